This is an optimization exercise on Yosys and OpenROAD, whose aim is small area and a short achievable clock period, not a production implementation. At most, simulation tests tie the RTL to the original design; equivalence was not proved. Order is by start time. A run may have started before the one above it ended, and the first run may already hold edits. Not every run is shown, and edits may drop behaviour that the tests do not exercise. For runs 2, 4 to 8, 11 to 15, 20, 22 and 23, only the layout was checked, not whether the RTL still works. Power and IR drop assume default switching activity.

$ cat design/flow/design.v
`timescale 1ns/1ps
module d_flip_flop (
    input clk,              
    input rst,              
    input d,                
    output reg q            
);
    always @(posedge clk or posedge rst) begin
        if (rst)
            q <= 1'b0;
        else
            q <= d;
    end
endmodule
module register #(parameter WIDTH = 16) (
    input clk,              
    input rst,              
    input [WIDTH-1:0] d,    
    output [WIDTH-1:0] q    
);
    genvar i;
    generate
        for (i = 0; i < WIDTH; i = i + 1) begin : dff_array
            d_flip_flop dff (
                .clk(clk),
                .rst(rst),
                .d(d[i]),
                .q(q[i])
            );
        end
    endgenerate
endmodule
module mac (
    input clk,               
    input rst,               
    input [15:0] a,          
    input [15:0] b,          
    input [31:0] acc_in,     
    output [31:0] acc_out    
);
    wire [15:0] a_reg1, b_reg1;
    wire [31:0] mul_reg1, mul_reg2;
    wire [31:0] acc_reg1, acc_reg2;
    register #(16) reg_a (.clk(clk), .rst(rst), .d(a), .q(a_reg1));
    register #(16) reg_b (.clk(clk), .rst(rst), .d(b), .q(b_reg1));
    wire [31:0] mul_result = a_reg1 * b_reg1;
    register #(32) reg_mul1 (.clk(clk), .rst(rst), .d(mul_result), .q(mul_reg1));
    register #(32) reg_mul2 (.clk(clk), .rst(rst), .d(mul_reg1), .q(mul_reg2));
    wire [31:0] acc_result = mul_reg2 + acc_in;
    register #(32) reg_acc1 (.clk(clk), .rst(rst), .d(acc_result), .q(acc_reg1));
    register #(32) reg_acc2 (.clk(clk), .rst(rst), .d(acc_reg1), .q(acc_reg2));
    assign acc_out = acc_reg2;
endmodule
$ cat design/flow/run.sh
#!/bin/bash
# synth_recipe.tcl (not shown) runs the flow's synth.tcl, then flattens the netlist and writes it again
# the make line also repeats each setting of config.mk as NAME=value (left out here)
make -C /OpenROAD-flow-scripts/flow DESIGN_CONFIG=/design/flow/config.mk WORK_HOME=/design/flow/orfs CLKGATE_MAP_FILE= SYNTH_SCRIPT=/design/flow/synth_recipe.tcl finish
$ cat design/flow/constraint.sdc
create_clock -name core_clock -period 6.5 [get_ports {clk}]
set_input_delay 1.3000 -clock core_clock [delete_from_list [all_inputs] [get_ports {clk}]]
set_output_delay 1.3000 -clock core_clock [all_outputs]
set_load 0.01 [all_outputs]
$ cat design/flow/config.mk
export PLATFORM = sky130hd
export DESIGN_NAME = mac
export DESIGN_NICKNAME = mac
export VERILOG_FILES = /design/flow/design.v
export SDC_FILE = /design/flow/constraint.sdc
export NUM_CORES = 4
export LEC_CHECK = 0
export CAP_MARGIN = 20
export CORE_MARGIN = 2
export CORE_UTILIZATION = 40
export SLEW_MARGIN = 20
==> flow_summary.toml, run 1 <==
[timing]
worstMarginPinSlew_ps = 844
final.min_clock_period_ps = 6090
relSlewSlack_pct = 43.7
finalHoldViolCount = 0
fmax_mhz = 164
setup_tns_ps = 0
clock_skew_ps = 11.6
setup_viol = 0
slew_violations = 0
rsz0062_at_grt = "false"
fin_crit_sh_pct = 93.6

[grt]
grt_pass1_vias = 10100
grt_pass1_wl_um = 52800
grt_max_degree = 99
antenna_found_initial = 0
grt.total_usage_pct = 17.7
overflow = 0

[worst_setup_path]
required_ps = 6860
path_max_fanout = 16
setup.worst_path.class = "flop to flop"
arrival_ps = 6440
rrSetupSlack_ps = 410
r2r-start = "reg_b.dff_array[10].dff.q"
path_delay_family = "adder cells"
critPathSlowestCell = "dfrtp_1"
r2r_cells = 19
crit_chain = "and2_1, fa_1, inv_1, fa_1, inv_1, fa_1, fa_1, fa_1, inv_1, fa_1, inv_1, ha_1, a21o_1, a31oi_1, o21ai_0, a2111oi_0, nor2_1, a31oi_1, xnor2_1"
start_kind = "flop"
max_stage_delay_ps = 680
crit_buf_inv = 4
end_kind = "flop"
cp_common_cell = "fa_1"
rr_endpoint = "reg_mul1.dff_array[30].dff.q"

[clocking]
clock_sinks = 160
ctsResizeCount = 0
insertion_delay_ps = 450
cts.clk_slew.worst_paths_ps = 60
htree_levels = 4
cts_root_buf = "clkbuf_16"
cts_setup_buffers = 0
cts_buffer_depth = 2
cts_made_buffers = 17
hold_buffers = 0
cts_tree = "built"

[place]
dp_cells = 1904
port-buffer-count = 97
place_congestion = 0.873
dpl.hpwl_um = 25100

[logic_synthesis]
synth-compound-area-share_pct = 7.79
synth_edf_count = 0
synthFlopType = "dfrtp_1"
yosysSeqAreaShare_pct = 27.7
synth_adder_area_share_pct = 38.7
ys_warn_count = 1
synth-xor-area-share_pct = 3.64
postSynthCellCount = 1413
synth.area.mux_share_pct = 0
synth-simple-area-share_pct = 13.3
avgSynthCellArea_um2 = 10.2
syn_area_um2 = 14400
async_reset_ff_share_pct = 100
synth.distinct_cells = 63
synth-seq-cells = 160
synth_top_family_by_area = "adder cells"

[route]
drt_first_pass_iters = 4
wl_per_cell_um = 16.3
ant_nets = 0
via_count = 9428
wirelength_um = 31600
drtIter0Drc = 479
drc = 0
detail_route.vias_per_cell = 4.87

[finish]
final_cell_mix = "inv_1, fa_1, nand2_1, dfrtp_1, ha_1"
diodes = 0
final_common_cell = "inv_1"
finalNonFillerCells = 1936
area_growth_pct = 12.9
nets = 1858
drive_above_1_share_pct = 3.59

[floorplan]
core_area_um2 = 35600
die_x_um = 194
placementRows = 69
initial_core_util_pct = 40.6
dieHeight_um = 194
num_io_pins = 98
die-area_um2 = 37600

[min_path]
hold_depth = 0
hp-class = "flop to flop"
whs_endpoint = "reg_mul2.dff_array[5].dff.q"
hp-start = "reg_mul1.dff_array[5].dff.q"

[flow_run]
drv_cap = 0

[outcome]
status = "timing/DRC/antenna clean"
## how the worst max path moves through the flow
stage                                         start                            to  depth (start not counted)
after floorplan                                 rst      reg_a.dff_array[0].dff.q                          1
after global placement     reg_a.dff_array[8].dff.q  reg_mul1.dff_array[30].dff.q                         18
after detailed placement   reg_a.dff_array[8].dff.q  reg_mul1.dff_array[30].dff.q                         18
after CTS                  reg_a.dff_array[8].dff.q  reg_mul1.dff_array[30].dff.q                         18
after global routing      reg_b.dff_array[10].dff.q  reg_mul1.dff_array[30].dff.q                         18
final                     reg_b.dff_array[10].dff.q  reg_mul1.dff_array[30].dff.q                         19
## final cells by class
cell class / count / area, µm²
multi-input combinational: 949 / 9170
clock inverter: 13 / 193
timing repair buffer: 106 / 1040
clock buffer: 19 / 453
fill: 3435 / 19300
sequential: 160 / 4000
tap: 461 / 577
inverter: 228 / 861
## worst register-to-register path, cell delays in order, from the launching register on
cell and delay [ps]:
dfrtp_1 680, and2_1 320, fa_1 530, inv_1 50, fa_1 530, inv_1 50, fa_1 520, fa_1 440
fa_1 500, inv_1 50, fa_1 470, inv_1 40, ha_1 370, a21o_1 230, a31oi_1 240, o21ai_0 120
a2111oi_0 420, nor2_1 110, a31oi_1 210, xnor2_1 140
## sequential cells by signal, summed over array words and instances (netlist names)
| signal | cells |
|---|---|
| reg_b.dff_array.dff.q | 16 |
| reg_acc1.dff_array.dff.q | 32 |
| reg_a.dff_array.dff.q | 16 |
| reg_mul1.dff_array.dff.q | 32 |
| reg_mul2.dff_array.dff.q | 32 |
| reg_acc2.dff_array.dff.q | 32 |
## kinds of logic after synthesis
group / after synthesis
simple gates: 388
fa+ha+maj: 330
buf+inv: 304
compound gates: 171
flops: 160
xor+xnor: 60
## per-stage QoR
stage	area (µm²)	setup slack [ps]	hold WS [ps]	utilization, %
2_1_floorplan	14400	880	331	-
3_3_place_gp	15600	459	331	44.0
3_5_place_dp	15600	410	335	44.0
4_1_cts	16300	397	345	45.8
5_1_grt	16300	41.7	346	45.8
6_report	16300	413	346	45.8
## cells in the mapped netlist (3+ instances only)
cell type / n / share of area [%]
nand4_1: 10 / 0.43
o21a_1: 9 / 0.47
clkbuf_1: 40 / 1.0
nor2_1: 30 / 0.78
a21oi_1: 48 / 1.7
buf_4: 32 / 1.7
xnor2_1: 37 / 2.2
dfrtp_1: 160 / 28
and2_1: 123 / 5.3
nand2b_1: 3 / 0.13
nand3_1: 7 / 0.24
a311oi_1: 4 / 0.24
and3_1: 9 / 0.39
o21ai_0: 25 / 0.87
a21o_1: 25 / 1.3
o211ai_1: 8 / 0.42
inv_1: 228 / 5.9
o31a_1: 4 / 0.24
a31oi_1: 15 / 0.65
xor2_1: 23 / 1.4
nand2_1: 183 / 4.8
nor2b_1: 4 / 0.17
o31ai_1: 3 / 0.16
buf_2: 3 / 0.10
a2111oi_0: 3 / 0.18
ha_1: 135 / 12
nor3_1: 6 / 0.21
fa_1: 195 / 27
## per-layer routing
metal  vias to the layer above  wire length [µm]  part of all wire [%]  global-route usage [%]
met1                      4641             14800                    47                    24.5
met3                        37              1470                   4.7                    3.25
met5                         -                 0                     0                       0
met4                         0               654                   2.1                    6.06
li1                       4503                 -                     -                       -
met2                       247             14600                    46                    28.1
Power of run 1 is not shown: the default activity estimate is doubtful for this run.
==> run 2: changes to the inputs <==
==> design/flow/design.v (replaced) <==
`timescale 1ns/1ps
module mac (
    input clk,
    input rst,
    input [15:0] a,
    input [15:0] b,
    input [31:0] acc_in,
    output [31:0] acc_out
);
reg [15:0] ar, br;
reg [61:0] e2;
wire bp_0_0;
wire bp_0_1;
wire bp_0_2;
wire bp_0_3;
wire bp_0_4;
wire bp_0_5;
wire bp_0_6;
wire bp_0_7;
wire bp_0_8;
wire bp_0_9;
wire bp_0_10;
wire bp_0_11;
wire bp_0_12;
wire bp_0_13;
wire bp_0_14;
wire bp_0_15;
wire bp_0_16;
wire ns_0;
wire bp_1_0;
wire bp_1_1;
wire bp_1_2;
wire bp_1_3;
wire bp_1_4;
wire bp_1_5;
wire bp_1_6;
wire bp_1_7;
wire bp_1_8;
wire bp_1_9;
wire bp_1_10;
wire bp_1_11;
wire bp_1_12;
wire bp_1_13;
wire bp_1_14;
wire bp_1_15;
wire bp_1_16;
wire ns_1;
wire bp_2_0;
wire bp_2_1;
wire bp_2_2;
wire bp_2_3;
wire bp_2_4;
wire bp_2_5;
wire bp_2_6;
wire bp_2_7;
wire bp_2_8;
wire bp_2_9;
wire bp_2_10;
wire bp_2_11;
wire bp_2_12;
wire bp_2_13;
wire bp_2_14;
wire bp_2_15;
wire bp_2_16;
wire ns_2;
wire bp_3_0;
wire bp_3_1;
wire bp_3_2;
wire bp_3_3;
wire bp_3_4;
wire bp_3_5;
wire bp_3_6;
wire bp_3_7;
wire bp_3_8;
wire bp_3_9;
wire bp_3_10;
wire bp_3_11;
wire bp_3_12;
wire bp_3_13;
wire bp_3_14;
wire bp_3_15;
wire bp_3_16;
wire ns_3;
wire bp_4_0;
wire bp_4_1;
wire bp_4_2;
wire bp_4_3;
wire bp_4_4;
wire bp_4_5;
wire bp_4_6;
wire bp_4_7;
wire bp_4_8;
wire bp_4_9;
wire bp_4_10;
wire bp_4_11;
wire bp_4_12;
wire bp_4_13;
wire bp_4_14;
wire bp_4_15;
wire bp_4_16;
wire ns_4;
wire bp_5_0;
wire bp_5_1;
wire bp_5_2;
wire bp_5_3;
wire bp_5_4;
wire bp_5_5;
wire bp_5_6;
wire bp_5_7;
wire bp_5_8;
wire bp_5_9;
wire bp_5_10;
wire bp_5_11;
wire bp_5_12;
wire bp_5_13;
wire bp_5_14;
wire bp_5_15;
wire bp_5_16;
wire ns_5;
wire bp_6_0;
wire bp_6_1;
wire bp_6_2;
wire bp_6_3;
wire bp_6_4;
wire bp_6_5;
wire bp_6_6;
wire bp_6_7;
wire bp_6_8;
wire bp_6_9;
wire bp_6_10;
wire bp_6_11;
wire bp_6_12;
wire bp_6_13;
wire bp_6_14;
wire bp_6_15;
wire bp_6_16;
wire ns_6;
wire bp_7_0;
wire bp_7_1;
wire bp_7_2;
wire bp_7_3;
wire bp_7_4;
wire bp_7_5;
wire bp_7_6;
wire bp_7_7;
wire bp_7_8;
wire bp_7_9;
wire bp_7_10;
wire bp_7_11;
wire bp_7_12;
wire bp_7_13;
wire bp_7_14;
wire bp_7_15;
wire bp_7_16;
wire ns_7;
wire bp_8_0;
wire bp_8_1;
wire bp_8_2;
wire bp_8_3;
wire bp_8_4;
wire bp_8_5;
wire bp_8_6;
wire bp_8_7;
wire bp_8_8;
wire bp_8_9;
wire bp_8_10;
wire bp_8_11;
wire bp_8_12;
wire bp_8_13;
wire bp_8_14;
wire bp_8_15;
wire s_1;
wire c_2;
wire s_3;
wire c_4;
wire s_5;
wire c_6;
wire s_7;
wire c_8;
wire s_9;
wire c_10;
wire s_11;
wire c_12;
wire s_13;
wire c_14;
wire s_15;
wire c_16;
wire s_17;
wire c_18;
wire s_19;
wire c_20;
wire s_21;
wire c_22;
wire s_23;
wire c_24;
wire s_25;
wire c_26;
wire s_27;
wire c_28;
wire s_29;
wire c_30;
wire s_31;
wire c_32;
wire s_33;
wire c_34;
wire s_35;
wire c_36;
wire s_37;
wire c_38;
wire s_39;
wire c_40;
wire s_41;
wire c_42;
wire s_43;
wire c_44;
wire s_45;
wire c_46;
wire s_47;
wire c_48;
wire s_49;
wire c_50;
wire s_51;
wire c_52;
wire s_53;
wire c_54;
wire s_55;
wire c_56;
wire s_57;
wire c_58;
wire s_59;
wire c_60;
wire s_61;
wire c_62;
wire s_63;
wire c_64;
wire s_65;
wire c_66;
wire s_67;
wire c_68;
wire s_69;
wire c_70;
wire s_71;
wire c_72;
wire s_73;
wire c_74;
wire s_75;
wire c_76;
wire s_77;
wire c_78;
wire s_79;
wire c_80;
wire s_81;
wire c_82;
wire s_83;
wire c_84;
wire s_85;
wire c_86;
wire s_87;
wire c_88;
wire s_89;
wire c_90;
wire s_91;
wire c_92;
wire s_93;
wire c_94;
wire s_95;
wire c_96;
wire s_97;
wire c_98;
wire s_99;
wire c_100;
wire s_101;
wire c_102;
wire s_103;
wire c_104;
wire s_105;
wire c_106;
wire s_107;
wire c_108;
wire s_109;
wire c_110;
wire s_111;
wire c_112;
wire s_113;
wire c_114;
wire s_115;
wire c_116;
wire s_117;
wire c_118;
wire s_119;
wire c_120;
wire s_121;
wire c_122;
wire s_123;
wire c_124;
wire s_125;
wire c_126;
wire s_127;
wire c_128;
wire s_129;
wire c_130;
wire s_131;
wire c_132;
wire s_133;
wire c_134;
wire s_135;
wire c_136;
wire s_137;
wire c_138;
wire s_139;
wire c_140;
wire s_141;
wire c_142;
wire s_143;
wire c_144;
wire s_145;
wire c_146;
wire s_147;
wire c_148;
wire s_149;
wire c_150;
wire s_151;
wire c_152;
wire s_153;
wire c_154;
wire s_155;
wire c_156;
wire s_157;
wire c_158;
wire s_159;
wire c_160;
wire s_161;
wire c_162;
wire s_163;
wire c_164;
wire s_165;
wire c_166;
wire s_167;
wire c_168;
wire s_169;
wire c_170;
wire s_171;
wire c_172;
wire s_173;
wire c_174;
wire s_175;
wire c_176;
wire s_177;
wire c_178;
wire s_179;
wire c_180;
wire s_181;
wire c_182;
wire s_183;
wire c_184;
wire s_185;
wire c_186;
wire s_187;
wire c_188;
wire s_189;
wire c_190;
wire s_191;
wire c_192;
wire s_193;
wire c_194;
wire s_195;
wire c_196;
wire s_197;
wire c_198;
wire s_199;
wire c_200;
wire s_201;
wire c_202;
wire s_203;
wire c_204;
wire s_205;
wire c_206;
wire s_207;
wire c_208;
wire s_209;
wire c_210;
wire s_211;
wire c_212;
wire s_213;
wire c_214;
wire s_215;
wire c_216;
wire s_217;
wire c_218;
wire s_219;
wire c_220;
wire s_221;
wire c_222;
wire s_223;
wire c_224;
wire s_225;
wire c_226;
wire one0 = br[0] ^ 1'b0;
wire two0 = (br[1] & ~br[0] & ~1'b0) | (~br[1] & br[0] & 1'b0);
wire neg0 = br[1];
assign bp_0_0 = ((one0 & ar[0]) | (two0 & 1'b0)) ^ neg0;
assign bp_0_1 = ((one0 & ar[1]) | (two0 & ar[0])) ^ neg0;
assign bp_0_2 = ((one0 & ar[2]) | (two0 & ar[1])) ^ neg0;
assign bp_0_3 = ((one0 & ar[3]) | (two0 & ar[2])) ^ neg0;
assign bp_0_4 = ((one0 & ar[4]) | (two0 & ar[3])) ^ neg0;
assign bp_0_5 = ((one0 & ar[5]) | (two0 & ar[4])) ^ neg0;
assign bp_0_6 = ((one0 & ar[6]) | (two0 & ar[5])) ^ neg0;
assign bp_0_7 = ((one0 & ar[7]) | (two0 & ar[6])) ^ neg0;
assign bp_0_8 = ((one0 & ar[8]) | (two0 & ar[7])) ^ neg0;
assign bp_0_9 = ((one0 & ar[9]) | (two0 & ar[8])) ^ neg0;
assign bp_0_10 = ((one0 & ar[10]) | (two0 & ar[9])) ^ neg0;
assign bp_0_11 = ((one0 & ar[11]) | (two0 & ar[10])) ^ neg0;
assign bp_0_12 = ((one0 & ar[12]) | (two0 & ar[11])) ^ neg0;
assign bp_0_13 = ((one0 & ar[13]) | (two0 & ar[12])) ^ neg0;
assign bp_0_14 = ((one0 & ar[14]) | (two0 & ar[13])) ^ neg0;
assign bp_0_15 = ((one0 & ar[15]) | (two0 & ar[14])) ^ neg0;
assign bp_0_16 = ((one0 & 1'b0) | (two0 & ar[15])) ^ neg0;
assign ns_0 = ~neg0;
wire one1 = br[2] ^ br[1];
wire two1 = (br[3] & ~br[2] & ~br[1]) | (~br[3] & br[2] & br[1]);
wire neg1 = br[3];
assign bp_1_0 = ((one1 & ar[0]) | (two1 & 1'b0)) ^ neg1;
assign bp_1_1 = ((one1 & ar[1]) | (two1 & ar[0])) ^ neg1;
assign bp_1_2 = ((one1 & ar[2]) | (two1 & ar[1])) ^ neg1;
assign bp_1_3 = ((one1 & ar[3]) | (two1 & ar[2])) ^ neg1;
assign bp_1_4 = ((one1 & ar[4]) | (two1 & ar[3])) ^ neg1;
assign bp_1_5 = ((one1 & ar[5]) | (two1 & ar[4])) ^ neg1;
assign bp_1_6 = ((one1 & ar[6]) | (two1 & ar[5])) ^ neg1;
assign bp_1_7 = ((one1 & ar[7]) | (two1 & ar[6])) ^ neg1;
assign bp_1_8 = ((one1 & ar[8]) | (two1 & ar[7])) ^ neg1;
assign bp_1_9 = ((one1 & ar[9]) | (two1 & ar[8])) ^ neg1;
assign bp_1_10 = ((one1 & ar[10]) | (two1 & ar[9])) ^ neg1;
assign bp_1_11 = ((one1 & ar[11]) | (two1 & ar[10])) ^ neg1;
assign bp_1_12 = ((one1 & ar[12]) | (two1 & ar[11])) ^ neg1;
assign bp_1_13 = ((one1 & ar[13]) | (two1 & ar[12])) ^ neg1;
assign bp_1_14 = ((one1 & ar[14]) | (two1 & ar[13])) ^ neg1;
assign bp_1_15 = ((one1 & ar[15]) | (two1 & ar[14])) ^ neg1;
assign bp_1_16 = ((one1 & 1'b0) | (two1 & ar[15])) ^ neg1;
assign ns_1 = ~neg1;
wire one2 = br[4] ^ br[3];
wire two2 = (br[5] & ~br[4] & ~br[3]) | (~br[5] & br[4] & br[3]);
wire neg2 = br[5];
assign bp_2_0 = ((one2 & ar[0]) | (two2 & 1'b0)) ^ neg2;
assign bp_2_1 = ((one2 & ar[1]) | (two2 & ar[0])) ^ neg2;
assign bp_2_2 = ((one2 & ar[2]) | (two2 & ar[1])) ^ neg2;
assign bp_2_3 = ((one2 & ar[3]) | (two2 & ar[2])) ^ neg2;
assign bp_2_4 = ((one2 & ar[4]) | (two2 & ar[3])) ^ neg2;
assign bp_2_5 = ((one2 & ar[5]) | (two2 & ar[4])) ^ neg2;
assign bp_2_6 = ((one2 & ar[6]) | (two2 & ar[5])) ^ neg2;
assign bp_2_7 = ((one2 & ar[7]) | (two2 & ar[6])) ^ neg2;
assign bp_2_8 = ((one2 & ar[8]) | (two2 & ar[7])) ^ neg2;
assign bp_2_9 = ((one2 & ar[9]) | (two2 & ar[8])) ^ neg2;
assign bp_2_10 = ((one2 & ar[10]) | (two2 & ar[9])) ^ neg2;
assign bp_2_11 = ((one2 & ar[11]) | (two2 & ar[10])) ^ neg2;
assign bp_2_12 = ((one2 & ar[12]) | (two2 & ar[11])) ^ neg2;
assign bp_2_13 = ((one2 & ar[13]) | (two2 & ar[12])) ^ neg2;
assign bp_2_14 = ((one2 & ar[14]) | (two2 & ar[13])) ^ neg2;
assign bp_2_15 = ((one2 & ar[15]) | (two2 & ar[14])) ^ neg2;
assign bp_2_16 = ((one2 & 1'b0) | (two2 & ar[15])) ^ neg2;
assign ns_2 = ~neg2;
wire one3 = br[6] ^ br[5];
wire two3 = (br[7] & ~br[6] & ~br[5]) | (~br[7] & br[6] & br[5]);
wire neg3 = br[7];
assign bp_3_0 = ((one3 & ar[0]) | (two3 & 1'b0)) ^ neg3;
assign bp_3_1 = ((one3 & ar[1]) | (two3 & ar[0])) ^ neg3;
assign bp_3_2 = ((one3 & ar[2]) | (two3 & ar[1])) ^ neg3;
assign bp_3_3 = ((one3 & ar[3]) | (two3 & ar[2])) ^ neg3;
assign bp_3_4 = ((one3 & ar[4]) | (two3 & ar[3])) ^ neg3;
assign bp_3_5 = ((one3 & ar[5]) | (two3 & ar[4])) ^ neg3;
assign bp_3_6 = ((one3 & ar[6]) | (two3 & ar[5])) ^ neg3;
assign bp_3_7 = ((one3 & ar[7]) | (two3 & ar[6])) ^ neg3;
assign bp_3_8 = ((one3 & ar[8]) | (two3 & ar[7])) ^ neg3;
assign bp_3_9 = ((one3 & ar[9]) | (two3 & ar[8])) ^ neg3;
assign bp_3_10 = ((one3 & ar[10]) | (two3 & ar[9])) ^ neg3;
assign bp_3_11 = ((one3 & ar[11]) | (two3 & ar[10])) ^ neg3;
assign bp_3_12 = ((one3 & ar[12]) | (two3 & ar[11])) ^ neg3;
assign bp_3_13 = ((one3 & ar[13]) | (two3 & ar[12])) ^ neg3;
assign bp_3_14 = ((one3 & ar[14]) | (two3 & ar[13])) ^ neg3;
assign bp_3_15 = ((one3 & ar[15]) | (two3 & ar[14])) ^ neg3;
assign bp_3_16 = ((one3 & 1'b0) | (two3 & ar[15])) ^ neg3;
assign ns_3 = ~neg3;
wire one4 = br[8] ^ br[7];
wire two4 = (br[9] & ~br[8] & ~br[7]) | (~br[9] & br[8] & br[7]);
wire neg4 = br[9];
assign bp_4_0 = ((one4 & ar[0]) | (two4 & 1'b0)) ^ neg4;
assign bp_4_1 = ((one4 & ar[1]) | (two4 & ar[0])) ^ neg4;
assign bp_4_2 = ((one4 & ar[2]) | (two4 & ar[1])) ^ neg4;
assign bp_4_3 = ((one4 & ar[3]) | (two4 & ar[2])) ^ neg4;
assign bp_4_4 = ((one4 & ar[4]) | (two4 & ar[3])) ^ neg4;
assign bp_4_5 = ((one4 & ar[5]) | (two4 & ar[4])) ^ neg4;
assign bp_4_6 = ((one4 & ar[6]) | (two4 & ar[5])) ^ neg4;
assign bp_4_7 = ((one4 & ar[7]) | (two4 & ar[6])) ^ neg4;
assign bp_4_8 = ((one4 & ar[8]) | (two4 & ar[7])) ^ neg4;
assign bp_4_9 = ((one4 & ar[9]) | (two4 & ar[8])) ^ neg4;
assign bp_4_10 = ((one4 & ar[10]) | (two4 & ar[9])) ^ neg4;
assign bp_4_11 = ((one4 & ar[11]) | (two4 & ar[10])) ^ neg4;
assign bp_4_12 = ((one4 & ar[12]) | (two4 & ar[11])) ^ neg4;
assign bp_4_13 = ((one4 & ar[13]) | (two4 & ar[12])) ^ neg4;
assign bp_4_14 = ((one4 & ar[14]) | (two4 & ar[13])) ^ neg4;
assign bp_4_15 = ((one4 & ar[15]) | (two4 & ar[14])) ^ neg4;
assign bp_4_16 = ((one4 & 1'b0) | (two4 & ar[15])) ^ neg4;
assign ns_4 = ~neg4;
wire one5 = br[10] ^ br[9];
wire two5 = (br[11] & ~br[10] & ~br[9]) | (~br[11] & br[10] & br[9]);
wire neg5 = br[11];
assign bp_5_0 = ((one5 & ar[0]) | (two5 & 1'b0)) ^ neg5;
assign bp_5_1 = ((one5 & ar[1]) | (two5 & ar[0])) ^ neg5;
assign bp_5_2 = ((one5 & ar[2]) | (two5 & ar[1])) ^ neg5;
assign bp_5_3 = ((one5 & ar[3]) | (two5 & ar[2])) ^ neg5;
assign bp_5_4 = ((one5 & ar[4]) | (two5 & ar[3])) ^ neg5;
assign bp_5_5 = ((one5 & ar[5]) | (two5 & ar[4])) ^ neg5;
assign bp_5_6 = ((one5 & ar[6]) | (two5 & ar[5])) ^ neg5;
assign bp_5_7 = ((one5 & ar[7]) | (two5 & ar[6])) ^ neg5;
assign bp_5_8 = ((one5 & ar[8]) | (two5 & ar[7])) ^ neg5;
assign bp_5_9 = ((one5 & ar[9]) | (two5 & ar[8])) ^ neg5;
assign bp_5_10 = ((one5 & ar[10]) | (two5 & ar[9])) ^ neg5;
assign bp_5_11 = ((one5 & ar[11]) | (two5 & ar[10])) ^ neg5;
assign bp_5_12 = ((one5 & ar[12]) | (two5 & ar[11])) ^ neg5;
assign bp_5_13 = ((one5 & ar[13]) | (two5 & ar[12])) ^ neg5;
assign bp_5_14 = ((one5 & ar[14]) | (two5 & ar[13])) ^ neg5;
assign bp_5_15 = ((one5 & ar[15]) | (two5 & ar[14])) ^ neg5;
assign bp_5_16 = ((one5 & 1'b0) | (two5 & ar[15])) ^ neg5;
assign ns_5 = ~neg5;
wire one6 = br[12] ^ br[11];
wire two6 = (br[13] & ~br[12] & ~br[11]) | (~br[13] & br[12] & br[11]);
wire neg6 = br[13];
assign bp_6_0 = ((one6 & ar[0]) | (two6 & 1'b0)) ^ neg6;
assign bp_6_1 = ((one6 & ar[1]) | (two6 & ar[0])) ^ neg6;
assign bp_6_2 = ((one6 & ar[2]) | (two6 & ar[1])) ^ neg6;
assign bp_6_3 = ((one6 & ar[3]) | (two6 & ar[2])) ^ neg6;
assign bp_6_4 = ((one6 & ar[4]) | (two6 & ar[3])) ^ neg6;
assign bp_6_5 = ((one6 & ar[5]) | (two6 & ar[4])) ^ neg6;
assign bp_6_6 = ((one6 & ar[6]) | (two6 & ar[5])) ^ neg6;
assign bp_6_7 = ((one6 & ar[7]) | (two6 & ar[6])) ^ neg6;
assign bp_6_8 = ((one6 & ar[8]) | (two6 & ar[7])) ^ neg6;
assign bp_6_9 = ((one6 & ar[9]) | (two6 & ar[8])) ^ neg6;
assign bp_6_10 = ((one6 & ar[10]) | (two6 & ar[9])) ^ neg6;
assign bp_6_11 = ((one6 & ar[11]) | (two6 & ar[10])) ^ neg6;
assign bp_6_12 = ((one6 & ar[12]) | (two6 & ar[11])) ^ neg6;
assign bp_6_13 = ((one6 & ar[13]) | (two6 & ar[12])) ^ neg6;
assign bp_6_14 = ((one6 & ar[14]) | (two6 & ar[13])) ^ neg6;
assign bp_6_15 = ((one6 & ar[15]) | (two6 & ar[14])) ^ neg6;
assign bp_6_16 = ((one6 & 1'b0) | (two6 & ar[15])) ^ neg6;
assign ns_6 = ~neg6;
wire one7 = br[14] ^ br[13];
wire two7 = (br[15] & ~br[14] & ~br[13]) | (~br[15] & br[14] & br[13]);
wire neg7 = br[15];
assign bp_7_0 = ((one7 & ar[0]) | (two7 & 1'b0)) ^ neg7;
assign bp_7_1 = ((one7 & ar[1]) | (two7 & ar[0])) ^ neg7;
assign bp_7_2 = ((one7 & ar[2]) | (two7 & ar[1])) ^ neg7;
assign bp_7_3 = ((one7 & ar[3]) | (two7 & ar[2])) ^ neg7;
assign bp_7_4 = ((one7 & ar[4]) | (two7 & ar[3])) ^ neg7;
assign bp_7_5 = ((one7 & ar[5]) | (two7 & ar[4])) ^ neg7;
assign bp_7_6 = ((one7 & ar[6]) | (two7 & ar[5])) ^ neg7;
assign bp_7_7 = ((one7 & ar[7]) | (two7 & ar[6])) ^ neg7;
assign bp_7_8 = ((one7 & ar[8]) | (two7 & ar[7])) ^ neg7;
assign bp_7_9 = ((one7 & ar[9]) | (two7 & ar[8])) ^ neg7;
assign bp_7_10 = ((one7 & ar[10]) | (two7 & ar[9])) ^ neg7;
assign bp_7_11 = ((one7 & ar[11]) | (two7 & ar[10])) ^ neg7;
assign bp_7_12 = ((one7 & ar[12]) | (two7 & ar[11])) ^ neg7;
assign bp_7_13 = ((one7 & ar[13]) | (two7 & ar[12])) ^ neg7;
assign bp_7_14 = ((one7 & ar[14]) | (two7 & ar[13])) ^ neg7;
assign bp_7_15 = ((one7 & ar[15]) | (two7 & ar[14])) ^ neg7;
assign bp_7_16 = ((one7 & 1'b0) | (two7 & ar[15])) ^ neg7;
assign ns_7 = ~neg7;
assign bp_8_0 = ar[0] & br[15];
assign bp_8_1 = ar[1] & br[15];
assign bp_8_2 = ar[2] & br[15];
assign bp_8_3 = ar[3] & br[15];
assign bp_8_4 = ar[4] & br[15];
assign bp_8_5 = ar[5] & br[15];
assign bp_8_6 = ar[6] & br[15];
assign bp_8_7 = ar[7] & br[15];
assign bp_8_8 = ar[8] & br[15];
assign bp_8_9 = ar[9] & br[15];
assign bp_8_10 = ar[10] & br[15];
assign bp_8_11 = ar[11] & br[15];
assign bp_8_12 = ar[12] & br[15];
assign bp_8_13 = ar[13] & br[15];
assign bp_8_14 = ar[14] & br[15];
assign bp_8_15 = ar[15] & br[15];
assign s_1 = neg1 ^ bp_0_2 ^ bp_1_0;
assign c_2 = (neg1 & bp_0_2) | (neg1 & bp_1_0) | (bp_0_2 & bp_1_0);
assign s_3 = bp_0_3 ^ bp_1_1 ^ c_2;
assign c_4 = (bp_0_3 & bp_1_1) | (bp_0_3 & c_2) | (bp_1_1 & c_2);
assign s_5 = neg2 ^ bp_0_4 ^ bp_1_2;
assign c_6 = (neg2 & bp_0_4) | (neg2 & bp_1_2) | (bp_0_4 & bp_1_2);
assign s_7 = bp_2_0 ^ s_5 ^ c_4;
assign c_8 = (bp_2_0 & s_5) | (bp_2_0 & c_4) | (s_5 & c_4);
assign s_9 = bp_0_5 ^ bp_1_3 ^ bp_2_1;
assign c_10 = (bp_0_5 & bp_1_3) | (bp_0_5 & bp_2_1) | (bp_1_3 & bp_2_1);
assign s_11 = c_6 ^ s_9 ^ c_8;
assign c_12 = (c_6 & s_9) | (c_6 & c_8) | (s_9 & c_8);
assign s_13 = neg3 ^ bp_0_6 ^ bp_1_4;
assign c_14 = (neg3 & bp_0_6) | (neg3 & bp_1_4) | (bp_0_6 & bp_1_4);
assign s_15 = bp_2_2 ^ bp_3_0 ^ c_10;
assign c_16 = (bp_2_2 & bp_3_0) | (bp_2_2 & c_10) | (bp_3_0 & c_10);
assign s_17 = bp_0_7 ^ bp_1_5 ^ bp_2_3;
assign c_18 = (bp_0_7 & bp_1_5) | (bp_0_7 & bp_2_3) | (bp_1_5 & bp_2_3);
assign s_19 = bp_3_1 ^ c_14 ^ s_17;
assign c_20 = (bp_3_1 & c_14) | (bp_3_1 & s_17) | (c_14 & s_17);
assign s_21 = neg4 ^ bp_0_8 ^ bp_1_6;
assign c_22 = (neg4 & bp_0_8) | (neg4 & bp_1_6) | (bp_0_8 & bp_1_6);
assign s_23 = bp_2_4 ^ bp_3_2 ^ bp_4_0;
assign c_24 = (bp_2_4 & bp_3_2) | (bp_2_4 & bp_4_0) | (bp_3_2 & bp_4_0);
assign s_25 = c_18 ^ s_21 ^ s_23;
assign c_26 = (c_18 & s_21) | (c_18 & s_23) | (s_21 & s_23);
assign s_27 = bp_0_9 ^ bp_1_7 ^ bp_2_5;
assign c_28 = (bp_0_9 & bp_1_7) | (bp_0_9 & bp_2_5) | (bp_1_7 & bp_2_5);
assign s_29 = bp_3_3 ^ bp_4_1 ^ c_22;
assign c_30 = (bp_3_3 & bp_4_1) | (bp_3_3 & c_22) | (bp_4_1 & c_22);
assign s_31 = c_24 ^ s_27 ^ c_26;
assign c_32 = (c_24 & s_27) | (c_24 & c_26) | (s_27 & c_26);
assign s_33 = neg5 ^ bp_0_10 ^ bp_1_8;
assign c_34 = (neg5 & bp_0_10) | (neg5 & bp_1_8) | (bp_0_10 & bp_1_8);
assign s_35 = bp_2_6 ^ bp_3_4 ^ bp_4_2;
assign c_36 = (bp_2_6 & bp_3_4) | (bp_2_6 & bp_4_2) | (bp_3_4 & bp_4_2);
assign s_37 = bp_5_0 ^ c_28 ^ s_33;
assign c_38 = (bp_5_0 & c_28) | (bp_5_0 & s_33) | (c_28 & s_33);
assign s_39 = s_35 ^ c_30 ^ s_37;
assign c_40 = (s_35 & c_30) | (s_35 & s_37) | (c_30 & s_37);
assign s_41 = bp_0_11 ^ bp_1_9 ^ bp_2_7;
assign c_42 = (bp_0_11 & bp_1_9) | (bp_0_11 & bp_2_7) | (bp_1_9 & bp_2_7);
assign s_43 = bp_3_5 ^ bp_4_3 ^ bp_5_1;
assign c_44 = (bp_3_5 & bp_4_3) | (bp_3_5 & bp_5_1) | (bp_4_3 & bp_5_1);
assign s_45 = c_34 ^ c_36 ^ s_41;
assign c_46 = (c_34 & c_36) | (c_34 & s_41) | (c_36 & s_41);
assign s_47 = s_43 ^ c_38 ^ s_45;
assign c_48 = (s_43 & c_38) | (s_43 & s_45) | (c_38 & s_45);
assign s_49 = neg6 ^ bp_0_12 ^ bp_1_10;
assign c_50 = (neg6 & bp_0_12) | (neg6 & bp_1_10) | (bp_0_12 & bp_1_10);
assign s_51 = bp_2_8 ^ bp_3_6 ^ bp_4_4;
assign c_52 = (bp_2_8 & bp_3_6) | (bp_2_8 & bp_4_4) | (bp_3_6 & bp_4_4);
assign s_53 = bp_5_2 ^ bp_6_0 ^ c_42;
assign c_54 = (bp_5_2 & bp_6_0) | (bp_5_2 & c_42) | (bp_6_0 & c_42);
assign s_55 = c_44 ^ s_49 ^ s_51;
assign c_56 = (c_44 & s_49) | (c_44 & s_51) | (s_49 & s_51);
assign s_57 = c_46 ^ s_53 ^ s_55;
assign c_58 = (c_46 & s_53) | (c_46 & s_55) | (s_53 & s_55);
assign s_59 = bp_0_13 ^ bp_1_11 ^ bp_2_9;
assign c_60 = (bp_0_13 & bp_1_11) | (bp_0_13 & bp_2_9) | (bp_1_11 & bp_2_9);
assign s_61 = bp_3_7 ^ bp_4_5 ^ bp_5_3;
assign c_62 = (bp_3_7 & bp_4_5) | (bp_3_7 & bp_5_3) | (bp_4_5 & bp_5_3);
assign s_63 = bp_6_1 ^ c_50 ^ c_52;
assign c_64 = (bp_6_1 & c_50) | (bp_6_1 & c_52) | (c_50 & c_52);
assign s_65 = s_59 ^ s_61 ^ c_54;
assign c_66 = (s_59 & s_61) | (s_59 & c_54) | (s_61 & c_54);
assign s_67 = c_56 ^ s_63 ^ s_65;
assign c_68 = (c_56 & s_63) | (c_56 & s_65) | (s_63 & s_65);
assign s_69 = neg7 ^ bp_0_14 ^ bp_1_12;
assign c_70 = (neg7 & bp_0_14) | (neg7 & bp_1_12) | (bp_0_14 & bp_1_12);
assign s_71 = bp_2_10 ^ bp_3_8 ^ bp_4_6;
assign c_72 = (bp_2_10 & bp_3_8) | (bp_2_10 & bp_4_6) | (bp_3_8 & bp_4_6);
assign s_73 = bp_5_4 ^ bp_6_2 ^ bp_7_0;
assign c_74 = (bp_5_4 & bp_6_2) | (bp_5_4 & bp_7_0) | (bp_6_2 & bp_7_0);
assign s_75 = c_60 ^ c_62 ^ s_69;
assign c_76 = (c_60 & c_62) | (c_60 & s_69) | (c_62 & s_69);
assign s_77 = s_71 ^ s_73 ^ c_64;
assign c_78 = (s_71 & s_73) | (s_71 & c_64) | (s_73 & c_64);
assign s_79 = s_75 ^ c_66 ^ s_77;
assign c_80 = (s_75 & c_66) | (s_75 & s_77) | (c_66 & s_77);
assign s_81 = bp_0_15 ^ bp_1_13 ^ bp_2_11;
assign c_82 = (bp_0_15 & bp_1_13) | (bp_0_15 & bp_2_11) | (bp_1_13 & bp_2_11);
assign s_83 = bp_3_9 ^ bp_4_7 ^ bp_5_5;
assign c_84 = (bp_3_9 & bp_4_7) | (bp_3_9 & bp_5_5) | (bp_4_7 & bp_5_5);
assign s_85 = bp_6_3 ^ bp_7_1 ^ c_70;
assign c_86 = (bp_6_3 & bp_7_1) | (bp_6_3 & c_70) | (bp_7_1 & c_70);
assign s_87 = c_72 ^ c_74 ^ s_81;
assign c_88 = (c_72 & c_74) | (c_72 & s_81) | (c_74 & s_81);
assign s_89 = s_83 ^ c_76 ^ s_85;
assign c_90 = (s_83 & c_76) | (s_83 & s_85) | (c_76 & s_85);
assign s_91 = s_87 ^ c_78 ^ s_89;
assign c_92 = (s_87 & c_78) | (s_87 & s_89) | (c_78 & s_89);
assign s_93 = bp_8_0 ^ bp_0_16 ^ bp_1_14;
assign c_94 = (bp_8_0 & bp_0_16) | (bp_8_0 & bp_1_14) | (bp_0_16 & bp_1_14);
assign s_95 = bp_2_12 ^ bp_3_10 ^ bp_4_8;
assign c_96 = (bp_2_12 & bp_3_10) | (bp_2_12 & bp_4_8) | (bp_3_10 & bp_4_8);
assign s_97 = bp_5_6 ^ bp_6_4 ^ bp_7_2;
assign c_98 = (bp_5_6 & bp_6_4) | (bp_5_6 & bp_7_2) | (bp_6_4 & bp_7_2);
assign s_99 = c_82 ^ c_84 ^ s_93;
assign c_100 = (c_82 & c_84) | (c_82 & s_93) | (c_84 & s_93);
assign s_101 = s_95 ^ s_97 ^ c_86;
assign c_102 = (s_95 & s_97) | (s_95 & c_86) | (s_97 & c_86);
assign s_103 = c_88 ^ s_99 ^ c_90;
assign c_104 = (c_88 & s_99) | (c_88 & c_90) | (s_99 & c_90);
assign s_105 = ~(bp_8_1 ^ ns_0);
assign c_106 = bp_8_1 | ns_0;
assign s_107 = bp_1_15 ^ bp_2_13 ^ bp_3_11;
assign c_108 = (bp_1_15 & bp_2_13) | (bp_1_15 & bp_3_11) | (bp_2_13 & bp_3_11);
assign s_109 = bp_4_9 ^ bp_5_7 ^ bp_6_5;
assign c_110 = (bp_4_9 & bp_5_7) | (bp_4_9 & bp_6_5) | (bp_5_7 & bp_6_5);
assign s_111 = bp_7_3 ^ s_105 ^ c_94;
assign c_112 = (bp_7_3 & s_105) | (bp_7_3 & c_94) | (s_105 & c_94);
assign s_113 = c_96 ^ c_98 ^ s_107;
assign c_114 = (c_96 & c_98) | (c_96 & s_107) | (c_98 & s_107);
assign s_115 = s_109 ^ c_100 ^ s_111;
assign c_116 = (s_109 & c_100) | (s_109 & s_111) | (c_100 & s_111);
assign s_117 = s_113 ^ c_102 ^ s_115;
assign c_118 = (s_113 & c_102) | (s_113 & s_115) | (c_102 & s_115);
assign s_119 = ~(bp_8_2 ^ bp_1_16);
assign c_120 = bp_8_2 | bp_1_16;
assign s_121 = bp_2_14 ^ bp_3_12 ^ bp_4_10;
assign c_122 = (bp_2_14 & bp_3_12) | (bp_2_14 & bp_4_10) | (bp_3_12 & bp_4_10);
assign s_123 = bp_5_8 ^ bp_6_6 ^ bp_7_4;
assign c_124 = (bp_5_8 & bp_6_6) | (bp_5_8 & bp_7_4) | (bp_6_6 & bp_7_4);
assign s_125 = c_106 ^ c_108 ^ c_110;
assign c_126 = (c_106 & c_108) | (c_106 & c_110) | (c_108 & c_110);
assign s_127 = s_119 ^ s_121 ^ s_123;
assign c_128 = (s_119 & s_121) | (s_119 & s_123) | (s_121 & s_123);
assign s_129 = c_112 ^ c_114 ^ s_125;
assign c_130 = (c_112 & c_114) | (c_112 & s_125) | (c_114 & s_125);
assign s_131 = s_127 ^ c_116 ^ s_129;
assign c_132 = (s_127 & c_116) | (s_127 & s_129) | (c_116 & s_129);
assign s_133 = bp_8_3 ^ ns_1 ^ bp_2_15;
assign c_134 = (bp_8_3 & ns_1) | (bp_8_3 & bp_2_15) | (ns_1 & bp_2_15);
assign s_135 = bp_3_13 ^ bp_4_11 ^ bp_5_9;
assign c_136 = (bp_3_13 & bp_4_11) | (bp_3_13 & bp_5_9) | (bp_4_11 & bp_5_9);
assign s_137 = bp_6_7 ^ bp_7_5 ^ c_120;
assign c_138 = (bp_6_7 & bp_7_5) | (bp_6_7 & c_120) | (bp_7_5 & c_120);
assign s_139 = c_122 ^ c_124 ^ s_133;
assign c_140 = (c_122 & c_124) | (c_122 & s_133) | (c_124 & s_133);
assign s_141 = s_135 ^ c_126 ^ c_128;
assign c_142 = (s_135 & c_126) | (s_135 & c_128) | (c_126 & c_128);
assign s_143 = s_137 ^ s_139 ^ c_130;
assign c_144 = (s_137 & s_139) | (s_137 & c_130) | (s_139 & c_130);
assign s_145 = ~(bp_8_4 ^ bp_2_16);
assign c_146 = bp_8_4 | bp_2_16;
assign s_147 = bp_3_14 ^ bp_4_12 ^ bp_5_10;
assign c_148 = (bp_3_14 & bp_4_12) | (bp_3_14 & bp_5_10) | (bp_4_12 & bp_5_10);
assign s_149 = bp_6_8 ^ bp_7_6 ^ c_134;
assign c_150 = (bp_6_8 & bp_7_6) | (bp_6_8 & c_134) | (bp_7_6 & c_134);
assign s_151 = c_136 ^ s_145 ^ s_147;
assign c_152 = (c_136 & s_145) | (c_136 & s_147) | (s_145 & s_147);
assign s_153 = c_138 ^ c_140 ^ s_149;
assign c_154 = (c_138 & c_140) | (c_138 & s_149) | (c_140 & s_149);
assign s_155 = s_151 ^ c_142 ^ s_153;
assign c_156 = (s_151 & c_142) | (s_151 & s_153) | (c_142 & s_153);
assign s_157 = bp_8_5 ^ ns_2 ^ bp_3_15;
assign c_158 = (bp_8_5 & ns_2) | (bp_8_5 & bp_3_15) | (ns_2 & bp_3_15);
assign s_159 = bp_4_13 ^ bp_5_11 ^ bp_6_9;
assign c_160 = (bp_4_13 & bp_5_11) | (bp_4_13 & bp_6_9) | (bp_5_11 & bp_6_9);
assign s_161 = bp_7_7 ^ c_146 ^ c_148;
assign c_162 = (bp_7_7 & c_146) | (bp_7_7 & c_148) | (c_146 & c_148);
assign s_163 = s_157 ^ s_159 ^ c_150;
assign c_164 = (s_157 & s_159) | (s_157 & c_150) | (s_159 & c_150);
assign s_165 = c_152 ^ s_161 ^ c_154;
assign c_166 = (c_152 & s_161) | (c_152 & c_154) | (s_161 & c_154);
assign s_167 = ~(bp_8_6 ^ bp_3_16);
assign c_168 = bp_8_6 | bp_3_16;
assign s_169 = bp_4_14 ^ bp_5_12 ^ bp_6_10;
assign c_170 = (bp_4_14 & bp_5_12) | (bp_4_14 & bp_6_10) | (bp_5_12 & bp_6_10);
assign s_171 = bp_7_8 ^ c_158 ^ c_160;
assign c_172 = (bp_7_8 & c_158) | (bp_7_8 & c_160) | (c_158 & c_160);
assign s_173 = s_167 ^ s_169 ^ c_162;
assign c_174 = (s_167 & s_169) | (s_167 & c_162) | (s_169 & c_162);
assign s_175 = s_171 ^ c_164 ^ s_173;
assign c_176 = (s_171 & c_164) | (s_171 & s_173) | (c_164 & s_173);
assign s_177 = bp_8_7 ^ ns_3 ^ bp_4_15;
assign c_178 = (bp_8_7 & ns_3) | (bp_8_7 & bp_4_15) | (ns_3 & bp_4_15);
assign s_179 = bp_5_13 ^ bp_6_11 ^ bp_7_9;
assign c_180 = (bp_5_13 & bp_6_11) | (bp_5_13 & bp_7_9) | (bp_6_11 & bp_7_9);
assign s_181 = c_168 ^ c_170 ^ s_177;
assign c_182 = (c_168 & c_170) | (c_168 & s_177) | (c_170 & s_177);
assign s_183 = s_179 ^ c_172 ^ s_181;
assign c_184 = (s_179 & c_172) | (s_179 & s_181) | (c_172 & s_181);
assign s_185 = ~(bp_8_8 ^ bp_4_16);
assign c_186 = bp_8_8 | bp_4_16;
assign s_187 = bp_5_14 ^ bp_6_12 ^ bp_7_10;
assign c_188 = (bp_5_14 & bp_6_12) | (bp_5_14 & bp_7_10) | (bp_6_12 & bp_7_10);
assign s_189 = c_178 ^ c_180 ^ s_185;
assign c_190 = (c_178 & c_180) | (c_178 & s_185) | (c_180 & s_185);
assign s_191 = s_187 ^ c_182 ^ s_189;
assign c_192 = (s_187 & c_182) | (s_187 & s_189) | (c_182 & s_189);
assign s_193 = bp_8_9 ^ ns_4 ^ bp_5_15;
assign c_194 = (bp_8_9 & ns_4) | (bp_8_9 & bp_5_15) | (ns_4 & bp_5_15);
assign s_195 = bp_6_13 ^ bp_7_11 ^ c_186;
assign c_196 = (bp_6_13 & bp_7_11) | (bp_6_13 & c_186) | (bp_7_11 & c_186);
assign s_197 = c_188 ^ s_193 ^ c_190;
assign c_198 = (c_188 & s_193) | (c_188 & c_190) | (s_193 & c_190);
assign s_199 = s_195 ^ c_192 ^ s_197;
assign c_200 = (s_195 & c_192) | (s_195 & s_197) | (c_192 & s_197);
assign s_201 = ~(bp_8_10 ^ bp_5_16);
assign c_202 = bp_8_10 | bp_5_16;
assign s_203 = bp_6_14 ^ bp_7_12 ^ c_194;
assign c_204 = (bp_6_14 & bp_7_12) | (bp_6_14 & c_194) | (bp_7_12 & c_194);
assign s_205 = s_201 ^ c_196 ^ s_203;
assign c_206 = (s_201 & c_196) | (s_201 & s_203) | (c_196 & s_203);
assign s_207 = bp_8_11 ^ ns_5 ^ bp_6_15;
assign c_208 = (bp_8_11 & ns_5) | (bp_8_11 & bp_6_15) | (ns_5 & bp_6_15);
assign s_209 = bp_7_13 ^ c_202 ^ s_207;
assign c_210 = (bp_7_13 & c_202) | (bp_7_13 & s_207) | (c_202 & s_207);
assign s_211 = c_204 ^ s_209 ^ c_206;
assign c_212 = (c_204 & s_209) | (c_204 & c_206) | (s_209 & c_206);
assign s_213 = ~(bp_8_12 ^ bp_6_16);
assign c_214 = bp_8_12 | bp_6_16;
assign s_215 = bp_7_14 ^ c_208 ^ s_213;
assign c_216 = (bp_7_14 & c_208) | (bp_7_14 & s_213) | (c_208 & s_213);
assign s_217 = bp_8_13 ^ ns_6 ^ bp_7_15;
assign c_218 = (bp_8_13 & ns_6) | (bp_8_13 & bp_7_15) | (ns_6 & bp_7_15);
assign s_219 = c_214 ^ s_217 ^ c_216;
assign c_220 = (c_214 & s_217) | (c_214 & c_216) | (s_217 & c_216);
assign s_221 = ~(bp_8_14 ^ bp_7_16);
assign c_222 = bp_8_14 | bp_7_16;
assign s_223 = c_218 ^ s_221 ^ c_220;
assign c_224 = (c_218 & s_221) | (c_218 & c_220) | (s_221 & c_220);
assign s_225 = bp_8_15 ^ ns_7 ^ c_222;
assign c_226 = (bp_8_15 & ns_7) | (bp_8_15 & c_222) | (ns_7 & c_222);
wire [61:0] e2_d;
assign e2_d[0] = bp_0_0;
assign e2_d[1] = neg0;
assign e2_d[2] = bp_0_1;
assign e2_d[3] = s_1;
assign e2_d[4] = s_3;
assign e2_d[5] = s_7;
assign e2_d[6] = s_11;
assign e2_d[7] = s_13;
assign e2_d[8] = c_12;
assign e2_d[9] = s_15;
assign e2_d[10] = c_16;
assign e2_d[11] = s_19;
assign e2_d[12] = c_20;
assign e2_d[13] = s_25;
assign e2_d[14] = s_29;
assign e2_d[15] = s_31;
assign e2_d[16] = c_32;
assign e2_d[17] = s_39;
assign e2_d[18] = c_40;
assign e2_d[19] = s_47;
assign e2_d[20] = c_48;
assign e2_d[21] = s_57;
assign e2_d[22] = c_58;
assign e2_d[23] = s_67;
assign e2_d[24] = c_68;
assign e2_d[25] = s_79;
assign e2_d[26] = c_80;
assign e2_d[27] = s_91;
assign e2_d[28] = s_101;
assign e2_d[29] = c_92;
assign e2_d[30] = s_103;
assign e2_d[31] = c_104;
assign e2_d[32] = s_117;
assign e2_d[33] = c_118;
assign e2_d[34] = s_131;
assign e2_d[35] = s_141;
assign e2_d[36] = c_132;
assign e2_d[37] = s_143;
assign e2_d[38] = c_144;
assign e2_d[39] = s_155;
assign e2_d[40] = s_163;
assign e2_d[41] = c_156;
assign e2_d[42] = s_165;
assign e2_d[43] = c_166;
assign e2_d[44] = s_175;
assign e2_d[45] = c_174;
assign e2_d[46] = c_176;
assign e2_d[47] = s_183;
assign e2_d[48] = c_184;
assign e2_d[49] = s_191;
assign e2_d[50] = s_199;
assign e2_d[51] = c_198;
assign e2_d[52] = c_200;
assign e2_d[53] = s_205;
assign e2_d[54] = s_211;
assign e2_d[55] = c_210;
assign e2_d[56] = c_212;
assign e2_d[57] = s_215;
assign e2_d[58] = s_219;
assign e2_d[59] = s_223;
assign e2_d[60] = c_224;
assign e2_d[61] = s_225;
reg [31:0] pr;
wire [31:0] row0 = {e2[60], e2[59], e2[58], e2[55], e2[54], e2[51], e2[50], e2[48], e2[45], e2[43], e2[40], e2[38], e2[35], e2[33], e2[31], e2[28], e2[26], e2[24], e2[22], e2[20], e2[18], e2[16], e2[14], e2[12], e2[10], e2[7], e2[6], e2[5], e2[4], e2[3], e2[2], e2[0]};
wire [31:0] row1 = {e2[61], 1'b0, 1'b0, e2[56], 1'b0, e2[52], 1'b0, e2[49], e2[46], e2[44], e2[41], e2[39], e2[36], e2[34], e2[32], e2[29], e2[27], e2[25], e2[23], e2[21], e2[19], e2[17], e2[15], e2[13], e2[11], e2[8], 1'b0, 1'b0, 1'b0, 1'b0, 1'b0, e2[1]};
wire [31:0] row2 = {1'b0, 1'b0, 1'b0, e2[57], 1'b0, e2[53], 1'b0, 1'b0, e2[47], 1'b0, e2[42], 1'b0, e2[37], 1'b0, 1'b0, e2[30], 1'b0, 1'b0, 1'b0, 1'b0, 1'b0, 1'b0, 1'b0, 1'b0, 1'b0, e2[9], 1'b0, 1'b0, 1'b0, 1'b0, 1'b0, 1'b0};
wire [31:0] prod = row0 + row1 + row2;
reg [31:0] s4, s5;
always @(posedge clk or posedge rst) begin
  if (rst) begin
    ar <= 16'd0; br <= 16'd0; e2 <= 0; pr <= 32'd0; s4 <= 32'd0; s5 <= 32'd0;
  end else begin
    ar <= a; br <= b; e2 <= e2_d; pr <= prod; s4 <= pr + acc_in; s5 <= s4;
  end
end
assign acc_out = s5;
endmodule
==> run 2 against run 1 <==
Effect of this change:
- clock skew increased by 1.2 ps
- worst hold slack improved by 3.6 ps
- sequential share of layout area increased by 2.0 points
- critical path depth decreased by 7
- clock-buffer cell count decreased by 1
==> flow_summary.toml, run 2 <==
[outcome]
status = "timing/DRC/antenna clean"

[finish]
postLayoutCoreUtil_pct = 45.1
diodes = 0
final_cell_mix = "nand2_1, o21ai_0, dfrtp_1, a21oi_1, nor2_1"
area_growth_pct = 11.5
finalNonFillerCells = 2413
final_common_cell = "nand2_1"
largest_reg_flops = 62
top_register = "e2"
post-route-cell-area_um2 = 17900
nets = 2129
drive_above_1_share_pct = 4.66

[floorplan]
num_io_pins = 98
initial_core_util_pct = 40.5
dieHeight_um = 204
die_x_um = 204
die-area_um2 = 41800
placementRows = 73
core_area_um2 = 39700

[logic_synthesis]
yosys-top-cells-area = "dfrtp_1, fa_1, ha_1"
yosysTopAreaCellShare_pct = 29.6
synthFlopType = "dfrtp_1"
async_reset_ff_share_pct = 100
ys_warn_count = 1
syn_area_um2 = 16100
synth_common_cells = "nand2_1, dfrtp_1, o21ai_0"
yosysSeqAreaShare_pct = 29.6
synth-seq-cells = 190
yosysMostFrequentCell = "nand2_1"
synth_edf_count = 0
avgSynthCellArea_um2 = 8.46
synth_top_area_cell = "dfrtp_1"
synth.distinct_cells = 71
postSynthCellCount = 1901

[place]
port-buffer-count = 97
dpl.hpwl_um = 30200
place_congestion = 0.917
pre_cts_ws_ps = 2290
dp_cells = 2381
dpl_cell_area_um2 = 17300

[clocking]
htree_levels = 4
hold_buffers = 0
cts_buffer_depth = 2
clock_sinks = 190
cts_made_buffers = 17
cts_root_buf = "clkbuf_16"
cts.clk_slew.worst_paths_ps = 80
insertion_delay_ps = 470
cts_setup_buffers = 0
ctsResizeCount = 0
cts_tree = "built"

[pwr]
p_switching_mw = 3.28
finalPower_mw = 7.45
netSwitchingFraction_pct = 44.0
p_clk_share_pct = 14.9
internal_power_mw = 4.18
p_leak_nw = 7.52
p_seq_share_pct = 25.4
power_density_nw_per_um2 = 416
peakVddDrop_mv = 0.202
pwr-share-comb_pct = 59.7

[timing]
finalHoldViolCount = 0
worstMarginPinSlew_ps = 1020
clock_skew_ps = 12.8
slew_violations = 0
fmax_mhz = 249
setup_viol = 0
fin_ws_ps = 2480
whs_ps = 350
final.min_clock_period_ps = 4020
rsz0062_at_grt = "false"
relSlewSlack_pct = 31.1
fin_crit_sh_pct = 61.9
setup_tns_ps = 0

[route]
drtIter0Drc = 1152
wirelength_um = 41800
drc = 0
drt_first_pass_iters = 6
wl_per_cell_um = 17.3
ant_nets = 0
via_count = 13200
detail_route.vias_per_cell = 5.48

[min_path]
hp-class = "flop to flop"
hp-start = "s4[15]"

[worst_setup_path]
r2r-start = "ar[13]"
required_ps = 6850
start_kind = "flop"
crit_chain = "inv_1, nand3_1, o211ai_1, o21ai_0, o21ai_0, fa_1, inv_1, fa_1, inv_1, fa_1, inv_1, fa_1"
end_kind = "flop"
startpoint = "ar[13]"
path_max_fanout = 24
critPathSlowestCell = "dfrtp_1"
arrival_ps = 4370
setup.worst_path.class = "flop to flop"
max_stage_delay_ps = 960

[grt]
overflow = 0
antenna_found_initial = 0
grt.total_usage_pct = 20.4
grt_pass1_vias = 12500
grt_max_degree = 97
grt_pass1_wl_um = 67100

[flow_run]
drv_cap = 0
[run 2: cell families after synthesis]
| family | synth area share [%] |
|---|---|
| muxes | 0.0623 |
| adders and majority gates | 22.4 |
| and+or+nand+nor | 13.3 |
| AOI/OAI and AO/OA | 22.8 |
| DFF | 29.6 |
| xor gates and xnor gates | 4.63 |
| buffers and inverters | 7.20 |
[run 2: routing by layer]
layer | up-vias | share of wire (%) | global-route usage, %
li1 | 6486 | - | -
met1 | 6248 | 46 | 28.1
met2 | 438 | 46 | 32.2
met3 | 61 | 6.2 | 3.96
met4 | 0 | 2.1 | 6.73
met5 | - | 0 | 0
[run 2: layout make-up]
cell class              count  area [µm²]
clock buffers              18         439
clock inverters            14         188
fillers                  3789       21800
inverters                 134         510
multi-input cells        1405       10200
flip-flops and latches    190        4760
well taps                 525         657
repair buffers            127        1200
[run 2: power by group through the flow]
stage / clock network, mW / registers (mW) / logic, mW
6_report: 1.11 / 1.90 / 4.45
5_1_grt: 1.19 / 1.95 / 5.02
2_1_floorplan: 0 / 1.92 / 3.27
3_3_place_gp: 0 / 1.92 / 4.36
4_1_cts: 1.14 / 1.90 / 4.46
3_5_place_dp: 0 / 1.93 / 4.44
[run 2: final timing paths]
check,to,slack (ps),cells after the start
max,e2[32],2480,12
min,s5[15],350,0
max reg2reg,e2[32],2480,12
min reg2reg,s5[15],350,0
max in group asynchronous,br[10],4020,3
min in group asynchronous,s5[5],1330,2
[run 2: worst max-delay path, delay by kind of cell (launching register included)]
kind	cells	cell delay (ps)
simple gates	1	180
compound gates	3	410
fa+ha+maj	4	1740
flops	1	960
buf+inv	4	600
==> run 3: changes to the inputs <==
==> design/flow/design.v (replaced) <==
`timescale 1ns/1ps
module d_flip_flop (
    input clk,              
    input rst,              
    input d,                
    output reg q            
);
    always @(posedge clk or posedge rst) begin
        if (rst)
            q <= 1'b0;
        else
            q <= d;
    end
endmodule
module register #(parameter WIDTH = 16) (
    input clk,              
    input rst,              
    input [WIDTH-1:0] d,    
    output [WIDTH-1:0] q    
);
    genvar i;
    generate
        for (i = 0; i < WIDTH; i = i + 1) begin : dff_array
            d_flip_flop dff (
                .clk(clk),
                .rst(rst),
                .d(d[i]),
                .q(q[i])
            );
        end
    endgenerate
endmodule
module mac (
    input clk,               
    input rst,               
    input [15:0] a,          
    input [15:0] b,          
    input [31:0] acc_in,     
    output [31:0] acc_out    
);
    wire [15:0] a_reg1, b_reg1;
    wire [31:0] mul_reg1, mul_reg2;
    wire [31:0] acc_reg1, acc_reg2;
    register #(16) reg_a (.clk(clk), .rst(rst), .d(a), .q(a_reg1));
    register #(16) reg_b (.clk(clk), .rst(rst), .d(b), .q(b_reg1));
    wire [31:0] mul_result = a_reg1 * b_reg1;
    register #(32) reg_mul1 (.clk(clk), .rst(rst), .d(mul_result), .q(mul_reg1));
    register #(32) reg_mul2 (.clk(clk), .rst(rst), .d(mul_reg1), .q(mul_reg2));
    wire [31:0] acc_result = mul_reg2 + acc_in;
    register #(32) reg_acc1 (.clk(clk), .rst(rst), .d(acc_result), .q(acc_reg1));
    register #(32) reg_acc2 (.clk(clk), .rst(rst), .d(acc_reg1), .q(acc_reg2));
    assign acc_out = acc_reg2;
endmodule
--- a/design/flow/config.mk
+++ b/design/flow/config.mk
@@ -9,3 +9,4 @@
 export CORE_MARGIN = 2
 export CORE_UTILIZATION = 40
+export SETUP_SLACK_MARGIN = 2.5
 export SLEW_MARGIN = 20
==> run 3 against run 2 <==
Effect of this change:
- fmax shrank 28%
- final cell count fell by 17%
- clock skew down 3.4 ps
- first-iteration DRC count shrank 54%
- synthesized cell count is 26% lower
- sequential share of layout area shrank 3.4 points
==> flow_summary.toml, run 3 <==
[route]
drtIter0Drc = 526
wirelength_um = 32900
drt_first_pass_iters = 5
ant_nets = 0
detail_route.vias_per_cell = 4.91
drc = 0
wl_per_cell_um = 16.4
via_count = 9865

[min_path]
hold_depth = 0
hp-class = "flop to flop"

[worst_setup_path]
end_kind = "flop"
path_max_fanout = 8
max_stage_delay_ps = 530
crit_chain = "buf_4, and2_1, fa_1, inv_1, fa_1, inv_1, fa_1, fa_1, fa_1, inv_1, fa_1, inv_1, ha_4, a21o_1, a31oi_2, o21ai_1, a2111oi_2, nor2_1, a31oi_1, xnor2_1"
required_ps = 6860
r2r_cells = 20
setup.worst_path.class = "flop to flop"
cp_common_cell = "fa_1"
arrival_ps = 5930
critPathSlowestCell = "fa_1"
crit_buf_inv = 5
start_kind = "flop"
cp.depth = 20
path_delay_family = "adder cells"

[logic_synthesis]
postSynthCellCount = 1413
yosys-top-cells-area = "dfrtp_1, fa_1, ha_1"
synth-seq-cells = 160
yosysTopAreaCellShare_pct = 27.7
ys_warn_count = 1
avgSynthCellArea_um2 = 10.2
yosysMostFrequentCell = "inv_1"
synth_edf_count = 0
synth_common_cells = "inv_1, fa_1, nand2_1"
yosysSeqAreaShare_pct = 27.7
synth.distinct_cells = 63
synth_top_area_cell = "dfrtp_1"
synthFlopType = "dfrtp_1"
syn_area_um2 = 14400
async_reset_ff_share_pct = 100

[clocking]
cts_buffer_depth = 2
hold_buffers = 0
cts_made_buffers = 17
clock_sinks = 160
cts_tree = "built"
cts_root_buf = "clkbuf_16"
htree_levels = 4
cts.clk_slew.worst_paths_ps = 60
insertion_delay_ps = 440

[outcome]
status = "timing/DRC/antenna clean"

[grt]
overflow = 0
grt_pass1_wl_um = 54600
grt.total_usage_pct = 18.4
grt_pass1_vias = 10600
grt_max_degree = 161
antenna_found_initial = 0

[floorplan]
die_x_um = 194
dieHeight_um = 194
num_io_pins = 98
core_area_um2 = 35600
placementRows = 69
die-area_um2 = 37600
initial_core_util_pct = 40.6

[timing]
final.min_clock_period_ps = 5570
worstMarginPinSlew_ps = 1090
relSlewSlack_pct = 27.4
rsz0062_at_grt = "true"
fmax_mhz = 180
setup_tns_ps = 0
finalHoldViolCount = 0
slew_violations = 0
fin_crit_sh_pct = 85.7
setup_viol = 0
clock_skew_ps = 9.42

[flow_run]
drv_cap = 0

[place]
port-buffer-count = 97
dpl.hpwl_um = 25100
dp_cells = 1906
place_congestion = 0.898

[finish]
drive_above_1_share_pct = 16.5
diodes = 0
area_growth_pct = 21.6
finalNonFillerCells = 2008
final_cell_mix = "inv_1, fa_1, nand2_1, dfrtp_1, ha_1"
nets = 1930
nFillCells = 3247
final_common_cell = "inv_1"
==> run 3: changes by cell type after synthesis, sizes merged, moves of 32 or more <==
cell | previous run | this run
clkbuf | 131 | 41
a21oi | 176 | 48
a211oi | 37 | 1
maj3 | 42 | 0
and2 | 15 | 123
o21ai | 183 | 29
ha | 77 | 135
a22oi | 32 | 0
fa | 111 | 195
nand3 | 47 | 7
nor2 | 157 | 30
inv | 131 | 228
==> run 3: final timing paths <==
kind / endpoint / slack [ps] / start
max in group asynchronous: reg_mul1.dff_array[14].dff.q / 4270 / rst
min in group asynchronous: reg_a.dff_array[15].dff.q / 1260 / rst
setup reg to reg: reg_mul1.dff_array[30].dff.q / 930 / reg_b.dff_array[4].dff.q
setup / recovery: reg_mul1.dff_array[30].dff.q / 930 / reg_b.dff_array[4].dff.q
hold reg to reg: reg_mul2.dff_array[8].dff.q / 340 / reg_mul1.dff_array[8].dff.q
hold / removal: reg_mul2.dff_array[8].dff.q / 340 / reg_mul1.dff_array[8].dff.q
==> run 3: metal layers <==
metal	global-route usage (%)	wire length (µm)
met1	26.1	15300
met2	28.8	15200
met3	3.41	1800
met4	5.36	558
met5	0	0
==> run 3: final cells by class <==
cell class | count | area [µm²] | area share (%)
repair buffers | 178 | 1690 | 9.62
clock inverters | 14 | 213 | 1.21
flip-flops and latches | 160 | 4060 | 23.1
multi-input cells | 949 | 9730 | 55.4
well taps | 461 | 577 | 3.29
inverters | 228 | 860 | 4.90
clock buffers | 18 | 429 | 2.44
==> run 3: kinds of logic (layout without fill, tap and decap cells) <==
logic type                 Yosys count  in the layout  share of synthesized area, %
AOI/OAI and AO/OA                  171            171                          7.79
xor gates and xnor gates            60             60                          3.64
adders and majority gates          330            330                          38.7
buffers and inverters              304            438                          8.77
DFF                                160            160                          27.7
and+or+nand+nor                    388            388                          13.3
==> run 3: metrics by stage <==
step | cell area [µm²] | worst slack [ps] | hold slack [ps] | util (%)
detailed placement | 16000 | 545 | 335 | 44.8
finish | 17600 | 930 | 345 | 49.4
global placement | 16000 | 655 | 332 | 44.8
global route | 17600 | 704 | 353 | 49.4
floorplan | 14900 | 1160 | 331 | -
CTS | 17300 | 932 | 345 | 48.8
==> run 3: what timing repair did <==
item                                    in CTS  in global routing
cloned                                       0                  0
resized for setup                           84                 35
setup buffers                               60                 10
pin swaps                                   46                 22
endpoints found under the setup margin      25                 26
Power of run 3 is not shown: the default activity estimate is doubtful for this run.
==> run 4: changes to the inputs <==
==> design/flow/design.v: back to that of run 2 <==
--- a/design/flow/config.mk
+++ b/design/flow/config.mk
@@ -9,4 +9,4 @@
 export CORE_MARGIN = 2
 export CORE_UTILIZATION = 40
-export SETUP_SLACK_MARGIN = 2.5
+export SETUP_SLACK_MARGIN = 3.5
 export SLEW_MARGIN = 20
==> run 4 against run 3 <==
Effect of this change:
- still clean
- design area increased by 17%
- critical path depth decreased by 7
- core utilization increased by 2.5 points
- fmax increased by 72%
- flip-flop and latch count increased by 30
- clock skew increased by 3.5 ps
- synthesized cell count increased by 35%
- final cell count increased by 27%
- clock-buffer cell count decreased by 1
- area after synthesis increased by 11%
- critical endpoint is now e2[32]
- highest routed layer unchanged
==> flow_summary.toml, run 4 <==
[outcome]
status = "timing/DRC/antenna clean"

[grt]
grt_max_degree = 144
grt_pass1_wl_um = 76100
overflow = 0
antenna_found_initial = 0
grt.total_usage_pct = 23.5
grt_pass1_vias = 14000

[logic_synthesis]
synth_edf_count = 0
synth_top_family_by_area = "compound AO/OA/AOI/OAI gates"
synth_top_area_cell = "dfrtp_1"
syn_area_um2 = 16100
ys_warn_count = 1
synth.distinct_cells = 71
synth_common_cells = "nand2_1, dfrtp_1, o21ai_0"
yosysSeqAreaShare_pct = 29.6
yosysTopAreaCellShare_pct = 29.6
synth.area.mux_share_pct = 0.0623
avgSynthCellArea_um2 = 8.46
yosysMostFrequentCell = "nand2_1"
synthFlopType = "dfrtp_1"
synth-xor-area-share_pct = 4.63
yosys-top-cells-area = "dfrtp_1, fa_1, ha_1"
postSynthCellCount = 1901
synth_adder_area_share_pct = 22.4
synth-compound-area-share_pct = 22.8
synth-simple-area-share_pct = 13.3
synth-seq-cells = 190
async_reset_ff_share_pct = 100

[place]
dpl_cell_area_um2 = 17500
port-buffer-count = 97
pre_cts_ws_ps = 2510
place_congestion = 0.907
dpl.hpwl_um = 29900

[flow_run]
drv_cap = 0

[finish]
final_cell_mix = "nand2_1, dfrtp_1, a21oi_1, nor2_1, o21ai_0"
post-route-cell-area_um2 = 20600
nets = 2270
drive_above_1_share_pct = 21.7
final_common_cell = "nand2_1"
ff_latch_area_um2 = 4810
top_register = "e2"
multi_input_area_um2 = 11100
largest_reg_flops = 62
nFillCells = 3656
diodes = 0
area_growth_pct = 28.3

[worst_setup_path]
required_ps = 6840
r2r-start = "br[3]"
arrival_ps = 3580
r2r_cells = 13
path_max_fanout = 9
rrSetupSlack_ps = 3270
start_kind = "flop"
setup.worst_path.class = "flop to flop"
startpoint = "br[3]"
end_kind = "flop"
rr_endpoint = "e2[32]"

[clocking]
hold_buffers = 0
cts_tree = "built"
cts_buffer_depth = 2
cts_root_buf = "clkbuf_16"
cts_made_buffers = 17
clock_sinks = 190
cts.clk_slew.worst_paths_ps = 70
insertion_delay_ps = 470
htree_levels = 4

[timing]
worstMarginPinSlew_ps = 797
fin_crit_sh_pct = 49.8
rsz0062_at_grt = "true"
relSlewSlack_pct = 46.9
finalHoldViolCount = 0
slew_violations = 0
setup_viol = 0
fin_ws_ps = 3270
fmax_mhz = 309
whs_ps = 348
clock_skew_ps = 12.9
final.min_clock_period_ps = 3230
setup_tns_ps = 0

[pwr]
peakVddDrop_mv = 0.205
p_leak_nw = 8.54
power_density_nw_per_um2 = 397

[floorplan]
initial_core_util_pct = 40.5
die-area_um2 = 41800
die_x_um = 204
num_io_pins = 98
placementRows = 73
core_area_um2 = 39700
dieHeight_um = 204

[min_path]
hp-start = "s4[5]"
whs_endpoint = "s5[5]"
hold_depth = 0
hp-class = "flop to flop"

[route]
ant_nets = 0
detail_route.vias_per_cell = 5.71
wirelength_um = 49100
drtIter0Drc = 1397
drc = 0
wl_per_cell_um = 19.2
drt_first_pass_iters = 7
via_count = 14600
==> run 4: changes by cell type after synthesis, moves of 90 or more <==
cell / before / now
nor2_1: 30 / 157
and2_1: 123 / 14
o21ai_0: 25 / 182
a21oi_1: 48 / 174
inv_1: 228 / 130
clkbuf_1: 40 / 130
==> run 4: per-layer routing <==
layer / up-vias / share of wire [%] / global-route usage, %
met5: - / 0 / 0
met4: 0 / 4.3 / 10.5
met3: 144 / 6.8 / 4.07
met2: 613 / 46 / 37.7
met1: 7029 / 43 / 31.0
li1: 6784 / - / -
==> run 4: final cells by class <==
| type | instances | share of cell area, % |
|---|---|---|
| Multi-Input combinational cell | 1406 | 53.7 |
| Clock inverter | 14 | 0.746 |
| Inverter | 134 | 2.77 |
| Tap cell | 525 | 3.18 |
| Clock buffer | 17 | 2.06 |
| Sequential cell | 190 | 23.3 |
| Timing Repair Buffer | 267 | 14.2 |
==> run 4: worst max path at each step <==
stage / end / slack, ps
2_1_floorplan: ar[0] / 2750
3_3_place_gp: e2[32] / 2540
3_5_place_dp: e2[44] / 2510
4_1_cts: e2[39] / 3260
5_1_grt: e2[32] / 3140
6_report: e2[32] / 3270
==> run 4: cells by family after synthesis <==
| family | count (synthesis) |
|---|---|
| DFF | 190 |
| and+or+nand+nor | 488 |
| AOI/OAI and AO/OA | 601 |
| adders and majority gates | 230 |
| buffers and inverters | 306 |
| muxes | 1 |
| xor gates and xnor gates | 85 |
==> run 4: per-stage QoR <==
stage | std cells | power [mW] | util [%]
floorplan | 1901 | 5.31 | -
global placement | 2378 | 6.38 | 44.0
detailed placement | 2378 | 6.48 | 44.0
CTS | 2513 | 7.86 | 49.9
global route | 2553 | 8.87 | 51.9
finish | 2553 | 8.19 | 51.9
==> run 4: critical path, stage by stage (launching register included) <==
cell        delay (ps)
dfrtp_4            480
buf_12             150
clkinvlp_4         180
nand3_2            120
o211ai_1            90
o21ai_0             80
o21ai_1            100
fa_2               530
inv_2               40
fa_2               370
inv_2               60
fa_1               400
inv_1               90
fa_1               400
==> run 4: power by group <==
| group | switching [mW] | internal [mW] | total, mW |
|---|---|---|---|
| clock | 0.498 | 0.540 | 1.04 |
| sequential | 0.212 | 1.72 | 1.93 |
| combinational | 2.84 | 2.38 | 5.22 |
==> run 4: repair_timing <==
| item | CTS | global route |
|---|---|---|
| pin swaps | 50 | 48 |
| setup endpoints to repair | 71 | 67 |
| setup buffers | 94 | 36 |
| gates resized for setup | 225 | 128 |
| cloned | 10 | 3 |
==> run 5: too many edits to list; what changed since run 4 <==
design/flow/design.v: 885 -> 573 lines; modules unchanged: 0
  mac: edited, 884 -> 572 lines, shown in part
==> module mac as of run 5, first 64 of 572 lines <==
module mac (
    input clk,
    input rst,
    input [15:0] a,
    input [15:0] b,
    input [31:0] acc_in,
    output [31:0] acc_out
);
reg [15:0] ar;
reg [7:0] one_r, two_r, neg_r;
reg b15r;
wire one0 = one_r[0];
wire two0 = two_r[0];
wire neg0 = neg_r[0];
wire one1 = one_r[1];
wire two1 = two_r[1];
wire neg1 = neg_r[1];
wire one2 = one_r[2];
wire two2 = two_r[2];
wire neg2 = neg_r[2];
wire one3 = one_r[3];
wire two3 = two_r[3];
wire neg3 = neg_r[3];
wire one4 = one_r[4];
wire two4 = two_r[4];
wire neg4 = neg_r[4];
wire one5 = one_r[5];
wire two5 = two_r[5];
wire neg5 = neg_r[5];
wire one6 = one_r[6];
wire two6 = two_r[6];
wire neg6 = neg_r[6];
wire one7 = one_r[7];
wire two7 = two_r[7];
wire neg7 = neg_r[7];
reg [50:0] e2;
reg [31:0] pr;
reg v1, v2, v3;
wire one_d0 = b[0] ^ 1'b0;
wire two_d0 = (b[1] & ~b[0] & ~1'b0) | (~b[1] & b[0] & 1'b0);
wire neg_d0 = b[1];
wire one_d1 = b[2] ^ b[1];
wire two_d1 = (b[3] & ~b[2] & ~b[1]) | (~b[3] & b[2] & b[1]);
wire neg_d1 = b[3];
wire one_d2 = b[4] ^ b[3];
wire two_d2 = (b[5] & ~b[4] & ~b[3]) | (~b[5] & b[4] & b[3]);
wire neg_d2 = b[5];
wire one_d3 = b[6] ^ b[5];
wire two_d3 = (b[7] & ~b[6] & ~b[5]) | (~b[7] & b[6] & b[5]);
wire neg_d3 = b[7];
wire one_d4 = b[8] ^ b[7];
wire two_d4 = (b[9] & ~b[8] & ~b[7]) | (~b[9] & b[8] & b[7]);
wire neg_d4 = b[9];
wire one_d5 = b[10] ^ b[9];
wire two_d5 = (b[11] & ~b[10] & ~b[9]) | (~b[11] & b[10] & b[9]);
wire neg_d5 = b[11];
wire one_d6 = b[12] ^ b[11];
wire two_d6 = (b[13] & ~b[12] & ~b[11]) | (~b[13] & b[12] & b[11]);
wire neg_d6 = b[13];
wire one_d7 = b[14] ^ b[13];
wire two_d7 = (b[15] & ~b[14] & ~b[13]) | (~b[15] & b[14] & b[13]);
wire neg_d7 = b[15];
wire pp0_0 = (one0 & ar[0]) ^ neg0;
wire pp0_1 = ((one0 & ar[1]) | (two0 & ar[0])) ^ neg0;
--- a/design/flow/config.mk
+++ b/design/flow/config.mk
@@ -9,4 +9,4 @@
 export CORE_MARGIN = 2
 export CORE_UTILIZATION = 40
-export SETUP_SLACK_MARGIN = 3.5
+export SETUP_SLACK_MARGIN = 3
 export SLEW_MARGIN = 20
==> run 5 against run 4 <==
Effect of this change:
- area after synthesis is 20% lower
- flip-flop and latch count did not move
- sequential power about the same
- fmax is 4.6% lower
- design area fell by 27%
- power down 25%
- register-to-register slack worse by 140 ps
- via count decreased by 39%
- synthesized cell count down 34%
- setup slack lost 160 ps
- clock power barely moved
- largest cell class unchanged
- largest power group unchanged
- highest routed layer unchanged
==> flow_summary.toml, run 5 <==
[outcome]
status = "timing/DRC/antenna clean"

[logic_synthesis]
ys_warn_count = 1
yosys-top-cells-area = "dfxtp_1, fa_1, dfrtp_1"
yosysSeqAreaShare_pct = 32.3
synth_edf_count = 0
yosysTopAreaCellShare_pct = 19.2
synth-seq-cells = 190
async_reset_ff_share_pct = 35.3
synth_common_cells = "xnor2_1, dfxtp_1, inv_1"
synthFlopType = "dfxtp_1"
synth.distinct_cells = 59
yosysMostFrequentCell = "xnor2_1"
synth_top_area_cell = "dfxtp_1"
syn_area_um2 = 12800
avgSynthCellArea_um2 = 10.2
postSynthCellCount = 1252

[timing]
fin_crit_sh_pct = 52.2
slew_violations = 0
finalHoldViolCount = 0
relSlewSlack_pct = 45.4
final.min_clock_period_ps = 3390
setup_tns_ps = 0
fmax_mhz = 295
worstMarginPinSlew_ps = 820
setup_viol = 0
clock_skew_ps = 13.7
rsz0062_at_grt = "true"

[grt]
grt_pass1_wl_um = 47300
grt_pass1_vias = 9103
antenna_found_initial = 0
grt.total_usage_pct = 17.7
overflow = 0
grt_max_degree = 68

[clocking]
cts_root_buf = "clkbuf_16"
cts.clk_slew.worst_paths_ps = 80
cts_tree = "built"
htree_levels = 4
cts_made_buffers = 17
clock_sinks = 190
cts_buffer_depth = 2
hold_buffers = 0
insertion_delay_ps = 440

[pwr]
finalPower_mw = 6.18
netSwitchingFraction_pct = 39.7
p_leak_nw = 6.33
power_density_nw_per_um2 = 410
p_clk_share_pct = 16.7
p_switching_mw = 2.45
p_seq_share_pct = 31.0
internal_power_mw = 3.72
pwr-share-comb_pct = 52.3
peakVddDrop_mv = 0.226

[worst_setup_path]
critPathCapture = "s4[31]"
max_stage_delay_ps = 490
required_ps = 6870
rr_endpoint = "e2[29]"
crit_chain = "clkdlybuf4s50_1, ha_1, a21oi_2, o21ai_0, a31oi_2, a211oi_1, or4b_1, a31oi_1, xnor2_1"
end_kind = "flop"
rrSetupSlack_ps = 3130
critPathSlowestCell = "or4b_1"
path_max_fanout = 6
r2r-start = "ar[14]"
arrival_ps = 3770
start_kind = "input pin"
setup.worst_path.class = "input pin to flop"
startpoint = "acc_in[14]"
r2r_cells = 10

[finish]
ff_latch_area_um2 = 4230
nFillCells = 2955
multi_input_area_um2 = 7960
finalNonFillerCells = 1729
largest_reg_flops = 51
top_register = "e2"
diodes = 0
final_common_cell = "xnor2_1"
area_growth_pct = 17.5
drive_above_1_share_pct = 11.1
postLayoutCoreUtil_pct = 47.7
final_cell_mix = "xnor2_1, inv_1, a22oi_1, fa_1, clkdlybuf4s50_1"
nets = 1563

[floorplan]
core_area_um2 = 31600
num_io_pins = 98
placementRows = 65
initial_core_util_pct = 40.6
die_x_um = 183
dieHeight_um = 183
die-area_um2 = 33500

[route]
drtIter0Drc = 754
drt_first_pass_iters = 7
drc = 0
via_count = 8873
wl_per_cell_um = 16.7
wirelength_um = 28800
detail_route.vias_per_cell = 5.13
ant_nets = 0

[place]
dp_cells = 1668
port-buffer-count = 97
place_congestion = 0.896
dpl.hpwl_um = 20400

[flow_run]
drv_cap = 0

[min_path]
hp-class = "flop to flop"
hold_depth = 0
==> run 5: cell count changes in the layout (fill, tap and decap cells not counted), sizes merged, moves of 42 or more <==
cell,previous run,this run
a22oi,32,121
xnor2,53,147
a21oi,176,42
maj3,42,0
buf,160,34
nor2,157,20
o21ai,183,40
dfrtp,190,67
nand2,197,61
dfxtp,0,123
==> run 5: logic make-up after synthesis <==
logic type,Yosys count,share of synthesized area [%]
fa+ha+maj,183,24.6
buf+inv,216,6.40
simple gates,183,7.56
compound gates,276,15.2
mux,1,0.0879
other cells,1,0.0293
flops,190,32.3
xor+xnor,202,13.8
==> run 5: stage by stage <==
stage | instance area, µm² | worst slack (ps) | hold WS, ps
final | 15100 | 3110 | 344
after global routing | 15100 | 2940 | 352
after CTS | 14700 | 2980 | 343
after detailed placement | 14000 | 2220 | 335
after global placement | 14000 | 2250 | 332
after floorplan | 12800 | 2980 | 331
==> run 5: layer usage <==
metal	up-vias	track usage [%]	part of all wire [%]
li1	4289	-	-
met1	4203	24.9	47
met2	342	27.8	45
met3	39	3.63	6.5
met4	0	4.80	1.6
met5	-	0	0
==> run 5: final cells by class <==
type                            count  area share, %
Clock buffer                       19           2.88
Sequential cell                   190           28.1
Inverter                          127           3.32
Clock inverter                     13          0.989
Timing Repair Buffer              132           8.53
Tap cell                          402           3.34
Multi-Input combinational cell    846           52.9
==> run 5: worst min path at each step <==
stage	from	to	slack (ps)
4_1_cts	s4[22]	s5[22]	340
3_5_place_dp	s4[10]	s5[10]	330
5_1_grt	s4[10]	s5[10]	350
3_3_place_gp	s4[9]	s5[9]	330
6_report	s4[22]	s5[22]	340
2_1_floorplan	s4[0]	s5[0]	330
==> run 5: worst max-delay path, delay by kind of cell <==
kind / cells / cell delay [ps]
AO/OA/AOI/OAI: 5 / 1020
AND/OR/NAND/NOR: 1 / 490
buffers and inverters: 1 / 430
adder cells (fa/ha/maj): 1 / 390
XOR/XNOR: 1 / 130
==> run 5: what timing repair did <==
| item | 4_1_cts | 5_1_grt |
|---|---|---|
| cloned | 0 | 1 |
| setup endpoints to repair | 38 | 21 |
| pin swaps | 7 | 3 |
| resized for setup | 51 | 51 |
| buffers inserted | 5 | 23 |
==> run 5: power groups by stage <==
stage	Combinational [mW]	Clock, mW	Sequential (mW)
after global placement	3.13	0	1.93
after detailed placement	3.18	0	1.94
after global routing	3.75	1.11	1.97
final	3.23	1.03	1.91
after floorplan	2.31	0	1.89
after CTS	3.22	1.06	1.92
==> run 6: changes to the inputs <==
--- a/design/flow/design.v
+++ b/design/flow/design.v
@@ -35,5 +35,5 @@
 wire two7 = two_r[7];
 wire neg7 = neg_r[7];
-reg [50:0] e2;
+reg [59:0] e2;
 reg [31:0] pr;
 reg v1, v2, v3;
@@ -238,12 +238,12 @@
 wire s_15 = pp2_2 ^ pp3_0 ^ c_10;
 wire c_16 = (pp2_2 & pp3_0) | (pp2_2 & c_10) | (pp3_0 & c_10);
-wire s_17 = s_13 ^ s_15 ^ c_12;
-wire c_18 = (s_13 & s_15) | (s_13 & c_12) | (s_15 & c_12);
+wire s_17 = s_13 ^ s_15;
+wire c_18 = s_13 & s_15;
 wire s_19 = pp0_7 ^ pp1_5 ^ pp2_3;
 wire c_20 = (pp0_7 & pp1_5) | (pp0_7 & pp2_3) | (pp1_5 & pp2_3);
 wire s_21 = pp3_1 ^ c_14 ^ s_19;
 wire c_22 = (pp3_1 & c_14) | (pp3_1 & s_19) | (c_14 & s_19);
-wire s_23 = c_16 ^ s_21;
-wire c_24 = c_16 & s_21;
+wire s_23 = c_16 ^ s_21 ^ c_18;
+wire c_24 = (c_16 & s_21) | (c_16 & c_18) | (s_21 & c_18);
 wire s_25 = neg4 ^ pp0_8 ^ pp1_6;
 wire c_26 = (neg4 & pp0_8) | (neg4 & pp1_6) | (pp0_8 & pp1_6);
@@ -252,6 +252,6 @@
 wire s_29 = c_20 ^ s_25 ^ s_27;
 wire c_30 = (c_20 & s_25) | (c_20 & s_27) | (s_25 & s_27);
-wire s_31 = c_22 ^ s_29 ^ c_24;
-wire c_32 = (c_22 & s_29) | (c_22 & c_24) | (s_29 & c_24);
+wire s_31 = c_22 ^ s_29;
+wire c_32 = c_22 & s_29;
 wire s_33 = pp0_9 ^ pp1_7 ^ pp2_5;
 wire c_34 = (pp0_9 & pp1_7) | (pp0_9 & pp2_5) | (pp1_7 & pp2_5);
@@ -260,6 +260,6 @@
 wire s_37 = c_28 ^ s_33 ^ c_30;
 wire c_38 = (c_28 & s_33) | (c_28 & c_30) | (s_33 & c_30);
-wire s_39 = s_35 ^ s_37 ^ c_32;
-wire c_40 = (s_35 & s_37) | (s_35 & c_32) | (s_37 & c_32);
+wire s_39 = s_35 ^ c_32 ^ s_37;
+wire c_40 = (s_35 & c_32) | (s_35 & s_37) | (c_32 & s_37);
 wire s_41 = neg5 ^ pp0_10 ^ pp1_8;
 wire c_42 = (neg5 & pp0_10) | (neg5 & pp1_8) | (pp0_10 & pp1_8);
@@ -280,6 +280,6 @@
 wire s_57 = s_53 ^ c_46 ^ s_55;
 wire c_58 = (s_53 & c_46) | (s_53 & s_55) | (c_46 & s_55);
-wire s_59 = c_48 ^ s_57 ^ c_50;
-wire c_60 = (c_48 & s_57) | (c_48 & c_50) | (s_57 & c_50);
+wire s_59 = c_48 ^ s_57;
+wire c_60 = c_48 & s_57;
 wire s_61 = neg6 ^ pp0_12 ^ pp1_10;
 wire c_62 = (neg6 & pp0_12) | (neg6 & pp1_10) | (pp0_12 & pp1_10);
@@ -304,191 +304,171 @@
 wire s_81 = c_68 ^ s_77 ^ s_79;
 wire c_82 = (c_68 & s_77) | (c_68 & s_79) | (s_77 & s_79);
-wire s_83 = c_70 ^ c_72 ^ s_81;
-wire c_84 = (c_70 & c_72) | (c_70 & s_81) | (c_72 & s_81);
-wire s_85 = neg7 ^ pp0_14 ^ pp1_12;
-wire c_86 = (neg7 & pp0_14) | (neg7 & pp1_12) | (pp0_14 & pp1_12);
-wire s_87 = pp2_10 ^ pp3_8 ^ pp4_6;
-wire c_88 = (pp2_10 & pp3_8) | (pp2_10 & pp4_6) | (pp3_8 & pp4_6);
-wire s_89 = pp5_4 ^ pp6_2 ^ pp7_0;
-wire c_90 = (pp5_4 & pp6_2) | (pp5_4 & pp7_0) | (pp6_2 & pp7_0);
-wire s_91 = c_74 ^ c_76 ^ s_85;
-wire c_92 = (c_74 & c_76) | (c_74 & s_85) | (c_76 & s_85);
-wire s_93 = s_87 ^ s_89 ^ c_78;
-wire c_94 = (s_87 & s_89) | (s_87 & c_78) | (s_89 & c_78);
-wire s_95 = s_91 ^ c_80 ^ s_93;
-wire c_96 = (s_91 & c_80) | (s_91 & s_93) | (c_80 & s_93);
-wire s_97 = c_82 ^ s_95;
-wire c_98 = c_82 & s_95;
-wire s_99 = pp0_15 ^ pp1_13 ^ pp2_11;
-wire c_100 = (pp0_15 & pp1_13) | (pp0_15 & pp2_11) | (pp1_13 & pp2_11);
-wire s_101 = pp3_9 ^ pp4_7 ^ pp5_5;
-wire c_102 = (pp3_9 & pp4_7) | (pp3_9 & pp5_5) | (pp4_7 & pp5_5);
-wire s_103 = pp6_3 ^ pp7_1 ^ c_86;
-wire c_104 = (pp6_3 & pp7_1) | (pp6_3 & c_86) | (pp7_1 & c_86);
-wire s_105 = c_88 ^ c_90 ^ s_99;
-wire c_106 = (c_88 & c_90) | (c_88 & s_99) | (c_90 & s_99);
-wire s_107 = s_101 ^ c_92 ^ s_103;
-wire c_108 = (s_101 & c_92) | (s_101 & s_103) | (c_92 & s_103);
-wire s_109 = s_105 ^ c_94 ^ s_107;
-wire c_110 = (s_105 & c_94) | (s_105 & s_107) | (c_94 & s_107);
-wire s_111 = c_96 ^ s_109;
-wire c_112 = c_96 & s_109;
-wire s_113 = pp8_0 ^ pp0_16 ^ pp1_14;
-wire c_114 = (pp8_0 & pp0_16) | (pp8_0 & pp1_14) | (pp0_16 & pp1_14);
-wire s_115 = pp2_12 ^ pp3_10 ^ pp4_8;
-wire c_116 = (pp2_12 & pp3_10) | (pp2_12 & pp4_8) | (pp3_10 & pp4_8);
-wire s_117 = pp5_6 ^ pp6_4 ^ pp7_2;
-wire c_118 = (pp5_6 & pp6_4) | (pp5_6 & pp7_2) | (pp6_4 & pp7_2);
-wire s_119 = c_100 ^ c_102 ^ s_113;
-wire c_120 = (c_100 & c_102) | (c_100 & s_113) | (c_102 & s_113);
-wire s_121 = s_115 ^ s_117 ^ c_104;
-wire c_122 = (s_115 & s_117) | (s_115 & c_104) | (s_117 & c_104);
-wire s_123 = c_106 ^ s_119 ^ c_108;
-wire c_124 = (c_106 & s_119) | (c_106 & c_108) | (s_119 & c_108);
-wire s_125 = s_121 ^ c_110 ^ s_123;
-wire c_126 = (s_121 & c_110) | (s_121 & s_123) | (c_110 & s_123);
-wire s_127 = ~(nsg0 ^ pp8_1);
-wire c_128 = nsg0 | pp8_1;
-wire s_129 = s_127 ^ pp1_15 ^ pp2_13;
-wire c_130 = (s_127 & pp1_15) | (s_127 & pp2_13) | (pp1_15 & pp2_13);
-wire s_131 = pp3_11 ^ pp4_9 ^ pp5_7;
-wire c_132 = (pp3_11 & pp4_9) | (pp3_11 & pp5_7) | (pp4_9 & pp5_7);
-wire s_133 = pp6_5 ^ pp7_3 ^ c_114;
-wire c_134 = (pp6_5 & pp7_3) | (pp6_5 & c_114) | (pp7_3 & c_114);
-wire s_135 = c_116 ^ c_118 ^ s_129;
-wire c_136 = (c_116 & c_118) | (c_116 & s_129) | (c_118 & s_129);
-wire s_137 = s_131 ^ c_120 ^ s_133;
-wire c_138 = (s_131 & c_120) | (s_131 & s_133) | (c_120 & s_133);
-wire s_139 = s_135 ^ c_122 ^ s_137;
-wire c_140 = (s_135 & c_122) | (s_135 & s_137) | (c_122 & s_137);
-wire s_141 = c_124 ^ s_139;
-wire c_142 = c_124 & s_139;
-wire s_143 = ~(pp8_2 ^ c_128);
-wire c_144 = pp8_2 | c_128;
-wire s_145 = pp1_16 ^ pp2_14 ^ pp3_12;
-wire c_146 = (pp1_16 & pp2_14) | (pp1_16 & pp3_12) | (pp2_14 & pp3_12);
-wire s_147 = pp4_10 ^ pp5_8 ^ pp6_6;
-wire c_148 = (pp4_10 & pp5_8) | (pp4_10 & pp6_6) | (pp5_8 & pp6_6);
-wire s_149 = pp7_4 ^ s_143 ^ c_130;
-wire c_150 = (pp7_4 & s_143) | (pp7_4 & c_130) | (s_143 & c_130);
-wire s_151 = c_132 ^ s_145 ^ s_147;
-wire c_152 = (c_132 & s_145) | (c_132 & s_147) | (s_145 & s_147);
-wire s_153 = c_134 ^ c_136 ^ s_149;
-wire c_154 = (c_134 & c_136) | (c_134 & s_149) | (c_136 & s_149);
-wire s_155 = s_151 ^ c_138 ^ s_153;
-wire c_156 = (s_151 & c_138) | (s_151 & s_153) | (c_138 & s_153);
-wire s_157 = c_140 ^ s_155;
-wire c_158 = c_140 & s_155;
-wire s_159 = nsg1 ^ pp8_3 ^ pp2_15;
-wire c_160 = (nsg1 & pp8_3) | (nsg1 & pp2_15) | (pp8_3 & pp2_15);
-wire s_161 = pp3_13 ^ pp4_11 ^ pp5_9;
-wire c_162 = (pp3_13 & pp4_11) | (pp3_13 & pp5_9) | (pp4_11 & pp5_9);
-wire s_163 = pp6_7 ^ pp7_5 ^ c_144;
-wire c_164 = (pp6_7 & pp7_5) | (pp6_7 & c_144) | (pp7_5 & c_144);
-wire s_165 = c_146 ^ c_148 ^ s_159;
-wire c_166 = (c_146 & c_148) | (c_146 & s_159) | (c_148 & s_159);
-wire s_167 = s_161 ^ s_163 ^ c_150;
-wire c_168 = (s_161 & s_163) | (s_161 & c_150) | (s_163 & c_150);
-wire s_169 = c_152 ^ s_165 ^ c_154;
-wire c_170 = (c_152 & s_165) | (c_152 & c_154) | (s_165 & c_154);
-wire s_171 = s_167 ^ c_156 ^ s_169;
-wire c_172 = (s_167 & c_156) | (s_167 & s_169) | (c_156 & s_169);
-wire s_173 = ~(pp8_4 ^ pp2_16);
-wire c_174 = pp8_4 | pp2_16;
-wire s_175 = pp3_14 ^ pp4_12 ^ pp5_10;
-wire c_176 = (pp3_14 & pp4_12) | (pp3_14 & pp5_10) | (pp4_12 & pp5_10);
-wire s_177 = pp6_8 ^ pp7_6 ^ s_173;
-wire c_178 = (pp6_8 & pp7_6) | (pp6_8 & s_173) | (pp7_6 & s_173);
-wire s_179 = c_160 ^ c_162 ^ s_175;
-wire c_180 = (c_160 & c_162) | (c_160 & s_175) | (c_162 & s_175);
-wire s_181 = c_164 ^ s_177 ^ c_166;
-wire c_182 = (c_164 & s_177) | (c_164 & c_166) | (s_177 & c_166);
-wire s_183 = s_179 ^ c_168 ^ s_181;
-wire c_184 = (s_179 & c_168) | (s_179 & s_181) | (c_168 & s_181);
-wire s_185 = c_170 ^ s_183;
-wire c_186 = c_170 & s_183;
-wire s_187 = nsg2 ^ pp8_5 ^ pp3_15;
-wire c_188 = (nsg2 & pp8_5) | (nsg2 & pp3_15) | (pp8_5 & pp3_15);
-wire s_189 = pp4_13 ^ pp5_11 ^ pp6_9;
-wire c_190 = (pp4_13 & pp5_11) | (pp4_13 & pp6_9) | (pp5_11 & pp6_9);
-wire s_191 = pp7_7 ^ c_174 ^ c_176;
-wire c_192 = (pp7_7 & c_174) | (pp7_7 & c_176) | (c_174 & c_176);
-wire s_193 = s_187 ^ s_189 ^ c_178;
-wire c_194 = (s_187 & s_189) | (s_187 & c_178) | (s_189 & c_178);
-wire s_195 = c_180 ^ s_191 ^ s_193;
-wire c_196 = (c_180 & s_191) | (c_180 & s_193) | (s_191 & s_193);
-wire s_197 = c_182 ^ s_195 ^ c_184;
-wire c_198 = (c_182 & s_195) | (c_182 & c_184) | (s_195 & c_184);
-wire s_199 = ~(pp8_6 ^ pp3_16);
-wire c_200 = pp8_6 | pp3_16;
-wire s_201 = pp4_14 ^ pp5_12 ^ pp6_10;
-wire c_202 = (pp4_14 & pp5_12) | (pp4_14 & pp6_10) | (pp5_12 & pp6_10);
-wire s_203 = pp7_8 ^ s_199 ^ c_188;
-wire c_204 = (pp7_8 & s_199) | (pp7_8 & c_188) | (s_199 & c_188);
-wire s_205 = c_190 ^ s_201 ^ c_192;
-wire c_206 = (c_190 & s_201) | (c_190 & c_192) | (s_201 & c_192);
-wire s_207 = s_203 ^ c_194 ^ s_205;
-wire c_208 = (s_203 & c_194) | (s_203 & s_205) | (c_194 & s_205);
-wire s_209 = c_196 ^ s_207;
-wire c_210 = c_196 & s_207;
-wire s_211 = nsg3 ^ pp8_7 ^ pp4_15;
-wire c_212 = (nsg3 & pp8_7) | (nsg3 & pp4_15) | (pp8_7 & pp4_15);
-wire s_213 = pp5_13 ^ pp6_11 ^ pp7_9;
-wire c_214 = (pp5_13 & pp6_11) | (pp5_13 & pp7_9) | (pp6_11 & pp7_9);
-wire s_215 = c_200 ^ c_202 ^ s_211;
-wire c_216 = (c_200 & c_202) | (c_200 & s_211) | (c_202 & s_211);
-wire s_217 = s_213 ^ c_204 ^ s_215;
-wire c_218 = (s_213 & c_204) | (s_213 & s_215) | (c_204 & s_215);
-wire s_219 = c_206 ^ s_217 ^ c_208;
-wire c_220 = (c_206 & s_217) | (c_206 & c_208) | (s_217 & c_208);
-wire s_221 = ~(pp8_8 ^ pp4_16);
-wire c_222 = pp8_8 | pp4_16;
-wire s_223 = pp5_14 ^ pp6_12 ^ pp7_10;
-wire c_224 = (pp5_14 & pp6_12) | (pp5_14 & pp7_10) | (pp6_12 & pp7_10);
-wire s_225 = s_221 ^ c_212 ^ c_214;
-wire c_226 = (s_221 & c_212) | (s_221 & c_214) | (c_212 & c_214);
-wire s_227 = s_223 ^ c_216 ^ s_225;
-wire c_228 = (s_223 & c_216) | (s_223 & s_225) | (c_216 & s_225);
-wire s_229 = c_218 ^ s_227;
-wire c_230 = c_218 & s_227;
-wire s_231 = nsg4 ^ pp8_9 ^ pp5_15;
-wire c_232 = (nsg4 & pp8_9) | (nsg4 & pp5_15) | (pp8_9 & pp5_15);
-wire s_233 = pp6_13 ^ pp7_11 ^ c_222;
-wire c_234 = (pp6_13 & pp7_11) | (pp6_13 & c_222) | (pp7_11 & c_222);
-wire s_235 = c_224 ^ s_231 ^ s_233;
-wire c_236 = (c_224 & s_231) | (c_224 & s_233) | (s_231 & s_233);
-wire s_237 = c_226 ^ s_235 ^ c_228;
-wire c_238 = (c_226 & s_235) | (c_226 & c_228) | (s_235 & c_228);
-wire s_239 = ~(pp8_10 ^ pp5_16);
-wire c_240 = pp8_10 | pp5_16;
-wire s_241 = pp6_14 ^ pp7_12 ^ s_239;
-wire c_242 = (pp6_14 & pp7_12) | (pp6_14 & s_239) | (pp7_12 & s_239);
-wire s_243 = c_232 ^ c_234 ^ s_241;
-wire c_244 = (c_232 & c_234) | (c_232 & s_241) | (c_234 & s_241);
-wire s_245 = c_236 ^ s_243 ^ c_238;
-wire c_246 = (c_236 & s_243) | (c_236 & c_238) | (s_243 & c_238);
-wire s_247 = nsg5 ^ pp8_11 ^ pp6_15;
-wire c_248 = (nsg5 & pp8_11) | (nsg5 & pp6_15) | (pp8_11 & pp6_15);
-wire s_249 = pp7_13 ^ c_240 ^ s_247;
-wire c_250 = (pp7_13 & c_240) | (pp7_13 & s_247) | (c_240 & s_247);
-wire s_251 = c_242 ^ s_249 ^ c_244;
-wire c_252 = (c_242 & s_249) | (c_242 & c_244) | (s_249 & c_244);
-wire s_253 = ~(pp8_12 ^ pp6_16);
-wire c_254 = pp8_12 | pp6_16;
-wire s_255 = pp7_14 ^ s_253 ^ c_248;
-wire c_256 = (pp7_14 & s_253) | (pp7_14 & c_248) | (s_253 & c_248);
-wire s_257 = c_250 ^ s_255 ^ c_252;
-wire c_258 = (c_250 & s_255) | (c_250 & c_252) | (s_255 & c_252);
-wire s_259 = nsg6 ^ pp8_13 ^ pp7_15;
-wire c_260 = (nsg6 & pp8_13) | (nsg6 & pp7_15) | (pp8_13 & pp7_15);
-wire s_261 = c_254 ^ s_259 ^ c_256;
-wire c_262 = (c_254 & s_259) | (c_254 & c_256) | (s_259 & c_256);
-wire s_263 = ~(pp8_14 ^ pp7_16);
-wire c_264 = pp8_14 | pp7_16;
-wire s_265 = s_263 ^ c_260 ^ c_262;
-wire c_266 = (s_263 & c_260) | (s_263 & c_262) | (c_260 & c_262);
-wire s_267 = nsg7 ^ pp8_15 ^ c_264;
-wire c_268 = (nsg7 & pp8_15) | (nsg7 & c_264) | (pp8_15 & c_264);
-wire [50:0] e2_d;
+wire s_83 = neg7 ^ pp0_14 ^ pp1_12;
+wire c_84 = (neg7 & pp0_14) | (neg7 & pp1_12) | (pp0_14 & pp1_12);
+wire s_85 = pp2_10 ^ pp3_8 ^ pp4_6;
+wire c_86 = (pp2_10 & pp3_8) | (pp2_10 & pp4_6) | (pp3_8 & pp4_6);
+wire s_87 = pp5_4 ^ pp6_2 ^ pp7_0;
+wire c_88 = (pp5_4 & pp6_2) | (pp5_4 & pp7_0) | (pp6_2 & pp7_0);
+wire s_89 = c_74 ^ c_76 ^ s_83;
+wire c_90 = (c_74 & c_76) | (c_74 & s_83) | (c_76 & s_83);
+wire s_91 = s_85 ^ s_87 ^ c_78;
+wire c_92 = (s_85 & s_87) | (s_85 & c_78) | (s_87 & c_78);
+wire s_93 = s_89 ^ c_80 ^ s_91;
+wire c_94 = (s_89 & c_80) | (s_89 & s_91) | (c_80 & s_91);
+wire s_95 = pp0_15 ^ pp1_13 ^ pp2_11;
+wire c_96 = (pp0_15 & pp1_13) | (pp0_15 & pp2_11) | (pp1_13 & pp2_11);
+wire s_97 = pp3_9 ^ pp4_7 ^ pp5_5;
+wire c_98 = (pp3_9 & pp4_7) | (pp3_9 & pp5_5) | (pp4_7 & pp5_5);
+wire s_99 = pp6_3 ^ pp7_1 ^ c_84;
+wire c_100 = (pp6_3 & pp7_1) | (pp6_3 & c_84) | (pp7_1 & c_84);
+wire s_101 = c_86 ^ c_88 ^ s_95;
+wire c_102 = (c_86 & c_88) | (c_86 & s_95) | (c_88 & s_95);
+wire s_103 = s_97 ^ c_90 ^ s_99;
+wire c_104 = (s_97 & c_90) | (s_97 & s_99) | (c_90 & s_99);
+wire s_105 = s_101 ^ c_92 ^ s_103;
+wire c_106 = (s_101 & c_92) | (s_101 & s_103) | (c_92 & s_103);
+wire s_107 = pp8_0 ^ pp0_16 ^ pp1_14;
+wire c_108 = (pp8_0 & pp0_16) | (pp8_0 & pp1_14) | (pp0_16 & pp1_14);
+wire s_109 = pp2_12 ^ pp3_10 ^ pp4_8;
+wire c_110 = (pp2_12 & pp3_10) | (pp2_12 & pp4_8) | (pp3_10 & pp4_8);
+wire s_111 = pp5_6 ^ pp6_4 ^ pp7_2;
+wire c_112 = (pp5_6 & pp6_4) | (pp5_6 & pp7_2) | (pp6_4 & pp7_2);
+wire s_113 = c_96 ^ c_98 ^ s_107;
+wire c_114 = (c_96 & c_98) | (c_96 & s_107) | (c_98 & s_107);
+wire s_115 = s_109 ^ s_111 ^ c_100;
+wire c_116 = (s_109 & s_111) | (s_109 & c_100) | (s_111 & c_100);
+wire s_117 = c_102 ^ s_113 ^ c_104;
+wire c_118 = (c_102 & s_113) | (c_102 & c_104) | (s_113 & c_104);
+wire s_119 = ~(nsg0 ^ pp8_1);
+wire c_120 = nsg0 | pp8_1;
+wire s_121 = s_119 ^ pp1_15 ^ pp2_13;
+wire c_122 = (s_119 & pp1_15) | (s_119 & pp2_13) | (pp1_15 & pp2_13);
+wire s_123 = pp3_11 ^ pp4_9 ^ pp5_7;
+wire c_124 = (pp3_11 & pp4_9) | (pp3_11 & pp5_7) | (pp4_9 & pp5_7);
+wire s_125 = pp6_5 ^ pp7_3 ^ c_108;
+wire c_126 = (pp6_5 & pp7_3) | (pp6_5 & c_108) | (pp7_3 & c_108);
+wire s_127 = c_110 ^ c_112 ^ s_121;
+wire c_128 = (c_110 & c_112) | (c_110 & s_121) | (c_112 & s_121);
+wire s_129 = s_123 ^ c_114 ^ s_125;
+wire c_130 = (s_123 & c_114) | (s_123 & s_125) | (c_114 & s_125);
+wire s_131 = s_127 ^ c_116 ^ s_129;
+wire c_132 = (s_127 & c_116) | (s_127 & s_129) | (c_116 & s_129);
+wire s_133 = ~(pp8_2 ^ c_120);
+wire c_134 = pp8_2 | c_120;
+wire s_135 = pp1_16 ^ pp2_14 ^ pp3_12;
+wire c_136 = (pp1_16 & pp2_14) | (pp1_16 & pp3_12) | (pp2_14 & pp3_12);
+wire s_137 = pp4_10 ^ pp5_8 ^ pp6_6;
+wire c_138 = (pp4_10 & pp5_8) | (pp4_10 & pp6_6) | (pp5_8 & pp6_6);
+wire s_139 = pp7_4 ^ s_133 ^ c_122;
+wire c_140 = (pp7_4 & s_133) | (pp7_4 & c_122) | (s_133 & c_122);
+wire s_141 = c_124 ^ s_135 ^ s_137;
+wire c_142 = (c_124 & s_135) | (c_124 & s_137) | (s_135 & s_137);
+wire s_143 = c_126 ^ c_128 ^ s_139;
+wire c_144 = (c_126 & c_128) | (c_126 & s_139) | (c_128 & s_139);
+wire s_145 = s_141 ^ c_130 ^ s_143;
+wire c_146 = (s_141 & c_130) | (s_141 & s_143) | (c_130 & s_143);
+wire s_147 = nsg1 ^ pp8_3 ^ pp2_15;
+wire c_148 = (nsg1 & pp8_3) | (nsg1 & pp2_15) | (pp8_3 & pp2_15);
+wire s_149 = pp3_13 ^ pp4_11 ^ pp5_9;
+wire c_150 = (pp3_13 & pp4_11) | (pp3_13 & pp5_9) | (pp4_11 & pp5_9);
+wire s_151 = pp6_7 ^ pp7_5 ^ c_134;
+wire c_152 = (pp6_7 & pp7_5) | (pp6_7 & c_134) | (pp7_5 & c_134);
+wire s_153 = c_136 ^ c_138 ^ s_147;
+wire c_154 = (c_136 & c_138) | (c_136 & s_147) | (c_138 & s_147);
+wire s_155 = s_149 ^ s_151 ^ c_140;
+wire c_156 = (s_149 & s_151) | (s_149 & c_140) | (s_151 & c_140);
+wire s_157 = c_142 ^ s_153 ^ c_144;
+wire c_158 = (c_142 & s_153) | (c_142 & c_144) | (s_153 & c_144);
+wire s_159 = ~(pp8_4 ^ pp2_16);
+wire c_160 = pp8_4 | pp2_16;
+wire s_161 = pp3_14 ^ pp4_12 ^ pp5_10;
+wire c_162 = (pp3_14 & pp4_12) | (pp3_14 & pp5_10) | (pp4_12 & pp5_10);
+wire s_163 = pp6_8 ^ pp7_6 ^ s_159;
+wire c_164 = (pp6_8 & pp7_6) | (pp6_8 & s_159) | (pp7_6 & s_159);
+wire s_165 = c_148 ^ c_150 ^ s_161;
+wire c_166 = (c_148 & c_150) | (c_148 & s_161) | (c_150 & s_161);
+wire s_167 = c_152 ^ s_163 ^ c_154;
+wire c_168 = (c_152 & s_163) | (c_152 & c_154) | (s_163 & c_154);
+wire s_169 = s_165 ^ c_156 ^ s_167;
+wire c_170 = (s_165 & c_156) | (s_165 & s_167) | (c_156 & s_167);
+wire s_171 = nsg2 ^ pp8_5 ^ pp3_15;
+wire c_172 = (nsg2 & pp8_5) | (nsg2 & pp3_15) | (pp8_5 & pp3_15);
+wire s_173 = pp4_13 ^ pp5_11 ^ pp6_9;
+wire c_174 = (pp4_13 & pp5_11) | (pp4_13 & pp6_9) | (pp5_11 & pp6_9);
+wire s_175 = pp7_7 ^ c_160 ^ c_162;
+wire c_176 = (pp7_7 & c_160) | (pp7_7 & c_162) | (c_160 & c_162);
+wire s_177 = s_171 ^ s_173 ^ c_164;
+wire c_178 = (s_171 & s_173) | (s_171 & c_164) | (s_173 & c_164);
+wire s_179 = c_166 ^ s_175 ^ s_177;
+wire c_180 = (c_166 & s_175) | (c_166 & s_177) | (s_175 & s_177);
+wire s_181 = ~(pp8_6 ^ pp3_16);
+wire c_182 = pp8_6 | pp3_16;
+wire s_183 = pp4_14 ^ pp5_12 ^ pp6_10;
+wire c_184 = (pp4_14 & pp5_12) | (pp4_14 & pp6_10) | (pp5_12 & pp6_10);
+wire s_185 = pp7_8 ^ s_181 ^ c_172;
+wire c_186 = (pp7_8 & s_181) | (pp7_8 & c_172) | (s_181 & c_172);
+wire s_187 = c_174 ^ s_183 ^ c_176;
+wire c_188 = (c_174 & s_183) | (c_174 & c_176) | (s_183 & c_176);
+wire s_189 = s_185 ^ c_178 ^ s_187;
+wire c_190 = (s_185 & c_178) | (s_185 & s_187) | (c_178 & s_187);
+wire s_191 = nsg3 ^ pp8_7 ^ pp4_15;
+wire c_192 = (nsg3 & pp8_7) | (nsg3 & pp4_15) | (pp8_7 & pp4_15);
+wire s_193 = pp5_13 ^ pp6_11 ^ pp7_9;
+wire c_194 = (pp5_13 & pp6_11) | (pp5_13 & pp7_9) | (pp6_11 & pp7_9);
+wire s_195 = c_182 ^ c_184 ^ s_191;
+wire c_196 = (c_182 & c_184) | (c_182 & s_191) | (c_184 & s_191);
+wire s_197 = s_193 ^ c_186 ^ s_195;
+wire c_198 = (s_193 & c_186) | (s_193 & s_195) | (c_186 & s_195);
+wire s_199 = c_188 ^ s_197;
+wire c_200 = c_188 & s_197;
+wire s_201 = ~(pp8_8 ^ pp4_16);
+wire c_202 = pp8_8 | pp4_16;
+wire s_203 = pp5_14 ^ pp6_12 ^ pp7_10;
+wire c_204 = (pp5_14 & pp6_12) | (pp5_14 & pp7_10) | (pp6_12 & pp7_10);
+wire s_205 = s_201 ^ c_192 ^ c_194;
+wire c_206 = (s_201 & c_192) | (s_201 & c_194) | (c_192 & c_194);
+wire s_207 = s_203 ^ c_196 ^ s_205;
+wire c_208 = (s_203 & c_196) | (s_203 & s_205) | (c_196 & s_205);
+wire s_209 = c_198 ^ s_207;
+wire c_210 = c_198 & s_207;
+wire s_211 = nsg4 ^ pp8_9 ^ pp5_15;
+wire c_212 = (nsg4 & pp8_9) | (nsg4 & pp5_15) | (pp8_9 & pp5_15);
+wire s_213 = pp6_13 ^ pp7_11 ^ c_202;
+wire c_214 = (pp6_13 & pp7_11) | (pp6_13 & c_202) | (pp7_11 & c_202);
+wire s_215 = c_204 ^ s_211 ^ s_213;
+wire c_216 = (c_204 & s_211) | (c_204 & s_213) | (s_211 & s_213);
+wire s_217 = c_206 ^ s_215 ^ c_208;
+wire c_218 = (c_206 & s_215) | (c_206 & c_208) | (s_215 & c_208);
+wire s_219 = ~(pp8_10 ^ pp5_16);
+wire c_220 = pp8_10 | pp5_16;
+wire s_221 = pp6_14 ^ pp7_12 ^ s_219;
+wire c_222 = (pp6_14 & pp7_12) | (pp6_14 & s_219) | (pp7_12 & s_219);
+wire s_223 = c_212 ^ c_214 ^ s_221;
+wire c_224 = (c_212 & c_214) | (c_212 & s_221) | (c_214 & s_221);
+wire s_225 = c_216 ^ s_223;
+wire c_226 = c_216 & s_223;
+wire s_227 = nsg5 ^ pp8_11 ^ pp6_15;
+wire c_228 = (nsg5 & pp8_11) | (nsg5 & pp6_15) | (pp8_11 & pp6_15);
+wire s_229 = pp7_13 ^ c_220 ^ s_227;
+wire c_230 = (pp7_13 & c_220) | (pp7_13 & s_227) | (c_220 & s_227);
+wire s_231 = c_222 ^ s_229 ^ c_224;
+wire c_232 = (c_222 & s_229) | (c_222 & c_224) | (s_229 & c_224);
+wire s_233 = ~(pp8_12 ^ pp6_16);
+wire c_234 = pp8_12 | pp6_16;
+wire s_235 = pp7_14 ^ s_233 ^ c_228;
+wire c_236 = (pp7_14 & s_233) | (pp7_14 & c_228) | (s_233 & c_228);
+wire s_237 = c_230 ^ s_235;
+wire c_238 = c_230 & s_235;
+wire s_239 = nsg6 ^ pp8_13 ^ pp7_15;
+wire c_240 = (nsg6 & pp8_13) | (nsg6 & pp7_15) | (pp8_13 & pp7_15);
+wire s_241 = c_234 ^ s_239 ^ c_236;
+wire c_242 = (c_234 & s_239) | (c_234 & c_236) | (s_239 & c_236);
+wire s_243 = ~(pp8_14 ^ pp7_16);
+wire c_244 = pp8_14 | pp7_16;
+wire s_245 = s_243 ^ c_240 ^ c_242;
+wire c_246 = (s_243 & c_240) | (s_243 & c_242) | (c_240 & c_242);
+wire s_247 = nsg7 ^ pp8_15 ^ c_244;
+wire c_248 = (nsg7 & pp8_15) | (nsg7 & c_244) | (pp8_15 & c_244);
+wire [59:0] e2_d;
 assign e2_d[0] = pp0_0;
 assign e2_d[1] = neg0;
@@ -498,51 +478,63 @@
 assign e2_d[5] = s_7;
 assign e2_d[6] = s_11;
-assign e2_d[7] = s_17;
-assign e2_d[8] = c_18;
+assign e2_d[7] = c_12;
+assign e2_d[8] = s_17;
 assign e2_d[9] = s_23;
-assign e2_d[10] = s_31;
-assign e2_d[11] = s_39;
-assign e2_d[12] = c_40;
-assign e2_d[13] = s_49;
-assign e2_d[14] = s_59;
-assign e2_d[15] = c_60;
-assign e2_d[16] = s_71;
-assign e2_d[17] = s_83;
-assign e2_d[18] = c_84;
-assign e2_d[19] = s_97;
-assign e2_d[20] = c_98;
-assign e2_d[21] = s_111;
-assign e2_d[22] = c_112;
-assign e2_d[23] = s_125;
-assign e2_d[24] = c_126;
-assign e2_d[25] = s_141;
-assign e2_d[26] = c_142;
-assign e2_d[27] = s_157;
-assign e2_d[28] = c_158;
-assign e2_d[29] = s_171;
-assign e2_d[30] = c_172;
-assign e2_d[31] = s_185;
-assign e2_d[32] = c_186;
-assign e2_d[33] = s_197;
-assign e2_d[34] = c_198;
-assign e2_d[35] = s_209;
-assign e2_d[36] = c_210;
-assign e2_d[37] = s_219;
-assign e2_d[38] = c_220;
-assign e2_d[39] = s_229;
-assign e2_d[40] = c_230;
-assign e2_d[41] = s_237;
-assign e2_d[42] = s_245;
-assign e2_d[43] = c_246;
-assign e2_d[44] = s_251;
-assign e2_d[45] = s_257;
-assign e2_d[46] = c_258;
-assign e2_d[47] = s_261;
-assign e2_d[48] = s_265;
-assign e2_d[49] = c_266;
-assign e2_d[50] = s_267;
-wire [31:0] row0 = {e2[49], e2[48], e2[46], e2[45], e2[43], e2[42], e2[40], e2[38], e2[36], e2[34], e2[32], e2[30], e2[28], e2[26], e2[24], e2[22], e2[20], e2[18], e2[17], e2[15], e2[14], e2[12], e2[11], e2[10], e2[8], e2[7], e2[6], e2[5], e2[4], e2[3], e2[2], e2[0]};
-wire [31:0] row1 = {e2[50], 1'b0, e2[47], 1'b0, e2[44], 1'b0, e2[41], e2[39], e2[37], e2[35], e2[33], e2[31], e2[29], e2[27], e2[25], e2[23], e2[21], e2[19], 1'b0, e2[16], 1'b0, e2[13], 1'b0, 1'b0, e2[9], 1'b0, 1'b0, 1'b0, 1'b0, 1'b0, 1'b0, e2[1]};
-wire [31:0] prod = row0 + row1;
+assign e2_d[10] = c_24;
+assign e2_d[11] = s_31;
+assign e2_d[12] = s_39;
+assign e2_d[13] = c_40;
+assign e2_d[14] = s_49;
+assign e2_d[15] = c_50;
+assign e2_d[16] = s_59;
+assign e2_d[17] = c_60;
+assign e2_d[18] = s_71;
+assign e2_d[19] = c_70;
+assign e2_d[20] = c_72;
+assign e2_d[21] = s_81;
+assign e2_d[22] = c_82;
+assign e2_d[23] = s_93;
+assign e2_d[24] = c_94;
+assign e2_d[25] = s_105;
+assign e2_d[26] = s_115;
+assign e2_d[27] = c_106;
+assign e2_d[28] = s_117;
+assign e2_d[29] = c_118;
+assign e2_d[30] = s_131;
+assign e2_d[31] = c_132;
+assign e2_d[32] = s_145;
+assign e2_d[33] = s_155;
+assign e2_d[34] = c_146;
+assign e2_d[35] = s_157;
+assign e2_d[36] = c_158;
+assign e2_d[37] = s_169;
+assign e2_d[38] = c_168;
+assign e2_d[39] = c_170;
+assign e2_d[40] = s_179;
+assign e2_d[41] = c_180;
+assign e2_d[42] = s_189;
+assign e2_d[43] = c_190;
+assign e2_d[44] = s_199;
+assign e2_d[45] = c_200;
+assign e2_d[46] = s_209;
+assign e2_d[47] = c_210;
+assign e2_d[48] = s_217;
+assign e2_d[49] = c_218;
+assign e2_d[50] = s_225;
+assign e2_d[51] = c_226;
+assign e2_d[52] = s_231;
+assign e2_d[53] = c_232;
+assign e2_d[54] = s_237;
+assign e2_d[55] = c_238;
+assign e2_d[56] = s_241;
+assign e2_d[57] = s_245;
+assign e2_d[58] = c_246;
+assign e2_d[59] = s_247;
+wire [31:0] row0 = {e2[58], e2[57], e2[55], e2[53], e2[51], e2[49], e2[47], e2[45], e2[43], e2[41], e2[38], e2[36], e2[33], e2[31], e2[29], e2[26], e2[24], e2[22], e2[19], e2[17], e2[15], e2[13], e2[12], e2[10], e2[9], e2[7], e2[6], e2[5], e2[4], e2[3], e2[2], e2[0]};
+wire [31:0] row1 = {e2[59], 1'b0, e2[56], e2[54], e2[52], e2[50], e2[48], e2[46], e2[44], e2[42], e2[39], e2[37], e2[34], e2[32], e2[30], e2[27], e2[25], e2[23], e2[20], e2[18], e2[16], e2[14], 1'b0, e2[11], 1'b0, e2[8], 1'b0, 1'b0, 1'b0, 1'b0, 1'b0, e2[1]};
+wire [31:0] row2 = {1'b0, 1'b0, 1'b0, 1'b0, 1'b0, 1'b0, 1'b0, 1'b0, 1'b0, 1'b0, e2[40], 1'b0, e2[35], 1'b0, 1'b0, e2[28], 1'b0, 1'b0, e2[21], 1'b0, 1'b0, 1'b0, 1'b0, 1'b0, 1'b0, 1'b0, 1'b0, 1'b0, 1'b0, 1'b0, 1'b0, 1'b0};
+wire [31:0] csx = row0 ^ row1 ^ row2;
+wire [31:0] csy = {(row0[30:0] & row1[30:0]) | (row0[30:0] & row2[30:0]) | (row1[30:0] & row2[30:0]), 1'b0};
+wire [31:0] prod = csx + csy;
 reg [31:0] s4, s5;
 always @(posedge clk) begin
--- a/design/flow/config.mk
+++ b/design/flow/config.mk
@@ -9,4 +9,4 @@
 export CORE_MARGIN = 2
 export CORE_UTILIZATION = 40
-export SETUP_SLACK_MARGIN = 3
+export SETUP_SLACK_MARGIN = 3.5
 export SLEW_MARGIN = 20
==> run 6 against run 5 <==
Effect of this change:
- register-to-register slack gained 440 ps
- combinational power grew 21%
- sequential share of layout area shrank 0.38 points
- area after synthesis grew 2.8%
- setup slack gained 350 ps
- final cell count grew 6.7%
- worst hold slack gained 3.0 ps
- synthesized cell count grew 2.7%
- largest power group unchanged
- critical endpoint is now s4[29]
==> flow_summary.toml, run 6 <==
[timing]
slew_violations = 0
fmax_mhz = 328
setup_tns_ps = 0
clock_skew_ps = 22.0
worstMarginPinSlew_ps = 827
setup_viol = 0
rsz0062_at_grt = "true"
whs_ps = 347
finalHoldViolCount = 0
relSlewSlack_pct = 44.9
fin_crit_sh_pct = 46.9
final.min_clock_period_ps = 3050

[route]
detail_route.vias_per_cell = 5.09
drc = 0
ant_nets = 0
via_count = 9379
wl_per_cell_um = 16.5
drtIter0Drc = 586
drt_first_pass_iters = 5
wirelength_um = 30400

[floorplan]
die_x_um = 185
dieHeight_um = 185
placementRows = 66
num_io_pins = 98
initial_core_util_pct = 40.6
die-area_um2 = 34400
core_area_um2 = 32500

[logic_synthesis]
synthFlopType = "dfxtp_1"
yosys-top-cells-area = "dfxtp_1, fa_1, dfrtp_1"
async_reset_ff_share_pct = 33.7
synth-seq-cells = 199
syn_area_um2 = 13200
synth_common_cells = "xnor2_1, dfxtp_1, a22oi_1"
yosysMostFrequentCell = "xnor2_1"
ys_warn_count = 1
yosysSeqAreaShare_pct = 32.8
synth_edf_count = 0
yosysTopAreaCellShare_pct = 20.1
synth_top_area_cell = "dfxtp_1"
synth.distinct_cells = 63
avgSynthCellArea_um2 = 10.2
postSynthCellCount = 1286

[finish]
final_cell_mix = "xnor2_1, a22oi_1, inv_1, fa_1, dfxtp_1"
final_common_cell = "xnor2_1"
finalNonFillerCells = 1844
nFillCells = 2927
drive_above_1_share_pct = 16.5
largest_reg_flops = 60
nets = 1656
diodes = 0
top_register = "e2"
area_growth_pct = 22.3

[place]
place_congestion = 0.868
dp_cells = 1742
dpl.hpwl_um = 20800
port-buffer-count = 97

[worst_setup_path]
crit_chain = "dlygate4sd2_1, ha_4, a21oi_1, o21ai_2, a21oi_2, or2_1, nand4_1, nand4_1, a31oi_4, nor4_2, a311o_1"
arrival_ps = 3380
max_stage_delay_ps = 310
path_max_fanout = 5
critPathSlowestCell = "a311o_1"
setup.worst_path.class = "input pin to flop"
rrSetupSlack_ps = 3570
end_kind = "flop"
start_kind = "input pin"
required_ps = 6840
cp_common_cell = "nand4_1"

[grt]
overflow = 0
grt_max_degree = 68
antenna_found_initial = 0
grt_pass1_vias = 9559
grt_pass1_wl_um = 49600
grt.total_usage_pct = 18.4

[clocking]
clock_sinks = 199
cts_root_buf = "clkbuf_16"
htree_levels = 4
cts_tree = "built"
insertion_delay_ps = 440
cts_made_buffers = 17
cts_buffer_depth = 2
cts.clk_slew.worst_paths_ps = 90
hold_buffers = 0

[outcome]
status = "timing/DRC/antenna clean"

[pwr]
power_density_nw_per_um2 = 435
p_leak_nw = 6.85
peakVddDrop_mv = 0.232

[flow_run]
drv_cap = 0

[min_path]
hp-class = "flop to flop"
==> run 6: changes by cell type after synthesis, moves of 6 or more <==
cell | before | now
nor2_1 | 20 | 36
o21ai_0 | 36 | 25
o21ai_1 | 4 | 15
a21oi_1 | 40 | 49
dfxtp_1 | 123 | 132
ha_1 | 68 | 91
xor2_1 | 55 | 44
a21o_1 | 14 | 26
nand2_1 | 61 | 55
xnor2_1 | 147 | 153
==> run 6: worst max-delay path: cells and delay by family <==
| kind | cells | cell delay (ps) |
|---|---|---|
| AO/OA/AOI/OAI | 5 | 920 |
| AND/OR/NAND/NOR | 4 | 720 |
| buffers and inverters | 1 | 260 |
| adder cells (fa/ha/maj) | 1 | 180 |
==> run 6: cell families (layout without fill, tap and decap cells) <==
group                      Yosys count  after routing  share of synthesized area [%]
AOI/OAI and AO/OA                  282            282                           14.8
buffers and inverters              204            320                           5.82
adders and majority gates          201            201                           25.4
and+or+nand+nor                    201            201                           7.97
DFF                                199            199                           32.8
xor gates and xnor gates           197            197                           13.1
other                                1              1                         0.0285
muxes                                1              1                         0.0855
==> run 6: layout make-up <==
cell class	instances	area, µm²	share of cell area, %
Clock buffer	18	439	2.73
Multi-Input combinational cell	883	8530	52.9
Clock inverter	14	175	1.09
Inverter	119	463	2.87
Tap cell	442	553	3.43
Timing Repair Buffer	169	1490	9.25
Sequential cell	199	4460	27.7
==> run 6: routing by layer <==
layer	share of wire (%)	up-vias	track usage, %
met5	0	-	0
li1	-	4486	-
met4	1.7	0	5.05
met3	7.5	43	4.17
met1	45	4486	25.0
met2	46	364	29.3
==> run 6: per-stage QoR <==
step	power [mW]	worst slack, ps	cell area (µm²)	util, %
final	7.00	3450	16100	49.6
after global routing	7.70	3340	16100	49.6
after global placement	5.68	2500	14500	44.7
after CTS	6.99	3480	15600	48.2
after floorplan	4.73	3270	13300	-
after detailed placement	5.74	2500	14500	44.7
==> run 6: what timing repair did <==
item / CTS / global route
resized for setup: 119 / 63
pin swaps: 41 / 43
setup buffers: 25 / 45
endpoints found under the setup margin: 63 / 30
==> run 6: path summary, 6_finish.rpt <==
check	startpoint	endpoint	depth (start not counted)
worst max-delay path	acc_in[5]	s4[29]	11
worst min-delay path	s4[3]	s5[3]	0
worst max register to register	v3	s4[29]	11
worst min register to register	s4[3]	s5[3]	0
max in group asynchronous	rst	v3	3
min in group asynchronous	rst	s5[30]	3
==> run 6: where the power goes <==
group	internal, mW	switching [mW]	total (mW)
clock network	0.540	0.546	1.09
registers	1.78	0.225	2.00
logic	1.86	2.05	3.92
total	4.18	2.82	7.00
==> run 7: changes to the inputs <==
==> design/flow/design.v (replaced) <==
`timescale 1ns/1ps
module mac (
    input clk,
    input rst,
    input [15:0] a,
    input [15:0] b,
    input [31:0] acc_in,
    output [31:0] acc_out
);
reg [15:0] ar;
reg [7:0] one_r, two_r, neg_r;
reg b15r;
reg [91:0] t0;
reg [62:0] t_cs;
reg [2:0] v;
wire one_d0 = b[0] ^ 1'b0;
wire two_d0 = (b[1] & ~b[0] & ~1'b0) | (~b[1] & b[0] & 1'b0);
wire neg_d0 = b[1];
wire one0 = one_r[0];
wire two0 = two_r[0];
wire neg0 = neg_r[0];
wire one_d1 = b[2] ^ b[1];
wire two_d1 = (b[3] & ~b[2] & ~b[1]) | (~b[3] & b[2] & b[1]);
wire neg_d1 = b[3];
wire one1 = one_r[1];
wire two1 = two_r[1];
wire neg1 = neg_r[1];
wire one_d2 = b[4] ^ b[3];
wire two_d2 = (b[5] & ~b[4] & ~b[3]) | (~b[5] & b[4] & b[3]);
wire neg_d2 = b[5];
wire one2 = one_r[2];
wire two2 = two_r[2];
wire neg2 = neg_r[2];
wire one_d3 = b[6] ^ b[5];
wire two_d3 = (b[7] & ~b[6] & ~b[5]) | (~b[7] & b[6] & b[5]);
wire neg_d3 = b[7];
wire one3 = one_r[3];
wire two3 = two_r[3];
wire neg3 = neg_r[3];
wire one_d4 = b[8] ^ b[7];
wire two_d4 = (b[9] & ~b[8] & ~b[7]) | (~b[9] & b[8] & b[7]);
wire neg_d4 = b[9];
wire one4 = one_r[4];
wire two4 = two_r[4];
wire neg4 = neg_r[4];
wire one_d5 = b[10] ^ b[9];
wire two_d5 = (b[11] & ~b[10] & ~b[9]) | (~b[11] & b[10] & b[9]);
wire neg_d5 = b[11];
wire one5 = one_r[5];
wire two5 = two_r[5];
wire neg5 = neg_r[5];
wire one_d6 = b[12] ^ b[11];
wire two_d6 = (b[13] & ~b[12] & ~b[11]) | (~b[13] & b[12] & b[11]);
wire neg_d6 = b[13];
wire one6 = one_r[6];
wire two6 = two_r[6];
wire neg6 = neg_r[6];
wire one_d7 = b[14] ^ b[13];
wire two_d7 = (b[15] & ~b[14] & ~b[13]) | (~b[15] & b[14] & b[13]);
wire neg_d7 = b[15];
wire one7 = one_r[7];
wire two7 = two_r[7];
wire neg7 = neg_r[7];
wire pp0_0 = (one0 & ar[0]) ^ neg0;
wire pp0_1 = ((one0 & ar[1]) | (two0 & ar[0])) ^ neg0;
wire pp0_2 = ((one0 & ar[2]) | (two0 & ar[1])) ^ neg0;
wire pp0_3 = ((one0 & ar[3]) | (two0 & ar[2])) ^ neg0;
wire pp0_4 = ((one0 & ar[4]) | (two0 & ar[3])) ^ neg0;
wire pp0_5 = ((one0 & ar[5]) | (two0 & ar[4])) ^ neg0;
wire pp0_6 = ((one0 & ar[6]) | (two0 & ar[5])) ^ neg0;
wire pp0_7 = ((one0 & ar[7]) | (two0 & ar[6])) ^ neg0;
wire pp0_8 = ((one0 & ar[8]) | (two0 & ar[7])) ^ neg0;
wire pp0_9 = ((one0 & ar[9]) | (two0 & ar[8])) ^ neg0;
wire pp0_10 = ((one0 & ar[10]) | (two0 & ar[9])) ^ neg0;
wire pp0_11 = ((one0 & ar[11]) | (two0 & ar[10])) ^ neg0;
wire pp0_12 = ((one0 & ar[12]) | (two0 & ar[11])) ^ neg0;
wire pp0_13 = ((one0 & ar[13]) | (two0 & ar[12])) ^ neg0;
wire pp0_14 = ((one0 & ar[14]) | (two0 & ar[13])) ^ neg0;
wire pp0_15 = ((one0 & ar[15]) | (two0 & ar[14])) ^ neg0;
wire pp0_16 = (two0 & ar[15]) ^ neg0;
wire nsg0 = ~neg0;
wire pp1_0 = (one1 & ar[0]) ^ neg1;
wire pp1_1 = ((one1 & ar[1]) | (two1 & ar[0])) ^ neg1;
wire pp1_2 = ((one1 & ar[2]) | (two1 & ar[1])) ^ neg1;
wire pp1_3 = ((one1 & ar[3]) | (two1 & ar[2])) ^ neg1;
wire pp1_4 = ((one1 & ar[4]) | (two1 & ar[3])) ^ neg1;
wire pp1_5 = ((one1 & ar[5]) | (two1 & ar[4])) ^ neg1;
wire pp1_6 = ((one1 & ar[6]) | (two1 & ar[5])) ^ neg1;
wire pp1_7 = ((one1 & ar[7]) | (two1 & ar[6])) ^ neg1;
wire pp1_8 = ((one1 & ar[8]) | (two1 & ar[7])) ^ neg1;
wire pp1_9 = ((one1 & ar[9]) | (two1 & ar[8])) ^ neg1;
wire pp1_10 = ((one1 & ar[10]) | (two1 & ar[9])) ^ neg1;
wire pp1_11 = ((one1 & ar[11]) | (two1 & ar[10])) ^ neg1;
wire pp1_12 = ((one1 & ar[12]) | (two1 & ar[11])) ^ neg1;
wire pp1_13 = ((one1 & ar[13]) | (two1 & ar[12])) ^ neg1;
wire pp1_14 = ((one1 & ar[14]) | (two1 & ar[13])) ^ neg1;
wire pp1_15 = ((one1 & ar[15]) | (two1 & ar[14])) ^ neg1;
wire pp1_16 = (two1 & ar[15]) ^ neg1;
wire nsg1 = ~neg1;
wire pp2_0 = (one2 & ar[0]) ^ neg2;
wire pp2_1 = ((one2 & ar[1]) | (two2 & ar[0])) ^ neg2;
wire pp2_2 = ((one2 & ar[2]) | (two2 & ar[1])) ^ neg2;
wire pp2_3 = ((one2 & ar[3]) | (two2 & ar[2])) ^ neg2;
wire pp2_4 = ((one2 & ar[4]) | (two2 & ar[3])) ^ neg2;
wire pp2_5 = ((one2 & ar[5]) | (two2 & ar[4])) ^ neg2;
wire pp2_6 = ((one2 & ar[6]) | (two2 & ar[5])) ^ neg2;
wire pp2_7 = ((one2 & ar[7]) | (two2 & ar[6])) ^ neg2;
wire pp2_8 = ((one2 & ar[8]) | (two2 & ar[7])) ^ neg2;
wire pp2_9 = ((one2 & ar[9]) | (two2 & ar[8])) ^ neg2;
wire pp2_10 = ((one2 & ar[10]) | (two2 & ar[9])) ^ neg2;
wire pp2_11 = ((one2 & ar[11]) | (two2 & ar[10])) ^ neg2;
wire pp2_12 = ((one2 & ar[12]) | (two2 & ar[11])) ^ neg2;
wire pp2_13 = ((one2 & ar[13]) | (two2 & ar[12])) ^ neg2;
wire pp2_14 = ((one2 & ar[14]) | (two2 & ar[13])) ^ neg2;
wire pp2_15 = ((one2 & ar[15]) | (two2 & ar[14])) ^ neg2;
wire pp2_16 = (two2 & ar[15]) ^ neg2;
wire nsg2 = ~neg2;
wire pp3_0 = (one3 & ar[0]) ^ neg3;
wire pp3_1 = ((one3 & ar[1]) | (two3 & ar[0])) ^ neg3;
wire pp3_2 = ((one3 & ar[2]) | (two3 & ar[1])) ^ neg3;
wire pp3_3 = ((one3 & ar[3]) | (two3 & ar[2])) ^ neg3;
wire pp3_4 = ((one3 & ar[4]) | (two3 & ar[3])) ^ neg3;
wire pp3_5 = ((one3 & ar[5]) | (two3 & ar[4])) ^ neg3;
wire pp3_6 = ((one3 & ar[6]) | (two3 & ar[5])) ^ neg3;
wire pp3_7 = ((one3 & ar[7]) | (two3 & ar[6])) ^ neg3;
wire pp3_8 = ((one3 & ar[8]) | (two3 & ar[7])) ^ neg3;
wire pp3_9 = ((one3 & ar[9]) | (two3 & ar[8])) ^ neg3;
wire pp3_10 = ((one3 & ar[10]) | (two3 & ar[9])) ^ neg3;
wire pp3_11 = ((one3 & ar[11]) | (two3 & ar[10])) ^ neg3;
wire pp3_12 = ((one3 & ar[12]) | (two3 & ar[11])) ^ neg3;
wire pp3_13 = ((one3 & ar[13]) | (two3 & ar[12])) ^ neg3;
wire pp3_14 = ((one3 & ar[14]) | (two3 & ar[13])) ^ neg3;
wire pp3_15 = ((one3 & ar[15]) | (two3 & ar[14])) ^ neg3;
wire pp3_16 = (two3 & ar[15]) ^ neg3;
wire nsg3 = ~neg3;
wire pp4_0 = (one4 & ar[0]) ^ neg4;
wire pp4_1 = ((one4 & ar[1]) | (two4 & ar[0])) ^ neg4;
wire pp4_2 = ((one4 & ar[2]) | (two4 & ar[1])) ^ neg4;
wire pp4_3 = ((one4 & ar[3]) | (two4 & ar[2])) ^ neg4;
wire pp4_4 = ((one4 & ar[4]) | (two4 & ar[3])) ^ neg4;
wire pp4_5 = ((one4 & ar[5]) | (two4 & ar[4])) ^ neg4;
wire pp4_6 = ((one4 & ar[6]) | (two4 & ar[5])) ^ neg4;
wire pp4_7 = ((one4 & ar[7]) | (two4 & ar[6])) ^ neg4;
wire pp4_8 = ((one4 & ar[8]) | (two4 & ar[7])) ^ neg4;
wire pp4_9 = ((one4 & ar[9]) | (two4 & ar[8])) ^ neg4;
wire pp4_10 = ((one4 & ar[10]) | (two4 & ar[9])) ^ neg4;
wire pp4_11 = ((one4 & ar[11]) | (two4 & ar[10])) ^ neg4;
wire pp4_12 = ((one4 & ar[12]) | (two4 & ar[11])) ^ neg4;
wire pp4_13 = ((one4 & ar[13]) | (two4 & ar[12])) ^ neg4;
wire pp4_14 = ((one4 & ar[14]) | (two4 & ar[13])) ^ neg4;
wire pp4_15 = ((one4 & ar[15]) | (two4 & ar[14])) ^ neg4;
wire pp4_16 = (two4 & ar[15]) ^ neg4;
wire nsg4 = ~neg4;
wire pp5_0 = (one5 & ar[0]) ^ neg5;
wire pp5_1 = ((one5 & ar[1]) | (two5 & ar[0])) ^ neg5;
wire pp5_2 = ((one5 & ar[2]) | (two5 & ar[1])) ^ neg5;
wire pp5_3 = ((one5 & ar[3]) | (two5 & ar[2])) ^ neg5;
wire pp5_4 = ((one5 & ar[4]) | (two5 & ar[3])) ^ neg5;
wire pp5_5 = ((one5 & ar[5]) | (two5 & ar[4])) ^ neg5;
wire pp5_6 = ((one5 & ar[6]) | (two5 & ar[5])) ^ neg5;
wire pp5_7 = ((one5 & ar[7]) | (two5 & ar[6])) ^ neg5;
wire pp5_8 = ((one5 & ar[8]) | (two5 & ar[7])) ^ neg5;
wire pp5_9 = ((one5 & ar[9]) | (two5 & ar[8])) ^ neg5;
wire pp5_10 = ((one5 & ar[10]) | (two5 & ar[9])) ^ neg5;
wire pp5_11 = ((one5 & ar[11]) | (two5 & ar[10])) ^ neg5;
wire pp5_12 = ((one5 & ar[12]) | (two5 & ar[11])) ^ neg5;
wire pp5_13 = ((one5 & ar[13]) | (two5 & ar[12])) ^ neg5;
wire pp5_14 = ((one5 & ar[14]) | (two5 & ar[13])) ^ neg5;
wire pp5_15 = ((one5 & ar[15]) | (two5 & ar[14])) ^ neg5;
wire pp5_16 = (two5 & ar[15]) ^ neg5;
wire nsg5 = ~neg5;
wire pp6_0 = (one6 & ar[0]) ^ neg6;
wire pp6_1 = ((one6 & ar[1]) | (two6 & ar[0])) ^ neg6;
wire pp6_2 = ((one6 & ar[2]) | (two6 & ar[1])) ^ neg6;
wire pp6_3 = ((one6 & ar[3]) | (two6 & ar[2])) ^ neg6;
wire pp6_4 = ((one6 & ar[4]) | (two6 & ar[3])) ^ neg6;
wire pp6_5 = ((one6 & ar[5]) | (two6 & ar[4])) ^ neg6;
wire pp6_6 = ((one6 & ar[6]) | (two6 & ar[5])) ^ neg6;
wire pp6_7 = ((one6 & ar[7]) | (two6 & ar[6])) ^ neg6;
wire pp6_8 = ((one6 & ar[8]) | (two6 & ar[7])) ^ neg6;
wire pp6_9 = ((one6 & ar[9]) | (two6 & ar[8])) ^ neg6;
wire pp6_10 = ((one6 & ar[10]) | (two6 & ar[9])) ^ neg6;
wire pp6_11 = ((one6 & ar[11]) | (two6 & ar[10])) ^ neg6;
wire pp6_12 = ((one6 & ar[12]) | (two6 & ar[11])) ^ neg6;
wire pp6_13 = ((one6 & ar[13]) | (two6 & ar[12])) ^ neg6;
wire pp6_14 = ((one6 & ar[14]) | (two6 & ar[13])) ^ neg6;
wire pp6_15 = ((one6 & ar[15]) | (two6 & ar[14])) ^ neg6;
wire pp6_16 = (two6 & ar[15]) ^ neg6;
wire nsg6 = ~neg6;
wire pp7_0 = (one7 & ar[0]) ^ neg7;
wire pp7_1 = ((one7 & ar[1]) | (two7 & ar[0])) ^ neg7;
wire pp7_2 = ((one7 & ar[2]) | (two7 & ar[1])) ^ neg7;
wire pp7_3 = ((one7 & ar[3]) | (two7 & ar[2])) ^ neg7;
wire pp7_4 = ((one7 & ar[4]) | (two7 & ar[3])) ^ neg7;
wire pp7_5 = ((one7 & ar[5]) | (two7 & ar[4])) ^ neg7;
wire pp7_6 = ((one7 & ar[6]) | (two7 & ar[5])) ^ neg7;
wire pp7_7 = ((one7 & ar[7]) | (two7 & ar[6])) ^ neg7;
wire pp7_8 = ((one7 & ar[8]) | (two7 & ar[7])) ^ neg7;
wire pp7_9 = ((one7 & ar[9]) | (two7 & ar[8])) ^ neg7;
wire pp7_10 = ((one7 & ar[10]) | (two7 & ar[9])) ^ neg7;
wire pp7_11 = ((one7 & ar[11]) | (two7 & ar[10])) ^ neg7;
wire pp7_12 = ((one7 & ar[12]) | (two7 & ar[11])) ^ neg7;
wire pp7_13 = ((one7 & ar[13]) | (two7 & ar[12])) ^ neg7;
wire pp7_14 = ((one7 & ar[14]) | (two7 & ar[13])) ^ neg7;
wire pp7_15 = ((one7 & ar[15]) | (two7 & ar[14])) ^ neg7;
wire pp7_16 = (two7 & ar[15]) ^ neg7;
wire nsg7 = ~neg7;
wire pp8_0 = ar[0] & b15r;
wire pp8_1 = ar[1] & b15r;
wire pp8_2 = ar[2] & b15r;
wire pp8_3 = ar[3] & b15r;
wire pp8_4 = ar[4] & b15r;
wire pp8_5 = ar[5] & b15r;
wire pp8_6 = ar[6] & b15r;
wire pp8_7 = ar[7] & b15r;
wire pp8_8 = ar[8] & b15r;
wire pp8_9 = ar[9] & b15r;
wire pp8_10 = ar[10] & b15r;
wire pp8_11 = ar[11] & b15r;
wire pp8_12 = ar[12] & b15r;
wire pp8_13 = ar[13] & b15r;
wire pp8_14 = ar[14] & b15r;
wire pp8_15 = ar[15] & b15r;
wire s_1 = neg5 ^ pp0_10;
wire c_2 = neg5 & pp0_10;
wire s_3 = pp0_11 ^ pp1_9;
wire c_4 = pp0_11 & pp1_9;
wire s_5 = neg6 ^ pp0_12 ^ pp1_10;
wire c_6 = (neg6 & pp0_12) | (neg6 & pp1_10) | (pp0_12 & pp1_10);
wire s_7 = pp2_8 ^ pp3_6;
wire c_8 = pp2_8 & pp3_6;
wire s_9 = pp0_13 ^ pp1_11 ^ pp2_9;
wire c_10 = (pp0_13 & pp1_11) | (pp0_13 & pp2_9) | (pp1_11 & pp2_9);
wire s_11 = pp3_7 ^ pp4_5;
wire c_12 = pp3_7 & pp4_5;
wire s_13 = neg7 ^ pp0_14 ^ pp1_12;
wire c_14 = (neg7 & pp0_14) | (neg7 & pp1_12) | (pp0_14 & pp1_12);
wire s_15 = pp2_10 ^ pp3_8 ^ pp4_6;
wire c_16 = (pp2_10 & pp3_8) | (pp2_10 & pp4_6) | (pp3_8 & pp4_6);
wire s_17 = pp5_4 ^ pp6_2;
wire c_18 = pp5_4 & pp6_2;
wire s_19 = pp0_15 ^ pp1_13 ^ pp2_11;
wire c_20 = (pp0_15 & pp1_13) | (pp0_15 & pp2_11) | (pp1_13 & pp2_11);
wire s_21 = pp3_9 ^ pp4_7 ^ pp5_5;
wire c_22 = (pp3_9 & pp4_7) | (pp3_9 & pp5_5) | (pp4_7 & pp5_5);
wire s_23 = pp6_3 ^ pp7_1;
wire c_24 = pp6_3 & pp7_1;
wire s_25 = pp8_0 ^ pp0_16 ^ pp1_14;
wire c_26 = (pp8_0 & pp0_16) | (pp8_0 & pp1_14) | (pp0_16 & pp1_14);
wire s_27 = pp2_12 ^ pp3_10 ^ pp4_8;
wire c_28 = (pp2_12 & pp3_10) | (pp2_12 & pp4_8) | (pp3_10 & pp4_8);
wire s_29 = pp5_6 ^ pp6_4 ^ pp7_2;
wire c_30 = (pp5_6 & pp6_4) | (pp5_6 & pp7_2) | (pp6_4 & pp7_2);
wire s_31 = neg0 ^ pp8_1 ^ pp1_15;
wire c_32 = (neg0 & pp8_1) | (neg0 & pp1_15) | (pp8_1 & pp1_15);
wire s_33 = pp2_13 ^ pp3_11 ^ pp4_9;
wire c_34 = (pp2_13 & pp3_11) | (pp2_13 & pp4_9) | (pp3_11 & pp4_9);
wire s_35 = pp5_7 ^ pp6_5 ^ pp7_3;
wire c_36 = (pp5_7 & pp6_5) | (pp5_7 & pp7_3) | (pp6_5 & pp7_3);
wire s_37 = neg0 ^ pp8_2 ^ pp1_16;
wire c_38 = (neg0 & pp8_2) | (neg0 & pp1_16) | (pp8_2 & pp1_16);
wire s_39 = pp2_14 ^ pp3_12 ^ pp4_10;
wire c_40 = (pp2_14 & pp3_12) | (pp2_14 & pp4_10) | (pp3_12 & pp4_10);
wire s_41 = pp5_8 ^ pp6_6 ^ pp7_4;
wire c_42 = (pp5_8 & pp6_6) | (pp5_8 & pp7_4) | (pp6_6 & pp7_4);
wire s_43 = nsg1 ^ nsg0 ^ pp8_3;
wire c_44 = (nsg1 & nsg0) | (nsg1 & pp8_3) | (nsg0 & pp8_3);
wire s_45 = pp2_15 ^ pp3_13 ^ pp4_11;
wire c_46 = (pp2_15 & pp3_13) | (pp2_15 & pp4_11) | (pp3_13 & pp4_11);
wire s_47 = pp5_9 ^ pp6_7 ^ pp7_5;
wire c_48 = (pp5_9 & pp6_7) | (pp5_9 & pp7_5) | (pp6_7 & pp7_5);
wire s_49 = ~(pp8_4 ^ pp2_16);
wire c_50 = pp8_4 | pp2_16;
wire s_51 = pp3_14 ^ pp4_12 ^ pp5_10;
wire c_52 = (pp3_14 & pp4_12) | (pp3_14 & pp5_10) | (pp4_12 & pp5_10);
wire s_53 = pp6_8 ^ pp7_6;
wire c_54 = pp6_8 & pp7_6;
wire s_55 = nsg2 ^ pp8_5 ^ pp3_15;
wire c_56 = (nsg2 & pp8_5) | (nsg2 & pp3_15) | (pp8_5 & pp3_15);
wire s_57 = pp4_13 ^ pp5_11 ^ pp6_9;
wire c_58 = (pp4_13 & pp5_11) | (pp4_13 & pp6_9) | (pp5_11 & pp6_9);
wire s_59 = ~(pp8_6 ^ pp3_16);
wire c_60 = pp8_6 | pp3_16;
wire s_61 = pp4_14 ^ pp5_12;
wire c_62 = pp4_14 & pp5_12;
wire s_63 = nsg3 ^ pp8_7 ^ pp4_15;
wire c_64 = (nsg3 & pp8_7) | (nsg3 & pp4_15) | (pp8_7 & pp4_15);
wire s_65 = ~pp8_8;
wire c_66 = pp8_8;
wire s_67 = neg3 ^ pp0_6;
wire c_68 = neg3 & pp0_6;
wire s_69 = pp0_7 ^ pp1_5;
wire c_70 = pp0_7 & pp1_5;
wire s_71 = neg4 ^ pp0_8 ^ pp1_6;
wire c_72 = (neg4 & pp0_8) | (neg4 & pp1_6) | (pp0_8 & pp1_6);
wire s_73 = pp2_4 ^ pp3_2;
wire c_74 = pp2_4 & pp3_2;
wire s_75 = pp0_9 ^ pp1_7 ^ pp2_5;
wire c_76 = (pp0_9 & pp1_7) | (pp0_9 & pp2_5) | (pp1_7 & pp2_5);
wire s_77 = pp3_3 ^ pp4_1;
wire c_78 = pp3_3 & pp4_1;
wire s_79 = pp1_8 ^ pp2_6 ^ pp3_4;
wire c_80 = (pp1_8 & pp2_6) | (pp1_8 & pp3_4) | (pp2_6 & pp3_4);
wire s_81 = pp4_2 ^ pp5_0 ^ s_1;
wire c_82 = (pp4_2 & pp5_0) | (pp4_2 & s_1) | (pp5_0 & s_1);
wire s_83 = pp2_7 ^ pp3_5 ^ pp4_3;
wire c_84 = (pp2_7 & pp3_5) | (pp2_7 & pp4_3) | (pp3_5 & pp4_3);
wire s_85 = pp5_1 ^ c_2 ^ s_3;
wire c_86 = (pp5_1 & c_2) | (pp5_1 & s_3) | (c_2 & s_3);
wire s_87 = pp4_4 ^ pp5_2 ^ pp6_0;
wire c_88 = (pp4_4 & pp5_2) | (pp4_4 & pp6_0) | (pp5_2 & pp6_0);
wire s_89 = c_4 ^ s_7 ^ s_5;
wire c_90 = (c_4 & s_7) | (c_4 & s_5) | (s_7 & s_5);
wire s_91 = pp5_3 ^ pp6_1 ^ c_8;
wire c_92 = (pp5_3 & pp6_1) | (pp5_3 & c_8) | (pp6_1 & c_8);
wire s_93 = s_11 ^ c_6 ^ s_9;
wire c_94 = (s_11 & c_6) | (s_11 & s_9) | (c_6 & s_9);
wire s_95 = pp7_0 ^ c_12 ^ s_17;
wire c_96 = (pp7_0 & c_12) | (pp7_0 & s_17) | (c_12 & s_17);
wire s_97 = c_10 ^ s_13 ^ s_15;
wire c_98 = (c_10 & s_13) | (c_10 & s_15) | (s_13 & s_15);
wire s_99 = c_18 ^ s_23 ^ c_14;
wire c_100 = (c_18 & s_23) | (c_18 & c_14) | (s_23 & c_14);
wire s_101 = c_16 ^ s_19 ^ s_21;
wire c_102 = (c_16 & s_19) | (c_16 & s_21) | (s_19 & s_21);
wire s_103 = c_24 ^ c_20 ^ c_22;
wire c_104 = (c_24 & c_20) | (c_24 & c_22) | (c_20 & c_22);
wire s_105 = s_25 ^ s_27 ^ s_29;
wire c_106 = (s_25 & s_27) | (s_25 & s_29) | (s_27 & s_29);
wire s_107 = c_26 ^ c_28 ^ c_30;
wire c_108 = (c_26 & c_28) | (c_26 & c_30) | (c_28 & c_30);
wire s_109 = s_31 ^ s_33 ^ s_35;
wire c_110 = (s_31 & s_33) | (s_31 & s_35) | (s_33 & s_35);
wire s_111 = c_32 ^ c_34 ^ c_36;
wire c_112 = (c_32 & c_34) | (c_32 & c_36) | (c_34 & c_36);
wire s_113 = s_37 ^ s_39 ^ s_41;
wire c_114 = (s_37 & s_39) | (s_37 & s_41) | (s_39 & s_41);
wire s_115 = s_43 ^ c_38 ^ c_40;
wire c_116 = (s_43 & c_38) | (s_43 & c_40) | (c_38 & c_40);
wire s_117 = c_42 ^ s_45 ^ s_47;
wire c_118 = (c_42 & s_45) | (c_42 & s_47) | (s_45 & s_47);
wire s_119 = c_44 ^ s_49 ^ s_53;
wire c_120 = (c_44 & s_49) | (c_44 & s_53) | (s_49 & s_53);
wire s_121 = c_46 ^ c_48 ^ s_51;
wire c_122 = (c_46 & c_48) | (c_46 & s_51) | (c_48 & s_51);
wire s_123 = pp7_7 ^ c_50 ^ c_54;
wire c_124 = (pp7_7 & c_50) | (pp7_7 & c_54) | (c_50 & c_54);
wire s_125 = c_52 ^ s_55 ^ s_57;
wire c_126 = (c_52 & s_55) | (c_52 & s_57) | (s_55 & s_57);
wire s_127 = pp6_10 ^ pp7_8 ^ s_59;
wire c_128 = (pp6_10 & pp7_8) | (pp6_10 & s_59) | (pp7_8 & s_59);
wire s_129 = s_61 ^ c_56 ^ c_58;
wire c_130 = (s_61 & c_56) | (s_61 & c_58) | (c_56 & c_58);
wire s_131 = pp5_13 ^ pp6_11 ^ pp7_9;
wire c_132 = (pp5_13 & pp6_11) | (pp5_13 & pp7_9) | (pp6_11 & pp7_9);
wire s_133 = c_60 ^ c_62 ^ s_63;
wire c_134 = (c_60 & c_62) | (c_60 & s_63) | (c_62 & s_63);
wire s_135 = s_65 ^ pp4_16 ^ pp5_14;
wire c_136 = (s_65 & pp4_16) | (s_65 & pp5_14) | (pp4_16 & pp5_14);
wire s_137 = pp6_12 ^ pp7_10 ^ c_64;
wire c_138 = (pp6_12 & pp7_10) | (pp6_12 & c_64) | (pp7_10 & c_64);
wire s_139 = nsg4 ^ c_66 ^ pp8_9;
wire c_140 = (nsg4 & c_66) | (nsg4 & pp8_9) | (c_66 & pp8_9);
wire s_141 = pp5_15 ^ pp6_13 ^ pp7_11;
wire c_142 = (pp5_15 & pp6_13) | (pp5_15 & pp7_11) | (pp6_13 & pp7_11);
wire s_143 = ~(pp8_10 ^ pp5_16);
wire c_144 = pp8_10 | pp5_16;
wire s_145 = pp6_14 ^ pp7_12;
wire c_146 = pp6_14 & pp7_12;
wire s_147 = nsg5 ^ pp8_11 ^ pp6_15;
wire c_148 = (nsg5 & pp8_11) | (nsg5 & pp6_15) | (pp8_11 & pp6_15);
wire s_149 = ~pp8_12;
wire c_150 = pp8_12;
wire s_151 = neg2 ^ pp0_4;
wire c_152 = neg2 & pp0_4;
wire s_153 = pp0_5 ^ pp1_3;
wire c_154 = pp0_5 & pp1_3;
wire s_155 = pp1_4 ^ pp2_2 ^ pp3_0;
wire c_156 = (pp1_4 & pp2_2) | (pp1_4 & pp3_0) | (pp2_2 & pp3_0);
wire s_157 = pp2_3 ^ pp3_1 ^ c_68;
wire c_158 = (pp2_3 & pp3_1) | (pp2_3 & c_68) | (pp3_1 & c_68);
wire s_159 = pp4_0 ^ c_70 ^ s_73;
wire c_160 = (pp4_0 & c_70) | (pp4_0 & s_73) | (c_70 & s_73);
wire s_161 = c_74 ^ s_77 ^ c_72;
wire c_162 = (c_74 & s_77) | (c_74 & c_72) | (s_77 & c_72);
wire s_163 = c_78 ^ c_76 ^ s_79;
wire c_164 = (c_78 & c_76) | (c_78 & s_79) | (c_76 & s_79);
wire s_165 = c_80 ^ s_83 ^ c_82;
wire c_166 = (c_80 & s_83) | (c_80 & c_82) | (s_83 & c_82);
wire s_167 = c_84 ^ s_87 ^ c_86;
wire c_168 = (c_84 & s_87) | (c_84 & c_86) | (s_87 & c_86);
wire s_169 = c_88 ^ s_91 ^ c_90;
wire c_170 = (c_88 & s_91) | (c_88 & c_90) | (s_91 & c_90);
wire s_171 = c_92 ^ s_95 ^ c_94;
wire c_172 = (c_92 & s_95) | (c_92 & c_94) | (s_95 & c_94);
wire s_173 = c_96 ^ c_98 ^ s_99;
wire c_174 = (c_96 & c_98) | (c_96 & s_99) | (c_98 & s_99);
wire s_175 = c_100 ^ c_102 ^ s_103;
wire c_176 = (c_100 & c_102) | (c_100 & s_103) | (c_102 & s_103);
wire s_177 = c_104 ^ c_106 ^ s_107;
wire c_178 = (c_104 & c_106) | (c_104 & s_107) | (c_106 & s_107);
wire s_179 = c_108 ^ c_110 ^ s_111;
wire c_180 = (c_108 & c_110) | (c_108 & s_111) | (c_110 & s_111);
wire s_181 = c_112 ^ c_114 ^ s_115;
wire c_182 = (c_112 & c_114) | (c_112 & s_115) | (c_114 & s_115);
wire s_183 = c_116 ^ s_119 ^ c_118;
wire c_184 = (c_116 & s_119) | (c_116 & c_118) | (s_119 & c_118);
wire s_185 = c_120 ^ s_123 ^ c_122;
wire c_186 = (c_120 & s_123) | (c_120 & c_122) | (s_123 & c_122);
wire s_187 = c_124 ^ s_127 ^ c_126;
wire c_188 = (c_124 & s_127) | (c_124 & c_126) | (s_127 & c_126);
wire s_189 = s_131 ^ c_128 ^ c_130;
wire c_190 = (s_131 & c_128) | (s_131 & c_130) | (c_128 & c_130);
wire s_191 = c_132 ^ s_135 ^ c_134;
wire c_192 = (c_132 & s_135) | (c_132 & c_134) | (s_135 & c_134);
wire s_193 = s_139 ^ c_136 ^ s_141;
wire c_194 = (s_139 & c_136) | (s_139 & s_141) | (c_136 & s_141);
wire s_195 = c_140 ^ s_143 ^ s_145;
wire c_196 = (c_140 & s_143) | (c_140 & s_145) | (s_143 & s_145);
wire s_197 = pp7_13 ^ c_144 ^ c_146;
wire c_198 = (pp7_13 & c_144) | (pp7_13 & c_146) | (c_144 & c_146);
wire s_199 = s_149 ^ pp6_16 ^ pp7_14;
wire c_200 = (s_149 & pp6_16) | (s_149 & pp7_14) | (pp6_16 & pp7_14);
wire s_201 = nsg6 ^ c_150 ^ pp8_13;
wire c_202 = (nsg6 & c_150) | (nsg6 & pp8_13) | (c_150 & pp8_13);
wire s_203 = ~pp8_14;
wire c_204 = pp8_14;
wire s_205 = t0[3] ^ t0[4];
wire c_206 = t0[3] & t0[4];
wire s_207 = t0[6] ^ t0[7];
wire c_208 = t0[6] & t0[7];
wire s_209 = t0[8] ^ t0[9] ^ t0[10];
wire c_210 = (t0[8] & t0[9]) | (t0[8] & t0[10]) | (t0[9] & t0[10]);
wire s_211 = t0[11] ^ t0[12] ^ t0[13];
wire c_212 = (t0[11] & t0[12]) | (t0[11] & t0[13]) | (t0[12] & t0[13]);
wire s_213 = t0[14] ^ t0[15] ^ t0[16];
wire c_214 = (t0[14] & t0[15]) | (t0[14] & t0[16]) | (t0[15] & t0[16]);
wire s_215 = t0[17] ^ t0[18] ^ t0[19];
wire c_216 = (t0[17] & t0[18]) | (t0[17] & t0[19]) | (t0[18] & t0[19]);
wire s_217 = t0[20] ^ t0[21] ^ t0[22];
wire c_218 = (t0[20] & t0[21]) | (t0[20] & t0[22]) | (t0[21] & t0[22]);
wire s_219 = t0[23] ^ t0[24] ^ t0[25];
wire c_220 = (t0[23] & t0[24]) | (t0[23] & t0[25]) | (t0[24] & t0[25]);
wire s_221 = t0[26] ^ t0[27] ^ t0[28];
wire c_222 = (t0[26] & t0[27]) | (t0[26] & t0[28]) | (t0[27] & t0[28]);
wire s_223 = t0[29] ^ t0[30] ^ t0[31];
wire c_224 = (t0[29] & t0[30]) | (t0[29] & t0[31]) | (t0[30] & t0[31]);
wire s_225 = t0[32] ^ t0[33] ^ t0[34];
wire c_226 = (t0[32] & t0[33]) | (t0[32] & t0[34]) | (t0[33] & t0[34]);
wire s_227 = t0[35] ^ t0[36] ^ t0[37];
wire c_228 = (t0[35] & t0[36]) | (t0[35] & t0[37]) | (t0[36] & t0[37]);
wire s_229 = t0[38] ^ t0[39] ^ t0[40];
wire c_230 = (t0[38] & t0[39]) | (t0[38] & t0[40]) | (t0[39] & t0[40]);
wire s_231 = t0[41] ^ t0[42] ^ t0[43];
wire c_232 = (t0[41] & t0[42]) | (t0[41] & t0[43]) | (t0[42] & t0[43]);
wire s_233 = t0[44] ^ t0[45] ^ t0[46];
wire c_234 = (t0[44] & t0[45]) | (t0[44] & t0[46]) | (t0[45] & t0[46]);
wire s_235 = t0[47] ^ t0[48] ^ t0[49];
wire c_236 = (t0[47] & t0[48]) | (t0[47] & t0[49]) | (t0[48] & t0[49]);
wire s_237 = t0[50] ^ t0[51] ^ t0[52];
wire c_238 = (t0[50] & t0[51]) | (t0[50] & t0[52]) | (t0[51] & t0[52]);
wire s_239 = t0[53] ^ t0[54] ^ t0[55];
wire c_240 = (t0[53] & t0[54]) | (t0[53] & t0[55]) | (t0[54] & t0[55]);
wire s_241 = t0[56] ^ t0[57] ^ t0[58];
wire c_242 = (t0[56] & t0[57]) | (t0[56] & t0[58]) | (t0[57] & t0[58]);
wire s_243 = t0[59] ^ t0[60] ^ t0[61];
wire c_244 = (t0[59] & t0[60]) | (t0[59] & t0[61]) | (t0[60] & t0[61]);
wire s_245 = t0[62] ^ t0[63] ^ t0[64];
wire c_246 = (t0[62] & t0[63]) | (t0[62] & t0[64]) | (t0[63] & t0[64]);
wire s_247 = t0[65] ^ t0[66] ^ t0[67];
wire c_248 = (t0[65] & t0[66]) | (t0[65] & t0[67]) | (t0[66] & t0[67]);
wire s_249 = t0[68] ^ t0[69] ^ t0[70];
wire c_250 = (t0[68] & t0[69]) | (t0[68] & t0[70]) | (t0[69] & t0[70]);
wire s_251 = t0[71] ^ t0[72] ^ t0[73];
wire c_252 = (t0[71] & t0[72]) | (t0[71] & t0[73]) | (t0[72] & t0[73]);
wire s_253 = t0[74] ^ t0[75] ^ t0[76];
wire c_254 = (t0[74] & t0[75]) | (t0[74] & t0[76]) | (t0[75] & t0[76]);
wire s_255 = t0[77] ^ t0[78] ^ t0[79];
wire c_256 = (t0[77] & t0[78]) | (t0[77] & t0[79]) | (t0[78] & t0[79]);
wire s_257 = t0[80] ^ t0[81] ^ t0[82];
wire c_258 = (t0[80] & t0[81]) | (t0[80] & t0[82]) | (t0[81] & t0[82]);
wire s_259 = t0[83] ^ t0[84] ^ t0[85];
wire c_260 = (t0[83] & t0[84]) | (t0[83] & t0[85]) | (t0[84] & t0[85]);
wire s_261 = t0[86] ^ t0[87] ^ t0[88];
wire c_262 = (t0[86] & t0[87]) | (t0[86] & t0[88]) | (t0[87] & t0[88]);
wire s_263 = t0[89] ^ t0[90] ^ t0[91];
wire c_264 = (t0[89] & t0[90]) | (t0[89] & t0[91]) | (t0[90] & t0[91]);
wire [31:0] row0 = {t_cs[31], t_cs[30], t_cs[29], t_cs[28], t_cs[27], t_cs[26], t_cs[25], t_cs[24], t_cs[23], t_cs[22], t_cs[21], t_cs[20], t_cs[19], t_cs[18], t_cs[17], t_cs[16], t_cs[15], t_cs[14], t_cs[13], t_cs[12], t_cs[11], t_cs[10], t_cs[9], t_cs[8], t_cs[7], t_cs[6], t_cs[5], t_cs[4], t_cs[3], t_cs[2], t_cs[1], t_cs[0]};
wire [31:0] row1 = {t_cs[62], t_cs[61], t_cs[60], t_cs[59], t_cs[58], t_cs[57], t_cs[56], t_cs[55], t_cs[54], t_cs[53], t_cs[52], t_cs[51], t_cs[50], t_cs[49], t_cs[48], t_cs[47], t_cs[46], t_cs[45], t_cs[44], t_cs[43], t_cs[42], t_cs[41], t_cs[40], t_cs[39], t_cs[38], t_cs[37], t_cs[36], t_cs[35], t_cs[34], t_cs[33], 1'b0, t_cs[32]};
wire [31:0] prod = row0 + row1;
always @(posedge clk) begin
    ar <= a;
    one_r <= {one_d7, one_d6, one_d5, one_d4, one_d3, one_d2, one_d1, one_d0};
    two_r <= {two_d7, two_d6, two_d5, two_d4, two_d3, two_d2, two_d1, two_d0};
    neg_r <= {neg_d7, neg_d6, neg_d5, neg_d4, neg_d3, neg_d2, neg_d1, neg_d0};
    b15r <= b[15];
    t0 <= {pp8_15, nsg7, c_204, pp7_16, s_203, c_202, pp7_15, s_201, c_200, c_148, s_199, c_198, s_147, s_197, c_196, c_142, s_195, c_194, c_138, s_193, c_192, s_137, s_191, c_190, s_133, s_189, c_188, s_129, s_187, c_186, s_125, s_185, c_184, s_121, s_183, c_182, s_117, s_181, c_180, s_113, s_179, c_178, s_109, s_177, c_176, s_105, s_175, c_174, s_101, s_173, c_172, s_97, s_171, c_170, s_93, s_169, c_168, s_89, s_167, c_166, s_85, s_165, c_164, s_81, s_163, c_162, s_75, s_161, c_160, s_71, s_159, c_158, s_69, s_157, c_156, s_67, s_155, c_154, pp2_1, s_153, c_152, pp2_0, pp1_2, s_151, pp1_1, pp0_3, pp1_0, pp0_2, neg1, pp0_1, pp0_0, neg0};
    t_cs <= {s_263, s_261, s_259, s_257, s_255, s_253, s_251, s_249, s_247, s_245, s_243, s_241, s_239, s_237, s_235, s_233, s_231, s_229, s_227, s_225, s_223, s_221, s_219, s_217, s_215, s_213, s_211, s_209, s_207, t0[5], t0[1], c_262, c_260, c_258, c_256, c_254, c_252, c_250, c_248, c_246, c_244, c_242, c_240, c_238, c_236, c_234, c_232, c_230, c_228, c_226, c_224, c_222, c_220, c_218, c_216, c_214, c_212, c_210, c_208, c_206, s_205, t0[2], t0[0]};
end
always @(posedge clk or posedge rst) begin
  if (rst) v <= 3'd0;
  else v <= {v[1:0], 1'b1};
end
wire [31:0] pg = prod & {32{v[2]}};
reg [31:0] p4, q4, s5;
always @(posedge clk or posedge rst) begin
  if (rst) begin
    p4 <= 32'd0; q4 <= 32'd0; s5 <= 32'd0;
  end else begin
    p4 <= pg; q4 <= acc_in; s5 <= p4 + q4;
  end
end
assign acc_out = s5;
endmodule
--- a/design/flow/config.mk
+++ b/design/flow/config.mk
@@ -9,4 +9,4 @@
 export CORE_MARGIN = 2
 export CORE_UTILIZATION = 40
-export SETUP_SLACK_MARGIN = 3.5
+export SETUP_SLACK_MARGIN = 4
 export SLEW_MARGIN = 20
==> run 7 against run 6 <==
Effect of this change:
- non-clock buffer count decreased by 16
- die area up 16%
- power is 20% higher
- critical path depth shrank 3
- sequential share of layout area grew 7.5 points
- clock-buffer cell count rose by 26
- synthesized cell count increased by 7.9%
- wire length is 18% higher
==> flow_summary.toml, run 7 <==
[outcome]
status = "timing/DRC/antenna clean"

[route]
via_count = 10300
ant_nets = 0
detail_route.vias_per_cell = 5.09
wirelength_um = 35700
wl_per_cell_um = 17.7
drc = 0
drtIter0Drc = 710
drt_first_pass_iters = 5

[timing]
worstMarginPinSlew_ps = 708
setup_tns_ps = 0
fmax_mhz = 368
whs_ps = 325
fin_crit_sh_pct = 41.8
slew_violations = 0
final.min_clock_period_ps = 2720
fin_ws_ps = 3780
finalHoldViolCount = 0
relSlewSlack_pct = 52.7
clock_skew_ps = 23.8
setup_viol = 0
rsz0062_at_grt = "true"

[floorplan]
die_x_um = 200
placementRows = 71
die-area_um2 = 39800
initial_core_util_pct = 40.6
dieHeight_um = 200
core_area_um2 = 37700
num_io_pins = 98

[clocking]
cts_buffer_depth = 3
cts_made_buffers = 34
cts.clk_slew.worst_paths_ps = 60
hold_buffers = 0
clock_sinks = 294
cts_tree = "built"
insertion_delay_ps = 530
cts_root_buf = "clkbuf_16"
htree_levels = 2

[finish]
finalNonFillerCells = 2019
post-route-cell-area_um2 = 18500
nets = 1742
largest_reg_flops = 92
final_cell_mix = "xnor2_1, dfxtp_1, a22oi_1, fa_1, dfrtp_1"
top_regs = "t0 (92), t_cs (63)"
top_register = "t0"
diodes = 0
area_growth_pct = 20.9
nFillCells = 3508
final_common_cell = "xnor2_1"
drive_above_1_share_pct = 13.5

[min_path]
hp-start = "t0[1]"
hp-class = "flop to flop"

[pwr]
netSwitchingFraction_pct = 37.2
p_clk_share_pct = 22.0
p_leak_nw = 7.83
peakVddDrop_mv = 0.187
pwr-share-comb_pct = 45.2
p_switching_mw = 3.14
power_density_nw_per_um2 = 456
internal_power_mw = 5.29
p_seq_share_pct = 32.7

[worst_setup_path]
max_stage_delay_ps = 410
start_kind = "flop"
required_ps = 6890
critPathSlowestCell = "or3_4"
r2r-start = "p4[1]"
setup.worst_path.class = "flop to flop"
startpoint = "p4[1]"
arrival_ps = 3100
cp_common_cell = "a2111oi_4"
end_kind = "flop"
crit_chain = "ha_1, a211o_1, a2111oi_4, o21ai_1, or3_4, a41o_4, a2111oi_4, nor3_2"
path_max_fanout = 4

[logic_synthesis]
yosys-top-cells-area = "dfxtp_1, dfrtp_1, fa_1"
synth_edf_count = 0
synthFlopType = "dfxtp_1"
async_reset_ff_share_pct = 33.7
synth-seq-cells = 294
ys_warn_count = 1
yosysTopAreaCellShare_pct = 25.5
postSynthCellCount = 1388
synth.distinct_cells = 67
syn_area_um2 = 15300
yosysSeqAreaShare_pct = 41.7
synth_common_cells = "dfxtp_1, xnor2_1, a22oi_1"
avgSynthCellArea_um2 = 11.0
synth_top_area_cell = "dfxtp_1"
yosysMostFrequentCell = "dfxtp_1"

[place]
pre_cts_ws_ps = 3380
dp_cells = 1909
place_congestion = 0.847
dpl_cell_area_um2 = 16600
dpl.hpwl_um = 24900
port-buffer-count = 97

[grt]
grt_max_degree = 66
grt_pass1_vias = 10400
overflow = 0
antenna_found_initial = 0
grt.total_usage_pct = 18.1
grt_pass1_wl_um = 56300

[flow_run]
drv_cap = 0
[run 7: area by class of cell]
cell class	count	area, µm²	area share [%]
Sequential cell	294	6520	35.2
Multi-Input combinational cell	922	8510	46.0
Inverter	80	313	1.69
Clock inverter	15	133	0.717
Tap cell	511	639	3.46
Timing Repair Buffer	153	1410	7.60
Clock buffer	44	980	5.30
[run 7: per-layer routing]
metal / global-route usage (%) / wire length (µm) / up-vias
li1: - / - / 4923
met1: 25.3 / 16500 / 4894
met2: 28.4 / 15800 / 384
met3: 3.00 / 2540 / 70
met4: 6.26 / 910 / 0
met5: 0 / 0 / -
[run 7: logic make-up (layout without fill, tap and decap cells)]
group	Yosys count	count (layout)	synth area share, %
muxes	4	4	0.262
AOI/OAI and AO/OA	312	312	14.5
xor gates and xnor gates	196	196	11.2
other	1	1	0.0245
and+or+nand+nor	218	218	7.08
adders and majority gates	191	191	21.0
buffers and inverters	172	292	4.24
DFF	294	294	41.7
[run 7: critical path: cells and delay by family, from the launching register on]
family          cells  cell delay, ps
compound gates      5            1390
fa+ha+maj           1             320
flops               1             400
simple gates        2             490
[run 7: path summary, 6_finish.rpt]
check | end | slack (ps) | cells past startpoint
max | s5[25] | 3780 | 8
min | t_cs[32] | 320 | 0
max reg2reg | s5[25] | 3780 | 8
min reg2reg | t_cs[32] | 320 | 0
max in group asynchronous | s5[30] | 4270 | 3
min in group asynchronous | s5[1] | 1260 | 2
[run 7: per-stage QoR]
| step | power, mW | util [%] |
|---|---|---|
| 5_1_grt | 9.10 | 49.1 |
| 2_1_floorplan | 5.31 | - |
| 4_1_cts | 8.32 | 47.6 |
| 6_report | 8.43 | 49.1 |
| 3_5_place_dp | 6.41 | 44.1 |
| 3_3_place_gp | 6.37 | 44.1 |
[run 7: repair_timing]
item,CTS,global route
resized for setup,105,55
pin swaps,12,16
buffers inserted,11,40
endpoints found under the setup margin,148,43
[run 7: power by group through the flow]
stage          sequential, mW  clock, mW  combinational [mW]
4_1_cts                  2.78       1.92                3.63
6_report                 2.76       1.86                3.81
2_1_floorplan            2.72          0                2.60
3_5_place_dp             2.82          0                3.59
3_3_place_gp             2.81          0                3.56
5_1_grt                  2.82       1.99                4.29
==> run 8: changes to the inputs <==
--- a/design/flow/design.v
+++ b/design/flow/design.v
@@ -12,5 +12,4 @@
 reg b15r;
 reg [91:0] t0;
-reg [62:0] t_cs;
 reg [2:0] v;
 wire one_d0 = b[0] ^ 1'b0;
@@ -486,6 +485,6 @@
 wire s_263 = t0[89] ^ t0[90] ^ t0[91];
 wire c_264 = (t0[89] & t0[90]) | (t0[89] & t0[91]) | (t0[90] & t0[91]);
-wire [31:0] row0 = {t_cs[31], t_cs[30], t_cs[29], t_cs[28], t_cs[27], t_cs[26], t_cs[25], t_cs[24], t_cs[23], t_cs[22], t_cs[21], t_cs[20], t_cs[19], t_cs[18], t_cs[17], t_cs[16], t_cs[15], t_cs[14], t_cs[13], t_cs[12], t_cs[11], t_cs[10], t_cs[9], t_cs[8], t_cs[7], t_cs[6], t_cs[5], t_cs[4], t_cs[3], t_cs[2], t_cs[1], t_cs[0]};
-wire [31:0] row1 = {t_cs[62], t_cs[61], t_cs[60], t_cs[59], t_cs[58], t_cs[57], t_cs[56], t_cs[55], t_cs[54], t_cs[53], t_cs[52], t_cs[51], t_cs[50], t_cs[49], t_cs[48], t_cs[47], t_cs[46], t_cs[45], t_cs[44], t_cs[43], t_cs[42], t_cs[41], t_cs[40], t_cs[39], t_cs[38], t_cs[37], t_cs[36], t_cs[35], t_cs[34], t_cs[33], 1'b0, t_cs[32]};
+wire [31:0] row0 = {c_262, c_260, c_258, c_256, c_254, c_252, c_250, c_248, c_246, c_244, c_242, c_240, c_238, c_236, c_234, c_232, c_230, c_228, c_226, c_224, c_222, c_220, c_218, c_216, c_214, c_212, c_210, c_208, c_206, s_205, t0[2], t0[0]};
+wire [31:0] row1 = {s_263, s_261, s_259, s_257, s_255, s_253, s_251, s_249, s_247, s_245, s_243, s_241, s_239, s_237, s_235, s_233, s_231, s_229, s_227, s_225, s_223, s_221, s_219, s_217, s_215, s_213, s_211, s_209, s_207, t0[5], 1'b0, t0[1]};
 wire [31:0] prod = row0 + row1;
 always @(posedge clk) begin
@@ -496,5 +495,4 @@
     b15r <= b[15];
     t0 <= {pp8_15, nsg7, c_204, pp7_16, s_203, c_202, pp7_15, s_201, c_200, c_148, s_199, c_198, s_147, s_197, c_196, c_142, s_195, c_194, c_138, s_193, c_192, s_137, s_191, c_190, s_133, s_189, c_188, s_129, s_187, c_186, s_125, s_185, c_184, s_121, s_183, c_182, s_117, s_181, c_180, s_113, s_179, c_178, s_109, s_177, c_176, s_105, s_175, c_174, s_101, s_173, c_172, s_97, s_171, c_170, s_93, s_169, c_168, s_89, s_167, c_166, s_85, s_165, c_164, s_81, s_163, c_162, s_75, s_161, c_160, s_71, s_159, c_158, s_69, s_157, c_156, s_67, s_155, c_154, pp2_1, s_153, c_152, pp2_0, pp1_2, s_151, pp1_1, pp0_3, pp1_0, pp0_2, neg1, pp0_1, pp0_0, neg0};
-    t_cs <= {s_263, s_261, s_259, s_257, s_255, s_253, s_251, s_249, s_247, s_245, s_243, s_241, s_239, s_237, s_235, s_233, s_231, s_229, s_227, s_225, s_223, s_221, s_219, s_217, s_215, s_213, s_211, s_209, s_207, t0[5], t0[1], c_262, c_260, c_258, c_256, c_254, c_252, c_250, c_248, c_246, c_244, c_242, c_240, c_238, c_236, c_234, c_232, c_230, c_228, c_226, c_224, c_222, c_220, c_218, c_216, c_214, c_212, c_210, c_208, c_206, s_205, t0[2], t0[0]};
 end
 always @(posedge clk or posedge rst) begin
@@ -502,5 +500,7 @@
   else v <= {v[1:0], 1'b1};
 end
-wire [31:0] pg = prod & {32{v[2]}};
+reg [31:0] pr;
+always @(posedge clk) pr <= prod;
+wire [31:0] pg = pr & {32{v[2]}};
 reg [31:0] p4, q4, s5;
 always @(posedge clk or posedge rst) begin
==> run 8 against run 7 <==
Effect of this change:
- still clean
- register-to-register slack worse by 100 ps
- design area is 2.5% lower
- largest cell class unchanged
- clock-buffer cell count is 7 lower
- via count is 7.2% lower
- sequential power is about 10% lower
- critical endpoint is now pr[30]
==> flow_summary.toml, run 8 <==
[route]
drc = 0
wirelength_um = 33000
drtIter0Drc = 531
wl_per_cell_um = 17.4
detail_route.vias_per_cell = 5.03
via_count = 9535
ant_nets = 0
drt_first_pass_iters = 6

[timing]
fmax_mhz = 355
rsz0062_at_grt = "true"
finalHoldViolCount = 0
final.min_clock_period_ps = 2820
setup_tns_ps = 0
clock_skew_ps = 14.6
fin_ws_ps = 3680
setup_viol = 0
fin_crit_sh_pct = 43.4
slew_violations = 0
worstMarginPinSlew_ps = 827
relSlewSlack_pct = 44.8

[logic_synthesis]
ys_warn_count = 1
synth_edf_count = 0
avgSynthCellArea_um2 = 11.1
yosysMostFrequentCell = "xnor2_1"
syn_area_um2 = 14500
synthFlopType = "dfxtp_1"
async_reset_ff_share_pct = 37.6
yosysSeqAreaShare_pct = 39.8
yosys-top-cells-area = "dfxtp_1, dfrtp_1, fa_1"
synth.distinct_cells = 66
yosysTopAreaCellShare_pct = 22.7
synth-seq-cells = 263
synth_common_cells = "xnor2_1, dfxtp_1, a22oi_1"
synth_top_area_cell = "dfxtp_1"
postSynthCellCount = 1308

[finish]
final_common_cell = "xnor2_1"
top_register = "t0"
diodes = 0
final_cell_mix = "xnor2_1, dfxtp_1, a22oi_1, fa_1, dfrtp_1"
nets = 1668
area_growth_pct = 24.7
postLayoutCoreUtil_pct = 50.7
finalNonFillerCells = 1894
largest_reg_flops = 92
drive_above_1_share_pct = 20.5

[worst_setup_path]
path_max_fanout = 5
r2r-start = "t0[29]"
rr_endpoint = "pr[30]"
r2r_cells = 10
start_kind = "flop"
crit_buf_inv = 0
max_stage_delay_ps = 600
crit_chain = "fa_1, ha_4, a21oi_2, or2_2, a21o_1, o41ai_4, o2111a_2, o21ba_2, o221a_2, xor2_1"
rrSetupSlack_ps = 3680
setup.worst_path.class = "flop to flop"
path_delay_family = "compound AO/OA/AOI/OAI gates"
end_kind = "flop"
required_ps = 6970
arrival_ps = 3290
critPathSlowestCell = "fa_1"

[place]
dpl.hpwl_um = 22400
dp_cells = 1786
port-buffer-count = 97
place_congestion = 0.867
pre_cts_ws_ps = 3410

[grt]
grt_pass1_vias = 9947
antenna_found_initial = 0
grt_pass1_wl_um = 53000
grt_max_degree = 60
overflow = 0
grt.total_usage_pct = 17.4

[pwr]
p_leak_nw = 7.59
peakVddDrop_mv = 0.360
power_density_nw_per_um2 = 560

[clocking]
htree_levels = 1
cts_tree = "built"
cts_made_buffers = 30
hold_buffers = 0
cts_root_buf = "clkbuf_16"
insertion_delay_ps = 590
cts.clk_slew.worst_paths_ps = 60
clock_sinks = 263
cts_buffer_depth = 3

[min_path]
hold_depth = 0
hp-class = "flop to flop"
whs_endpoint = "v[2]"
hp-start = "v[1]"

[floorplan]
core_area_um2 = 35600
num_io_pins = 98
die-area_um2 = 37700
placementRows = 69
dieHeight_um = 194
die_x_um = 194
initial_core_util_pct = 40.7

[outcome]
status = "timing/DRC/antenna clean"

[flow_run]
drv_cap = 0
-- run 8: changes by cell type after synthesis, sizes merged, moves of 11 or more --
cell / change
dfxtp: -31
nand2: -15
nor2: -15
and3: -15
xor2: +11
and2: +27
-- run 8: cell type report --
type / instances / area, µm²
Clock buffer: 37 / 847
Fill cell: 3175 / 17500
Sequential cell: 263 / 5900
Clock inverter: 17 / 233
Timing Repair Buffer: 157 / 1330
Multi-Input combinational cell: 879 / 8830
Tap cell: 461 / 577
Inverter: 80 / 314
-- run 8: power by group --
part	switching, mW	leakage, nW	internal, mW
clock	0.701	0.526	1.09
sequential	0.287	2.59	2.19
combinational	2.85	4.47	2.98
-- run 8: worst reg2reg max path: cells and delay by family, from the launching register on --
kind            cells  cell delay [ps]
compound gates      6             1250
fa+ha+maj           2              850
flops               1              310
simple gates        1              150
xor+xnor            1              130
-- run 8: kinds of logic after synthesis --
group / Yosys count / synth area share [%]
AOI/OAI and AO/OA: 295 / 14.6
xor gates and xnor gates: 204 / 12.4
DFF: 263 / 39.8
buffers and inverters: 166 / 4.32
adders and majority gates: 191 / 22.2
and+or+nand+nor: 188 / 6.67
other: 1 / 0.0259
-- run 8: how the worst max path moves through the flow --
stage	endpoint	startpoint	slack [ps]	depth (start not counted)
finish	pr[30]	t0[29]	3680	10
global route	pr[25]	t0[25]	3590	10
CTS	pr[27]	t0[10]	3680	10
detailed placement	s5[28]	rst	3410	3
global placement	s5[27]	rst	3410	3
floorplan	pr[27]	t0[25]	3860	10
-- run 8: through the flow --
step / hold slack (ps) / cell area (µm²) / power (mW)
after detailed placement: 341 / 15900 / 7.39
final: 350 / 18000 / 10.1
after global routing: 368 / 18000 / 10.9
after floorplan: 330 / 14700 / 6.19
after CTS: 354 / 17500 / 9.52
after global placement: 335 / 15900 / 7.32
-- run 8: repair_timing --
action                                  4_1_cts  5_1_grt
endpoints found under the hold margin         0        0
pin swaps                                    29       38
endpoints found under the setup margin       93      126
resized for setup                           180      117
buffers inserted                             17       37
-- run 8: per-layer routing --
metal / global-route usage, % / part of all wire [%]
met1: 24.3 / 47
met2: 26.7 / 44
met3: 3.69 / 5.9
met4: 6.51 / 3.3
met5: 0 / 0
==> run 9: changes to the inputs <==
--- a/design/flow/design.v
+++ b/design/flow/design.v
@@ -12,5 +12,9 @@
 reg b15r;
 reg [91:0] t0;
-reg [2:0] v;
+reg [31:0] pr;           
+reg [2:0] v;             
+reg [31:0] t4;           
+reg [2:0] g4;            
+reg [31:0] s5;           
 wire one_d0 = b[0] ^ 1'b0;
 wire two_d0 = (b[1] & ~b[0] & ~1'b0) | (~b[1] & b[0] & 1'b0);
@@ -488,4 +492,14 @@
 wire [31:0] row1 = {s_263, s_261, s_259, s_257, s_255, s_253, s_251, s_249, s_247, s_245, s_243, s_241, s_239, s_237, s_235, s_233, s_231, s_229, s_227, s_225, s_223, s_221, s_219, s_217, s_215, s_213, s_211, s_209, s_207, t0[5], 1'b0, t0[1]};
 wire [31:0] prod = row0 + row1;
+wire [31:0] pg = pr & {32{v[2]}};
+wire [8:0] bs_0 = {1'b0, pg[7:0]} + {1'b0, acc_in[7:0]};
+wire [8:0] bs_1 = {1'b0, pg[15:8]} + {1'b0, acc_in[15:8]};
+wire [8:0] bs_2 = {1'b0, pg[23:16]} + {1'b0, acc_in[23:16]};
+wire [8:0] bs_3 = {1'b0, pg[31:24]} + {1'b0, acc_in[31:24]};
+wire rc_0 = 1'b0;
+wire rc_1 = g4[0] | (rc_0 & (&t4[7:0]));
+wire rc_2 = g4[1] | (rc_1 & (&t4[15:8]));
+wire rc_3 = g4[2] | (rc_2 & (&t4[23:16]));
+wire [31:0] sum = {(t4[31:24] + {7'd0, rc_3}), (t4[23:16] + {7'd0, rc_2}), (t4[15:8] + {7'd0, rc_1}), (t4[7:0] + {7'd0, rc_0})};
 always @(posedge clk) begin
     ar <= a;
@@ -495,4 +509,5 @@
     b15r <= b[15];
     t0 <= {pp8_15, nsg7, c_204, pp7_16, s_203, c_202, pp7_15, s_201, c_200, c_148, s_199, c_198, s_147, s_197, c_196, c_142, s_195, c_194, c_138, s_193, c_192, s_137, s_191, c_190, s_133, s_189, c_188, s_129, s_187, c_186, s_125, s_185, c_184, s_121, s_183, c_182, s_117, s_181, c_180, s_113, s_179, c_178, s_109, s_177, c_176, s_105, s_175, c_174, s_101, s_173, c_172, s_97, s_171, c_170, s_93, s_169, c_168, s_89, s_167, c_166, s_85, s_165, c_164, s_81, s_163, c_162, s_75, s_161, c_160, s_71, s_159, c_158, s_69, s_157, c_156, s_67, s_155, c_154, pp2_1, s_153, c_152, pp2_0, pp1_2, s_151, pp1_1, pp0_3, pp1_0, pp0_2, neg1, pp0_1, pp0_0, neg0};
+    pr <= prod;
 end
 always @(posedge clk or posedge rst) begin
@@ -500,13 +515,11 @@
   else v <= {v[1:0], 1'b1};
 end
-reg [31:0] pr;
-always @(posedge clk) pr <= prod;
-wire [31:0] pg = pr & {32{v[2]}};
-reg [31:0] p4, q4, s5;
 always @(posedge clk or posedge rst) begin
   if (rst) begin
-    p4 <= 32'd0; q4 <= 32'd0; s5 <= 32'd0;
+    t4 <= 32'd0; g4 <= 3'd0; s5 <= 32'd0;
   end else begin
-    p4 <= pg; q4 <= acc_in; s5 <= p4 + q4;
+    t4 <= {bs_3[7:0], bs_2[7:0], bs_1[7:0], bs_0[7:0]};
+    g4 <= {bs_2[8], bs_1[8], bs_0[8]};
+    s5 <= sum;
   end
 end
--- a/design/flow/config.mk
+++ b/design/flow/config.mk
@@ -9,4 +9,4 @@
 export CORE_MARGIN = 2
 export CORE_UTILIZATION = 40
-export SETUP_SLACK_MARGIN = 4
+export SETUP_SLACK_MARGIN = 3.5
 export SLEW_MARGIN = 20
==> run 9 against run 8 <==
Effect of this change:
- clock skew grew 6.4 ps
- critical endpoint is now t0[48]
- critical path type unchanged
- fmax decreased by 3.9%
- setup slack lost 110 ps
- largest cell class unchanged
- first-iteration DRC count decreased by 0.19%
- critical path depth down 4
==> flow_summary.toml, run 9 <==
[outcome]
status = "timing/DRC/antenna clean"

[floorplan]
die-area_um2 = 35900
core_area_um2 = 33700
die_x_um = 189
initial_core_util_pct = 40.8
num_io_pins = 98
placementRows = 67
dieHeight_um = 189

[finish]
multi_input_area_um2 = 8080
nFillCells = 3141
largest_reg_flops = 92
drive_above_1_share_pct = 6.31
diodes = 0
area_growth_pct = 16.0
top_register = "t0"
final_common_cell = "xnor2_1"
nets = 1595
final_cell_mix = "xnor2_1, dfxtp_1, a22oi_1, fa_1, clkdlybuf4s50_1"
postLayoutCoreUtil_pct = 47.4
ff_latch_area_um2 = 5050

[clocking]
cts_buffer_depth = 3
insertion_delay_ps = 540
cts_tree = "built"
htree_levels = 1
cts_root_buf = "clkbuf_16"
cts_made_buffers = 26
clock_sinks = 234
cts.clk_slew.worst_paths_ps = 60

[worst_setup_path]
setup.worst_path.class = "flop to flop"
rrSetupSlack_ps = 3570
arrival_ps = 3330
max_stage_delay_ps = 850
path_max_fanout = 17
r2r_cells = 6
start_kind = "flop"
cp_common_cell = "fa_1"
crit_chain = "a22oi_1, xor2_1, fa_1, inv_1, fa_1, fa_1"
rr_endpoint = "t0[48]"
end_kind = "flop"
path_delay_family = "adder cells"
r2r-start = "ar[9]"
required_ps = 6900
critPathSlowestCell = "dfxtp_1"
crit_buf_inv = 1

[pwr]
finalPower_mw = 8.61
power_density_nw_per_um2 = 539
netSwitchingFraction_pct = 40.5
p_seq_share_pct = 27.5
peakVddDrop_mv = 0.281
p_clk_share_pct = 17.2
internal_power_mw = 5.12
pwr-share-comb_pct = 55.3
p_leak_nw = 6.70
p_switching_mw = 3.48

[min_path]
hp-class = "flop to flop"
whs_endpoint = "v[2]"
hold_depth = 0
hp-start = "v[1]"

[grt]
antenna_found_initial = 0
grt_pass1_vias = 9299
overflow = 0
grt_max_degree = 71
grt.total_usage_pct = 17.0
grt_pass1_wl_um = 49100

[timing]
whs_ps = 343
rsz0062_at_grt = "true"
relSlewSlack_pct = 43.3
fmax_mhz = 341
setup_viol = 0
fin_crit_sh_pct = 45.1
fin_ws_ps = 3570
slew_violations = 0
worstMarginPinSlew_ps = 850
finalHoldViolCount = 0
final.min_clock_period_ps = 2930
setup_tns_ps = 0
clock_skew_ps = 21.0

[place]
pre_cts_ws_ps = 3130
place_congestion = 0.846
dpl.hpwl_um = 21300
port-buffer-count = 97

[logic_synthesis]
synth-seq-cells = 234
ys_warn_count = 1
yosysSeqAreaShare_pct = 36.6
async_reset_ff_share_pct = 29.9
syn_area_um2 = 13800
synth_top_area_cell = "dfxtp_1"
yosysTopAreaCellShare_pct = 23.9
avgSynthCellArea_um2 = 10.7
synth.distinct_cells = 49
yosysMostFrequentCell = "xnor2_1"
postSynthCellCount = 1287
synth_edf_count = 0
synth_common_cells = "xnor2_1, dfxtp_1, a22oi_1"
yosys-top-cells-area = "dfxtp_1, fa_1, dfrtp_1"
synthFlopType = "dfxtp_1"

[route]
via_count = 9071
ant_nets = 0
drc = 0
detail_route.vias_per_cell = 5.05
wirelength_um = 29900
drt_first_pass_iters = 5
drtIter0Drc = 530
wl_per_cell_um = 16.7

[flow_run]
drv_cap = 0
-- run 9: cell types whose count changed after synthesis, moves of 8 or more --
cell | previous run | this run
inv_1 | 75 | 91
dfrtp_1 | 99 | 70
a21o_1 | 33 | 18
a21oi_1 | 51 | 40
nor3_1 | 12 | 1
xnor2_1 | 166 | 180
o21ai_0 | 32 | 40
-- run 9: worst max path at each step --
stage                     from     end  slack (ps)  cells past startpoint
finish                   ar[9]  t0[48]        3570                      6
global placement    acc_in[16]   g4[2]        3170                     11
CTS                     t0[17]  pr[27]        3490                      9
detailed placement  acc_in[16]   g4[2]        3130                     11
global route             t0[8]  pr[20]        3460                      9
floorplan             neg_r[0]  t0[45]        3580                      8
-- run 9: per-stage QoR --
step / cell area (µm²) / cells
3_3_place_gp: 15000 / 1749
2_1_floorplan: 13800 / 1287
3_5_place_dp: 15000 / 1749
4_1_cts: 15900 / 1796
5_1_grt: 16000 / 1796
6_report: 16000 / 1796
-- run 9: area by class of cell --
cell class | count | share of cell area [%]
multi-input combinational | 869 | 50.6
clock buffer | 40 | 5.10
inverter | 96 | 2.28
timing repair buffer | 102 | 6.32
clock inverter | 7 | 0.494
sequential | 234 | 31.7
tap | 448 | 3.51
-- run 9: cell families (layout without fill, tap and decap cells) --
family	Yosys count	after routing	share of synthesized area [%]
adders and majority gates	200	200	24.3
and+or+nand+nor	183	183	6.92
xor gates and xnor gates	213	213	13.6
buffers and inverters	184	245	5.02
AOI/OAI and AO/OA	272	272	13.6
other	1	1	0.0273
DFF	234	234	36.6
-- run 9: metal layers --
layer	track usage (%)	part of all wire [%]	wire [µm]
met4	5.10	2.2	665
met3	2.82	6.5	1950
met1	24.4	48	14400
met5	0	0	0
met2	26.2	43	12900
-- run 9: power groups by stage --
stage | logic [mW] | clock network (mW) | registers (mW)
final | 4.76 | 1.48 | 2.37
after global routing | 5.35 | 1.59 | 2.43
after CTS | 4.68 | 1.53 | 2.37
after detailed placement | 4.63 | 0 | 2.40
after global placement | 4.59 | 0 | 2.38
after floorplan | 3.44 | 0 | 2.32
-- run 9: repair_timing --
item / in CTS / in global routing
setup buffers: 0 / 0
pin swaps: 0 / 0
hold endpoints to repair: 0 / 0
endpoints found under the setup margin: 9 / 18
resized for setup: 6 / 22
hold buffers: 0 / 0
==> run 10: changes to the inputs <==
--- a/design/flow/config.mk
+++ b/design/flow/config.mk
@@ -9,4 +9,4 @@
 export CORE_MARGIN = 2
 export CORE_UTILIZATION = 40
-export SETUP_SLACK_MARGIN = 3.5
+export SETUP_SLACK_MARGIN = 4
 export SLEW_MARGIN = 20
==> run 10 against run 9 <==
Effect of this change:
- final cell count is 3.2% higher
- area after synthesis stayed put
- highest routed layer unchanged
- setup slack better by 240 ps
- wire length is 4.8% higher
- clock skew is 5.5 ps lower
- critical path depth is 5 higher
- register-to-register slack better by 240 ps
- via count is 2.4% higher
==> flow_summary.toml, run 10 <==
[route]
drt_first_pass_iters = 5
detail_route.vias_per_cell = 5.01
ant_nets = 0
drtIter0Drc = 694
wl_per_cell_um = 16.9
wirelength_um = 31400
drc = 0
via_count = 9290

[logic_synthesis]
synth.area.mux_share_pct = 0
synth-simple-area-share_pct = 6.92
synth_top_family_by_area = "adder cells"
yosysSeqAreaShare_pct = 36.6
synth-seq-cells = 234
yosysMostFrequentCell = "xnor2_1"
syn_area_um2 = 13800
ys_warn_count = 1
synth.distinct_cells = 49
synth_common_cells = "xnor2_1, dfxtp_1, a22oi_1"
yosysTopAreaCellShare_pct = 23.9
synth-compound-area-share_pct = 13.6
async_reset_ff_share_pct = 29.9
synth_adder_area_share_pct = 24.3
synth_top_area_cell = "dfxtp_1"
synth-xor-area-share_pct = 13.6
synth_edf_count = 0
avgSynthCellArea_um2 = 10.7
postSynthCellCount = 1287
synthFlopType = "dfxtp_1"
yosys-top-cells-area = "dfxtp_1, fa_1, dfrtp_1"

[worst_setup_path]
start_kind = "flop"
arrival_ps = 3130
r2r-start = "t0[8]"
startpoint = "t0[8]"
path_max_fanout = 2
required_ps = 6940
setup.worst_path.class = "flop to flop"
end_kind = "flop"
r2r_cells = 11

[grt]
grt_pass1_vias = 9459
grt.total_usage_pct = 17.2
antenna_found_initial = 0
overflow = 0
grt_max_degree = 71
grt_pass1_wl_um = 49900

[min_path]
hp-start = "v[0]"
hp-class = "flop to flop"
hold_depth = 0

[clocking]
clock_sinks = 234
cts_tree = "built"
hold_buffers = 0
insertion_delay_ps = 560
htree_levels = 1
cts.clk_slew.worst_paths_ps = 60
cts_made_buffers = 27
cts_root_buf = "clkbuf_16"
cts_buffer_depth = 3

[place]
port-buffer-count = 97
dpl.hpwl_um = 21600
place_congestion = 0.857

[timing]
relSlewSlack_pct = 43.9
worstMarginPinSlew_ps = 842
slew_violations = 0
fin_crit_sh_pct = 41.4
rsz0062_at_grt = "true"
fmax_mhz = 372
clock_skew_ps = 15.5
setup_tns_ps = 0
setup_viol = 0
finalHoldViolCount = 0
final.min_clock_period_ps = 2690

[finish]
final_common_cell = "xnor2_1"
top_register = "t0"
nets = 1653
nFillCells = 3008
diodes = 0
area_growth_pct = 23.7
final_cell_mix = "xnor2_1, dfxtp_1, a22oi_1, fa_1, inv_1"
postLayoutCoreUtil_pct = 50.5
drive_above_1_share_pct = 17.1
largest_reg_flops = 92

[floorplan]
num_io_pins = 98
core_area_um2 = 33700
initial_core_util_pct = 40.8
dieHeight_um = 189
placementRows = 67
die_x_um = 189
die-area_um2 = 35900

[flow_run]
drv_cap = 0

[outcome]
status = "timing/DRC/antenna clean"
[run 10: logic make-up (layout without fill, tap and decap cells)]
family | after synthesis | in the layout
xor gates and xnor gates | 213 | 213
DFF | 234 | 234
other | 1 | 1
AOI/OAI and AO/OA | 272 | 272
adders and majority gates | 200 | 200
and+or+nand+nor | 183 | 183
buffers and inverters | 184 | 303
[run 10: final cells by class]
class                   instances  area (µm²)  share of cell area, %
multi-input cells             869        8580                   50.4
repair buffers                159        1490                   8.73
clock buffers                  35         736                   4.32
clock inverters                13         111                  0.654
well taps                     448         561                   3.29
flip-flops and latches        234        5170                   30.4
inverters                      96         370                   2.18
[run 10: timing repair]
action / in CTS / in global routing
gates resized for setup: 187 / 62
hold endpoints to repair: 0 / 0
buffers inserted: 21 / 35
gates cloned: 0 / 0
pin swaps: 40 / 31
endpoints found under the setup margin: 92 / 37
[run 10: through the flow]
step / hold slack [ps] / instance area (µm²) / setup slack, ps / std cells
final: 343 / 17000 / 3810 / 1854
after global placement: 332 / 15200 / 3260 / 1750
after global routing: 356 / 17000 / 3710 / 1854
after detailed placement: 336 / 15200 / 3210 / 1750
after CTS: 347 / 16500 / 3760 / 1819
after floorplan: 330 / 14000 / 3900 / 1287
[run 10: path summary, 6_finish.rpt]
path,end,slack (ps)
setup / recovery,pr[28],3810
hold / removal,v[1],340
setup reg to reg,pr[28],3810
hold reg to reg,v[1],340
max in group asynchronous,v[2],4490
min in group asynchronous,s5[16],1380
[run 10: critical path, cell delays in order (launching register included)]
cell	delay [ps]
dfxtp_2	320
fa_1	490
ha_1	310
o21a_1	120
a211o_1	310
buf_6	140
buf_6	110
a31oi_4	230
a211oi_4	110
o21bai_1	210
a21oi_2	90
xor2_1	150
[run 10: metal layers]
metal / GRT usage (%) / vias up / part of all wire [%]
li1: - / 4495 / -
met1: 24.7 / 4441 / 47
met2: 26.5 / 297 / 44
met3: 3.00 / 57 / 6.0
met4: 5.58 / 0 / 2.6
met5: 0 / - / 0
Power of run 10 is not shown: the default activity estimate is doubtful for this run.
==> run 11: changes to the inputs <==
--- a/design/flow/design.v
+++ b/design/flow/design.v
@@ -12,8 +12,9 @@
 reg b15r;
 reg [91:0] t0;
-reg [31:0] pr;           
+reg [31:0] bs3;          
+reg [6:0] bc3;           
 reg [2:0] v;             
 reg [31:0] t4;           
-reg [2:0] g4;            
+reg [6:0] g4;            
 reg [31:0] s5;           
 wire one_d0 = b[0] ^ 1'b0;
@@ -491,15 +492,26 @@
 wire [31:0] row0 = {c_262, c_260, c_258, c_256, c_254, c_252, c_250, c_248, c_246, c_244, c_242, c_240, c_238, c_236, c_234, c_232, c_230, c_228, c_226, c_224, c_222, c_220, c_218, c_216, c_214, c_212, c_210, c_208, c_206, s_205, t0[2], t0[0]};
 wire [31:0] row1 = {s_263, s_261, s_259, s_257, s_255, s_253, s_251, s_249, s_247, s_245, s_243, s_241, s_239, s_237, s_235, s_233, s_231, s_229, s_227, s_225, s_223, s_221, s_219, s_217, s_215, s_213, s_211, s_209, s_207, t0[5], 1'b0, t0[1]};
-wire [31:0] prod = row0 + row1;
-wire [31:0] pg = pr & {32{v[2]}};
-wire [8:0] bs_0 = {1'b0, pg[7:0]} + {1'b0, acc_in[7:0]};
-wire [8:0] bs_1 = {1'b0, pg[15:8]} + {1'b0, acc_in[15:8]};
-wire [8:0] bs_2 = {1'b0, pg[23:16]} + {1'b0, acc_in[23:16]};
-wire [8:0] bs_3 = {1'b0, pg[31:24]} + {1'b0, acc_in[31:24]};
-wire rc_0 = 1'b0;
-wire rc_1 = g4[0] | (rc_0 & (&t4[7:0]));
-wire rc_2 = g4[1] | (rc_1 & (&t4[15:8]));
-wire rc_3 = g4[2] | (rc_2 & (&t4[23:16]));
-wire [31:0] sum = {(t4[31:24] + {7'd0, rc_3}), (t4[23:16] + {7'd0, rc_2}), (t4[15:8] + {7'd0, rc_1}), (t4[7:0] + {7'd0, rc_0})};
+wire [4:0] cs_0 = {1'b0, row0[3:0]} + {1'b0, row1[3:0]};
+wire [4:0] cs_1 = {1'b0, row0[7:4]} + {1'b0, row1[7:4]};
+wire [4:0] cs_2 = {1'b0, row0[11:8]} + {1'b0, row1[11:8]};
+wire [4:0] cs_3 = {1'b0, row0[15:12]} + {1'b0, row1[15:12]};
+wire [4:0] cs_4 = {1'b0, row0[19:16]} + {1'b0, row1[19:16]};
+wire [4:0] cs_5 = {1'b0, row0[23:20]} + {1'b0, row1[23:20]};
+wire [4:0] cs_6 = {1'b0, row0[27:24]} + {1'b0, row1[27:24]};
+wire [4:0] cs_7 = {1'b0, row0[31:28]} + {1'b0, row1[31:28]};
+wire [31:0] bs_d = {cs_7[3:0], cs_6[3:0], cs_5[3:0], cs_4[3:0], cs_3[3:0], cs_2[3:0], cs_1[3:0], cs_0[3:0]};
+wire [6:0] bc_d = {cs_6[4], cs_5[4], cs_4[4], cs_3[4], cs_2[4], cs_1[4], cs_0[4]};
+wire [31:0] xg = bs3 & {32{v[2]}};
+wire [6:0] cg = bc3 & {7{v[2]}};
+wire [4:0] bs_0 = {1'b0, xg[3:0]} + {1'b0, acc_in[3:0]};
+wire [4:0] bs_1 = {1'b0, xg[7:4]} + {1'b0, acc_in[7:4]} + {4'd0, cg[0]};
+wire [4:0] bs_2 = {1'b0, xg[11:8]} + {1'b0, acc_in[11:8]} + {4'd0, cg[1]};
+wire [4:0] bs_3 = {1'b0, xg[15:12]} + {1'b0, acc_in[15:12]} + {4'd0, cg[2]};
+wire [4:0] bs_4 = {1'b0, xg[19:16]} + {1'b0, acc_in[19:16]} + {4'd0, cg[3]};
+wire [4:0] bs_5 = {1'b0, xg[23:20]} + {1'b0, acc_in[23:20]} + {4'd0, cg[4]};
+wire [4:0] bs_6 = {1'b0, xg[27:24]} + {1'b0, acc_in[27:24]} + {4'd0, cg[5]};
+wire [4:0] bs_7 = {1'b0, xg[31:28]} + {1'b0, acc_in[31:28]} + {4'd0, cg[6]};
+wire [31:0] gsp = {1'b0, 1'b0, 1'b0, g4[6], 1'b0, 1'b0, 1'b0, g4[5], 1'b0, 1'b0, 1'b0, g4[4], 1'b0, 1'b0, 1'b0, g4[3], 1'b0, 1'b0, 1'b0, g4[2], 1'b0, 1'b0, 1'b0, g4[1], 1'b0, 1'b0, 1'b0, g4[0], 1'b0, 1'b0, 1'b0, 1'b0};
+wire [31:0] sum = t4 + gsp;
 always @(posedge clk) begin
     ar <= a;
@@ -509,5 +521,6 @@
     b15r <= b[15];
     t0 <= {pp8_15, nsg7, c_204, pp7_16, s_203, c_202, pp7_15, s_201, c_200, c_148, s_199, c_198, s_147, s_197, c_196, c_142, s_195, c_194, c_138, s_193, c_192, s_137, s_191, c_190, s_133, s_189, c_188, s_129, s_187, c_186, s_125, s_185, c_184, s_121, s_183, c_182, s_117, s_181, c_180, s_113, s_179, c_178, s_109, s_177, c_176, s_105, s_175, c_174, s_101, s_173, c_172, s_97, s_171, c_170, s_93, s_169, c_168, s_89, s_167, c_166, s_85, s_165, c_164, s_81, s_163, c_162, s_75, s_161, c_160, s_71, s_159, c_158, s_69, s_157, c_156, s_67, s_155, c_154, pp2_1, s_153, c_152, pp2_0, pp1_2, s_151, pp1_1, pp0_3, pp1_0, pp0_2, neg1, pp0_1, pp0_0, neg0};
-    pr <= prod;
+    bs3 <= bs_d;
+    bc3 <= bc_d;
 end
 always @(posedge clk or posedge rst) begin
@@ -517,8 +530,8 @@
 always @(posedge clk or posedge rst) begin
   if (rst) begin
-    t4 <= 32'd0; g4 <= 3'd0; s5 <= 32'd0;
+    t4 <= 32'd0; g4 <= 7'd0; s5 <= 32'd0;
   end else begin
-    t4 <= {bs_3[7:0], bs_2[7:0], bs_1[7:0], bs_0[7:0]};
-    g4 <= {bs_2[8], bs_1[8], bs_0[8]};
+    t4 <= {bs_7[3:0], bs_6[3:0], bs_5[3:0], bs_4[3:0], bs_3[3:0], bs_2[3:0], bs_1[3:0], bs_0[3:0]};
+    g4 <= {bs_6[4], bs_5[4], bs_4[4], bs_3[4], bs_2[4], bs_1[4], bs_0[4]};
     s5 <= sum;
   end
==> run 11 against run 10 <==
Effect of this change:
- final cell count decreased by 5.8%
- design area decreased by 4.9%
- fmax increased by 8.8%
- synthesized cell count decreased by 5.9%
- setup slack improved by 220 ps
- worst hold slack improved by 3.4 ps
- die area decreased by 0.52%
==> flow_summary.toml, run 11 <==
[logic_synthesis]
synth_common_cells = "xnor2_1, dfxtp_1, fa_1"
synth_top_area_cell = "dfxtp_1"
yosys-top-cells-area = "dfxtp_1, fa_1, dfrtp_1"
synth-seq-cells = 245
synth-xor-area-share_pct = 13.1
async_reset_ff_share_pct = 30.2
synth.distinct_cells = 41
synth_adder_area_share_pct = 26.6
synth-compound-area-share_pct = 10.7
yosysTopAreaCellShare_pct = 25.0
postSynthCellCount = 1211
synth.area.mux_share_pct = 0
syn_area_um2 = 13700
synthFlopType = "dfxtp_1"
synth_edf_count = 0
synth-simple-area-share_pct = 5.46
avgSynthCellArea_um2 = 11.3
ys_warn_count = 1
yosysSeqAreaShare_pct = 38.6
yosysMostFrequentCell = "xnor2_1"
synth_top_family_by_area = "adder cells"

[finish]
final_cell_mix = "xnor2_1, dfxtp_1, fa_1, a22oi_1, inv_1"
nets = 1560
area_growth_pct = 18.2
top_register = "t0"
final_common_cell = "xnor2_1"
ff_latch_area_um2 = 5400
largest_reg_flops = 92
nFillCells = 3027
drive_above_1_share_pct = 9.71
diodes = 0
multi_input_area_um2 = 7670

[worst_setup_path]
rrSetupSlack_ps = 4030
arrival_ps = 2870
path_max_fanout = 17
start_kind = "flop"
setup.worst_path.class = "flop to flop"
end_kind = "flop"
required_ps = 6900

[timing]
fin_ws_ps = 4030
fmax_mhz = 404
final.min_clock_period_ps = 2470
whs_ps = 347
finalHoldViolCount = 0
relSlewSlack_pct = 40.3
rsz0062_at_grt = "true"
worstMarginPinSlew_ps = 896
setup_tns_ps = 0
clock_skew_ps = 13.4
fin_crit_sh_pct = 38.1
slew_violations = 0
setup_viol = 0

[place]
place_congestion = 0.886
port-buffer-count = 97
pre_cts_ws_ps = 3400
dpl.hpwl_um = 20400

[clocking]
cts_tree = "built"
htree_levels = 1
insertion_delay_ps = 530
cts_buffer_depth = 3
hold_buffers = 0
cts.clk_slew.worst_paths_ps = 60
clock_sinks = 245
cts_root_buf = "clkbuf_16"
cts_made_buffers = 27

[route]
wl_per_cell_um = 16.5
wirelength_um = 28800
ant_nets = 0
drc = 0
detail_route.vias_per_cell = 4.88
via_count = 8520
drt_first_pass_iters = 7
drtIter0Drc = 581

[grt]
grt_pass1_wl_um = 47000
globalRouteMet1Util_pct = 23.3
grt.total_usage_pct = 16.4
busiest_layer = "met2"
overflow = 0
use_met3_pct = 3.19
use_met2_pct = 25.6
antenna_found_initial = 0
grt_pass1_vias = 8764
grt_max_degree = 75

[pwr]
power_density_nw_per_um2 = 421
peakVddDrop_mv = 0.207
p_leak_nw = 7.02

[flow_run]
drv_cap = 0

[floorplan]
die_x_um = 189
die-area_um2 = 35700
initial_core_util_pct = 40.7
dieHeight_um = 189
placementRows = 67
core_area_um2 = 33600
num_io_pins = 98

[min_path]
hp-class = "flop to flop"

[outcome]
status = "timing/DRC/antenna clean"
run 11: cell count changes in the layout (fill, tap and decap cells not counted), sizes merged, moves of 10 or more:
cell           delta
buf              -34
o21ai            -22
inv              +21
nor2             -21
a21oi            -18
clkdlybuf4s15    -18
fa               +18
and2             -13
a211oi           -11
a21o             +11
clkdlybuf4s50    +10
dlygate4sd2      +10
run 11: cell type report:
cell class / count / share of cell area (%)
Multi-Input combinational cell: 763 / 47.4
Sequential cell: 245 / 33.4
Timing Repair Buffer: 124 / 7.40
Clock buffer: 40 / 5.17
Tap cell: 448 / 3.47
Inverter: 120 / 2.91
Clock inverter: 6 / 0.255
run 11: timing repair:
action                                  CTS  global route
gates resized for setup                  95            40
setup buffers                             5            16
endpoints found under the setup margin   65            32
pin swaps                                 0             0
hold endpoints to repair                  0             0
run 11: final timing paths:
path,startpoint,endpoint,cells after the start
worst max-delay path,ar[10],t0[42],7
worst min-delay path,v[1],v[2],0
worst max register to register,ar[10],t0[42],7
worst min register to register,v[1],v[2],0
max in group asynchronous,rst,s5[2],3
min in group asynchronous,rst,s5[21],3
run 11: cells by family after synthesis:
group	count (synthesis)
adders and majority gates	213
other	1
and+or+nand+nor	141
AOI/OAI and AO/OA	204
xor gates and xnor gates	204
DFF	245
buffers and inverters	203
run 11: where the power goes:
group          internal [mW]  switching, mW  total (mW)  leakage (nW)
Sequential              2.14          0.343        2.48          2.33
Combinational           1.46           1.40        2.86          4.27
Clock                  0.885          0.582        1.47         0.425
run 11: per-stage QoR:
step / total power [mW] / utilization, % / std cells / area [µm²]
finish: 6.81 / 48.1 / 1746 / 16200
global route: 7.47 / 48.1 / 1746 / 16200
CTS: 6.89 / 47.4 / 1730 / 15900
detailed placement: 5.45 / 44.5 / 1679 / 14900
global placement: 5.37 / 44.5 / 1679 / 14900
floorplan: 4.57 / - / 1211 / 13800
run 11: critical path, stage by stage (launching register included):
cell,delay [ps]
dfxtp_4,490
a22oi_1,150
xnor2_1,160
fa_1,630
inv_1,80
fa_1,360
inv_1,80
fa_1,400
run 11: layer usage:
metal / part of all wire, % / vias to the layer above
met3: 7.8 / 54
li1: - / 4070
met4: 1.8 / 0
met1: 46 / 4065
met2: 44 / 331
met5: 0 / -
==> run 12: changes to the inputs <==
--- a/design/flow/design.v
+++ b/design/flow/design.v
@@ -11,5 +11,5 @@
 reg [7:0] one_r, two_r, neg_r;
 reg b15r;
-reg [91:0] t0;
+reg [114:0] t0;
 reg [31:0] bs3;          
 reg [6:0] bc3;           
@@ -376,118 +376,118 @@
 wire s_149 = ~pp8_12;
 wire c_150 = pp8_12;
-wire s_151 = neg2 ^ pp0_4;
-wire c_152 = neg2 & pp0_4;
-wire s_153 = pp0_5 ^ pp1_3;
-wire c_154 = pp0_5 & pp1_3;
-wire s_155 = pp1_4 ^ pp2_2 ^ pp3_0;
-wire c_156 = (pp1_4 & pp2_2) | (pp1_4 & pp3_0) | (pp2_2 & pp3_0);
-wire s_157 = pp2_3 ^ pp3_1 ^ c_68;
-wire c_158 = (pp2_3 & pp3_1) | (pp2_3 & c_68) | (pp3_1 & c_68);
-wire s_159 = pp4_0 ^ c_70 ^ s_73;
-wire c_160 = (pp4_0 & c_70) | (pp4_0 & s_73) | (c_70 & s_73);
-wire s_161 = c_74 ^ s_77 ^ c_72;
-wire c_162 = (c_74 & s_77) | (c_74 & c_72) | (s_77 & c_72);
-wire s_163 = c_78 ^ c_76 ^ s_79;
-wire c_164 = (c_78 & c_76) | (c_78 & s_79) | (c_76 & s_79);
-wire s_165 = c_80 ^ s_83 ^ c_82;
-wire c_166 = (c_80 & s_83) | (c_80 & c_82) | (s_83 & c_82);
-wire s_167 = c_84 ^ s_87 ^ c_86;
-wire c_168 = (c_84 & s_87) | (c_84 & c_86) | (s_87 & c_86);
-wire s_169 = c_88 ^ s_91 ^ c_90;
-wire c_170 = (c_88 & s_91) | (c_88 & c_90) | (s_91 & c_90);
-wire s_171 = c_92 ^ s_95 ^ c_94;
-wire c_172 = (c_92 & s_95) | (c_92 & c_94) | (s_95 & c_94);
-wire s_173 = c_96 ^ c_98 ^ s_99;
-wire c_174 = (c_96 & c_98) | (c_96 & s_99) | (c_98 & s_99);
-wire s_175 = c_100 ^ c_102 ^ s_103;
-wire c_176 = (c_100 & c_102) | (c_100 & s_103) | (c_102 & s_103);
-wire s_177 = c_104 ^ c_106 ^ s_107;
-wire c_178 = (c_104 & c_106) | (c_104 & s_107) | (c_106 & s_107);
-wire s_179 = c_108 ^ c_110 ^ s_111;
-wire c_180 = (c_108 & c_110) | (c_108 & s_111) | (c_110 & s_111);
-wire s_181 = c_112 ^ c_114 ^ s_115;
-wire c_182 = (c_112 & c_114) | (c_112 & s_115) | (c_114 & s_115);
-wire s_183 = c_116 ^ s_119 ^ c_118;
-wire c_184 = (c_116 & s_119) | (c_116 & c_118) | (s_119 & c_118);
-wire s_185 = c_120 ^ s_123 ^ c_122;
-wire c_186 = (c_120 & s_123) | (c_120 & c_122) | (s_123 & c_122);
-wire s_187 = c_124 ^ s_127 ^ c_126;
-wire c_188 = (c_124 & s_127) | (c_124 & c_126) | (s_127 & c_126);
-wire s_189 = s_131 ^ c_128 ^ c_130;
-wire c_190 = (s_131 & c_128) | (s_131 & c_130) | (c_128 & c_130);
-wire s_191 = c_132 ^ s_135 ^ c_134;
-wire c_192 = (c_132 & s_135) | (c_132 & c_134) | (s_135 & c_134);
-wire s_193 = s_139 ^ c_136 ^ s_141;
-wire c_194 = (s_139 & c_136) | (s_139 & s_141) | (c_136 & s_141);
-wire s_195 = c_140 ^ s_143 ^ s_145;
-wire c_196 = (c_140 & s_143) | (c_140 & s_145) | (s_143 & s_145);
-wire s_197 = pp7_13 ^ c_144 ^ c_146;
-wire c_198 = (pp7_13 & c_144) | (pp7_13 & c_146) | (c_144 & c_146);
-wire s_199 = s_149 ^ pp6_16 ^ pp7_14;
-wire c_200 = (s_149 & pp6_16) | (s_149 & pp7_14) | (pp6_16 & pp7_14);
-wire s_201 = nsg6 ^ c_150 ^ pp8_13;
-wire c_202 = (nsg6 & c_150) | (nsg6 & pp8_13) | (c_150 & pp8_13);
-wire s_203 = ~pp8_14;
-wire c_204 = pp8_14;
+wire s_151 = t0[8] ^ t0[9];
+wire c_152 = t0[8] & t0[9];
+wire s_153 = t0[12] ^ t0[13];
+wire c_154 = t0[12] & t0[13];
+wire s_155 = t0[15] ^ t0[16] ^ t0[17];
+wire c_156 = (t0[15] & t0[16]) | (t0[15] & t0[17]) | (t0[16] & t0[17]);
+wire s_157 = t0[19] ^ t0[20] ^ t0[21];
+wire c_158 = (t0[19] & t0[20]) | (t0[19] & t0[21]) | (t0[20] & t0[21]);
+wire s_159 = t0[23] ^ t0[24] ^ t0[25];
+wire c_160 = (t0[23] & t0[24]) | (t0[23] & t0[25]) | (t0[24] & t0[25]);
+wire s_161 = t0[27] ^ t0[28] ^ t0[29];
+wire c_162 = (t0[27] & t0[28]) | (t0[27] & t0[29]) | (t0[28] & t0[29]);
+wire s_163 = t0[31] ^ t0[32] ^ t0[33];
+wire c_164 = (t0[31] & t0[32]) | (t0[31] & t0[33]) | (t0[32] & t0[33]);
+wire s_165 = t0[35] ^ t0[36] ^ t0[37];
+wire c_166 = (t0[35] & t0[36]) | (t0[35] & t0[37]) | (t0[36] & t0[37]);
+wire s_167 = t0[39] ^ t0[40] ^ t0[41];
+wire c_168 = (t0[39] & t0[40]) | (t0[39] & t0[41]) | (t0[40] & t0[41]);
+wire s_169 = t0[43] ^ t0[44] ^ t0[45];
+wire c_170 = (t0[43] & t0[44]) | (t0[43] & t0[45]) | (t0[44] & t0[45]);
+wire s_171 = t0[47] ^ t0[48] ^ t0[49];
+wire c_172 = (t0[47] & t0[48]) | (t0[47] & t0[49]) | (t0[48] & t0[49]);
+wire s_173 = t0[51] ^ t0[52] ^ t0[53];
+wire c_174 = (t0[51] & t0[52]) | (t0[51] & t0[53]) | (t0[52] & t0[53]);
+wire s_175 = t0[55] ^ t0[56] ^ t0[57];
+wire c_176 = (t0[55] & t0[56]) | (t0[55] & t0[57]) | (t0[56] & t0[57]);
+wire s_177 = t0[59] ^ t0[60] ^ t0[61];
+wire c_178 = (t0[59] & t0[60]) | (t0[59] & t0[61]) | (t0[60] & t0[61]);
+wire s_179 = t0[63] ^ t0[64] ^ t0[65];
+wire c_180 = (t0[63] & t0[64]) | (t0[63] & t0[65]) | (t0[64] & t0[65]);
+wire s_181 = t0[67] ^ t0[68] ^ t0[69];
+wire c_182 = (t0[67] & t0[68]) | (t0[67] & t0[69]) | (t0[68] & t0[69]);
+wire s_183 = t0[71] ^ t0[72] ^ t0[73];
+wire c_184 = (t0[71] & t0[72]) | (t0[71] & t0[73]) | (t0[72] & t0[73]);
+wire s_185 = t0[75] ^ t0[76] ^ t0[77];
+wire c_186 = (t0[75] & t0[76]) | (t0[75] & t0[77]) | (t0[76] & t0[77]);
+wire s_187 = t0[79] ^ t0[80] ^ t0[81];
+wire c_188 = (t0[79] & t0[80]) | (t0[79] & t0[81]) | (t0[80] & t0[81]);
+wire s_189 = t0[83] ^ t0[84] ^ t0[85];
+wire c_190 = (t0[83] & t0[84]) | (t0[83] & t0[85]) | (t0[84] & t0[85]);
+wire s_191 = t0[87] ^ t0[88] ^ t0[89];
+wire c_192 = (t0[87] & t0[88]) | (t0[87] & t0[89]) | (t0[88] & t0[89]);
+wire s_193 = t0[91] ^ t0[92] ^ t0[93];
+wire c_194 = (t0[91] & t0[92]) | (t0[91] & t0[93]) | (t0[92] & t0[93]);
+wire s_195 = t0[95] ^ t0[96] ^ t0[97];
+wire c_196 = (t0[95] & t0[96]) | (t0[95] & t0[97]) | (t0[96] & t0[97]);
+wire s_197 = t0[99] ^ t0[100] ^ t0[101];
+wire c_198 = (t0[99] & t0[100]) | (t0[99] & t0[101]) | (t0[100] & t0[101]);
+wire s_199 = t0[103] ^ t0[104] ^ t0[105];
+wire c_200 = (t0[103] & t0[104]) | (t0[103] & t0[105]) | (t0[104] & t0[105]);
+wire s_201 = t0[107] ^ t0[108] ^ t0[109];
+wire c_202 = (t0[107] & t0[108]) | (t0[107] & t0[109]) | (t0[108] & t0[109]);
+wire s_203 = ~t0[111];
+wire c_204 = t0[111];
 wire s_205 = t0[3] ^ t0[4];
 wire c_206 = t0[3] & t0[4];
 wire s_207 = t0[6] ^ t0[7];
 wire c_208 = t0[6] & t0[7];
-wire s_209 = t0[8] ^ t0[9] ^ t0[10];
-wire c_210 = (t0[8] & t0[9]) | (t0[8] & t0[10]) | (t0[9] & t0[10]);
-wire s_211 = t0[11] ^ t0[12] ^ t0[13];
-wire c_212 = (t0[11] & t0[12]) | (t0[11] & t0[13]) | (t0[12] & t0[13]);
-wire s_213 = t0[14] ^ t0[15] ^ t0[16];
-wire c_214 = (t0[14] & t0[15]) | (t0[14] & t0[16]) | (t0[15] & t0[16]);
-wire s_215 = t0[17] ^ t0[18] ^ t0[19];
-wire c_216 = (t0[17] & t0[18]) | (t0[17] & t0[19]) | (t0[18] & t0[19]);
-wire s_217 = t0[20] ^ t0[21] ^ t0[22];
-wire c_218 = (t0[20] & t0[21]) | (t0[20] & t0[22]) | (t0[21] & t0[22]);
-wire s_219 = t0[23] ^ t0[24] ^ t0[25];
-wire c_220 = (t0[23] & t0[24]) | (t0[23] & t0[25]) | (t0[24] & t0[25]);
-wire s_221 = t0[26] ^ t0[27] ^ t0[28];
-wire c_222 = (t0[26] & t0[27]) | (t0[26] & t0[28]) | (t0[27] & t0[28]);
-wire s_223 = t0[29] ^ t0[30] ^ t0[31];
-wire c_224 = (t0[29] & t0[30]) | (t0[29] & t0[31]) | (t0[30] & t0[31]);
-wire s_225 = t0[32] ^ t0[33] ^ t0[34];
-wire c_226 = (t0[32] & t0[33]) | (t0[32] & t0[34]) | (t0[33] & t0[34]);
-wire s_227 = t0[35] ^ t0[36] ^ t0[37];
-wire c_228 = (t0[35] & t0[36]) | (t0[35] & t0[37]) | (t0[36] & t0[37]);
-wire s_229 = t0[38] ^ t0[39] ^ t0[40];
-wire c_230 = (t0[38] & t0[39]) | (t0[38] & t0[40]) | (t0[39] & t0[40]);
-wire s_231 = t0[41] ^ t0[42] ^ t0[43];
-wire c_232 = (t0[41] & t0[42]) | (t0[41] & t0[43]) | (t0[42] & t0[43]);
-wire s_233 = t0[44] ^ t0[45] ^ t0[46];
-wire c_234 = (t0[44] & t0[45]) | (t0[44] & t0[46]) | (t0[45] & t0[46]);
-wire s_235 = t0[47] ^ t0[48] ^ t0[49];
-wire c_236 = (t0[47] & t0[48]) | (t0[47] & t0[49]) | (t0[48] & t0[49]);
-wire s_237 = t0[50] ^ t0[51] ^ t0[52];
-wire c_238 = (t0[50] & t0[51]) | (t0[50] & t0[52]) | (t0[51] & t0[52]);
-wire s_239 = t0[53] ^ t0[54] ^ t0[55];
-wire c_240 = (t0[53] & t0[54]) | (t0[53] & t0[55]) | (t0[54] & t0[55]);
-wire s_241 = t0[56] ^ t0[57] ^ t0[58];
-wire c_242 = (t0[56] & t0[57]) | (t0[56] & t0[58]) | (t0[57] & t0[58]);
-wire s_243 = t0[59] ^ t0[60] ^ t0[61];
-wire c_244 = (t0[59] & t0[60]) | (t0[59] & t0[61]) | (t0[60] & t0[61]);
-wire s_245 = t0[62] ^ t0[63] ^ t0[64];
-wire c_246 = (t0[62] & t0[63]) | (t0[62] & t0[64]) | (t0[63] & t0[64]);
-wire s_247 = t0[65] ^ t0[66] ^ t0[67];
-wire c_248 = (t0[65] & t0[66]) | (t0[65] & t0[67]) | (t0[66] & t0[67]);
-wire s_249 = t0[68] ^ t0[69] ^ t0[70];
-wire c_250 = (t0[68] & t0[69]) | (t0[68] & t0[70]) | (t0[69] & t0[70]);
-wire s_251 = t0[71] ^ t0[72] ^ t0[73];
-wire c_252 = (t0[71] & t0[72]) | (t0[71] & t0[73]) | (t0[72] & t0[73]);
-wire s_253 = t0[74] ^ t0[75] ^ t0[76];
-wire c_254 = (t0[74] & t0[75]) | (t0[74] & t0[76]) | (t0[75] & t0[76]);
-wire s_255 = t0[77] ^ t0[78] ^ t0[79];
-wire c_256 = (t0[77] & t0[78]) | (t0[77] & t0[79]) | (t0[78] & t0[79]);
-wire s_257 = t0[80] ^ t0[81] ^ t0[82];
-wire c_258 = (t0[80] & t0[81]) | (t0[80] & t0[82]) | (t0[81] & t0[82]);
-wire s_259 = t0[83] ^ t0[84] ^ t0[85];
-wire c_260 = (t0[83] & t0[84]) | (t0[83] & t0[85]) | (t0[84] & t0[85]);
-wire s_261 = t0[86] ^ t0[87] ^ t0[88];
-wire c_262 = (t0[86] & t0[87]) | (t0[86] & t0[88]) | (t0[87] & t0[88]);
-wire s_263 = t0[89] ^ t0[90] ^ t0[91];
-wire c_264 = (t0[89] & t0[90]) | (t0[89] & t0[91]) | (t0[90] & t0[91]);
+wire s_209 = t0[10] ^ t0[11] ^ s_151;
+wire c_210 = (t0[10] & t0[11]) | (t0[10] & s_151) | (t0[11] & s_151);
+wire s_211 = t0[14] ^ c_152 ^ s_153;
+wire c_212 = (t0[14] & c_152) | (t0[14] & s_153) | (c_152 & s_153);
+wire s_213 = t0[18] ^ c_154 ^ s_155;
+wire c_214 = (t0[18] & c_154) | (t0[18] & s_155) | (c_154 & s_155);
+wire s_215 = t0[22] ^ c_156 ^ s_157;
+wire c_216 = (t0[22] & c_156) | (t0[22] & s_157) | (c_156 & s_157);
+wire s_217 = t0[26] ^ c_158 ^ s_159;
+wire c_218 = (t0[26] & c_158) | (t0[26] & s_159) | (c_158 & s_159);
+wire s_219 = t0[30] ^ c_160 ^ s_161;
+wire c_220 = (t0[30] & c_160) | (t0[30] & s_161) | (c_160 & s_161);
+wire s_221 = t0[34] ^ c_162 ^ s_163;
+wire c_222 = (t0[34] & c_162) | (t0[34] & s_163) | (c_162 & s_163);
+wire s_223 = t0[38] ^ c_164 ^ s_165;
+wire c_224 = (t0[38] & c_164) | (t0[38] & s_165) | (c_164 & s_165);
+wire s_225 = t0[42] ^ c_166 ^ s_167;
+wire c_226 = (t0[42] & c_166) | (t0[42] & s_167) | (c_166 & s_167);
+wire s_227 = t0[46] ^ c_168 ^ s_169;
+wire c_228 = (t0[46] & c_168) | (t0[46] & s_169) | (c_168 & s_169);
+wire s_229 = t0[50] ^ c_170 ^ s_171;
+wire c_230 = (t0[50] & c_170) | (t0[50] & s_171) | (c_170 & s_171);
+wire s_231 = t0[54] ^ c_172 ^ s_173;
+wire c_232 = (t0[54] & c_172) | (t0[54] & s_173) | (c_172 & s_173);
+wire s_233 = t0[58] ^ c_174 ^ s_175;
+wire c_234 = (t0[58] & c_174) | (t0[58] & s_175) | (c_174 & s_175);
+wire s_235 = t0[62] ^ c_176 ^ s_177;
+wire c_236 = (t0[62] & c_176) | (t0[62] & s_177) | (c_176 & s_177);
+wire s_237 = t0[66] ^ c_178 ^ s_179;
+wire c_238 = (t0[66] & c_178) | (t0[66] & s_179) | (c_178 & s_179);
+wire s_239 = t0[70] ^ c_180 ^ s_181;
+wire c_240 = (t0[70] & c_180) | (t0[70] & s_181) | (c_180 & s_181);
+wire s_241 = t0[74] ^ c_182 ^ s_183;
+wire c_242 = (t0[74] & c_182) | (t0[74] & s_183) | (c_182 & s_183);
+wire s_243 = t0[78] ^ c_184 ^ s_185;
+wire c_244 = (t0[78] & c_184) | (t0[78] & s_185) | (c_184 & s_185);
+wire s_245 = t0[82] ^ c_186 ^ s_187;
+wire c_246 = (t0[82] & c_186) | (t0[82] & s_187) | (c_186 & s_187);
+wire s_247 = t0[86] ^ c_188 ^ s_189;
+wire c_248 = (t0[86] & c_188) | (t0[86] & s_189) | (c_188 & s_189);
+wire s_249 = t0[90] ^ c_190 ^ s_191;
+wire c_250 = (t0[90] & c_190) | (t0[90] & s_191) | (c_190 & s_191);
+wire s_251 = t0[94] ^ c_192 ^ s_193;
+wire c_252 = (t0[94] & c_192) | (t0[94] & s_193) | (c_192 & s_193);
+wire s_253 = t0[98] ^ c_194 ^ s_195;
+wire c_254 = (t0[98] & c_194) | (t0[98] & s_195) | (c_194 & s_195);
+wire s_255 = t0[102] ^ c_196 ^ s_197;
+wire c_256 = (t0[102] & c_196) | (t0[102] & s_197) | (c_196 & s_197);
+wire s_257 = t0[106] ^ c_198 ^ s_199;
+wire c_258 = (t0[106] & c_198) | (t0[106] & s_199) | (c_198 & s_199);
+wire s_259 = t0[110] ^ c_200 ^ s_201;
+wire c_260 = (t0[110] & c_200) | (t0[110] & s_201) | (c_200 & s_201);
+wire s_261 = t0[112] ^ s_203 ^ c_202;
+wire c_262 = (t0[112] & s_203) | (t0[112] & c_202) | (s_203 & c_202);
+wire s_263 = c_204 ^ t0[113] ^ t0[114];
+wire c_264 = (c_204 & t0[113]) | (c_204 & t0[114]) | (t0[113] & t0[114]);
 wire [31:0] row0 = {c_262, c_260, c_258, c_256, c_254, c_252, c_250, c_248, c_246, c_244, c_242, c_240, c_238, c_236, c_234, c_232, c_230, c_228, c_226, c_224, c_222, c_220, c_218, c_216, c_214, c_212, c_210, c_208, c_206, s_205, t0[2], t0[0]};
 wire [31:0] row1 = {s_263, s_261, s_259, s_257, s_255, s_253, s_251, s_249, s_247, s_245, s_243, s_241, s_239, s_237, s_235, s_233, s_231, s_229, s_227, s_225, s_223, s_221, s_219, s_217, s_215, s_213, s_211, s_209, s_207, t0[5], 1'b0, t0[1]};
@@ -520,5 +520,5 @@
     neg_r <= {neg_d7, neg_d6, neg_d5, neg_d4, neg_d3, neg_d2, neg_d1, neg_d0};
     b15r <= b[15];
-    t0 <= {pp8_15, nsg7, c_204, pp7_16, s_203, c_202, pp7_15, s_201, c_200, c_148, s_199, c_198, s_147, s_197, c_196, c_142, s_195, c_194, c_138, s_193, c_192, s_137, s_191, c_190, s_133, s_189, c_188, s_129, s_187, c_186, s_125, s_185, c_184, s_121, s_183, c_182, s_117, s_181, c_180, s_113, s_179, c_178, s_109, s_177, c_176, s_105, s_175, c_174, s_101, s_173, c_172, s_97, s_171, c_170, s_93, s_169, c_168, s_89, s_167, c_166, s_85, s_165, c_164, s_81, s_163, c_162, s_75, s_161, c_160, s_71, s_159, c_158, s_69, s_157, c_156, s_67, s_155, c_154, pp2_1, s_153, c_152, pp2_0, pp1_2, s_151, pp1_1, pp0_3, pp1_0, pp0_2, neg1, pp0_1, pp0_0, neg0};
+    t0 <= {pp8_15, nsg7, pp7_16, pp8_14, pp7_15, pp8_13, nsg6, c_150, pp7_14, pp6_16, s_149, c_148, pp7_13, s_147, c_146, c_144, s_145, s_143, c_142, c_140, s_141, s_139, c_138, c_136, s_137, s_135, c_134, c_132, s_133, s_131, c_130, c_128, s_129, s_127, c_126, c_124, s_125, s_123, c_122, c_120, s_121, s_119, c_118, c_116, s_117, s_115, c_114, c_112, s_113, s_111, c_110, c_108, s_109, s_107, c_106, c_104, s_105, s_103, c_102, c_100, s_101, s_99, c_98, c_96, s_97, s_95, c_94, c_92, s_93, s_91, c_90, c_88, s_89, s_87, c_86, c_84, s_85, s_83, c_82, c_80, s_81, s_79, c_78, c_76, s_77, s_75, c_74, c_72, pp4_0, s_73, s_71, c_70, pp3_1, pp2_3, s_69, c_68, pp3_0, pp2_2, pp1_4, s_67, pp2_1, pp1_3, pp0_5, pp2_0, pp1_2, pp0_4, neg2, pp1_1, pp0_3, pp1_0, pp0_2, neg1, pp0_1, pp0_0, neg0};
     bs3 <= bs_d;
     bc3 <= bc_d;
==> run 12 against run 11 <==
Effect of this change:
- sequential share of layout area up 0.84 points
- worst hold slack about the same
- power up 14%
- critical endpoint is now acc_out[2]
- flip-flop and latch count up 23
- highest routed layer unchanged
- final cell count up 8.0%
- still clean on timing, DRC and antenna
- non-clock buffer count down 19
==> flow_summary.toml, run 12 <==
[outcome]
status = "timing/DRC/antenna clean"

[timing]
relSlewSlack_pct = 39.2
rsz0062_at_grt = "false"
setup_tns_ps = 0
fmax_mhz = 409
final.min_clock_period_ps = 2440
setup_viol = 0
clock_skew_ps = 24.5
fin_ws_ps = 4060
fin_crit_sh_pct = 37.6
slew_violations = 0
worstMarginPinSlew_ps = 913
finalHoldViolCount = 0

[grt]
grt_pass1_vias = 9453
grt_max_degree = 75
grt.total_usage_pct = 16.3
overflow = 0
antenna_found_initial = 0
grt_pass1_wl_um = 49700

[finish]
top_register = "t0"
nets = 1680
area_growth_pct = 15.6
multi_input_area_um2 = 7700
largest_reg_flops = 115
post-route-cell-area_um2 = 16900
postLayoutCoreUtil_pct = 47.2
diodes = 0
drive_above_1_share_pct = 7.72
nFillCells = 3306
final_cell_mix = "inv_1, xnor2_1, dfxtp_1, fa_1, a22oi_1"
ff_latch_area_um2 = 5770
finalNonFillerCells = 1885
final_common_cell = "inv_1"

[floorplan]
num_io_pins = 98
dieHeight_um = 195
die-area_um2 = 38000
core_area_um2 = 35700
placementRows = 69
initial_core_util_pct = 40.8
die_x_um = 195

[route]
wirelength_um = 29900
via_count = 8967
drt_first_pass_iters = 6
ant_nets = 0
wl_per_cell_um = 15.9
drc = 0
drtIter0Drc = 570
detail_route.vias_per_cell = 4.76

[clocking]
cts_root_buf = "clkbuf_16"
cts.clk_slew.worst_paths_ps = 60
cts_buffer_depth = 3
hold_buffers = 0
clock_sinks = 268
htree_levels = 1
cts_made_buffers = 29
insertion_delay_ps = 570
cts_tree = "built"

[worst_setup_path]
critPathSlowestCell = "dfrtp_1"
r2r-start = "two_r[1]"
start_kind = "flop"
end_kind = "primary output"
arrival_ps = 1140
setup.worst_path.class = "flop to primary output"
path_delay_family = "flip-flops"
startpoint = "s5[2]"
required_ps = 5200
max_stage_delay_ps = 360
crit_buf_inv = 1
path_max_fanout = 1
crit_chain = "clkdlybuf4s15_1"

[logic_synthesis]
avgSynthCellArea_um2 = 10.8
synth-seq-cells = 268
postSynthCellCount = 1348
yosysMostFrequentCell = "inv_1"
async_reset_ff_share_pct = 27.6
ys_warn_count = 1
synthFlopType = "dfxtp_1"
yosysTopAreaCellShare_pct = 26.6
yosysSeqAreaShare_pct = 39.3
synth_top_area_cell = "dfxtp_1"
yosys-top-cells-area = "dfxtp_1, fa_1, dfrtp_1"
synth.distinct_cells = 45
synth_edf_count = 0
syn_area_um2 = 14600
synth_common_cells = "inv_1, dfxtp_1, xnor2_1"

[place]
place_congestion = 0.911
dpl_cell_area_um2 = 15900
dpl.hpwl_um = 21400
pre_cts_ws_ps = 3480
dp_cells = 1831
port-buffer-count = 97

[flow_run]
drv_cap = 0

[pwr]
power_density_nw_per_um2 = 460
p_leak_nw = 7.67
peakVddDrop_mv = 0.211

[min_path]
hp-class = "flop to flop"
hp-start = "t4[1]"
run 12: area by class of cell:
type	count	area share [%]
inverters	224	5.05
clock buffers	38	4.87
flip-flops and latches	268	34.2
clock inverters	16	0.846
well taps	461	3.42
repair buffers	105	5.94
multi-input cells	773	45.7
run 12: routing by layer:
| metal | routed length, µm | GRT usage (%) | share of wire [%] | up-vias |
|---|---|---|---|---|
| li1 | - | - | - | 4349 |
| met1 | 14100 | 22.4 | 47 | 4268 |
| met2 | 12900 | 25.4 | 43 | 281 |
| met3 | 2040 | 3.12 | 6.8 | 69 |
| met4 | 917 | 6.22 | 3.1 | 0 |
| met5 | 0 | 0 | 0 | - |
run 12: path summary, 6_finish.rpt:
path,endpoint,slack (ps),depth (start not counted)
min in group asynchronous,t4[2],1390,3
min,s5[1],350,0
max in group asynchronous,g4[6],4500,3
min reg2reg,s5[1],350,0
max reg2reg,t0[54],4080,5
max,acc_out[2],4060,1
run 12: cells by family after synthesis:
logic type      Yosys count  synth area share, %
simple gates            149                 5.35
buf+inv                 307                 7.98
compound gates          205                 10.1
xor+xnor                205                 12.3
fa+ha+maj               213                 25.0
other cells               1               0.0257
flops                   268                 39.3
run 12: per-stage QoR:
| stage | total power [mW] | hold WS, ps |
|---|---|---|
| floorplan | 5.22 | 331 |
| global placement | 6.15 | 332 |
| detailed placement | 6.25 | 336 |
| CTS | 7.90 | 349 |
| global route | 8.56 | 355 |
| finish | 7.76 | 347 |
run 12: timing repair:
action                                  in CTS  in global routing
setup buffers                                0                  0
hold endpoints to repair                     0                  0
gates resized for setup                     72                 34
endpoints found under the setup margin      45                 22
run 12: worst reg2reg max path, delay by kind of cell, from the launching register on:
kind	cells	cell delay, ps
adders and majority gates	2	1030
DFF	1	780
xor gates and xnor gates	1	210
AOI/OAI and AO/OA	1	200
buffers and inverters	1	50
run 12: where the power goes:
part | internal, mW | switching (mW) | total [mW]
clock | 0.971 | 0.674 | 1.64
combinational | 1.73 | 1.79 | 3.51
sequential | 2.29 | 0.311 | 2.60
total | 4.99 | 2.77 | 7.76
==> run 13: changes to the inputs <==
==> design/flow/design.v: back to that of run 11 <==
--- a/design/flow/config.mk
+++ b/design/flow/config.mk
@@ -9,4 +9,4 @@
 export CORE_MARGIN = 2
 export CORE_UTILIZATION = 40
-export SETUP_SLACK_MARGIN = 4
+export SETUP_SLACK_MARGIN = 4.3
 export SLEW_MARGIN = 20
==> run 13 against run 12 <==
Effect of this change:
- still clean on timing, DRC and antenna
- non-clock buffer count grew 123
- clock-buffer cell count rose by 3
- via count rose by 1.1%
- clock power rose by 2%
- clock skew is 9.5 ps lower
- setup slack improved by 71 ps
- register-to-register slack improved by 50 ps
- worst hold slack barely moved
- sequential share of layout area decreased by 4.0 points
- first-iteration DRC count up 2.6%
- wire length up 6.0%
- global-route usage is 1.9 points higher
- critical path type is now flop to flop
==> flow_summary.toml, run 13 <==
[outcome]
status = "timing/DRC/antenna clean"

[logic_synthesis]
yosys-top-cells-area = "dfxtp_1, fa_1, dfrtp_1"
synth_top_area_cell = "dfxtp_1"
synthFlopType = "dfxtp_1"
synth_edf_count = 0
postSynthCellCount = 1211
avgSynthCellArea_um2 = 11.3
syn_area_um2 = 13700
synth-seq-cells = 245
ys_warn_count = 1
yosysSeqAreaShare_pct = 38.6
yosysMostFrequentCell = "xnor2_1"
synth.distinct_cells = 41
yosysTopAreaCellShare_pct = 25.0
async_reset_ff_share_pct = 30.2
synth_common_cells = "xnor2_1, dfxtp_1, fa_1"

[floorplan]
num_io_pins = 98
die-area_um2 = 35700
placementRows = 67
dieHeight_um = 189
core_area_um2 = 33600
initial_core_util_pct = 40.7
die_x_um = 189

[finish]
largest_reg_flops = 92
top_register = "t0"
nets = 1665
nFillCells = 2871
final_cell_mix = "xnor2_1, dfxtp_1, buf_4, inv_1, ha_1"
drive_above_1_share_pct = 31.5
area_growth_pct = 30.9
diodes = 0
final_common_cell = "xnor2_1"

[grt]
grt_pass1_vias = 9459
grt_max_degree = 75
overflow = 0
grt_pass1_wl_um = 51200
grt.total_usage_pct = 18.2
antenna_found_initial = 0

[route]
drc = 0
detail_route.vias_per_cell = 4.89
via_count = 9068
wl_per_cell_um = 17.1
wirelength_um = 31700
ant_nets = 0
drtIter0Drc = 585
drt_first_pass_iters = 5

[place]
port-buffer-count = 97
dpl.hpwl_um = 20600
place_congestion = 0.850

[worst_setup_path]
path_delay_family = "adder cells"
rr_endpoint = "t0[63]"
rrSetupSlack_ps = 4130
crit_chain = "buf_4, a22oi_2, xnor2_2, fa_2, fa_2, fa_2"
start_kind = "flop"
end_kind = "flop"
setup.worst_path.class = "flop to flop"
max_stage_delay_ps = 530
critPathSlowestCell = "fa_2"
startpoint = "one_r[3]"
cp.depth = 6
required_ps = 6980
arrival_ps = 2850
r2r-start = "one_r[3]"
critPathCapture = "t0[63]"
path_max_fanout = 6
r2r_cells = 6
cp_common_cell = "fa_2"
crit_buf_inv = 1

[clocking]
cts_made_buffers = 28
cts.clk_slew.worst_paths_ps = 60
insertion_delay_ps = 540
clock_sinks = 245
cts_root_buf = "clkbuf_16"
cts_tree = "built"
cts_buffer_depth = 3
htree_levels = 1

[min_path]
hp-class = "flop to flop"

[pwr]
peakVddDrop_mv = 0.205
p_leak_nw = 7.77
power_density_nw_per_um2 = 403

[timing]
final.min_clock_period_ps = 2370
whs_ps = 347
fmax_mhz = 421
setup_viol = 0
worstMarginPinSlew_ps = 872
relSlewSlack_pct = 41.8
setup_tns_ps = 0
slew_violations = 0
fin_crit_sh_pct = 36.5
finalHoldViolCount = 0
rsz0062_at_grt = "true"
clock_skew_ps = 15.0

[flow_run]
drv_cap = 0
-- run 13: cell families after synthesis --
logic type	share of synthesized area, %
AO/OA/AOI/OAI	10.7
adder cells (fa/ha/maj)	26.6
flip-flops	38.6
AND/OR/NAND/NOR	5.46
XOR/XNOR	13.1
buffers and inverters	5.61
other	0.0274
-- run 13: power breakdown --
group / switching, mW / internal, mW
sequential: 0.312 / 2.14
combinational: 1.53 / 1.57
clock: 0.606 / 1.07
-- run 13: timing repair --
action                     in CTS  in global routing
pin swaps                      56                 37
hold buffers                    0                  0
resized for setup             277                 67
setup endpoints to repair     110                 70
setup buffers                 110                 15
-- run 13: per-stage QoR --
stage | cells | instance area (µm²) | power [mW] | utilization, % | setup WS [ps]
detailed placement | 1679 | 15300 | 5.53 | 45.5 | 3440
floorplan | 1211 | 14600 | 4.67 | - | 4040
global route | 1855 | 17900 | 7.89 | 53.3 | 4070
finish | 1855 | 17900 | 7.22 | 53.3 | 4130
global placement | 1679 | 15300 | 5.44 | 45.5 | 3440
CTS | 1840 | 17500 | 7.25 | 52.0 | 4110
-- run 13: worst min path at each step --
stage / slack [ps] / start / to / depth (start not counted)
global route: 350 / t4[1] / s5[1] / 0
global placement: 330 / t4[1] / s5[1] / 0
CTS: 350 / t4[1] / s5[1] / 0
floorplan: 330 / neg_r[0] / t0[0] / 0
detailed placement: 330 / v[1] / v[2] / 0
finish: 350 / t4[1] / s5[1] / 0
-- run 13: area by class of cell --
type | instances | area, µm² | share of cell area [%]
tap | 448 | 561 | 3.13
timing repair buffer | 228 | 2060 | 11.5
sequential | 245 | 5410 | 30.2
clock inverter | 10 | 179 | 0.999
clock buffer | 41 | 822 | 4.59
inverter | 120 | 526 | 2.94
multi-input combinational | 763 | 8350 | 46.6
-- run 13: routing by layer --
metal	global-route usage, %	vias up	share of wire (%)
met5	0	-	0
met4	6.40	0	3.1
met1	24.9	4390	44
met2	29.0	310	45
met3	3.19	81	7.0
li1	-	4287	-
==> run 14: changes to the inputs <==
==> design/flow/design.v (replaced) <==
`timescale 1ns/1ps
module mac (
    input clk,
    input rst,
    input [15:0] a,
    input [15:0] b,
    input [31:0] acc_in,
    output [31:0] acc_out
);
reg [15:0] ar;
reg [7:0] one_r, two_r, neg_r;
reg b15r;
reg [114:0] t0;
reg [31:0] bs3;          
reg [6:0] bc3;           
reg [2:0] v;             
reg [31:0] t4;           
reg [6:0] g4;            
reg [31:0] s5;           
wire one_d0 = b[0] ^ 1'b0;
wire two_d0 = (b[1] & ~b[0] & ~1'b0) | (~b[1] & b[0] & 1'b0);
wire neg_d0 = b[1];
wire one0 = one_r[0];
wire two0 = two_r[0];
wire neg0 = neg_r[0];
wire one_d1 = b[2] ^ b[1];
wire two_d1 = (b[3] & ~b[2] & ~b[1]) | (~b[3] & b[2] & b[1]);
wire neg_d1 = b[3];
wire one1 = one_r[1];
wire two1 = two_r[1];
wire neg1 = neg_r[1];
wire one_d2 = b[4] ^ b[3];
wire two_d2 = (b[5] & ~b[4] & ~b[3]) | (~b[5] & b[4] & b[3]);
wire neg_d2 = b[5];
wire one2 = one_r[2];
wire two2 = two_r[2];
wire neg2 = neg_r[2];
wire one_d3 = b[6] ^ b[5];
wire two_d3 = (b[7] & ~b[6] & ~b[5]) | (~b[7] & b[6] & b[5]);
wire neg_d3 = b[7];
wire one3 = one_r[3];
wire two3 = two_r[3];
wire neg3 = neg_r[3];
wire one_d4 = b[8] ^ b[7];
wire two_d4 = (b[9] & ~b[8] & ~b[7]) | (~b[9] & b[8] & b[7]);
wire neg_d4 = b[9];
wire one4 = one_r[4];
wire two4 = two_r[4];
wire neg4 = neg_r[4];
wire one_d5 = b[10] ^ b[9];
wire two_d5 = (b[11] & ~b[10] & ~b[9]) | (~b[11] & b[10] & b[9]);
wire neg_d5 = b[11];
wire one5 = one_r[5];
wire two5 = two_r[5];
wire neg5 = neg_r[5];
wire one_d6 = b[12] ^ b[11];
wire two_d6 = (b[13] & ~b[12] & ~b[11]) | (~b[13] & b[12] & b[11]);
wire neg_d6 = b[13];
wire one6 = one_r[6];
wire two6 = two_r[6];
wire neg6 = neg_r[6];
wire one_d7 = b[14] ^ b[13];
wire two_d7 = (b[15] & ~b[14] & ~b[13]) | (~b[15] & b[14] & b[13]);
wire neg_d7 = b[15];
wire one7 = one_r[7];
wire two7 = two_r[7];
wire neg7 = neg_r[7];
wire pp0_0 = (one0 & ar[0]) ^ neg0;
wire pp0_1 = ((one0 & ar[1]) | (two0 & ar[0])) ^ neg0;
wire pp0_2 = ((one0 & ar[2]) | (two0 & ar[1])) ^ neg0;
wire pp0_3 = ((one0 & ar[3]) | (two0 & ar[2])) ^ neg0;
wire pp0_4 = ((one0 & ar[4]) | (two0 & ar[3])) ^ neg0;
wire pp0_5 = ((one0 & ar[5]) | (two0 & ar[4])) ^ neg0;
wire pp0_6 = ((one0 & ar[6]) | (two0 & ar[5])) ^ neg0;
wire pp0_7 = ((one0 & ar[7]) | (two0 & ar[6])) ^ neg0;
wire pp0_8 = ((one0 & ar[8]) | (two0 & ar[7])) ^ neg0;
wire pp0_9 = ((one0 & ar[9]) | (two0 & ar[8])) ^ neg0;
wire pp0_10 = ((one0 & ar[10]) | (two0 & ar[9])) ^ neg0;
wire pp0_11 = ((one0 & ar[11]) | (two0 & ar[10])) ^ neg0;
wire pp0_12 = ((one0 & ar[12]) | (two0 & ar[11])) ^ neg0;
wire pp0_13 = ((one0 & ar[13]) | (two0 & ar[12])) ^ neg0;
wire pp0_14 = ((one0 & ar[14]) | (two0 & ar[13])) ^ neg0;
wire pp0_15 = ((one0 & ar[15]) | (two0 & ar[14])) ^ neg0;
wire pp0_16 = (two0 & ar[15]) ^ neg0;
wire nsg0 = ~neg0;
wire pp1_0 = (one1 & ar[0]) ^ neg1;
wire pp1_1 = ((one1 & ar[1]) | (two1 & ar[0])) ^ neg1;
wire pp1_2 = ((one1 & ar[2]) | (two1 & ar[1])) ^ neg1;
wire pp1_3 = ((one1 & ar[3]) | (two1 & ar[2])) ^ neg1;
wire pp1_4 = ((one1 & ar[4]) | (two1 & ar[3])) ^ neg1;
wire pp1_5 = ((one1 & ar[5]) | (two1 & ar[4])) ^ neg1;
wire pp1_6 = ((one1 & ar[6]) | (two1 & ar[5])) ^ neg1;
wire pp1_7 = ((one1 & ar[7]) | (two1 & ar[6])) ^ neg1;
wire pp1_8 = ((one1 & ar[8]) | (two1 & ar[7])) ^ neg1;
wire pp1_9 = ((one1 & ar[9]) | (two1 & ar[8])) ^ neg1;
wire pp1_10 = ((one1 & ar[10]) | (two1 & ar[9])) ^ neg1;
wire pp1_11 = ((one1 & ar[11]) | (two1 & ar[10])) ^ neg1;
wire pp1_12 = ((one1 & ar[12]) | (two1 & ar[11])) ^ neg1;
wire pp1_13 = ((one1 & ar[13]) | (two1 & ar[12])) ^ neg1;
wire pp1_14 = ((one1 & ar[14]) | (two1 & ar[13])) ^ neg1;
wire pp1_15 = ((one1 & ar[15]) | (two1 & ar[14])) ^ neg1;
wire pp1_16 = (two1 & ar[15]) ^ neg1;
wire nsg1 = ~neg1;
wire pp2_0 = (one2 & ar[0]) ^ neg2;
wire pp2_1 = ((one2 & ar[1]) | (two2 & ar[0])) ^ neg2;
wire pp2_2 = ((one2 & ar[2]) | (two2 & ar[1])) ^ neg2;
wire pp2_3 = ((one2 & ar[3]) | (two2 & ar[2])) ^ neg2;
wire pp2_4 = ((one2 & ar[4]) | (two2 & ar[3])) ^ neg2;
wire pp2_5 = ((one2 & ar[5]) | (two2 & ar[4])) ^ neg2;
wire pp2_6 = ((one2 & ar[6]) | (two2 & ar[5])) ^ neg2;
wire pp2_7 = ((one2 & ar[7]) | (two2 & ar[6])) ^ neg2;
wire pp2_8 = ((one2 & ar[8]) | (two2 & ar[7])) ^ neg2;
wire pp2_9 = ((one2 & ar[9]) | (two2 & ar[8])) ^ neg2;
wire pp2_10 = ((one2 & ar[10]) | (two2 & ar[9])) ^ neg2;
wire pp2_11 = ((one2 & ar[11]) | (two2 & ar[10])) ^ neg2;
wire pp2_12 = ((one2 & ar[12]) | (two2 & ar[11])) ^ neg2;
wire pp2_13 = ((one2 & ar[13]) | (two2 & ar[12])) ^ neg2;
wire pp2_14 = ((one2 & ar[14]) | (two2 & ar[13])) ^ neg2;
wire pp2_15 = ((one2 & ar[15]) | (two2 & ar[14])) ^ neg2;
wire pp2_16 = (two2 & ar[15]) ^ neg2;
wire nsg2 = ~neg2;
wire pp3_0 = (one3 & ar[0]) ^ neg3;
wire pp3_1 = ((one3 & ar[1]) | (two3 & ar[0])) ^ neg3;
wire pp3_2 = ((one3 & ar[2]) | (two3 & ar[1])) ^ neg3;
wire pp3_3 = ((one3 & ar[3]) | (two3 & ar[2])) ^ neg3;
wire pp3_4 = ((one3 & ar[4]) | (two3 & ar[3])) ^ neg3;
wire pp3_5 = ((one3 & ar[5]) | (two3 & ar[4])) ^ neg3;
wire pp3_6 = ((one3 & ar[6]) | (two3 & ar[5])) ^ neg3;
wire pp3_7 = ((one3 & ar[7]) | (two3 & ar[6])) ^ neg3;
wire pp3_8 = ((one3 & ar[8]) | (two3 & ar[7])) ^ neg3;
wire pp3_9 = ((one3 & ar[9]) | (two3 & ar[8])) ^ neg3;
wire pp3_10 = ((one3 & ar[10]) | (two3 & ar[9])) ^ neg3;
wire pp3_11 = ((one3 & ar[11]) | (two3 & ar[10])) ^ neg3;
wire pp3_12 = ((one3 & ar[12]) | (two3 & ar[11])) ^ neg3;
wire pp3_13 = ((one3 & ar[13]) | (two3 & ar[12])) ^ neg3;
wire pp3_14 = ((one3 & ar[14]) | (two3 & ar[13])) ^ neg3;
wire pp3_15 = ((one3 & ar[15]) | (two3 & ar[14])) ^ neg3;
wire pp3_16 = (two3 & ar[15]) ^ neg3;
wire nsg3 = ~neg3;
wire pp4_0 = (one4 & ar[0]) ^ neg4;
wire pp4_1 = ((one4 & ar[1]) | (two4 & ar[0])) ^ neg4;
wire pp4_2 = ((one4 & ar[2]) | (two4 & ar[1])) ^ neg4;
wire pp4_3 = ((one4 & ar[3]) | (two4 & ar[2])) ^ neg4;
wire pp4_4 = ((one4 & ar[4]) | (two4 & ar[3])) ^ neg4;
wire pp4_5 = ((one4 & ar[5]) | (two4 & ar[4])) ^ neg4;
wire pp4_6 = ((one4 & ar[6]) | (two4 & ar[5])) ^ neg4;
wire pp4_7 = ((one4 & ar[7]) | (two4 & ar[6])) ^ neg4;
wire pp4_8 = ((one4 & ar[8]) | (two4 & ar[7])) ^ neg4;
wire pp4_9 = ((one4 & ar[9]) | (two4 & ar[8])) ^ neg4;
wire pp4_10 = ((one4 & ar[10]) | (two4 & ar[9])) ^ neg4;
wire pp4_11 = ((one4 & ar[11]) | (two4 & ar[10])) ^ neg4;
wire pp4_12 = ((one4 & ar[12]) | (two4 & ar[11])) ^ neg4;
wire pp4_13 = ((one4 & ar[13]) | (two4 & ar[12])) ^ neg4;
wire pp4_14 = ((one4 & ar[14]) | (two4 & ar[13])) ^ neg4;
wire pp4_15 = ((one4 & ar[15]) | (two4 & ar[14])) ^ neg4;
wire pp4_16 = (two4 & ar[15]) ^ neg4;
wire nsg4 = ~neg4;
wire pp5_0 = (one5 & ar[0]) ^ neg5;
wire pp5_1 = ((one5 & ar[1]) | (two5 & ar[0])) ^ neg5;
wire pp5_2 = ((one5 & ar[2]) | (two5 & ar[1])) ^ neg5;
wire pp5_3 = ((one5 & ar[3]) | (two5 & ar[2])) ^ neg5;
wire pp5_4 = ((one5 & ar[4]) | (two5 & ar[3])) ^ neg5;
wire pp5_5 = ((one5 & ar[5]) | (two5 & ar[4])) ^ neg5;
wire pp5_6 = ((one5 & ar[6]) | (two5 & ar[5])) ^ neg5;
wire pp5_7 = ((one5 & ar[7]) | (two5 & ar[6])) ^ neg5;
wire pp5_8 = ((one5 & ar[8]) | (two5 & ar[7])) ^ neg5;
wire pp5_9 = ((one5 & ar[9]) | (two5 & ar[8])) ^ neg5;
wire pp5_10 = ((one5 & ar[10]) | (two5 & ar[9])) ^ neg5;
wire pp5_11 = ((one5 & ar[11]) | (two5 & ar[10])) ^ neg5;
wire pp5_12 = ((one5 & ar[12]) | (two5 & ar[11])) ^ neg5;
wire pp5_13 = ((one5 & ar[13]) | (two5 & ar[12])) ^ neg5;
wire pp5_14 = ((one5 & ar[14]) | (two5 & ar[13])) ^ neg5;
wire pp5_15 = ((one5 & ar[15]) | (two5 & ar[14])) ^ neg5;
wire pp5_16 = (two5 & ar[15]) ^ neg5;
wire nsg5 = ~neg5;
wire pp6_0 = (one6 & ar[0]) ^ neg6;
wire pp6_1 = ((one6 & ar[1]) | (two6 & ar[0])) ^ neg6;
wire pp6_2 = ((one6 & ar[2]) | (two6 & ar[1])) ^ neg6;
wire pp6_3 = ((one6 & ar[3]) | (two6 & ar[2])) ^ neg6;
wire pp6_4 = ((one6 & ar[4]) | (two6 & ar[3])) ^ neg6;
wire pp6_5 = ((one6 & ar[5]) | (two6 & ar[4])) ^ neg6;
wire pp6_6 = ((one6 & ar[6]) | (two6 & ar[5])) ^ neg6;
wire pp6_7 = ((one6 & ar[7]) | (two6 & ar[6])) ^ neg6;
wire pp6_8 = ((one6 & ar[8]) | (two6 & ar[7])) ^ neg6;
wire pp6_9 = ((one6 & ar[9]) | (two6 & ar[8])) ^ neg6;
wire pp6_10 = ((one6 & ar[10]) | (two6 & ar[9])) ^ neg6;
wire pp6_11 = ((one6 & ar[11]) | (two6 & ar[10])) ^ neg6;
wire pp6_12 = ((one6 & ar[12]) | (two6 & ar[11])) ^ neg6;
wire pp6_13 = ((one6 & ar[13]) | (two6 & ar[12])) ^ neg6;
wire pp6_14 = ((one6 & ar[14]) | (two6 & ar[13])) ^ neg6;
wire pp6_15 = ((one6 & ar[15]) | (two6 & ar[14])) ^ neg6;
wire pp6_16 = (two6 & ar[15]) ^ neg6;
wire nsg6 = ~neg6;
wire pp7_0 = (one7 & ar[0]) ^ neg7;
wire pp7_1 = ((one7 & ar[1]) | (two7 & ar[0])) ^ neg7;
wire pp7_2 = ((one7 & ar[2]) | (two7 & ar[1])) ^ neg7;
wire pp7_3 = ((one7 & ar[3]) | (two7 & ar[2])) ^ neg7;
wire pp7_4 = ((one7 & ar[4]) | (two7 & ar[3])) ^ neg7;
wire pp7_5 = ((one7 & ar[5]) | (two7 & ar[4])) ^ neg7;
wire pp7_6 = ((one7 & ar[6]) | (two7 & ar[5])) ^ neg7;
wire pp7_7 = ((one7 & ar[7]) | (two7 & ar[6])) ^ neg7;
wire pp7_8 = ((one7 & ar[8]) | (two7 & ar[7])) ^ neg7;
wire pp7_9 = ((one7 & ar[9]) | (two7 & ar[8])) ^ neg7;
wire pp7_10 = ((one7 & ar[10]) | (two7 & ar[9])) ^ neg7;
wire pp7_11 = ((one7 & ar[11]) | (two7 & ar[10])) ^ neg7;
wire pp7_12 = ((one7 & ar[12]) | (two7 & ar[11])) ^ neg7;
wire pp7_13 = ((one7 & ar[13]) | (two7 & ar[12])) ^ neg7;
wire pp7_14 = ((one7 & ar[14]) | (two7 & ar[13])) ^ neg7;
wire pp7_15 = ((one7 & ar[15]) | (two7 & ar[14])) ^ neg7;
wire pp7_16 = (two7 & ar[15]) ^ neg7;
wire nsg7 = ~neg7;
wire pp8_0 = ar[0] & b15r;
wire pp8_1 = ar[1] & b15r;
wire pp8_2 = ar[2] & b15r;
wire pp8_3 = ar[3] & b15r;
wire pp8_4 = ar[4] & b15r;
wire pp8_5 = ar[5] & b15r;
wire pp8_6 = ar[6] & b15r;
wire pp8_7 = ar[7] & b15r;
wire pp8_8 = ar[8] & b15r;
wire pp8_9 = ar[9] & b15r;
wire pp8_10 = ar[10] & b15r;
wire pp8_11 = ar[11] & b15r;
wire pp8_12 = ar[12] & b15r;
wire pp8_13 = ar[13] & b15r;
wire pp8_14 = ar[14] & b15r;
wire pp8_15 = ar[15] & b15r;
wire s_1, c_2;
ha us_1 (.a(neg5), .b(pp0_10), .s(s_1), .co(c_2));
wire s_3, c_4;
ha us_3 (.a(pp0_11), .b(pp1_9), .s(s_3), .co(c_4));
wire s_5, c_6;
fa us_5 (.a(neg6), .b(pp0_12), .c(pp1_10), .s(s_5), .co(c_6));
wire s_7, c_8;
ha us_7 (.a(pp2_8), .b(pp3_6), .s(s_7), .co(c_8));
wire s_9, c_10;
fa us_9 (.a(pp0_13), .b(pp1_11), .c(pp2_9), .s(s_9), .co(c_10));
wire s_11, c_12;
ha us_11 (.a(pp3_7), .b(pp4_5), .s(s_11), .co(c_12));
wire s_13, c_14;
fa us_13 (.a(neg7), .b(pp0_14), .c(pp1_12), .s(s_13), .co(c_14));
wire s_15, c_16;
fa us_15 (.a(pp2_10), .b(pp3_8), .c(pp4_6), .s(s_15), .co(c_16));
wire s_17, c_18;
ha us_17 (.a(pp5_4), .b(pp6_2), .s(s_17), .co(c_18));
wire s_19, c_20;
fa us_19 (.a(pp0_15), .b(pp1_13), .c(pp2_11), .s(s_19), .co(c_20));
wire s_21, c_22;
fa us_21 (.a(pp3_9), .b(pp4_7), .c(pp5_5), .s(s_21), .co(c_22));
wire s_23, c_24;
ha us_23 (.a(pp6_3), .b(pp7_1), .s(s_23), .co(c_24));
wire s_25, c_26;
fa us_25 (.a(pp8_0), .b(pp0_16), .c(pp1_14), .s(s_25), .co(c_26));
wire s_27, c_28;
fa us_27 (.a(pp2_12), .b(pp3_10), .c(pp4_8), .s(s_27), .co(c_28));
wire s_29, c_30;
fa us_29 (.a(pp5_6), .b(pp6_4), .c(pp7_2), .s(s_29), .co(c_30));
wire s_31, c_32;
fa us_31 (.a(neg0), .b(pp8_1), .c(pp1_15), .s(s_31), .co(c_32));
wire s_33, c_34;
fa us_33 (.a(pp2_13), .b(pp3_11), .c(pp4_9), .s(s_33), .co(c_34));
wire s_35, c_36;
fa us_35 (.a(pp5_7), .b(pp6_5), .c(pp7_3), .s(s_35), .co(c_36));
wire s_37, c_38;
fa us_37 (.a(neg0), .b(pp8_2), .c(pp1_16), .s(s_37), .co(c_38));
wire s_39, c_40;
fa us_39 (.a(pp2_14), .b(pp3_12), .c(pp4_10), .s(s_39), .co(c_40));
wire s_41, c_42;
fa us_41 (.a(pp5_8), .b(pp6_6), .c(pp7_4), .s(s_41), .co(c_42));
wire s_43, c_44;
fa us_43 (.a(nsg1), .b(nsg0), .c(pp8_3), .s(s_43), .co(c_44));
wire s_45, c_46;
fa us_45 (.a(pp2_15), .b(pp3_13), .c(pp4_11), .s(s_45), .co(c_46));
wire s_47, c_48;
fa us_47 (.a(pp5_9), .b(pp6_7), .c(pp7_5), .s(s_47), .co(c_48));
wire s_49 = ~(pp8_4 ^ pp2_16);
wire c_50 = pp8_4 | pp2_16;
wire s_51, c_52;
fa us_51 (.a(pp3_14), .b(pp4_12), .c(pp5_10), .s(s_51), .co(c_52));
wire s_53, c_54;
ha us_53 (.a(pp6_8), .b(pp7_6), .s(s_53), .co(c_54));
wire s_55, c_56;
fa us_55 (.a(nsg2), .b(pp8_5), .c(pp3_15), .s(s_55), .co(c_56));
wire s_57, c_58;
fa us_57 (.a(pp4_13), .b(pp5_11), .c(pp6_9), .s(s_57), .co(c_58));
wire s_59 = ~(pp8_6 ^ pp3_16);
wire c_60 = pp8_6 | pp3_16;
wire s_61, c_62;
ha us_61 (.a(pp4_14), .b(pp5_12), .s(s_61), .co(c_62));
wire s_63, c_64;
fa us_63 (.a(nsg3), .b(pp8_7), .c(pp4_15), .s(s_63), .co(c_64));
wire s_65 = ~pp8_8;
wire c_66 = pp8_8;
wire s_67, c_68;
ha us_67 (.a(neg3), .b(pp0_6), .s(s_67), .co(c_68));
wire s_69, c_70;
ha us_69 (.a(pp0_7), .b(pp1_5), .s(s_69), .co(c_70));
wire s_71, c_72;
fa us_71 (.a(neg4), .b(pp0_8), .c(pp1_6), .s(s_71), .co(c_72));
wire s_73, c_74;
ha us_73 (.a(pp2_4), .b(pp3_2), .s(s_73), .co(c_74));
wire s_75, c_76;
fa us_75 (.a(pp0_9), .b(pp1_7), .c(pp2_5), .s(s_75), .co(c_76));
wire s_77, c_78;
ha us_77 (.a(pp3_3), .b(pp4_1), .s(s_77), .co(c_78));
wire s_79, c_80;
fa us_79 (.a(pp1_8), .b(pp2_6), .c(pp3_4), .s(s_79), .co(c_80));
wire s_81, c_82;
fa us_81 (.a(pp4_2), .b(pp5_0), .c(s_1), .s(s_81), .co(c_82));
wire s_83, c_84;
fa us_83 (.a(pp2_7), .b(pp3_5), .c(pp4_3), .s(s_83), .co(c_84));
wire s_85, c_86;
fa us_85 (.a(pp5_1), .b(c_2), .c(s_3), .s(s_85), .co(c_86));
wire s_87, c_88;
fa us_87 (.a(pp4_4), .b(pp5_2), .c(pp6_0), .s(s_87), .co(c_88));
wire s_89, c_90;
fa us_89 (.a(c_4), .b(s_7), .c(s_5), .s(s_89), .co(c_90));
wire s_91, c_92;
fa us_91 (.a(pp5_3), .b(pp6_1), .c(c_8), .s(s_91), .co(c_92));
wire s_93, c_94;
fa us_93 (.a(s_11), .b(c_6), .c(s_9), .s(s_93), .co(c_94));
wire s_95, c_96;
fa us_95 (.a(pp7_0), .b(c_12), .c(s_17), .s(s_95), .co(c_96));
wire s_97, c_98;
fa us_97 (.a(c_10), .b(s_13), .c(s_15), .s(s_97), .co(c_98));
wire s_99, c_100;
fa us_99 (.a(c_18), .b(s_23), .c(c_14), .s(s_99), .co(c_100));
wire s_101, c_102;
fa us_101 (.a(c_16), .b(s_19), .c(s_21), .s(s_101), .co(c_102));
wire s_103, c_104;
fa us_103 (.a(c_24), .b(c_20), .c(c_22), .s(s_103), .co(c_104));
wire s_105, c_106;
fa us_105 (.a(s_25), .b(s_27), .c(s_29), .s(s_105), .co(c_106));
wire s_107, c_108;
fa us_107 (.a(c_26), .b(c_28), .c(c_30), .s(s_107), .co(c_108));
wire s_109, c_110;
fa us_109 (.a(s_31), .b(s_33), .c(s_35), .s(s_109), .co(c_110));
wire s_111, c_112;
fa us_111 (.a(c_32), .b(c_34), .c(c_36), .s(s_111), .co(c_112));
wire s_113, c_114;
fa us_113 (.a(s_37), .b(s_39), .c(s_41), .s(s_113), .co(c_114));
wire s_115, c_116;
fa us_115 (.a(s_43), .b(c_38), .c(c_40), .s(s_115), .co(c_116));
wire s_117, c_118;
fa us_117 (.a(c_42), .b(s_45), .c(s_47), .s(s_117), .co(c_118));
wire s_119, c_120;
fa us_119 (.a(c_44), .b(s_49), .c(s_53), .s(s_119), .co(c_120));
wire s_121, c_122;
fa us_121 (.a(c_46), .b(c_48), .c(s_51), .s(s_121), .co(c_122));
wire s_123, c_124;
fa us_123 (.a(pp7_7), .b(c_50), .c(c_54), .s(s_123), .co(c_124));
wire s_125, c_126;
fa us_125 (.a(c_52), .b(s_55), .c(s_57), .s(s_125), .co(c_126));
wire s_127, c_128;
fa us_127 (.a(pp6_10), .b(pp7_8), .c(s_59), .s(s_127), .co(c_128));
wire s_129, c_130;
fa us_129 (.a(s_61), .b(c_56), .c(c_58), .s(s_129), .co(c_130));
wire s_131, c_132;
fa us_131 (.a(pp5_13), .b(pp6_11), .c(pp7_9), .s(s_131), .co(c_132));
wire s_133, c_134;
fa us_133 (.a(c_60), .b(c_62), .c(s_63), .s(s_133), .co(c_134));
wire s_135, c_136;
fa us_135 (.a(s_65), .b(pp4_16), .c(pp5_14), .s(s_135), .co(c_136));
wire s_137, c_138;
fa us_137 (.a(pp6_12), .b(pp7_10), .c(c_64), .s(s_137), .co(c_138));
wire s_139, c_140;
fa us_139 (.a(nsg4), .b(c_66), .c(pp8_9), .s(s_139), .co(c_140));
wire s_141, c_142;
fa us_141 (.a(pp5_15), .b(pp6_13), .c(pp7_11), .s(s_141), .co(c_142));
wire s_143 = ~(pp8_10 ^ pp5_16);
wire c_144 = pp8_10 | pp5_16;
wire s_145, c_146;
ha us_145 (.a(pp6_14), .b(pp7_12), .s(s_145), .co(c_146));
wire s_147, c_148;
fa us_147 (.a(nsg5), .b(pp8_11), .c(pp6_15), .s(s_147), .co(c_148));
wire s_149 = ~pp8_12;
wire c_150 = pp8_12;
wire s_151, c_152;
ha us_151 (.a(t0[8]), .b(t0[9]), .s(s_151), .co(c_152));
wire s_153, c_154;
ha us_153 (.a(t0[12]), .b(t0[13]), .s(s_153), .co(c_154));
wire s_155, c_156;
fa us_155 (.a(t0[15]), .b(t0[16]), .c(t0[17]), .s(s_155), .co(c_156));
wire s_157, c_158;
fa us_157 (.a(t0[19]), .b(t0[20]), .c(t0[21]), .s(s_157), .co(c_158));
wire s_159, c_160;
fa us_159 (.a(t0[23]), .b(t0[24]), .c(t0[25]), .s(s_159), .co(c_160));
wire s_161, c_162;
fa us_161 (.a(t0[27]), .b(t0[28]), .c(t0[29]), .s(s_161), .co(c_162));
wire s_163, c_164;
fa us_163 (.a(t0[31]), .b(t0[32]), .c(t0[33]), .s(s_163), .co(c_164));
wire s_165, c_166;
fa us_165 (.a(t0[35]), .b(t0[36]), .c(t0[37]), .s(s_165), .co(c_166));
wire s_167, c_168;
fa us_167 (.a(t0[39]), .b(t0[40]), .c(t0[41]), .s(s_167), .co(c_168));
wire s_169, c_170;
fa us_169 (.a(t0[43]), .b(t0[44]), .c(t0[45]), .s(s_169), .co(c_170));
wire s_171, c_172;
fa us_171 (.a(t0[47]), .b(t0[48]), .c(t0[49]), .s(s_171), .co(c_172));
wire s_173, c_174;
fa us_173 (.a(t0[51]), .b(t0[52]), .c(t0[53]), .s(s_173), .co(c_174));
wire s_175, c_176;
fa us_175 (.a(t0[55]), .b(t0[56]), .c(t0[57]), .s(s_175), .co(c_176));
wire s_177, c_178;
fa us_177 (.a(t0[59]), .b(t0[60]), .c(t0[61]), .s(s_177), .co(c_178));
wire s_179, c_180;
fa us_179 (.a(t0[63]), .b(t0[64]), .c(t0[65]), .s(s_179), .co(c_180));
wire s_181, c_182;
fa us_181 (.a(t0[67]), .b(t0[68]), .c(t0[69]), .s(s_181), .co(c_182));
wire s_183, c_184;
fa us_183 (.a(t0[71]), .b(t0[72]), .c(t0[73]), .s(s_183), .co(c_184));
wire s_185, c_186;
fa us_185 (.a(t0[75]), .b(t0[76]), .c(t0[77]), .s(s_185), .co(c_186));
wire s_187, c_188;
fa us_187 (.a(t0[79]), .b(t0[80]), .c(t0[81]), .s(s_187), .co(c_188));
wire s_189, c_190;
fa us_189 (.a(t0[83]), .b(t0[84]), .c(t0[85]), .s(s_189), .co(c_190));
wire s_191, c_192;
fa us_191 (.a(t0[87]), .b(t0[88]), .c(t0[89]), .s(s_191), .co(c_192));
wire s_193, c_194;
fa us_193 (.a(t0[91]), .b(t0[92]), .c(t0[93]), .s(s_193), .co(c_194));
wire s_195, c_196;
fa us_195 (.a(t0[95]), .b(t0[96]), .c(t0[97]), .s(s_195), .co(c_196));
wire s_197, c_198;
fa us_197 (.a(t0[99]), .b(t0[100]), .c(t0[101]), .s(s_197), .co(c_198));
wire s_199, c_200;
fa us_199 (.a(t0[103]), .b(t0[104]), .c(t0[105]), .s(s_199), .co(c_200));
wire s_201, c_202;
fa us_201 (.a(t0[107]), .b(t0[108]), .c(t0[109]), .s(s_201), .co(c_202));
wire s_203 = ~t0[111];
wire c_204 = t0[111];
wire s_205, c_206;
ha us_205 (.a(t0[3]), .b(t0[4]), .s(s_205), .co(c_206));
wire s_207, c_208;
ha us_207 (.a(t0[6]), .b(t0[7]), .s(s_207), .co(c_208));
wire s_209, c_210;
fa us_209 (.a(t0[10]), .b(t0[11]), .c(s_151), .s(s_209), .co(c_210));
wire s_211, c_212;
fa us_211 (.a(t0[14]), .b(c_152), .c(s_153), .s(s_211), .co(c_212));
wire s_213, c_214;
fa us_213 (.a(t0[18]), .b(c_154), .c(s_155), .s(s_213), .co(c_214));
wire s_215, c_216;
fa us_215 (.a(t0[22]), .b(c_156), .c(s_157), .s(s_215), .co(c_216));
wire s_217, c_218;
fa us_217 (.a(t0[26]), .b(c_158), .c(s_159), .s(s_217), .co(c_218));
wire s_219, c_220;
fa us_219 (.a(t0[30]), .b(c_160), .c(s_161), .s(s_219), .co(c_220));
wire s_221, c_222;
fa us_221 (.a(t0[34]), .b(c_162), .c(s_163), .s(s_221), .co(c_222));
wire s_223, c_224;
fa us_223 (.a(t0[38]), .b(c_164), .c(s_165), .s(s_223), .co(c_224));
wire s_225, c_226;
fa us_225 (.a(t0[42]), .b(c_166), .c(s_167), .s(s_225), .co(c_226));
wire s_227, c_228;
fa us_227 (.a(t0[46]), .b(c_168), .c(s_169), .s(s_227), .co(c_228));
wire s_229, c_230;
fa us_229 (.a(t0[50]), .b(c_170), .c(s_171), .s(s_229), .co(c_230));
wire s_231, c_232;
fa us_231 (.a(t0[54]), .b(c_172), .c(s_173), .s(s_231), .co(c_232));
wire s_233, c_234;
fa us_233 (.a(t0[58]), .b(c_174), .c(s_175), .s(s_233), .co(c_234));
wire s_235, c_236;
fa us_235 (.a(t0[62]), .b(c_176), .c(s_177), .s(s_235), .co(c_236));
wire s_237, c_238;
fa us_237 (.a(t0[66]), .b(c_178), .c(s_179), .s(s_237), .co(c_238));
wire s_239, c_240;
fa us_239 (.a(t0[70]), .b(c_180), .c(s_181), .s(s_239), .co(c_240));
wire s_241, c_242;
fa us_241 (.a(t0[74]), .b(c_182), .c(s_183), .s(s_241), .co(c_242));
wire s_243, c_244;
fa us_243 (.a(t0[78]), .b(c_184), .c(s_185), .s(s_243), .co(c_244));
wire s_245, c_246;
fa us_245 (.a(t0[82]), .b(c_186), .c(s_187), .s(s_245), .co(c_246));
wire s_247, c_248;
fa us_247 (.a(t0[86]), .b(c_188), .c(s_189), .s(s_247), .co(c_248));
wire s_249, c_250;
fa us_249 (.a(t0[90]), .b(c_190), .c(s_191), .s(s_249), .co(c_250));
wire s_251, c_252;
fa us_251 (.a(t0[94]), .b(c_192), .c(s_193), .s(s_251), .co(c_252));
wire s_253, c_254;
fa us_253 (.a(t0[98]), .b(c_194), .c(s_195), .s(s_253), .co(c_254));
wire s_255, c_256;
fa us_255 (.a(t0[102]), .b(c_196), .c(s_197), .s(s_255), .co(c_256));
wire s_257, c_258;
fa us_257 (.a(t0[106]), .b(c_198), .c(s_199), .s(s_257), .co(c_258));
wire s_259, c_260;
fa us_259 (.a(t0[110]), .b(c_200), .c(s_201), .s(s_259), .co(c_260));
wire s_261, c_262;
fa us_261 (.a(t0[112]), .b(s_203), .c(c_202), .s(s_261), .co(c_262));
wire s_263, c_264;
fa us_263 (.a(c_204), .b(t0[113]), .c(t0[114]), .s(s_263), .co(c_264));
wire [31:0] row0 = {c_262, c_260, c_258, c_256, c_254, c_252, c_250, c_248, c_246, c_244, c_242, c_240, c_238, c_236, c_234, c_232, c_230, c_228, c_226, c_224, c_222, c_220, c_218, c_216, c_214, c_212, c_210, c_208, c_206, s_205, t0[2], t0[0]};
wire [31:0] row1 = {s_263, s_261, s_259, s_257, s_255, s_253, s_251, s_249, s_247, s_245, s_243, s_241, s_239, s_237, s_235, s_233, s_231, s_229, s_227, s_225, s_223, s_221, s_219, s_217, s_215, s_213, s_211, s_209, s_207, t0[5], 1'b0, t0[1]};
wire [4:0] cs_0 = {1'b0, row0[3:0]} + {1'b0, row1[3:0]};
wire [4:0] cs_1 = {1'b0, row0[7:4]} + {1'b0, row1[7:4]};
wire [4:0] cs_2 = {1'b0, row0[11:8]} + {1'b0, row1[11:8]};
wire [4:0] cs_3 = {1'b0, row0[15:12]} + {1'b0, row1[15:12]};
wire [4:0] cs_4 = {1'b0, row0[19:16]} + {1'b0, row1[19:16]};
wire [4:0] cs_5 = {1'b0, row0[23:20]} + {1'b0, row1[23:20]};
wire [4:0] cs_6 = {1'b0, row0[27:24]} + {1'b0, row1[27:24]};
wire [4:0] cs_7 = {1'b0, row0[31:28]} + {1'b0, row1[31:28]};
wire [31:0] bs_d = {cs_7[3:0], cs_6[3:0], cs_5[3:0], cs_4[3:0], cs_3[3:0], cs_2[3:0], cs_1[3:0], cs_0[3:0]};
wire [6:0] bc_d = {cs_6[4], cs_5[4], cs_4[4], cs_3[4], cs_2[4], cs_1[4], cs_0[4]};
wire [31:0] xg = bs3 & {32{v[2]}};
wire [6:0] cg = bc3 & {7{v[2]}};
wire [4:0] bs_0 = {1'b0, xg[3:0]} + {1'b0, acc_in[3:0]};
wire [4:0] bs_1 = {1'b0, xg[7:4]} + {1'b0, acc_in[7:4]} + {4'd0, cg[0]};
wire [4:0] bs_2 = {1'b0, xg[11:8]} + {1'b0, acc_in[11:8]} + {4'd0, cg[1]};
wire [4:0] bs_3 = {1'b0, xg[15:12]} + {1'b0, acc_in[15:12]} + {4'd0, cg[2]};
wire [4:0] bs_4 = {1'b0, xg[19:16]} + {1'b0, acc_in[19:16]} + {4'd0, cg[3]};
wire [4:0] bs_5 = {1'b0, xg[23:20]} + {1'b0, acc_in[23:20]} + {4'd0, cg[4]};
wire [4:0] bs_6 = {1'b0, xg[27:24]} + {1'b0, acc_in[27:24]} + {4'd0, cg[5]};
wire [4:0] bs_7 = {1'b0, xg[31:28]} + {1'b0, acc_in[31:28]} + {4'd0, cg[6]};
wire [31:0] gsp = {1'b0, 1'b0, 1'b0, g4[6], 1'b0, 1'b0, 1'b0, g4[5], 1'b0, 1'b0, 1'b0, g4[4], 1'b0, 1'b0, 1'b0, g4[3], 1'b0, 1'b0, 1'b0, g4[2], 1'b0, 1'b0, 1'b0, g4[1], 1'b0, 1'b0, 1'b0, g4[0], 1'b0, 1'b0, 1'b0, 1'b0};
wire [31:0] sum = t4 + gsp;
always @(posedge clk) begin
    ar <= a;
    one_r <= {one_d7, one_d6, one_d5, one_d4, one_d3, one_d2, one_d1, one_d0};
    two_r <= {two_d7, two_d6, two_d5, two_d4, two_d3, two_d2, two_d1, two_d0};
    neg_r <= {neg_d7, neg_d6, neg_d5, neg_d4, neg_d3, neg_d2, neg_d1, neg_d0};
    b15r <= b[15];
    t0 <= {pp8_15, nsg7, pp7_16, pp8_14, pp7_15, pp8_13, nsg6, c_150, pp7_14, pp6_16, s_149, c_148, pp7_13, s_147, c_146, c_144, s_145, s_143, c_142, c_140, s_141, s_139, c_138, c_136, s_137, s_135, c_134, c_132, s_133, s_131, c_130, c_128, s_129, s_127, c_126, c_124, s_125, s_123, c_122, c_120, s_121, s_119, c_118, c_116, s_117, s_115, c_114, c_112, s_113, s_111, c_110, c_108, s_109, s_107, c_106, c_104, s_105, s_103, c_102, c_100, s_101, s_99, c_98, c_96, s_97, s_95, c_94, c_92, s_93, s_91, c_90, c_88, s_89, s_87, c_86, c_84, s_85, s_83, c_82, c_80, s_81, s_79, c_78, c_76, s_77, s_75, c_74, c_72, pp4_0, s_73, s_71, c_70, pp3_1, pp2_3, s_69, c_68, pp3_0, pp2_2, pp1_4, s_67, pp2_1, pp1_3, pp0_5, pp2_0, pp1_2, pp0_4, neg2, pp1_1, pp0_3, pp1_0, pp0_2, neg1, pp0_1, pp0_0, neg0};
    bs3 <= bs_d;
    bc3 <= bc_d;
end
always @(posedge clk or posedge rst) begin
  if (rst) v <= 3'd0;
  else v <= {v[1:0], 1'b1};
end
always @(posedge clk or posedge rst) begin
  if (rst) begin
    t4 <= 32'd0; g4 <= 7'd0; s5 <= 32'd0;
  end else begin
    t4 <= {bs_7[3:0], bs_6[3:0], bs_5[3:0], bs_4[3:0], bs_3[3:0], bs_2[3:0], bs_1[3:0], bs_0[3:0]};
    g4 <= {bs_6[4], bs_5[4], bs_4[4], bs_3[4], bs_2[4], bs_1[4], bs_0[4]};
    s5 <= sum;
  end
end
assign acc_out = s5;
endmodule
module fa (input a, input b, input c, output s, output co);
  assign s = a ^ b ^ c;
  assign co = (a & b) | (a & c) | (b & c);
endmodule
module ha (input a, input b, output s, output co);
  assign s = a ^ b;
  assign co = a & b;
endmodule
==> design/flow/flow/run.sh (new file) <==
#!/bin/bash
# Layout flow: the standard layout (standard.sh), with buf_2 cells as the
# port buffers instead of the default choice. Everything else is unchanged.
set -eo pipefail
export BUFFER_PORTS_ARGS="-buffer_cell sky130_fd_sc_hd__buf_2"
bash standard.sh > standard.log 2>&1
==> design/flow/standard.sh (new file) <==
#!/bin/bash
# synth_recipe.tcl (not shown) runs the flow's synth.tcl, then flattens the netlist and writes it again
# the make line also repeats each setting of config.mk as NAME=value (left out here)
make -C /OpenROAD-flow-scripts/flow DESIGN_CONFIG=/design/flow/config.mk WORK_HOME=/design/flow/orfs CLKGATE_MAP_FILE= SYNTH_SCRIPT=/design/flow/synth_recipe.tcl "${@:-finish}"
--- a/design/flow/config.mk
+++ b/design/flow/config.mk
@@ -9,4 +9,7 @@
 export CORE_MARGIN = 2
 export CORE_UTILIZATION = 40
-export SETUP_SLACK_MARGIN = 4.3
+export CTS_CLUSTER_DIAMETER = 80
+export CTS_CLUSTER_SIZE = 30
+export SETUP_SLACK_MARGIN = 4
 export SLEW_MARGIN = 20
+export SYNTH_HIERARCHICAL = 1
removed: design/flow/run.sh
==> run 14 against run 13 <==
Effect of this change:
- core utilization shrank 9.1 points
- first-iteration DRC count decreased by 1.4%
- wire length shrank 12%
- clock power down 38%
- critical path depth down 2
- synthesized cell count decreased by 2.7%
- combinational power is essentially flat
- register-to-register slack lost 60 ps
- critical endpoint is now t0[66]
- via count down 11%
- design area down 15%
- worst hold slack improved by 7.2 ps
- largest power group unchanged
==> flow_summary.toml, run 14 <==
[finish]
postLayoutCoreUtil_pct = 44.2
final_common_cell = "dfxtp_1"
final_cell_mix = "dfxtp_1, xnor2_1, fa_1, a22oi_1, buf_2"
top_register = "t0"
diodes = 0
nets = 1491
area_growth_pct = 9.17
largest_reg_flops = 115
drive_above_1_share_pct = 12.2

[pwr]
p_leak_nw = 6.60
p_switching_mw = 2.46
netSwitchingFraction_pct = 36.1
power_density_nw_per_um2 = 449
pwr-share-comb_pct = 45.8
p_clk_share_pct = 15.4
internal_power_mw = 4.37
p_seq_share_pct = 38.8
peakVddDrop_mv = 0.223

[route]
wirelength_um = 27800
drc = 0
ant_nets = 0
via_count = 8115
drt_first_pass_iters = 5
detail_route.vias_per_cell = 4.85
wl_per_cell_um = 16.6
drtIter0Drc = 577

[logic_synthesis]
synth-compound-area-share_pct = 10.2
synth_edf_count = 0
ys_warn_count = 7
yosys-top-cells-area = "dfxtp_1, fa_1, dfrtp_1"
async_reset_ff_share_pct = 27.6
postSynthCellCount = 1178
syn_area_um2 = 13900
yosysMostFrequentCell = "dfxtp_1"
synth.distinct_cells = 35
synth_adder_area_share_pct = 26.3
synth.area.mux_share_pct = 0
avgSynthCellArea_um2 = 11.8
yosysSeqAreaShare_pct = 41.2
synth-xor-area-share_pct = 12.7
synth_top_area_cell = "dfxtp_1"
synthFlopType = "dfxtp_1"
synth-simple-area-share_pct = 5.40
synth_common_cells = "dfxtp_1, xnor2_1, fa_1"
synth-seq-cells = 268
yosysTopAreaCellShare_pct = 27.9
synth_top_family_by_area = "adder cells"

[clocking]
cts.clk_slew.worst_paths_ps = 100
cts_root_buf = "clkbuf_16"
cts_made_buffers = 15
clock_sinks = 268
insertion_delay_ps = 510
cts_tree = "built"
htree_levels = 1
cts_buffer_depth = 3

[grt]
antenna_found_initial = 0
grt_pass1_wl_um = 45900
grt.total_usage_pct = 15.9
grt_max_degree = 75
overflow = 0
grt_pass1_vias = 8578

[timing]
slew_violations = 0
worstMarginPinSlew_ps = 891
finalHoldViolCount = 0
final.min_clock_period_ps = 2430
fin_crit_sh_pct = 37.4
rsz0062_at_grt = "false"
relSlewSlack_pct = 40.6
setup_viol = 0
fin_ws_ps = 4070
fmax_mhz = 411
setup_tns_ps = 0
whs_ps = 354
clock_skew_ps = 25.5

[place]
pre_cts_ws_ps = 3840
port-buffer-count = 97
dpl.hpwl_um = 19900
place_congestion = 0.841

[floorplan]
die-area_um2 = 36300
dieHeight_um = 191
die_x_um = 191
core_area_um2 = 34400
placementRows = 68
initial_core_util_pct = 40.5
num_io_pins = 98

[worst_setup_path]
r2r_cells = 4
end_kind = "flop"
path_max_fanout = 17
required_ps = 6900
arrival_ps = 2830
start_kind = "flop"
setup.worst_path.class = "flop to flop"
rrSetupSlack_ps = 4070

[min_path]
hp-class = "flop to flop"
hold_depth = 0

[outcome]
status = "timing/DRC/antenna clean"

[flow_run]
drv_cap = 0
==> run 14: changes by cell type after synthesis, moves of 3 or more <==
cell,previous run,this run
and2_1,32,29
nand4_1,5,2
nor2_1,3,11
dfxtp_1,171,194
inv_1,114,66
a21oi_1,22,19
inv_2,4,0
xnor2_1,179,175
buf_2,4,7
==> run 14: worst paths after layout <==
path                        from  endpoint
setup / recovery           ar[7]    t0[66]
hold / removal              v[1]      v[2]
setup reg to reg           ar[7]    t0[66]
hold reg to reg             v[1]      v[2]
max in group asynchronous    rst      v[2]
min in group asynchronous    rst    t4[20]
==> run 14: stage by stage <==
step                power, mW  cells  area, µm²
finish                   6.83   1674      15200
global route             7.52   1674      15200
CTS                      6.96   1674      15200
detailed placement       5.86   1649      14700
global placement         5.78   1649      14700
floorplan                5.04   1178      13900
==> run 14: per-module statistics from Yosys (local to each module, per instance) <==
module | cells | times used | area, µm² | flip-flops and latches
mac | 1052 | 1 | 11500 | 268
fa | 1 | 109 | 20.0 | 0
ha | 1 | 17 | 12.5 | 0
==> run 14: kinds of logic after synthesis <==
family                     after synthesis
other                                    1
and+or+nand+nor                        145
xor gates and xnor gates               202
DFF                                    268
AOI/OAI and AO/OA                      196
adders and majority gates              214
buffers and inverters                  152
==> run 14: power groups by stage <==
stage	sequential, mW	clock [mW]	combinational [mW]
finish	2.65	1.05	3.13
global route	2.71	1.16	3.64
CTS	2.65	1.11	3.19
detailed placement	2.69	0	3.17
global placement	2.69	0	3.10
floorplan	2.58	0	2.46
==> run 14: what timing repair did <==
item / 4_1_cts / 5_1_grt
hold buffers: 0 / 0
cloned: 0 / 0
pin swaps: 0 / 0
endpoints found under the setup margin: 5 / 26
buffers inserted: 0 / 0
gates resized for setup: 2 / 12
==> run 14: final cells by class <==
type	instances	area, µm²
Multi-Input combinational cell	758	7610
Clock inverter	9	104
Inverter	66	251
Sequential cell	268	5750
Fill cell	3205	19200
Clock buffer	16	389
Tap cell	455	569
Timing Repair Buffer	102	523
==> run 14: layer usage <==
metal,GRT usage [%],vias to the layer above,wire length [µm]
met1,23.1,3927,13800
met2,24.1,224,11900
met3,2.61,48,1620
met4,4.80,0,555
li1,-,3916,-
met5,0,-,0
==> run 14: critical path, cell delays in order (launching register included) <==
cell,delay (ps)
dfxtp_1,850
a22oi_1,220
xnor2_1,200
fa_1,620
fa_1,430
==> run 15: changes to the inputs <==
--- a/design/flow/config.mk
+++ b/design/flow/config.mk
@@ -11,5 +11,5 @@
 export CTS_CLUSTER_DIAMETER = 80
 export CTS_CLUSTER_SIZE = 30
-export SETUP_SLACK_MARGIN = 4
+export SETUP_SLACK_MARGIN = 4.2
 export SLEW_MARGIN = 20
 export SYNTH_HIERARCHICAL = 1
==> run 15 against run 14 <==
Effect of this change:
- die area is the same
- fmax is 5.4% higher
- highest routed layer unchanged
- critical path depth grew 2
- first-iteration DRC count down 11%
- critical path type unchanged
- clock-buffer cell count down 1
- non-clock buffer count up 4
- power is 1.5% higher
- synthesized cell count unchanged
==> flow_summary.toml, run 15 <==
[clocking]
cts.clk_slew.worst_paths_ps = 100
cts_buffer_depth = 3
cts_root_buf = "clkbuf_16"
hold_buffers = 0
cts_made_buffers = 15
cts_tree = "built"
insertion_delay_ps = 500
htree_levels = 1
clock_sinks = 268

[timing]
clock_skew_ps = 22.0
slew_violations = 0
whs_ps = 358
worstMarginPinSlew_ps = 889
setup_tns_ps = 0
setup_viol = 0
fin_crit_sh_pct = 35.5
fmax_mhz = 434
relSlewSlack_pct = 40.7
rsz0062_at_grt = "true"
final.min_clock_period_ps = 2310
finalHoldViolCount = 0

[logic_synthesis]
ys_warn_count = 7
synth_common_cells = "dfxtp_1, xnor2_1, fa_1"
synth_top_area_cell = "dfxtp_1"
syn_area_um2 = 13900
postSynthCellCount = 1178
avgSynthCellArea_um2 = 11.8
synthFlopType = "dfxtp_1"
synth-seq-cells = 268
async_reset_ff_share_pct = 27.6
yosys-top-cells-area = "dfxtp_1, fa_1, dfrtp_1"
yosysTopAreaCellShare_pct = 27.9
yosysSeqAreaShare_pct = 41.2
yosysMostFrequentCell = "dfxtp_1"
synth_edf_count = 0
synth.distinct_cells = 35

[finish]
nFillCells = 3208
top_register = "t0"
drive_above_1_share_pct = 16.9
diodes = 0
postLayoutCoreUtil_pct = 44.7
finalNonFillerCells = 1677
final_common_cell = "xnor2_1"
nets = 1495
final_cell_mix = "xnor2_1, dfxtp_1, a22oi_1, fa_1, buf_2"
largest_reg_flops = 115
area_growth_pct = 10.4

[floorplan]
dieHeight_um = 191
initial_core_util_pct = 40.5
num_io_pins = 98
placementRows = 68
die-area_um2 = 36300
die_x_um = 191
core_area_um2 = 34400

[route]
wirelength_um = 28400
drt_first_pass_iters = 8
drtIter0Drc = 514
via_count = 8194
detail_route.vias_per_cell = 4.89
drc = 0
ant_nets = 0
wl_per_cell_um = 17.0

[place]
port-buffer-count = 97
place_congestion = 0.849
dp_cells = 1651
dpl.hpwl_um = 20100

[worst_setup_path]
rr_endpoint = "bc3[2]"
end_kind = "flop"
required_ps = 6890
arrival_ps = 2690
r2r_cells = 6
r2r-start = "t0[24]"
rrSetupSlack_ps = 4190
start_kind = "flop"
path_max_fanout = 2
startpoint = "t0[24]"
setup.worst_path.class = "flop to flop"
critPathCapture = "bc3[2]"

[min_path]
hp-class = "flop to flop"
hold_depth = 0

[grt]
grt_pass1_vias = 8778
grt.total_usage_pct = 16.1
grt_max_degree = 75
antenna_found_initial = 0
grt_pass1_wl_um = 46700
overflow = 0

[pwr]
finalPower_mw = 6.93
power_density_nw_per_um2 = 451
p_leak_nw = 6.61
peakVddDrop_mv = 0.246

[flow_run]
drv_cap = 0

[outcome]
status = "timing/DRC/antenna clean"
-- run 15: changes by cell type in the layout (fill, tap and decap cells not counted), moves of 6 or more --
| cell | change |
|---|---|
| dfxtp_1 | -24 |
| dfxtp_2 | +23 |
| fa_1 | -19 |
| fa_2 | +19 |
| inv_8 | +7 |
| o21ai_0 | -7 |
| o21ai_1 | +7 |
| inv_1 | -6 |
-- run 15: metrics by stage --
step                instance area [µm²]  setup WS, ps
finish                            15400          4190
global route                      15400          4110
CTS                               15300          4170
detailed placement                14800          3900
global placement                  14800          3960
floorplan                         14000          4140
-- run 15: logic make-up after synthesis --
| logic type | Yosys count | share of synthesized area, % |
|---|---|---|
| fa+ha+maj | 214 | 26.3 |
| simple gates | 145 | 5.40 |
| compound gates | 196 | 10.2 |
| xor+xnor | 202 | 12.7 |
| other cells | 1 | 0.0269 |
| buf+inv | 152 | 4.16 |
| flops | 268 | 41.2 |
-- run 15: power by group --
part / internal (mW) / total (mW) / switching, mW
registers: 2.29 / 2.66 / 0.364
clock network: 0.461 / 1.05 / 0.588
logic: 1.67 / 3.23 / 1.56
total: 4.42 / 6.93 / 2.51
-- run 15: how the worst min path moves through the flow --
stage,start,endpoint,slack (ps)
finish,t4[0],s5[0],360
global placement,v[0],v[1],330
global route,v[0],v[1],360
floorplan,neg_r[1],t0[3],330
detailed placement,t4[0],s5[0],340
CTS,t4[0],s5[0],360
-- run 15: per-module statistics from Yosys (local to each module, per instance) --
| module | cell area (µm²) | flip-flops and latches |
|---|---|---|
| ha | 12.5 | 0 |
| fa | 20.0 | 0 |
| mac | 11500 | 268 |
-- run 15: layout make-up --
| type | count | area, µm² | share of cell area [%] |
|---|---|---|---|
| Tap cell | 455 | 569 | 3.71 |
| Multi-Input combinational cell | 758 | 7670 | 49.9 |
| Clock buffer | 15 | 375 | 2.44 |
| Clock inverter | 9 | 106 | 0.692 |
| Sequential cell | 268 | 5790 | 37.7 |
| Inverter | 66 | 297 | 1.93 |
| Timing Repair Buffer | 106 | 559 | 3.64 |
-- run 15: timing repair --
item                                    CTS  global route
endpoints found under the setup margin   99            66
gates resized for setup                  43            11
buffers inserted                          0             2
pin swaps                                 1             2
-- run 15: metal layers --
layer / vias up / track usage (%) / wire [µm] / part of all wire [%]
met5: - / 0 / 0 / 0
met4: 0 / 4.35 / 525 / 1.8
met3: 38 / 2.69 / 1920 / 6.7
met2: 236 / 25.9 / 12600 / 44
met1: 3998 / 22.5 / 13400 / 47
li1: 3922 / - / - / -
-- run 15: worst max-delay path: stages, from the launching register on --
cell and delay, ps:
dfxtp_2 340, fa_1 560, fa_1 420, ha_2 200
fa_2 350, a21o_1 160, a21o_1 170
==> run 16: changes to the inputs <==
--- a/design/flow/design.v
+++ b/design/flow/design.v
@@ -11,5 +11,5 @@
 reg [7:0] one_r, two_r, neg_r;
 reg b15r;
-reg [114:0] t0;
+reg [91:0] t0;
 reg [31:0] bs3;          
 reg [6:0] bc3;           
@@ -377,57 +377,57 @@
 wire c_150 = pp8_12;
 wire s_151, c_152;
-ha us_151 (.a(t0[8]), .b(t0[9]), .s(s_151), .co(c_152));
+ha us_151 (.a(neg2), .b(pp0_4), .s(s_151), .co(c_152));
 wire s_153, c_154;
-ha us_153 (.a(t0[12]), .b(t0[13]), .s(s_153), .co(c_154));
+ha us_153 (.a(pp0_5), .b(pp1_3), .s(s_153), .co(c_154));
 wire s_155, c_156;
-fa us_155 (.a(t0[15]), .b(t0[16]), .c(t0[17]), .s(s_155), .co(c_156));
+fa us_155 (.a(pp1_4), .b(pp2_2), .c(pp3_0), .s(s_155), .co(c_156));
 wire s_157, c_158;
-fa us_157 (.a(t0[19]), .b(t0[20]), .c(t0[21]), .s(s_157), .co(c_158));
+fa us_157 (.a(pp2_3), .b(pp3_1), .c(c_68), .s(s_157), .co(c_158));
 wire s_159, c_160;
-fa us_159 (.a(t0[23]), .b(t0[24]), .c(t0[25]), .s(s_159), .co(c_160));
+fa us_159 (.a(pp4_0), .b(c_70), .c(s_73), .s(s_159), .co(c_160));
 wire s_161, c_162;
-fa us_161 (.a(t0[27]), .b(t0[28]), .c(t0[29]), .s(s_161), .co(c_162));
+fa us_161 (.a(c_74), .b(s_77), .c(c_72), .s(s_161), .co(c_162));
 wire s_163, c_164;
-fa us_163 (.a(t0[31]), .b(t0[32]), .c(t0[33]), .s(s_163), .co(c_164));
+fa us_163 (.a(c_78), .b(c_76), .c(s_79), .s(s_163), .co(c_164));
 wire s_165, c_166;
-fa us_165 (.a(t0[35]), .b(t0[36]), .c(t0[37]), .s(s_165), .co(c_166));
+fa us_165 (.a(c_80), .b(s_83), .c(c_82), .s(s_165), .co(c_166));
 wire s_167, c_168;
-fa us_167 (.a(t0[39]), .b(t0[40]), .c(t0[41]), .s(s_167), .co(c_168));
+fa us_167 (.a(c_84), .b(s_87), .c(c_86), .s(s_167), .co(c_168));
 wire s_169, c_170;
-fa us_169 (.a(t0[43]), .b(t0[44]), .c(t0[45]), .s(s_169), .co(c_170));
+fa us_169 (.a(c_88), .b(s_91), .c(c_90), .s(s_169), .co(c_170));
 wire s_171, c_172;
-fa us_171 (.a(t0[47]), .b(t0[48]), .c(t0[49]), .s(s_171), .co(c_172));
+fa us_171 (.a(c_92), .b(s_95), .c(c_94), .s(s_171), .co(c_172));
 wire s_173, c_174;
-fa us_173 (.a(t0[51]), .b(t0[52]), .c(t0[53]), .s(s_173), .co(c_174));
+fa us_173 (.a(c_96), .b(c_98), .c(s_99), .s(s_173), .co(c_174));
 wire s_175, c_176;
-fa us_175 (.a(t0[55]), .b(t0[56]), .c(t0[57]), .s(s_175), .co(c_176));
+fa us_175 (.a(c_100), .b(c_102), .c(s_103), .s(s_175), .co(c_176));
 wire s_177, c_178;
-fa us_177 (.a(t0[59]), .b(t0[60]), .c(t0[61]), .s(s_177), .co(c_178));
+fa us_177 (.a(c_104), .b(c_106), .c(s_107), .s(s_177), .co(c_178));
 wire s_179, c_180;
-fa us_179 (.a(t0[63]), .b(t0[64]), .c(t0[65]), .s(s_179), .co(c_180));
+fa us_179 (.a(c_108), .b(c_110), .c(s_111), .s(s_179), .co(c_180));
 wire s_181, c_182;
-fa us_181 (.a(t0[67]), .b(t0[68]), .c(t0[69]), .s(s_181), .co(c_182));
+fa us_181 (.a(c_112), .b(c_114), .c(s_115), .s(s_181), .co(c_182));
 wire s_183, c_184;
-fa us_183 (.a(t0[71]), .b(t0[72]), .c(t0[73]), .s(s_183), .co(c_184));
+fa us_183 (.a(c_116), .b(s_119), .c(c_118), .s(s_183), .co(c_184));
 wire s_185, c_186;
-fa us_185 (.a(t0[75]), .b(t0[76]), .c(t0[77]), .s(s_185), .co(c_186));
+fa us_185 (.a(c_120), .b(s_123), .c(c_122), .s(s_185), .co(c_186));
 wire s_187, c_188;
-fa us_187 (.a(t0[79]), .b(t0[80]), .c(t0[81]), .s(s_187), .co(c_188));
+fa us_187 (.a(c_124), .b(s_127), .c(c_126), .s(s_187), .co(c_188));
 wire s_189, c_190;
-fa us_189 (.a(t0[83]), .b(t0[84]), .c(t0[85]), .s(s_189), .co(c_190));
+fa us_189 (.a(s_131), .b(c_128), .c(c_130), .s(s_189), .co(c_190));
 wire s_191, c_192;
-fa us_191 (.a(t0[87]), .b(t0[88]), .c(t0[89]), .s(s_191), .co(c_192));
+fa us_191 (.a(c_132), .b(s_135), .c(c_134), .s(s_191), .co(c_192));
 wire s_193, c_194;
-fa us_193 (.a(t0[91]), .b(t0[92]), .c(t0[93]), .s(s_193), .co(c_194));
+fa us_193 (.a(s_139), .b(c_136), .c(s_141), .s(s_193), .co(c_194));
 wire s_195, c_196;
-fa us_195 (.a(t0[95]), .b(t0[96]), .c(t0[97]), .s(s_195), .co(c_196));
+fa us_195 (.a(c_140), .b(s_143), .c(s_145), .s(s_195), .co(c_196));
 wire s_197, c_198;
-fa us_197 (.a(t0[99]), .b(t0[100]), .c(t0[101]), .s(s_197), .co(c_198));
+fa us_197 (.a(pp7_13), .b(c_144), .c(c_146), .s(s_197), .co(c_198));
 wire s_199, c_200;
-fa us_199 (.a(t0[103]), .b(t0[104]), .c(t0[105]), .s(s_199), .co(c_200));
+fa us_199 (.a(s_149), .b(pp6_16), .c(pp7_14), .s(s_199), .co(c_200));
 wire s_201, c_202;
-fa us_201 (.a(t0[107]), .b(t0[108]), .c(t0[109]), .s(s_201), .co(c_202));
-wire s_203 = ~t0[111];
-wire c_204 = t0[111];
+fa us_201 (.a(nsg6), .b(c_150), .c(pp8_13), .s(s_201), .co(c_202));
+wire s_203 = ~pp8_14;
+wire c_204 = pp8_14;
 wire s_205, c_206;
 ha us_205 (.a(t0[3]), .b(t0[4]), .s(s_205), .co(c_206));
@@ -435,59 +435,59 @@
 ha us_207 (.a(t0[6]), .b(t0[7]), .s(s_207), .co(c_208));
 wire s_209, c_210;
-fa us_209 (.a(t0[10]), .b(t0[11]), .c(s_151), .s(s_209), .co(c_210));
+fa us_209 (.a(t0[8]), .b(t0[9]), .c(t0[10]), .s(s_209), .co(c_210));
 wire s_211, c_212;
-fa us_211 (.a(t0[14]), .b(c_152), .c(s_153), .s(s_211), .co(c_212));
+fa us_211 (.a(t0[11]), .b(t0[12]), .c(t0[13]), .s(s_211), .co(c_212));
 wire s_213, c_214;
-fa us_213 (.a(t0[18]), .b(c_154), .c(s_155), .s(s_213), .co(c_214));
+fa us_213 (.a(t0[14]), .b(t0[15]), .c(t0[16]), .s(s_213), .co(c_214));
 wire s_215, c_216;
-fa us_215 (.a(t0[22]), .b(c_156), .c(s_157), .s(s_215), .co(c_216));
+fa us_215 (.a(t0[17]), .b(t0[18]), .c(t0[19]), .s(s_215), .co(c_216));
 wire s_217, c_218;
-fa us_217 (.a(t0[26]), .b(c_158), .c(s_159), .s(s_217), .co(c_218));
+fa us_217 (.a(t0[20]), .b(t0[21]), .c(t0[22]), .s(s_217), .co(c_218));
 wire s_219, c_220;
-fa us_219 (.a(t0[30]), .b(c_160), .c(s_161), .s(s_219), .co(c_220));
+fa us_219 (.a(t0[23]), .b(t0[24]), .c(t0[25]), .s(s_219), .co(c_220));
 wire s_221, c_222;
-fa us_221 (.a(t0[34]), .b(c_162), .c(s_163), .s(s_221), .co(c_222));
+fa us_221 (.a(t0[26]), .b(t0[27]), .c(t0[28]), .s(s_221), .co(c_222));
 wire s_223, c_224;
-fa us_223 (.a(t0[38]), .b(c_164), .c(s_165), .s(s_223), .co(c_224));
+fa us_223 (.a(t0[29]), .b(t0[30]), .c(t0[31]), .s(s_223), .co(c_224));
 wire s_225, c_226;
-fa us_225 (.a(t0[42]), .b(c_166), .c(s_167), .s(s_225), .co(c_226));
+fa us_225 (.a(t0[32]), .b(t0[33]), .c(t0[34]), .s(s_225), .co(c_226));
 wire s_227, c_228;
-fa us_227 (.a(t0[46]), .b(c_168), .c(s_169), .s(s_227), .co(c_228));
+fa us_227 (.a(t0[35]), .b(t0[36]), .c(t0[37]), .s(s_227), .co(c_228));
 wire s_229, c_230;
-fa us_229 (.a(t0[50]), .b(c_170), .c(s_171), .s(s_229), .co(c_230));
+fa us_229 (.a(t0[38]), .b(t0[39]), .c(t0[40]), .s(s_229), .co(c_230));
 wire s_231, c_232;
-fa us_231 (.a(t0[54]), .b(c_172), .c(s_173), .s(s_231), .co(c_232));
+fa us_231 (.a(t0[41]), .b(t0[42]), .c(t0[43]), .s(s_231), .co(c_232));
 wire s_233, c_234;
-fa us_233 (.a(t0[58]), .b(c_174), .c(s_175), .s(s_233), .co(c_234));
+fa us_233 (.a(t0[44]), .b(t0[45]), .c(t0[46]), .s(s_233), .co(c_234));
 wire s_235, c_236;
-fa us_235 (.a(t0[62]), .b(c_176), .c(s_177), .s(s_235), .co(c_236));
+fa us_235 (.a(t0[47]), .b(t0[48]), .c(t0[49]), .s(s_235), .co(c_236));
 wire s_237, c_238;
-fa us_237 (.a(t0[66]), .b(c_178), .c(s_179), .s(s_237), .co(c_238));
+fa us_237 (.a(t0[50]), .b(t0[51]), .c(t0[52]), .s(s_237), .co(c_238));
 wire s_239, c_240;
-fa us_239 (.a(t0[70]), .b(c_180), .c(s_181), .s(s_239), .co(c_240));
+fa us_239 (.a(t0[53]), .b(t0[54]), .c(t0[55]), .s(s_239), .co(c_240));
 wire s_241, c_242;
-fa us_241 (.a(t0[74]), .b(c_182), .c(s_183), .s(s_241), .co(c_242));
+fa us_241 (.a(t0[56]), .b(t0[57]), .c(t0[58]), .s(s_241), .co(c_242));
 wire s_243, c_244;
-fa us_243 (.a(t0[78]), .b(c_184), .c(s_185), .s(s_243), .co(c_244));
+fa us_243 (.a(t0[59]), .b(t0[60]), .c(t0[61]), .s(s_243), .co(c_244));
 wire s_245, c_246;
-fa us_245 (.a(t0[82]), .b(c_186), .c(s_187), .s(s_245), .co(c_246));
+fa us_245 (.a(t0[62]), .b(t0[63]), .c(t0[64]), .s(s_245), .co(c_246));
 wire s_247, c_248;
-fa us_247 (.a(t0[86]), .b(c_188), .c(s_189), .s(s_247), .co(c_248));
+fa us_247 (.a(t0[65]), .b(t0[66]), .c(t0[67]), .s(s_247), .co(c_248));
 wire s_249, c_250;
-fa us_249 (.a(t0[90]), .b(c_190), .c(s_191), .s(s_249), .co(c_250));
+fa us_249 (.a(t0[68]), .b(t0[69]), .c(t0[70]), .s(s_249), .co(c_250));
 wire s_251, c_252;
-fa us_251 (.a(t0[94]), .b(c_192), .c(s_193), .s(s_251), .co(c_252));
+fa us_251 (.a(t0[71]), .b(t0[72]), .c(t0[73]), .s(s_251), .co(c_252));
 wire s_253, c_254;
-fa us_253 (.a(t0[98]), .b(c_194), .c(s_195), .s(s_253), .co(c_254));
+fa us_253 (.a(t0[74]), .b(t0[75]), .c(t0[76]), .s(s_253), .co(c_254));
 wire s_255, c_256;
-fa us_255 (.a(t0[102]), .b(c_196), .c(s_197), .s(s_255), .co(c_256));
+fa us_255 (.a(t0[77]), .b(t0[78]), .c(t0[79]), .s(s_255), .co(c_256));
 wire s_257, c_258;
-fa us_257 (.a(t0[106]), .b(c_198), .c(s_199), .s(s_257), .co(c_258));
+fa us_257 (.a(t0[80]), .b(t0[81]), .c(t0[82]), .s(s_257), .co(c_258));
 wire s_259, c_260;
-fa us_259 (.a(t0[110]), .b(c_200), .c(s_201), .s(s_259), .co(c_260));
+fa us_259 (.a(t0[83]), .b(t0[84]), .c(t0[85]), .s(s_259), .co(c_260));
 wire s_261, c_262;
-fa us_261 (.a(t0[112]), .b(s_203), .c(c_202), .s(s_261), .co(c_262));
+fa us_261 (.a(t0[86]), .b(t0[87]), .c(t0[88]), .s(s_261), .co(c_262));
 wire s_263, c_264;
-fa us_263 (.a(c_204), .b(t0[113]), .c(t0[114]), .s(s_263), .co(c_264));
+fa us_263 (.a(t0[89]), .b(t0[90]), .c(t0[91]), .s(s_263), .co(c_264));
 wire [31:0] row0 = {c_262, c_260, c_258, c_256, c_254, c_252, c_250, c_248, c_246, c_244, c_242, c_240, c_238, c_236, c_234, c_232, c_230, c_228, c_226, c_224, c_222, c_220, c_218, c_216, c_214, c_212, c_210, c_208, c_206, s_205, t0[2], t0[0]};
 wire [31:0] row1 = {s_263, s_261, s_259, s_257, s_255, s_253, s_251, s_249, s_247, s_245, s_243, s_241, s_239, s_237, s_235, s_233, s_231, s_229, s_227, s_225, s_223, s_221, s_219, s_217, s_215, s_213, s_211, s_209, s_207, t0[5], 1'b0, t0[1]};
@@ -520,5 +520,5 @@
     neg_r <= {neg_d7, neg_d6, neg_d5, neg_d4, neg_d3, neg_d2, neg_d1, neg_d0};
     b15r <= b[15];
-    t0 <= {pp8_15, nsg7, pp7_16, pp8_14, pp7_15, pp8_13, nsg6, c_150, pp7_14, pp6_16, s_149, c_148, pp7_13, s_147, c_146, c_144, s_145, s_143, c_142, c_140, s_141, s_139, c_138, c_136, s_137, s_135, c_134, c_132, s_133, s_131, c_130, c_128, s_129, s_127, c_126, c_124, s_125, s_123, c_122, c_120, s_121, s_119, c_118, c_116, s_117, s_115, c_114, c_112, s_113, s_111, c_110, c_108, s_109, s_107, c_106, c_104, s_105, s_103, c_102, c_100, s_101, s_99, c_98, c_96, s_97, s_95, c_94, c_92, s_93, s_91, c_90, c_88, s_89, s_87, c_86, c_84, s_85, s_83, c_82, c_80, s_81, s_79, c_78, c_76, s_77, s_75, c_74, c_72, pp4_0, s_73, s_71, c_70, pp3_1, pp2_3, s_69, c_68, pp3_0, pp2_2, pp1_4, s_67, pp2_1, pp1_3, pp0_5, pp2_0, pp1_2, pp0_4, neg2, pp1_1, pp0_3, pp1_0, pp0_2, neg1, pp0_1, pp0_0, neg0};
+    t0 <= {pp8_15, nsg7, c_204, pp7_16, s_203, c_202, pp7_15, s_201, c_200, c_148, s_199, c_198, s_147, s_197, c_196, c_142, s_195, c_194, c_138, s_193, c_192, s_137, s_191, c_190, s_133, s_189, c_188, s_129, s_187, c_186, s_125, s_185, c_184, s_121, s_183, c_182, s_117, s_181, c_180, s_113, s_179, c_178, s_109, s_177, c_176, s_105, s_175, c_174, s_101, s_173, c_172, s_97, s_171, c_170, s_93, s_169, c_168, s_89, s_167, c_166, s_85, s_165, c_164, s_81, s_163, c_162, s_75, s_161, c_160, s_71, s_159, c_158, s_69, s_157, c_156, s_67, s_155, c_154, pp2_1, s_153, c_152, pp2_0, pp1_2, s_151, pp1_1, pp0_3, pp1_0, pp0_2, neg1, pp0_1, pp0_0, neg0};
     bs3 <= bs_d;
     bc3 <= bc_d;
==> run 16 against run 15 <==
Effect of this change:
- wire length grew 7.0%
- sequential power shrank 7%
- clock skew shrank 7.7 ps
- core utilization grew 4.8 points
- non-clock buffer count grew 113
- synthesized cell count shrank 0.85%
- highest routed layer unchanged
- largest power group unchanged
==> flow_summary.toml, run 16 <==
[outcome]
status = "timing/DRC/antenna clean"

[grt]
antenna_found_initial = 0
grt_pass1_vias = 8903
grt.total_usage_pct = 17.0
grt_max_degree = 75
grt_pass1_wl_um = 47700
overflow = 0

[logic_synthesis]
synth_edf_count = 0
yosysTopAreaCellShare_pct = 25.3
synth_top_area_cell = "dfxtp_1"
ys_warn_count = 7
synthFlopType = "dfxtp_1"
yosys-top-cells-area = "dfxtp_1, fa_1, dfrtp_1"
avgSynthCellArea_um2 = 11.6
yosysSeqAreaShare_pct = 38.9
postSynthCellCount = 1168
yosysMostFrequentCell = "xnor2_1"
synth.distinct_cells = 46
syn_area_um2 = 13600
async_reset_ff_share_pct = 30.2
synth-seq-cells = 245
synth_common_cells = "xnor2_1, dfxtp_1, fa_1"

[route]
drt_first_pass_iters = 5
ant_nets = 0
wl_per_cell_um = 17.2
drc = 0
drtIter0Drc = 625
wirelength_um = 30400
detail_route.vias_per_cell = 4.93
via_count = 8737

[pwr]
p_leak_nw = 7.21
peakVddDrop_mv = 0.228
power_density_nw_per_um2 = 390

[worst_setup_path]
arrival_ps = 2740
required_ps = 6880
start_kind = "flop"
end_kind = "flop"
path_max_fanout = 5
setup.worst_path.class = "flop to flop"

[timing]
fin_crit_sh_pct = 36.3
fin_ws_ps = 4140
finalHoldViolCount = 0
relSlewSlack_pct = 39.8
slew_violations = 0
worstMarginPinSlew_ps = 904
clock_skew_ps = 14.3
setup_viol = 0
setup_tns_ps = 0
rsz0062_at_grt = "true"
final.min_clock_period_ps = 2360
fmax_mhz = 424

[place]
dpl.hpwl_um = 20100
pre_cts_ws_ps = 3520
port-buffer-count = 97
place_congestion = 0.849

[finish]
nets = 1598
largest_reg_flops = 92
drive_above_1_share_pct = 29.7
diodes = 0
top_register = "t0"
area_growth_pct = 22.2
final_common_cell = "xnor2_1"
final_cell_mix = "xnor2_1, dfxtp_1, buf_2, buf_4, fa_1"

[floorplan]
placementRows = 67
die_x_um = 188
num_io_pins = 98
initial_core_util_pct = 40.5
core_area_um2 = 33400
dieHeight_um = 188
die-area_um2 = 35400

[flow_run]
drv_cap = 0

[clocking]
cts_root_buf = "clkbuf_16"
hold_buffers = 0
cts_tree = "built"
cts_buffer_depth = 3
cts.clk_slew.worst_paths_ps = 100
htree_levels = 1
cts_made_buffers = 15
insertion_delay_ps = 510
clock_sinks = 245

[min_path]
hp-class = "flop to flop"
==> run 16: repair_timing <==
item                                   CTS  global route
gates resized for setup                 98            25
setup endpoints to repair              102            55
endpoints found under the hold margin    0             0
pin swaps                               31            34
setup buffers                           69            46
gates cloned                             1             0
==> run 16: final timing paths <==
check,start,end,slack (ps),cells after the start
setup / recovery,ar[13],t0[39],4140,6
hold / removal,v[1],v[2],350,0
setup reg to reg,ar[13],t0[39],4140,6
hold reg to reg,v[1],v[2],350,0
max in group asynchronous,rst,v[2],4780,3
min in group asynchronous,rst,s5[1],1090,3
==> run 16: cell type report <==
class                           count  area, µm²
Clock inverter                      9        109
Tap cell                          448        561
Sequential cell                   245       5410
Inverter                           68        304
Fill cell                        2977      16900
Clock buffer                       16        379
Multi-Input combinational cell    769       8140
Timing Repair Buffer              219       1670
==> run 16: logic make-up (layout without fill, tap and decap cells) <==
kind of cell	Yosys count	count (layout)	synth area share, %
other	1	1	0.0277
buffers and inverters	154	312	4.33
adder cells (fa/ha/maj)	214	214	27.0
AO/OA/AOI/OAI	206	206	10.9
AND/OR/NAND/NOR	147	147	5.86
XOR/XNOR	201	201	13.0
flip-flops	245	245	38.9
==> run 16: where the power goes <==
group / switching, mW / leakage (nW) / internal [mW] / total (mW)
clock network: 0.555 / 0.241 / 0.460 / 1.01
logic: 1.45 / 4.65 / 1.51 / 2.96
registers: 0.350 / 2.32 / 2.13 / 2.48
==> run 16: worst max-delay path: stages (launching register included) <==
cell     delay, ps
dfxtp_4        360
buf_4          170
a22oi_2        210
xnor2_2        150
fa_2           520
fa_2           370
fa_1           440
==> run 16: Yosys stat by module (local to each module, per instance) <==
module	cells inside	copies in the design	cell area, µm²
fa	1	109	20.0
ha	1	17	12.5
mac	1042	1	11200
==> run 16: per-stage QoR <==
stage | total power, mW | util [%] | hold slack [ps] | area (µm²) | std cells
after floorplan | 4.63 | - | 329 | 14300 | 1168
after global placement | 5.29 | 43.7 | 332 | 14600 | 1633
after detailed placement | 5.38 | 43.7 | 336 | 14600 | 1633
after CTS | 6.49 | 47.9 | 358 | 16000 | 1728
after global routing | 7.06 | 49.5 | 369 | 16600 | 1774
final | 6.46 | 49.5 | 354 | 16600 | 1774
==> run 16: per-layer routing <==
metal	share of wire, %	wire, µm	global-route usage, %	vias up
li1	-	-	-	4146
met1	45	13600	23.4	4239
met2	46	13900	27.3	302
met3	6.9	2100	3.26	50
met4	2.6	796	4.75	0
met5	0	0	0	-
==> run 17: changes to the inputs <==
--- a/design/flow/config.mk
+++ b/design/flow/config.mk
@@ -11,5 +11,5 @@
 export CTS_CLUSTER_DIAMETER = 80
 export CTS_CLUSTER_SIZE = 30
-export SETUP_SLACK_MARGIN = 4.2
+export SETUP_SLACK_MARGIN = 4
 export SLEW_MARGIN = 20
 export SYNTH_HIERARCHICAL = 1
==> run 17 against run 16 <==
Effect of this change:
- still clean on timing, DRC and antenna
- die area stayed put
- core utilization shrank 4.8 points
- flip-flop and latch count did not move
- clock power about the same
- sequential share of layout area is 3.5 points higher
- worst hold slack got worse by 8.9 ps
- global-route usage shrank 0.65 points
- combinational power fell by 7.4%
- design area is 9.7% lower
- final cell count decreased by 6.5%
- critical endpoint is now t0[54]
==> flow_summary.toml, run 17 <==
[pwr]
netSwitchingFraction_pct = 36.2
p_clk_share_pct = 16.3
p_switching_mw = 2.26
power_density_nw_per_um2 = 419
p_seq_share_pct = 40.0
peakVddDrop_mv = 0.172
p_leak_nw = 6.47
pwr-share-comb_pct = 43.7
internal_power_mw = 4.00

[logic_synthesis]
avgSynthCellArea_um2 = 11.6
synth_top_area_cell = "dfxtp_1"
async_reset_ff_share_pct = 30.2
yosysTopAreaCellShare_pct = 25.3
synthFlopType = "dfxtp_1"
yosys-top-cells-area = "dfxtp_1, fa_1, dfrtp_1"
synth.distinct_cells = 46
synth-seq-cells = 245
synth_common_cells = "xnor2_1, dfxtp_1, fa_1"
synth_edf_count = 0
yosysSeqAreaShare_pct = 38.9
postSynthCellCount = 1168
ys_warn_count = 7
yosysMostFrequentCell = "xnor2_1"
syn_area_um2 = 13600

[route]
ant_nets = 0
wl_per_cell_um = 16.9
drt_first_pass_iters = 6
drc = 0
drtIter0Drc = 721
detail_route.vias_per_cell = 4.95
via_count = 8207
wirelength_um = 28100

[finish]
final_cell_mix = "xnor2_1, dfxtp_1, fa_1, a22oi_1, buf_2"
final_common_cell = "xnor2_1"
nFillCells = 3073
top_register = "t0"
drive_above_1_share_pct = 14.3
largest_reg_flops = 92
nets = 1482
area_growth_pct = 10.3

[timing]
clock_skew_ps = 16.9
setup_tns_ps = 0
setup_viol = 0
relSlewSlack_pct = 40.2
slew_violations = 0
worstMarginPinSlew_ps = 897
fmax_mhz = 416
fin_crit_sh_pct = 37.0
fin_ws_ps = 4100
rsz0062_at_grt = "false"
finalHoldViolCount = 0
final.min_clock_period_ps = 2400

[clocking]
insertion_delay_ps = 500
hold_buffers = 0
cts_root_buf = "clkbuf_16"
cts_buffer_depth = 3
htree_levels = 1
clock_sinks = 245
cts_made_buffers = 15
cts_tree = "built"
cts.clk_slew.worst_paths_ps = 90

[floorplan]
die-area_um2 = 35400
num_io_pins = 98
core_area_um2 = 33400
placementRows = 67
dieHeight_um = 188
initial_core_util_pct = 40.5
die_x_um = 188

[grt]
antenna_found_initial = 1
overflow = 0
grt.total_usage_pct = 16.3
grt_max_degree = 75
grt_pass1_wl_um = 46500
grt_pass1_vias = 8687

[worst_setup_path]
max_stage_delay_ps = 570
critPathSlowestCell = "fa_1"
start_kind = "flop"
end_kind = "flop"
rrSetupSlack_ps = 4100
path_max_fanout = 19
path_delay_family = "adder cells"
setup.worst_path.class = "flop to flop"
required_ps = 6870
r2r_cells = 5
crit_chain = "buf_4, inv_1, fa_1, fa_1, fa_1"
crit_buf_inv = 2
rr_endpoint = "t0[54]"
arrival_ps = 2780
r2r-start = "neg_r[1]"
cp_common_cell = "fa_1"

[min_path]
hp-start = "v[1]"
whs_endpoint = "v[2]"
hold_depth = 0
hp-class = "flop to flop"

[place]
pre_cts_ws_ps = 3560
place_congestion = 0.883
port-buffer-count = 97
dpl.hpwl_um = 19900

[outcome]
status = "timing/DRC/antenna clean"

[flow_run]
drv_cap = 0
run 17: cell counts after synthesis:
Identical to the previous run, type by type.
run 17: cell type report:
cell class / count / area [µm²] / area share (%)
multi-input combinational: 769 / 7690 / 51.4
sequential: 245 / 5410 / 36.1
tap: 448 / 561 / 3.75
timing repair buffer: 103 / 538 / 3.60
clock buffer: 18 / 417 / 2.79
inverter: 68 / 259 / 1.73
clock inverter: 7 / 81.3 / 0.544
antenna: 1 / 2.50 / 0.0167
run 17: logic make-up after synthesis:
kind of cell | synth area share, %
DFF | 38.9
adders and majority gates | 27.0
AOI/OAI and AO/OA | 10.9
xor gates and xnor gates | 13.0
buffers and inverters | 4.33
and+or+nand+nor | 5.86
other | 0.0277
run 17: stage by stage:
stage	cell area (µm²)	power [mW]	util [%]	std cells	hold WS, ps
2_1_floorplan	13600	4.55	-	1168	330
5_1_grt	15000	6.86	44.7	1659	360
4_1_cts	14900	6.37	44.5	1658	346
6_report	15000	6.26	44.7	1659	345
3_5_place_dp	14300	5.32	42.8	1633	336
3_3_place_gp	14300	5.23	42.8	1633	333
run 17: power by group through the flow:
stage	clock network [mW]	registers (mW)	logic [mW]
after global routing	1.12	2.57	3.17
after floorplan	0	2.44	2.11
after detailed placement	0	2.54	2.78
final	1.02	2.50	2.74
after global placement	0	2.53	2.70
after CTS	1.06	2.51	2.80
run 17: worst max-delay path by stage:
| stage | from | slack [ps] | cells past startpoint | to |
|---|---|---|---|---|
| 3_5_place_dp | neg_r[2] | 3560 | 6 | t0[57] |
| 3_3_place_gp | neg_r[2] | 3570 | 6 | t0[57] |
| 6_report | neg_r[1] | 4100 | 5 | t0[54] |
| 4_1_cts | one_r[1] | 4000 | 5 | t0[51] |
| 5_1_grt | neg_r[7] | 4000 | 5 | t0[54] |
| 2_1_floorplan | ar[12] | 4010 | 7 | t0[51] |
run 17: worst register-to-register path, cell delays in order (launching register included):
cell and delay, ps:
dfxtp_1 310, buf_4 350, inv_1 120, fa_1 540
fa_1 570, fa_1 400
run 17: repair_timing:
action | 4_1_cts | 5_1_grt
endpoints found under the setup margin | 39 | 17
resized for setup | 43 | 29
gates cloned | 0 | 0
buffers inserted | 0 | 0
run 17: per-module statistics from Yosys, one instance, submodules excluded:
module / cells / copies in the design / cell area [µm²]
mac: 1042 / 1 / 11200
fa: 1 / 109 / 20.0
ha: 1 / 17 / 12.5
run 17: layer usage:
metal / wire, µm / track usage, % / vias up / share of wire [%]
li1: - / - / 3904 / -
met1: 12800 / 23.1 / 3960 / 46
met2: 12400 / 25.6 / 301 / 44
met3: 2250 / 3.22 / 42 / 8.0
met4: 578 / 4.57 / 0 / 2.1
met5: 0 / 0 / - / 0
==> run 18: changes to the inputs <==
--- a/design/flow/design.v
+++ b/design/flow/design.v
@@ -11,5 +11,5 @@
 reg [7:0] one_r, two_r, neg_r;
 reg b15r;
-reg [91:0] t0;
+reg [103:0] t0;
 reg [31:0] bs3;          
 reg [6:0] bc3;           
@@ -377,119 +377,119 @@
 wire c_150 = pp8_12;
 wire s_151, c_152;
-ha us_151 (.a(neg2), .b(pp0_4), .s(s_151), .co(c_152));
+fa us_151 (.a(neg1), .b(pp0_2), .c(pp1_0), .s(s_151), .co(c_152));
 wire s_153, c_154;
-ha us_153 (.a(pp0_5), .b(pp1_3), .s(s_153), .co(c_154));
+fa us_153 (.a(neg2), .b(pp0_4), .c(pp1_2), .s(s_153), .co(c_154));
 wire s_155, c_156;
-fa us_155 (.a(pp1_4), .b(pp2_2), .c(pp3_0), .s(s_155), .co(c_156));
-wire s_157, c_158;
-fa us_157 (.a(pp2_3), .b(pp3_1), .c(c_68), .s(s_157), .co(c_158));
+fa us_155 (.a(nsg6), .b(c_150), .c(pp8_13), .s(s_155), .co(c_156));
+wire s_157 = ~(pp8_14 ^ pp7_16);
+wire c_158 = pp8_14 | pp7_16;
 wire s_159, c_160;
-fa us_159 (.a(pp4_0), .b(c_70), .c(s_73), .s(s_159), .co(c_160));
+fa us_159 (.a(nsg7), .b(pp8_15), .c(c_158), .s(s_159), .co(c_160));
 wire s_161, c_162;
-fa us_161 (.a(c_74), .b(s_77), .c(c_72), .s(s_161), .co(c_162));
+fa us_161 (.a(pp0_3), .b(pp1_1), .c(c_152), .s(s_161), .co(c_162));
 wire s_163, c_164;
-fa us_163 (.a(c_78), .b(c_76), .c(s_79), .s(s_163), .co(c_164));
+fa us_163 (.a(s_149), .b(pp6_16), .c(pp7_14), .s(s_163), .co(c_164));
 wire s_165, c_166;
-fa us_165 (.a(c_80), .b(s_83), .c(c_82), .s(s_165), .co(c_166));
+fa us_165 (.a(pp7_15), .b(s_155), .c(c_164), .s(s_165), .co(c_166));
 wire s_167, c_168;
-fa us_167 (.a(c_84), .b(s_87), .c(c_86), .s(s_167), .co(c_168));
+fa us_167 (.a(pp7_13), .b(c_144), .c(c_146), .s(s_167), .co(c_168));
 wire s_169, c_170;
-fa us_169 (.a(c_88), .b(s_91), .c(c_90), .s(s_169), .co(c_170));
+fa us_169 (.a(c_140), .b(s_143), .c(s_145), .s(s_169), .co(c_170));
 wire s_171, c_172;
-fa us_171 (.a(c_92), .b(s_95), .c(c_94), .s(s_171), .co(c_172));
+fa us_171 (.a(s_139), .b(c_136), .c(s_141), .s(s_171), .co(c_172));
 wire s_173, c_174;
-fa us_173 (.a(c_96), .b(c_98), .c(s_99), .s(s_173), .co(c_174));
+ha us_173 (.a(t0[8]), .b(t0[9]), .s(s_173), .co(c_174));
 wire s_175, c_176;
-fa us_175 (.a(c_100), .b(c_102), .c(s_103), .s(s_175), .co(c_176));
+fa us_175 (.a(t0[12]), .b(t0[13]), .c(t0[14]), .s(s_175), .co(c_176));
 wire s_177, c_178;
-fa us_177 (.a(c_104), .b(c_106), .c(s_107), .s(s_177), .co(c_178));
+fa us_177 (.a(t0[16]), .b(t0[17]), .c(t0[18]), .s(s_177), .co(c_178));
 wire s_179, c_180;
-fa us_179 (.a(c_108), .b(c_110), .c(s_111), .s(s_179), .co(c_180));
+fa us_179 (.a(t0[20]), .b(t0[21]), .c(t0[22]), .s(s_179), .co(c_180));
 wire s_181, c_182;
-fa us_181 (.a(c_112), .b(c_114), .c(s_115), .s(s_181), .co(c_182));
+fa us_181 (.a(t0[24]), .b(t0[25]), .c(t0[26]), .s(s_181), .co(c_182));
 wire s_183, c_184;
-fa us_183 (.a(c_116), .b(s_119), .c(c_118), .s(s_183), .co(c_184));
+fa us_183 (.a(t0[28]), .b(t0[29]), .c(t0[30]), .s(s_183), .co(c_184));
 wire s_185, c_186;
-fa us_185 (.a(c_120), .b(s_123), .c(c_122), .s(s_185), .co(c_186));
+fa us_185 (.a(t0[32]), .b(t0[33]), .c(t0[34]), .s(s_185), .co(c_186));
 wire s_187, c_188;
-fa us_187 (.a(c_124), .b(s_127), .c(c_126), .s(s_187), .co(c_188));
+fa us_187 (.a(t0[36]), .b(t0[37]), .c(t0[38]), .s(s_187), .co(c_188));
 wire s_189, c_190;
-fa us_189 (.a(s_131), .b(c_128), .c(c_130), .s(s_189), .co(c_190));
+fa us_189 (.a(t0[40]), .b(t0[41]), .c(t0[42]), .s(s_189), .co(c_190));
 wire s_191, c_192;
-fa us_191 (.a(c_132), .b(s_135), .c(c_134), .s(s_191), .co(c_192));
+fa us_191 (.a(t0[44]), .b(t0[45]), .c(t0[46]), .s(s_191), .co(c_192));
 wire s_193, c_194;
-fa us_193 (.a(s_139), .b(c_136), .c(s_141), .s(s_193), .co(c_194));
+fa us_193 (.a(t0[48]), .b(t0[49]), .c(t0[50]), .s(s_193), .co(c_194));
 wire s_195, c_196;
-fa us_195 (.a(c_140), .b(s_143), .c(s_145), .s(s_195), .co(c_196));
+fa us_195 (.a(t0[52]), .b(t0[53]), .c(t0[54]), .s(s_195), .co(c_196));
 wire s_197, c_198;
-fa us_197 (.a(pp7_13), .b(c_144), .c(c_146), .s(s_197), .co(c_198));
+fa us_197 (.a(t0[56]), .b(t0[57]), .c(t0[58]), .s(s_197), .co(c_198));
 wire s_199, c_200;
-fa us_199 (.a(s_149), .b(pp6_16), .c(pp7_14), .s(s_199), .co(c_200));
+fa us_199 (.a(t0[60]), .b(t0[61]), .c(t0[62]), .s(s_199), .co(c_200));
 wire s_201, c_202;
-fa us_201 (.a(nsg6), .b(c_150), .c(pp8_13), .s(s_201), .co(c_202));
-wire s_203 = ~pp8_14;
-wire c_204 = pp8_14;
+fa us_201 (.a(t0[64]), .b(t0[65]), .c(t0[66]), .s(s_201), .co(c_202));
+wire s_203, c_204;
+fa us_203 (.a(t0[68]), .b(t0[69]), .c(t0[70]), .s(s_203), .co(c_204));
 wire s_205, c_206;
-ha us_205 (.a(t0[3]), .b(t0[4]), .s(s_205), .co(c_206));
+fa us_205 (.a(t0[72]), .b(t0[73]), .c(t0[74]), .s(s_205), .co(c_206));
 wire s_207, c_208;
-ha us_207 (.a(t0[6]), .b(t0[7]), .s(s_207), .co(c_208));
+fa us_207 (.a(t0[76]), .b(t0[77]), .c(t0[78]), .s(s_207), .co(c_208));
 wire s_209, c_210;
-fa us_209 (.a(t0[8]), .b(t0[9]), .c(t0[10]), .s(s_209), .co(c_210));
+fa us_209 (.a(t0[80]), .b(t0[81]), .c(t0[82]), .s(s_209), .co(c_210));
 wire s_211, c_212;
-fa us_211 (.a(t0[11]), .b(t0[12]), .c(t0[13]), .s(s_211), .co(c_212));
+fa us_211 (.a(t0[84]), .b(t0[85]), .c(t0[86]), .s(s_211), .co(c_212));
 wire s_213, c_214;
-fa us_213 (.a(t0[14]), .b(t0[15]), .c(t0[16]), .s(s_213), .co(c_214));
+ha us_213 (.a(t0[5]), .b(t0[6]), .s(s_213), .co(c_214));
 wire s_215, c_216;
-fa us_215 (.a(t0[17]), .b(t0[18]), .c(t0[19]), .s(s_215), .co(c_216));
+fa us_215 (.a(t0[10]), .b(t0[11]), .c(s_173), .s(s_215), .co(c_216));
 wire s_217, c_218;
-fa us_217 (.a(t0[20]), .b(t0[21]), .c(t0[22]), .s(s_217), .co(c_218));
+fa us_217 (.a(t0[15]), .b(c_174), .c(s_175), .s(s_217), .co(c_218));
 wire s_219, c_220;
-fa us_219 (.a(t0[23]), .b(t0[24]), .c(t0[25]), .s(s_219), .co(c_220));
+fa us_219 (.a(t0[19]), .b(c_176), .c(s_177), .s(s_219), .co(c_220));
 wire s_221, c_222;
-fa us_221 (.a(t0[26]), .b(t0[27]), .c(t0[28]), .s(s_221), .co(c_222));
+fa us_221 (.a(t0[23]), .b(c_178), .c(s_179), .s(s_221), .co(c_222));
 wire s_223, c_224;
-fa us_223 (.a(t0[29]), .b(t0[30]), .c(t0[31]), .s(s_223), .co(c_224));
+fa us_223 (.a(t0[27]), .b(c_180), .c(s_181), .s(s_223), .co(c_224));
 wire s_225, c_226;
-fa us_225 (.a(t0[32]), .b(t0[33]), .c(t0[34]), .s(s_225), .co(c_226));
+fa us_225 (.a(t0[31]), .b(c_182), .c(s_183), .s(s_225), .co(c_226));
 wire s_227, c_228;
-fa us_227 (.a(t0[35]), .b(t0[36]), .c(t0[37]), .s(s_227), .co(c_228));
+fa us_227 (.a(t0[35]), .b(c_184), .c(s_185), .s(s_227), .co(c_228));
 wire s_229, c_230;
-fa us_229 (.a(t0[38]), .b(t0[39]), .c(t0[40]), .s(s_229), .co(c_230));
+fa us_229 (.a(t0[39]), .b(c_186), .c(s_187), .s(s_229), .co(c_230));
 wire s_231, c_232;
-fa us_231 (.a(t0[41]), .b(t0[42]), .c(t0[43]), .s(s_231), .co(c_232));
+fa us_231 (.a(t0[43]), .b(c_188), .c(s_189), .s(s_231), .co(c_232));
 wire s_233, c_234;
-fa us_233 (.a(t0[44]), .b(t0[45]), .c(t0[46]), .s(s_233), .co(c_234));
+fa us_233 (.a(t0[47]), .b(c_190), .c(s_191), .s(s_233), .co(c_234));
 wire s_235, c_236;
-fa us_235 (.a(t0[47]), .b(t0[48]), .c(t0[49]), .s(s_235), .co(c_236));
+fa us_235 (.a(t0[51]), .b(c_192), .c(s_193), .s(s_235), .co(c_236));
 wire s_237, c_238;
-fa us_237 (.a(t0[50]), .b(t0[51]), .c(t0[52]), .s(s_237), .co(c_238));
+fa us_237 (.a(t0[55]), .b(c_194), .c(s_195), .s(s_237), .co(c_238));
 wire s_239, c_240;
-fa us_239 (.a(t0[53]), .b(t0[54]), .c(t0[55]), .s(s_239), .co(c_240));
+fa us_239 (.a(t0[59]), .b(c_196), .c(s_197), .s(s_239), .co(c_240));
 wire s_241, c_242;
-fa us_241 (.a(t0[56]), .b(t0[57]), .c(t0[58]), .s(s_241), .co(c_242));
+fa us_241 (.a(t0[63]), .b(c_198), .c(s_199), .s(s_241), .co(c_242));
 wire s_243, c_244;
-fa us_243 (.a(t0[59]), .b(t0[60]), .c(t0[61]), .s(s_243), .co(c_244));
+fa us_243 (.a(t0[67]), .b(c_200), .c(s_201), .s(s_243), .co(c_244));
 wire s_245, c_246;
-fa us_245 (.a(t0[62]), .b(t0[63]), .c(t0[64]), .s(s_245), .co(c_246));
+fa us_245 (.a(t0[71]), .b(c_202), .c(s_203), .s(s_245), .co(c_246));
 wire s_247, c_248;
-fa us_247 (.a(t0[65]), .b(t0[66]), .c(t0[67]), .s(s_247), .co(c_248));
+fa us_247 (.a(t0[75]), .b(c_204), .c(s_205), .s(s_247), .co(c_248));
 wire s_249, c_250;
-fa us_249 (.a(t0[68]), .b(t0[69]), .c(t0[70]), .s(s_249), .co(c_250));
+fa us_249 (.a(t0[79]), .b(c_206), .c(s_207), .s(s_249), .co(c_250));
 wire s_251, c_252;
-fa us_251 (.a(t0[71]), .b(t0[72]), .c(t0[73]), .s(s_251), .co(c_252));
+fa us_251 (.a(t0[83]), .b(c_208), .c(s_209), .s(s_251), .co(c_252));
 wire s_253, c_254;
-fa us_253 (.a(t0[74]), .b(t0[75]), .c(t0[76]), .s(s_253), .co(c_254));
+fa us_253 (.a(t0[87]), .b(c_210), .c(s_211), .s(s_253), .co(c_254));
 wire s_255, c_256;
-fa us_255 (.a(t0[77]), .b(t0[78]), .c(t0[79]), .s(s_255), .co(c_256));
+fa us_255 (.a(t0[88]), .b(t0[89]), .c(c_212), .s(s_255), .co(c_256));
 wire s_257, c_258;
-fa us_257 (.a(t0[80]), .b(t0[81]), .c(t0[82]), .s(s_257), .co(c_258));
+fa us_257 (.a(t0[90]), .b(t0[91]), .c(t0[92]), .s(s_257), .co(c_258));
 wire s_259, c_260;
-fa us_259 (.a(t0[83]), .b(t0[84]), .c(t0[85]), .s(s_259), .co(c_260));
+fa us_259 (.a(t0[93]), .b(t0[94]), .c(t0[95]), .s(s_259), .co(c_260));
 wire s_261, c_262;
-fa us_261 (.a(t0[86]), .b(t0[87]), .c(t0[88]), .s(s_261), .co(c_262));
+fa us_261 (.a(t0[96]), .b(t0[97]), .c(t0[98]), .s(s_261), .co(c_262));
 wire s_263, c_264;
-fa us_263 (.a(t0[89]), .b(t0[90]), .c(t0[91]), .s(s_263), .co(c_264));
-wire [31:0] row0 = {c_262, c_260, c_258, c_256, c_254, c_252, c_250, c_248, c_246, c_244, c_242, c_240, c_238, c_236, c_234, c_232, c_230, c_228, c_226, c_224, c_222, c_220, c_218, c_216, c_214, c_212, c_210, c_208, c_206, s_205, t0[2], t0[0]};
-wire [31:0] row1 = {s_263, s_261, s_259, s_257, s_255, s_253, s_251, s_249, s_247, s_245, s_243, s_241, s_239, s_237, s_235, s_233, s_231, s_229, s_227, s_225, s_223, s_221, s_219, s_217, s_215, s_213, s_211, s_209, s_207, t0[5], 1'b0, t0[1]};
+ha us_263 (.a(t0[100]), .b(t0[101]), .s(s_263), .co(c_264));
+wire [31:0] row0 = {c_264, s_263, c_262, c_260, c_258, c_256, c_254, c_252, c_250, c_248, c_246, c_244, c_242, c_240, c_238, c_236, c_234, c_232, c_230, c_228, c_226, c_224, c_222, c_220, c_218, c_216, c_214, s_213, t0[4], t0[3], t0[2], t0[0]};
+wire [31:0] row1 = {t0[103], t0[102], t0[99], s_261, s_259, s_257, s_255, s_253, s_251, s_249, s_247, s_245, s_243, s_241, s_239, s_237, s_235, s_233, s_231, s_229, s_227, s_225, s_223, s_221, s_219, s_217, s_215, t0[7], 1'b0, 1'b0, 1'b0, t0[1]};
 wire [4:0] cs_0 = {1'b0, row0[3:0]} + {1'b0, row1[3:0]};
 wire [4:0] cs_1 = {1'b0, row0[7:4]} + {1'b0, row1[7:4]};
@@ -520,5 +520,5 @@
     neg_r <= {neg_d7, neg_d6, neg_d5, neg_d4, neg_d3, neg_d2, neg_d1, neg_d0};
     b15r <= b[15];
-    t0 <= {pp8_15, nsg7, c_204, pp7_16, s_203, c_202, pp7_15, s_201, c_200, c_148, s_199, c_198, s_147, s_197, c_196, c_142, s_195, c_194, c_138, s_193, c_192, s_137, s_191, c_190, s_133, s_189, c_188, s_129, s_187, c_186, s_125, s_185, c_184, s_121, s_183, c_182, s_117, s_181, c_180, s_113, s_179, c_178, s_109, s_177, c_176, s_105, s_175, c_174, s_101, s_173, c_172, s_97, s_171, c_170, s_93, s_169, c_168, s_89, s_167, c_166, s_85, s_165, c_164, s_81, s_163, c_162, s_75, s_161, c_160, s_71, s_159, c_158, s_69, s_157, c_156, s_67, s_155, c_154, pp2_1, s_153, c_152, pp2_0, pp1_2, s_151, pp1_1, pp0_3, pp1_0, pp0_2, neg1, pp0_1, pp0_0, neg0};
+    t0 <= {s_159, c_166, s_157, c_156, s_165, c_168, s_163, c_148, c_170, s_167, s_147, c_172, s_169, c_142, s_171, c_138, s_137, s_135, c_134, c_132, s_133, s_131, c_130, c_128, s_129, s_127, c_126, c_124, s_125, s_123, c_122, c_120, s_121, s_119, c_118, c_116, s_117, s_115, c_114, c_112, s_113, s_111, c_110, c_108, s_109, s_107, c_106, c_104, s_105, s_103, c_102, c_100, s_101, s_99, c_98, c_96, s_97, s_95, c_94, c_92, s_93, s_91, c_90, c_88, s_89, s_87, c_86, c_84, s_85, s_83, c_82, c_80, s_81, s_79, c_78, c_76, s_77, s_75, c_74, c_72, pp4_0, s_73, s_71, c_70, pp3_1, pp2_3, s_69, c_68, pp3_0, pp2_2, pp1_4, s_67, c_154, pp2_1, pp1_3, pp0_5, c_162, s_153, pp2_0, s_161, s_151, pp0_1, pp0_0, neg0};
     bs3 <= bs_d;
     bc3 <= bc_d;
--- a/design/flow/config.mk
+++ b/design/flow/config.mk
@@ -11,5 +11,5 @@
 export CTS_CLUSTER_DIAMETER = 80
 export CTS_CLUSTER_SIZE = 30
-export SETUP_SLACK_MARGIN = 4
+export SETUP_SLACK_MARGIN = 4.2
 export SLEW_MARGIN = 20
 export SYNTH_HIERARCHICAL = 1
==> run 18 against run 17 <==
Effect of this change:
- first-iteration DRC count fell by 34%
- via count barely moved
- critical path type unchanged
- combinational power rose by 18%
==> flow_summary.toml, run 18 <==
[worst_setup_path]
path_max_fanout = 2
rrSetupSlack_ps = 4180
r2r-start = "t0[53]"
r2r_cells = 6
setup.worst_path.class = "flop to flop"
start_kind = "flop"
required_ps = 6890
end_kind = "flop"
arrival_ps = 2710
rr_endpoint = "bc3[4]"

[min_path]
hp-start = "t4[2]"
hold_depth = 0
hp-class = "flop to flop"
whs_endpoint = "s5[2]"

[pwr]
pwr-share-comb_pct = 46.4
p_leak_nw = 6.51
p_clk_share_pct = 15.6
peakVddDrop_mv = 0.226
p_seq_share_pct = 38.0
netSwitchingFraction_pct = 36.6
p_switching_mw = 2.54
internal_power_mw = 4.39
power_density_nw_per_um2 = 453

[logic_synthesis]
syn_area_um2 = 13800
postSynthCellCount = 1180
async_reset_ff_share_pct = 28.8
synth_top_area_cell = "dfxtp_1"
synth_edf_count = 0
ys_warn_count = 7
synth_common_cells = "dfxtp_1, xnor2_1, fa_1"
synth.distinct_cells = 48
yosys-top-cells-area = "dfxtp_1, fa_1, dfrtp_1"
synth-compound-area-share_pct = 10.6
synth-simple-area-share_pct = 5.86
synth-seq-cells = 257
synthFlopType = "dfxtp_1"
synth_adder_area_share_pct = 26.5
synth.area.mux_share_pct = 0.0725
yosysMostFrequentCell = "dfxtp_1"
yosysTopAreaCellShare_pct = 26.5
synth_top_family_by_area = "adder cells"
avgSynthCellArea_um2 = 11.7
yosysSeqAreaShare_pct = 40.0
synth-xor-area-share_pct = 12.7

[route]
drc = 0
drt_first_pass_iters = 6
drtIter0Drc = 476
via_count = 8204
detail_route.vias_per_cell = 4.89
wirelength_um = 28200
wl_per_cell_um = 16.8
ant_nets = 0

[outcome]
status = "timing/DRC/antenna clean"

[floorplan]
initial_core_util_pct = 40.3
placementRows = 68
dieHeight_um = 190
num_io_pins = 98
die-area_um2 = 36000
die_x_um = 190
core_area_um2 = 34300

[grt]
grt_max_degree = 75
antenna_found_initial = 0
grt_pass1_wl_um = 46700
overflow = 0
grt_pass1_vias = 8721
grt.total_usage_pct = 16.2

[place]
port-buffer-count = 97
place_congestion = 0.866
dpl_cell_area_um2 = 14600
dpl.hpwl_um = 20000

[timing]
setup_tns_ps = 0
setup_viol = 0
finalHoldViolCount = 0
worstMarginPinSlew_ps = 899
fin_crit_sh_pct = 35.7
final.min_clock_period_ps = 2320
rsz0062_at_grt = "true"
whs_ps = 357
slew_violations = 0
clock_skew_ps = 18.5
relSlewSlack_pct = 40.0
fmax_mhz = 432

[finish]
post-route-cell-area_um2 = 15300
multi_input_area_um2 = 7790
drive_above_1_share_pct = 17.3
nFillCells = 3150
largest_reg_flops = 104
diodes = 0
area_growth_pct = 10.8
final_common_cell = "xnor2_1"
nets = 1493
postLayoutCoreUtil_pct = 44.6
ff_latch_area_um2 = 5570
top_register = "t0"
final_cell_mix = "xnor2_1, dfxtp_1, a22oi_1, fa_1, buf_2"

[clocking]
cts_made_buffers = 15
cts_root_buf = "clkbuf_16"
cts.clk_slew.worst_paths_ps = 110
htree_levels = 1
hold_buffers = 0
clock_sinks = 257
cts_buffer_depth = 3
cts_tree = "built"
insertion_delay_ps = 500

[flow_run]
drv_cap = 0
[run 18: layout make-up]
cell class	instances	area share, %
tap	455	3.72
clock buffer	16	2.55
inverter	69	2.01
clock inverter	9	0.802
multi-input combinational	767	51.0
sequential	257	36.4
timing repair buffer	104	3.52
[run 18: Yosys stat by module, one instance, submodules excluded]
module	cells	area [µm²]	flip-flops and latches	copies in the design
mac	1054	11400	257	1
fa	1	20.0	0	110
ha	1	12.5	0	16
[run 18: per-layer routing]
metal | share of wire [%] | global-route usage (%) | wire (µm) | vias to the layer above
li1 | - | - | - | 3947
met1 | 47 | 23.0 | 13200 | 4002
met2 | 45 | 25.5 | 12600 | 222
met3 | 6.9 | 3.25 | 1960 | 33
met4 | 1.5 | 4.47 | 421 | 0
met5 | 0 | 0 | 0 | -
[run 18: kinds of logic after synthesis]
kind of cell,count (synthesis)
buf+inv,156
compound gates,200
mux,1
xor+xnor,200
other cells,1
flops,257
fa+ha+maj,213
simple gates,152
[run 18: per-stage QoR]
stage	power [mW]	cells	setup WS, ps
floorplan	5.03	1180	4140
global placement	5.75	1651	3960
detailed placement	5.84	1651	3920
CTS	7.01	1676	4150
global route	7.65	1677	4130
finish	6.93	1677	4180
[run 18: critical path, cell delays in order (launching register included)]
cell and delay, ps:
dfxtp_4 380, fa_1 520, fa_1 420, ha_2 200, fa_2 350, a21o_1 170
a21o_1 170
[run 18: timing repair]
action	4_1_cts	5_1_grt
endpoints found under the setup margin	103	63
buffers inserted	0	1
resized for setup	41	17
pin swaps	0	4
[run 18: worst max-delay path by stage]
| stage | from | to | slack, ps |
|---|---|---|---|
| final | t0[53] | bc3[4] | 4180 |
| after CTS | s5[5] | acc_out[5] | 4150 |
| after global placement | acc_in[20] | g4[5] | 3960 |
| after detailed placement | acc_in[16] | g4[4] | 3920 |
| after floorplan | acc_in[12] | t4[13] | 4140 |
| after global routing | t0[53] | bc3[4] | 4130 |
[run 18: power groups by stage]
| stage | sequential (mW) | combinational [mW] | clock (mW) |
|---|---|---|---|
| detailed placement | 2.66 | 3.18 | 0 |
| global route | 2.70 | 3.76 | 1.19 |
| CTS | 2.63 | 3.26 | 1.12 |
| global placement | 2.65 | 3.10 | 0 |
| floorplan | 2.54 | 2.49 | 0 |
| finish | 2.63 | 3.22 | 1.08 |
==> run 19: changes to the inputs <==
--- a/design/flow/config.mk
+++ b/design/flow/config.mk
@@ -8,5 +8,5 @@
 export CAP_MARGIN = 20
 export CORE_MARGIN = 2
-export CORE_UTILIZATION = 40
+export CORE_UTILIZATION = 60
 export CTS_CLUSTER_DIAMETER = 80
 export CTS_CLUSTER_SIZE = 30
==> run 19 against run 18 <==
Effect of this change:
- die area down 33%
- critical path depth unchanged
- fmax up 0.76%
- core utilization up 22 points
- setup slack better by 18 ps
- final cell count down 10%
- register-to-register slack better by 20 ps
- clock power down 6%
- area after synthesis unchanged
- sequential power about the same
- critical endpoint is now bc3[5]
==> flow_summary.toml, run 19 <==
[timing]
clock_skew_ps = 24.4
final.min_clock_period_ps = 2300
rsz0062_at_grt = "true"
finalHoldViolCount = 0
whs_ps = 357
fin_crit_sh_pct = 35.4
setup_viol = 0
relSlewSlack_pct = 42.7
worstMarginPinSlew_ps = 860
fmax_mhz = 435
setup_tns_ps = 0
fin_ws_ps = 4200
slew_violations = 0

[grt]
grt_max_degree = 75
overflow = 0
antenna_found_initial = 0
grt.total_usage_pct = 23.0
use_met2_pct = 35.3
grt_pass1_wl_um = 44400
use_met3_pct = 3.69
grt_pass1_vias = 8507
busiest_layer = "met2"
globalRouteMet1Util_pct = 34.1

[logic_synthesis]
yosysSeqAreaShare_pct = 40.0
yosysTopAreaCellShare_pct = 26.5
yosys-top-cells-area = "dfxtp_1, fa_1, dfrtp_1"
avgSynthCellArea_um2 = 11.7
async_reset_ff_share_pct = 28.8
postSynthCellCount = 1180
synth.distinct_cells = 48
synth_top_area_cell = "dfxtp_1"
synth_edf_count = 0
synth-seq-cells = 257
syn_area_um2 = 13800
ys_warn_count = 7
synthFlopType = "dfxtp_1"
synth_common_cells = "dfxtp_1, xnor2_1, fa_1"
yosysMostFrequentCell = "dfxtp_1"

[place]
place_congestion = 0.852
dpl.hpwl_um = 18600
port-buffer-count = 97
pre_cts_ws_ps = 3920
dpl_cell_area_um2 = 14400

[floorplan]
placementRows = 55
initial_core_util_pct = 61.0
dieHeight_um = 156
num_io_pins = 98
die-area_um2 = 24200
die_x_um = 156
core_area_um2 = 22600

[clocking]
cts_tree = "built"
cts_root_buf = "clkbuf_16"
hold_buffers = 0
clock_sinks = 257
cts.clk_slew.worst_paths_ps = 100
cts_buffer_depth = 3
insertion_delay_ps = 500
htree_levels = 1
cts_made_buffers = 14

[finish]
final_common_cell = "xnor2_1"
post-route-cell-area_um2 = 15100
top_register = "t0"
drive_above_1_share_pct = 17.2
diodes = 0
final_cell_mix = "xnor2_1, dfxtp_1, a22oi_1, fa_1, buf_2"
largest_reg_flops = 104
area_growth_pct = 9.27
nets = 1492

[worst_setup_path]
end_kind = "flop"
path_max_fanout = 2
required_ps = 6880
setup.worst_path.class = "flop to flop"
r2r_cells = 6
arrival_ps = 2680
start_kind = "flop"
r2r-start = "t0[68]"
rrSetupSlack_ps = 4200
rr_endpoint = "bc3[5]"

[pwr]
peakVddDrop_mv = 0.337
p_leak_nw = 6.51
finalPower_mw = 6.92
power_density_nw_per_um2 = 459

[route]
wl_per_cell_um = 17.5
detail_route.vias_per_cell = 5.48
drtIter0Drc = 498
ant_nets = 0
via_count = 8256
wirelength_um = 26400
drt_first_pass_iters = 5
drc = 0

[min_path]
hold_depth = 0
whs_endpoint = "s5[3]"
hp-class = "flop to flop"
hp-start = "t4[3]"

[flow_run]
drv_cap = 0

[outcome]
status = "timing/DRC/antenna clean"
==> run 19: worst max path at each step <==
stage,cells after the start,end,start,slack [ps]
finish,6,bc3[5],t0[68],4200
global route,1,acc_out[16],s5[16],4140
CTS,1,acc_out[16],s5[16],4180
detailed placement,7,g4[5],acc_in[20],3920
global placement,7,g4[2],acc_in[8],3950
floorplan,4,t4[13],acc_in[12],4140
==> run 19: layout make-up <==
class | instances | area, µm²
Fill cell | 1738 | 7560
Sequential cell | 257 | 5570
Multi-Input combinational cell | 767 | 7800
Timing Repair Buffer | 104 | 544
Inverter | 69 | 308
Clock inverter | 6 | 91.3
Tap cell | 285 | 357
Clock buffer | 18 | 417
==> run 19: Yosys stat by module, one instance, submodules excluded <==
module	flip-flops and latches	copies in the design	cells
mac	257	1	1054
fa	0	110	1
ha	0	16	1
==> run 19: metrics by stage <==
stage               cells  utilization, %
floorplan            1180               -
global placement     1481            63.7
global route         1506            66.6
finish               1506            66.6
CTS                  1505            66.3
detailed placement   1481            63.7
==> run 19: report_power, final <==
group          switching (mW)  leakage [nW]  internal (mW)
Sequential              0.383          2.41           2.23
Combinational            1.59          3.85           1.69
Clock                   0.541         0.246          0.482
==> run 19: metal layers <==
| layer | vias up | routed length [µm] |
|---|---|---|
| li1 | 3947 | - |
| met1 | 3992 | 12700 |
| met2 | 277 | 11500 |
| met3 | 40 | 1680 |
| met4 | 0 | 561 |
| met5 | - | 0 |
==> run 19: kinds of logic after synthesis <==
logic type / share of synthesized area, %
adder cells (fa/ha/maj): 26.5
AND/OR/NAND/NOR: 5.86
multiplexers: 0.0725
AO/OA/AOI/OAI: 10.6
XOR/XNOR: 12.7
other: 0.0272
buffers and inverters: 4.33
flip-flops: 40.0
==> run 19: timing repair <==
action	4_1_cts	5_1_grt
gates resized for setup	35	25
setup buffers	0	1
hold endpoints to repair	0	0
setup endpoints to repair	94	73
pin swaps	0	5
==> run 19: worst max-delay path: stages (launching register included) <==
cell     delay, ps
dfxtp_2        340
fa_1           540
fa_1           420
ha_2           200
fa_2           350
a21o_1         170
a21o_1         170
--- run 20: outline of the changes from run 19 ---
design/flow/design.v: 548 -> 540 lines; modules unchanged: 2
  mac: edited, 539 -> 527 lines, shown in part
  han: new, 4 lines
==> module mac as of run 20, first 56 of 527 lines <==
module mac (
    input clk,
    input rst,
    input [15:0] a,
    input [15:0] b,
    input [31:0] acc_in,
    output [31:0] acc_out
);
reg [15:0] ar;
reg [7:0] s1_r, s2_r, s3_r;
reg [17:0] a3r;
reg [87:0] t0;
reg [31:0] bs3;          
reg [6:0] bc3;           
reg [2:0] v;             
reg [31:0] t4;           
reg [6:0] g4;            
reg [31:0] s5;           
wire [17:0] a3x = {2'b00, a};
wire [17:0] a3y = {1'b0, a, 1'b0};
wire [17:0] a3p = a3x ^ a3y;
wire [17:0] a3g = a3x & a3y;
wire a3G1_1 = a3g[1] | (a3p[1] & a3g[0]);
wire a3P1_1 = a3p[1] & a3p[0];
wire a3G1_3 = a3g[3] | (a3p[3] & a3g[2]);
wire a3P1_3 = a3p[3] & a3p[2];
wire a3G1_5 = a3g[5] | (a3p[5] & a3g[4]);
wire a3P1_5 = a3p[5] & a3p[4];
wire a3G1_7 = a3g[7] | (a3p[7] & a3g[6]);
wire a3P1_7 = a3p[7] & a3p[6];
wire a3G1_9 = a3g[9] | (a3p[9] & a3g[8]);
wire a3P1_9 = a3p[9] & a3p[8];
wire a3G1_11 = a3g[11] | (a3p[11] & a3g[10]);
wire a3P1_11 = a3p[11] & a3p[10];
wire a3G1_13 = a3g[13] | (a3p[13] & a3g[12]);
wire a3P1_13 = a3p[13] & a3p[12];
wire a3G1_15 = a3g[15] | (a3p[15] & a3g[14]);
wire a3P1_15 = a3p[15] & a3p[14];
wire a3G1_17 = a3g[17] | (a3p[17] & a3g[16]);
wire a3P1_17 = a3p[17] & a3p[16];
wire a3G2_2 = a3g[2] | (a3p[2] & a3G1_1);
wire a3P2_2 = a3p[2] & a3P1_1;
wire a3G2_3 = a3G1_3 | (a3P1_3 & a3G1_1);
wire a3P2_3 = a3P1_3 & a3P1_1;
wire a3G2_6 = a3g[6] | (a3p[6] & a3G1_5);
wire a3P2_6 = a3p[6] & a3P1_5;
wire a3G2_7 = a3G1_7 | (a3P1_7 & a3G1_5);
wire a3P2_7 = a3P1_7 & a3P1_5;
wire a3G2_10 = a3g[10] | (a3p[10] & a3G1_9);
wire a3P2_10 = a3p[10] & a3P1_9;
wire a3G2_11 = a3G1_11 | (a3P1_11 & a3G1_9);
wire a3P2_11 = a3P1_11 & a3P1_9;
wire a3G2_14 = a3g[14] | (a3p[14] & a3G1_13);
wire a3P2_14 = a3p[14] & a3P1_13;
wire a3G2_15 = a3G1_15 | (a3P1_15 & a3G1_13);
wire a3P2_15 = a3P1_15 & a3P1_13;
==> module han as of run 20 <==
module han (input an, input bn, output sn, output con);
  assign sn = ~(an ^ bn);
  assign con = an | bn;
endmodule
--- a/design/flow/config.mk
+++ b/design/flow/config.mk
@@ -8,5 +8,5 @@
 export CAP_MARGIN = 20
 export CORE_MARGIN = 2
-export CORE_UTILIZATION = 60
+export CORE_UTILIZATION = 50
 export CTS_CLUSTER_DIAMETER = 80
 export CTS_CLUSTER_SIZE = 30
==> run 20 against run 19 <==
Effect of this change:
- still clean on timing, DRC and antenna
- worst hold slack lost 20 ps
- non-clock buffer count rose by 14
- die area is 10% higher
- power down 16%
- first-iteration DRC count grew to 3.0 times the previous value
- final cell count decreased by 1.9%
- via count fell by 0.45%
- critical endpoint is now a3r[15]
- highest routed layer unchanged
==> flow_summary.toml, run 20 <==
[min_path]
hp-class = "flop to flop"
hp-start = "t0[0]"
whs_endpoint = "bs3[0]"
hold_depth = 0

[worst_setup_path]
required_ps = 6940
end_kind = "flop"
max_stage_delay_ps = 470
path_max_fanout = 3
r2r_cells = 8
rrSetupSlack_ps = 4190
setup.worst_path.class = "input pin to flop"
arrival_ps = 3020
rr_endpoint = "bc3[5]"
critPathSlowestCell = "or4_1"
crit_chain = "buf_8, ha_4, a21o_1, a21oi_2, buf_4, a21oi_2, o2111a_1, or4_1, nand3_1"
path_delay_family = "compound AO/OA/AOI/OAI gates"
crit_buf_inv = 2
start_kind = "input pin"
cp_common_cell = "a21oi_2"
r2r-start = "t0[59]"

[route]
wirelength_um = 25800
via_count = 8219
drt_first_pass_iters = 15
ant_nets = 0
wl_per_cell_um = 17.5
detail_route.vias_per_cell = 5.56
drtIter0Drc = 1500
drc = 0

[finish]
largest_reg_flops = 88
nFillCells = 2161
nets = 1399
multi_input_area_um2 = 6640
diodes = 0
top_register = "t0"
final_cell_mix = "dfxtp_1, a222oi_1, inv_1, fa_1, buf_2"
ff_latch_area_um2 = 5540
post-route-cell-area_um2 = 14300
drive_above_1_share_pct = 17.3
final_common_cell = "dfxtp_1"
area_growth_pct = 12.5

[timing]
finalHoldViolCount = 0
worstMarginPinSlew_ps = 881
slew_violations = 0
relSlewSlack_pct = 41.3
setup_tns_ps = 0
rsz0062_at_grt = "true"
fin_ws_ps = 3920
clock_skew_ps = 27.8
final.min_clock_period_ps = 2580
fmax_mhz = 387
fin_crit_sh_pct = 39.7
setup_viol = 0

[logic_synthesis]
yosys-top-cells-area = "dfxtp_1, fa_1, dfrtp_1"
ys_warn_count = 7
syn_area_um2 = 12700
async_reset_ff_share_pct = 28.7
yosysTopAreaCellShare_pct = 28.9
synthFlopType = "dfxtp_1"
synth-seq-cells = 258
yosysMostFrequentCell = "dfxtp_1"
synth.distinct_cells = 43
synth_common_cells = "dfxtp_1, inv_1, a222oi_1"
avgSynthCellArea_um2 = 11.9
postSynthCellCount = 1073
synth_top_area_cell = "dfxtp_1"
synth_edf_count = 0
yosysSeqAreaShare_pct = 43.5

[grt]
grt_pass1_vias = 8457
grt_max_degree = 75
grt.total_usage_pct = 19.8
antenna_found_initial = 0
grt_pass1_wl_um = 42700
overflow = 0

[pwr]
power_density_nw_per_um2 = 406
peakVddDrop_mv = 0.209
p_leak_nw = 6.22

[clocking]
clock_sinks = 258
cts.clk_slew.worst_paths_ps = 100
insertion_delay_ps = 490
cts_buffer_depth = 3
hold_buffers = 0
cts_made_buffers = 15
cts_tree = "built"
htree_levels = 1
cts_root_buf = "clkbuf_16"

[outcome]
status = "timing/DRC/antenna clean"

[place]
port-buffer-count = 97
pre_cts_ws_ps = 3340
dpl_cell_area_um2 = 13500
dpl.hpwl_um = 18500
place_congestion = 0.901

[floorplan]
core_area_um2 = 25100
num_io_pins = 98
initial_core_util_pct = 50.7
die-area_um2 = 26800
dieHeight_um = 164
die_x_um = 164
placementRows = 58

[flow_run]
drv_cap = 0
==> run 20: changes by cell type after synthesis, moves of 12 or more <==
cell      change
xor2_1       -12
a222oi_1    +120
nor2b_1      +41
and2_1       -19
clkbuf_1     -21
inv_1        +56
nand2_1      -33
fa_1         -21
a22oi_1     -112
nand2b_1     +13
xnor2_1     -125
==> run 20: worst max-delay path by stage <==
stage,slack [ps],from,depth (start not counted),end
3_5_place_dp,3340,a[8],9,a3r[16]
3_3_place_gp,3370,a[8],9,a3r[16]
6_report,3920,a[4],9,a3r[15]
5_1_grt,3880,a[11],9,a3r[16]
4_1_cts,3980,a[11],9,a3r[16]
2_1_floorplan,3610,a[8],8,a3r[16]
==> run 20: layout make-up <==
type	instances	share of cell area, %
clock inverter	10	0.873
multi-input combinational	621	46.4
inverter	125	3.56
clock buffer	15	2.62
sequential	258	38.7
timing repair buffer	118	5.03
tap	330	2.88
==> run 20: metrics by stage <==
| step | util [%] | power [mW] | instances | hold slack [ps] |
|---|---|---|---|---|
| final | 57.1 | 5.81 | 1477 | 337 |
| after global routing | 57.1 | 6.38 | 1477 | 339 |
| after CTS | 56.7 | 5.86 | 1471 | 336 |
| after detailed placement | 53.9 | 4.78 | 1432 | 312 |
| after global placement | 53.9 | 4.72 | 1432 | 313 |
| after floorplan | - | 4.16 | 1073 | 310 |
==> run 20: report_power, final <==
group / leakage [nW] / total (mW) / switching [mW] / internal (mW)
Clock: 0.244 / 1.02 / 0.561 / 0.460
Sequential: 2.41 / 2.47 / 0.338 / 2.13
Combinational: 3.56 / 2.32 / 1.13 / 1.19
==> run 20: cells by family after synthesis <==
| group | count (synthesis) | synth area share, % |
|---|---|---|
| adder cells (fa/ha/maj) | 194 | 25.6 |
| flip-flops | 258 | 43.5 |
| AO/OA/AOI/OAI | 215 | 14.3 |
| AND/OR/NAND/NOR | 148 | 6.58 |
| other | 1 | 0.0294 |
| buffers and inverters | 194 | 5.72 |
| XOR/XNOR | 63 | 4.33 |
==> run 20: routing by layer <==
metal  track usage [%]  share of wire [%]  up-vias
met5                 0                  0        -
met4              6.50                2.3        0
met3              4.16                9.6       64
met2              30.7                 44      431
met1              27.8                 44     3827
li1                  -                  -     3897
==> run 20: what timing repair did <==
action / in CTS / in global routing
setup endpoints to repair: 64 / 56
buffers inserted: 14 / 6
pin swaps: 18 / 10
resized for setup: 30 / 14
hold endpoints to repair: 0 / 0
cloned: 0 / 0
==> run 20: per-module statistics from Yosys (local to each module, per instance) <==
| module | cell area [µm²] | cells | flops+latches |
|---|---|---|---|
| fa | 20.0 | 1 | 0 |
| han | 27.5 | 5 | 0 |
| mac | 10700 | 941 | 258 |
==> run 21: changes to the inputs <==
--- a/design/flow/design.v
+++ b/design/flow/design.v
@@ -18,80 +18,5 @@
 reg [6:0] g4;            
 reg [31:0] s5;           
-wire [17:0] a3x = {2'b00, a};
-wire [17:0] a3y = {1'b0, a, 1'b0};
-wire [17:0] a3p = a3x ^ a3y;
-wire [17:0] a3g = a3x & a3y;
-wire a3G1_1 = a3g[1] | (a3p[1] & a3g[0]);
-wire a3P1_1 = a3p[1] & a3p[0];
-wire a3G1_3 = a3g[3] | (a3p[3] & a3g[2]);
-wire a3P1_3 = a3p[3] & a3p[2];
-wire a3G1_5 = a3g[5] | (a3p[5] & a3g[4]);
-wire a3P1_5 = a3p[5] & a3p[4];
-wire a3G1_7 = a3g[7] | (a3p[7] & a3g[6]);
-wire a3P1_7 = a3p[7] & a3p[6];
-wire a3G1_9 = a3g[9] | (a3p[9] & a3g[8]);
-wire a3P1_9 = a3p[9] & a3p[8];
-wire a3G1_11 = a3g[11] | (a3p[11] & a3g[10]);
-wire a3P1_11 = a3p[11] & a3p[10];
-wire a3G1_13 = a3g[13] | (a3p[13] & a3g[12]);
-wire a3P1_13 = a3p[13] & a3p[12];
-wire a3G1_15 = a3g[15] | (a3p[15] & a3g[14]);
-wire a3P1_15 = a3p[15] & a3p[14];
-wire a3G1_17 = a3g[17] | (a3p[17] & a3g[16]);
-wire a3P1_17 = a3p[17] & a3p[16];
-wire a3G2_2 = a3g[2] | (a3p[2] & a3G1_1);
-wire a3P2_2 = a3p[2] & a3P1_1;
-wire a3G2_3 = a3G1_3 | (a3P1_3 & a3G1_1);
-wire a3P2_3 = a3P1_3 & a3P1_1;
-wire a3G2_6 = a3g[6] | (a3p[6] & a3G1_5);
-wire a3P2_6 = a3p[6] & a3P1_5;
-wire a3G2_7 = a3G1_7 | (a3P1_7 & a3G1_5);
-wire a3P2_7 = a3P1_7 & a3P1_5;
-wire a3G2_10 = a3g[10] | (a3p[10] & a3G1_9);
-wire a3P2_10 = a3p[10] & a3P1_9;
-wire a3G2_11 = a3G1_11 | (a3P1_11 & a3G1_9);
-wire a3P2_11 = a3P1_11 & a3P1_9;
-wire a3G2_14 = a3g[14] | (a3p[14] & a3G1_13);
-wire a3P2_14 = a3p[14] & a3P1_13;
-wire a3G2_15 = a3G1_15 | (a3P1_15 & a3G1_13);
-wire a3P2_15 = a3P1_15 & a3P1_13;
-wire a3G3_4 = a3g[4] | (a3p[4] & a3G2_3);
-wire a3P3_4 = a3p[4] & a3P2_3;
-wire a3G3_5 = a3G1_5 | (a3P1_5 & a3G2_3);
-wire a3P3_5 = a3P1_5 & a3P2_3;
-wire a3G3_6 = a3G2_6 | (a3P2_6 & a3G2_3);
-wire a3P3_6 = a3P2_6 & a3P2_3;
-wire a3G3_7 = a3G2_7 | (a3P2_7 & a3G2_3);
-wire a3P3_7 = a3P2_7 & a3P2_3;
-wire a3G3_12 = a3g[12] | (a3p[12] & a3G2_11);
-wire a3P3_12 = a3p[12] & a3P2_11;
-wire a3G3_13 = a3G1_13 | (a3P1_13 & a3G2_11);
-wire a3P3_13 = a3P1_13 & a3P2_11;
-wire a3G3_14 = a3G2_14 | (a3P2_14 & a3G2_11);
-wire a3P3_14 = a3P2_14 & a3P2_11;
-wire a3G3_15 = a3G2_15 | (a3P2_15 & a3G2_11);
-wire a3P3_15 = a3P2_15 & a3P2_11;
-wire a3G4_8 = a3g[8] | (a3p[8] & a3G3_7);
-wire a3P4_8 = a3p[8] & a3P3_7;
-wire a3G4_9 = a3G1_9 | (a3P1_9 & a3G3_7);
-wire a3P4_9 = a3P1_9 & a3P3_7;
-wire a3G4_10 = a3G2_10 | (a3P2_10 & a3G3_7);
-wire a3P4_10 = a3P2_10 & a3P3_7;
-wire a3G4_11 = a3G2_11 | (a3P2_11 & a3G3_7);
-wire a3P4_11 = a3P2_11 & a3P3_7;
-wire a3G4_12 = a3G3_12 | (a3P3_12 & a3G3_7);
-wire a3P4_12 = a3P3_12 & a3P3_7;
-wire a3G4_13 = a3G3_13 | (a3P3_13 & a3G3_7);
-wire a3P4_13 = a3P3_13 & a3P3_7;
-wire a3G4_14 = a3G3_14 | (a3P3_14 & a3G3_7);
-wire a3P4_14 = a3P3_14 & a3P3_7;
-wire a3G4_15 = a3G3_15 | (a3P3_15 & a3G3_7);
-wire a3P4_15 = a3P3_15 & a3P3_7;
-wire a3G5_16 = a3g[16] | (a3p[16] & a3G4_15);
-wire a3P5_16 = a3p[16] & a3P4_15;
-wire a3G5_17 = a3G1_17 | (a3P1_17 & a3G4_15);
-wire a3P5_17 = a3P1_17 & a3P4_15;
-wire [17:0] a3c = {a3G5_16, a3G4_15, a3G4_14, a3G4_13, a3G4_12, a3G4_11, a3G4_10, a3G4_9, a3G4_8, a3G3_7, a3G3_6, a3G3_5, a3G3_4, a3G2_3, a3G2_2, a3G1_1, a3g[0], 1'b0};
-wire [17:0] a3_d = a3p ^ a3c;
+wire [17:0] a3_d = {2'b00, a} + {1'b0, a, 1'b0};
 wire s1_d0 = b[0] & ~b[1];
 wire s2_d0 = ~b[0] & b[1];
--- a/design/flow/config.mk
+++ b/design/flow/config.mk
@@ -8,5 +8,5 @@
 export CAP_MARGIN = 20
 export CORE_MARGIN = 2
-export CORE_UTILIZATION = 50
+export CORE_UTILIZATION = 60
 export CTS_CLUSTER_DIAMETER = 80
 export CTS_CLUSTER_SIZE = 30
==> run 21 against run 20 <==
Effect of this change:
- area after synthesis is 1.6% higher
- sequential power about the same
- largest cell class unchanged
- combinational power increased by 5%
- still clean on timing, DRC and antenna
- via count increased by 5.2%
==> flow_summary.toml, run 21 <==
[outcome]
status = "timing/DRC/antenna clean"

[pwr]
p_seq_share_pct = 42.0
internal_power_mw = 3.85
peakVddDrop_mv = 0.216
p_switching_mw = 2.10
p_clk_share_pct = 17.1
pwr-share-comb_pct = 40.9
p_leak_nw = 6.19
power_density_nw_per_um2 = 413
netSwitchingFraction_pct = 35.3

[timing]
worstMarginPinSlew_ps = 888
fmax_mhz = 420
relSlewSlack_pct = 40.8
rsz0062_at_grt = "true"
clock_skew_ps = 28.6
slew_violations = 0
fin_ws_ps = 4120
final.min_clock_period_ps = 2380
setup_tns_ps = 0
setup_viol = 0
fin_crit_sh_pct = 36.6
finalHoldViolCount = 0

[finish]
final_common_cell = "dfxtp_1"
largest_reg_flops = 88
top_register = "t0"
postLayoutCoreUtil_pct = 68.3
final_cell_mix = "dfxtp_1, a222oi_1, inv_1, fa_1, buf_2"
nets = 1411
drive_above_1_share_pct = 17.1
diodes = 0
nFillCells = 1592
area_growth_pct = 11.3

[route]
wirelength_um = 26300
via_count = 8645
drtIter0Drc = 1557
wl_per_cell_um = 18.3
drc = 0
drt_first_pass_iters = 14
detail_route.vias_per_cell = 6.03
ant_nets = 0

[logic_synthesis]
yosysMostFrequentCell = "dfxtp_1"
synth_edf_count = 0
synth.distinct_cells = 51
avgSynthCellArea_um2 = 11.8
ys_warn_count = 7
syn_area_um2 = 12900
yosys-top-cells-area = "dfxtp_1, fa_1, dfrtp_1"
synth-seq-cells = 258
synth_common_cells = "dfxtp_1, inv_1, a222oi_1"
synth_top_area_cell = "dfxtp_1"
yosysTopAreaCellShare_pct = 28.5
yosysSeqAreaShare_pct = 42.8
async_reset_ff_share_pct = 28.7
postSynthCellCount = 1100
synthFlopType = "dfxtp_1"

[place]
pre_cts_ws_ps = 3500
dpl.hpwl_um = 19000
port-buffer-count = 97
place_congestion = 0.917

[worst_setup_path]
path_delay_family = "compound AO/OA/AOI/OAI gates"
start_kind = "input pin"
setup.worst_path.class = "input pin to flop"
path_max_fanout = 4
crit_chain = "buf_8, ha_4, fa_2, a211oi_4, o21ai_2, a31oi_4, a21oi_2, a21o_1"
arrival_ps = 2780
critPathSlowestCell = "fa_2"
required_ps = 6900
end_kind = "flop"
crit_buf_inv = 1
max_stage_delay_ps = 370

[grt]
overflow = 0
grt_pass1_wl_um = 43300
grt_pass1_vias = 8661
grt_max_degree = 75
antenna_found_initial = 0
grt.total_usage_pct = 23.6

[clocking]
cts_root_buf = "clkbuf_16"
cts.clk_slew.worst_paths_ps = 100
hold_buffers = 0
cts_buffer_depth = 3
clock_sinks = 258
htree_levels = 1
insertion_delay_ps = 510
cts_made_buffers = 14
cts_tree = "built"

[floorplan]
num_io_pins = 98
core_area_um2 = 21100
initial_core_util_pct = 61.4
die-area_um2 = 22800
dieHeight_um = 151
die_x_um = 151
placementRows = 53

[flow_run]
drv_cap = 0

[min_path]
hp-class = "flop to flop"
[run 21: cell types whose count changed in the layout (fill, tap and decap cells not counted), moves of 4 or more]
cell,delta
a21oi_2,+4
inv_1,-4
nor2_1,+6
buf_4,-13
nor2b_1,-8
o21bai_1,+4
nand2_1,+4
[run 21: layer usage]
metal / track usage, % / routed length [µm] / vias to the layer above
li1: - / - / 3996
met1: 32.3 / 10800 / 3991
met4: 8.55 / 898 / 0
met5: 0 / 0 / -
met2: 37.5 / 11800 / 570
met3: 4.82 / 2780 / 88
[run 21: timing repair]
item	in CTS	in global routing
pin swaps	10	8
buffers inserted	4	3
setup endpoints to repair	48	51
gates resized for setup	13	30
hold endpoints to repair	0	0
[run 21: kinds of logic (layout without fill, tap and decap cells)]
| group | Yosys count | after routing | synth area share (%) |
|---|---|---|---|
| DFF | 258 | 258 | 42.8 |
| AOI/OAI and AO/OA | 242 | 242 | 15.8 |
| adders and majority gates | 193 | 193 | 25.0 |
| buffers and inverters | 191 | 250 | 5.54 |
| and+or+nand+nor | 148 | 148 | 6.33 |
| xor gates and xnor gates | 67 | 67 | 4.54 |
| other | 1 | 1 | 0.0290 |
[run 21: worst register-to-register path: stages (launching register included)]
cell	delay, ps
dfxtp_2	330
fa_1	550
fa_1	410
inv_1	70
ha_1	140
inv_2	50
fa_2	350
a21o_1	160
a21o_1	170
[run 21: cell type report]
cell class                      count  area (µm²)  area share (%)
Multi-Input combinational cell    651        6900            47.9
Sequential cell                   258        5550            38.5
Timing Repair Buffer              105         606            4.21
Inverter                          122         507            3.52
Clock buffer                       17         404            2.81
Tap cell                          275         344            2.39
Clock inverter                      6        93.8           0.652
[run 21: power groups by stage]
| stage | Clock (mW) | Combinational (mW) | Sequential [mW] |
|---|---|---|---|
| after detailed placement | 0 | 2.34 | 2.52 |
| after floorplan | 0 | 1.79 | 2.41 |
| final | 1.02 | 2.43 | 2.50 |
| after global placement | 0 | 2.25 | 2.50 |
| after global routing | 1.11 | 2.80 | 2.55 |
| after CTS | 1.04 | 2.38 | 2.48 |
[run 21: final timing paths]
check                      slack [ps]  cells past startpoint       to    from
min in group asynchronous        1090                      3   s5[24]     rst
max in group asynchronous        4750                      3     v[2]     rst
hold / removal                    340                      0   bs3[4]   t0[6]
hold reg to reg                   340                      0   bs3[4]   t0[6]
setup / recovery                 4120                      8  a3r[17]    a[1]
setup reg to reg                 4150                      8   bc3[4]  t0[44]
[run 21: metrics by stage]
| stage | total power, mW | hold slack, ps | instances | area (µm²) |
|---|---|---|---|---|
| 2_1_floorplan | 4.21 | 310 | 1100 | 13100 |
| 5_1_grt | 6.47 | 345 | 1434 | 14400 |
| 3_3_place_gp | 4.75 | 314 | 1404 | 13700 |
| 6_report | 5.95 | 337 | 1434 | 14400 |
| 3_5_place_dp | 4.86 | 313 | 1404 | 13700 |
| 4_1_cts | 5.91 | 341 | 1431 | 14300 |
[run 21: modules after synthesis, one instance, submodules excluded]
| module | flops+latches | times used |
|---|---|---|
| mac | 258 | 1 |
| han | 0 | 9 |
| fa | 0 | 87 |
==> run 22: changes to the inputs <==
--- a/design/flow/design.v
+++ b/design/flow/design.v
@@ -18,5 +18,117 @@
 reg [6:0] g4;            
 reg [31:0] s5;           
-wire [17:0] a3_d = {2'b00, a} + {1'b0, a, 1'b0};
+wire [17:0] a3x = {2'b00, a};
+wire [17:0] a3y = {1'b0, a, 1'b0};
+wire [17:0] a3g = a3x & a3y;
+wire [17:0] a3t = a3x | a3y;
+wire [17:0] a3p;
+x2 ua3p0 (.a(a3x[0]), .b(a3y[0]), .y(a3p[0]));
+x2 ua3p1 (.a(a3x[1]), .b(a3y[1]), .y(a3p[1]));
+x2 ua3p2 (.a(a3x[2]), .b(a3y[2]), .y(a3p[2]));
+x2 ua3p3 (.a(a3x[3]), .b(a3y[3]), .y(a3p[3]));
+x2 ua3p4 (.a(a3x[4]), .b(a3y[4]), .y(a3p[4]));
+x2 ua3p5 (.a(a3x[5]), .b(a3y[5]), .y(a3p[5]));
+x2 ua3p6 (.a(a3x[6]), .b(a3y[6]), .y(a3p[6]));
+x2 ua3p7 (.a(a3x[7]), .b(a3y[7]), .y(a3p[7]));
+x2 ua3p8 (.a(a3x[8]), .b(a3y[8]), .y(a3p[8]));
+x2 ua3p9 (.a(a3x[9]), .b(a3y[9]), .y(a3p[9]));
+x2 ua3p10 (.a(a3x[10]), .b(a3y[10]), .y(a3p[10]));
+x2 ua3p11 (.a(a3x[11]), .b(a3y[11]), .y(a3p[11]));
+x2 ua3p12 (.a(a3x[12]), .b(a3y[12]), .y(a3p[12]));
+x2 ua3p13 (.a(a3x[13]), .b(a3y[13]), .y(a3p[13]));
+x2 ua3p14 (.a(a3x[14]), .b(a3y[14]), .y(a3p[14]));
+x2 ua3p15 (.a(a3x[15]), .b(a3y[15]), .y(a3p[15]));
+x2 ua3p16 (.a(a3x[16]), .b(a3y[16]), .y(a3p[16]));
+x2 ua3p17 (.a(a3x[17]), .b(a3y[17]), .y(a3p[17]));
+wire a3G1_1 = a3g[1] | (a3t[1] & a3g[0]);
+wire a3P1_1 = a3t[1] & a3t[0];
+wire a3G1_3 = a3g[3] | (a3t[3] & a3g[2]);
+wire a3P1_3 = a3t[3] & a3t[2];
+wire a3G1_5 = a3g[5] | (a3t[5] & a3g[4]);
+wire a3P1_5 = a3t[5] & a3t[4];
+wire a3G1_7 = a3g[7] | (a3t[7] & a3g[6]);
+wire a3P1_7 = a3t[7] & a3t[6];
+wire a3G1_9 = a3g[9] | (a3t[9] & a3g[8]);
+wire a3P1_9 = a3t[9] & a3t[8];
+wire a3G1_11 = a3g[11] | (a3t[11] & a3g[10]);
+wire a3P1_11 = a3t[11] & a3t[10];
+wire a3G1_13 = a3g[13] | (a3t[13] & a3g[12]);
+wire a3P1_13 = a3t[13] & a3t[12];
+wire a3G1_15 = a3g[15] | (a3t[15] & a3g[14]);
+wire a3P1_15 = a3t[15] & a3t[14];
+wire a3G1_17 = a3g[17] | (a3t[17] & a3g[16]);
+wire a3P1_17 = a3t[17] & a3t[16];
+wire a3G2_2 = a3g[2] | (a3t[2] & a3G1_1);
+wire a3P2_2 = a3t[2] & a3P1_1;
+wire a3G2_3 = a3G1_3 | (a3P1_3 & a3G1_1);
+wire a3P2_3 = a3P1_3 & a3P1_1;
+wire a3G2_6 = a3g[6] | (a3t[6] & a3G1_5);
+wire a3P2_6 = a3t[6] & a3P1_5;
+wire a3G2_7 = a3G1_7 | (a3P1_7 & a3G1_5);
+wire a3P2_7 = a3P1_7 & a3P1_5;
+wire a3G2_10 = a3g[10] | (a3t[10] & a3G1_9);
+wire a3P2_10 = a3t[10] & a3P1_9;
+wire a3G2_11 = a3G1_11 | (a3P1_11 & a3G1_9);
+wire a3P2_11 = a3P1_11 & a3P1_9;
+wire a3G2_14 = a3g[14] | (a3t[14] & a3G1_13);
+wire a3P2_14 = a3t[14] & a3P1_13;
+wire a3G2_15 = a3G1_15 | (a3P1_15 & a3G1_13);
+wire a3P2_15 = a3P1_15 & a3P1_13;
+wire a3G3_4 = a3g[4] | (a3t[4] & a3G2_3);
+wire a3P3_4 = a3t[4] & a3P2_3;
+wire a3G3_5 = a3G1_5 | (a3P1_5 & a3G2_3);
+wire a3P3_5 = a3P1_5 & a3P2_3;
+wire a3G3_6 = a3G2_6 | (a3P2_6 & a3G2_3);
+wire a3P3_6 = a3P2_6 & a3P2_3;
+wire a3G3_7 = a3G2_7 | (a3P2_7 & a3G2_3);
+wire a3P3_7 = a3P2_7 & a3P2_3;
+wire a3G3_12 = a3g[12] | (a3t[12] & a3G2_11);
+wire a3P3_12 = a3t[12] & a3P2_11;
+wire a3G3_13 = a3G1_13 | (a3P1_13 & a3G2_11);
+wire a3P3_13 = a3P1_13 & a3P2_11;
+wire a3G3_14 = a3G2_14 | (a3P2_14 & a3G2_11);
+wire a3P3_14 = a3P2_14 & a3P2_11;
+wire a3G3_15 = a3G2_15 | (a3P2_15 & a3G2_11);
+wire a3P3_15 = a3P2_15 & a3P2_11;
+wire a3G4_8 = a3g[8] | (a3t[8] & a3G3_7);
+wire a3P4_8 = a3t[8] & a3P3_7;
+wire a3G4_9 = a3G1_9 | (a3P1_9 & a3G3_7);
+wire a3P4_9 = a3P1_9 & a3P3_7;
+wire a3G4_10 = a3G2_10 | (a3P2_10 & a3G3_7);
+wire a3P4_10 = a3P2_10 & a3P3_7;
+wire a3G4_11 = a3G2_11 | (a3P2_11 & a3G3_7);
+wire a3P4_11 = a3P2_11 & a3P3_7;
+wire a3G4_12 = a3G3_12 | (a3P3_12 & a3G3_7);
+wire a3P4_12 = a3P3_12 & a3P3_7;
+wire a3G4_13 = a3G3_13 | (a3P3_13 & a3G3_7);
+wire a3P4_13 = a3P3_13 & a3P3_7;
+wire a3G4_14 = a3G3_14 | (a3P3_14 & a3G3_7);
+wire a3P4_14 = a3P3_14 & a3P3_7;
+wire a3G4_15 = a3G3_15 | (a3P3_15 & a3G3_7);
+wire a3P4_15 = a3P3_15 & a3P3_7;
+wire a3G5_16 = a3g[16] | (a3t[16] & a3G4_15);
+wire a3P5_16 = a3t[16] & a3P4_15;
+wire a3G5_17 = a3G1_17 | (a3P1_17 & a3G4_15);
+wire a3P5_17 = a3P1_17 & a3P4_15;
+wire [17:0] a3c = {a3G5_16, a3G4_15, a3G4_14, a3G4_13, a3G4_12, a3G4_11, a3G4_10, a3G4_9, a3G4_8, a3G3_7, a3G3_6, a3G3_5, a3G3_4, a3G2_3, a3G2_2, a3G1_1, a3g[0], 1'b0};
+wire [17:0] a3_d;
+x2 ua3s0 (.a(a3p[0]), .b(a3c[0]), .y(a3_d[0]));
+x2 ua3s1 (.a(a3p[1]), .b(a3c[1]), .y(a3_d[1]));
+x2 ua3s2 (.a(a3p[2]), .b(a3c[2]), .y(a3_d[2]));
+x2 ua3s3 (.a(a3p[3]), .b(a3c[3]), .y(a3_d[3]));
+x2 ua3s4 (.a(a3p[4]), .b(a3c[4]), .y(a3_d[4]));
+x2 ua3s5 (.a(a3p[5]), .b(a3c[5]), .y(a3_d[5]));
+x2 ua3s6 (.a(a3p[6]), .b(a3c[6]), .y(a3_d[6]));
+x2 ua3s7 (.a(a3p[7]), .b(a3c[7]), .y(a3_d[7]));
+x2 ua3s8 (.a(a3p[8]), .b(a3c[8]), .y(a3_d[8]));
+x2 ua3s9 (.a(a3p[9]), .b(a3c[9]), .y(a3_d[9]));
+x2 ua3s10 (.a(a3p[10]), .b(a3c[10]), .y(a3_d[10]));
+x2 ua3s11 (.a(a3p[11]), .b(a3c[11]), .y(a3_d[11]));
+x2 ua3s12 (.a(a3p[12]), .b(a3c[12]), .y(a3_d[12]));
+x2 ua3s13 (.a(a3p[13]), .b(a3c[13]), .y(a3_d[13]));
+x2 ua3s14 (.a(a3p[14]), .b(a3c[14]), .y(a3_d[14]));
+x2 ua3s15 (.a(a3p[15]), .b(a3c[15]), .y(a3_d[15]));
+x2 ua3s16 (.a(a3p[16]), .b(a3c[16]), .y(a3_d[16]));
+x2 ua3s17 (.a(a3p[17]), .b(a3c[17]), .y(a3_d[17]));
 wire s1_d0 = b[0] & ~b[1];
 wire s2_d0 = ~b[0] & b[1];
@@ -460,4 +572,7 @@
   assign co = a & b;
 endmodule
+module x2 (input a, input b, output y);
+  assign y = a ^ b;
+endmodule
 module han (input an, input bn, output sn, output con);
   assign sn = ~(an ^ bn);
==> run 22 against run 21 <==
Effect of this change:
- power is 1.5% higher
- worst hold slack gained 0.53 ps
- critical path type is now flop to flop
- still clean
- clock power barely moved
- largest cell class unchanged
- largest power group unchanged
==> flow_summary.toml, run 22 <==
[floorplan]
dieHeight_um = 152
num_io_pins = 98
placementRows = 54
core_area_um2 = 21600
die_x_um = 152
initial_core_util_pct = 60.5
die-area_um2 = 23000

[timing]
finalHoldViolCount = 0
relSlewSlack_pct = 41.5
worstMarginPinSlew_ps = 877
whs_ps = 338
final.min_clock_period_ps = 2360
fmax_mhz = 423
slew_violations = 0
fin_crit_sh_pct = 36.4
setup_tns_ps = 0
setup_viol = 0
clock_skew_ps = 18.8
rsz0062_at_grt = "true"

[logic_synthesis]
synth_top_family_by_area = "adder cells"
synth_adder_area_share_pct = 23.1
synth_edf_count = 0
synth-xor-area-share_pct = 5.82
synthFlopType = "dfxtp_1"
postSynthCellCount = 1137
yosysSeqAreaShare_pct = 42.5
yosysMostFrequentCell = "dfxtp_1"
synth-seq-cells = 259
synth.distinct_cells = 52
synth-compound-area-share_pct = 15.5
synth-simple-area-share_pct = 7.45
yosysTopAreaCellShare_pct = 28.3
async_reset_ff_share_pct = 28.6
avgSynthCellArea_um2 = 11.5
ys_warn_count = 7
synth_common_cells = "dfxtp_1, inv_1, a222oi_1"
synth_top_area_cell = "dfxtp_1"
yosys-top-cells-area = "dfxtp_1, fa_1, dfrtp_1"
syn_area_um2 = 13100
synth.area.mux_share_pct = 0

[route]
detail_route.vias_per_cell = 6.02
drtIter0Drc = 1723
drt_first_pass_iters = 17
wl_per_cell_um = 18.1
via_count = 8857
drc = 0
wirelength_um = 26600
ant_nets = 0

[finish]
area_growth_pct = 10.5
diodes = 0
finalNonFillerCells = 1472
largest_reg_flops = 88
top_register = "t0"
nets = 1427
drive_above_1_share_pct = 15.4
final_common_cell = "dfxtp_1"
final_cell_mix = "dfxtp_1, a222oi_1, inv_1, fa_1, buf_2"

[place]
port-buffer-count = 97
dp_cells = 1448
place_congestion = 0.873
dpl.hpwl_um = 18800

[worst_setup_path]
max_stage_delay_ps = 570
end_kind = "flop"
arrival_ps = 2740
start_kind = "flop"
r2r_cells = 8
required_ps = 6880
cp.depth = 8
crit_chain = "fa_1, fa_1, inv_1, ha_1, inv_1, fa_2, a21o_1, a21o_1"
crit_buf_inv = 2
path_delay_family = "adder cells"
path_max_fanout = 2
setup.worst_path.class = "flop to flop"
critPathSlowestCell = "fa_1"

[grt]
antenna_found_initial = 0
grt_pass1_vias = 8687
grt.total_usage_pct = 23.1
grt_pass1_wl_um = 42500
grt_max_degree = 75
overflow = 0

[pwr]
pwr-share-comb_pct = 41.0
p_clk_share_pct = 17.3
power_density_nw_per_um2 = 418
internal_power_mw = 3.94
p_leak_nw = 6.24
netSwitchingFraction_pct = 34.8
p_seq_share_pct = 41.7
finalPower_mw = 6.04
peakVddDrop_mv = 0.238
p_switching_mw = 2.10

[min_path]
hold_depth = 0
hp-class = "flop to flop"

[flow_run]
drv_cap = 0

[clocking]
cts_tree = "built"
clock_sinks = 259
cts_made_buffers = 13
cts.clk_slew.worst_paths_ps = 100
htree_levels = 1
cts_root_buf = "clkbuf_16"
insertion_delay_ps = 490
cts_buffer_depth = 3

[outcome]
status = "timing/DRC/antenna clean"
run 22: cell count changes in the layout (fill, tap and decap cells not counted), sizes merged, moves of 5 or more:
| cell | change |
|---|---|
| xor2 | +33 |
| ha | -17 |
| xnor2 | -13 |
| a22oi | +10 |
| buf | -6 |
| conb | +6 |
| nand3 | +6 |
| nor2b | +5 |
| o21bai | -5 |
run 22: Yosys stat by module, one instance, submodules excluded:
module  cells  cell area (µm²)
mac       969            10800
han         5             27.5
fa          1             20.0
x2          1             8.76
run 22: final timing paths:
path / startpoint / to / slack, ps
setup / recovery: t0[58] / bc3[5] / 4140
min in group asynchronous: rst / t4[13] / 1110
max in group asynchronous: rst / v[2] / 4780
setup reg to reg: t0[58] / bc3[5] / 4140
hold reg to reg: t0[0] / bs3[0] / 340
hold / removal: t0[0] / bs3[0] / 340
run 22: area by class of cell:
cell class	instances	area (µm²)
Sequential cell	259	5560
Tap cell	280	350
Inverter	124	507
Fill cell	1706	7170
Clock inverter	5	114
Clock buffer	16	378
Timing Repair Buffer	101	569
Multi-Input combinational cell	687	6970
run 22: metal layers:
metal / global-route usage (%) / vias to the layer above / wire (µm) / part of all wire, %
met2: 37.0 / 561 / 11900 / 45
met5: 0 / - / 0 / 0
met4: 8.19 / 0 / 769 / 2.9
li1: - / 4116 / - / -
met3: 5.90 / 99 / 2620 / 9.8
met1: 30.7 / 4081 / 11300 / 42
run 22: kinds of logic after synthesis:
kind of cell | Yosys count
compound gates | 243
fa+ha+maj | 177
other cells | 2
xor+xnor | 87
simple gates | 173
buf+inv | 196
flops | 259
run 22: what timing repair did:
| action | in CTS | in global routing |
|---|---|---|
| setup endpoints to repair | 29 | 44 |
| gates resized for setup | 4 | 31 |
| pin swaps | 1 | 9 |
| buffers inserted | 0 | 3 |
| hold buffers | 0 | 0 |
run 22: metrics by stage:
stage | util [%] | setup WS, ps | cell area, µm²
6_report | 66.9 | 4140 | 14500
5_1_grt | 66.9 | 4060 | 14500
4_1_cts | 66.3 | 4130 | 14300
3_5_place_dp | 63.9 | 3660 | 13800
3_3_place_gp | 63.9 | 3730 | 13800
2_1_floorplan | - | 4020 | 13300
run 22: power groups by stage:
stage	clock network, mW	registers, mW	logic, mW
after CTS	1.07	2.50	2.46
after global placement	0	2.52	2.33
after floorplan	0	2.43	1.87
final	1.04	2.52	2.48
after global routing	1.13	2.58	2.89
after detailed placement	0	2.54	2.42
==> run 23: changes to the inputs <==
--- a/design/flow/config.mk
+++ b/design/flow/config.mk
@@ -7,6 +7,8 @@
 export LEC_CHECK = 0
 export CAP_MARGIN = 20
+export CELL_PAD_IN_SITES_DETAIL_PLACEMENT = 1
+export CELL_PAD_IN_SITES_GLOBAL_PLACEMENT = 1
 export CORE_MARGIN = 2
-export CORE_UTILIZATION = 60
+export CORE_UTILIZATION = 50
 export CTS_CLUSTER_DIAMETER = 80
 export CTS_CLUSTER_SIZE = 30
==> run 23 against run 22 <==
Effect of this change:
- still clean
- core utilization decreased by 11 points
- combinational power increased by 3%
- fmax is 0.42% higher
- critical endpoint unchanged
==> flow_summary.toml, run 23 <==
[pwr]
peakVddDrop_mv = 0.284
p_leak_nw = 6.24
power_density_nw_per_um2 = 424
finalPower_mw = 6.17

[logic_synthesis]
synth.area.mux_share_pct = 0
avgSynthCellArea_um2 = 11.5
postSynthCellCount = 1137
yosysMostFrequentCell = "dfxtp_1"
synth.distinct_cells = 52
yosys-top-cells-area = "dfxtp_1, fa_1, dfrtp_1"
syn_area_um2 = 13100
synth_adder_area_share_pct = 23.1
synth-seq-cells = 259
async_reset_ff_share_pct = 28.6
synth-simple-area-share_pct = 7.45
synthFlopType = "dfxtp_1"
synth_common_cells = "dfxtp_1, inv_1, a222oi_1"
ys_warn_count = 7
yosysSeqAreaShare_pct = 42.5
synth-xor-area-share_pct = 5.82
synth_top_family_by_area = "adder cells"
synth_top_area_cell = "dfxtp_1"
synth-compound-area-share_pct = 15.5
synth_edf_count = 0
yosysTopAreaCellShare_pct = 28.3

[timing]
fmax_mhz = 425
slew_violations = 0
relSlewSlack_pct = 40.2
fin_crit_sh_pct = 36.2
clock_skew_ps = 25.7
fin_ws_ps = 4150
finalHoldViolCount = 0
worstMarginPinSlew_ps = 897
setup_viol = 0
final.min_clock_period_ps = 2350
rsz0062_at_grt = "true"
setup_tns_ps = 0

[worst_setup_path]
path_max_fanout = 2
end_kind = "flop"
arrival_ps = 2740
start_kind = "flop"
required_ps = 6890
setup.worst_path.class = "flop to flop"

[clocking]
cts_made_buffers = 15
cts.clk_slew.worst_paths_ps = 110
htree_levels = 1
clock_sinks = 259
cts_root_buf = "clkbuf_16"
cts_tree = "built"
cts_buffer_depth = 3
insertion_delay_ps = 510

[finish]
final_cell_mix = "dfxtp_1, a222oi_1, inv_1, buf_2, fa_1"
area_growth_pct = 11.2
post-route-cell-area_um2 = 14500
final_common_cell = "dfxtp_1"
nets = 1430
diodes = 0
largest_reg_flops = 88
top_register = "t0"
drive_above_1_share_pct = 16.0

[route]
wl_per_cell_um = 20.0
drc = 0
detail_route.vias_per_cell = 5.92
drtIter0Drc = 1252
via_count = 9071
wirelength_um = 30700
ant_nets = 0
drt_first_pass_iters = 12

[place]
dpl.hpwl_um = 22500
place_congestion = 0.895
pre_cts_ws_ps = 3650
port-buffer-count = 97
dpl_cell_area_um2 = 13900

[min_path]
hp-class = "flop to flop"

[grt]
overflow = 0
grt_max_degree = 75
antenna_found_initial = 0
grt_pass1_wl_um = 50100
grt.total_usage_pct = 22.2
grt_pass1_vias = 9616

[floorplan]
dieHeight_um = 166
num_io_pins = 98
placementRows = 59
die-area_um2 = 27500
die_x_um = 166
core_area_um2 = 25800
initial_core_util_pct = 50.6

[flow_run]
drv_cap = 0

[outcome]
status = "timing/DRC/antenna clean"
run 23: final cells by class:
class	count	area, µm²
Sequential cell	259	5570
Timing Repair Buffer	102	554
Multi-Input combinational cell	687	6970
Fill cell	2710	11300
Inverter	124	507
Tap cell	335	419
Clock buffer	18	408
Clock inverter	7	116
run 23: critical path: stages (launching register included):
cell and delay [ps]:
dfxtp_2 340, fa_1 560, fa_1 410, inv_1 60, ha_1 130, inv_1 60
fa_2 350, a21o_1 160, a21o_1 170
run 23: power by group:
| part | internal [mW] | switching, mW |
|---|---|---|
| registers | 2.15 | 0.388 |
| clock network | 0.490 | 0.584 |
| logic | 1.27 | 1.29 |
run 23: cells by family (layout without fill, tap and decap cells):
| family | after synthesis | in the layout |
|---|---|---|
| and+or+nand+nor | 173 | 173 |
| xor gates and xnor gates | 87 | 87 |
| adders and majority gates | 177 | 177 |
| AOI/OAI and AO/OA | 243 | 243 |
| DFF | 259 | 259 |
| other | 2 | 7 |
| buffers and inverters | 196 | 251 |
run 23: modules after synthesis, one instance, submodules excluded:
| module | flops+latches | area (µm²) | times used | cells inside |
|---|---|---|---|---|
| fa | 0 | 20.0 | 87 | 1 |
| x2 | 0 | 8.76 | 36 | 1 |
| mac | 259 | 10800 | 1 | 969 |
| han | 0 | 27.5 | 9 | 5 |
run 23: worst paths after layout:
check / start / end / slack [ps] / depth (start not counted)
max: t0[58] / bc3[5] / 4150 / 8
min: t0[6] / bs3[4] / 340 / 0
max reg2reg: t0[58] / bc3[5] / 4150 / 8
min reg2reg: t0[6] / bs3[4] / 340 / 0
max in group asynchronous: rst / v[2] / 4740 / 3
min in group asynchronous: rst / s5[4] / 1100 / 3
run 23: repair_timing:
action,in CTS,in global routing
endpoints found under the setup margin,58,57
setup buffers,1,3
hold buffers,0,0
pin swaps,1,8
gates resized for setup,7,31
hold endpoints to repair,0,0
run 23: stage by stage:
step,utilization (%),instances,hold WS [ps]
2_1_floorplan,-,1142,310
3_3_place_gp,53.8,1503,313
3_5_place_dp,53.8,1503,313
4_1_cts,55.9,1529,338
5_1_grt,56.3,1532,344
6_report,56.3,1532,337
run 23: metal layers:
metal,global-route usage (%),wire [µm],up-vias
met2,37.2,14300,455
met4,7.26,830,0
met3,4.34,2600,80
met1,29.1,12900,4416
met5,0,0,-
li1,-,-,4120
==> run 24: changes to the inputs <==
==> design/flow/design.v (replaced) <==
`timescale 1ns/1ps
module mac (
    input clk,
    input rst,
    input [15:0] a,
    input [15:0] b,
    input [31:0] acc_in,
    output [31:0] acc_out
);
reg [15:0] ar;
reg [7:0] one_r, two_r, neg_r;
reg b15r;
reg [98:0] t0;
reg [31:0] bs3;          
reg [6:0] bc3;           
reg [2:0] v;             
reg [31:0] t4;           
reg [6:0] g4;            
reg [31:0] s5;           
wire one_d0 = b[0] ^ 1'b0;
wire two_d0 = (b[1] & ~b[0] & ~1'b0) | (~b[1] & b[0] & 1'b0);
wire neg_d0 = b[1];
wire one0 = one_r[0];
wire two0 = two_r[0];
wire neg0 = neg_r[0];
wire one_d1 = b[2] ^ b[1];
wire two_d1 = (b[3] & ~b[2] & ~b[1]) | (~b[3] & b[2] & b[1]);
wire neg_d1 = b[3];
wire one1 = one_r[1];
wire two1 = two_r[1];
wire neg1 = neg_r[1];
wire one_d2 = b[4] ^ b[3];
wire two_d2 = (b[5] & ~b[4] & ~b[3]) | (~b[5] & b[4] & b[3]);
wire neg_d2 = b[5];
wire one2 = one_r[2];
wire two2 = two_r[2];
wire neg2 = neg_r[2];
wire one_d3 = b[6] ^ b[5];
wire two_d3 = (b[7] & ~b[6] & ~b[5]) | (~b[7] & b[6] & b[5]);
wire neg_d3 = b[7];
wire one3 = one_r[3];
wire two3 = two_r[3];
wire neg3 = neg_r[3];
wire one_d4 = b[8] ^ b[7];
wire two_d4 = (b[9] & ~b[8] & ~b[7]) | (~b[9] & b[8] & b[7]);
wire neg_d4 = b[9];
wire one4 = one_r[4];
wire two4 = two_r[4];
wire neg4 = neg_r[4];
wire one_d5 = b[10] ^ b[9];
wire two_d5 = (b[11] & ~b[10] & ~b[9]) | (~b[11] & b[10] & b[9]);
wire neg_d5 = b[11];
wire one5 = one_r[5];
wire two5 = two_r[5];
wire neg5 = neg_r[5];
wire one_d6 = b[12] ^ b[11];
wire two_d6 = (b[13] & ~b[12] & ~b[11]) | (~b[13] & b[12] & b[11]);
wire neg_d6 = b[13];
wire one6 = one_r[6];
wire two6 = two_r[6];
wire neg6 = neg_r[6];
wire one_d7 = b[14] ^ b[13];
wire two_d7 = (b[15] & ~b[14] & ~b[13]) | (~b[15] & b[14] & b[13]);
wire neg_d7 = b[15];
wire one7 = one_r[7];
wire two7 = two_r[7];
wire neg7 = neg_r[7];
wire pp0_0 = (one0 & ar[0]) ^ neg0;
wire pp0_1 = ((one0 & ar[1]) | (two0 & ar[0])) ^ neg0;
wire pp0_2 = ((one0 & ar[2]) | (two0 & ar[1])) ^ neg0;
wire pp0_3 = ((one0 & ar[3]) | (two0 & ar[2])) ^ neg0;
wire pp0_4 = ((one0 & ar[4]) | (two0 & ar[3])) ^ neg0;
wire pp0_5 = ((one0 & ar[5]) | (two0 & ar[4])) ^ neg0;
wire pp0_6 = ((one0 & ar[6]) | (two0 & ar[5])) ^ neg0;
wire pp0_7 = ((one0 & ar[7]) | (two0 & ar[6])) ^ neg0;
wire pp0_8 = ((one0 & ar[8]) | (two0 & ar[7])) ^ neg0;
wire pp0_9 = ((one0 & ar[9]) | (two0 & ar[8])) ^ neg0;
wire pp0_10 = ((one0 & ar[10]) | (two0 & ar[9])) ^ neg0;
wire pp0_11 = ((one0 & ar[11]) | (two0 & ar[10])) ^ neg0;
wire pp0_12 = ((one0 & ar[12]) | (two0 & ar[11])) ^ neg0;
wire pp0_13 = ((one0 & ar[13]) | (two0 & ar[12])) ^ neg0;
wire pp0_14 = ((one0 & ar[14]) | (two0 & ar[13])) ^ neg0;
wire pp0_15 = ((one0 & ar[15]) | (two0 & ar[14])) ^ neg0;
wire pp0_16 = (two0 & ar[15]) ^ neg0;
wire nsg0 = ~neg0;
wire pp1_0 = (one1 & ar[0]) ^ neg1;
wire pp1_1 = ((one1 & ar[1]) | (two1 & ar[0])) ^ neg1;
wire pp1_2 = ((one1 & ar[2]) | (two1 & ar[1])) ^ neg1;
wire pp1_3 = ((one1 & ar[3]) | (two1 & ar[2])) ^ neg1;
wire pp1_4 = ((one1 & ar[4]) | (two1 & ar[3])) ^ neg1;
wire pp1_5 = ((one1 & ar[5]) | (two1 & ar[4])) ^ neg1;
wire pp1_6 = ((one1 & ar[6]) | (two1 & ar[5])) ^ neg1;
wire pp1_7 = ((one1 & ar[7]) | (two1 & ar[6])) ^ neg1;
wire pp1_8 = ((one1 & ar[8]) | (two1 & ar[7])) ^ neg1;
wire pp1_9 = ((one1 & ar[9]) | (two1 & ar[8])) ^ neg1;
wire pp1_10 = ((one1 & ar[10]) | (two1 & ar[9])) ^ neg1;
wire pp1_11 = ((one1 & ar[11]) | (two1 & ar[10])) ^ neg1;
wire pp1_12 = ((one1 & ar[12]) | (two1 & ar[11])) ^ neg1;
wire pp1_13 = ((one1 & ar[13]) | (two1 & ar[12])) ^ neg1;
wire pp1_14 = ((one1 & ar[14]) | (two1 & ar[13])) ^ neg1;
wire pp1_15 = ((one1 & ar[15]) | (two1 & ar[14])) ^ neg1;
wire pp1_16 = (two1 & ar[15]) ^ neg1;
wire nsg1 = ~neg1;
wire pp2_0 = (one2 & ar[0]) ^ neg2;
wire pp2_1 = ((one2 & ar[1]) | (two2 & ar[0])) ^ neg2;
wire pp2_2 = ((one2 & ar[2]) | (two2 & ar[1])) ^ neg2;
wire pp2_3 = ((one2 & ar[3]) | (two2 & ar[2])) ^ neg2;
wire pp2_4 = ((one2 & ar[4]) | (two2 & ar[3])) ^ neg2;
wire pp2_5 = ((one2 & ar[5]) | (two2 & ar[4])) ^ neg2;
wire pp2_6 = ((one2 & ar[6]) | (two2 & ar[5])) ^ neg2;
wire pp2_7 = ((one2 & ar[7]) | (two2 & ar[6])) ^ neg2;
wire pp2_8 = ((one2 & ar[8]) | (two2 & ar[7])) ^ neg2;
wire pp2_9 = ((one2 & ar[9]) | (two2 & ar[8])) ^ neg2;
wire pp2_10 = ((one2 & ar[10]) | (two2 & ar[9])) ^ neg2;
wire pp2_11 = ((one2 & ar[11]) | (two2 & ar[10])) ^ neg2;
wire pp2_12 = ((one2 & ar[12]) | (two2 & ar[11])) ^ neg2;
wire pp2_13 = ((one2 & ar[13]) | (two2 & ar[12])) ^ neg2;
wire pp2_14 = ((one2 & ar[14]) | (two2 & ar[13])) ^ neg2;
wire pp2_15 = ((one2 & ar[15]) | (two2 & ar[14])) ^ neg2;
wire pp2_16 = (two2 & ar[15]) ^ neg2;
wire nsg2 = ~neg2;
wire pp3_0 = (one3 & ar[0]) ^ neg3;
wire pp3_1 = ((one3 & ar[1]) | (two3 & ar[0])) ^ neg3;
wire pp3_2 = ((one3 & ar[2]) | (two3 & ar[1])) ^ neg3;
wire pp3_3 = ((one3 & ar[3]) | (two3 & ar[2])) ^ neg3;
wire pp3_4 = ((one3 & ar[4]) | (two3 & ar[3])) ^ neg3;
wire pp3_5 = ((one3 & ar[5]) | (two3 & ar[4])) ^ neg3;
wire pp3_6 = ((one3 & ar[6]) | (two3 & ar[5])) ^ neg3;
wire pp3_7 = ((one3 & ar[7]) | (two3 & ar[6])) ^ neg3;
wire pp3_8 = ((one3 & ar[8]) | (two3 & ar[7])) ^ neg3;
wire pp3_9 = ((one3 & ar[9]) | (two3 & ar[8])) ^ neg3;
wire pp3_10 = ((one3 & ar[10]) | (two3 & ar[9])) ^ neg3;
wire pp3_11 = ((one3 & ar[11]) | (two3 & ar[10])) ^ neg3;
wire pp3_12 = ((one3 & ar[12]) | (two3 & ar[11])) ^ neg3;
wire pp3_13 = ((one3 & ar[13]) | (two3 & ar[12])) ^ neg3;
wire pp3_14 = ((one3 & ar[14]) | (two3 & ar[13])) ^ neg3;
wire pp3_15 = ((one3 & ar[15]) | (two3 & ar[14])) ^ neg3;
wire pp3_16 = (two3 & ar[15]) ^ neg3;
wire nsg3 = ~neg3;
wire pp4_0 = (one4 & ar[0]) ^ neg4;
wire pp4_1 = ((one4 & ar[1]) | (two4 & ar[0])) ^ neg4;
wire pp4_2 = ((one4 & ar[2]) | (two4 & ar[1])) ^ neg4;
wire pp4_3 = ((one4 & ar[3]) | (two4 & ar[2])) ^ neg4;
wire pp4_4 = ((one4 & ar[4]) | (two4 & ar[3])) ^ neg4;
wire pp4_5 = ((one4 & ar[5]) | (two4 & ar[4])) ^ neg4;
wire pp4_6 = ((one4 & ar[6]) | (two4 & ar[5])) ^ neg4;
wire pp4_7 = ((one4 & ar[7]) | (two4 & ar[6])) ^ neg4;
wire pp4_8 = ((one4 & ar[8]) | (two4 & ar[7])) ^ neg4;
wire pp4_9 = ((one4 & ar[9]) | (two4 & ar[8])) ^ neg4;
wire pp4_10 = ((one4 & ar[10]) | (two4 & ar[9])) ^ neg4;
wire pp4_11 = ((one4 & ar[11]) | (two4 & ar[10])) ^ neg4;
wire pp4_12 = ((one4 & ar[12]) | (two4 & ar[11])) ^ neg4;
wire pp4_13 = ((one4 & ar[13]) | (two4 & ar[12])) ^ neg4;
wire pp4_14 = ((one4 & ar[14]) | (two4 & ar[13])) ^ neg4;
wire pp4_15 = ((one4 & ar[15]) | (two4 & ar[14])) ^ neg4;
wire pp4_16 = (two4 & ar[15]) ^ neg4;
wire nsg4 = ~neg4;
wire pp5_0 = (one5 & ar[0]) ^ neg5;
wire pp5_1 = ((one5 & ar[1]) | (two5 & ar[0])) ^ neg5;
wire pp5_2 = ((one5 & ar[2]) | (two5 & ar[1])) ^ neg5;
wire pp5_3 = ((one5 & ar[3]) | (two5 & ar[2])) ^ neg5;
wire pp5_4 = ((one5 & ar[4]) | (two5 & ar[3])) ^ neg5;
wire pp5_5 = ((one5 & ar[5]) | (two5 & ar[4])) ^ neg5;
wire pp5_6 = ((one5 & ar[6]) | (two5 & ar[5])) ^ neg5;
wire pp5_7 = ((one5 & ar[7]) | (two5 & ar[6])) ^ neg5;
wire pp5_8 = ((one5 & ar[8]) | (two5 & ar[7])) ^ neg5;
wire pp5_9 = ((one5 & ar[9]) | (two5 & ar[8])) ^ neg5;
wire pp5_10 = ((one5 & ar[10]) | (two5 & ar[9])) ^ neg5;
wire pp5_11 = ((one5 & ar[11]) | (two5 & ar[10])) ^ neg5;
wire pp5_12 = ((one5 & ar[12]) | (two5 & ar[11])) ^ neg5;
wire pp5_13 = ((one5 & ar[13]) | (two5 & ar[12])) ^ neg5;
wire pp5_14 = ((one5 & ar[14]) | (two5 & ar[13])) ^ neg5;
wire pp5_15 = ((one5 & ar[15]) | (two5 & ar[14])) ^ neg5;
wire pp5_16 = (two5 & ar[15]) ^ neg5;
wire nsg5 = ~neg5;
wire pp6_0 = (one6 & ar[0]) ^ neg6;
wire pp6_1 = ((one6 & ar[1]) | (two6 & ar[0])) ^ neg6;
wire pp6_2 = ((one6 & ar[2]) | (two6 & ar[1])) ^ neg6;
wire pp6_3 = ((one6 & ar[3]) | (two6 & ar[2])) ^ neg6;
wire pp6_4 = ((one6 & ar[4]) | (two6 & ar[3])) ^ neg6;
wire pp6_5 = ((one6 & ar[5]) | (two6 & ar[4])) ^ neg6;
wire pp6_6 = ((one6 & ar[6]) | (two6 & ar[5])) ^ neg6;
wire pp6_7 = ((one6 & ar[7]) | (two6 & ar[6])) ^ neg6;
wire pp6_8 = ((one6 & ar[8]) | (two6 & ar[7])) ^ neg6;
wire pp6_9 = ((one6 & ar[9]) | (two6 & ar[8])) ^ neg6;
wire pp6_10 = ((one6 & ar[10]) | (two6 & ar[9])) ^ neg6;
wire pp6_11 = ((one6 & ar[11]) | (two6 & ar[10])) ^ neg6;
wire pp6_12 = ((one6 & ar[12]) | (two6 & ar[11])) ^ neg6;
wire pp6_13 = ((one6 & ar[13]) | (two6 & ar[12])) ^ neg6;
wire pp6_14 = ((one6 & ar[14]) | (two6 & ar[13])) ^ neg6;
wire pp6_15 = ((one6 & ar[15]) | (two6 & ar[14])) ^ neg6;
wire pp6_16 = (two6 & ar[15]) ^ neg6;
wire nsg6 = ~neg6;
wire pp7_0 = (one7 & ar[0]) ^ neg7;
wire pp7_1 = ((one7 & ar[1]) | (two7 & ar[0])) ^ neg7;
wire pp7_2 = ((one7 & ar[2]) | (two7 & ar[1])) ^ neg7;
wire pp7_3 = ((one7 & ar[3]) | (two7 & ar[2])) ^ neg7;
wire pp7_4 = ((one7 & ar[4]) | (two7 & ar[3])) ^ neg7;
wire pp7_5 = ((one7 & ar[5]) | (two7 & ar[4])) ^ neg7;
wire pp7_6 = ((one7 & ar[6]) | (two7 & ar[5])) ^ neg7;
wire pp7_7 = ((one7 & ar[7]) | (two7 & ar[6])) ^ neg7;
wire pp7_8 = ((one7 & ar[8]) | (two7 & ar[7])) ^ neg7;
wire pp7_9 = ((one7 & ar[9]) | (two7 & ar[8])) ^ neg7;
wire pp7_10 = ((one7 & ar[10]) | (two7 & ar[9])) ^ neg7;
wire pp7_11 = ((one7 & ar[11]) | (two7 & ar[10])) ^ neg7;
wire pp7_12 = ((one7 & ar[12]) | (two7 & ar[11])) ^ neg7;
wire pp7_13 = ((one7 & ar[13]) | (two7 & ar[12])) ^ neg7;
wire pp7_14 = ((one7 & ar[14]) | (two7 & ar[13])) ^ neg7;
wire pp7_15 = ((one7 & ar[15]) | (two7 & ar[14])) ^ neg7;
wire pp7_16 = (two7 & ar[15]) ^ neg7;
wire nsg7 = ~neg7;
wire pp8_0 = ar[0] & b15r;
wire pp8_1 = ar[1] & b15r;
wire pp8_2 = ar[2] & b15r;
wire pp8_3 = ar[3] & b15r;
wire pp8_4 = ar[4] & b15r;
wire pp8_5 = ar[5] & b15r;
wire pp8_6 = ar[6] & b15r;
wire pp8_7 = ar[7] & b15r;
wire pp8_8 = ar[8] & b15r;
wire pp8_9 = ar[9] & b15r;
wire pp8_10 = ar[10] & b15r;
wire pp8_11 = ar[11] & b15r;
wire pp8_12 = ar[12] & b15r;
wire pp8_13 = ar[13] & b15r;
wire pp8_14 = ar[14] & b15r;
wire pp8_15 = ar[15] & b15r;
wire s_1, c_2;
fa us_1 (.a(neg5), .b(pp0_10), .c(pp1_8), .s(s_1), .co(c_2));
wire s_3, c_4;
fa us_3 (.a(pp0_11), .b(pp1_9), .c(pp2_7), .s(s_3), .co(c_4));
wire s_5, c_6;
fa us_5 (.a(neg6), .b(pp0_12), .c(pp1_10), .s(s_5), .co(c_6));
wire s_7, c_8;
fa us_7 (.a(pp2_8), .b(pp3_6), .c(pp4_4), .s(s_7), .co(c_8));
wire s_9, c_10;
fa us_9 (.a(pp0_13), .b(pp1_11), .c(pp2_9), .s(s_9), .co(c_10));
wire s_11, c_12;
fa us_11 (.a(pp3_7), .b(pp4_5), .c(pp5_3), .s(s_11), .co(c_12));
wire s_13, c_14;
fa us_13 (.a(neg7), .b(pp0_14), .c(pp1_12), .s(s_13), .co(c_14));
wire s_15, c_16;
fa us_15 (.a(pp2_10), .b(pp3_8), .c(pp4_6), .s(s_15), .co(c_16));
wire s_17, c_18;
fa us_17 (.a(pp5_4), .b(pp6_2), .c(pp7_0), .s(s_17), .co(c_18));
wire s_19, c_20;
fa us_19 (.a(pp0_15), .b(pp1_13), .c(pp2_11), .s(s_19), .co(c_20));
wire s_21, c_22;
fa us_21 (.a(pp3_9), .b(pp4_7), .c(pp5_5), .s(s_21), .co(c_22));
wire s_23, c_24;
ha us_23 (.a(pp6_3), .b(pp7_1), .s(s_23), .co(c_24));
wire s_25, c_26;
fa us_25 (.a(pp8_0), .b(pp0_16), .c(pp1_14), .s(s_25), .co(c_26));
wire s_27, c_28;
fa us_27 (.a(pp2_12), .b(pp3_10), .c(pp4_8), .s(s_27), .co(c_28));
wire s_29, c_30;
fa us_29 (.a(pp5_6), .b(pp6_4), .c(pp7_2), .s(s_29), .co(c_30));
wire s_31, c_32;
fa us_31 (.a(neg0), .b(pp8_1), .c(pp1_15), .s(s_31), .co(c_32));
wire s_33, c_34;
fa us_33 (.a(pp2_13), .b(pp3_11), .c(pp4_9), .s(s_33), .co(c_34));
wire s_35, c_36;
fa us_35 (.a(pp5_7), .b(pp6_5), .c(pp7_3), .s(s_35), .co(c_36));
wire s_37, c_38;
fa us_37 (.a(neg0), .b(pp8_2), .c(pp1_16), .s(s_37), .co(c_38));
wire s_39, c_40;
fa us_39 (.a(pp2_14), .b(pp3_12), .c(pp4_10), .s(s_39), .co(c_40));
wire s_41, c_42;
fa us_41 (.a(pp5_8), .b(pp6_6), .c(pp7_4), .s(s_41), .co(c_42));
wire s_43, c_44;
fa us_43 (.a(nsg1), .b(nsg0), .c(pp8_3), .s(s_43), .co(c_44));
wire s_45, c_46;
fa us_45 (.a(pp2_15), .b(pp3_13), .c(pp4_11), .s(s_45), .co(c_46));
wire s_47, c_48;
fa us_47 (.a(pp5_9), .b(pp6_7), .c(pp7_5), .s(s_47), .co(c_48));
wire s_49 = ~(pp8_4 ^ pp2_16);
wire c_50 = pp8_4 | pp2_16;
wire s_51, c_52;
fa us_51 (.a(pp3_14), .b(pp4_12), .c(pp5_10), .s(s_51), .co(c_52));
wire s_53, c_54;
ha us_53 (.a(pp6_8), .b(pp7_6), .s(s_53), .co(c_54));
wire s_55, c_56;
fa us_55 (.a(nsg2), .b(pp8_5), .c(pp3_15), .s(s_55), .co(c_56));
wire s_57, c_58;
fa us_57 (.a(pp4_13), .b(pp5_11), .c(pp6_9), .s(s_57), .co(c_58));
wire s_59 = ~(pp8_6 ^ pp3_16);
wire c_60 = pp8_6 | pp3_16;
wire s_61, c_62;
fa us_61 (.a(pp4_14), .b(pp5_12), .c(pp6_10), .s(s_61), .co(c_62));
wire s_63, c_64;
fa us_63 (.a(nsg3), .b(pp8_7), .c(pp4_15), .s(s_63), .co(c_64));
wire s_65 = ~(pp8_8 ^ pp4_16);
wire c_66 = pp8_8 | pp4_16;
wire s_67, c_68;
fa us_67 (.a(neg3), .b(pp0_6), .c(pp1_4), .s(s_67), .co(c_68));
wire s_69, c_70;
fa us_69 (.a(pp0_7), .b(pp1_5), .c(pp2_3), .s(s_69), .co(c_70));
wire s_71, c_72;
fa us_71 (.a(neg4), .b(pp0_8), .c(pp1_6), .s(s_71), .co(c_72));
wire s_73, c_74;
fa us_73 (.a(pp2_4), .b(pp3_2), .c(pp4_0), .s(s_73), .co(c_74));
wire s_75, c_76;
fa us_75 (.a(pp0_9), .b(pp1_7), .c(pp2_5), .s(s_75), .co(c_76));
wire s_77, c_78;
ha us_77 (.a(pp3_3), .b(pp4_1), .s(s_77), .co(c_78));
wire s_79, c_80;
fa us_79 (.a(pp2_6), .b(pp3_4), .c(pp4_2), .s(s_79), .co(c_80));
wire s_81, c_82;
ha us_81 (.a(pp5_0), .b(s_1), .s(s_81), .co(c_82));
wire s_83, c_84;
fa us_83 (.a(pp3_5), .b(pp4_3), .c(pp5_1), .s(s_83), .co(c_84));
wire s_85, c_86;
ha us_85 (.a(c_2), .b(s_3), .s(s_85), .co(c_86));
wire s_87, c_88;
fa us_87 (.a(pp5_2), .b(pp6_0), .c(c_4), .s(s_87), .co(c_88));
wire s_89, c_90;
ha us_89 (.a(s_5), .b(s_7), .s(s_89), .co(c_90));
wire s_91, c_92;
fa us_91 (.a(pp6_1), .b(c_6), .c(c_8), .s(s_91), .co(c_92));
wire s_93, c_94;
ha us_93 (.a(s_9), .b(s_11), .s(s_93), .co(c_94));
wire s_95, c_96;
fa us_95 (.a(c_10), .b(c_12), .c(s_13), .s(s_95), .co(c_96));
wire s_97, c_98;
ha us_97 (.a(s_15), .b(s_17), .s(s_97), .co(c_98));
wire s_99, c_100;
fa us_99 (.a(s_23), .b(c_14), .c(c_16), .s(s_99), .co(c_100));
wire s_101, c_102;
fa us_101 (.a(c_18), .b(s_19), .c(s_21), .s(s_101), .co(c_102));
wire s_103, c_104;
fa us_103 (.a(c_24), .b(c_20), .c(c_22), .s(s_103), .co(c_104));
wire s_105, c_106;
fa us_105 (.a(s_25), .b(s_27), .c(s_29), .s(s_105), .co(c_106));
wire s_107, c_108;
fa us_107 (.a(c_26), .b(c_28), .c(c_30), .s(s_107), .co(c_108));
wire s_109, c_110;
fa us_109 (.a(s_31), .b(s_33), .c(s_35), .s(s_109), .co(c_110));
wire s_111, c_112;
fa us_111 (.a(c_32), .b(c_34), .c(c_36), .s(s_111), .co(c_112));
wire s_113, c_114;
fa us_113 (.a(s_37), .b(s_39), .c(s_41), .s(s_113), .co(c_114));
wire s_115, c_116;
fa us_115 (.a(s_43), .b(c_38), .c(c_40), .s(s_115), .co(c_116));
wire s_117, c_118;
fa us_117 (.a(c_42), .b(s_45), .c(s_47), .s(s_117), .co(c_118));
wire s_119, c_120;
fa us_119 (.a(c_44), .b(s_49), .c(s_53), .s(s_119), .co(c_120));
wire s_121, c_122;
fa us_121 (.a(c_46), .b(c_48), .c(s_51), .s(s_121), .co(c_122));
wire s_123, c_124;
fa us_123 (.a(pp7_7), .b(c_50), .c(c_54), .s(s_123), .co(c_124));
wire s_125, c_126;
fa us_125 (.a(c_52), .b(s_55), .c(s_57), .s(s_125), .co(c_126));
wire s_127, c_128;
fa us_127 (.a(pp7_8), .b(s_59), .c(c_56), .s(s_127), .co(c_128));
wire s_129, c_130;
ha us_129 (.a(c_58), .b(s_61), .s(s_129), .co(c_130));
wire s_131, c_132;
fa us_131 (.a(pp5_13), .b(pp6_11), .c(pp7_9), .s(s_131), .co(c_132));
wire s_133, c_134;
fa us_133 (.a(c_60), .b(c_62), .c(s_63), .s(s_133), .co(c_134));
wire s_135, c_136;
fa us_135 (.a(pp5_14), .b(pp6_12), .c(pp7_10), .s(s_135), .co(c_136));
wire s_137, c_138;
ha us_137 (.a(s_65), .b(c_64), .s(s_137), .co(c_138));
wire s_139, c_140;
fa us_139 (.a(nsg4), .b(pp8_9), .c(pp5_15), .s(s_139), .co(c_140));
wire s_141, c_142;
fa us_141 (.a(pp6_13), .b(pp7_11), .c(c_66), .s(s_141), .co(c_142));
wire s_143 = ~(pp8_10 ^ pp5_16);
wire c_144 = pp8_10 | pp5_16;
wire s_145, c_146;
ha us_145 (.a(pp6_14), .b(pp7_12), .s(s_145), .co(c_146));
wire s_147, c_148;
fa us_147 (.a(nsg5), .b(pp8_11), .c(pp6_15), .s(s_147), .co(c_148));
wire s_149 = ~(pp8_12 ^ pp6_16);
wire c_150 = pp8_12 | pp6_16;
wire s_151, c_152;
fa us_151 (.a(neg1), .b(pp0_2), .c(pp1_0), .s(s_151), .co(c_152));
wire s_153, c_154;
fa us_153 (.a(neg2), .b(pp0_4), .c(pp1_2), .s(s_153), .co(c_154));
wire s_155, c_156;
fa us_155 (.a(pp0_5), .b(pp1_3), .c(pp2_1), .s(s_155), .co(c_156));
wire s_157, c_158;
fa us_157 (.a(pp2_2), .b(pp3_0), .c(c_156), .s(s_157), .co(c_158));
wire s_159, c_160;
fa us_159 (.a(pp3_1), .b(c_68), .c(s_69), .s(s_159), .co(c_160));
wire s_161, c_162;
fa us_161 (.a(pp7_13), .b(c_144), .c(c_146), .s(s_161), .co(c_162));
wire s_163, c_164;
fa us_163 (.a(nsg6), .b(pp8_13), .c(pp7_15), .s(s_163), .co(c_164));
wire s_165 = ~(pp8_14 ^ pp7_16);
wire c_166 = pp8_14 | pp7_16;
wire s_167, c_168;
fa us_167 (.a(nsg7), .b(pp8_15), .c(c_166), .s(s_167), .co(c_168));
wire s_169, c_170;
fa us_169 (.a(pp0_3), .b(pp1_1), .c(c_152), .s(s_169), .co(c_170));
wire s_171, c_172;
fa us_171 (.a(s_143), .b(s_145), .c(c_140), .s(s_171), .co(c_172));
wire s_173, c_174;
fa us_173 (.a(pp7_14), .b(s_149), .c(c_148), .s(s_173), .co(c_174));
wire s_175, c_176;
fa us_175 (.a(t0[14]), .b(t0[15]), .c(t0[16]), .s(s_175), .co(c_176));
wire s_177, c_178;
fa us_177 (.a(t0[18]), .b(t0[19]), .c(t0[20]), .s(s_177), .co(c_178));
wire s_179, c_180;
fa us_179 (.a(t0[22]), .b(t0[23]), .c(t0[24]), .s(s_179), .co(c_180));
wire s_181, c_182;
fa us_181 (.a(t0[26]), .b(t0[27]), .c(t0[28]), .s(s_181), .co(c_182));
wire s_183, c_184;
fa us_183 (.a(t0[30]), .b(t0[31]), .c(t0[32]), .s(s_183), .co(c_184));
wire s_185, c_186;
fa us_185 (.a(t0[34]), .b(t0[35]), .c(t0[36]), .s(s_185), .co(c_186));
wire s_187, c_188;
fa us_187 (.a(t0[38]), .b(t0[39]), .c(t0[40]), .s(s_187), .co(c_188));
wire s_189, c_190;
fa us_189 (.a(t0[42]), .b(t0[43]), .c(t0[44]), .s(s_189), .co(c_190));
wire s_191, c_192;
fa us_191 (.a(t0[46]), .b(t0[47]), .c(t0[48]), .s(s_191), .co(c_192));
wire s_193, c_194;
fa us_193 (.a(t0[50]), .b(t0[51]), .c(t0[52]), .s(s_193), .co(c_194));
wire s_195, c_196;
fa us_195 (.a(t0[54]), .b(t0[55]), .c(t0[56]), .s(s_195), .co(c_196));
wire s_197, c_198;
fa us_197 (.a(t0[58]), .b(t0[59]), .c(t0[60]), .s(s_197), .co(c_198));
wire s_199, c_200;
fa us_199 (.a(t0[62]), .b(t0[63]), .c(t0[64]), .s(s_199), .co(c_200));
wire s_201, c_202;
fa us_201 (.a(t0[66]), .b(t0[67]), .c(t0[68]), .s(s_201), .co(c_202));
wire s_203, c_204;
fa us_203 (.a(t0[70]), .b(t0[71]), .c(t0[72]), .s(s_203), .co(c_204));
wire s_205, c_206;
fa us_205 (.a(t0[74]), .b(t0[75]), .c(t0[76]), .s(s_205), .co(c_206));
wire s_207, c_208;
fa us_207 (.a(t0[78]), .b(t0[79]), .c(t0[80]), .s(s_207), .co(c_208));
wire s_209, c_210;
fa us_209 (.a(t0[82]), .b(t0[83]), .c(t0[84]), .s(s_209), .co(c_210));
wire s_211, c_212;
fa us_211 (.a(t0[5]), .b(t0[6]), .c(t0[7]), .s(s_211), .co(c_212));
wire s_213, c_214;
ha us_213 (.a(t0[8]), .b(t0[9]), .s(s_213), .co(c_214));
wire s_215, c_216;
ha us_215 (.a(t0[10]), .b(t0[11]), .s(s_215), .co(c_216));
wire s_217, c_218;
ha us_217 (.a(t0[12]), .b(t0[13]), .s(s_217), .co(c_218));
wire s_219, c_220;
ha us_219 (.a(t0[17]), .b(s_175), .s(s_219), .co(c_220));
wire s_221, c_222;
fa us_221 (.a(t0[21]), .b(c_176), .c(s_177), .s(s_221), .co(c_222));
wire s_223, c_224;
fa us_223 (.a(t0[25]), .b(c_178), .c(s_179), .s(s_223), .co(c_224));
wire s_225, c_226;
fa us_225 (.a(t0[29]), .b(c_180), .c(s_181), .s(s_225), .co(c_226));
wire s_227, c_228;
fa us_227 (.a(t0[33]), .b(c_182), .c(s_183), .s(s_227), .co(c_228));
wire s_229, c_230;
fa us_229 (.a(t0[37]), .b(c_184), .c(s_185), .s(s_229), .co(c_230));
wire s_231, c_232;
fa us_231 (.a(t0[41]), .b(c_186), .c(s_187), .s(s_231), .co(c_232));
wire s_233, c_234;
fa us_233 (.a(t0[45]), .b(c_188), .c(s_189), .s(s_233), .co(c_234));
wire s_235, c_236;
fa us_235 (.a(t0[49]), .b(c_190), .c(s_191), .s(s_235), .co(c_236));
wire s_237, c_238;
fa us_237 (.a(t0[53]), .b(c_192), .c(s_193), .s(s_237), .co(c_238));
wire s_239, c_240;
fa us_239 (.a(t0[57]), .b(c_194), .c(s_195), .s(s_239), .co(c_240));
wire s_241, c_242;
fa us_241 (.a(t0[61]), .b(c_196), .c(s_197), .s(s_241), .co(c_242));
wire s_243, c_244;
fa us_243 (.a(t0[65]), .b(c_198), .c(s_199), .s(s_243), .co(c_244));
wire s_245, c_246;
fa us_245 (.a(t0[69]), .b(c_200), .c(s_201), .s(s_245), .co(c_246));
wire s_247, c_248;
fa us_247 (.a(t0[73]), .b(c_202), .c(s_203), .s(s_247), .co(c_248));
wire s_249, c_250;
fa us_249 (.a(t0[77]), .b(c_204), .c(s_205), .s(s_249), .co(c_250));
wire s_251, c_252;
fa us_251 (.a(t0[81]), .b(c_206), .c(s_207), .s(s_251), .co(c_252));
wire s_253, c_254;
fa us_253 (.a(t0[85]), .b(c_208), .c(s_209), .s(s_253), .co(c_254));
wire s_255, c_256;
fa us_255 (.a(t0[86]), .b(t0[87]), .c(c_210), .s(s_255), .co(c_256));
wire s_257, c_258;
fa us_257 (.a(t0[88]), .b(t0[89]), .c(t0[90]), .s(s_257), .co(c_258));
wire s_259, c_260;
ha us_259 (.a(t0[91]), .b(t0[92]), .s(s_259), .co(c_260));
wire s_261, c_262;
fa us_261 (.a(t0[93]), .b(t0[94]), .c(t0[95]), .s(s_261), .co(c_262));
wire s_263, c_264;
ha us_263 (.a(t0[96]), .b(t0[97]), .s(s_263), .co(c_264));
wire [31:0] row0 = {c_264, c_262, c_260, c_258, c_256, c_254, c_252, c_250, c_248, c_246, c_244, c_242, c_240, c_238, c_236, c_234, c_232, c_230, c_228, c_226, c_224, c_222, c_220, c_218, c_216, c_214, c_212, s_211, t0[4], t0[3], t0[2], t0[0]};
wire [31:0] row1 = {t0[98], s_263, s_261, s_259, s_257, s_255, s_253, s_251, s_249, s_247, s_245, s_243, s_241, s_239, s_237, s_235, s_233, s_231, s_229, s_227, s_225, s_223, s_221, s_219, s_217, s_215, s_213, 1'b0, 1'b0, 1'b0, 1'b0, t0[1]};
wire [4:0] cs_0 = {1'b0, row0[3:0]} + {1'b0, row1[3:0]};
wire [4:0] cs_1 = {1'b0, row0[7:4]} + {1'b0, row1[7:4]};
wire [4:0] cs_2 = {1'b0, row0[11:8]} + {1'b0, row1[11:8]};
wire [4:0] cs_3 = {1'b0, row0[15:12]} + {1'b0, row1[15:12]};
wire [4:0] cs_4 = {1'b0, row0[19:16]} + {1'b0, row1[19:16]};
wire [4:0] cs_5 = {1'b0, row0[23:20]} + {1'b0, row1[23:20]};
wire [4:0] cs_6 = {1'b0, row0[27:24]} + {1'b0, row1[27:24]};
wire [4:0] cs_7 = {1'b0, row0[31:28]} + {1'b0, row1[31:28]};
wire [31:0] bs_d = {cs_7[3:0], cs_6[3:0], cs_5[3:0], cs_4[3:0], cs_3[3:0], cs_2[3:0], cs_1[3:0], cs_0[3:0]};
wire [6:0] bc_d = {cs_6[4], cs_5[4], cs_4[4], cs_3[4], cs_2[4], cs_1[4], cs_0[4]};
wire [31:0] xg = bs3 & {32{v[2]}};
wire [6:0] cg = bc3 & {7{v[2]}};
wire [4:0] bs_0 = {1'b0, xg[3:0]} + {1'b0, acc_in[3:0]};
wire [4:0] bs_1 = {1'b0, xg[7:4]} + {1'b0, acc_in[7:4]} + {4'd0, cg[0]};
wire [4:0] bs_2 = {1'b0, xg[11:8]} + {1'b0, acc_in[11:8]} + {4'd0, cg[1]};
wire [4:0] bs_3 = {1'b0, xg[15:12]} + {1'b0, acc_in[15:12]} + {4'd0, cg[2]};
wire [4:0] bs_4 = {1'b0, xg[19:16]} + {1'b0, acc_in[19:16]} + {4'd0, cg[3]};
wire [4:0] bs_5 = {1'b0, xg[23:20]} + {1'b0, acc_in[23:20]} + {4'd0, cg[4]};
wire [4:0] bs_6 = {1'b0, xg[27:24]} + {1'b0, acc_in[27:24]} + {4'd0, cg[5]};
wire [4:0] bs_7 = {1'b0, xg[31:28]} + {1'b0, acc_in[31:28]} + {4'd0, cg[6]};
wire [31:0] gsp = {1'b0, 1'b0, 1'b0, g4[6], 1'b0, 1'b0, 1'b0, g4[5], 1'b0, 1'b0, 1'b0, g4[4], 1'b0, 1'b0, 1'b0, g4[3], 1'b0, 1'b0, 1'b0, g4[2], 1'b0, 1'b0, 1'b0, g4[1], 1'b0, 1'b0, 1'b0, g4[0], 1'b0, 1'b0, 1'b0, 1'b0};
wire [31:0] sum = t4 + gsp;
always @(posedge clk) begin
    ar <= a;
    one_r <= {one_d7, one_d6, one_d5, one_d4, one_d3, one_d2, one_d1, one_d0};
    two_r <= {two_d7, two_d6, two_d5, two_d4, two_d3, two_d2, two_d1, two_d0};
    neg_r <= {neg_d7, neg_d6, neg_d5, neg_d4, neg_d3, neg_d2, neg_d1, neg_d0};
    b15r <= b[15];
    t0 <= {s_167, s_165, c_164, c_174, s_163, c_150, s_173, c_162, c_172, s_161, s_147, s_171, c_142, s_141, s_139, c_138, c_136, s_137, s_135, c_134, c_132, s_133, s_131, c_130, c_128, s_129, s_127, c_126, c_124, s_125, s_123, c_122, c_120, s_121, s_119, c_118, c_116, s_117, s_115, c_114, c_112, s_113, s_111, c_110, c_108, s_109, s_107, c_106, c_104, s_105, s_103, c_102, c_100, s_101, s_99, c_98, c_96, s_97, s_95, c_94, c_92, s_93, s_91, c_90, c_88, s_89, s_87, c_86, c_84, s_85, s_83, c_82, c_80, s_81, s_79, c_78, c_76, s_77, s_75, c_74, c_72, c_160, s_73, s_71, c_70, s_159, c_158, s_157, s_67, s_155, c_154, c_170, s_153, pp2_0, s_169, s_151, pp0_1, pp0_0, neg0};
    bs3 <= bs_d;
    bc3 <= bc_d;
end
always @(posedge clk or posedge rst) begin
  if (rst) v <= 3'd0;
  else v <= {v[1:0], 1'b1};
end
always @(posedge clk or posedge rst) begin
  if (rst) begin
    t4 <= 32'd0; g4 <= 7'd0; s5 <= 32'd0;
  end else begin
    t4 <= {bs_7[3:0], bs_6[3:0], bs_5[3:0], bs_4[3:0], bs_3[3:0], bs_2[3:0], bs_1[3:0], bs_0[3:0]};
    g4 <= {bs_6[4], bs_5[4], bs_4[4], bs_3[4], bs_2[4], bs_1[4], bs_0[4]};
    s5 <= sum;
  end
end
assign acc_out = s5;
endmodule
module fa (input a, input b, input c, output s, output co);
  assign s = a ^ b ^ c;
  assign co = (a & b) | (a & c) | (b & c);
endmodule
module ha (input a, input b, output s, output co);
  assign s = a ^ b;
  assign co = a & b;
endmodule
module x2 (input a, input b, output y);
  assign y = a ^ b;
endmodule
module han (input an, input bn, output sn, output con);
  assign sn = ~(an ^ bn);
  assign con = an | bn;
endmodule
--- a/design/flow/config.mk
+++ b/design/flow/config.mk
@@ -7,8 +7,6 @@
 export LEC_CHECK = 0
 export CAP_MARGIN = 20
-export CELL_PAD_IN_SITES_DETAIL_PLACEMENT = 1
-export CELL_PAD_IN_SITES_GLOBAL_PLACEMENT = 1
 export CORE_MARGIN = 2
-export CORE_UTILIZATION = 50
+export CORE_UTILIZATION = 60
 export CTS_CLUSTER_DIAMETER = 80
 export CTS_CLUSTER_SIZE = 30
==> run 24 against run 23 <==
Effect of this change:
- still clean
- first-iteration DRC count down 58%
- worst hold slack improved by 19 ps
- power rose by 13%
- design area up 2.6%
- setup slack improved by 56 ps
- die area down 13%
- via count shrank 9.9%
- largest power group unchanged
==> flow_summary.toml, run 24 <==
[grt]
grt.total_usage_pct = 22.4
grt_pass1_vias = 8235
overflow = 0
grt_max_degree = 75
antenna_found_initial = 0
grt_pass1_wl_um = 42900

[timing]
fin_crit_sh_pct = 35.4
clock_skew_ps = 20.4
setup_tns_ps = 0
worstMarginPinSlew_ps = 869
final.min_clock_period_ps = 2300
setup_viol = 0
rsz0062_at_grt = "true"
slew_violations = 0
whs_ps = 356
finalHoldViolCount = 0
relSlewSlack_pct = 42.0
fmax_mhz = 435

[logic_synthesis]
avgSynthCellArea_um2 = 11.7
synth_common_cells = "dfxtp_1, xnor2_1, fa_1"
synth-seq-cells = 252
synth-simple-area-share_pct = 5.55
syn_area_um2 = 13600
synth.distinct_cells = 46
synth_top_area_cell = "dfxtp_1"
synth_top_family_by_area = "adder cells"
yosysMostFrequentCell = "dfxtp_1"
yosysTopAreaCellShare_pct = 26.1
async_reset_ff_share_pct = 29.4
synth.area.mux_share_pct = 0.0734
yosys-top-cells-area = "dfxtp_1, fa_1, dfrtp_1"
synth-compound-area-share_pct = 10.5
ys_warn_count = 7
synth_edf_count = 0
synth-xor-area-share_pct = 12.8
synthFlopType = "dfxtp_1"
synth_adder_area_share_pct = 26.9
postSynthCellCount = 1170
yosysSeqAreaShare_pct = 39.7

[finish]
area_growth_pct = 9.42
final_common_cell = "xnor2_1"
finalNonFillerCells = 1499
largest_reg_flops = 99
diodes = 0
drive_above_1_share_pct = 16.6
nets = 1486
top_register = "t0"
nFillCells = 1801
final_cell_mix = "xnor2_1, dfxtp_1, a22oi_1, fa_1, buf_2"

[route]
wl_per_cell_um = 17.3
top_layer = "met4"
drtIter0Drc = 527
routed-wl-met3_um = 1530
ant_nets = 0
detail_route.vias_per_cell = 5.45
drt-met1-wl_um = 12700
wirelength_um = 25900
via_count = 8177
drc = 0
drt_first_pass_iters = 7
wl_met2_um = 11300

[clocking]
cts_root_buf = "clkbuf_16"
cts.clk_slew.worst_paths_ps = 100
cts_buffer_depth = 3
cts_tree = "built"
cts_made_buffers = 14
htree_levels = 1
insertion_delay_ps = 500
clock_sinks = 252

[place]
place_congestion = 0.869
dp_cells = 1471
port-buffer-count = 97
dpl.hpwl_um = 18300

[worst_setup_path]
end_kind = "flop"
path_max_fanout = 2
rrSetupSlack_ps = 4200
startpoint = "t0[30]"
r2r-start = "t0[30]"
r2r_cells = 6
setup.worst_path.class = "flop to flop"
start_kind = "flop"
rr_endpoint = "bc3[3]"
required_ps = 6900
critPathCapture = "bc3[3]"
arrival_ps = 2690

[outcome]
status = "timing/DRC/antenna clean"

[pwr]
p_leak_nw = 6.48
power_density_nw_per_um2 = 466
finalPower_mw = 6.95
peakVddDrop_mv = 0.303

[floorplan]
num_io_pins = 98
placementRows = 55
die_x_um = 155
core_area_um2 = 22500
die-area_um2 = 23900
dieHeight_um = 155
initial_core_util_pct = 60.6

[flow_run]
drv_cap = 0

[min_path]
hp-class = "flop to flop"
## run 24: modules after synthesis (local to each module, per instance)
module,cells inside,cell area [µm²],times used,flip-flops and latches
fa,1,20.0,109,0
mac,1044,11200,1,252
ha,1,12.5,17,0
## run 24: per-layer routing
metal / GRT usage [%] / up-vias
met4: 5.73 / 0
li1: - / 3900
met3: 2.58 / 38
met1: 34.0 / 3951
met2: 34.5 / 288
met5: 0 / -
## run 24: report_power, final
| group | total (mW) | internal (mW) | switching, mW |
|---|---|---|---|
| combinational | 3.30 | 1.71 | 1.59 |
| sequential | 2.57 | 2.21 | 0.360 |
| clock | 1.08 | 0.547 | 0.530 |
## run 24: repair_timing
| action | 4_1_cts | 5_1_grt |
|---|---|---|
| setup buffers | 0 | 4 |
| endpoints found under the hold margin | 0 | 0 |
| hold buffers | 0 | 0 |
| pin swaps | 0 | 1 |
| gates resized for setup | 32 | 15 |
| setup endpoints to repair | 89 | 66 |
## run 24: worst max-delay path, stage by stage, from the launching register on
cell and delay, ps:
dfxtp_2 340, fa_1 540, fa_1 420, ha_2 200
fa_2 350, a21o_1 170, a21o_1 170
## run 24: cells by family after synthesis
family / after synthesis
other: 1
buffers and inverters: 160
adder cells (fa/ha/maj): 214
multiplexers: 1
AO/OA/AOI/OAI: 200
XOR/XNOR: 200
AND/OR/NAND/NOR: 142
flip-flops: 252
## run 24: final cells by class
cell class	count	area [µm²]	area share [%]
clock inverter	5	108	0.721
tap	285	357	2.39
multi-input combinational	758	7670	51.4
clock buffer	19	443	2.97
inverter	73	323	2.16
timing repair buffer	107	561	3.76
sequential	252	5460	36.6
## run 24: worst min path at each step
stage | endpoint | slack, ps | from | cells past startpoint
after CTS | s5[0] | 360 | t4[0] | 0
after global placement | s5[0] | 330 | t4[0] | 0
after global routing | s5[2] | 360 | t4[2] | 0
final | s5[0] | 360 | t4[0] | 0
after detailed placement | s5[0] | 340 | t4[0] | 0
after floorplan | s5[0] | 330 | t4[0] | 0
## run 24: stage by stage
step | setup slack (ps) | area (µm²) | utilization [%]
after floorplan | 4140 | 13700 | -
after global placement | 3950 | 14300 | 63.4
after detailed placement | 3910 | 14300 | 63.4
after CTS | 4170 | 14900 | 66.1
after global routing | 4130 | 14900 | 66.3
final | 4200 | 14900 | 66.3
==> run 25: changes to the inputs <==
--- a/design/flow/config.mk
+++ b/design/flow/config.mk
@@ -9,4 +9,5 @@
 export CORE_MARGIN = 2
 export CORE_UTILIZATION = 60
+export CTS_BUF_LIST = sky130_fd_sc_hd__clkbuf_8 sky130_fd_sc_hd__clkbuf_16
 export CTS_CLUSTER_DIAMETER = 80
 export CTS_CLUSTER_SIZE = 30
==> run 25 against run 24 <==
Effect of this change:
- still clean on timing, DRC and antenna
- global-route usage unchanged
- largest power group unchanged
- synthesized cell count unchanged
- first-iteration DRC count unchanged
- power about the same
- worst hold slack about the same
- sequential share of layout area unchanged
==> flow_summary.toml, run 25 <==
[route]
drc = 0
wl_per_cell_um = 17.3
via_count = 8190
drtIter0Drc = 527
wirelength_um = 25900
detail_route.vias_per_cell = 5.46
drt_first_pass_iters = 7
ant_nets = 0

[finish]
final_common_cell = "xnor2_1"
largest_reg_flops = 99
area_growth_pct = 9.42
drive_above_1_share_pct = 16.6
nets = 1486
diodes = 0
final_cell_mix = "xnor2_1, dfxtp_1, a22oi_1, fa_1, buf_2"
top_register = "t0"

[logic_synthesis]
synth_top_area_cell = "dfxtp_1"
synthFlopType = "dfxtp_1"
avgSynthCellArea_um2 = 11.7
synth_common_cells = "dfxtp_1, xnor2_1, fa_1"
yosysSeqAreaShare_pct = 39.7
syn_area_um2 = 13600
yosys-top-cells-area = "dfxtp_1, fa_1, dfrtp_1"
yosysTopAreaCellShare_pct = 26.1
postSynthCellCount = 1170
async_reset_ff_share_pct = 29.4
ys_warn_count = 7
synth.distinct_cells = 46
yosysMostFrequentCell = "dfxtp_1"
synth-seq-cells = 252
synth_edf_count = 0

[flow_run]
drv_cap = 0

[timing]
setup_viol = 0
rsz0062_at_grt = "true"
finalHoldViolCount = 0
relSlewSlack_pct = 42.1
clock_skew_ps = 20.4
fmax_mhz = 435
setup_tns_ps = 0
worstMarginPinSlew_ps = 869
fin_crit_sh_pct = 35.4
slew_violations = 0
final.min_clock_period_ps = 2300

[clocking]
htree_levels = 1
cts_tree = "built"
cts_root_buf = "clkbuf_16"
insertion_delay_ps = 500
cts_made_buffers = 14
clock_sinks = 252
cts.clk_slew.worst_paths_ps = 100
cts_buffer_depth = 3

[pwr]
p_seq_share_pct = 36.9
p_switching_mw = 2.48
p_clk_share_pct = 15.5
peakVddDrop_mv = 0.303
finalPower_mw = 6.94
netSwitchingFraction_pct = 35.8
pwr-share-comb_pct = 47.6
power_density_nw_per_um2 = 465
p_leak_nw = 6.48
internal_power_mw = 4.46

[worst_setup_path]
max_stage_delay_ps = 540
path_delay_family = "adder cells"
crit_buf_inv = 0
setup.worst_path.class = "flop to flop"
critPathSlowestCell = "fa_1"
rrSetupSlack_ps = 4200
required_ps = 6900
arrival_ps = 2690
end_kind = "flop"
path_max_fanout = 2
crit_chain = "fa_1, fa_1, ha_2, fa_2, a21o_1, a21o_1"
start_kind = "flop"

[grt]
antenna_found_initial = 0
grt_pass1_vias = 8235
overflow = 0
grt_max_degree = 75
grt_pass1_wl_um = 42900
grt.total_usage_pct = 22.4

[outcome]
status = "timing/DRC/antenna clean"

[floorplan]
die_x_um = 155
num_io_pins = 98
core_area_um2 = 22500
die-area_um2 = 23900
initial_core_util_pct = 60.6
dieHeight_um = 155
placementRows = 55

[place]
place_congestion = 0.869
port-buffer-count = 97
dpl.hpwl_um = 18300

[min_path]
hp-class = "flop to flop"
run 25: area by class of cell:
class	count	area (µm²)
flip-flops and latches	252	5460
well taps	285	357
repair buffers	107	561
multi-input cells	758	7670
clock inverters	6	111
inverters	73	323
clock buffers	18	439
fillers	1801	7580
run 25: per-layer routing:
metal,vias up,part of all wire [%],track usage (%)
met5,-,0,0
li1,3900,-,-
met1,3954,49,34.0
met4,0,1.7,5.73
met2,298,43,34.5
met3,38,6.1,2.58
run 25: repair_timing:
item | CTS | global route
hold buffers | 0 | 0
endpoints found under the hold margin | 0 | 0
pin swaps | 0 | 1
resized for setup | 32 | 15
setup buffers | 0 | 4
setup endpoints to repair | 89 | 66
run 25: metrics by stage:
step                      area [µm²]  cells  util, %  worst slack (ps)  hold WS (ps)
after global placement         14300   1471     63.4              3950           332
after CTS                      14900   1495     66.1              4170           361
final                          14900   1499     66.3              4200           356
after detailed placement       14300   1471     63.4              3910           336
after floorplan                13700   1170        -              4140           331
after global routing           14900   1499     66.3              4130           363
run 25: Yosys stat by module (local to each module, per instance):
| module | times used | cells inside | flops+latches |
|---|---|---|---|
| fa | 109 | 1 | 0 |
| ha | 17 | 1 | 0 |
| mac | 1 | 1044 | 252 |
run 25: power by group through the flow:
stage	clock network, mW	registers, mW	logic [mW]
4_1_cts	1.11	2.56	3.28
5_1_grt	1.17	2.64	3.84
3_5_place_dp	0	2.60	3.21
2_1_floorplan	0	2.51	2.46
6_report	1.08	2.57	3.30
3_3_place_gp	0	2.59	3.11
run 25: worst paths after layout:
path,from,to,cells past startpoint
max,t0[30],bc3[3],6
min,t4[0],s5[0],0
max reg2reg,t0[30],bc3[3],6
min reg2reg,t4[0],s5[0],0
max in group asynchronous,rst,v[2],3
min in group asynchronous,rst,s5[2],3
run 25: logic make-up after synthesis:
logic type	after synthesis	synth area share, %
flops	252	39.7
fa+ha+maj	214	26.9
compound gates	200	10.5
xor+xnor	200	12.8
buf+inv	160	4.47
simple gates	142	5.55
other cells	1	0.0275
mux	1	0.0734
==> run 26: changes to the inputs <==
--- a/design/flow/config.mk
+++ b/design/flow/config.mk
@@ -8,6 +8,5 @@
 export CAP_MARGIN = 20
 export CORE_MARGIN = 2
-export CORE_UTILIZATION = 60
-export CTS_BUF_LIST = sky130_fd_sc_hd__clkbuf_8 sky130_fd_sc_hd__clkbuf_16
+export CORE_UTILIZATION = 70
 export CTS_CLUSTER_DIAMETER = 80
 export CTS_CLUSTER_SIZE = 30
==> run 26 against run 25 <==
Effect of this change:
- still clean on timing, DRC and antenna
- setup slack worse by 9.2 ps
- clock-buffer cell count shrank 1
- synthesized cell count unchanged
- clock skew up 9.0 ps
- global-route usage increased by 4.0 points
- clock power down 6%
- worst hold slack hardly changed
- design area shrank 0.26%
- area after synthesis did not move
- first-iteration DRC count grew 42%
- highest routed layer unchanged
==> flow_summary.toml, run 26 <==
[min_path]
hold_depth = 0
hp-class = "flop to flop"

[logic_synthesis]
synth_top_area_cell = "dfxtp_1"
avgSynthCellArea_um2 = 11.7
synth.distinct_cells = 46
postSynthCellCount = 1170
synth-seq-cells = 252
yosysTopAreaCellShare_pct = 26.1
synth_common_cells = "dfxtp_1, xnor2_1, fa_1"
async_reset_ff_share_pct = 29.4
syn_area_um2 = 13600
synth_edf_count = 0
yosys-top-cells-area = "dfxtp_1, fa_1, dfrtp_1"
synthFlopType = "dfxtp_1"
yosysMostFrequentCell = "dfxtp_1"
ys_warn_count = 7
yosysSeqAreaShare_pct = 39.7

[grt]
overflow = 0
grt_pass1_vias = 8736
grt.total_usage_pct = 26.4
grt_pass1_wl_um = 43000
antenna_found_initial = 0
grt_max_degree = 75

[route]
drtIter0Drc = 747
detail_route.vias_per_cell = 5.79
drt_first_pass_iters = 6
via_count = 8554
wl_per_cell_um = 17.7
wirelength_um = 26100
ant_nets = 0
drc = 0

[finish]
final_common_cell = "xnor2_1"
diodes = 0
largest_reg_flops = 99
post-route-cell-area_um2 = 14900
nets = 1484
drive_above_1_share_pct = 17.0
top_register = "t0"
final_cell_mix = "xnor2_1, dfxtp_1, a22oi_1, fa_1, buf_2"
area_growth_pct = 9.14

[worst_setup_path]
max_stage_delay_ps = 540
setup.worst_path.class = "flop to flop"
end_kind = "flop"
start_kind = "flop"
arrival_ps = 2680
crit_buf_inv = 0
cp.depth = 6
required_ps = 6870
crit_chain = "fa_1, fa_1, ha_2, fa_2, a21o_1, a21o_1"
path_max_fanout = 2
path_delay_family = "adder cells"
critPathSlowestCell = "fa_1"
r2r_cells = 6

[timing]
whs_ps = 356
rsz0062_at_grt = "true"
fmax_mhz = 433
finalHoldViolCount = 0
fin_ws_ps = 4190
relSlewSlack_pct = 43.4
clock_skew_ps = 29.4
final.min_clock_period_ps = 2310
setup_tns_ps = 0
slew_violations = 0
setup_viol = 0
worstMarginPinSlew_ps = 849
fin_crit_sh_pct = 35.5

[flow_run]
drv_cap = 0

[floorplan]
core_area_um2 = 19300
die_x_um = 144
placementRows = 51
die-area_um2 = 20600
initial_core_util_pct = 70.8
dieHeight_um = 144
num_io_pins = 98

[outcome]
status = "timing/DRC/antenna clean"

[pwr]
p_leak_nw = 6.46
power_density_nw_per_um2 = 469
peakVddDrop_mv = 0.255
finalPower_mw = 6.98

[place]
place_congestion = 0.911
port-buffer-count = 97
dpl.hpwl_um = 18400
dpl_cell_area_um2 = 14200
pre_cts_ws_ps = 3910

[clocking]
cts_tree = "built"
cts_made_buffers = 14
htree_levels = 1
cts_root_buf = "clkbuf_16"
hold_buffers = 0
cts.clk_slew.worst_paths_ps = 100
insertion_delay_ps = 500
clock_sinks = 252
cts_buffer_depth = 3
## run 26: changes by cell type in the layout (fill, tap and decap cells not counted), moves of 3 or more
cell | previous run | this run
a21oi_1 | 19 | 16
a21oi_2 | 0 | 3
buf_2 | 97 | 89
buf_6 | 0 | 8
dfxtp_1 | 142 | 139
dfxtp_2 | 36 | 39
## run 26: power by group
part / switching, mW / internal [mW] / leakage, nW / total (mW)
clock network: 0.523 / 0.486 / 0.236 / 1.01
registers: 0.378 / 2.21 / 2.37 / 2.59
logic: 1.64 / 1.74 / 3.85 / 3.38
## run 26: cells by family (layout without fill, tap and decap cells)
group                      count (synthesis)  count (layout)  share of synthesized area (%)
DFF                                      252             252                           39.7
adders and majority gates                214             214                           26.9
other                                      1               1                         0.0275
xor gates and xnor gates                 200             200                           12.8
and+or+nand+nor                          142             142                           5.55
AOI/OAI and AO/OA                        200             200                           10.5
buffers and inverters                    160             202                           4.47
muxes                                      1               1                         0.0734
## run 26: final cells by class
class                      count  area, µm²
sequential                   252       5470
timing repair buffer         105        596
fill                        1314       4390
clock buffer                  17        383
tap                          265        332
clock inverter                 7       98.8
inverter                      73        323
multi-input combinational    758       7680
## run 26: worst reg2reg max path: stages (launching register included)
cell and delay (ps):
dfxtp_2 340, fa_1 540, fa_1 420, ha_2 200, fa_2 350, a21o_1 180, a21o_1 170
## run 26: path summary, 6_finish.rpt
path | start | endpoint | slack [ps]
max | t0[46] | bc3[4] | 4190
min | t4[2] | s5[2] | 360
max reg2reg | t0[46] | bc3[4] | 4190
min reg2reg | t4[2] | s5[2] | 360
max in group asynchronous | rst | v[2] | 4750
min in group asynchronous | rst | s5[0] | 1110
## run 26: timing repair
item / 4_1_cts / 5_1_grt
setup buffers: 0 / 3
gates resized for setup: 34 / 29
endpoints found under the hold margin: 0 / 0
endpoints found under the setup margin: 64 / 73
pin swaps: 0 / 5
## run 26: layer usage
| metal | up-vias | GRT usage [%] | wire [µm] |
|---|---|---|---|
| li1 | 3907 | - | - |
| met1 | 4198 | 37.1 | 11200 |
| met2 | 389 | 43.1 | 12100 |
| met3 | 60 | 5.23 | 2250 |
| met4 | 0 | 5.78 | 541 |
| met5 | - | 0 | 0 |
## run 26: per-module statistics from Yosys (local to each module, per instance)
module | cell area, µm² | flops+latches | times used
fa | 20.0 | 0 | 109
mac | 11200 | 252 | 1
ha | 12.5 | 0 | 17
## run 26: metrics by stage
stage | instances | utilization (%)
after detailed placement | 1450 | 73.9
after floorplan | 1170 | -
final | 1477 | 77.2
after CTS | 1474 | 76.6
after global placement | 1450 | 73.9
after global routing | 1477 | 77.2

[port drivers added, routing unchanged]
How much do the figures lean on ideal ports? The routed layouts below were timed once more, with nothing changed but the port constraints.
Step 1 sets driving cells, clkbuf_16 on the clock port and buf_2 on the other inputs (assumed; they add their load-dependent delay and slew).
Step 2 times the ports against the registers' clock, not the clock port: input delays grow and output delays shrink by t, the midpoint of the rising clock arrivals with the driver on.
a / b / c = ideal ports / drivers / drivers and shift; a / b = the first two.
| run | shift t [ns] | setup slack, ns | worst setup path after step 2 |
|---|---|---|---|
| run 1 | 0.489 | 0.413 / 0.413 / 0.413 | register to register |
| run 2 | 0.514 | 2.479 / 2.479 / 2.264 | input to register |
| run 3 | 0.490 | 0.930 / 0.930 / 0.930 | register to register |
| run 4 | 0.520 | 3.265 / 3.265 / 2.986 | input to register |
| run 5 | 0.482 | 3.108 / 3.124 / 2.642 | input to register |
| run 6 | 0.480 | 3.453 / 3.474 / 2.994 | input to register |
| run 7 | 0.559 | 3.782 / 3.782 / 3.736 | input, reset recovery |
| run 8 | 0.625 | 3.682 / 3.682 / 3.682 | register to register |
| run 9 | 0.574 | 3.568 / 3.568 / 3.146 | input to register |
| run 10 | 0.591 | 3.809 / 3.809 / 3.496 | input to register |
| run 11 | 0.569 | 4.027 / 4.001 / 3.508 | input to register |
| run 12 | 0.601 | 4.056 / 4.010 / 3.477 | input to register |
| run 13 | 0.585 | 4.127 / 4.116 / 3.789 | input to register |
| run 14 | 0.541 | 4.069 / 4.069 / 3.820 | input to register |
| run 15 | 0.540 | 4.194 / 4.147 / 3.911 | input to register |
| run 16 | 0.551 | 4.140 / 4.124 / 3.894 | input to register |
| run 17 | 0.531 | 4.098 / 4.098 / 3.816 | input to register |
| run 18 | 0.542 | 4.183 / 4.137 / 3.922 | input to register |
| run 19 | 0.536 | 4.200 / 4.171 / 3.916 | input to register |
| run 20 | 0.524 | 3.919 / 3.922 / 3.398 | input to register |
| run 21 | 0.538 | 4.120 / 4.122 / 3.584 | input to register |
| run 22 | 0.526 | 4.136 / 4.136 / 3.695 | input to register |
| run 23 | 0.542 | 4.146 / 4.143 / 3.707 | input to register |
| run 24 | 0.532 | 4.201 / 4.167 / 3.913 | input to register |
| run 25 | 0.532 | 4.201 / 4.166 / 3.913 | input to register |
| run 26 | 0.526 | 4.192 / 4.164 / 3.893 | input to register |
After both steps every run listed still meets setup and hold. For run 12, which loses most, drivers alone change the setup slack by -0.046 ns; drivers and shift together by -0.579 ns. Setup slack includes reset recovery checks.
